This is an optimization exercise on Yosys and OpenROAD, whose aim is small area, a short achievable clock period and few clock cycles per item, not a production implementation. Only simulation tests tie the RTL to the original design; equivalence was not proved. The runs stand in the order in which they began. Some may have run side by side, so a run need not build on the results above it, and the first need not be the original design. Not every run is shown, and edits may drop behaviour that the tests do not exercise. Power figures rest on the tool's default switching activity, not on a simulated workload.

==> design.v <==
module uint_div #(parameter WIDTH=32)
( 
    input                  clk, resetn,
    input                  start,     
    output                 idle,       
    output reg             dbz,  
    input      [WIDTH-1:0] A,    
    input      [WIDTH-1:0] B,    
    output reg [WIDTH-1:0] RESULT,  
    output reg [WIDTH-1:0] remainder
);
reg fsm_state;
assign idle = (fsm_state == 0 && start == 0);
reg [WIDTH-1:0]         b1;             
reg [WIDTH-1:0]         quo, quo_next;  
reg [WIDTH:0]           acc, acc_next;    
reg [$clog2(WIDTH)-1:0] i;      
always @* begin
    if (acc >= {1'b0, b1}) begin
        acc_next = acc - b1;
        {acc_next, quo_next} = {acc_next[WIDTH-1:0], quo, 1'b1};
    end else begin
        {acc_next, quo_next} = {acc, quo} << 1;
    end
end
always @(posedge clk) begin
    if (resetn == 0) begin
        fsm_state <= 0;
    end else case(fsm_state)
    0:  if (start) begin
            if (B == 0)
                dbz <= 1;
            else begin
                i          <= 0;
                dbz        <= 0;
                b1         <= B;
                {acc, quo} <= {{WIDTH{1'b0}}, A, 1'b0};  
                fsm_state  <= 1;
            end
        end
    1: if (i < WIDTH-1) begin
            i         <= i + 1;
            acc       <= acc_next;
            quo       <= quo_next;
        end else begin
            RESULT    <= quo_next;
            remainder <= acc_next[WIDTH:1];   
            fsm_state <= 0;
        end 
    endcase
end
endmodule
module si570_math
(
    input             clk, resetn,
    input      [47:0] old_si570_regs,
    output     [47:0] new_si570_regs,
    output reg [31:0] fxtal,
    input             start,
    output            idle
);
localparam IB = 40;
localparam FB = 28;
localparam TB = IB + FB;
localparam DB = IB + FB + FB;
localparam[TB-1:0] OLD_FREQ = 156250000;
localparam[TB-1:0] NEW_FREQ = 322265625;
reg          div_start;
reg [DB-1:0] div_A, div_B;
wire         div_idle;
wire[TB-1:0] div_RESULT;
wire[TB-1:0] div_REMAINDER;
wire         div_ROUND = (div_REMAINDER >= (div_B/2));
uint_div #(.WIDTH(DB)) i_uint_div
( 
    .clk        (clk),
    .resetn     (resetn),
    .start      (div_start),
    .idle       (div_idle),
    .A          (div_A),
    .B          (div_B),
    .RESULT     (div_RESULT),
    .remainder  (div_REMAINDER),
    .dbz        () 
);
reg[2:0] fsm_state;
wire[ 2:0] old_HS_DIV_reg;
wire[ 6:0] old_N1_reg;
wire[37:0] old_RFREQ;
assign {old_HS_DIV_reg, old_N1_reg, old_RFREQ} = old_si570_regs;
wire[ 3:0] old_HS_DIV = old_HS_DIV_reg + 4;
wire[ 7:0] old_N1     = old_N1_reg     + 1;
localparam[3:0] new_HS_DIV = 4;
localparam[7:0] new_N1     = 4;
localparam[2:0] new_HS_DIV_reg = new_HS_DIV - 4;
localparam[6:0] new_N1_reg     = new_N1      -1;
localparam[12:0] new_HS_DIVxN1 = new_HS_DIV * new_N1;
localparam[TB-1:0] new_fdco = (NEW_FREQ * new_HS_DIVxN1) << FB;
reg[TB-1:0] old_fdco;
reg[37:0] new_RFREQ;
reg[12:0] old_HS_DIVxN1;
assign new_si570_regs = {new_HS_DIV_reg, new_N1_reg, new_RFREQ};
assign idle = (fsm_state == 0 && start == 0); 
always @(posedge clk) begin
    div_start <= 0;
    if (resetn == 0) begin
        fsm_state <= 0;
        div_start <= 0;
    end else case (fsm_state)
        0:  if (start) begin
                old_HS_DIVxN1 <= old_HS_DIV * old_N1;
                fsm_state     <= fsm_state + 1;
            end
        1:  begin
                old_fdco  <= (OLD_FREQ * old_HS_DIVxN1) << FB;
                fsm_state <= fsm_state + 1;
            end
        2:  begin
                div_A     <= old_fdco << FB;
                div_B     <= old_RFREQ;
                div_start <= 1;
                fsm_state <= fsm_state + 1;
            end
        3:  if (div_idle) begin
                fxtal     <= (div_RESULT >> FB);
                div_A     <= new_fdco << FB;
                div_B     <= div_RESULT;
                div_start <= 1;
                fsm_state <= fsm_state + 1;
            end
        4:  if (div_idle) begin
                new_RFREQ <= div_RESULT + div_ROUND;
                fsm_state <= 0;
            end
    endcase
end
endmodule
==> run.sh <==
#!/bin/bash
# synth_recipe.tcl (not shown) runs the flow's synth.tcl, then flattens the netlist and writes it again
# the make line also repeats each setting of config.mk as NAME=value (left out here)
make -C /OpenROAD-flow-scripts/flow DESIGN_CONFIG=/design/flow/config.mk WORK_HOME=/design/flow/orfs CLKGATE_MAP_FILE= SYNTH_SCRIPT=/design/flow/synth_recipe.tcl finish
==> config.mk <==
export PLATFORM = sky130hd
export DESIGN_NAME = si570_math
export DESIGN_NICKNAME = si570_math
export VERILOG_FILES = /design/flow/design.v
export SDC_FILE = /design/flow/constraint.sdc
export NUM_CORES = 4
export LEC_CHECK = 0
export CAP_MARGIN = 20
export CORE_MARGIN = 2
export CORE_UTILIZATION = 40
export SLEW_MARGIN = 20
==> constraint.sdc <==
create_clock -name core_clock -period 6.5 [get_ports {clk}]
set_input_delay 1.3000 -clock core_clock [delete_from_list [all_inputs] [get_ports {clk}]]
set_output_delay 1.3000 -clock core_clock [all_outputs]
set_load 0.01 [all_outputs]
==> results of run 1 <==
## registers in the layout, indices dropped and copies added, names as in the netlist, 12 cells and up
register	flops
i_uint_div.acc	97
i_uint_div.quo	96
div_A	36
i_uint_div.remainder	68
old_HS_DIVxN1	12
old_fdco	36
i_uint_div.RESULT	68
div_B	68
new_RFREQ	38
i_uint_div.b1	68
fxtal	32
## area by class of cell
type | count | area [um2] | area share
Inverter | 305 | 1150 | 0.0286
Tap cell | 1165 | 1460 | 0.0362
Clock inverter | 53 | 552 | 0.0137
Multi-Input combinational cell | 1946 | 14900 | 0.370
Sequential cell | 631 | 18900 | 0.470
Timing Repair Buffer | 142 | 1450 | 0.0359
Clock buffer | 81 | 1860 | 0.0461
## path summary, 6_finish.rpt
path / from / endpoint / slack [ns] / cells after the start
hold reg to reg: i_uint_div.RESULT[41]$_DFFE_PP_ / fxtal[13]$_DFFE_PP_ / 0.42 / 0
setup / recovery: old_HS_DIVxN1[4]$_DFFE_PP_ / old_fdco[67]$_DFFE_PP_ / 0.51 / 18
setup reg to reg: old_HS_DIVxN1[4]$_DFFE_PP_ / old_fdco[67]$_DFFE_PP_ / 0.51 / 18
hold / removal: i_uint_div.RESULT[41]$_DFFE_PP_ / fxtal[13]$_DFFE_PP_ / 0.42 / 0
## power groups by stage
stage / Sequential, mW / Clock, mW / Combinational [mW]
after floorplan: 5.46 / 0 / 5.27
after global placement: 5.52 / 0 / 6.84
after detailed placement: 5.53 / 0 / 6.82
after CTS: 5.45 / 4.22 / 6.89
after global routing: 5.48 / 4.37 / 7.85
final: 5.44 / 4.13 / 6.82
## kinds of logic after synthesis
group	after synthesis	share of synthesized area
flip-flops	631	0.535
AO/OA/AOI/OAI	513	0.0910
XOR/XNOR	159	0.0394
buffers and inverters	421	0.0469
other	2	0.000212
AND/OR/NAND/NOR	829	0.123
multiplexers	86	0.0271
adder cells (fa/ha/maj)	349	0.138
## layer usage
| metal | wire length (um) | vias up |
|---|---|---|
| met3 | 4160 | 132 |
| met2 | 38100 | 450 |
| met5 | 75 | - |
| met1 | 38100 | 11000 |
| li1 | - | 10900 |
| met4 | 2330 | 6 |
## critical path, stage by stage (launching register included)
cell and delay [ns]:
edfxtp_1 0.54, fa_1 0.52, fa_1 0.52, fa_1 0.44, fa_1 0.55, inv_1 0.06
fa_1 0.52, inv_1 0.04, ha_1 0.37, a21oi_1 0.17, o21ai_0 0.13, nand3_1 0.10
a21bo_2 0.26, o41ai_2 0.41, o21ai_0 0.28, o211ai_1 0.36, o221ai_1 0.18, a21oi_1 0.20
xnor2_1 0.08
## layout by cell type (no fill, tap or decap), drive strengths merged, types with 22 or more instances in the layout
| cell | count |
|---|---|
| edfxtp | 626 |
| inv | 306 |
| ha | 282 |
| a21oi | 193 |
| nor2 | 188 |
| and2 | 166 |
| nand2 | 141 |
| clkdlybuf4s50 | 121 |
| xnor2 | 97 |
| o21ai | 96 |
| clkbuf | 81 |
| mux2 | 79 |
| fa | 67 |
| nand4 | 63 |
| xor2 | 62 |
| a21o | 57 |
| nor2b | 50 |
| nand3 | 39 |
| nor4 | 39 |
| clkinv | 39 |
| nor3 | 30 |
| o21a | 27 |
| nand2b | 27 |
| o21bai | 24 |
| or3 | 23 |
| or2 | 22 |
==> parameters.txt, run 1 <==
Parameter                              Value

Synthesis
  Top post-synthesis cells by count    edfxtp_1, inv_1, ha_1
  EDFF count, synth    626
  Share of synthesized registers carrying an async set or reset    0
  Post-synthesis cell count    2990
  Synthesized area    35400 um2
  Proportion of synthesized chip area in sequential cells    0.535
  Mean instance size in the synthesized netlist    11.8 um2
  Netlist cell types    76
  Dominant cells by area after synthesis    edfxtp_1, ha_1, fa_1
  Synthesized flop and latch total    631
  Ys Warns    4
  Area leader, netlist    edfxtp_1
  Area share of the largest cell type after synthesis    0.532
  Flip-flop cell with the highest count after synthesis    edfxtp_1
  Leading cell type by number of instances after synthesis    edfxtp_1

Floorplanning
  Floorplan row count    109
  Floorplan Core Area    88000 um2
  Die Ht    301 um
  Overall die area    90800 um2
  DIE WIDTH    301 um
  Number of top-level design ports    132
  Effective utilization at floorplan    0.402

Clock tree
  Max clock buf depth    3
  Count of instances resized after the clock tree is built    0
  Hold_buf cts    0
  Insertion delay to the later sink of the worst-skew pair    0.62 ns
  # clock sinks    631
  Post-CTS Repair Setup Buffers    0
  Number of buffers created by CTS    72
  Clock transition time at the flip-flop clock pins of the worst setup and hold paths    0.06 ns
  Buffer type at the clock tree root    clkbuf_16
  CTS tree    yes
  H-tree lvl count    3

Detailed routing
  First-pass DRT Iterations    5
  Routed length per instance    19.1 um
  Iteration-0 DRC Markers    1811
  Number of nets with antenna violations after routing    0
  Ratio of routed vias to standard cells    5.20
  Via Count    22500
  DRC violation count after routing    0
  Final wirelength    82800 um

Global route
  Wire length of the first global-routing pass    130000 um
  Met2 capacity usage during global routing    0.295
  Via count of the first global-routing pass    22800
  Number of antenna violations at the first check in global routing    4
  Global-route met3 utilization    0.0354
  Global-route met1 utilization    0.254
  Total grt overflow    0
  Maximum number of pins on one net before global-route repair    101
  Most crowded layer after global routing    met2
  Total routing resource utilization after global routing    0.185

Timing
  Setup repair after global routing missed its margin    false
  Max_slew headroom    0.279
  Final worst path period share    0.921
  Measured slew at the worst slew-check pin    1.08 ns
  Shortest clock period the worst path allows after layout    5.99 ns
  Count of endpoints failing hold in the final timing report    0
  Max-slew violations    0
  Worst hold slack    0.422 ns
  F_max    0.167 GHz
  Setup-violating endpoint count in the final report    0
  Final worst clock skew    0.0298 ns
  Final setup slack of the worst path    0.510 ns
  Setup_tns    0 ns

Placed design
  Port Buffer Count    121
  Detailed placer's ending HPWL    61100 um
  GP Congestion    0.883
  Number of placed instances with taps included    4187
  Worst slack, placed    0.291 ns
  DP Area    37800 um2

Setup path
  Setup crit start kind    flop
  Worst EP required    6.85 ns
  Data arrival at the endpoint of the critical path    6.34 ns
  Maximum fanout count along the critical path    7
  Critical setup path kind    flop to flop
  Worst Setup End Kind    flop

Power and ir drop
  Share of total power in combinational logic    0.416
  Cell Pwr Density    407 nW/um2
  Sw Ratio    0.347
  Design internal power    10.7 mW
  Switching power summed over all nets    5.69 mW
  Total power    16.4 mW
  Leakage    15.3 nW
  Maximum VDD drop    0.000829 V
  Portion of total power attributed to sequential cells    0.332
  Proportion of power drawn by the clock network    0.252

Final layout
  Fill cell total of the finished layout    7990
  Share of layout cells above drive strength 1    0.0795
  Layout overhead on the synthesized area    13.9%
  Non-filler cells in the finished layout    4323
  Final cell utilization of the core    0.458
  Final standard cell area without fillers    40300 um2
  Antenna cell count    0
  Count of nets after finishing    3498

Hold path
  Tightest Hold Check Type    flop to flop

Run status
  Status  no timing/DRC/antenna violations

Flow run
  Count of max-cap constraint violations    0
Testbench counts, summed over its fixed seeds: cycles 76,416, items 384.
==> run 2, diff against run 1 <==
==> design.v (replaced) <==
module uint_div #(parameter WIDTH=38)
(
    input  [WIDTH-1:0] rem_in,      
    input              bit_in,      
    input  [WIDTH-1:0] div,         
    output [WIDTH-1:0] rem_out,     
    output             q            
);
wire [WIDTH:0]   a = {rem_in, bit_in};
wire [WIDTH+1:0] d = {1'b0, a} - {2'b0, div};
assign q       = ~d[WIDTH+1];
assign rem_out = q ? d[WIDTH-1:0] : a[WIDTH-1:0];
endmodule
module si570_math
(
    input             clk, resetn,
    input      [47:0] old_si570_regs,
    output     [47:0] new_si570_regs,
    output     [31:0] fxtal,
    input             start,
    output            idle
);
localparam S1 = 2;
localparam NI = 6;
localparam NF = 32;
localparam NC1 = (NI + NF) / S1;
localparam S2 = 3;
localparam NS2 = 42;
localparam NC2 = NS2 / S2;
wire[ 2:0] in_hs  = old_si570_regs[47:45];
wire[ 6:0] in_n1  = old_si570_regs[44:38];
wire[37:0] in_rf  = old_si570_regs[37:0];
function [27:0] d5p10(input [3:0] d);
    case (d)
        4'd0:  d5p10 = 28'd0;
        4'd1:  d5p10 = 28'd9765625;
        4'd2:  d5p10 = 28'd19531250;
        4'd3:  d5p10 = 28'd29296875;
        4'd4:  d5p10 = 28'd39062500;
        4'd5:  d5p10 = 28'd48828125;
        4'd6:  d5p10 = 28'd58593750;
        4'd7:  d5p10 = 28'd68359375;
        4'd8:  d5p10 = 28'd78125000;
        4'd9:  d5p10 = 28'd87890625;
        4'd10: d5p10 = 28'd97656250;
        4'd11: d5p10 = 28'd107421875;
        4'd12: d5p10 = 28'd117187500;
        4'd13: d5p10 = 28'd126953125;
        4'd14: d5p10 = 28'd136718750;
        default: d5p10 = 28'd146484375;
    endcase
endfunction
localparam ST_IDLE = 2'd0, ST_PREP = 2'd1, ST_HORN = 2'd2, ST_DIV = 2'd3;
reg [1:0]  state;
reg [4:0]  cnt1;         
reg [3:0]  cnt2;         
reg        hlast;        
reg [37:0] rf;           
reg [10:0] k;            
reg [37:0] p1;           
reg [NI-1:0] qi;         
reg [31:0] fq;           
reg [10:0] p2;           
reg [41:0] qd;           
assign fxtal          = fq;
assign new_si570_regs = {3'd0, 7'd3, qd[37:0]};
assign idle           = (state == ST_IDLE) & ~start;
wire [37:0] r1 [0:S1];
wire [S1-1:0] q1;
wire [NI-1:0] qi_sh = qi << S1;
assign r1[0] = p1;
genvar g;
generate for (g = 0; g < S1; g = g + 1) begin : g_div1
    uint_div #(.WIDTH(38)) u_step (
        .rem_in (r1[g]),
        .bit_in (qi[NI-1-g]),
        .div    (rf),
        .rem_out(r1[g+1]),
        .q      (q1[S1-1-g])
    );
end endgenerate
wire [10:0] r2 [0:S2];
wire [S2-1:0] q2;
assign r2[0] = p2;
generate for (g = 0; g < S2; g = g + 1) begin : g_div2
    uint_div #(.WIDTH(11)) u_step (
        .rem_in (r2[g]),
        .bit_in (qd[41-g]),
        .div    (k),
        .rem_out(r2[g+1]),
        .q      (q2[S2-1-g])
    );
end endgenerate
wire [43:0] e = {rf, 5'd0} + {6'd0, rf} + {34'd0, k[10:1]};
wire [3:0]  hdig  = (state == ST_PREP) ? ((k[10:8] != 0) ? {1'b0, k[10:8]} : k[7:4])
                                       : (hlast ? k[3:0] : k[7:4]);
wire [NI+37:0] acc  = {p1, qi};
wire [NI+37:0] hsum = (state == ST_PREP) ? {{(NI+10){1'b0}}, d5p10(hdig)}
                                         : {acc[NI+33:0], 4'd0} + {{(NI+10){1'b0}}, d5p10(hdig)};
always @(posedge clk) begin
    if (resetn == 0) begin
        state <= ST_IDLE;
    end else case (state)
        ST_IDLE: if (start) begin
            rf    <= in_rf;
            k     <= ({1'b0, in_hs} + 4'd4) * ({1'b0, in_n1} + 8'd1);
            state <= ST_PREP;
        end
        ST_PREP: begin
            {p2, qd}   <= {e[43:42], e[41:0]};
            cnt2       <= NC2 - 1;
            {p1, qi}   <= hsum;
            hlast      <= (k[10:8] == 0);
            state      <= ST_HORN;
        end
        ST_HORN: begin
            {p1, qi} <= hsum;
            hlast    <= 1'b1;
            cnt1     <= NC1 - 1;
            if (hlast) state <= ST_DIV;
        end
        ST_DIV: begin
            p1 <= r1[S1];
            qi <= qi_sh;
            fq <= {fq[31-S1:0], q1};
            cnt1 <= cnt1 - 1;
            if (cnt1 == 0) state <= ST_IDLE;
        end
    endcase
    if (resetn != 0 && (state == ST_HORN || state == ST_DIV) && cnt2 != 4'hF) begin
        p2   <= r2[S2];
        qd   <= {qd[41-S2:0], q2};
        cnt2 <= cnt2 - 1;
    end
end
endmodule
==> parameters.txt, run 2 <==
Parameter                              Value

Floorplanning
  Effective utilization at floorplan    0.406 (was 0.402)
  Overall die area    50200 um2 (was 90800 um2)
  DIE WIDTH    224 um (was 301 um)
  Floorplan Core Area    47700 um2 (was 88000 um2)
  Number of top-level design ports    132 (unchanged)
  Die Ht    224 um (was 301 um)
  Floorplan row count    80 (was 109)

Setup path
  Worst EP required    6.84 ns (was 6.85 ns)
  Worst Setup End Kind    flop (unchanged)
  Critical Path Slowest Stage Cell    o41ai_2 (was fa_1)
  Critical setup path kind    flop to flop (unchanged)
  Setup crit start kind    flop (unchanged)
  Data arrival at the endpoint of the critical path    6.57 ns (was 6.34 ns)
  Delay contributed by the slowest stage of the critical path    0.43 ns (was 0.55 ns)
  Maximum fanout count along the critical path    6 (was 7)

Global route
  Wire length of the first global-routing pass    90800 um (was 130000 um)
  Number of antenna violations at the first check in global routing    0 (was 4)
  Via count of the first global-routing pass    16300 (was 22800)
  Total routing resource utilization after global routing    0.232 (was 0.185)
  Total grt overflow    0 (unchanged)
  Maximum number of pins on one net before global-route repair    58 (was 101)

Detailed routing
  Iteration-0 DRC Markers    1439 (was 1811)
  First-pass DRT Iterations    5 (unchanged)
  Number of nets with antenna violations after routing    0 (unchanged)
  Via Count    17300 (was 22500)
  Ratio of routed vias to standard cells    5.77 (was 5.20)
  Routed length per instance    19.7 um (was 19.1 um)
  Final wirelength    59000 um (was 82800 um)
  DRC violation count after routing    0 (unchanged)

Clock tree
  # clock sinks    190 (was 631)
  Buffer type at the clock tree root    clkbuf_16 (unchanged)
  CTS tree    yes (unchanged)
  Max clock buf depth    2 (was 3)
  Insertion delay to the later sink of the worst-skew pair    0.50 ns (was 0.62 ns)
  H-tree lvl count    4 (was 3)
  Hold_buf cts    0 (unchanged)
  Clock transition time at the flip-flop clock pins of the worst setup and hold paths    0.09 ns (was 0.06 ns)
  Number of buffers created by CTS    17 (was 72)

Final layout
  Antenna cell count    0 (unchanged)
  Most common library cell in the layout ignoring fill and taps    ha_1 (was edfxtp_1)
  Non-filler cells in the finished layout    2996 (was 4323)
  Layout overhead on the synthesized area    16.6% (was 13.9%)
  Fill cell total of the finished layout    4538 (was 7990)
  Max reg flops    42 (was 97)
  Top library cells by usage in the layout, fill and taps aside    ha_1, nand2_1, a21oi_1 (was edfxtp_1, inv_1, ha_1)
  Largest register by flop count    qd (was i_uint_div.acc)
  Count of nets after finishing    2672 (was 3498)
  Final cell utilization of the core    0.474 (was 0.458)
  Regs by FF count    qd (42), p1 (38), rf (38) (was i_uint_div.acc (97), i_uint_div.quo (96))
  Share of layout cells above drive strength 1    0.102 (was 0.0795)

Synthesis
  EDFF count, synth    188 (was 626)
  Top post-synthesis cells by count    ha_1, nand2_1, a21oi_1 (was edfxtp_1, inv_1, ha_1)
  Share of synthesized registers carrying an async set or reset    0 (unchanged)
  Proportion of synthesized chip area in sequential cells    0.293 (was 0.535)
  Dominant cells by area after synthesis    edfxtp_1, ha_1, a21oi_1 (was edfxtp_1, ha_1, fa_1)
  Area share of the largest cell type after synthesis    0.291 (was 0.532)
  Area leader, netlist    edfxtp_1 (unchanged)
  Ys Warns    1 (was 4)
  Synthesized flop and latch total    190 (was 631)
  Leading cell type by number of instances after synthesis    ha_1 (was edfxtp_1)
  Mean instance size in the synthesized netlist    8.75 um2 (was 11.8 um2)
  Synthesized area    19400 um2 (was 35400 um2)
  Flip-flop cell with the highest count after synthesis    edfxtp_1 (unchanged)
  Post-synthesis cell count    2215 (was 2990)
  Netlist cell types    83 (was 76)

Timing
  Count of endpoints failing hold in the final timing report    0 (unchanged)
  Max_slew headroom    0.331 (was 0.279)
  F_max    0.161 GHz (was 0.167 GHz)
  Final worst clock skew    0.0152 ns (was 0.0298 ns)
  Measured slew at the worst slew-check pin    0.978 ns (was 1.08 ns)
  Setup_tns    0 ns (unchanged)
  Shortest clock period the worst path allows after layout    6.23 ns (was 5.99 ns)
  Final worst path period share    0.958 (was 0.921)
  Max-slew violations    0 (unchanged)
  Setup-violating endpoint count in the final report    0 (unchanged)
  Setup repair after global routing missed its margin    true (was false)
  Worst hold slack    0.439 ns (was 0.422 ns)

Flow run
  Count of max-cap constraint violations    0 (unchanged)

Placed design
  Number of placed instances with taps included    2958 (was 4187)
  Detailed placer's ending HPWL    47100 um (was 61100 um)
  GP Congestion    0.956 (was 0.883)
  Port Buffer Count    121 (unchanged)

Hold path
  Tightest Hold Check Type    flop to flop (unchanged)

Run status
  Status  no timing/DRC/antenna violations (unchanged)
run 2: changes by cell type after synthesis, sizes merged, moves of 45 or more:
cell,previous run,this run
mux2,79,18
inv,304,124
fa,67,18
nand4,63,18
edfxtp,626,188
and2,166,24
nand2,141,218
ha,282,235
o21ai,96,173
run 2: routing by layer:
metal  track usage  vias to the layer above  routed length (um)  share of wire
met3        0.0316                       68                3090          0.052
li1              -                     8422                   -              -
met4        0.0630                        0                1200          0.020
met2         0.373                      497               26900           0.46
met5             0                        -                   0              0
met1         0.326                     8293               27800           0.47
run 2: worst max-delay path, delay by kind of cell, from the launching register on:
kind	cells	cell delay, ns
multiplexers	2	0.68
flip-flops	1	0.39
adder cells (fa/ha/maj)	4	1.13
AND/OR/NAND/NOR	5	0.60
buffers and inverters	5	0.69
AO/OA/AOI/OAI	13	2.58
run 2: repair_timing:
action | CTS | global route
resized for setup | 2 | 54
setup endpoints to repair | 11 | 48
pin swaps | 1 | 23
gates cloned | 0 | 0
buffers inserted | 0 | 6
run 2: path summary, 6_finish.rpt:
path         cells past startpoint              from              end  slack (ns)
max                             29  qd[41]$_DFFE_PP_  p2[1]$_DFFE_PP_        0.27
min                              0   fq[7]$_DFFE_PP_  fq[9]$_DFFE_PP_        0.44
max reg2reg                     29  qd[41]$_DFFE_PP_  p2[1]$_DFFE_PP_        0.27
min reg2reg                      0   fq[7]$_DFFE_PP_  fq[9]$_DFFE_PP_        0.44
run 2: kinds of logic after synthesis:
group,Yosys count,share of synthesized area
muxes,62,0.0334
xor gates and xnor gates,158,0.0714
buffers and inverters,247,0.0585
adders and majority gates,253,0.170
DFF,190,0.293
other,2,0.000387
AOI/OAI and AO/OA,685,0.225
and+or+nand+nor,618,0.148
run 2: layout make-up:
cell class,count,area [um2],share of cell area
repair buffers,245,2190,0.0971
inverters,128,480,0.0213
clock buffers,17,425,0.0188
well taps,615,769,0.0340
flip-flops and latches,190,5690,0.251
clock inverters,15,196,0.00869
multi-input cells,1786,12900,0.569
run 2: stage by stage:
| stage | worst slack (ns) | instance area (um2) |
|---|---|---|
| final | 0.274 | 22600 |
| after global routing | -0.0893 | 22600 |
| after CTS | 0.0117 | 22300 |
| after detailed placement | -0.205 | 21700 |
| after global placement | -0.118 | 21700 |
| after floorplan | 0.00669 | 19400 |
Testbench counts for the RTL of run 2, summed over its fixed seeds: cycles 8,599, items 384.
Power of run 2 is not shown: the default activity estimate is doubtful for this run.
==> run 3, diff against run 2 <==
==> design.v (replaced) <==
module add_sk #(parameter W=8)
(
    input  [W-1:0] a, b,
    input          ci,
    output [W-1:0] s,
    output         co
);
localparam L = (W > 1) ? $clog2(W) : 1;
wire [W-1:0] g [0:L];
wire [W-1:0] p [0:L];
wire [W-1:0] p0 = a ^ b;
assign g[0] = (a & b) | {{(W-1){1'b0}}, p0[0] & ci};
assign p[0] = p0;
genvar l, i;
generate for (l = 0; l < L; l = l + 1) begin : g_lvl
    for (i = 0; i < W; i = i + 1) begin : g_bit
        if ((i >> l) & 1) begin : g_op
            localparam integer J = ((i >> l) << l) - 1;
            assign g[l+1][i] = g[l][i] | (p[l][i] & g[l][J]);
            assign p[l+1][i] = p[l][i] & p[l][J];
        end else begin : g_pass
            assign g[l+1][i] = g[l][i];
            assign p[l+1][i] = p[l][i];
        end
    end
end endgenerate
assign s  = p0 ^ {g[L][W-2:0], ci};
assign co = g[L][W-1];
endmodule
module csa #(parameter W=8)
(
    input  [W-1:0] x, y, z,
    output [W-1:0] s, c       
);
assign s = x ^ y ^ z;
wire [W-1:0] m = (x & y) | (x & z) | (y & z);
assign c = {m[W-2:0], 1'b0};
endmodule
module uint_div #(parameter WIDTH=38)
(
    input  [WIDTH-1:0] rem_in,      
    input              bit_in,      
    input  [WIDTH-1:0] div,         
    output [WIDTH-1:0] rem_out,     
    output             q            
);
wire [WIDTH:0] a = {rem_in, bit_in};
wire [WIDTH:0] d;
add_sk #(.W(WIDTH+1)) i_sub (.a(a), .b(~{1'b0, div}), .ci(1'b1), .s(d), .co(q));
assign rem_out = q ? d[WIDTH-1:0] : a[WIDTH-1:0];
endmodule
module add_bk #(parameter W=8)
(
    input  [W-1:0] a, b,
    input          ci,
    output [W-1:0] s,
    output         co
);
localparam L = (W > 1) ? $clog2(W) : 1;
localparam NS = 2 * L;                        
wire [W-1:0] g [0:NS];
wire [W-1:0] p [0:NS];
wire [W-1:0] p0 = a ^ b;
assign g[0] = (a & b) | {{(W-1){1'b0}}, p0[0] & ci};
assign p[0] = p0;
genvar l, i;
generate
    for (l = 0; l < L; l = l + 1) begin : g_up
        for (i = 0; i < W; i = i + 1) begin : g_bit
            if (((i + 1) % (2 << l)) == 0) begin : g_op
                assign g[l+1][i] = g[l][i] | (p[l][i] & g[l][i - (1 << l)]);
                assign p[l+1][i] = p[l][i] & p[l][i - (1 << l)];
            end else begin : g_pass
                assign g[l+1][i] = g[l][i];
                assign p[l+1][i] = p[l][i];
            end
        end
    end
    for (l = 0; l < L; l = l + 1) begin : g_dn
        for (i = 0; i < W; i = i + 1) begin : g_bit
            if ((L - 1 - l) >= 0 && i >= (3 << (L - 1 - l)) - 1 &&
                ((i + 1 - (1 << (L - 1 - l))) % (2 << (L - 1 - l))) == 0) begin : g_op
                assign g[L+l+1][i] = g[L+l][i] | (p[L+l][i] & g[L+l][i - (1 << (L - 1 - l))]);
                assign p[L+l+1][i] = p[L+l][i] & p[L+l][i - (1 << (L - 1 - l))];
            end else begin : g_pass
                assign g[L+l+1][i] = g[L+l][i];
                assign p[L+l+1][i] = p[L+l][i];
            end
        end
    end
endgenerate
assign s  = p0 ^ {g[NS][W-2:0], ci};
assign co = g[NS][W-1];
endmodule
module si570_math
(
    input             clk, resetn,
    input      [47:0] old_si570_regs,
    output     [47:0] new_si570_regs,
    output     [31:0] fxtal,
    input             start,
    output            idle
);
localparam S1  = 2;
localparam NI  = 6;
localparam NC1 = (NI + 32) / S1;           
localparam NCS = 32 / S1;                  
localparam S2  = 3;
localparam NC2 = 42 / S2;                  
wire[ 2:0] in_hs  = old_si570_regs[47:45];
wire[ 6:0] in_n1  = old_si570_regs[44:38];
wire[37:0] in_rf  = old_si570_regs[37:0];
reg        busy;
reg        prep;         
reg [4:0]  cnt;          
reg [37:0] rf;           
reg [10:0] k;            
reg [37:0] p1;           
reg [31:0] fq;           
reg [10:0] p2;           
reg [41:0] qd;           
assign fxtal          = fq;
assign new_si570_regs = {3'd0, 7'd3, qd[37:0]};
assign idle           = ~busy & ~start;
wire [33:0] mt0 = {k, 23'd0};
wire [33:0] mt1 = {3'd0, k, 20'd0};
wire [33:0] mt2 = {5'd0, k, 18'd0};
wire [33:0] mt3 = {7'd0, k, 16'd0};
wire [33:0] mt4 = {14'd0, k, 9'd0};
wire [33:0] mt5 = {15'd0, k, 8'd0};
wire [33:0] mt6 = ~{20'd0, k, 3'd0};      
wire [33:0] mt7 = {23'd0, k};
wire [33:0] ms1, mc1, ms2, mc2, ms3, mc3, ms4, mc4, ms5, mc5, ms6, mc6, m;
csa #(34) i_m1 (mt0, mt1, mt2, ms1, mc1);
csa #(34) i_m2 (mt3, mt4, mt5, ms2, mc2);
csa #(34) i_m3 (ms1, mc1, ms2, ms3, mc3);
csa #(34) i_m4 (mc2, mt6, mt7, ms4, mc4);
csa #(34) i_m5 (ms3, mc3, ms4, ms5, mc5);
csa #(34) i_m6 (ms5, mc5, mc4, ms6, mc6);
add_bk #(34) i_m (.a(ms6), .b(mc6), .ci(1'b1), .s(m), .co());
wire skip = (rf[37:34] != 0)
          | ((rf[37:33] != 0) && (k <= 11'd879))
          | ((rf[37:31] != 0) && (k <= 11'd219))
          | ((rf[37:29] != 0) && (k <= 11'd54));
wire [43:0] es, ec, e;
csa #(44) i_e1 ({1'b0, rf, 5'd0}, {6'd0, rf}, {34'd0, k[10:1]}, es, ec);
add_bk #(44) i_e (.a(es), .b(ec), .ci(1'b0), .s(e), .co());
wire int_phase = (cnt > NC1 - 1 - NI / S1);
wire rf_phase = (cnt <= NCS - 1) && (cnt >= NCS - NC2);
wire [37:0] r1 [0:S1];
wire [S1-1:0] q1;
assign r1[0] = p1;
genvar g;
generate for (g = 0; g < S1; g = g + 1) begin : g_div1
    uint_div #(.WIDTH(38)) u_step (
        .rem_in (r1[g]),
        .bit_in (fq[31-g] & int_phase),
        .div    (rf),
        .rem_out(r1[g+1]),
        .q      (q1[S1-1-g])
    );
end endgenerate
wire [10:0] r2 [0:S2];
wire [S2-1:0] q2;
assign r2[0] = p2;
generate for (g = 0; g < S2; g = g + 1) begin : g_div2
    uint_div #(.WIDTH(11)) u_step (
        .rem_in (r2[g]),
        .bit_in (qd[41-g]),
        .div    (k),
        .rem_out(r2[g+1]),
        .q      (q2[S2-1-g])
    );
end endgenerate
always @(posedge clk) begin
    if (resetn == 0) begin
        busy <= 1'b0;
        prep <= 1'b0;
    end else if (!busy) begin
        if (start) begin
            rf   <= in_rf;
            k    <= ({1'b0, in_hs} + 4'd4) * ({1'b0, in_n1} + 8'd1);
            busy <= 1'b1;
            prep <= 1'b1;
        end
    end else if (prep) begin
        if (skip) begin
            p1        <= {4'd0, m};
            fq[31:26] <= 6'd0;
            cnt       <= NCS - 1;
        end else begin
            p1        <= m[33:NI];
            fq[31:26] <= m[NI-1:0];
            cnt       <= NC1 - 1;
        end
        {p2, qd}  <= {9'd0, e};
        prep      <= 1'b0;
    end else begin
        p1  <= r1[S1];
        fq  <= {fq[31-S1:0], q1};
        if (rf_phase) begin
            p2   <= r2[S2];
            qd   <= {qd[41-S2:0], q2};
        end
        cnt <= cnt - 1;
        if (cnt == 0) busy <= 1'b0;
    end
end
endmodule
--- a/config.mk
+++ b/config.mk
@@ -9,3 +9,4 @@
 export CORE_MARGIN = 2
 export CORE_UTILIZATION = 40
+export SETUP_SLACK_MARGIN = 0.2
 export SLEW_MARGIN = 20
==> parameters.txt, run 3 <==
Parameter                              Value

Global route
  Number of antenna violations at the first check in global routing    2 (was 0)
  Maximum number of pins on one net before global-route repair    70 (was 58)
  Total routing resource utilization after global routing    0.215 (was 0.232)
  Total grt overflow    0 (unchanged)
  Via count of the first global-routing pass    15300 (was 16300)
  Wire length of the first global-routing pass    82500 um (was 90800 um)

Clock tree
  Clock transition time at the flip-flop clock pins of the worst setup and hold paths    0.08 ns (was 0.09 ns)
  Buffer type at the clock tree root    clkbuf_16 (unchanged)
  # clock sinks    179 (was 190)
  Number of buffers created by CTS    17 (unchanged)
  CTS tree    yes (unchanged)
  Insertion delay to the later sink of the worst-skew pair    0.51 ns (was 0.50 ns)
  Hold_buf cts    0 (unchanged)
  Max clock buf depth    2 (unchanged)
  H-tree lvl count    4 (unchanged)

Setup path
  Cell count of the worst reg-to-reg path    28 (was 29)
  RR Endpoint    p1[13]$_DFFE_PP_ (was p2[1]$_DFFE_PP_)
  Worst R2R Start    cnt[0]$_DFFE_PP_ (was qd[41]$_DFFE_PP_)
  Worst EP required    6.73 ns (was 6.84 ns)
  Delay contributed by the slowest stage of the critical path    0.46 ns (was 0.43 ns)
  Setup crit start kind    flop (unchanged)
  Register-to-Register Setup Slack    0.08 ns (was 0.27 ns)
  Critical setup path kind    flop to flop (unchanged)
  Data arrival at the endpoint of the critical path    6.65 ns (was 6.57 ns)
  Maximum fanout count along the critical path    5 (was 6)
  WP buf/inv    5 (unchanged)
  Category of cells accounting for the largest share of critical-path delay    compound AO/OA/AOI/OAI gates (unchanged)
  Critical Path Slowest Stage Cell    or4_4 (was o41ai_2)
  Worst Setup End Kind    flop (unchanged)

Synthesis
  Simple-gate portion of the synthesized area    0.0794 (was 0.148)
  Share of synthesized registers carrying an async set or reset    0 (unchanged)
  Largest family of logic cells by synthesized area    adder cells (was compound AO/OA/AOI/OAI gates)
  Netlist cell types    76 (was 83)
  Synthesized area    19400 um2 (about the same)
  XOR/XNOR share of the synthesized area    0.0565 (was 0.0714)
  Area leader, netlist    edfxtp_1 (unchanged)
  Mean instance size in the synthesized netlist    10.2 um2 (was 8.75 um2)
  Ys Warns    5 (was 1)
  Leading cell type by number of instances after synthesis    ha_1 (unchanged)
  Dominant cells by area after synthesis    edfxtp_1, ha_1, fa_1 (was edfxtp_1, ha_1, a21oi_1)
  Post-synthesis cell count    1894 (was 2215)
  Post-synthesis compound-gate area fraction    0.130 (was 0.225)
  Area share of the largest cell type after synthesis    0.274 (was 0.291)
  Fraction of synthesized area in multiplexers    0.0717 (was 0.0334)
  Synthesized flop and latch total    179 (was 190)
  Flip-flop cell with the highest count after synthesis    edfxtp_1 (unchanged)
  Adder-cell area share of the yosys netlist    0.307 (was 0.170)
  EDFF count, synth    177 (was 188)
  Proportion of synthesized chip area in sequential cells    0.276 (was 0.293)
  Top post-synthesis cells by count    ha_1, inv_1, edfxtp_1 (was ha_1, nand2_1, a21oi_1)

Hold path
  Number of stages on the worst hold path    0 (unchanged)
  Tightest Hold Check Type    flop to flop (unchanged)
  Endpoint of the worst hold-timing path    fq[8]$_DFFE_PP_ (was fq[9]$_DFFE_PP_)
  Hold Startpoint    fq[6]$_DFFE_PP_ (was fq[7]$_DFFE_PP_)

Timing
  Shortest clock period the worst path allows after layout    6.42 ns (was 6.23 ns)
  F_max    0.156 GHz (was 0.161 GHz)
  Count of endpoints failing hold in the final timing report    0 (unchanged)
  Measured slew at the worst slew-check pin    0.890 ns (was 0.978 ns)
  Max_slew headroom    0.407 (was 0.331)
  Final worst path period share    0.987 (was 0.958)
  Setup-violating endpoint count in the final report    0 (unchanged)
  Setup repair after global routing missed its margin    true (unchanged)
  Max-slew violations    0 (unchanged)
  Final worst clock skew    0.0117 ns (was 0.0152 ns)

Placed design
  Number of placed instances with taps included    2656 (was 2958)
  Detailed placer's ending HPWL    41200 um (was 47100 um)
  GP Congestion    0.881 (was 0.956)
  Port Buffer Count    121 (unchanged)

Power and ir drop
  Leakage    10.5 nW
  Cell Pwr Density    476 nW/um2
  Maximum VDD drop    0.000593 V

Floorplanning
  Floorplan Core Area    47700 um2 (unchanged)
  Die Ht    224 um (about the same)
  Effective utilization at floorplan    0.406 (about the same)
  Floorplan row count    80 (unchanged)
  Number of top-level design ports    132 (unchanged)
  Overall die area    50200 um2 (about the same)
  DIE WIDTH    224 um (about the same)

Detailed routing
  Routed length per instance    19.4 um (was 19.7 um)
  DRC violation count after routing    0 (unchanged)
  Via Count    14700 (was 17300)
  Ratio of routed vias to standard cells    5.39 (was 5.77)
  First-pass DRT Iterations    5 (unchanged)
  Number of nets with antenna violations after routing    0 (unchanged)
  Final wirelength    52900 um (was 59000 um)
  Iteration-0 DRC Markers    729 (was 1439)

Flow run
  Count of max-cap constraint violations    0 (unchanged)

Final layout
  Top library cells by usage in the layout, fill and taps aside    ha_1, inv_1, edfxtp_1 (was ha_1, nand2_1, a21oi_1)
  Non-filler cells in the finished layout    2729 (was 2996)
  Largest register by flop count    qd (unchanged)
  Share of layout cells above drive strength 1    0.155 (was 0.102)
  Layout overhead on the synthesized area    19.4% (was 16.6%)
  Final cell utilization of the core    0.485 (was 0.474)
  Max reg flops    42 (unchanged)
  Count of nets after finishing    2566 (was 2672)
  Most common library cell in the layout ignoring fill and taps    ha_1 (unchanged)
  Regs by FF count    qd (42), p1 (38), rf (38) (unchanged)

Run status
  Status  no timing/DRC/antenna violations (unchanged)
==> run 3: cell count changes after synthesis, sizes merged, moves of 80 or more <==
cell and delta:
inv +138, o21ai -105, ha +80, a21oi -110
nand2 -136, fa +82
==> run 3: how the worst max path moves through the flow <==
stage / start / to / slack (ns) / cells after the start
after CTS: cnt[1]$_SDFFCE_PP1P_ / p1[18]$_DFFE_PP_ / 0.18 / 29
after global placement: cnt[1]$_SDFFCE_PP1P_ / p1[29]$_DFFE_PP_ / -0.07 / 25
after detailed placement: cnt[0]$_DFFE_PP_ / p1[29]$_DFFE_PP_ / -0.20 / 26
final: cnt[0]$_DFFE_PP_ / p1[13]$_DFFE_PP_ / 0.08 / 28
after floorplan: k[0]$_DFFE_PP_ / qd[0]$_DFFE_PP_ / -0.06 / 30
after global routing: cnt[0]$_DFFE_PP_ / p1[13]$_DFFE_PP_ / -0.23 / 28
==> run 3: worst register-to-register path, delay by kind of cell (launching register included) <==
| kind | cells | cell delay, ns |
|---|---|---|
| AO/OA/AOI/OAI | 9 | 1.82 |
| XOR/XNOR | 1 | 0.17 |
| adder cells (fa/ha/maj) | 5 | 1.41 |
| buffers and inverters | 5 | 0.60 |
| flip-flops | 1 | 0.42 |
| multiplexers | 3 | 0.58 |
| AND/OR/NAND/NOR | 5 | 1.14 |
==> run 3: metrics by stage <==
stage	setup slack (ns)	hold slack (ns)	area [um2]	TNS [ns]	power, mW
6_report	0.0825	0.454	23100	0	11.0
5_1_grt	-0.225	0.465	23100	-4.89	11.9
4_1_cts	0.176	0.454	22800	0	10.5
3_5_place_dp	-0.199	0.437	21800	-3.66	9.14
3_3_place_gp	-0.0719	0.433	21800	-0.590	8.95
2_1_floorplan	-0.0614	0.471	19600	-0.183	7.07
==> run 3: metal layers <==
metal  GRT usage  vias to the layer above  wire length [um]
met5           0                        -                 0
li1            -                     7050                 -
met3      0.0405                       93              2790
met2       0.359                      388             24900
met4      0.0953                        0              1800
met1       0.270                     7169             23400
==> run 3: logic make-up (layout without fill, tap and decap cells) <==
group | Yosys count | in the layout
AOI/OAI and AO/OA | 371 | 371
xor gates and xnor gates | 125 | 125
adders and majority gates | 415 | 415
buffers and inverters | 351 | 562
DFF | 179 | 179
muxes | 131 | 131
other | 2 | 11
and+or+nand+nor | 320 | 320
==> run 3: power by group <==
| group | internal (mW) | switching [mW] |
|---|---|---|
| Combinational | 3.97 | 4.23 |
| Sequential | 1.62 | 0.103 |
| Clock | 0.544 | 0.548 |
| Total | 6.13 | 4.89 |
==> run 3: layout make-up <==
type	count	area [um2]
multi-input cells	1372	12900
clock buffers	17	425
diodes	1	2.50
repair buffers	268	2490
flip-flops and latches	179	5360
inverters	262	986
well taps	615	769
clock inverters	15	161
fillers	4329	24600
==> run 3: timing repair <==
item / 4_1_cts / 5_1_grt
setup endpoints to repair: 50 / 50
resized for setup: 26 / 52
setup buffers: 27 / 10
pin swaps: 21 / 27
gates cloned: 2 / 1
Testbench counts for the RTL of run 3, summed over its fixed seeds: cycles 7,188, items 384.
==> run 4, diff against run 3 <==
--- a/design.v
+++ b/design.v
@@ -41,11 +41,13 @@
     input  [WIDTH-1:0] rem_in,      
     input              bit_in,      
-    input  [WIDTH-1:0] div,         
+    input  [WIDTH-1:0] divn,        
     output [WIDTH-1:0] rem_out,     
-    output             q            
+    output             q,           
+    output [WIDTH:0]   sum          
 );
 wire [WIDTH:0] a = {rem_in, bit_in};
 wire [WIDTH:0] d;
-add_sk #(.W(WIDTH+1)) i_sub (.a(a), .b(~{1'b0, div}), .ci(1'b1), .s(d), .co(q));
+add_sk #(.W(WIDTH+1)) i_sub (.a(a), .b({1'b1, divn}), .ci(1'b1), .s(d), .co(q));
+assign sum = d;
 assign rem_out = q ? d[WIDTH-1:0] : a[WIDTH-1:0];
 endmodule
@@ -114,6 +116,7 @@
 reg        prep;         
 reg [4:0]  cnt;          
-reg [37:0] rf;           
-reg [10:0] k;            
+reg [37:0] rfn;          
+reg [10:0] kn;           
+wire [10:0] k = ~kn;
 reg [37:0] p1;           
 reg [31:0] fq;           
@@ -123,13 +126,14 @@
 assign new_si570_regs = {3'd0, 7'd3, qd[37:0]};
 assign idle           = ~busy & ~start;
-wire [33:0] mt0 = {k, 23'd0};
-wire [33:0] mt1 = {3'd0, k, 20'd0};
-wire [33:0] mt2 = {5'd0, k, 18'd0};
-wire [33:0] mt3 = {7'd0, k, 16'd0};
-wire [33:0] mt4 = {14'd0, k, 9'd0};
-wire [33:0] mt5 = {15'd0, k, 8'd0};
-wire [33:0] mt6 = ~{20'd0, k, 3'd0};      
-wire [33:0] mt7 = {23'd0, k};
-wire [33:0] ms1, mc1, ms2, mc2, ms3, mc3, ms4, mc4, ms5, mc5, ms6, mc6, m;
+wire [10:0] in_k = ({1'b0, in_hs} + 4'd4) * ({1'b0, in_n1} + 8'd1);
+wire [33:0] mt0 = {in_k, 23'd0};
+wire [33:0] mt1 = {3'd0, in_k, 20'd0};
+wire [33:0] mt2 = {5'd0, in_k, 18'd0};
+wire [33:0] mt3 = {7'd0, in_k, 16'd0};
+wire [33:0] mt4 = {14'd0, in_k, 9'd0};
+wire [33:0] mt5 = {15'd0, in_k, 8'd0};
+wire [33:0] mt6 = ~{20'd0, in_k, 3'd0};      
+wire [33:0] mt7 = {23'd0, in_k};
+wire [33:0] ms1, mc1, ms2, mc2, ms3, mc3, ms4, mc4, ms5, mc5, ms, mc;
 csa #(34) i_m1 (mt0, mt1, mt2, ms1, mc1);
 csa #(34) i_m2 (mt3, mt4, mt5, ms2, mc2);
@@ -137,28 +141,31 @@
 csa #(34) i_m4 (mc2, mt6, mt7, ms4, mc4);
 csa #(34) i_m5 (ms3, mc3, ms4, ms5, mc5);
-csa #(34) i_m6 (ms5, mc5, mc4, ms6, mc6);
-add_bk #(34) i_m (.a(ms6), .b(mc6), .ci(1'b1), .s(m), .co());
-wire skip = (rf[37:34] != 0)
-          | ((rf[37:33] != 0) && (k <= 11'd879))
-          | ((rf[37:31] != 0) && (k <= 11'd219))
-          | ((rf[37:29] != 0) && (k <= 11'd54));
+csa #(34) i_m6 (ms5, mc5, mc4, ms, mc);
 wire [43:0] es, ec, e;
-csa #(44) i_e1 ({1'b0, rf, 5'd0}, {6'd0, rf}, {34'd0, k[10:1]}, es, ec);
+csa #(44) i_e1 ({1'b0, in_rf, 5'd0}, {6'd0, in_rf}, {34'd0, k[10:1]}, es, ec);
 add_bk #(44) i_e (.a(es), .b(ec), .ci(1'b0), .s(e), .co());
 wire int_phase = (cnt > NC1 - 1 - NI / S1);
-wire rf_phase = (cnt <= NCS - 1) && (cnt >= NCS - NC2);
 wire [37:0] r1 [0:S1];
 wire [S1-1:0] q1;
+wire [38:0] sum1;        
 assign r1[0] = p1;
 genvar g;
 generate for (g = 0; g < S1; g = g + 1) begin : g_div1
+    wire [38:0] sum;
     uint_div #(.WIDTH(38)) u_step (
         .rem_in (r1[g]),
         .bit_in (fq[31-g] & int_phase),
-        .div    (rf),
+        .divn   (rfn),
         .rem_out(r1[g+1]),
-        .q      (q1[S1-1-g])
+        .q      (q1[S1-1-g]),
+        .sum    (sum)
     );
 end endgenerate
+assign sum1 = g_div1[0].sum;
+wire [33:0] m = sum1[33:0];
+wire skip = (in_rf[37:34] != 0)
+          | ((in_rf[37:33] != 0) && (k <= 11'd879))
+          | ((in_rf[37:31] != 0) && (k <= 11'd219))
+          | ((in_rf[37:29] != 0) && (k <= 11'd54));
 wire [10:0] r2 [0:S2];
 wire [S2-1:0] q2;
@@ -168,9 +175,11 @@
         .rem_in (r2[g]),
         .bit_in (qd[41-g]),
-        .div    (k),
+        .divn   (kn),
         .rem_out(r2[g+1]),
-        .q      (q2[S2-1-g])
+        .q      (q2[S2-1-g]),
+        .sum    ()
     );
 end endgenerate
+wire rf_phase = (cnt <= NCS - 1) && (cnt >= NCS - NC2);
 always @(posedge clk) begin
     if (resetn == 0) begin
@@ -179,8 +188,11 @@
     end else if (!busy) begin
         if (start) begin
-            rf   <= in_rf;
-            k    <= ({1'b0, in_hs} + 4'd4) * ({1'b0, in_n1} + 8'd1);
-            busy <= 1'b1;
-            prep <= 1'b1;
+            kn       <= ~in_k;
+            p1       <= {5'd0, ms[33:1]};
+            fq[31]   <= ms[0];
+            rfn      <= {4'd0, mc};
+            cnt      <= NC1 - 1;
+            busy     <= 1'b1;
+            prep     <= 1'b1;
         end
     end else if (prep) begin
@@ -194,6 +206,7 @@
             cnt       <= NC1 - 1;
         end
-        {p2, qd}  <= {9'd0, e};
-        prep      <= 1'b0;
+        rfn  <= ~in_rf;
+        {p2, qd} <= {9'd0, e};
+        prep <= 1'b0;
     end else begin
         p1  <= r1[S1];
--- a/config.mk
+++ b/config.mk
@@ -8,5 +8,5 @@
 export CAP_MARGIN = 20
 export CORE_MARGIN = 2
-export CORE_UTILIZATION = 40
-export SETUP_SLACK_MARGIN = 0.2
+export CORE_UTILIZATION = 65
+export SETUP_SLACK_MARGIN = 0.1
 export SLEW_MARGIN = 20
==> parameters.txt, run 4 <==
Parameter                              Value

Synthesis
  Dominant cells by area after synthesis    edfxtp_1, ha_1, fa_1 (unchanged)
  Ys Warns    4 (was 5)
  Leading cell type by number of instances after synthesis    ha_1 (unchanged)
  Synthesized flop and latch total    179 (unchanged)
  Proportion of synthesized chip area in sequential cells    0.290 (was 0.276)
  EDFF count, synth    177 (unchanged)
  Flip-flop cell with the highest count after synthesis    edfxtp_1 (unchanged)
  Netlist cell types    80 (was 76)
  Post-synthesis cell count    1848 (was 1894)
  Synthesized area    18500 um2 (was 19400 um2)
  Share of synthesized registers carrying an async set or reset    0 (unchanged)
  Mean instance size in the synthesized netlist    9.99 um2 (was 10.2 um2)
  Area share of the largest cell type after synthesis    0.288 (was 0.274)
  Area leader, netlist    edfxtp_1 (unchanged)
  Top post-synthesis cells by count    ha_1, inv_1, edfxtp_1 (unchanged)

Timing
  F_max    0.152 GHz (was 0.156 GHz)
  Measured slew at the worst slew-check pin    1.01 ns (was 0.890 ns)
  Max-slew violations    0 (unchanged)
  Final setup slack of the worst path    -0.0870 ns (was 0.0825 ns)
  Shortest clock period the worst path allows after layout    6.59 ns (was 6.42 ns)
  Count of endpoints failing hold in the final timing report    0 (unchanged)
  Final worst clock skew    0.0159 ns (was 0.0117 ns)
  Setup repair after global routing missed its margin    true (unchanged)
  Final worst path period share    1.01 (was 0.987)
  Worst hold slack    0.457 ns (was 0.454 ns)
  Setup-violating endpoint count in the final report    16 (was 0)
  Max_slew headroom    0.328 (was 0.407)

Setup path
  Critical setup path kind    flop to flop (unchanged)
  Delay contributed by the slowest stage of the critical path    0.39 ns (was 0.46 ns)
  Data arrival at the endpoint of the critical path    6.79 ns (was 6.65 ns)
  Worst Setup End Kind    flop (unchanged)
  Critical Path Slowest Stage Cell    edfxtp_1 (was or4_4)
  RR Endpoint    p2[1]$_DFFE_PP_ (was p1[13]$_DFFE_PP_)
  Register-to-Register Setup Slack    -0.09 ns (was 0.08 ns)
  Worst R2R Start    kn[0]$_DFFE_PP_ (was cnt[0]$_DFFE_PP_)
  Worst EP required    6.70 ns (was 6.73 ns)
  Setup crit start kind    flop (unchanged)
  Maximum fanout count along the critical path    6 (was 5)
  Cell count of the worst reg-to-reg path    34 (was 28)

Floorplanning
  Floorplan Core Area    27900 um2 (was 47700 um2)
  Die Ht    173 um (was 224 um)
  Number of top-level design ports    132 (unchanged)
  Floorplan row count    61 (was 80)
  DIE WIDTH    173 um (was 224 um)
  Effective utilization at floorplan    0.663 (was 0.406)
  Overall die area    29800 um2 (was 50200 um2)

Final layout
  Antenna cell count    0 (was 1)
  Multi-input combinational cell area    12500 um2 (was 12900 um2)
  Count of nets after finishing    2553 (was 2566)
  Share of layout cells above drive strength 1    0.219 (was 0.155)
  Max reg flops    42 (unchanged)
  Top library cells by usage in the layout, fill and taps aside    ha_1, inv_1, buf_4 (was ha_1, inv_1, edfxtp_1)
  Most common library cell in the layout ignoring fill and taps    ha_1 (unchanged)
  Regs by FF count    qd (42), p1 (38), rfn (38) (was qd (42), p1 (38), rf (38))
  Layout overhead on the synthesized area    24.9% (was 19.4%)
  Largest register by flop count    qd (unchanged)
  Final standard cell area without fillers    23100 um2 (about the same)
  Sequential standard cell area    5360 um2 (about the same)
  Non-filler cells in the finished layout    2528 (was 2729)
  Fill cell total of the finished layout    1629 (was 4329)

Detailed routing
  Routed length per instance    22.4 um (was 19.4 um)
  DRC violation count after routing    0 (unchanged)
  Ratio of routed vias to standard cells    6.22 (was 5.39)
  Final wirelength    56700 um (was 52900 um)
  First-pass DRT Iterations    9 (was 5)
  Number of nets with antenna violations after routing    0 (unchanged)
  Via Count    15700 (was 14700)
  Iteration-0 DRC Markers    1472 (was 729)

Clock tree
  # clock sinks    179 (unchanged)
  Hold_buf cts    0 (unchanged)
  Buffer type at the clock tree root    clkbuf_16 (unchanged)
  CTS tree    yes (unchanged)
  Clock transition time at the flip-flop clock pins of the worst setup and hold paths    0.09 ns (was 0.08 ns)
  Max clock buf depth    2 (unchanged)
  Number of buffers created by CTS    17 (unchanged)
  Insertion delay to the later sink of the worst-skew pair    0.46 ns (was 0.51 ns)
  H-tree lvl count    4 (unchanged)

Placed design
  Worst slack, placed    -0.480 ns (was -0.199 ns)
  DP Area    21100 um2 (was 21800 um2)
  Number of placed instances with taps included    2430 (was 2656)
  GP Congestion    0.967 (was 0.881)
  Port Buffer Count    121 (unchanged)
  Detailed placer's ending HPWL    41000 um (was 41200 um)

Global route
  Total routing resource utilization after global routing    0.362 (was 0.215)
  Maximum number of pins on one net before global-route repair    68 (was 70)
  Via count of the first global-routing pass    15800 (was 15300)
  Number of antenna violations at the first check in global routing    1 (was 2)
  Total grt overflow    0 (unchanged)
  Wire length of the first global-routing pass    83800 um (was 82500 um)

Hold path
  Tightest Hold Check Type    flop to flop (unchanged)
  Hold Startpoint    fq[5]$_DFFE_PP_ (was fq[6]$_DFFE_PP_)
  Endpoint of the worst hold-timing path    fq[7]$_DFFE_PP_ (was fq[8]$_DFFE_PP_)
  Number of stages on the worst hold path    0 (unchanged)

Flow run
  Count of max-cap constraint violations    0 (unchanged)

Run status
  Layout checks that failed      setup timing
  Status    finished with violations (was no timing/DRC/antenna violations)
-- run 4: changes by cell type after synthesis, sizes merged, moves of 10 or more --
| cell | before | now |
|---|---|---|
| a21o | 54 | 41 |
| a21oi | 97 | 118 |
| clkbuf | 29 | 39 |
| fa | 100 | 85 |
| ha | 315 | 280 |
| inv | 262 | 217 |
| mux2i | 69 | 58 |
| nand2 | 82 | 113 |
| nor2 | 85 | 126 |
| xor2 | 47 | 32 |
-- run 4: cell families after synthesis --
kind of cell    Yosys count  share of synthesized area
other cells               2                   0.000407
buf+inv                 318                     0.0754
compound gates          390                      0.140
xor+xnor                101                     0.0479
fa+ha+maj               365                      0.282
mux                     126                     0.0729
simple gates            367                     0.0914
flops                   179                      0.290
-- run 4: layer usage --
metal,track usage,up-vias,part of all wire
li1,-,7090,-
met1,0.453,7520,0.38
met2,0.609,879,0.48
met3,0.0596,224,0.090
met4,0.178,0,0.053
met5,0,-,0
-- run 4: how the worst max path moves through the flow --
stage                          from                  end  slack, ns  cells past startpoint
3_5_place_dp     old_si570_regs[39]     p1[19]$_DFFE_PP_      -0.48                     26
2_1_floorplan       kn[0]$_DFFE_PP_  p2[5]$_SDFFCE_PP0P_       0.10                     34
6_report            kn[0]$_DFFE_PP_      p2[1]$_DFFE_PP_      -0.09                     34
5_1_grt        cnt[0]$_SDFFCE_PN0P_     p1[10]$_DFFE_PP_      -0.25                     30
4_1_cts             kn[0]$_DFFE_PP_  p2[9]$_SDFFCE_PP0P_        0.1                     33
3_3_place_gp     old_si570_regs[39]     p1[19]$_DFFE_PP_      -0.41                     26
-- run 4: metrics by stage --
step	setup TNS, ns	utilization
floorplan	0	-
global placement	-6.08	0.757
detailed placement	-10.03	0.758
CTS	0	0.798
global route	-6.69	0.828
finish	-0.697	0.828
-- run 4: final cells by class --
| cell class | instances | area share |
|---|---|---|
| Sequential cell | 179 | 0.232 |
| Timing Repair Buffer | 361 | 0.141 |
| Tap cell | 378 | 0.0205 |
| Clock inverter | 14 | 0.00808 |
| Multi-Input combinational cell | 1360 | 0.544 |
| Clock buffer | 18 | 0.0186 |
| Inverter | 218 | 0.0357 |
-- run 4: worst max-delay path: cells and delay by family (launching register included) --
kind	cells	cell delay (ns)
buf+inv	5	0.55
flops	1	0.39
compound gates	19	3.20
simple gates	4	0.56
mux	2	0.63
fa+ha+maj	4	0.98
-- run 4: what timing repair did --
action / CTS / global route
endpoints found under the setup margin: 49 / 50
endpoints found under the hold margin: 0 / 0
pin swaps: 37 / 58
gates resized for setup: 54 / 112
cloned: 2 / 3
buffers inserted: 30 / 31
Testbench counts for the RTL of run 4, summed over its fixed seeds: cycles 7,188, items 384.
Power of run 4 is not shown: the default activity estimate is doubtful for this run.
==> run 5, diff against run 4 <==
--- a/design.v
+++ b/design.v
@@ -95,4 +95,59 @@
 assign co = g[NS][W-1];
 endmodule
+module div4_step #(parameter WIDTH=38)
+(
+    input  [WIDTH-1:0] rem_in,      
+    input  [1:0]       bits_in,     
+    input  [WIDTH-1:0] divn,        
+    input  [WIDTH+1:0] div3n,       
+    output [WIDTH-1:0] rem_out,     
+    output [1:0]       q,           
+    output [WIDTH+1:0] sum1         
+);
+wire [WIDTH+1:0] x = {rem_in, bits_in};
+wire [WIDTH+1:0] s1, s2, s3;
+wire             c1, c2, c3;        
+add_sk #(.W(WIDTH+2)) i_s1 (.a(x), .b({2'b11, divn}),       .ci(1'b1), .s(s1), .co(c1));
+add_sk #(.W(WIDTH+2)) i_s2 (.a(x), .b({1'b1, divn, 1'b1}),  .ci(1'b1), .s(s2), .co(c2));
+add_sk #(.W(WIDTH+2)) i_s3 (.a(x), .b(div3n),               .ci(1'b1), .s(s3), .co(c3));
+assign rem_out = c3 ? s3[WIDTH-1:0] :
+                 c2 ? s2[WIDTH-1:0] :
+                 c1 ? s1[WIDTH-1:0] : x[WIDTH-1:0];
+assign q       = {c2, c3 | (c1 & ~c2)};
+assign sum1    = s1;
+endmodule
+module div8_step #(parameter WIDTH=11)
+(
+    input  [WIDTH-1:0] rem_in,      
+    input  [2:0]       bits_in,     
+    input  [WIDTH+2:0] d1n, d3n, d5n, d7n,
+    output [WIDTH-1:0] rem_out,     
+    output [2:0]       q            
+);
+wire [WIDTH+2:0] x = {rem_in, bits_in};
+wire [WIDTH+2:0] mn [1:7];          
+assign mn[1] = d1n;
+assign mn[2] = {d1n[WIDTH+1:0], 1'b1};
+assign mn[3] = d3n;
+assign mn[4] = {d1n[WIDTH:0], 2'b11};
+assign mn[5] = d5n;
+assign mn[6] = {d3n[WIDTH+1:0], 1'b1};
+assign mn[7] = d7n;
+wire [WIDTH+2:0] s [1:7];
+wire [7:1]       c;                 
+genvar j;
+generate for (j = 1; j <= 7; j = j + 1) begin : g_sub
+    add_sk #(.W(WIDTH+3)) i_s (.a(x), .b(mn[j]), .ci(1'b1), .s(s[j]), .co(c[j]));
+end endgenerate
+assign q = {c[4], c[6] | (c[2] & ~c[4]),
+            c[7] | (c[5] & ~c[6]) | (c[3] & ~c[4]) | (c[1] & ~c[2])};
+assign rem_out = c[7]          ? s[7][WIDTH-1:0] :
+                 c[6]          ? s[6][WIDTH-1:0] :
+                 c[5]          ? s[5][WIDTH-1:0] :
+                 c[4]          ? s[4][WIDTH-1:0] :
+                 c[3]          ? s[3][WIDTH-1:0] :
+                 c[2]          ? s[2][WIDTH-1:0] :
+                 c[1]          ? s[1][WIDTH-1:0] : x[WIDTH-1:0];
+endmodule
 module si570_math
 (
@@ -104,19 +159,21 @@
     output            idle
 );
-localparam S1  = 2;
 localparam NI  = 6;
-localparam NC1 = (NI + 32) / S1;           
-localparam NCS = 32 / S1;                  
-localparam S2  = 3;
-localparam NC2 = 42 / S2;                  
+localparam NC1 = (NI + 32) / 2;            
+localparam NCS = 32 / 2;                   
+localparam NC2 = 42 / 3;                   
 wire[ 2:0] in_hs  = old_si570_regs[47:45];
 wire[ 6:0] in_n1  = old_si570_regs[44:38];
 wire[37:0] in_rf  = old_si570_regs[37:0];
 reg        busy;
-reg        prep;         
+reg        prep1;        
+reg        prep2;        
+reg        sk;           
 reg [4:0]  cnt;          
+reg [3:0]  cnt2;         
 reg [37:0] rfn;          
-reg [10:0] kn;           
-wire [10:0] k = ~kn;
+reg [39:0] r3n;          
+reg [10:0] k;            
+reg [13:0] k3n, k5n, k7n;   
 reg [37:0] p1;           
 reg [31:0] fq;           
@@ -126,13 +183,15 @@
 assign new_si570_regs = {3'd0, 7'd3, qd[37:0]};
 assign idle           = ~busy & ~start;
-wire [10:0] in_k = ({1'b0, in_hs} + 4'd4) * ({1'b0, in_n1} + 8'd1);
-wire [33:0] mt0 = {in_k, 23'd0};
-wire [33:0] mt1 = {3'd0, in_k, 20'd0};
-wire [33:0] mt2 = {5'd0, in_k, 18'd0};
-wire [33:0] mt3 = {7'd0, in_k, 16'd0};
-wire [33:0] mt4 = {14'd0, in_k, 9'd0};
-wire [33:0] mt5 = {15'd0, in_k, 8'd0};
-wire [33:0] mt6 = ~{20'd0, in_k, 3'd0};      
-wire [33:0] mt7 = {23'd0, in_k};
+wire [7:0]  in_n  = {1'b0, in_n1} + 8'd1;
+wire [10:0] in_k  = {1'b0, in_n, 2'b0} + (in_hs[0] ? {3'd0, in_n} : 11'd0)
+                  + (in_hs[1] ? {2'd0, in_n, 1'b0} : 11'd0) + (in_hs[2] ? {1'b0, in_n, 2'b0} : 11'd0);
+wire [33:0] mt0 = {k, 23'd0};
+wire [33:0] mt1 = {3'd0, k, 20'd0};
+wire [33:0] mt2 = {5'd0, k, 18'd0};
+wire [33:0] mt3 = {7'd0, k, 16'd0};
+wire [33:0] mt4 = {14'd0, k, 9'd0};
+wire [33:0] mt5 = {15'd0, k, 8'd0};
+wire [33:0] mt6 = ~{20'd0, k, 3'd0};      
+wire [33:0] mt7 = {23'd0, k};
 wire [33:0] ms1, mc1, ms2, mc2, ms3, mc3, ms4, mc4, ms5, mc5, ms, mc;
 csa #(34) i_m1 (mt0, mt1, mt2, ms1, mc1);
@@ -142,25 +201,25 @@
 csa #(34) i_m5 (ms3, mc3, ms4, ms5, mc5);
 csa #(34) i_m6 (ms5, mc5, mc4, ms, mc);
+wire [39:0] in_r3;
+add_sk #(40) i_r3 (.a({1'b0, in_rf, 1'b0}), .b({2'd0, in_rf}), .ci(1'b0), .s(in_r3), .co());
+wire [13:0] k3 = {2'd0, k, 1'b0} + {3'd0, k};
+wire [13:0] k5 = {1'b0, k, 2'b0} + {3'd0, k};
+wire [13:0] k7 = {k, 3'b0} - {3'd0, k};
 wire [43:0] es, ec, e;
-csa #(44) i_e1 ({1'b0, in_rf, 5'd0}, {6'd0, in_rf}, {34'd0, k[10:1]}, es, ec);
-add_bk #(44) i_e (.a(es), .b(ec), .ci(1'b0), .s(e), .co());
-wire int_phase = (cnt > NC1 - 1 - NI / S1);
-wire [37:0] r1 [0:S1];
-wire [S1-1:0] q1;
-wire [38:0] sum1;        
-assign r1[0] = p1;
-genvar g;
-generate for (g = 0; g < S1; g = g + 1) begin : g_div1
-    wire [38:0] sum;
-    uint_div #(.WIDTH(38)) u_step (
-        .rem_in (r1[g]),
-        .bit_in (fq[31-g] & int_phase),
-        .divn   (rfn),
-        .rem_out(r1[g+1]),
-        .q      (q1[S1-1-g]),
-        .sum    (sum)
-    );
-end endgenerate
-assign sum1 = g_div1[0].sum;
+csa #(44) i_e1 ({1'b0, ~rfn, 5'd0}, {6'd0, ~rfn}, {34'd0, k[10:1]}, es, ec);
+add_sk #(44) i_e (.a(es), .b(ec), .ci(1'b0), .s(e), .co());
+wire int_phase = (cnt > NC1 - 1 - NI / 2);
+wire [37:0] r1;
+wire [1:0]  q1;
+wire [39:0] sum1;        
+div4_step #(.WIDTH(38)) u_div1 (
+    .rem_in (p1),
+    .bits_in(fq[31:30] & {2{int_phase}}),
+    .divn   (rfn),
+    .div3n  (r3n),
+    .rem_out(r1),
+    .q      (q1),
+    .sum1   (sum1)
+);
 wire [33:0] m = sum1[33:0];
 wire skip = (in_rf[37:34] != 0)
@@ -168,55 +227,75 @@
           | ((in_rf[37:31] != 0) && (k <= 11'd219))
           | ((in_rf[37:29] != 0) && (k <= 11'd54));
-wire [10:0] r2 [0:S2];
-wire [S2-1:0] q2;
-assign r2[0] = p2;
-generate for (g = 0; g < S2; g = g + 1) begin : g_div2
-    uint_div #(.WIDTH(11)) u_step (
-        .rem_in (r2[g]),
-        .bit_in (qd[41-g]),
-        .divn   (kn),
-        .rem_out(r2[g+1]),
-        .q      (q2[S2-1-g]),
-        .sum    ()
-    );
-end endgenerate
-wire rf_phase = (cnt <= NCS - 1) && (cnt >= NCS - NC2);
+wire [10:0] r2;
+wire [2:0]  q2;
+div8_step #(.WIDTH(11)) u_div2 (
+    .rem_in (p2),
+    .bits_in(qd[41:39]),
+    .d1n    (~{3'd0, k}),
+    .d3n    (k3n),
+    .d5n    (k5n),
+    .d7n    (k7n),
+    .rem_out(r2),
+    .q      (q2)
+);
+wire rf_phase = (cnt2 != 4'hF);
 always @(posedge clk) begin
     if (resetn == 0) begin
-        busy <= 1'b0;
-        prep <= 1'b0;
+        busy  <= 1'b0;
+        prep1 <= 1'b0;
+        prep2 <= 1'b0;
     end else if (!busy) begin
         if (start) begin
-            kn       <= ~in_k;
-            p1       <= {5'd0, ms[33:1]};
-            fq[31]   <= ms[0];
-            rfn      <= {4'd0, mc};
-            cnt      <= NC1 - 1;
-            busy     <= 1'b1;
-            prep     <= 1'b1;
-        end
-    end else if (prep) begin
-        if (skip) begin
-            p1        <= {4'd0, m};
-            fq[31:26] <= 6'd0;
-            cnt       <= NCS - 1;
+            busy  <= 1'b1;
+            prep1 <= 1'b1;
+        end
+    end else if (prep1) begin
+        prep1 <= 1'b0;
+        prep2 <= 1'b1;
+    end else if (prep2) begin
+        prep2 <= 1'b0;
+    end else if (cnt == 0) begin
+        busy  <= 1'b0;
+    end
+end
+always @(posedge clk) begin
+    r3n <= ~in_r3;
+    k3n <= ~k3;
+    k5n <= ~k5;
+    k7n <= ~k7;
+    if (!busy) k <= in_k;
+    if (prep1) begin
+        p1  <= {6'd0, ms[33:2]};
+        rfn <= {4'd0, mc};
+        cnt <= NC1 - 1;
+    end else begin
+        rfn <= ~in_rf;
+        if (prep2) begin
+            p1  <= skip ? {4'd0, m} : m[33:NI];
+            cnt <= skip ? NCS - 1 : NC1 - 1;
         end else begin
-            p1        <= m[33:NI];
-            fq[31:26] <= m[NI-1:0];
-            cnt       <= NC1 - 1;
-        end
-        rfn  <= ~in_rf;
-        {p2, qd} <= {9'd0, e};
-        prep <= 1'b0;
+            p1  <= r1;
+            cnt <= cnt - 1;
+        end
+    end
+    if (prep1) begin
+        p2   <= {9'd0, e[43:42]};
+        cnt2 <= NC2 - 1;
     end else begin
-        p1  <= r1[S1];
-        fq  <= {fq[31-S1:0], q1};
-        if (rf_phase) begin
-            p2   <= r2[S2];
-            qd   <= {qd[41-S2:0], q2};
-        end
-        cnt <= cnt - 1;
-        if (cnt == 0) busy <= 1'b0;
+        p2   <= r2;
+        if (rf_phase) cnt2 <= cnt2 - 1;
     end
 end
-endmodule
+always @(posedge clk) begin
+    if (prep1) begin
+        fq[31:30] <= ms[1:0];
+        qd        <= e[41:0];
+    end else if (prep2) begin
+        fq[31:26] <= skip ? 6'd0 : m[NI-1:0];
+        if (rf_phase) qd <= {qd[38:0], q2};
+    end else if (busy) begin
+        fq <= {fq[29:0], q1};
+        if (rf_phase) qd <= {qd[38:0], q2};
+    end
+end
+endmodule
--- a/config.mk
+++ b/config.mk
@@ -8,5 +8,4 @@
 export CAP_MARGIN = 20
 export CORE_MARGIN = 2
-export CORE_UTILIZATION = 65
-export SETUP_SLACK_MARGIN = 0.1
+export CORE_UTILIZATION = 60
 export SLEW_MARGIN = 20
==> parameters.txt, run 5 <==
Parameter                              Value

Synthesis
  Area share of the largest cell type after synthesis    0.207 (was 0.288)
  Netlist cell types    80 (unchanged)
  Adder-cell area share of the yosys netlist    0.287 (was 0.282)
  XOR/XNOR share of the synthesized area    0.0683 (was 0.0479)
  Post-synthesis compound-gate area fraction    0.204 (was 0.140)
  Flip-flop cell with the highest count after synthesis    dfxtp_1 (was edfxtp_1)
  Area leader, netlist    ha_1 (was edfxtp_1)
  EDFF count, synth    85 (was 177)
  Dominant cells by area after synthesis    ha_1, dfxtp_1, edfxtp_1 (was edfxtp_1, ha_1, fa_1)
  Synthesized flop and latch total    262 (was 179)
  Largest family of logic cells by synthesized area    adder cells (unchanged)
  Synthesized area    26300 um2 (was 18500 um2)
  Simple-gate portion of the synthesized area    0.116 (was 0.0914)
  Proportion of synthesized chip area in sequential cells    0.232 (was 0.290)
  Fraction of synthesized area in multiplexers    0.0309 (was 0.0729)
  Mean instance size in the synthesized netlist    9.11 um2 (was 9.99 um2)
  Share of synthesized registers carrying an async set or reset    0 (unchanged)
  Post-synthesis cell count    2888 (was 1848)
  Top post-synthesis cells by count    ha_1, inv_1, nand2_1 (was ha_1, inv_1, edfxtp_1)
  Leading cell type by number of instances after synthesis    ha_1 (unchanged)
  Ys Warns    5 (was 4)

Run status
  Status  no timing/DRC/antenna violations (was finished with violations)

Detailed routing
  Number of nets with antenna violations after routing    0 (unchanged)
  Routed length per instance    23.2 um (was 22.4 um)
  First-pass DRT Iterations    7 (was 9)
  Iteration-0 DRC Markers    1995 (was 1472)
  DRC violation count after routing    0 (unchanged)
  Via Count    22600 (was 15700)
  Final wirelength    83300 um (was 56700 um)
  Ratio of routed vias to standard cells    6.30 (was 6.22)

Timing
  Setup repair after global routing missed its margin    false (was true)
  F_max    0.199 GHz (was 0.152 GHz)
  Setup-violating endpoint count in the final report    0 (was 16)
  Measured slew at the worst slew-check pin    1.07 ns (was 1.01 ns)
  Shortest clock period the worst path allows after layout    5.02 ns (was 6.59 ns)
  Max-slew violations    0 (unchanged)
  Count of endpoints failing hold in the final timing report    0 (unchanged)
  Setup_tns    0 ns (was -0.697 ns)
  Final worst clock skew    0.0221 ns (was 0.0159 ns)
  Final worst path period share    0.772 (was 1.01)
  Max_slew headroom    0.287 (was 0.328)

Clock tree
  Insertion delay to the later sink of the worst-skew pair    0.56 ns (was 0.46 ns)
  Max clock buf depth    3 (was 2)
  Count of instances resized after the clock tree is built    0 (was 54)
  Buffer type at the clock tree root    clkbuf_16 (unchanged)
  CTS tree    yes (unchanged)
  Number of buffers created by CTS    34 (was 17)
  Hold_buf cts    0 (unchanged)
  # clock sinks    262 (was 179)
  H-tree lvl count    2 (was 4)
  Clock transition time at the flip-flop clock pins of the worst setup and hold paths    0.07 ns (was 0.09 ns)
  Post-CTS Repair Setup Buffers    0 (was 30)

Final layout
  Share of layout cells above drive strength 1    0.0579 (was 0.219)
  Fill cell total of the finished layout    3576 (was 1629)
  Top library cells by usage in the layout, fill and taps aside    ha_1, inv_1, nand2_1 (was ha_1, inv_1, buf_4)
  Max reg flops    42 (unchanged)
  Count of nets after finishing    3569 (was 2553)
  Layout overhead on the synthesized area    10.8% (was 24.9%)
  Final cell utilization of the core    0.675 (was 0.828)
  Regs by FF count    qd (42), r3n (40) (was qd (42), p1 (38), rfn (38))
  Most common library cell in the layout ignoring fill and taps    ha_1 (unchanged)
  Largest register by flop count    qd (unchanged)
  Antenna cell count    0 (unchanged)

Placed design
  Port Buffer Count    121 (unchanged)
  GP Congestion    1.02 (was 0.967)
  Detailed placer's ending HPWL    65900 um (was 41000 um)

Setup path
  Data arrival at the endpoint of the critical path    5.43 ns (was 6.79 ns)
  Maximum fanout count along the critical path    24 (was 6)
  Worst EP required    6.91 ns (was 6.70 ns)
  Worst Setup End Kind    flop (unchanged)
  Critical setup path kind    flop to flop (unchanged)
  Setup crit start kind    flop (unchanged)

Global route
  Total routing resource utilization after global routing    0.370 (was 0.362)
  Number of antenna violations at the first check in global routing    0 (was 1)
  Total grt overflow    0 (unchanged)
  Wire length of the first global-routing pass    127000 um (was 83800 um)
  Maximum number of pins on one net before global-route repair    68 (unchanged)
  Via count of the first global-routing pass    22600 (was 15800)

Floorplanning
  Overall die area    45500 um2 (was 29800 um2)
  Effective utilization at floorplan    0.609 (was 0.663)
  Floorplan row count    76 (was 61)
  Floorplan Core Area    43200 um2 (was 27900 um2)
  Die Ht    213 um (was 173 um)
  Number of top-level design ports    132 (unchanged)
  DIE WIDTH    213 um (was 173 um)

Hold path
  Tightest Hold Check Type    flop to flop (unchanged)

Flow run
  Count of max-cap constraint violations    0 (unchanged)
run 5: through the flow:
stage / worst slack, ns / instances / area, um2 / hold WS, ns
3_3_place_gp: 1.00 / 3526 / 28000 / 0.428
5_1_grt: 1.23 / 3588 / 29100 / 0.451
2_1_floorplan: 1.88 / 2896 / 26300 / 0.478
3_5_place_dp: 0.935 / 3526 / 28000 / 0.435
6_report: 1.48 / 3588 / 29100 / 0.445
4_1_cts: 1.52 / 3588 / 29100 / 0.448
run 5: metal layers:
metal,vias up,GRT usage,share of wire
li1,10600,-,-
met5,-,0,0
met4,0,0.221,0.064
met2,951,0.588,0.44
met1,10800,0.468,0.42
met3,249,0.0703,0.080
run 5: kinds of logic after synthesis:
group,Yosys count
other,2
AND/OR/NAND/NOR,625
flip-flops,262
AO/OA/AOI/OAI,798
XOR/XNOR,205
buffers and inverters,379
adder cells (fa/ha/maj),541
multiplexers,76
run 5: layout make-up:
cell class	instances	area [um2]	area share
flip-flops and latches	262	6100	0.209
well taps	585	732	0.0251
clock inverters	12	97.6	0.00335
clock buffers	50	1080	0.0370
repair buffers	155	1470	0.0503
multi-input cells	2255	18700	0.640
inverters	269	1010	0.0347
run 5: final timing paths:
check                         start                to  slack (ns)  cells past startpoint
setup / recovery  cnt[0]$_SDFF_PP0_     p1[5]$_DFF_P_        1.48                     14
hold / removal     fq[22]$_DFFE_PP_  fq[24]$_DFFE_PP_        0.45                      0
setup reg to reg  cnt[0]$_SDFF_PP0_     p1[5]$_DFF_P_        1.48                     14
hold reg to reg    fq[22]$_DFFE_PP_  fq[24]$_DFFE_PP_        0.45                      0
run 5: worst max-delay path, cell delays in order (launching register included):
cell      delay (ns)
dfxtp_1         0.34
ha_1            0.20
o21ai_0         0.43
nand2_1         0.17
ha_1            0.23
fa_1            0.41
nand2b_1        0.19
a21o_1          0.23
a211o_1         0.41
a21oi_2         0.35
o21ai_1         0.23
a21oi_4         0.89
mux2_2          0.43
o21ai_0         0.22
o21ai_0         0.14
Testbench counts for the RTL of run 5, summed over its fixed seeds: cycles 7,572, items 384.
Power of run 5 is not shown: the default activity estimate is doubtful for this run.
==> run 6, diff against run 5 <==
--- a/design.v
+++ b/design.v
@@ -103,5 +103,6 @@
     output [WIDTH-1:0] rem_out,     
     output [1:0]       q,           
-    output [WIDTH+1:0] sum1         
+    output [WIDTH+1:0] sum1,        
+    output [WIDTH+1:0] sum2         
 );
 wire [WIDTH+1:0] x = {rem_in, bits_in};
@@ -116,4 +117,5 @@
 assign q       = {c2, c3 | (c1 & ~c2)};
 assign sum1    = s1;
+assign sum2    = s2;
 endmodule
 module div8_step #(parameter WIDTH=11)
@@ -174,4 +176,5 @@
 reg [37:0] rfn;          
 reg [39:0] r3n;          
+reg        int_ph;       
 reg [10:0] k;            
 reg [13:0] k3n, k5n, k7n;   
@@ -201,6 +204,4 @@
 csa #(34) i_m5 (ms3, mc3, ms4, ms5, mc5);
 csa #(34) i_m6 (ms5, mc5, mc4, ms, mc);
-wire [39:0] in_r3;
-add_sk #(40) i_r3 (.a({1'b0, in_rf, 1'b0}), .b({2'd0, in_rf}), .ci(1'b0), .s(in_r3), .co());
 wire [13:0] k3 = {2'd0, k, 1'b0} + {3'd0, k};
 wire [13:0] k5 = {1'b0, k, 2'b0} + {3'd0, k};
@@ -209,16 +210,17 @@
 csa #(44) i_e1 ({1'b0, ~rfn, 5'd0}, {6'd0, ~rfn}, {34'd0, k[10:1]}, es, ec);
 add_sk #(44) i_e (.a(es), .b(ec), .ci(1'b0), .s(e), .co());
-wire int_phase = (cnt > NC1 - 1 - NI / 2);
 wire [37:0] r1;
 wire [1:0]  q1;
 wire [39:0] sum1;        
+wire [39:0] sum2;        
 div4_step #(.WIDTH(38)) u_div1 (
     .rem_in (p1),
-    .bits_in(fq[31:30] & {2{int_phase}}),
+    .bits_in(fq[31:30] & {2{int_ph}}),
     .divn   (rfn),
     .div3n  (r3n),
     .rem_out(r1),
     .q      (q1),
-    .sum1   (sum1)
+    .sum1   (sum1),
+    .sum2   (sum2)
 );
 wire [33:0] m = sum1[33:0];
@@ -260,9 +262,17 @@
 end
 always @(posedge clk) begin
-    r3n <= ~in_r3;
     k3n <= ~k3;
     k5n <= ~k5;
     k7n <= ~k7;
-    if (!busy) k <= in_k;
+    if (!busy) begin
+        k      <= in_k;
+        p1     <= {2'b11, ~in_rf[37:2]};
+        int_ph <= 1'b1;
+    end else if (prep1 | prep2) begin
+        int_ph <= 1'b1;
+    end else begin
+        int_ph <= (cnt > NC1 - NI / 2);
+    end
+    if (prep1) r3n <= sum2;
     if (prep1) begin
         p1  <= {6'd0, ms[33:2]};
@@ -275,5 +285,5 @@
             cnt <= skip ? NCS - 1 : NC1 - 1;
         end else begin
-            p1  <= r1;
+            if (busy) p1 <= r1;
             cnt <= cnt - 1;
         end
@@ -288,5 +298,7 @@
 end
 always @(posedge clk) begin
-    if (prep1) begin
+    if (!busy) begin
+        if (start) fq[31:30] <= ~in_rf[1:0];
+    end else if (prep1) begin
         fq[31:30] <= ms[1:0];
         qd        <= e[41:0];
--- a/config.mk
+++ b/config.mk
@@ -8,4 +8,5 @@
 export CAP_MARGIN = 20
 export CORE_MARGIN = 2
-export CORE_UTILIZATION = 60
+export CORE_UTILIZATION = 55
+export SETUP_SLACK_MARGIN = 2.0
 export SLEW_MARGIN = 20
==> parameters.txt, run 6 <==
Parameter                              Value

Placed design
  Detailed placer's ending HPWL    61700 um (was 65900 um)
  GP Congestion    0.973 (was 1.02)
  Port Buffer Count    121 (unchanged)

Synthesis
  Proportion of synthesized chip area in sequential cells    0.264 (was 0.232)
  Synthesized area    24700 um2 (was 26300 um2)
  Share of synthesized registers carrying an async set or reset    0 (unchanged)
  Area share of the largest cell type after synthesis    0.199 (was 0.207)
  Netlist cell types    84 (was 80)
  Top post-synthesis cells by count    ha_1, inv_1, nand2_1 (unchanged)
  Dominant cells by area after synthesis    ha_1, edfxtp_1, dfxtp_1 (was ha_1, dfxtp_1, edfxtp_1)
  Synthesized flop and latch total    263 (was 262)
  Flip-flop cell with the highest count after synthesis    dfxtp_1 (unchanged)
  Area leader, netlist    ha_1 (unchanged)
  Mean instance size in the synthesized netlist    9.32 um2 (was 9.11 um2)
  EDFF count, synth    125 (was 85)
  Post-synthesis cell count    2644 (was 2888)
  Leading cell type by number of instances after synthesis    ha_1 (unchanged)
  Ys Warns    5 (unchanged)

Final layout
  Fill cell total of the finished layout    3805 (was 3576)
  Max reg flops    42 (unchanged)
  Most common library cell in the layout ignoring fill and taps    ha_1 (unchanged)
  Layout overhead on the synthesized area    12.3% (was 10.8%)
  Largest register by flop count    qd (unchanged)
  Top library cells by usage in the layout, fill and taps aside    ha_1, inv_1, nand2_1 (unchanged)
  Count of nets after finishing    3279 (was 3569)
  Multi-input combinational cell area    16800 um2 (was 18700 um2)
  Sequential standard cell area    6520 um2 (was 6100 um2)
  Share of layout cells above drive strength 1    0.0691 (was 0.0579)
  Regs by FF count    qd (42), r3n (40) (unchanged)

Floorplanning
  DIE WIDTH    216 um (was 213 um)
  Floorplan Core Area    44200 um2 (was 43200 um2)
  Overall die area    46500 um2 (was 45500 um2)
  Effective utilization at floorplan    0.558 (was 0.609)
  Floorplan row count    77 (was 76)
  Die Ht    216 um (was 213 um)
  Number of top-level design ports    132 (unchanged)

Setup path
  Critical Path Slowest Stage Cell    dfxtp_1 (was a21oi_4)
  Worst Setup End Kind    flop (unchanged)
  Setup crit start kind    flop (unchanged)
  Category of cells accounting for the largest share of critical-path delay    compound AO/OA/AOI/OAI gates (unchanged)
  Register-to-Register Setup Slack    1.94 ns (was 1.48 ns)
  Worst R2R Start    rfn[10]$_DFF_P_ (was cnt[0]$_SDFF_PP0_)
  Crit path to    p1[26]$_DFF_P_ (was p1[5]$_DFF_P_)
  Data arrival at the endpoint of the critical path    5.01 ns (was 5.43 ns)
  Critical setup path kind    flop to flop (unchanged)
  Critical path, cell by cell    ha_1 > a21o_1 > o21bai_1 > a221o_1 > o2111ai_1 > a21boi_1 > o31ai_2 > a21o_1 > and2_1 > clkinvlp_4 > buf_4 > a21oi_1 > a21oi_1 > a221o_1 (was ha_1 > o21ai_0 > nand2_1 > ha_1 > fa_1 > nand2b_1 > a21o_1 > a211o_1 > a21oi_2 > o21ai_1 > a21oi_4 > mux2_2 > o21ai_0 > o21ai_0)
  Worst setup path startpoint    rfn[10]$_DFF_P_ (was cnt[0]$_SDFF_PP0_)
  Cell count of the worst reg-to-reg path    14 (unchanged)
  Logic depth of the worst setup path including buffers    14 (unchanged)
  Delay contributed by the slowest stage of the critical path    0.52 ns (was 0.89 ns)
  RR Endpoint    p1[26]$_DFF_P_ (was p1[5]$_DFF_P_)
  WP buf/inv    2 (was 0)
  Maximum fanout count along the critical path    22 (was 24)
  Worst EP required    6.94 ns (was 6.91 ns)

Timing
  Max_slew headroom    0.278 (was 0.287)
  Final worst path period share    0.702 (was 0.772)
  Max-slew violations    0 (unchanged)
  Shortest clock period the worst path allows after layout    4.56 ns (was 5.02 ns)
  Measured slew at the worst slew-check pin    1.08 ns (was 1.07 ns)
  Setup_tns    0 ns (unchanged)
  Setup repair after global routing missed its margin    true (was false)
  F_max    0.219 GHz (was 0.199 GHz)
  Count of endpoints failing hold in the final timing report    0 (unchanged)
  Setup-violating endpoint count in the final report    0 (unchanged)
  Final worst clock skew    0.0203 ns (was 0.0221 ns)

Run status
  Status  no timing/DRC/antenna violations (unchanged)

Clock tree
  Number of buffers created by CTS    35 (was 34)
  Insertion delay to the later sink of the worst-skew pair    0.55 ns (was 0.56 ns)
  Max clock buf depth    3 (unchanged)
  # clock sinks    263 (was 262)
  Buffer type at the clock tree root    clkbuf_16 (unchanged)
  H-tree lvl count    2 (unchanged)
  CTS tree    yes (unchanged)
  Hold_buf cts    0 (unchanged)
  Clock transition time at the flip-flop clock pins of the worst setup and hold paths    0.06 ns (was 0.07 ns)

Global route
  Total routing resource utilization after global routing    0.338 (was 0.370)
  Via count of the first global-routing pass    20400 (was 22600)
  Wire length of the first global-routing pass    120000 um (was 127000 um)
  Number of antenna violations at the first check in global routing    1 (was 0)
  Total grt overflow    0 (unchanged)
  Maximum number of pins on one net before global-route repair    68 (unchanged)

Hold path
  Tightest Hold Check Type    flop to flop (unchanged)

Detailed routing
  Ratio of routed vias to standard cells    6.16 (was 6.30)
  Via Count    20700 (was 22600)
  DRC violation count after routing    0 (unchanged)
  First-pass DRT Iterations    6 (was 7)
  Number of nets with antenna violations after routing    0 (unchanged)
  Final wirelength    79600 um (was 83300 um)
  Routed length per instance    23.7 um (was 23.2 um)
  Iteration-0 DRC Markers    1782 (was 1995)

Flow run
  Count of max-cap constraint violations    0 (unchanged)
[run 6: changes by cell type in the layout (fill, tap and decap cells not counted), moves of 13 or more]
| cell | previous run | this run |
|---|---|---|
| ha_1 | 436 | 391 |
| edfxtp_1 | 85 | 125 |
| dfxtp_1 | 176 | 137 |
| o21ai_0 | 156 | 120 |
| inv_1 | 268 | 237 |
| o211ai_1 | 46 | 19 |
| o221ai_1 | 6 | 22 |
| nand3_1 | 50 | 36 |
| nor3b_1 | 14 | 1 |
| xor2_1 | 82 | 69 |
[run 6: timing repair]
| item | 4_1_cts | 5_1_grt |
|---|---|---|
| resized for setup | 8 | 22 |
| pin swaps | 2 | 9 |
| buffers inserted | 3 | 5 |
| endpoints found under the setup margin | 28 | 30 |
| gates cloned | 0 | 0 |
[run 6: routing by layer]
| layer | vias up | share of wire | track usage |
|---|---|---|---|
| met4 | 0 | 0.043 | 0.141 |
| met3 | 197 | 0.081 | 0.0516 |
| met2 | 854 | 0.44 | 0.526 |
| met5 | - | 0 | 0 |
| li1 | 9588 | - | - |
| met1 | 10000 | 0.43 | 0.470 |
[run 6: logic make-up (layout without fill, tap and decap cells)]
kind of cell,count (synthesis),after routing,share of synthesized area
compound gates,685,685,0.183
xor+xnor,201,201,0.0714
fa+ha+maj,491,491,0.279
buf+inv,358,469,0.0627
flops,263,263,0.264
mux,67,67,0.0291
other cells,2,11,0.000305
simple gates,577,577,0.110
[run 6: worst min path at each step]
stage / depth (start not counted) / start / endpoint
2_1_floorplan: 2 / cnt[4]$_SDFF_PP1_ / int_ph$_SDFF_PN1_
3_3_place_gp: 0 / fq[12]$_DFFE_PP_ / fq[14]$_DFFE_PP_
3_5_place_dp: 0 / fq[14]$_DFFE_PP_ / fq[16]$_DFFE_PP_
4_1_cts: 0 / fq[19]$_DFFE_PP_ / fq[21]$_DFFE_PP_
5_1_grt: 0 / fq[19]$_DFFE_PP_ / fq[21]$_DFFE_PP_
6_report: 0 / fq[9]$_DFFE_PP_ / fq[11]$_DFFE_PP_
[run 6: cell type report]
| class | count | share of cell area |
|---|---|---|
| antenna | 1 | 0.0000904 |
| timing repair buffer | 164 | 0.0566 |
| tap | 592 | 0.0268 |
| clock inverter | 18 | 0.00610 |
| sequential | 263 | 0.236 |
| inverter | 242 | 0.0331 |
| multi-input combinational | 2031 | 0.605 |
| clock buffer | 45 | 0.0364 |
[run 6: metrics by stage]
step	hold WS [ns]	instances	setup WS, ns	util	instance area (um2)
finish	0.442	3356	1.94	0.626	27700
global route	0.456	3355	1.87	0.626	27700
CTS	0.448	3349	2.01	0.622	27500
detailed placement	0.435	3283	1.14	0.595	26300
global placement	0.429	3283	1.19	0.595	26300
floorplan	0.435	2652	2.05	-	24700
Testbench counts for the RTL of run 6, summed over its fixed seeds: cycles 7,572, items 384.
Power of run 6 is not shown: the default activity estimate is doubtful for this run.
==> run 7, diff against run 6 <==
==> design.v (replaced) <==
module add_sk #(parameter W=8)
(
    input  [W-1:0] a, b,
    input          ci,
    output [W-1:0] s,
    output         co
);
localparam L = (W > 1) ? $clog2(W) : 1;
wire [W-1:0] g [0:L];
wire [W-1:0] p [0:L];
wire [W-1:0] p0 = a ^ b;
assign g[0] = (a & b) | {{(W-1){1'b0}}, p0[0] & ci};
assign p[0] = p0;
genvar l, i;
generate for (l = 0; l < L; l = l + 1) begin : g_lvl
    for (i = 0; i < W; i = i + 1) begin : g_bit
        if ((i >> l) & 1) begin : g_op
            localparam integer J = ((i >> l) << l) - 1;
            assign g[l+1][i] = g[l][i] | (p[l][i] & g[l][J]);
            assign p[l+1][i] = p[l][i] & p[l][J];
        end else begin : g_pass
            assign g[l+1][i] = g[l][i];
            assign p[l+1][i] = p[l][i];
        end
    end
end endgenerate
assign s  = p0 ^ {g[L][W-2:0], ci};
assign co = g[L][W-1];
endmodule
module csa #(parameter W=8)
(
    input  [W-1:0] x, y, z,
    output [W-1:0] s, c       
);
assign s = x ^ y ^ z;
wire [W-1:0] m = (x & y) | (x & z) | (y & z);
assign c = {m[W-2:0], 1'b0};
endmodule
module uint_div #(parameter WIDTH=38)
(
    input  [WIDTH-1:0] rem_in,      
    input              bit_in,      
    input  [WIDTH-1:0] divn,        
    output [WIDTH-1:0] rem_out,     
    output             q,           
    output [WIDTH:0]   sum          
);
wire [WIDTH:0] a = {rem_in, bit_in};
wire [WIDTH:0] d;
add_sk #(.W(WIDTH+1)) i_sub (.a(a), .b({1'b1, divn}), .ci(1'b1), .s(d), .co(q));
assign sum = d;
assign rem_out = q ? d[WIDTH-1:0] : a[WIDTH-1:0];
endmodule
module add_bk #(parameter W=8)
(
    input  [W-1:0] a, b,
    input          ci,
    output [W-1:0] s,
    output         co
);
localparam L = (W > 1) ? $clog2(W) : 1;
localparam NS = 2 * L;                        
wire [W-1:0] g [0:NS];
wire [W-1:0] p [0:NS];
wire [W-1:0] p0 = a ^ b;
assign g[0] = (a & b) | {{(W-1){1'b0}}, p0[0] & ci};
assign p[0] = p0;
genvar l, i;
generate
    for (l = 0; l < L; l = l + 1) begin : g_up
        for (i = 0; i < W; i = i + 1) begin : g_bit
            if (((i + 1) % (2 << l)) == 0) begin : g_op
                assign g[l+1][i] = g[l][i] | (p[l][i] & g[l][i - (1 << l)]);
                assign p[l+1][i] = p[l][i] & p[l][i - (1 << l)];
            end else begin : g_pass
                assign g[l+1][i] = g[l][i];
                assign p[l+1][i] = p[l][i];
            end
        end
    end
    for (l = 0; l < L; l = l + 1) begin : g_dn
        for (i = 0; i < W; i = i + 1) begin : g_bit
            if ((L - 1 - l) >= 0 && i >= (3 << (L - 1 - l)) - 1 &&
                ((i + 1 - (1 << (L - 1 - l))) % (2 << (L - 1 - l))) == 0) begin : g_op
                assign g[L+l+1][i] = g[L+l][i] | (p[L+l][i] & g[L+l][i - (1 << (L - 1 - l))]);
                assign p[L+l+1][i] = p[L+l][i] & p[L+l][i - (1 << (L - 1 - l))];
            end else begin : g_pass
                assign g[L+l+1][i] = g[L+l][i];
                assign p[L+l+1][i] = p[L+l][i];
            end
        end
    end
endgenerate
assign s  = p0 ^ {g[NS][W-2:0], ci};
assign co = g[NS][W-1];
endmodule
module si570_math
(
    input             clk, resetn,
    input      [47:0] old_si570_regs,
    output     [47:0] new_si570_regs,
    output     [31:0] fxtal,
    input             start,
    output            idle
);
localparam S1  = 2;
localparam NI  = 6;
localparam NC1 = (NI + 32) / S1;           
localparam NCS = 32 / S1;                  
localparam S2  = 3;
localparam NC2 = 42 / S2;                  
wire[ 2:0] in_hs  = old_si570_regs[47:45];
wire[ 6:0] in_n1  = old_si570_regs[44:38];
wire[37:0] in_rf  = old_si570_regs[37:0];
reg        busy;
reg        prep;         
reg [4:0]  cnt;          
reg [37:0] rfn;          
reg [10:0] kn;           
wire [10:0] k = ~kn;
reg [37:0] p1;           
reg [31:0] fq;           
reg [10:0] p2;           
reg [41:0] qd;           
assign fxtal          = fq;
assign new_si570_regs = {3'd0, 7'd3, qd[37:0]};
assign idle           = ~busy & ~start;
wire [10:0] in_k = ({1'b0, in_hs} + 4'd4) * ({1'b0, in_n1} + 8'd1);
wire [33:0] mt0 = {in_k, 23'd0};
wire [33:0] mt1 = {3'd0, in_k, 20'd0};
wire [33:0] mt2 = {5'd0, in_k, 18'd0};
wire [33:0] mt3 = {7'd0, in_k, 16'd0};
wire [33:0] mt4 = {14'd0, in_k, 9'd0};
wire [33:0] mt5 = {15'd0, in_k, 8'd0};
wire [33:0] mt6 = ~{20'd0, in_k, 3'd0};      
wire [33:0] mt7 = {23'd0, in_k};
wire [33:0] ms1, mc1, ms2, mc2, ms3, mc3, ms4, mc4, ms5, mc5, ms, mc;
csa #(34) i_m1 (mt0, mt1, mt2, ms1, mc1);
csa #(34) i_m2 (mt3, mt4, mt5, ms2, mc2);
csa #(34) i_m3 (ms1, mc1, ms2, ms3, mc3);
csa #(34) i_m4 (mc2, mt6, mt7, ms4, mc4);
csa #(34) i_m5 (ms3, mc3, ms4, ms5, mc5);
csa #(34) i_m6 (ms5, mc5, mc4, ms, mc);
wire [43:0] es, ec, e;
csa #(44) i_e1 ({1'b0, in_rf, 5'd0}, {6'd0, in_rf}, {34'd0, k[10:1]}, es, ec);
add_bk #(44) i_e (.a(es), .b(ec), .ci(1'b0), .s(e), .co());
wire int_phase = (cnt > NC1 - 1 - NI / S1);
wire [37:0] r1 [0:S1];
wire [S1-1:0] q1;
wire [38:0] sum1;        
assign r1[0] = p1;
genvar g;
generate for (g = 0; g < S1; g = g + 1) begin : g_div1
    wire [38:0] sum;
    uint_div #(.WIDTH(38)) u_step (
        .rem_in (r1[g]),
        .bit_in (fq[31-g] & int_phase),
        .divn   (rfn),
        .rem_out(r1[g+1]),
        .q      (q1[S1-1-g]),
        .sum    (sum)
    );
end endgenerate
assign sum1 = g_div1[0].sum;
wire [33:0] m = sum1[33:0];
wire skip = (in_rf[37:34] != 0)
          | ((in_rf[37:33] != 0) && (k <= 11'd879))
          | ((in_rf[37:31] != 0) && (k <= 11'd219))
          | ((in_rf[37:29] != 0) && (k <= 11'd54));
wire [10:0] r2 [0:S2];
wire [S2-1:0] q2;
assign r2[0] = p2;
generate for (g = 0; g < S2; g = g + 1) begin : g_div2
    uint_div #(.WIDTH(11)) u_step (
        .rem_in (r2[g]),
        .bit_in (qd[41-g]),
        .divn   (kn),
        .rem_out(r2[g+1]),
        .q      (q2[S2-1-g]),
        .sum    ()
    );
end endgenerate
reg sk;                  
wire rf_phase = sk ? (cnt >= NCS - NC2) : (cnt >= NC1 - NC2);
always @(posedge clk) begin
    if (resetn == 0) begin
        busy <= 1'b0;
        prep <= 1'b0;
    end else if (!busy) begin
        if (start) begin
            busy <= 1'b1;
            prep <= 1'b1;
        end
    end else if (prep) begin
        prep <= 1'b0;
    end else if (cnt == 0) begin
        busy <= 1'b0;
    end
end
always @(posedge clk) begin
    if (!busy) begin
        p1  <= {5'd0, ms[33:1]};
        cnt <= NC1 - 1;
        kn  <= ~in_k;
        rfn <= {4'd0, mc};
    end else if (prep) begin
        p1  <= skip ? {4'd0, m} : m[33:NI];
        cnt <= skip ? NCS - 1 : NC1 - 1;
        sk  <= skip;
        rfn <= ~in_rf;
    end else begin
        p1  <= r1[S1];
        cnt <= cnt - 1;
    end
    p2 <= prep ? {9'd0, e[43:42]} : r2[S2];
end
always @(posedge clk) begin
    if (!busy) begin
        if (start) fq[31] <= ms[0];
    end else if (prep) begin
        fq[31:26] <= skip ? 6'd0 : m[NI-1:0];
        qd        <= e[41:0];
    end else begin
        fq <= {fq[31-S1:0], q1};
        if (rf_phase) qd <= {qd[41-S2:0], q2};
    end
end
endmodule
--- a/config.mk
+++ b/config.mk
@@ -8,5 +8,5 @@
 export CAP_MARGIN = 20
 export CORE_MARGIN = 2
-export CORE_UTILIZATION = 55
-export SETUP_SLACK_MARGIN = 2.0
+export CORE_UTILIZATION = 50
+export SETUP_SLACK_MARGIN = 0.2
 export SLEW_MARGIN = 20
==> parameters.txt, run 7 <==
Parameter                              Value

Synthesis
  EDFF count, synth    119 (was 125)
  Top post-synthesis cells by count    ha_1, inv_1, nand2_1 (unchanged)
  Proportion of synthesized chip area in sequential cells    0.265 (was 0.264)
  Ys Warns    4 (was 5)
  Netlist cell types    88 (was 84)
  Area leader, netlist    edfxtp_1 (was ha_1)
  Dominant cells by area after synthesis    edfxtp_1, ha_1, fa_1 (was ha_1, edfxtp_1, dfxtp_1)
  Flip-flop cell with the highest count after synthesis    edfxtp_1 (was dfxtp_1)
  Leading cell type by number of instances after synthesis    ha_1 (unchanged)
  Synthesized area    18100 um2 (was 24700 um2)
  Mean instance size in the synthesized netlist    9.66 um2 (was 9.32 um2)
  Area share of the largest cell type after synthesis    0.197 (was 0.199)
  Synthesized flop and latch total    180 (was 263)
  Share of synthesized registers carrying an async set or reset    0 (unchanged)
  Post-synthesis cell count    1875 (was 2644)

Timing
  Max_slew headroom    0.355 (was 0.278)
  Shortest clock period the worst path allows after layout    6.20 ns (was 4.56 ns)
  Max-slew violations    0 (unchanged)
  Measured slew at the worst slew-check pin    0.967 ns (was 1.08 ns)
  Final worst clock skew    0.0228 ns (was 0.0203 ns)
  F_max    0.161 GHz (was 0.219 GHz)
  Count of endpoints failing hold in the final timing report    0 (unchanged)
  Final worst path period share    0.953 (was 0.702)
  Setup-violating endpoint count in the final report    0 (unchanged)
  Setup repair after global routing missed its margin    true (unchanged)

Setup path
  Data arrival at the endpoint of the critical path    6.52 ns (was 5.01 ns)
  Worst EP required    6.83 ns (was 6.94 ns)
  Delay contributed by the slowest stage of the critical path    0.42 ns (was 0.52 ns)
  Critical Path Slowest Stage Cell    or4_4 (was dfxtp_1)
  Worst Setup End Kind    flop (unchanged)
  Setup crit start kind    flop (unchanged)
  Critical setup path kind    flop to flop (unchanged)
  Maximum fanout count along the critical path    7 (was 22)

Floorplanning
  Floorplan Core Area    35700 um2 (was 44200 um2)
  Number of top-level design ports    132 (unchanged)
  Overall die area    37800 um2 (was 46500 um2)
  Die Ht    194 um (was 216 um)
  Effective utilization at floorplan    0.508 (was 0.558)
  DIE WIDTH    194 um (was 216 um)
  Floorplan row count    69 (was 77)

Final layout
  Regs by FF count    qd (42), p1 (38), rfn (38) (was qd (42), r3n (40))
  Count of nets after finishing    2460 (was 3279)
  Layout overhead on the synthesized area    18.2% (was 12.3%)
  Top library cells by usage in the layout, fill and taps aside    ha_1, inv_1, nand2_1 (unchanged)
  Largest register by flop count    qd (unchanged)
  Share of layout cells above drive strength 1    0.147 (was 0.0691)
  Final standard cell area without fillers    21400 um2 (was 27700 um2)
  Fill cell total of the finished layout    3071 (was 3805)
  Most common library cell in the layout ignoring fill and taps    ha_1 (unchanged)
  Max reg flops    42 (unchanged)
  Antenna cell count    0 (was 1)

Detailed routing
  First-pass DRT Iterations    19 (was 6)
  Routed length per instance    21.3 um (was 23.7 um)
  Final wirelength    53600 um (was 79600 um)
  Via Count    14700 (was 20700)
  Number of nets with antenna violations after routing    0 (unchanged)
  DRC violation count after routing    0 (unchanged)
  Iteration-0 DRC Markers    855 (was 1782)
  Ratio of routed vias to standard cells    5.82 (was 6.16)

Run status
  Status  no timing/DRC/antenna violations (unchanged)

Hold path
  Tightest Hold Check Type    flop to flop (unchanged)

Clock tree
  # clock sinks    180 (was 263)
  Number of buffers created by CTS    17 (was 35)
  Clock transition time at the flip-flop clock pins of the worst setup and hold paths    0.08 ns (was 0.06 ns)
  Insertion delay to the later sink of the worst-skew pair    0.47 ns (was 0.55 ns)
  Buffer type at the clock tree root    clkbuf_16 (unchanged)
  Max clock buf depth    2 (was 3)
  CTS tree    yes (unchanged)
  Hold_buf cts    0 (unchanged)
  H-tree lvl count    4 (was 2)

Global route
  Number of antenna violations at the first check in global routing    0 (was 1)
  Wire length of the first global-routing pass    83900 um (was 120000 um)
  Total routing resource utilization after global routing    0.287 (was 0.338)
  Total grt overflow    0 (unchanged)
  Maximum number of pins on one net before global-route repair    61 (was 68)
  Via count of the first global-routing pass    14800 (was 20400)

Placed design
  Detailed placer's ending HPWL    41800 um (was 61700 um)
  GP Congestion    0.906 (was 0.973)
  DP Area    20300 um2 (was 26300 um2)
  Port Buffer Count    121 (unchanged)

Flow run
  Count of max-cap constraint violations    0 (unchanged)
[run 7: cell count changes in the layout (fill, tap and decap cells not counted), sizes merged, moves of 42 or more]
cell / change
nor2: -42
nand2: -63
dfxtp: -77
buf: +82
xor2: -52
ha: -112
a21oi: -75
xnor2: -53
o21ai: -43
[run 7: layout make-up]
type                    instances  area, um2  area share
multi-input cells            1385      12400       0.577
flip-flops and latches        180       4800       0.224
repair buffers                246       2230       0.104
inverters                     213        810      0.0378
well taps                     461        577      0.0269
clock buffers                  18        429      0.0200
clock inverters                14        209     0.00976
[run 7: worst max-delay path: cells and delay by family (launching register included)]
family	cells	cell delay [ns]
flops	1	0.39
fa+ha+maj	4	0.75
compound gates	11	2.37
buf+inv	5	0.51
simple gates	7	1.35
mux	3	0.69
[run 7: worst paths after layout]
path	slack, ns	from	depth (start not counted)	to
min	0.45	fq[5]$_DFFE_PP_	0	fq[7]$_DFFE_PP_
max reg2reg	0.30	qd[41]$_DFFE_PP_	30	p2[7]$_SDFF_PP0_
min reg2reg	0.45	fq[5]$_DFFE_PP_	0	fq[7]$_DFFE_PP_
max	0.30	qd[41]$_DFFE_PP_	30	p2[7]$_SDFF_PP0_
[run 7: routing by layer]
metal	part of all wire	vias to the layer above	global-route usage
met1	0.45	7176	0.387
met3	0.052	83	0.0401
met4	0.023	0	0.0823
met5	0	-	0
li1	-	6967	-
met2	0.48	430	0.483
[run 7: cells by family (layout without fill, tap and decap cells)]
logic type	Yosys count	in the layout	synth area share
AOI/OAI and AO/OA	428	428	0.161
and+or+nand+nor	384	384	0.102
adders and majority gates	366	366	0.288
buffers and inverters	318	491	0.0779
DFF	180	180	0.265
muxes	101	101	0.0592
xor gates and xnor gates	96	96	0.0464
other	2	10	0.000414
[run 7: repair_timing]
action / CTS / global route
setup buffers: 1 / 8
pin swaps: 10 / 31
gates resized for setup: 17 / 82
endpoints found under the setup margin: 27 / 51
[run 7: per-stage QoR]
step	TNS (ns)	std cells	hold WS [ns]	util	setup slack, ns
2_1_floorplan	0	1883	0.478	-	0.203
3_3_place_gp	-1.77	2476	0.429	0.569	-0.267
3_5_place_dp	-4.81	2476	0.436	0.569	-0.363
4_1_cts	0	2509	0.456	0.588	0.203
5_1_grt	0	2517	0.467	0.601	0.0529
6_report	0	2517	0.453	0.601	0.305
Testbench counts for the RTL of run 7, summed over its fixed seeds: cycles 7,188, items 384.
Power of run 7 is not shown: the default activity estimate is doubtful for this run.
==> run 8, diff against run 7 <==
--- a/design.v
+++ b/design.v
@@ -95,4 +95,61 @@
 assign co = g[NS][W-1];
 endmodule
+module div4_step #(parameter WIDTH=38)
+(
+    input  [WIDTH-1:0] rem_in,      
+    input  [1:0]       bits_in,     
+    input  [WIDTH-1:0] divn,        
+    input  [WIDTH+1:0] div3n,       
+    output [WIDTH-1:0] rem_out,     
+    output [1:0]       q,           
+    output [WIDTH+1:0] sum1,        
+    output [WIDTH+1:0] sum2         
+);
+wire [WIDTH+1:0] x = {rem_in, bits_in};
+wire [WIDTH+1:0] s1, s2, s3;
+wire             c1, c2, c3;        
+add_sk #(.W(WIDTH+2)) i_s1 (.a(x), .b({2'b11, divn}),       .ci(1'b1), .s(s1), .co(c1));
+add_sk #(.W(WIDTH+2)) i_s2 (.a(x), .b({1'b1, divn, 1'b1}),  .ci(1'b1), .s(s2), .co(c2));
+add_sk #(.W(WIDTH+2)) i_s3 (.a(x), .b(div3n),               .ci(1'b1), .s(s3), .co(c3));
+assign rem_out = c3 ? s3[WIDTH-1:0] :
+                 c2 ? s2[WIDTH-1:0] :
+                 c1 ? s1[WIDTH-1:0] : x[WIDTH-1:0];
+assign q       = {c2, c3 | (c1 & ~c2)};
+assign sum1    = s1;
+assign sum2    = s2;
+endmodule
+module div8_step #(parameter WIDTH=11)
+(
+    input  [WIDTH-1:0] rem_in,      
+    input  [2:0]       bits_in,     
+    input  [WIDTH+2:0] d1n, d3n, d5n, d7n,
+    output [WIDTH-1:0] rem_out,     
+    output [2:0]       q            
+);
+wire [WIDTH+2:0] x = {rem_in, bits_in};
+wire [WIDTH+2:0] mn [1:7];          
+assign mn[1] = d1n;
+assign mn[2] = {d1n[WIDTH+1:0], 1'b1};
+assign mn[3] = d3n;
+assign mn[4] = {d1n[WIDTH:0], 2'b11};
+assign mn[5] = d5n;
+assign mn[6] = {d3n[WIDTH+1:0], 1'b1};
+assign mn[7] = d7n;
+wire [WIDTH+2:0] s [1:7];
+wire [7:1]       c;                 
+genvar j;
+generate for (j = 1; j <= 7; j = j + 1) begin : g_sub
+    add_sk #(.W(WIDTH+3)) i_s (.a(x), .b(mn[j]), .ci(1'b1), .s(s[j]), .co(c[j]));
+end endgenerate
+assign q = {c[4], c[6] | (c[2] & ~c[4]),
+            c[7] | (c[5] & ~c[6]) | (c[3] & ~c[4]) | (c[1] & ~c[2])};
+assign rem_out = c[7]          ? s[7][WIDTH-1:0] :
+                 c[6]          ? s[6][WIDTH-1:0] :
+                 c[5]          ? s[5][WIDTH-1:0] :
+                 c[4]          ? s[4][WIDTH-1:0] :
+                 c[3]          ? s[3][WIDTH-1:0] :
+                 c[2]          ? s[2][WIDTH-1:0] :
+                 c[1]          ? s[1][WIDTH-1:0] : x[WIDTH-1:0];
+endmodule
 module si570_math
 (
@@ -104,19 +161,22 @@
     output            idle
 );
-localparam S1  = 2;
 localparam NI  = 6;
-localparam NC1 = (NI + 32) / S1;           
-localparam NCS = 32 / S1;                  
-localparam S2  = 3;
-localparam NC2 = 42 / S2;                  
+localparam NC1 = (NI + 32) / 2;            
+localparam NCS = 32 / 2;                   
+localparam NC2 = 42 / 3;                   
 wire[ 2:0] in_hs  = old_si570_regs[47:45];
 wire[ 6:0] in_n1  = old_si570_regs[44:38];
 wire[37:0] in_rf  = old_si570_regs[37:0];
 reg        busy;
-reg        prep;         
+reg        prep1;        
+reg        prep2;        
+reg        sk;           
 reg [4:0]  cnt;          
+reg [3:0]  cnt2;         
 reg [37:0] rfn;          
-reg [10:0] kn;           
-wire [10:0] k = ~kn;
+reg [39:0] r3n;          
+reg        int_ph;       
+reg [10:0] k;            
+wire [13:0] k3n, k5n, k7n;  
 reg [37:0] p1;           
 reg [31:0] fq;           
@@ -126,13 +186,15 @@
 assign new_si570_regs = {3'd0, 7'd3, qd[37:0]};
 assign idle           = ~busy & ~start;
-wire [10:0] in_k = ({1'b0, in_hs} + 4'd4) * ({1'b0, in_n1} + 8'd1);
-wire [33:0] mt0 = {in_k, 23'd0};
-wire [33:0] mt1 = {3'd0, in_k, 20'd0};
-wire [33:0] mt2 = {5'd0, in_k, 18'd0};
-wire [33:0] mt3 = {7'd0, in_k, 16'd0};
-wire [33:0] mt4 = {14'd0, in_k, 9'd0};
-wire [33:0] mt5 = {15'd0, in_k, 8'd0};
-wire [33:0] mt6 = ~{20'd0, in_k, 3'd0};      
-wire [33:0] mt7 = {23'd0, in_k};
+wire [7:0]  in_n  = {1'b0, in_n1} + 8'd1;
+wire [10:0] in_k  = {1'b0, in_n, 2'b0} + (in_hs[0] ? {3'd0, in_n} : 11'd0)
+                  + (in_hs[1] ? {2'd0, in_n, 1'b0} : 11'd0) + (in_hs[2] ? {1'b0, in_n, 2'b0} : 11'd0);
+wire [33:0] mt0 = {k, 23'd0};
+wire [33:0] mt1 = {3'd0, k, 20'd0};
+wire [33:0] mt2 = {5'd0, k, 18'd0};
+wire [33:0] mt3 = {7'd0, k, 16'd0};
+wire [33:0] mt4 = {14'd0, k, 9'd0};
+wire [33:0] mt5 = {15'd0, k, 8'd0};
+wire [33:0] mt6 = ~{20'd0, k, 3'd0};      
+wire [33:0] mt7 = {23'd0, k};
 wire [33:0] ms1, mc1, ms2, mc2, ms3, mc3, ms4, mc4, ms5, mc5, ms, mc;
 csa #(34) i_m1 (mt0, mt1, mt2, ms1, mc1);
@@ -142,25 +204,27 @@
 csa #(34) i_m5 (ms3, mc3, ms4, ms5, mc5);
 csa #(34) i_m6 (ms5, mc5, mc4, ms, mc);
+wire [13:0] k3 = {2'd0, k, 1'b0} + {3'd0, k};
+wire [13:0] k5 = {1'b0, k, 2'b0} + {3'd0, k};
+wire [13:0] k7 = {k, 3'b0} - {3'd0, k};
+assign k3n = ~k3;
+assign k5n = ~k5;
+assign k7n = ~k7;
 wire [43:0] es, ec, e;
-csa #(44) i_e1 ({1'b0, in_rf, 5'd0}, {6'd0, in_rf}, {34'd0, k[10:1]}, es, ec);
-add_bk #(44) i_e (.a(es), .b(ec), .ci(1'b0), .s(e), .co());
-wire int_phase = (cnt > NC1 - 1 - NI / S1);
-wire [37:0] r1 [0:S1];
-wire [S1-1:0] q1;
-wire [38:0] sum1;        
-assign r1[0] = p1;
-genvar g;
-generate for (g = 0; g < S1; g = g + 1) begin : g_div1
-    wire [38:0] sum;
-    uint_div #(.WIDTH(38)) u_step (
-        .rem_in (r1[g]),
-        .bit_in (fq[31-g] & int_phase),
-        .divn   (rfn),
-        .rem_out(r1[g+1]),
-        .q      (q1[S1-1-g]),
-        .sum    (sum)
-    );
-end endgenerate
-assign sum1 = g_div1[0].sum;
+csa #(44) i_e1 ({1'b0, ~rfn, 5'd0}, {6'd0, ~rfn}, {34'd0, k[10:1]}, es, ec);
+add_sk #(44) i_e (.a(es), .b(ec), .ci(1'b0), .s(e), .co());
+wire [37:0] r1;
+wire [1:0]  q1;
+wire [39:0] sum1;        
+wire [39:0] sum2;        
+div4_step #(.WIDTH(38)) u_div1 (
+    .rem_in (p1),
+    .bits_in(fq[31:30] & {2{int_ph}}),
+    .divn   (rfn),
+    .div3n  (r3n),
+    .rem_out(r1),
+    .q      (q1),
+    .sum1   (sum1),
+    .sum2   (sum2)
+);
 wire [33:0] m = sum1[33:0];
 wire skip = (in_rf[37:34] != 0)
@@ -168,60 +232,81 @@
           | ((in_rf[37:31] != 0) && (k <= 11'd219))
           | ((in_rf[37:29] != 0) && (k <= 11'd54));
-wire [10:0] r2 [0:S2];
-wire [S2-1:0] q2;
-assign r2[0] = p2;
-generate for (g = 0; g < S2; g = g + 1) begin : g_div2
-    uint_div #(.WIDTH(11)) u_step (
-        .rem_in (r2[g]),
-        .bit_in (qd[41-g]),
-        .divn   (kn),
-        .rem_out(r2[g+1]),
-        .q      (q2[S2-1-g]),
-        .sum    ()
-    );
-end endgenerate
-reg sk;                  
-wire rf_phase = sk ? (cnt >= NCS - NC2) : (cnt >= NC1 - NC2);
+wire [10:0] r2;
+wire [2:0]  q2;
+div8_step #(.WIDTH(11)) u_div2 (
+    .rem_in (p2),
+    .bits_in(qd[41:39]),
+    .d1n    (~{3'd0, k}),
+    .d3n    (k3n),
+    .d5n    (k5n),
+    .d7n    (k7n),
+    .rem_out(r2),
+    .q      (q2)
+);
+wire rf_phase = (cnt2 != 4'hF);
 always @(posedge clk) begin
     if (resetn == 0) begin
-        busy <= 1'b0;
-        prep <= 1'b0;
+        busy  <= 1'b0;
+        prep1 <= 1'b0;
+        prep2 <= 1'b0;
     end else if (!busy) begin
         if (start) begin
-            busy <= 1'b1;
-            prep <= 1'b1;
-        end
-    end else if (prep) begin
-        prep <= 1'b0;
+            busy  <= 1'b1;
+            prep1 <= 1'b1;
+        end
+    end else if (prep1) begin
+        prep1 <= 1'b0;
+        prep2 <= 1'b1;
+    end else if (prep2) begin
+        prep2 <= 1'b0;
     end else if (cnt == 0) begin
-        busy <= 1'b0;
+        busy  <= 1'b0;
     end
 end
 always @(posedge clk) begin
     if (!busy) begin
-        p1  <= {5'd0, ms[33:1]};
+        k      <= in_k;
+        p1     <= {2'b11, ~in_rf[37:2]};
+        int_ph <= 1'b1;
+    end else if (prep1 | prep2) begin
+        int_ph <= 1'b1;
+    end else begin
+        int_ph <= (cnt > NC1 - NI / 2);
+    end
+    if (prep1) r3n <= sum2;
+    if (prep1) begin
+        p1  <= {6'd0, ms[33:2]};
+        rfn <= {4'd0, mc};
         cnt <= NC1 - 1;
-        kn  <= ~in_k;
-        rfn <= {4'd0, mc};
-    end else if (prep) begin
-        p1  <= skip ? {4'd0, m} : m[33:NI];
-        cnt <= skip ? NCS - 1 : NC1 - 1;
-        sk  <= skip;
+    end else begin
         rfn <= ~in_rf;
+        if (prep2) begin
+            p1  <= skip ? {4'd0, m} : m[33:NI];
+            cnt <= skip ? NCS - 1 : NC1 - 1;
+        end else begin
+            if (busy) p1 <= r1;
+            cnt <= cnt - 1;
+        end
+    end
+    if (prep1) begin
+        p2   <= {9'd0, e[43:42]};
+        cnt2 <= NC2 - 1;
     end else begin
-        p1  <= r1[S1];
-        cnt <= cnt - 1;
-    end
-    p2 <= prep ? {9'd0, e[43:42]} : r2[S2];
+        p2   <= r2;
+        if (rf_phase) cnt2 <= cnt2 - 1;
+    end
 end
 always @(posedge clk) begin
     if (!busy) begin
-        if (start) fq[31] <= ms[0];
-    end else if (prep) begin
+        if (start) fq[31:30] <= ~in_rf[1:0];
+    end else if (prep1) begin
+        fq[31:30] <= ms[1:0];
+        qd        <= e[41:0];
+    end else if (prep2) begin
         fq[31:26] <= skip ? 6'd0 : m[NI-1:0];
-        qd        <= e[41:0];
-    end else begin
-        fq <= {fq[31-S1:0], q1};
-        if (rf_phase) qd <= {qd[41-S2:0], q2};
+        if (rf_phase) qd <= {qd[38:0], q2};
+    end else if (busy) begin
+        fq <= {fq[29:0], q1};
+        if (rf_phase) qd <= {qd[38:0], q2};
     end
 end
--- a/config.mk
+++ b/config.mk
@@ -8,5 +8,5 @@
 export CAP_MARGIN = 20
 export CORE_MARGIN = 2
-export CORE_UTILIZATION = 50
-export SETUP_SLACK_MARGIN = 0.2
+export CORE_UTILIZATION = 55
+export SETUP_SLACK_MARGIN = 2.0
 export SLEW_MARGIN = 20
==> parameters.txt, run 8 <==
Parameter                              Value

Timing
  Final setup slack of the worst path    1.95 ns (was 0.305 ns)
  F_max    0.220 GHz (was 0.161 GHz)
  Max_slew headroom    0.369 (was 0.355)
  Setup_tns    0 ns (unchanged)
  Shortest clock period the worst path allows after layout    4.55 ns (was 6.20 ns)
  Max-slew violations    0 (unchanged)
  Final worst clock skew    0.0250 ns (was 0.0228 ns)
  Final worst path period share    0.700 (was 0.953)
  Setup repair after global routing missed its margin    true (unchanged)
  Setup-violating endpoint count in the final report    0 (unchanged)
  Measured slew at the worst slew-check pin    0.944 ns (was 0.967 ns)
  Count of endpoints failing hold in the final timing report    0 (unchanged)

Detailed routing
  Met2 Wirelength    35500 um (was 25600 um)
  Via Count    20500 (was 14700)
  Iteration-0 DRC Markers    1908 (was 855)
  Routed length per instance    23.7 um (was 21.3 um)
  Detailed route wirelength on metal3    5970 um (was 2810 um)
  Number of nets with antenna violations after routing    0 (unchanged)
  DRT met1 WL    34300 um (was 23900 um)
  DRC violation count after routing    0 (unchanged)
  First-pass DRT Iterations    7 (was 19)
  Ratio of routed vias to standard cells    6.10 (was 5.82)
  Final wirelength    79700 um (was 53600 um)
  Max Used Layer    met5 (was met4)

Global route
  Total grt overflow    0 (unchanged)
  Wire length of the first global-routing pass    120000 um (was 83900 um)
  Maximum number of pins on one net before global-route repair    74 (was 61)
  Total routing resource utilization after global routing    0.349 (was 0.287)
  Via count of the first global-routing pass    20100 (was 14800)
  Number of antenna violations at the first check in global routing    1 (was 0)

Synthesis
  Area share of the largest cell type after synthesis    0.197 (about the same)
  Top post-synthesis cells by count    ha_1, inv_1, a21oi_1 (was ha_1, inv_1, nand2_1)
  Dominant cells by area after synthesis    ha_1, edfxtp_1, dfxtp_1 (was edfxtp_1, ha_1, fa_1)
  Post-synthesis compound-gate area fraction    0.187 (was 0.161)
  Synthesized flop and latch total    225 (was 180)
  Simple-gate portion of the synthesized area    0.109 (was 0.102)
  Post-synthesis cell count    2612 (was 1875)
  Proportion of synthesized chip area in sequential cells    0.238 (was 0.265)
  Adder-cell area share of the yosys netlist    0.279 (was 0.288)
  XOR/XNOR share of the synthesized area    0.0747 (was 0.0464)
  Ys Warns    5 (was 4)
  Leading cell type by number of instances after synthesis    ha_1 (unchanged)
  Area leader, netlist    ha_1 (was edfxtp_1)
  EDFF count, synth    125 (was 119)
  Share of synthesized registers carrying an async set or reset    0 (unchanged)
  Synthesized area    24200 um2 (was 18100 um2)
  Mean instance size in the synthesized netlist    9.25 um2 (was 9.66 um2)
  Fraction of synthesized area in multiplexers    0.0469 (was 0.0592)
  Flip-flop cell with the highest count after synthesis    edfxtp_1 (unchanged)
  Largest family of logic cells by synthesized area    adder cells (unchanged)
  Netlist cell types    99 (was 88)

Clock tree
  Max clock buf depth    3 (was 2)
  Buffer type at the clock tree root    clkbuf_16 (unchanged)
  CTS tree    yes (unchanged)
  Insertion delay to the later sink of the worst-skew pair    0.59 ns (was 0.47 ns)
  H-tree lvl count    1 (was 4)
  Number of buffers created by CTS    30 (was 17)
  # clock sinks    225 (was 180)
  Clock transition time at the flip-flop clock pins of the worst setup and hold paths    0.07 ns (was 0.08 ns)

Floorplanning
  Die Ht    214 um (was 194 um)
  Overall die area    45600 um2 (was 37800 um2)
  Floorplan row count    76 (was 69)
  DIE WIDTH    214 um (was 194 um)
  Floorplan Core Area    43200 um2 (was 35700 um2)
  Number of top-level design ports    132 (unchanged)
  Effective utilization at floorplan    0.560 (was 0.508)

Final layout
  Sequential standard cell area    5760 um2 (was 4800 um2)
  Count of nets after finishing    3283 (was 2460)
  Multi-input combinational cell area    17400 um2 (was 12400 um2)
  Antenna cell count    0 (unchanged)
  Largest register by flop count    qd (unchanged)
  Layout overhead on the synthesized area    16.1% (was 18.2%)
  Non-filler cells in the finished layout    3362 (was 2517)
  Top library cells by usage in the layout, fill and taps aside    ha_1, inv_1, nand2_1 (unchanged)
  Most common library cell in the layout ignoring fill and taps    ha_1 (unchanged)
  Max reg flops    42 (unchanged)
  Share of layout cells above drive strength 1    0.116 (was 0.147)
  Fill cell total of the finished layout    3647 (was 3071)
  Regs by FF count    qd (42), r3n (40) (was qd (42), p1 (38), rfn (38))

Setup path
  Maximum fanout count along the critical path    8 (was 7)
  Setup crit start kind    flop (unchanged)
  Critical path, cell by cell    buf_6 > clkinvlp_4 > fa_2 > nor2_4 > nor2_1 > nor2_1 > nor2_1 > xnor2_2 > ha_2 > or3_4 > o2111ai_4 > o211ai_1 > a221oi_2 > o32ai_1 > or4_4 > buf_12 > a211o_1 > a311oi_2 > o32ai_2
  Delay contributed by the slowest stage of the critical path    0.47 ns (was 0.42 ns)
  Cell occurring most often along the worst timing path    nor2_1
  Worst EP required    6.96 ns (was 6.83 ns)
  Cell count of the worst reg-to-reg path    19 (was 30)
  Worst Setup End Kind    flop (unchanged)
  Register-to-Register Setup Slack    1.95 ns (was 0.30 ns)
  Critical setup path kind    flop to flop (unchanged)
  Critical Path Slowest Stage Cell    or4_4 (unchanged)
  RR Endpoint    p2[6]$_SDFF_PP0_ (was p2[7]$_SDFF_PP0_)
  Data arrival at the endpoint of the critical path    5.01 ns (was 6.52 ns)
  Worst R2R Start    k[1]$_DFFE_PN_ (was qd[41]$_DFFE_PP_)

Hold path
  Number of stages on the worst hold path    0 (unchanged)
  Tightest Hold Check Type    flop to flop (unchanged)
  Endpoint of the worst hold-timing path    fq[24]$_DFFE_PP_ (was fq[7]$_DFFE_PP_)
  Hold Startpoint    fq[22]$_DFFE_PP_ (was fq[5]$_DFFE_PP_)

Placed design
  Port Buffer Count    121 (unchanged)
  Detailed placer's ending HPWL    60100 um (was 41800 um)
  Worst slack, placed    1.09 ns (was -0.363 ns)
  Number of placed instances with taps included    3244 (was 2476)
  GP Congestion    1.01 (was 0.906)

Run status
  Status  no timing/DRC/antenna violations (unchanged)

Flow run
  Count of max-cap constraint violations    0 (unchanged)
## run 8: changes by cell type after synthesis, moves of 24 or more
cell | before | now
a21o_1 | 43 | 83
a21oi_1 | 111 | 171
dfxtp_1 | 61 | 100
ha_1 | 281 | 381
inv_1 | 207 | 239
nand2_1 | 130 | 165
nor2_1 | 96 | 159
nor2b_1 | 15 | 39
o21ai_0 | 75 | 116
o2bb2ai_1 | 26 | 2
xnor2_1 | 76 | 148
xor2_1 | 20 | 58
## run 8: logic make-up after synthesis
kind of cell	after synthesis
adder cells (fa/ha/maj)	479
AO/OA/AOI/OAI	670
buffers and inverters	360
flip-flops	225
AND/OR/NAND/NOR	563
XOR/XNOR	206
other	2
multiplexers	107
## run 8: through the flow
stage                     cell area [um2]   util  hold WS [ns]
after global placement              25800  0.597         0.431
after detailed placement            25800  0.597         0.439
after global routing                28000  0.649         0.461
final                               28000  0.649         0.448
after floorplan                     24200      -         0.448
after CTS                           27500  0.636         0.452
## run 8: area by class of cell
| class | count | share of cell area |
|---|---|---|
| clock buffers | 33 | 0.0279 |
| clock inverters | 23 | 0.0125 |
| inverters | 243 | 0.0335 |
| multi-input cells | 2037 | 0.622 |
| flip-flops and latches | 225 | 0.205 |
| well taps | 585 | 0.0261 |
| repair buffers | 216 | 0.0726 |
## run 8: timing repair
item / CTS / global route
endpoints found under the setup margin: 54 / 48
resized for setup: 53 / 84
pin swaps: 12 / 45
hold buffers: 0 / 0
buffers inserted: 32 / 27
cloned: 3 / 0
## run 8: worst max-delay path, delay by kind of cell, from the launching register on
| kind | cells | cell delay, ns |
|---|---|---|
| AO/OA/AOI/OAI | 7 | 1.55 |
| AND/OR/NAND/NOR | 6 | 1.18 |
| adder cells (fa/ha/maj) | 2 | 0.66 |
| buffers and inverters | 3 | 0.44 |
| flip-flops | 1 | 0.44 |
| XOR/XNOR | 1 | 0.17 |
## run 8: worst max-delay path by stage
stage	to	startpoint	cells after the start
floorplan	qd[0]$_DFFE_PP_	k[0]$_DFFE_PN_	18
global placement	k[10]$_DFFE_PN_	old_si570_regs[38]	16
detailed placement	k[10]$_DFFE_PN_	old_si570_regs[38]	16
CTS	p2[9]$_SDFF_PP0_	k[6]$_DFFE_PN_	18
global route	p2[6]$_SDFF_PP0_	k[0]$_DFFE_PN_	19
finish	p2[6]$_SDFF_PP0_	k[1]$_DFFE_PN_	19
## run 8: metal layers
layer  global-route usage  up-vias
met5                    0        -
met3               0.0599      197
met4                0.149        2
met2                0.555      826
li1                     -     9616
met1                0.470     9866
Testbench counts for the RTL of run 8, summed over its fixed seeds: cycles 7,572, items 384.
Power of run 8 is not shown: default switching activity piles up to over one toggle a cycle in this logic, so the estimate is an artifact.
==> run 9, diff against run 8 <==
--- a/config.mk
+++ b/config.mk
@@ -9,4 +9,7 @@
 export CORE_MARGIN = 2
 export CORE_UTILIZATION = 55
+export CTS_BUF_LIST = sky130_fd_sc_hd__clkbuf_8
+export CTS_CLUSTER_DIAMETER = 60
+export CTS_CLUSTER_SIZE = 24
 export SETUP_SLACK_MARGIN = 2.0
 export SLEW_MARGIN = 20
==> parameters.txt, run 9 <==
Parameter                              Value

Placed design
  Port Buffer Count    121 (unchanged)
  DP Area    25800 um2 (unchanged)
  Detailed placer's ending HPWL    60100 um (unchanged)
  GP Congestion    1.01 (unchanged)

Synthesis
  Post-synthesis compound-gate area fraction    0.187 (unchanged)
  Leading cell type by number of instances after synthesis    ha_1 (unchanged)
  Post-synthesis cell count    2612 (unchanged)
  Synthesized flop and latch total    225 (unchanged)
  EDFF count, synth    125 (unchanged)
  Dominant cells by area after synthesis    ha_1, edfxtp_1, dfxtp_1 (unchanged)
  Proportion of synthesized chip area in sequential cells    0.238 (unchanged)
  Netlist cell types    99 (unchanged)
  Largest family of logic cells by synthesized area    adder cells (unchanged)
  Share of synthesized registers carrying an async set or reset    0 (unchanged)
  Top post-synthesis cells by count    ha_1, inv_1, a21oi_1 (unchanged)
  Synthesized area    24200 um2 (unchanged)
  Area leader, netlist    ha_1 (unchanged)
  Area share of the largest cell type after synthesis    0.197 (unchanged)
  Mean instance size in the synthesized netlist    9.25 um2 (unchanged)
  Ys Warns    5 (unchanged)
  Flip-flop cell with the highest count after synthesis    edfxtp_1 (unchanged)
  XOR/XNOR share of the synthesized area    0.0747 (unchanged)
  Simple-gate portion of the synthesized area    0.109 (unchanged)
  Adder-cell area share of the yosys netlist    0.279 (unchanged)
  Fraction of synthesized area in multiplexers    0.0469 (unchanged)

Flow run
  Count of max-cap constraint violations    0 (unchanged)

Floorplanning
  DIE WIDTH    214 um (unchanged)
  Number of top-level design ports    132 (unchanged)
  Overall die area    45600 um2 (unchanged)
  Floorplan Core Area    43200 um2 (unchanged)
  Effective utilization at floorplan    0.560 (unchanged)
  Floorplan row count    76 (unchanged)
  Die Ht    214 um (unchanged)

Final layout
  Antenna cell count    0 (unchanged)
  Count of nets after finishing    3306 (was 3283)
  Max reg flops    42 (unchanged)
  Regs by FF count    qd (42), r3n (40) (unchanged)
  Final standard cell area without fillers    28000 um2 (about the same)
  Fill cell total of the finished layout    3652 (was 3647)
  Largest register by flop count    qd (unchanged)
  Multi-input combinational cell area    17600 um2 (was 17400 um2)
  Share of layout cells above drive strength 1    0.131 (was 0.116)
  Sequential standard cell area    5760 um2 (unchanged)
  Layout overhead on the synthesized area    15.8% (was 16.1%)
  Top library cells by usage in the layout, fill and taps aside    ha_1, inv_1, nand2_1 (unchanged)
  Most common library cell in the layout ignoring fill and taps    ha_1 (unchanged)

Setup path
  Worst EP required    6.99 ns (was 6.96 ns)
  Maximum fanout count along the critical path    7 (was 8)
  Worst Setup End Kind    flop (unchanged)
  Cell count of the worst reg-to-reg path    21 (was 19)
  Setup crit start kind    flop (unchanged)
  Critical setup path kind    flop to flop (unchanged)
  Data arrival at the endpoint of the critical path    4.98 ns (was 5.01 ns)

Timing
  Max-slew violations    0 (unchanged)
  Count of endpoints failing hold in the final timing report    0 (unchanged)
  Setup_tns    0 ns (unchanged)
  Shortest clock period the worst path allows after layout    4.49 ns (was 4.55 ns)
  Measured slew at the worst slew-check pin    0.965 ns (was 0.944 ns)
  F_max    0.223 GHz (was 0.220 GHz)
  Worst hold slack    0.469 ns (was 0.448 ns)
  Setup repair after global routing missed its margin    true (unchanged)
  Final worst path period share    0.691 (was 0.700)
  Max_slew headroom    0.356 (was 0.369)
  Final worst clock skew    0.0531 ns (was 0.0250 ns)
  Setup-violating endpoint count in the final report    0 (unchanged)

Detailed routing
  Number of nets with antenna violations after routing    0 (unchanged)
  Final wirelength    80500 um (was 79700 um)
  First-pass DRT Iterations    6 (was 7)
  DRC violation count after routing    0 (unchanged)
  Routed length per instance    23.7 um (about the same)
  Ratio of routed vias to standard cells    6.11 (was 6.10)
  Iteration-0 DRC Markers    1923 (was 1908)
  Via Count    20700 (was 20500)

Global route
  Most crowded layer after global routing    met2 (unchanged)
  Maximum number of pins on one net before global-route repair    74 (unchanged)
  Global-route met1 utilization    0.469 (was 0.470)
  Met2 capacity usage during global routing    0.546 (was 0.555)
  Total routing resource utilization after global routing    0.350 (was 0.349)
  Number of antenna violations at the first check in global routing    1 (unchanged)
  Via count of the first global-routing pass    20200 (was 20100)
  Total grt overflow    0 (unchanged)
  Wire length of the first global-routing pass    120000 um (about the same)
  Global-route met3 utilization    0.0681 (was 0.0599)

Hold path
  Tightest Hold Check Type    flop to flop (unchanged)
  Number of stages on the worst hold path    0 (unchanged)

Clock tree
  Clock transition time at the flip-flop clock pins of the worst setup and hold paths    0.12 ns (was 0.07 ns)
  Max clock buf depth    3 (unchanged)
  H-tree lvl count    2 (was 1)
  # clock sinks    225 (unchanged)
  Hold_buf cts    0 (unchanged)
  Buffer type at the clock tree root    clkbuf_8 (was clkbuf_16)
  CTS tree    yes (unchanged)
  Insertion delay to the later sink of the worst-skew pair    0.65 ns (was 0.59 ns)
  Number of buffers created by CTS    35 (was 30)

Run status
  Status  no timing/DRC/antenna violations (unchanged)
==> run 9: cell types whose count changed in the layout (fill, tap and decap cells not counted), moves of 3 or more <==
cell,previous run,this run
ha_1,366,362
buf_4,81,93
clkbuf_16,31,0
nor4_2,1,4
ha_2,9,13
nor4_1,6,3
bufinv_16,8,3
o21ai_1,35,32
buf_6,7,11
inv_12,0,3
clkbuf_8,0,36
==> run 9: area by class of cell <==
cell class	instances	area share
flip-flops and latches	225	0.206
repair buffers	232	0.0774
inverters	243	0.0337
clock buffers	36	0.0177
multi-input cells	2039	0.627
clock inverters	28	0.0118
well taps	585	0.0262
==> run 9: cell families (layout without fill, tap and decap cells) <==
kind of cell,Yosys count,in the layout
AO/OA/AOI/OAI,670,673
AND/OR/NAND/NOR,563,564
adder cells (fa/ha/maj),479,479
buffers and inverters,360,539
flip-flops,225,225
XOR/XNOR,206,206
multiplexers,107,107
other,2,10
==> run 9: per-stage QoR <==
step / cells / util / setup WS, ns
3_3_place_gp: 3243 / 0.597 / 1.12
5_1_grt: 3388 / 0.648 / 1.88
3_5_place_dp: 3244 / 0.597 / 1.09
2_1_floorplan: 2620 / - / 1.92
6_report: 3388 / 0.648 / 2.01
4_1_cts: 3347 / 0.630 / 1.99
==> run 9: repair_timing <==
| action | 4_1_cts | 5_1_grt |
|---|---|---|
| endpoints found under the setup margin | 53 | 48 |
| cloned | 3 | 1 |
| pin swaps | 14 | 47 |
| buffers inserted | 36 | 40 |
| gates resized for setup | 57 | 107 |
==> run 9: critical path, cell delays in order, from the launching register on <==
cell and delay [ns]:
edfxtp_1 0.44, buf_6 0.13, ha_4 0.14, inv_4 0.04, fa_2 0.42, nor2_4 0.14, nor2_1 0.05, nor2_1 0.10
nor2_1 0.08, xnor2_2 0.17, ha_2 0.20, or3_4 0.36, o2111ai_4 0.23, o211ai_1 0.16, a221oi_2 0.36, nor4b_2 0.10
or4_4 0.58, buf_6 0.16, nor2_4 0.20, o21ai_1 0.10, o21ai_1 0.12, nor2_1 0.05
==> run 9: path summary, 6_finish.rpt <==
check,from,slack (ns),endpoint
setup / recovery,k[1]$_DFFE_PN_,2.01,p2[8]$_SDFF_PP0_
hold / removal,fq[7]$_DFFE_PP_,0.47,fq[9]$_DFFE_PP_
setup reg to reg,k[1]$_DFFE_PN_,2.01,p2[8]$_SDFF_PP0_
hold reg to reg,fq[7]$_DFFE_PP_,0.47,fq[9]$_DFFE_PP_
==> run 9: routing by layer <==
metal	part of all wire	routed length (um)	up-vias
li1	-	-	9654
met1	0.43	34400	9937
met2	0.44	35500	889
met3	0.079	6380	209
met4	0.052	4170	2
met5	0.00014	11	-
Power of run 9 is left out for the same reason.
==> run 10, diff against run 9 <==
==> design.v: back to that of run 7 <==
==> config.mk (replaced) <==
export PLATFORM = sky130hd
export DESIGN_NAME = si570_math
export DESIGN_NICKNAME = si570_math
export VERILOG_FILES = /design/flow/design.v
export SDC_FILE = /design/flow/constraint.sdc
export NUM_CORES = 4
export LEC_CHECK = 0
export CAP_MARGIN = 20
export CORE_MARGIN = 2
export CORE_UTILIZATION = 50
export SETUP_SLACK_MARGIN = 1.0
export SLEW_MARGIN = 20
==> parameters.txt, run 10 <==
Parameter                              Value

Run status
  Status  no timing/DRC/antenna violations (unchanged)

Final layout
  Layout overhead on the synthesized area    29.3% (was 15.8%)
  Largest register by flop count    qd (unchanged)
  Share of layout cells above drive strength 1    0.260 (was 0.131)
  Regs by FF count    qd (42), p1 (38), rfn (38) (was qd (42), r3n (40))
  Antenna cell count    0 (unchanged)
  Count of nets after finishing    2547 (was 3306)
  Sequential standard cell area    4810 um2 (was 5760 um2)
  Fill cell total of the finished layout    2868 (was 3652)
  Final cell utilization of the core    0.657 (was 0.648)
  Most common library cell in the layout ignoring fill and taps    ha_1 (unchanged)
  Top library cells by usage in the layout, fill and taps aside    ha_1, inv_1, buf_4 (was ha_1, inv_1, nand2_1)
  Multi-input combinational cell area    13500 um2 (was 17600 um2)
  Max reg flops    42 (unchanged)

Detailed routing
  Via Count    15100 (was 20700)
  Ratio of routed vias to standard cells    5.81 (was 6.11)
  Final wirelength    55800 um (was 80500 um)
  Number of nets with antenna violations after routing    0 (unchanged)
  DRC violation count after routing    0 (unchanged)
  Routed length per instance    21.4 um (was 23.7 um)
  Iteration-0 DRC Markers    784 (was 1923)
  First-pass DRT Iterations    21 (was 6)

Global route
  Via count of the first global-routing pass    15600 (was 20200)
  Total routing resource utilization after global routing    0.295 (was 0.350)
  Number of antenna violations at the first check in global routing    0 (was 1)
  Maximum number of pins on one net before global-route repair    65 (was 74)
  Total grt overflow    0 (unchanged)
  Wire length of the first global-routing pass    86500 um (was 120000 um)

Setup path
  Critical setup path kind    flop to flop (unchanged)
  Worst EP required    6.86 ns (was 6.99 ns)
  Delay contributed by the slowest stage of the critical path    0.42 ns (was 0.58 ns)
  Maximum fanout count along the critical path    5 (was 7)
  Worst Setup End Kind    flop (unchanged)
  Data arrival at the endpoint of the critical path    6.51 ns (was 4.98 ns)
  Critical Path Slowest Stage Cell    or4_4 (unchanged)
  Setup crit start kind    flop (unchanged)

Timing
  Final worst clock skew    0.0102 ns (was 0.0531 ns)
  Setup repair after global routing missed its margin    true (unchanged)
  Setup-violating endpoint count in the final report    0 (unchanged)
  Measured slew at the worst slew-check pin    1.02 ns (was 0.965 ns)
  Max_slew headroom    0.318 (was 0.356)
  Count of endpoints failing hold in the final timing report    0 (unchanged)
  F_max    0.163 GHz (was 0.223 GHz)
  Max-slew violations    0 (unchanged)
  Final worst path period share    0.946 (was 0.691)
  Shortest clock period the worst path allows after layout    6.15 ns (was 4.49 ns)

Synthesis
  Area share of the largest cell type after synthesis    0.197 (about the same)
  Mean instance size in the synthesized netlist    9.66 um2 (was 9.25 um2)
  EDFF count, synth    119 (was 125)
  Post-synthesis cell count    1875 (was 2612)
  Synthesized flop and latch total    180 (was 225)
  Dominant cells by area after synthesis    edfxtp_1, ha_1, fa_1 (was ha_1, edfxtp_1, dfxtp_1)
  Flip-flop cell with the highest count after synthesis    edfxtp_1 (unchanged)
  Netlist cell types    88 (was 99)
  Share of synthesized registers carrying an async set or reset    0 (unchanged)
  Proportion of synthesized chip area in sequential cells    0.265 (was 0.238)
  Ys Warns    4 (was 5)
  Synthesized area    18100 um2 (was 24200 um2)
  Top post-synthesis cells by count    ha_1, inv_1, nand2_1 (was ha_1, inv_1, a21oi_1)
  Leading cell type by number of instances after synthesis    ha_1 (unchanged)
  Area leader, netlist    edfxtp_1 (was ha_1)

Clock tree
  CTS tree    yes (unchanged)
  # clock sinks    180 (was 225)
  Clock transition time at the flip-flop clock pins of the worst setup and hold paths    0.08 ns (was 0.12 ns)
  Max clock buf depth    2 (was 3)
  Number of buffers created by CTS    17 (was 35)
  H-tree lvl count    4 (was 2)
  Hold_buf cts    0 (unchanged)
  Insertion delay to the later sink of the worst-skew pair    0.46 ns (was 0.65 ns)
  Buffer type at the clock tree root    clkbuf_16 (was clkbuf_8)

Placed design
  Port Buffer Count    121 (unchanged)
  GP Congestion    0.931 (was 1.01)
  Detailed placer's ending HPWL    41800 um (was 60100 um)

Floorplanning
  DIE WIDTH    194 um (was 214 um)
  Overall die area    37800 um2 (was 45600 um2)
  Die Ht    194 um (was 214 um)
  Floorplan row count    69 (was 76)
  Effective utilization at floorplan    0.508 (was 0.560)
  Number of top-level design ports    132 (unchanged)
  Floorplan Core Area    35700 um2 (was 43200 um2)

Flow run
  Count of max-cap constraint violations    0 (unchanged)

Hold path
  Tightest Hold Check Type    flop to flop (unchanged)
[run 10: metal layers]
metal | vias up | wire (um) | GRT usage
met3 | 128 | 2840 | 0.0446
li1 | 7151 | - | -
met2 | 420 | 27300 | 0.511
met1 | 7429 | 23700 | 0.377
met5 | - | 0 | 0
met4 | 0 | 1970 | 0.100
[run 10: what timing repair did]
action / in CTS / in global routing
gates cloned: 4 / 0
gates resized for setup: 206 / 143
setup buffers: 72 / 27
setup endpoints to repair: 76 / 74
pin swaps: 86 / 79
[run 10: logic make-up (layout without fill, tap and decap cells)]
group | Yosys count | count (layout) | share of synthesized area
AND/OR/NAND/NOR | 384 | 384 | 0.102
adder cells (fa/ha/maj) | 366 | 366 | 0.288
multiplexers | 101 | 101 | 0.0592
other | 2 | 10 | 0.000414
AO/OA/AOI/OAI | 428 | 428 | 0.161
flip-flops | 180 | 180 | 0.265
buffers and inverters | 318 | 578 | 0.0779
XOR/XNOR | 96 | 96 | 0.0464
[run 10: area by class of cell]
type | instances | area share
clock buffer | 17 | 0.0182
clock inverter | 15 | 0.00678
inverter | 213 | 0.0350
multi-input combinational | 1385 | 0.577
sequential | 180 | 0.205
tap | 461 | 0.0246
timing repair buffer | 333 | 0.133
[run 10: path summary, 6_finish.rpt]
kind / start / to / slack [ns] / cells after the start
max: kn[0]$_DFFE_PN_ / p2[0]$_DFF_P_ / 0.35 / 28
min reg2reg: fq[11]$_DFFE_PP_ / fq[13]$_DFFE_PP_ / 0.45 / 0
max reg2reg: kn[0]$_DFFE_PN_ / p2[0]$_DFF_P_ / 0.35 / 28
min: fq[11]$_DFFE_PP_ / fq[13]$_DFFE_PP_ / 0.45 / 0
[run 10: through the flow]
stage	cells	hold slack, ns	setup WS, ns	TNS, ns	cell area, um2
6_report	2604	0.452	0.353	0	23400
5_1_grt	2604	0.461	0.0939	0	23400
4_1_cts	2577	0.451	0.321	0	22500
3_5_place_dp	2469	0.433	-0.174	-0.461	20400
3_3_place_gp	2469	0.429	-0.0732	-0.118	20400
2_1_floorplan	1883	0.478	0.469	0	18400
[run 10: critical path: cells and delay by family, from the launching register on]
family,cells,cell delay (ns)
compound gates,11,2.12
simple gates,6,1.30
fa+ha+maj,4,0.94
mux,4,0.87
flops,1,0.40
buf+inv,3,0.40
Testbench counts for the RTL of run 10, summed over its fixed seeds: cycles 7,188, items 384.
Power of run 10 is left out for the same reason.
==> run 11, diff against run 10 <==
--- a/design.v
+++ b/design.v
@@ -95,4 +95,61 @@
 assign co = g[NS][W-1];
 endmodule
+module div4_step #(parameter WIDTH=38)
+(
+    input  [WIDTH-1:0] rem_in,      
+    input  [1:0]       bits_in,     
+    input  [WIDTH-1:0] divn,        
+    input  [WIDTH+1:0] div3n,       
+    output [WIDTH-1:0] rem_out,     
+    output [1:0]       q,           
+    output [WIDTH+1:0] sum1,        
+    output [WIDTH+1:0] sum2         
+);
+wire [WIDTH+1:0] x = {rem_in, bits_in};
+wire [WIDTH+1:0] s1, s2, s3;
+wire             c1, c2, c3;        
+add_sk #(.W(WIDTH+2)) i_s1 (.a(x), .b({2'b11, divn}),       .ci(1'b1), .s(s1), .co(c1));
+add_sk #(.W(WIDTH+2)) i_s2 (.a(x), .b({1'b1, divn, 1'b1}),  .ci(1'b1), .s(s2), .co(c2));
+add_sk #(.W(WIDTH+2)) i_s3 (.a(x), .b(div3n),               .ci(1'b1), .s(s3), .co(c3));
+assign rem_out = c3 ? s3[WIDTH-1:0] :
+                 c2 ? s2[WIDTH-1:0] :
+                 c1 ? s1[WIDTH-1:0] : x[WIDTH-1:0];
+assign q       = {c2, c3 | (c1 & ~c2)};
+assign sum1    = s1;
+assign sum2    = s2;
+endmodule
+module div8_step #(parameter WIDTH=11)
+(
+    input  [WIDTH-1:0] rem_in,      
+    input  [2:0]       bits_in,     
+    input  [WIDTH+2:0] d1n, d3n, d5n, d7n,
+    output [WIDTH-1:0] rem_out,     
+    output [2:0]       q            
+);
+wire [WIDTH+2:0] x = {rem_in, bits_in};
+wire [WIDTH+2:0] mn [1:7];          
+assign mn[1] = d1n;
+assign mn[2] = {d1n[WIDTH+1:0], 1'b1};
+assign mn[3] = d3n;
+assign mn[4] = {d1n[WIDTH:0], 2'b11};
+assign mn[5] = d5n;
+assign mn[6] = {d3n[WIDTH+1:0], 1'b1};
+assign mn[7] = d7n;
+wire [WIDTH+2:0] s [1:7];
+wire [7:1]       c;                 
+genvar j;
+generate for (j = 1; j <= 7; j = j + 1) begin : g_sub
+    add_sk #(.W(WIDTH+3)) i_s (.a(x), .b(mn[j]), .ci(1'b1), .s(s[j]), .co(c[j]));
+end endgenerate
+assign q = {c[4], c[6] | (c[2] & ~c[4]),
+            c[7] | (c[5] & ~c[6]) | (c[3] & ~c[4]) | (c[1] & ~c[2])};
+assign rem_out = c[7]          ? s[7][WIDTH-1:0] :
+                 c[6]          ? s[6][WIDTH-1:0] :
+                 c[5]          ? s[5][WIDTH-1:0] :
+                 c[4]          ? s[4][WIDTH-1:0] :
+                 c[3]          ? s[3][WIDTH-1:0] :
+                 c[2]          ? s[2][WIDTH-1:0] :
+                 c[1]          ? s[1][WIDTH-1:0] : x[WIDTH-1:0];
+endmodule
 module si570_math
 (
@@ -104,19 +161,22 @@
     output            idle
 );
-localparam S1  = 2;
 localparam NI  = 6;
-localparam NC1 = (NI + 32) / S1;           
-localparam NCS = 32 / S1;                  
-localparam S2  = 3;
-localparam NC2 = 42 / S2;                  
+localparam NC1 = (NI + 32) / 2;            
+localparam NCS = 32 / 2;                   
+localparam NC2 = 42 / 3;                   
 wire[ 2:0] in_hs  = old_si570_regs[47:45];
 wire[ 6:0] in_n1  = old_si570_regs[44:38];
 wire[37:0] in_rf  = old_si570_regs[37:0];
 reg        busy;
-reg        prep;         
+reg        prep1;        
+reg        prep2;        
+reg        sk;           
 reg [4:0]  cnt;          
+reg [3:0]  cnt2;         
 reg [37:0] rfn;          
-reg [10:0] kn;           
-wire [10:0] k = ~kn;
+reg [39:0] r3n;          
+reg        int_ph;       
+reg [10:0] k;            
+reg [12:0] k3n;          
 reg [37:0] p1;           
 reg [31:0] fq;           
@@ -126,13 +186,15 @@
 assign new_si570_regs = {3'd0, 7'd3, qd[37:0]};
 assign idle           = ~busy & ~start;
-wire [10:0] in_k = ({1'b0, in_hs} + 4'd4) * ({1'b0, in_n1} + 8'd1);
-wire [33:0] mt0 = {in_k, 23'd0};
-wire [33:0] mt1 = {3'd0, in_k, 20'd0};
-wire [33:0] mt2 = {5'd0, in_k, 18'd0};
-wire [33:0] mt3 = {7'd0, in_k, 16'd0};
-wire [33:0] mt4 = {14'd0, in_k, 9'd0};
-wire [33:0] mt5 = {15'd0, in_k, 8'd0};
-wire [33:0] mt6 = ~{20'd0, in_k, 3'd0};      
-wire [33:0] mt7 = {23'd0, in_k};
+wire [7:0]  in_n  = {1'b0, in_n1} + 8'd1;
+wire [10:0] in_k  = {1'b0, in_n, 2'b0} + (in_hs[0] ? {3'd0, in_n} : 11'd0)
+                  + (in_hs[1] ? {2'd0, in_n, 1'b0} : 11'd0) + (in_hs[2] ? {1'b0, in_n, 2'b0} : 11'd0);
+wire [33:0] mt0 = {k, 23'd0};
+wire [33:0] mt1 = {3'd0, k, 20'd0};
+wire [33:0] mt2 = {5'd0, k, 18'd0};
+wire [33:0] mt3 = {7'd0, k, 16'd0};
+wire [33:0] mt4 = {14'd0, k, 9'd0};
+wire [33:0] mt5 = {15'd0, k, 8'd0};
+wire [33:0] mt6 = ~{20'd0, k, 3'd0};      
+wire [33:0] mt7 = {23'd0, k};
 wire [33:0] ms1, mc1, ms2, mc2, ms3, mc3, ms4, mc4, ms5, mc5, ms, mc;
 csa #(34) i_m1 (mt0, mt1, mt2, ms1, mc1);
@@ -142,25 +204,22 @@
 csa #(34) i_m5 (ms3, mc3, ms4, ms5, mc5);
 csa #(34) i_m6 (ms5, mc5, mc4, ms, mc);
+wire [12:0] k3 = {1'b0, k, 1'b0} + {2'd0, k};
 wire [43:0] es, ec, e;
-csa #(44) i_e1 ({1'b0, in_rf, 5'd0}, {6'd0, in_rf}, {34'd0, k[10:1]}, es, ec);
-add_bk #(44) i_e (.a(es), .b(ec), .ci(1'b0), .s(e), .co());
-wire int_phase = (cnt > NC1 - 1 - NI / S1);
-wire [37:0] r1 [0:S1];
-wire [S1-1:0] q1;
-wire [38:0] sum1;        
-assign r1[0] = p1;
-genvar g;
-generate for (g = 0; g < S1; g = g + 1) begin : g_div1
-    wire [38:0] sum;
-    uint_div #(.WIDTH(38)) u_step (
-        .rem_in (r1[g]),
-        .bit_in (fq[31-g] & int_phase),
-        .divn   (rfn),
-        .rem_out(r1[g+1]),
-        .q      (q1[S1-1-g]),
-        .sum    (sum)
-    );
-end endgenerate
-assign sum1 = g_div1[0].sum;
+csa #(44) i_e1 ({1'b0, ~rfn, 5'd0}, {6'd0, ~rfn}, {34'd0, k[10:1]}, es, ec);
+add_sk #(44) i_e (.a(es), .b(ec), .ci(1'b0), .s(e), .co());
+wire [37:0] r1;
+wire [1:0]  q1;
+wire [39:0] sum1;        
+wire [39:0] sum2;        
+div4_step #(.WIDTH(38)) u_div1 (
+    .rem_in (p1),
+    .bits_in(fq[31:30] & {2{int_ph}}),
+    .divn   (rfn),
+    .div3n  (r3n),
+    .rem_out(r1),
+    .q      (q1),
+    .sum1   (sum1),
+    .sum2   (sum2)
+);
 wire [33:0] m = sum1[33:0];
 wire skip = (in_rf[37:34] != 0)
@@ -168,61 +227,93 @@
           | ((in_rf[37:31] != 0) && (k <= 11'd219))
           | ((in_rf[37:29] != 0) && (k <= 11'd54));
-wire [10:0] r2 [0:S2];
-wire [S2-1:0] q2;
-assign r2[0] = p2;
-generate for (g = 0; g < S2; g = g + 1) begin : g_div2
-    uint_div #(.WIDTH(11)) u_step (
-        .rem_in (r2[g]),
-        .bit_in (qd[41-g]),
-        .divn   (kn),
-        .rem_out(r2[g+1]),
-        .q      (q2[S2-1-g]),
-        .sum    ()
-    );
-end endgenerate
-reg sk;                  
-wire rf_phase = sk ? (cnt >= NCS - NC2) : (cnt >= NC1 - NC2);
+wire [10:0] r2a, r2;
+wire [1:0]  q2a;
+wire        q2b;
+wire [2:0]  q2 = {q2a, q2b};
+div4_step #(.WIDTH(11)) u_div2a (
+    .rem_in (p2),
+    .bits_in(qd[41:40]),
+    .divn   (~k),
+    .div3n  (k3n),
+    .rem_out(r2a),
+    .q      (q2a),
+    .sum1   (),
+    .sum2   ()
+);
+uint_div #(.WIDTH(11)) u_div2b (
+    .rem_in (r2a),
+    .bit_in (qd[39]),
+    .divn   (~k),
+    .rem_out(r2),
+    .q      (q2b),
+    .sum    ()
+);
+wire rf_phase = (cnt2 != 4'hF);
 always @(posedge clk) begin
     if (resetn == 0) begin
-        busy <= 1'b0;
-        prep <= 1'b0;
+        busy  <= 1'b0;
+        prep1 <= 1'b0;
+        prep2 <= 1'b0;
     end else if (!busy) begin
         if (start) begin
-            busy <= 1'b1;
-            prep <= 1'b1;
-        end
-    end else if (prep) begin
-        prep <= 1'b0;
+            busy  <= 1'b1;
+            prep1 <= 1'b1;
+        end
+    end else if (prep1) begin
+        prep1 <= 1'b0;
+        prep2 <= 1'b1;
+    end else if (prep2) begin
+        prep2 <= 1'b0;
     end else if (cnt == 0) begin
-        busy <= 1'b0;
+        busy  <= 1'b0;
+    end
+end
+always @(posedge clk) begin
+    k3n <= ~k3;
+    if (!busy) begin
+        k      <= in_k;
+        p1     <= {2'b11, ~in_rf[37:2]};
+        int_ph <= 1'b1;
+    end else if (prep1 | prep2) begin
+        int_ph <= 1'b1;
+    end else begin
+        int_ph <= (cnt > NC1 - NI / 2);
+    end
+    if (prep1) r3n <= sum2;
+    if (prep1) begin
+        p1  <= {6'd0, ms[33:2]};
+        rfn <= {4'd0, mc};
+        cnt <= NC1 - 1;
+    end else begin
+        rfn <= ~in_rf;
+        if (prep2) begin
+            p1  <= skip ? {4'd0, m} : m[33:NI];
+            cnt <= skip ? NCS - 1 : NC1 - 1;
+        end else begin
+            if (busy) p1 <= r1;
+            cnt <= cnt - 1;
+        end
+    end
+    if (prep1) begin
+        p2   <= {9'd0, e[43:42]};
+        cnt2 <= NC2 - 1;
+    end else begin
+        p2   <= r2;
+        if (rf_phase) cnt2 <= cnt2 - 1;
     end
 end
 always @(posedge clk) begin
     if (!busy) begin
-        p1  <= {5'd0, ms[33:1]};
-        cnt <= NC1 - 1;
-        kn  <= ~in_k;
-        rfn <= {4'd0, mc};
-    end else if (prep) begin
-        p1  <= skip ? {4'd0, m} : m[33:NI];
-        cnt <= skip ? NCS - 1 : NC1 - 1;
-        sk  <= skip;
-        rfn <= ~in_rf;
-    end else begin
-        p1  <= r1[S1];
-        cnt <= cnt - 1;
-    end
-    p2 <= prep ? {9'd0, e[43:42]} : r2[S2];
+        if (start) fq[31:30] <= ~in_rf[1:0];
+    end else if (prep1) begin
+        fq[31:30] <= ms[1:0];
+        qd        <= e[41:0];
+    end else if (prep2) begin
+        fq[31:26] <= skip ? 6'd0 : m[NI-1:0];
+        if (rf_phase) qd <= {qd[38:0], q2};
+    end else if (busy) begin
+        fq <= {fq[29:0], q1};
+        if (rf_phase) qd <= {qd[38:0], q2};
+    end
 end
-always @(posedge clk) begin
-    if (!busy) begin
-        if (start) fq[31] <= ms[0];
-    end else if (prep) begin
-        fq[31:26] <= skip ? 6'd0 : m[NI-1:0];
-        qd        <= e[41:0];
-    end else begin
-        fq <= {fq[31-S1:0], q1};
-        if (rf_phase) qd <= {qd[41-S2:0], q2};
-    end
-end
-endmodule
+endmodule
--- a/config.mk
+++ b/config.mk
@@ -8,5 +8,5 @@
 export CAP_MARGIN = 20
 export CORE_MARGIN = 2
-export CORE_UTILIZATION = 50
-export SETUP_SLACK_MARGIN = 1.0
+export CORE_UTILIZATION = 55
+export SETUP_SLACK_MARGIN = 2.0
 export SLEW_MARGIN = 20
==> parameters.txt, run 11 <==
Parameter                              Value

Synthesis
  Post-synthesis cell count    2364 (was 1875)
  EDFF count, synth    125 (was 119)
  Area leader, netlist    ha_1 (was edfxtp_1)
  Area share of the largest cell type after synthesis    0.187 (was 0.197)
  Share of synthesized registers carrying an async set or reset    0 (unchanged)
  Mean instance size in the synthesized netlist    9.52 um2 (was 9.66 um2)
  Ys Warns    5 (was 4)
  Netlist cell types    90 (was 88)
  Top post-synthesis cells by count    ha_1, inv_1, a21oi_1 (was ha_1, inv_1, nand2_1)
  Flip-flop cell with the highest count after synthesis    edfxtp_1 (unchanged)
  Synthesized area    22500 um2 (was 18100 um2)
  Synthesized flop and latch total    238 (was 180)
  Proportion of synthesized chip area in sequential cells    0.267 (was 0.265)
  Leading cell type by number of instances after synthesis    ha_1 (unchanged)
  Dominant cells by area after synthesis    ha_1, edfxtp_1, dfxtp_1 (was edfxtp_1, ha_1, fa_1)

Global route
  Met2 capacity usage during global routing    0.551 (was 0.511)
  Maximum number of pins on one net before global-route repair    52 (was 65)
  Total grt overflow    0 (unchanged)
  Total routing resource utilization after global routing    0.341 (was 0.295)
  Global-route met1 utilization    0.456 (was 0.377)
  Number of antenna violations at the first check in global routing    0 (unchanged)
  Most crowded layer after global routing    met2 (unchanged)
  Global-route met3 utilization    0.0531 (was 0.0446)
  Via count of the first global-routing pass    18400 (was 15600)
  Wire length of the first global-routing pass    109000 um (was 86500 um)

Setup path
  Setup crit start kind    flop (unchanged)
  Critical setup path kind    flop to flop (unchanged)
  Worst Setup End Kind    flop (unchanged)
  Maximum fanout count along the critical path    8 (was 5)
  Critical Path Slowest Stage Cell    edfxtp_1 (was or4_4)
  Critical path, cell by cell    ha_4 > inv_2 > fa_2 > a21o_1 > a21o_1 > a21oi_2 > o31ai_2 > a21boi_2 > buf_6 > mux2_4 > mux2i_2 > mux2i_2 > ha_1 > a21o_1 > a21o_1 > a21oi_2 > o21ai_2 > nand4_1 > nand4b_1 > a221o_2 > mux2_4
  Category of cells accounting for the largest share of critical-path delay    compound AO/OA/AOI/OAI gates (unchanged)
  Cell occurring most often along the worst timing path    a21o_1
  Delay contributed by the slowest stage of the critical path    0.48 ns (was 0.42 ns)
  WP buf/inv    2 (was 3)
  Worst EP required    6.83 ns (was 6.86 ns)
  Data arrival at the endpoint of the critical path    5.00 ns (was 6.51 ns)

Timing
  Measured slew at the worst slew-check pin    1.10 ns (was 1.02 ns)
  Max-slew violations    0 (unchanged)
  Final worst path period share    0.718 (was 0.946)
  F_max    0.214 GHz (was 0.163 GHz)
  Max_slew headroom    0.264 (was 0.318)
  Count of endpoints failing hold in the final timing report    0 (unchanged)
  Final worst clock skew    0.0187 ns (was 0.0102 ns)
  Setup_tns    0 ns (unchanged)
  Setup repair after global routing missed its margin    true (unchanged)
  Shortest clock period the worst path allows after layout    4.67 ns (was 6.15 ns)
  Final setup slack of the worst path    1.83 ns (was 0.353 ns)
  Setup-violating endpoint count in the final report    0 (unchanged)

Clock tree
  Number of buffers created by CTS    31 (was 17)
  # clock sinks    238 (was 180)
  H-tree lvl count    1 (was 4)
  Buffer type at the clock tree root    clkbuf_16 (unchanged)
  Insertion delay to the later sink of the worst-skew pair    0.59 ns (was 0.46 ns)
  Hold_buf cts    0 (unchanged)
  CTS tree    yes (unchanged)
  Max clock buf depth    3 (was 2)
  Clock transition time at the flip-flop clock pins of the worst setup and hold paths    0.06 ns (was 0.08 ns)

Final layout
  Final cell utilization of the core    0.639 (was 0.657)
  Share of layout cells above drive strength 1    0.115 (was 0.260)
  Largest register by flop count    qd (unchanged)
  Top library cells by usage in the layout, fill and taps aside    ha_1, inv_1, nand2_1 (was ha_1, inv_1, buf_4)
  Regs by FF count    qd (42), r3n (40) (was qd (42), p1 (38), rfn (38))
  Antenna cell count    0 (unchanged)
  Count of nets after finishing    2986 (was 2547)
  Layout overhead on the synthesized area    15.4% (was 29.3%)
  Most common library cell in the layout ignoring fill and taps    ha_1 (unchanged)
  Max reg flops    42 (unchanged)

Detailed routing
  Via Count    18800 (was 15100)
  First-pass DRT Iterations    7 (was 21)
  Number of nets with antenna violations after routing    0 (unchanged)
  DRC violation count after routing    0 (unchanged)
  Iteration-0 DRC Markers    1538 (was 784)
  Final wirelength    73000 um (was 55800 um)
  Ratio of routed vias to standard cells    6.13 (was 5.81)
  Routed length per instance    23.8 um (was 21.4 um)

Flow run
  Count of max-cap constraint violations    0 (unchanged)

Run status
  Status  no timing/DRC/antenna violations (unchanged)

Placed design
  Detailed placer's ending HPWL    56000 um (was 41800 um)
  GP Congestion    0.944 (was 0.931)
  Worst slack, placed    0.825 ns (was -0.174 ns)
  Port Buffer Count    121 (unchanged)

Floorplanning
  DIE WIDTH    206 um (was 194 um)
  Number of top-level design ports    132 (unchanged)
  Die Ht    206 um (was 194 um)
  Overall die area    42600 um2 (was 37800 um2)
  Floorplan Core Area    40600 um2 (was 35700 um2)
  Floorplan row count    74 (was 69)
  Effective utilization at floorplan    0.554 (was 0.508)

Hold path
  Tightest Hold Check Type    flop to flop (unchanged)
## run 11: layout make-up
type,count,area [um2]
Clock buffer,42,908
Clock inverter,15,128
Fill cell,3415,14700
Inverter,242,930
Multi-Input combinational cell,1780,15300
Sequential cell,238,6020
Tap cell,532,666
Timing Repair Buffer,216,2030
## run 11: logic make-up after synthesis
kind of cell               after synthesis  share of synthesized area
AOI/OAI and AO/OA                      580                      0.176
xor gates and xnor gates               165                     0.0642
adders and majority gates              426                      0.267
buffers and inverters                  355                     0.0693
DFF                                    238                      0.267
muxes                                  110                     0.0513
other                                    2                   0.000334
and+or+nand+nor                        488                      0.104
## run 11: metrics by stage
step | cells | hold WS [ns] | instance area (um2)
final | 3065 | 0.445 | 26000
after global routing | 3065 | 0.449 | 26000
after CTS | 3047 | 0.444 | 25700
after detailed placement | 2949 | 0.436 | 24100
after global placement | 2949 | 0.434 | 24100
after floorplan | 2372 | 0.448 | 22600
## run 11: worst paths after layout
| check | from | end | slack [ns] | depth (start not counted) |
|---|---|---|---|---|
| max | k[0]$_DFFE_PN_ | qd[0]$_DFFE_PP_ | 1.83 | 21 |
| min reg2reg | fq[22]$_DFFE_PP_ | fq[24]$_DFFE_PP_ | 0.45 | 0 |
| min | fq[22]$_DFFE_PP_ | fq[24]$_DFFE_PP_ | 0.45 | 0 |
| max reg2reg | k[0]$_DFFE_PN_ | qd[0]$_DFFE_PP_ | 1.83 | 21 |
## run 11: timing repair
action                     4_1_cts  5_1_grt
gates resized for setup         49       31
gates cloned                     1        0
setup buffers                   40       17
pin swaps                       26       20
setup endpoints to repair       42       37
## run 11: metal layers
layer  routed length [um]  vias to the layer above
met5                    0                        -
met4                 3300                        0
met3                 5470                      172
met2                33300                      721
met1                31000                     9167
li1                     -                     8714
Testbench counts for the RTL of run 11, summed over its fixed seeds: cycles 7,572, items 384.
Power of run 11 is not shown: the default activity estimate is doubtful for this run.
==> run 12, diff against run 11 <==
--- a/config.mk
+++ b/config.mk
@@ -9,4 +9,4 @@
 export CORE_MARGIN = 2
 export CORE_UTILIZATION = 55
-export SETUP_SLACK_MARGIN = 2.0
+export SETUP_SLACK_MARGIN = 2.5
 export SLEW_MARGIN = 20
==> parameters.txt, run 12 <==
Parameter                              Value

Detailed routing
  First-pass DRT Iterations    5 (was 7)
  Number of nets with antenna violations after routing    0 (unchanged)
  Iteration-0 DRC Markers    1717 (was 1538)
  DRC violation count after routing    0 (unchanged)
  Routed length per instance    23.6 um (was 23.8 um)
  Ratio of routed vias to standard cells    6.14 (was 6.13)
  Final wirelength    73200 um (was 73000 um)
  Via Count    19000 (was 18800)

Setup path
  Critical setup path kind    flop to flop (unchanged)
  Delay contributed by the slowest stage of the critical path    0.48 ns (about the same)
  Setup crit start kind    flop (unchanged)
  Register-to-Register Setup Slack    1.80 ns (was 1.83 ns)
  Worst EP required    6.93 ns (was 6.83 ns)
  Data arrival at the endpoint of the critical path    5.13 ns (was 5.00 ns)
  Critical Path Slowest Stage Cell    edfxtp_1 (unchanged)
  Cell occurring most often along the worst timing path    buf_4 (was a21o_1)
  Maximum fanout count along the critical path    14 (was 8)
  Worst Setup End Kind    flop (unchanged)

Final layout
  Multi-input combinational cell area    15400 um2 (was 15300 um2)
  Top library cells by usage in the layout, fill and taps aside    ha_1, inv_1, nand2_1 (unchanged)
  Max reg flops    42 (unchanged)
  Regs by FF count    qd (42), r3n (40) (unchanged)
  Layout overhead on the synthesized area    17.8% (was 15.4%)
  Fill cell total of the finished layout    3405 (was 3415)
  Largest register by flop count    qd (unchanged)
  Count of nets after finishing    3019 (was 2986)
  Most common library cell in the layout ignoring fill and taps    ha_1 (unchanged)
  Sequential standard cell area    6030 um2 (was 6020 um2)
  Share of layout cells above drive strength 1    0.136 (was 0.115)

Floorplanning
  Floorplan Core Area    40600 um2 (unchanged)
  Die Ht    206 um (unchanged)
  DIE WIDTH    206 um (unchanged)
  Floorplan row count    74 (unchanged)
  Number of top-level design ports    132 (unchanged)
  Effective utilization at floorplan    0.554 (unchanged)
  Overall die area    42600 um2 (unchanged)

Synthesis
  Synthesized area    22500 um2 (unchanged)
  EDFF count, synth    125 (unchanged)
  Flip-flop cell with the highest count after synthesis    edfxtp_1 (unchanged)
  Share of synthesized registers carrying an async set or reset    0 (unchanged)
  Ys Warns    5 (unchanged)
  Netlist cell types    90 (unchanged)
  Mean instance size in the synthesized netlist    9.52 um2 (unchanged)
  Dominant cells by area after synthesis    ha_1, edfxtp_1, dfxtp_1 (unchanged)
  Post-synthesis cell count    2364 (unchanged)
  Area share of the largest cell type after synthesis    0.187 (unchanged)
  Area leader, netlist    ha_1 (unchanged)
  Top post-synthesis cells by count    ha_1, inv_1, a21oi_1 (unchanged)
  Synthesized flop and latch total    238 (unchanged)
  Leading cell type by number of instances after synthesis    ha_1 (unchanged)
  Proportion of synthesized chip area in sequential cells    0.267 (unchanged)

Placed design
  Detailed placer's ending HPWL    55800 um (was 56000 um)
  GP Congestion    0.967 (was 0.944)
  Worst slack, placed    1.12 ns (was 0.825 ns)
  Port Buffer Count    121 (unchanged)

Clock tree
  Clock transition time at the flip-flop clock pins of the worst setup and hold paths    0.06 ns (about the same)
  Insertion delay to the later sink of the worst-skew pair    0.59 ns (about the same)
  Buffer type at the clock tree root    clkbuf_16 (unchanged)
  H-tree lvl count    1 (unchanged)
  # clock sinks    238 (unchanged)
  Hold_buf cts    0 (unchanged)
  Max clock buf depth    3 (unchanged)
  CTS tree    yes (unchanged)
  Number of buffers created by CTS    31 (unchanged)

Timing
  Setup-violating endpoint count in the final report    0 (unchanged)
  Final worst path period share    0.723 (was 0.718)
  Max-slew violations    0 (unchanged)
  Shortest clock period the worst path allows after layout    4.70 ns (was 4.67 ns)
  Measured slew at the worst slew-check pin    0.897 ns (was 1.10 ns)
  Setup_tns    0 ns (unchanged)
  Final setup slack of the worst path    1.80 ns (was 1.83 ns)
  Setup repair after global routing missed its margin    true (unchanged)
  Max_slew headroom    0.402 (was 0.264)
  Final worst clock skew    0.0229 ns (was 0.0187 ns)
  F_max    0.213 GHz (was 0.214 GHz)
  Count of endpoints failing hold in the final timing report    0 (unchanged)
  Worst hold slack    0.452 ns (was 0.445 ns)

Flow run
  Count of max-cap constraint violations    0 (unchanged)

Global route
  Number of antenna violations at the first check in global routing    0 (unchanged)
  Total grt overflow    0 (unchanged)
  Wire length of the first global-routing pass    111000 um (was 109000 um)
  Via count of the first global-routing pass    18800 (was 18400)
  Maximum number of pins on one net before global-route repair    75 (was 52)
  Total routing resource utilization after global routing    0.344 (was 0.341)

Run status
  Status  no timing/DRC/antenna violations (unchanged)

Hold path
  Tightest Hold Check Type    flop to flop (unchanged)
[run 12: path summary, 6_finish.rpt]
check                                       from               end  depth (start not counted)
worst max-delay path              k[0]$_DFFE_PN_  p2[3]$_SDFF_PP0_                         28
worst max register to register    k[0]$_DFFE_PN_  p2[3]$_SDFF_PP0_                         28
worst min register to register  fq[13]$_DFFE_PP_  fq[15]$_DFFE_PP_                          0
worst min-delay path            fq[13]$_DFFE_PP_  fq[15]$_DFFE_PP_                          0
[run 12: cell type report]
type	instances	area share
multi-input combinational	1779	0.582
sequential	238	0.227
timing repair buffer	250	0.0888
inverter	242	0.0355
clock buffer	35	0.0298
tap	532	0.0251
clock inverter	22	0.0110
antenna	1	0.0000944
[run 12: worst max-delay path, delay by kind of cell (launching register included)]
family	cells	cell delay, ns
muxes	3	0.45
AOI/OAI and AO/OA	4	0.76
DFF	1	0.48
and+or+nand+nor	3	0.27
adders and majority gates	1	0.23
buffers and inverters	17	2.32
[run 12: cells by family after synthesis]
kind of cell	after synthesis	share of synthesized area
AO/OA/AOI/OAI	580	0.176
XOR/XNOR	165	0.0642
adder cells (fa/ha/maj)	426	0.267
buffers and inverters	355	0.0693
flip-flops	238	0.267
multiplexers	110	0.0513
other	2	0.000334
AND/OR/NAND/NOR	488	0.104
[run 12: per-stage QoR]
stage	cell area, um2	util	cells
floorplan	22700	-	2372
global placement	24200	0.596	2947
detailed placement	24200	0.596	2947
CTS	26300	0.646	3085
global route	26500	0.652	3098
finish	26500	0.652	3099
[run 12: timing repair]
action	4_1_cts	5_1_grt
pin swaps	31	21
endpoints found under the setup margin	60	44
cloned	1	1
gates resized for setup	88	51
setup buffers	80	12
[run 12: per-layer routing]
| layer | GRT usage | routed length, um | vias to the layer above |
|---|---|---|---|
| li1 | - | - | 8798 |
| met1 | 0.456 | 30600 | 9209 |
| met2 | 0.560 | 33500 | 837 |
| met3 | 0.0470 | 5530 | 185 |
| met4 | 0.151 | 3500 | 2 |
| met5 | 0 | 109 | - |
Power of run 12 is not shown: the default activity estimate is doubtful for this run.
==> run 13, diff against run 12 <==
--- a/config.mk
+++ b/config.mk
@@ -9,4 +9,4 @@
 export CORE_MARGIN = 2
 export CORE_UTILIZATION = 55
-export SETUP_SLACK_MARGIN = 2.5
+export SETUP_SLACK_MARGIN = 1.5
 export SLEW_MARGIN = 20
==> parameters.txt, run 13 <==
Parameter                              Value

Floorplanning
  Number of top-level design ports    132 (unchanged)
  DIE WIDTH    206 um (unchanged)
  Overall die area    42600 um2 (unchanged)
  Die Ht    206 um (unchanged)
  Effective utilization at floorplan    0.554 (unchanged)
  Floorplan Core Area    40600 um2 (unchanged)
  Floorplan row count    74 (unchanged)

Clock tree
  Max clock buf depth    3 (unchanged)
  Clock transition time at the flip-flop clock pins of the worst setup and hold paths    0.06 ns (about the same)
  H-tree lvl count    1 (unchanged)
  Insertion delay to the later sink of the worst-skew pair    0.60 ns (was 0.59 ns)
  Buffer type at the clock tree root    clkbuf_16 (unchanged)
  CTS tree    yes (unchanged)
  # clock sinks    238 (unchanged)
  Number of buffers created by CTS    30 (was 31)

Global route
  Global-route met3 utilization    0.0377 (was 0.0470)
  Maximum number of pins on one net before global-route repair    159 (was 75)
  Wire length of the first global-routing pass    107000 um (was 111000 um)
  Most crowded layer after global routing    met2 (unchanged)
  Total grt overflow    0 (unchanged)
  Met2 capacity usage during global routing    0.559 (was 0.560)
  Global-route met1 utilization    0.443 (was 0.456)
  Total routing resource utilization after global routing    0.332 (was 0.344)
  Via count of the first global-routing pass    18300 (was 18800)
  Number of antenna violations at the first check in global routing    0 (unchanged)

Timing
  Final worst clock skew    0.0239 ns (was 0.0229 ns)
  Final worst path period share    0.751 (was 0.723)
  Max-slew violations    0 (unchanged)
  Max_slew headroom    0.240 (was 0.402)
  Count of endpoints failing hold in the final timing report    0 (unchanged)
  Setup repair after global routing missed its margin    true (unchanged)
  F_max    0.205 GHz (was 0.213 GHz)
  Setup-violating endpoint count in the final report    0 (unchanged)
  Setup_tns    0 ns (unchanged)
  Shortest clock period the worst path allows after layout    4.88 ns (was 4.70 ns)
  Measured slew at the worst slew-check pin    1.13 ns (was 0.897 ns)

Synthesis
  Synthesized area    22500 um2 (unchanged)
  Share of synthesized registers carrying an async set or reset    0 (unchanged)
  Flip-flop cell with the highest count after synthesis    edfxtp_1 (unchanged)
  Dominant cells by area after synthesis    ha_1, edfxtp_1, dfxtp_1 (unchanged)
  EDFF count, synth    125 (unchanged)
  Leading cell type by number of instances after synthesis    ha_1 (unchanged)
  Area leader, netlist    ha_1 (unchanged)
  Synthesized flop and latch total    238 (unchanged)
  Proportion of synthesized chip area in sequential cells    0.267 (unchanged)
  Area share of the largest cell type after synthesis    0.187 (unchanged)
  Post-synthesis cell count    2364 (unchanged)
  Top post-synthesis cells by count    ha_1, inv_1, a21oi_1 (unchanged)
  Mean instance size in the synthesized netlist    9.52 um2 (unchanged)
  Ys Warns    5 (unchanged)
  Netlist cell types    90 (unchanged)

Detailed routing
  First-pass DRT Iterations    6 (was 5)
  Ratio of routed vias to standard cells    6.14 (about the same)
  DRC violation count after routing    0 (unchanged)
  Number of nets with antenna violations after routing    0 (unchanged)
  Final wirelength    71400 um (was 73200 um)
  Iteration-0 DRC Markers    1443 (was 1717)
  Via Count    18700 (was 19000)
  Routed length per instance    23.4 um (was 23.6 um)

Setup path
  Critical Path Slowest Stage Cell    or4_1 (was edfxtp_1)
  Data arrival at the endpoint of the critical path    5.22 ns (was 5.13 ns)
  Worst EP required    6.84 ns (was 6.93 ns)
  Worst Setup End Kind    flop (unchanged)
  Delay contributed by the slowest stage of the critical path    0.57 ns (was 0.48 ns)
  Critical path, cell by cell    buf_12 > clkinvlp_4 > ha_1 > or4_1 > a21oi_4 > o31ai_4 > a21boi_2 > buf_6 > mux2_2 > mux2i_1 > mux2i_1 > ha_1 > a21o_1 > a21o_1 > a21oi_4 > o21ai_2 > nand4_1 > nand4b_1 > a221o_4 > mux2_4
  Maximum fanout count along the critical path    11 (was 14)
  Critical setup path kind    flop to flop (unchanged)
  Setup crit start kind    flop (unchanged)

Final layout
  Regs by FF count    qd (42), r3n (40) (unchanged)
  Largest register by flop count    qd (unchanged)
  Fill cell total of the finished layout    3389 (was 3405)
  Final cell utilization of the core    0.633 (was 0.652)
  Top library cells by usage in the layout, fill and taps aside    ha_1, inv_1, nand2_1 (unchanged)
  Layout overhead on the synthesized area    14.3% (was 17.8%)
  Most common library cell in the layout ignoring fill and taps    ha_1 (unchanged)
  Share of layout cells above drive strength 1    0.101 (was 0.136)
  Max reg flops    42 (unchanged)
  Antenna cell count    0 (was 1)
  Count of nets after finishing    2971 (was 3019)

Placed design
  Detailed placer's ending HPWL    55000 um (was 55800 um)
  GP Congestion    0.972 (was 0.967)
  Port Buffer Count    121 (unchanged)

Hold path
  Tightest Hold Check Type    flop to flop (unchanged)

Run status
  Status  no timing/DRC/antenna violations (unchanged)

Flow run
  Count of max-cap constraint violations    0 (unchanged)
[run 13: changes by cell type in the layout (fill, tap and decap cells not counted), moves of 5 or more]
cell | previous run | this run
buf_6 | 16 | 3
nand2_2 | 7 | 1
clkinvlp_4 | 11 | 6
buf_4 | 105 | 72
clkinv_1 | 10 | 3
nand2_1 | 131 | 137
inv_1 | 224 | 230
clkdlybuf4s50_1 | 112 | 121
[run 13: final timing paths]
kind | startpoint | end | slack (ns) | cells past startpoint
hold reg to reg | fq[23]$_DFFE_PP_ | fq[25]$_DFFE_PP_ | 0.45 | 0
setup reg to reg | k[4]$_DFFE_PN_ | qd[0]$_DFFE_PP_ | 1.62 | 20
hold / removal | fq[23]$_DFFE_PP_ | fq[25]$_DFFE_PP_ | 0.45 | 0
setup / recovery | k[4]$_DFFE_PN_ | qd[0]$_DFFE_PP_ | 1.62 | 20
[run 13: final cells by class]
class	count	area (um2)	area share
Timing Repair Buffer	202	1890	0.0733
Sequential cell	238	6020	0.234
Multi-Input combinational cell	1780	15100	0.589
Tap cell	532	666	0.0259
Inverter	242	927	0.0360
Clock buffer	38	830	0.0323
Clock inverter	18	249	0.00968
[run 13: kinds of logic (layout without fill, tap and decap cells)]
group,count (synthesis),after routing,share of synthesized area
other,2,10,0.000334
multiplexers,110,110,0.0513
XOR/XNOR,165,165,0.0642
buffers and inverters,355,500,0.0693
flip-flops,238,238,0.267
AO/OA/AOI/OAI,580,581,0.176
adder cells (fa/ha/maj),426,426,0.267
AND/OR/NAND/NOR,488,488,0.104
[run 13: timing repair]
item	4_1_cts	5_1_grt
setup endpoints to repair	12	15
gates resized for setup	13	25
pin swaps	1	12
hold buffers	0	0
buffers inserted	13	29
cloned	0	2
[run 13: metrics by stage]
| stage | hold WS, ns | setup WS [ns] | cell area [um2] | cells |
|---|---|---|---|---|
| after floorplan | 0.448 | 1.50 | 22600 | 2372 |
| after global placement | 0.433 | 1.08 | 24100 | 2949 |
| after detailed placement | 0.436 | 1.01 | 24100 | 2950 |
| after CTS | 0.445 | 1.51 | 25400 | 3019 |
| after global routing | 0.457 | 1.44 | 25700 | 3050 |
| final | 0.447 | 1.62 | 25700 | 3050 |
[run 13: critical path, delay by kind of cell, from the launching register on]
| kind | cells | cell delay (ns) |
|---|---|---|
| adder cells (fa/ha/maj) | 2 | 0.53 |
| AO/OA/AOI/OAI | 8 | 1.57 |
| buffers and inverters | 3 | 0.44 |
| multiplexers | 4 | 0.84 |
| AND/OR/NAND/NOR | 3 | 0.83 |
| flip-flops | 1 | 0.38 |
[run 13: layer usage]
| layer | share of wire | wire [um] | up-vias |
|---|---|---|---|
| met5 | 0 | 0 | - |
| met1 | 0.43 | 30300 | 9149 |
| li1 | - | - | 8709 |
| met2 | 0.47 | 33500 | 718 |
| met4 | 0.039 | 2770 | 0 |
| met3 | 0.066 | 4740 | 139 |
Power of run 13 is not shown: the default activity estimate is doubtful for this run.
==> run 14, diff against run 13 <==
--- a/config.mk
+++ b/config.mk
@@ -6,7 +6,9 @@
 export NUM_CORES = 4
 export LEC_CHECK = 0
+export ABC_AREA = 1
+export ABC_CLOCK_PERIOD_IN_PS = 4000
 export CAP_MARGIN = 20
 export CORE_MARGIN = 2
 export CORE_UTILIZATION = 55
-export SETUP_SLACK_MARGIN = 1.5
+export SETUP_SLACK_MARGIN = 2.5
 export SLEW_MARGIN = 20
==> parameters.txt, run 14 <==
Parameter                              Value

Final layout
  Regs by FF count    qd (42), r3n (40) (unchanged)
  Count of nets after finishing    3718 (was 2971)
  Most common library cell in the layout ignoring fill and taps    nand2_1 (was ha_1)
  Non-filler cells in the finished layout    3809 (was 3050)
  Max reg flops    42 (unchanged)
  Antenna cell count    0 (unchanged)
  Largest register by flop count    qd (unchanged)
  Layout overhead on the synthesized area    13.3% (was 14.3%)
  Top library cells by usage in the layout, fill and taps aside    nand2_1, inv_1, ha_1 (was ha_1, inv_1, nand2_1)
  Share of layout cells above drive strength 1    0.0883 (was 0.101)
  Final standard cell area without fillers    26800 um2 (was 25700 um2)

Synthesis
  Top post-synthesis cells by count    nand2_1, inv_1, ha_1 (was ha_1, inv_1, a21oi_1)
  Proportion of synthesized chip area in sequential cells    0.254 (was 0.267)
  Share of synthesized registers carrying an async set or reset    0 (unchanged)
  Synthesized area    23700 um2 (was 22500 um2)
  Dominant cells by area after synthesis    ha_1, edfxtp_1, nand2_1 (was ha_1, edfxtp_1, dfxtp_1)
  EDFF count, synth    125 (unchanged)
  Flip-flop cell with the highest count after synthesis    edfxtp_1 (unchanged)
  Leading cell type by number of instances after synthesis    nand2_1 (was ha_1)
  Mean instance size in the synthesized netlist    7.57 um2 (was 9.52 um2)
  Post-synthesis cell count    3130 (was 2364)
  Area leader, netlist    ha_1 (unchanged)
  Ys Warns    5 (unchanged)
  Area share of the largest cell type after synthesis    0.177 (was 0.187)
  Synthesized flop and latch total    238 (unchanged)
  Netlist cell types    63 (was 90)

Clock tree
  H-tree lvl count    1 (unchanged)
  CTS tree    yes (unchanged)
  Max clock buf depth    3 (unchanged)
  Buffer type at the clock tree root    clkbuf_16 (unchanged)
  # clock sinks    238 (unchanged)
  Insertion delay to the later sink of the worst-skew pair    0.59 ns (was 0.60 ns)
  Number of buffers created by CTS    29 (was 30)
  Clock transition time at the flip-flop clock pins of the worst setup and hold paths    0.06 ns (about the same)
  Hold_buf cts    0 (unchanged)

Timing
  Max-slew violations    0 (unchanged)
  Setup_tns    0 ns (unchanged)
  Max_slew headroom    0.364 (was 0.240)
  F_max    0.255 GHz (was 0.205 GHz)
  Count of endpoints failing hold in the final timing report    0 (unchanged)
  Measured slew at the worst slew-check pin    0.954 ns (was 1.13 ns)
  Setup-violating endpoint count in the final report    0 (unchanged)
  Final worst path period share    0.603 (was 0.751)
  Shortest clock period the worst path allows after layout    3.92 ns (was 4.88 ns)
  Final worst clock skew    0.0295 ns (was 0.0239 ns)
  Setup repair after global routing missed its margin    true (unchanged)

Detailed routing
  Final wirelength    75100 um (was 71400 um)
  First-pass DRT Iterations    6 (unchanged)
  DRC violation count after routing    0 (unchanged)
  Ratio of routed vias to standard cells    5.64 (was 6.14)
  Via Count    21500 (was 18700)
  Routed length per instance    19.7 um (was 23.4 um)
  Iteration-0 DRC Markers    1881 (was 1443)
  Number of nets with antenna violations after routing    0 (unchanged)

Setup path
  Cell occurring most often along the worst timing path    nand2_2
  Cell count of the worst reg-to-reg path    25 (was 20)
  Worst R2R Start    k[9]$_DFFE_PN_ (was k[4]$_DFFE_PN_)
  Delay contributed by the slowest stage of the critical path    0.51 ns (was 0.57 ns)
  RR Endpoint    qd[0]$_DFFE_PP_ (unchanged)
  Register-to-Register Setup Slack    2.58 ns (was 1.62 ns)
  Setup crit start kind    flop (unchanged)
  Critical Path Slowest Stage Cell    edfxtp_1 (was or4_1)
  Data arrival at the endpoint of the critical path    4.25 ns (was 5.22 ns)
  Critical setup path kind    flop to flop (unchanged)
  Worst EP required    6.83 ns (was 6.84 ns)
  Maximum fanout count along the critical path    6 (was 11)
  Worst Setup End Kind    flop (unchanged)

Placed design
  DP Area    25100 um2 (was 24100 um2)
  Port Buffer Count    121 (unchanged)
  Number of placed instances with taps included    3699 (was 2950)
  GP Congestion    0.943 (was 0.972)
  Detailed placer's ending HPWL    58400 um (was 55000 um)

Floorplanning
  DIE WIDTH    212 um (was 206 um)
  Floorplan row count    76 (was 74)
  Floorplan Core Area    42800 um2 (was 40600 um2)
  Effective utilization at floorplan    0.554 (about the same)
  Number of top-level design ports    132 (unchanged)
  Overall die area    44800 um2 (was 42600 um2)
  Die Ht    212 um (was 206 um)

Global route
  Total grt overflow    0 (unchanged)
  Maximum number of pins on one net before global-route repair    81 (was 159)
  Wire length of the first global-routing pass    115000 um (was 107000 um)
  Via count of the first global-routing pass    20100 (was 18300)
  Total routing resource utilization after global routing    0.332 (about the same)
  Number of antenna violations at the first check in global routing    0 (unchanged)

Run status
  Status  no timing/DRC/antenna violations (unchanged)

Flow run
  Count of max-cap constraint violations    0 (unchanged)

Hold path
  Endpoint of the worst hold-timing path    prep1$_SDFFE_PP0P_ (was fq[25]$_DFFE_PP_)
  Hold Startpoint    busy$_SDFF_PN0_ (was fq[23]$_DFFE_PP_)
  Tightest Hold Check Type    flop to flop (unchanged)
  Number of stages on the worst hold path    1 (was 0)
run 14: cell families after synthesis:
family	count (synthesis)	synth area share
simple gates	1335	0.239
buf+inv	571	0.104
compound gates	446	0.108
fa+ha+maj	426	0.253
flops	238	0.254
xor+xnor	102	0.0377
mux	10	0.00422
other cells	2	0.000317
run 14: cell type report:
| cell class | instances | area, um2 |
|---|---|---|
| Fill cell | 3859 | 16000 |
| Timing Repair Buffer | 187 | 1740 |
| Multi-Input combinational cell | 2329 | 15700 |
| Tap cell | 546 | 683 |
| Clock buffer | 40 | 791 |
| Sequential cell | 238 | 6020 |
| Inverter | 456 | 1760 |
| Clock inverter | 13 | 101 |
run 14: repair_timing:
action | in CTS | in global routing
gates cloned | 0 | 1
endpoints found under the setup margin | 19 | 39
gates resized for setup | 22 | 93
buffers inserted | 26 | 30
pin swaps | 17 | 44
run 14: critical path, delay by kind of cell (launching register included):
kind / cells / cell delay [ns]
fa+ha+maj: 2 / 0.57
flops: 1 / 0.51
simple gates: 16 / 1.58
compound gates: 4 / 0.66
buf+inv: 3 / 0.35
run 14: routing by layer:
layer,GRT usage,up-vias,part of all wire
met1,0.482,10100,0.46
met5,0,-,0
li1,-,10400,-
met4,0.0903,0,0.029
met3,0.0384,141,0.074
met2,0.522,821,0.44
run 14: worst max-delay path by stage:
| stage | slack [ns] | startpoint | depth (start not counted) | end |
|---|---|---|---|---|
| after floorplan | 2.43 | old_si570_regs[40] | 17 | k[10]$_DFFE_PN_ |
| after detailed placement | 1.43 | k[6]$_DFFE_PN_ | 25 | qd[0]$_DFFE_PP_ |
| final | 2.58 | k[9]$_DFFE_PN_ | 25 | qd[0]$_DFFE_PP_ |
| after global routing | 2.36 | k[0]$_DFFE_PN_ | 31 | p2[7]$_SDFF_PP0_ |
| after global placement | 1.46 | old_si570_regs[38] | 19 | k[10]$_DFFE_PN_ |
| after CTS | 2.49 | k[0]$_DFFE_PN_ | 29 | qd[0]$_DFFE_PP_ |
run 14: per-stage QoR:
| step | utilization | setup WS (ns) | hold WS, ns |
|---|---|---|---|
| 4_1_cts | 0.614 | 2.49 | 0.432 |
| 2_1_floorplan | - | 2.43 | 0.432 |
| 6_report | 0.627 | 2.58 | 0.428 |
| 5_1_grt | 0.627 | 2.36 | 0.446 |
| 3_3_place_gp | 0.587 | 1.46 | 0.406 |
| 3_5_place_dp | 0.587 | 1.43 | 0.418 |
Power of run 14 is not shown: the default activity estimate is doubtful for this run.
==> run 15, diff against run 14 <==
--- a/design.v
+++ b/design.v
@@ -173,9 +173,9 @@
 reg        sk;           
 reg [4:0]  cnt;          
-reg [3:0]  cnt2;         
 reg [37:0] rfn;          
 reg [39:0] r3n;          
 reg        int_ph;       
-reg [10:0] k;            
+reg [10:0] kn;           
+wire [10:0] k = ~kn;
 reg [12:0] k3n;          
 reg [37:0] p1;           
@@ -234,5 +234,5 @@
     .rem_in (p2),
     .bits_in(qd[41:40]),
-    .divn   (~k),
+    .divn   (kn),
     .div3n  (k3n),
     .rem_out(r2a),
@@ -244,10 +244,10 @@
     .rem_in (r2a),
     .bit_in (qd[39]),
-    .divn   (~k),
+    .divn   (kn),
     .rem_out(r2),
     .q      (q2b),
     .sum    ()
 );
-wire rf_phase = (cnt2 != 4'hF);
+wire rf_phase = prep2 | (sk ? (cnt >= NCS - NC2 + 1) : (cnt >= NC1 - NC2 + 1));
 always @(posedge clk) begin
     if (resetn == 0) begin
@@ -272,5 +272,5 @@
     k3n <= ~k3;
     if (!busy) begin
-        k      <= in_k;
+        kn     <= ~in_k;
         p1     <= {2'b11, ~in_rf[37:2]};
         int_ph <= 1'b1;
@@ -290,4 +290,5 @@
             p1  <= skip ? {4'd0, m} : m[33:NI];
             cnt <= skip ? NCS - 1 : NC1 - 1;
+            sk  <= skip;
         end else begin
             if (busy) p1 <= r1;
@@ -295,11 +296,5 @@
         end
     end
-    if (prep1) begin
-        p2   <= {9'd0, e[43:42]};
-        cnt2 <= NC2 - 1;
-    end else begin
-        p2   <= r2;
-        if (rf_phase) cnt2 <= cnt2 - 1;
-    end
+    p2 <= prep1 ? {9'd0, e[43:42]} : r2;
 end
 always @(posedge clk) begin
--- a/config.mk
+++ b/config.mk
@@ -6,9 +6,7 @@
 export NUM_CORES = 4
 export LEC_CHECK = 0
-export ABC_AREA = 1
-export ABC_CLOCK_PERIOD_IN_PS = 4000
 export CAP_MARGIN = 20
 export CORE_MARGIN = 2
 export CORE_UTILIZATION = 55
-export SETUP_SLACK_MARGIN = 2.5
+export SETUP_SLACK_MARGIN = 2.0
 export SLEW_MARGIN = 20
==> parameters.txt, run 15 <==
Parameter                              Value

Global route
  Total grt overflow    0 (unchanged)
  Number of antenna violations at the first check in global routing    1 (was 0)
  Wire length of the first global-routing pass    119000 um (was 115000 um)
  Via count of the first global-routing pass    20000 (was 20100)
  Total routing resource utilization after global routing    0.358 (was 0.332)
  Maximum number of pins on one net before global-route repair    173 (was 81)

Timing
  Count of endpoints failing hold in the final timing report    0 (unchanged)
  Setup_tns    0 ns (unchanged)
  F_max    0.222 GHz (was 0.255 GHz)
  Shortest clock period the worst path allows after layout    4.50 ns (was 3.92 ns)
  Max_slew headroom    0.277 (was 0.364)
  Setup-violating endpoint count in the final report    0 (unchanged)
  Final worst clock skew    0.0136 ns (was 0.0295 ns)
  Max-slew violations    0 (unchanged)
  Final worst path period share    0.692 (was 0.603)
  Measured slew at the worst slew-check pin    1.07 ns (was 0.954 ns)
  Setup repair after global routing missed its margin    true (unchanged)

Final layout
  Layout overhead on the synthesized area    14.7% (was 13.3%)
  Most common library cell in the layout ignoring fill and taps    ha_1 (was nand2_1)
  Fill cell total of the finished layout    3643 (was 3859)
  Share of layout cells above drive strength 1    0.107 (was 0.0883)
  Largest register by flop count    qd (unchanged)
  Max reg flops    42 (unchanged)
  Final cell utilization of the core    0.636 (was 0.627)
  Regs by FF count    qd (42), r3n (40) (unchanged)
  Top library cells by usage in the layout, fill and taps aside    ha_1, inv_1, nand2_1 (was nand2_1, inv_1, ha_1)
  Count of nets after finishing    3163 (was 3718)

Clock tree
  H-tree lvl count    1 (unchanged)
  Clock transition time at the flip-flop clock pins of the worst setup and hold paths    0.06 ns (about the same)
  Max clock buf depth    3 (unchanged)
  Insertion delay to the later sink of the worst-skew pair    0.59 ns (about the same)
  # clock sinks    235 (was 238)
  Number of buffers created by CTS    31 (was 29)
  CTS tree    yes (unchanged)
  Buffer type at the clock tree root    clkbuf_16 (unchanged)

Setup path
  Data arrival at the endpoint of the critical path    5.02 ns (was 4.25 ns)
  Setup crit start kind    flop (unchanged)
  Critical setup path kind    flop to flop (unchanged)
  Worst EP required    7.02 ns (was 6.83 ns)
  Maximum fanout count along the critical path    7 (was 6)
  Worst Setup End Kind    flop (unchanged)
  Cell count of the worst reg-to-reg path    21 (was 25)

Detailed routing
  Final wirelength    80300 um (was 75100 um)
  Ratio of routed vias to standard cells    6.37 (was 5.64)
  First-pass DRT Iterations    5 (was 6)
  Via Count    20700 (was 21500)
  DRC violation count after routing    0 (unchanged)
  Number of nets with antenna violations after routing    0 (unchanged)
  Iteration-0 DRC Markers    2081 (was 1881)
  Routed length per instance    24.8 um (was 19.7 um)

Synthesis
  Area leader, netlist    ha_1 (unchanged)
  Leading cell type by number of instances after synthesis    ha_1 (was nand2_1)
  Ys Warns    5 (unchanged)
  Mean instance size in the synthesized netlist    9.09 um2 (was 7.57 um2)
  Dominant cells by area after synthesis    ha_1, edfxtp_1, dfxtp_1 (was ha_1, edfxtp_1, nand2_1)
  Flip-flop cell with the highest count after synthesis    edfxtp_1 (unchanged)
  Share of synthesized registers carrying an async set or reset    0 (unchanged)
  Post-synthesis cell count    2556 (was 3130)
  EDFF count, synth    126 (was 125)
  Netlist cell types    86 (was 63)
  Synthesized flop and latch total    235 (was 238)
  Area share of the largest cell type after synthesis    0.184 (was 0.177)
  Proportion of synthesized chip area in sequential cells    0.257 (was 0.254)
  Top post-synthesis cells by count    ha_1, inv_1, a21oi_1 (was nand2_1, inv_1, ha_1)
  Synthesized area    23200 um2 (was 23700 um2)

Hold path
  Tightest Hold Check Type    flop to flop (unchanged)
  Number of stages on the worst hold path    0 (was 1)

Floorplanning
  DIE WIDTH    209 um (was 212 um)
  Floorplan Core Area    41900 um2 (was 42800 um2)
  Floorplan row count    75 (was 76)
  Die Ht    209 um (was 212 um)
  Overall die area    43900 um2 (was 44800 um2)
  Effective utilization at floorplan    0.555 (was 0.554)
  Number of top-level design ports    132 (unchanged)

Flow run
  Count of max-cap constraint violations    0 (unchanged)

Placed design
  Port Buffer Count    121 (unchanged)
  GP Congestion    0.976 (was 0.943)
  Detailed placer's ending HPWL    61900 um (was 58400 um)

Run status
  Status  no timing/DRC/antenna violations (unchanged)
## run 15: cell count changes in the layout (fill, tap and decap cells not counted), moves of 36 or more
cell,change
nand2_1,-628
mux2_2,+41
xnor2_1,+38
nand3_1,-164
a21o_1,+46
inv_1,-153
nor2_1,-42
nand2_2,-36
o21ai_0,+43
## run 15: worst max-delay path, stage by stage, from the launching register on
cell and delay [ns]:
edfxtp_1 0.48, clkinvlp_4 0.17, fa_2 0.38, nand2b_4 0.16
a21oi_4 0.17, o211ai_1 0.12, buf_4 0.17, a31oi_4 0.24
nor2_4 0.08, o21a_1 0.20, o31ai_4 0.32, fa_2 0.27
nor2b_1 0.06, o21a_1 0.19, o21ai_2 0.18, a21oi_2 0.09
o21ai_2 0.14, buf_4 0.14, a21oi_4 0.08, a21o_4 0.28
or4_1 0.40, nand3_1 0.10
## run 15: what timing repair did
item / CTS / global route
setup buffers: 16 / 34
hold endpoints to repair: 0 / 0
setup endpoints to repair: 18 / 33
cloned: 1 / 0
pin swaps: 12 / 25
hold buffers: 0 / 0
resized for setup: 32 / 45
## run 15: cell families after synthesis
logic type                 count (synthesis)  share of synthesized area
adders and majority gates                432                      0.262
buffers and inverters                    398                     0.0742
xor gates and xnor gates                 142                     0.0536
DFF                                      235                      0.257
muxes                                     74                     0.0341
and+or+nand+nor                          590                      0.123
AOI/OAI and AO/OA                        683                      0.196
other                                      2                   0.000323
## run 15: final cells by class
type / count / area (um2) / share of cell area
multi-input combinational: 1932 / 16000 / 0.600
timing repair buffer: 202 / 1840 / 0.0692
sequential: 235 / 5970 / 0.224
clock inverter: 25 / 310 / 0.0116
tap: 539 / 674 / 0.0253
clock buffer: 33 / 783 / 0.0294
inverter: 278 / 1060 / 0.0397
antenna: 1 / 2.50 / 0.0000939
## run 15: layer usage
| layer | GRT usage | wire [um] | vias to the layer above |
|---|---|---|---|
| met5 | 0 | 0 | - |
| met4 | 0.165 | 4220 | 0 |
| met3 | 0.0612 | 7240 | 231 |
| met2 | 0.571 | 35900 | 1066 |
| met1 | 0.478 | 33000 | 9962 |
| li1 | - | - | 9412 |
## run 15: stage by stage
| stage | cell area (um2) | setup slack (ns) | hold WS [ns] | instances |
|---|---|---|---|---|
| floorplan | 23300 | 2.00 | 0.466 | 2564 |
| global placement | 24800 | 1.24 | 0.437 | 3135 |
| detailed placement | 24800 | 1.13 | 0.436 | 3135 |
| CTS | 26100 | 2.00 | 0.452 | 3210 |
| global route | 26600 | 1.81 | 0.470 | 3244 |
| finish | 26600 | 2.00 | 0.454 | 3245 |
## run 15: final timing paths
check                  start         endpoint  slack (ns)
min          fq[7]$_DFFE_PP_  fq[9]$_DFFE_PP_        0.45
max          kn[1]$_DFFE_PN_    p2[1]$_DFF_P_        2.00
max reg2reg  kn[1]$_DFFE_PN_    p2[1]$_DFF_P_        2.00
min reg2reg  fq[7]$_DFFE_PP_  fq[9]$_DFFE_PP_        0.45
Testbench counts for the RTL of run 15, summed over its fixed seeds: cycles 7,572, items 384.
Power of run 15 is left out: the tool's default activity adds up to more than one toggle a clock period on the data nets, which glitch-free logic cannot reach.
==> run 16, diff against run 15 <==
--- a/config.mk
+++ b/config.mk
@@ -6,7 +6,9 @@
 export NUM_CORES = 4
 export LEC_CHECK = 0
+export ABC_AREA = 1
+export ABC_CLOCK_PERIOD_IN_PS = 4000
 export CAP_MARGIN = 20
 export CORE_MARGIN = 2
 export CORE_UTILIZATION = 55
-export SETUP_SLACK_MARGIN = 2.0
+export SETUP_SLACK_MARGIN = 2.5
 export SLEW_MARGIN = 20
==> parameters.txt, run 16 <==
Parameter                              Value

Global route
  Maximum number of pins on one net before global-route repair    71 (was 173)
  Number of antenna violations at the first check in global routing    2 (was 1)
  Wire length of the first global-routing pass    118000 um (was 119000 um)
  Via count of the first global-routing pass    21700 (was 20000)
  Total grt overflow    0 (unchanged)
  Total routing resource utilization after global routing    0.337 (was 0.358)

Setup path
  Data arrival at the endpoint of the critical path    4.43 ns (was 5.02 ns)
  Worst R2R Start    kn[0]$_DFFE_PN_ (was kn[1]$_DFFE_PN_)
  RR Endpoint    qd[0]$_DFFE_PP_ (was p2[1]$_DFF_P_)
  Worst Setup End Kind    flop (unchanged)
  Maximum fanout count along the critical path    7 (unchanged)
  Setup crit start kind    flop (unchanged)
  Worst EP required    6.86 ns (was 7.02 ns)
  Critical setup path kind    flop to flop (unchanged)
  Register-to-Register Setup Slack    2.43 ns (was 2.00 ns)
  Cell count of the worst reg-to-reg path    25 (was 21)

Detailed routing
  Ratio of routed vias to standard cells    5.55 (was 6.37)
  Routed length per instance    19.2 um (was 24.8 um)
  Number of nets with antenna violations after routing    0 (unchanged)
  Detailed route wirelength on metal3    6290 um (was 7240 um)
  First-pass DRT Iterations    6 (was 5)
  Met2 Wirelength    34100 um (was 35900 um)
  DRT met1 WL    33200 um (was 33000 um)
  Max Used Layer    met4 (unchanged)
  DRC violation count after routing    0 (unchanged)
  Final wirelength    76400 um (was 80300 um)
  Via Count    22100 (was 20700)
  Iteration-0 DRC Markers    1882 (was 2081)

Final layout
  Count of nets after finishing    3858 (was 3163)
  Max reg flops    42 (unchanged)
  Most common library cell in the layout ignoring fill and taps    nand2_1 (was ha_1)
  Share of layout cells above drive strength 1    0.0880 (was 0.107)
  Final standard cell area without fillers    27500 um2 (was 26600 um2)
  Largest register by flop count    qd (unchanged)
  Top library cells by usage in the layout, fill and taps aside    nand2_1, inv_1, ha_1 (was ha_1, inv_1, nand2_1)
  Fill cell total of the finished layout    3917 (was 3643)
  Regs by FF count    qd (42), r3n (40) (unchanged)
  Layout overhead on the synthesized area    14.2% (was 14.7%)

Synthesis
  Share of synthesized registers carrying an async set or reset    0 (unchanged)
  Mean instance size in the synthesized netlist    7.40 um2 (was 9.09 um2)
  Dominant cells by area after synthesis    ha_1, edfxtp_1, nand2_1 (was ha_1, edfxtp_1, dfxtp_1)
  EDFF count, synth    126 (unchanged)
  Flip-flop cell with the highest count after synthesis    edfxtp_1 (unchanged)
  Synthesized flop and latch total    235 (unchanged)
  Proportion of synthesized chip area in sequential cells    0.248 (was 0.257)
  Synthesized area    24100 um2 (was 23200 um2)
  Netlist cell types    61 (was 86)
  Area leader, netlist    ha_1 (unchanged)
  Leading cell type by number of instances after synthesis    nand2_1 (was ha_1)
  Post-synthesis cell count    3257 (was 2556)
  Top post-synthesis cells by count    nand2_1, inv_1, ha_1 (was ha_1, inv_1, a21oi_1)
  Area share of the largest cell type after synthesis    0.178 (was 0.184)
  Ys Warns    5 (unchanged)

Floorplanning
  Floorplan row count    76 (was 75)
  Overall die area    45500 um2 (was 43900 um2)
  Effective utilization at floorplan    0.558 (was 0.555)
  DIE WIDTH    213 um (was 209 um)
  Floorplan Core Area    43200 um2 (was 41900 um2)
  Number of top-level design ports    132 (unchanged)
  Die Ht    213 um (was 209 um)

Run status
  Status  no timing/DRC/antenna violations (unchanged)

Clock tree
  Clock transition time at the flip-flop clock pins of the worst setup and hold paths    0.06 ns (about the same)
  Buffer type at the clock tree root    clkbuf_16 (unchanged)
  Max clock buf depth    3 (unchanged)
  H-tree lvl count    1 (unchanged)
  # clock sinks    235 (unchanged)
  Number of buffers created by CTS    30 (was 31)
  CTS tree    yes (unchanged)
  Insertion delay to the later sink of the worst-skew pair    0.60 ns (was 0.59 ns)

Placed design
  Port Buffer Count    121 (unchanged)
  DP Area    25600 um2 (was 24800 um2)
  Detailed placer's ending HPWL    57800 um (was 61900 um)
  GP Congestion    0.980 (was 0.976)

Timing
  Setup_tns    0 ns (unchanged)
  Final worst path period share    0.627 (was 0.692)
  Measured slew at the worst slew-check pin    1.03 ns (was 1.07 ns)
  Final worst clock skew    0.0213 ns (was 0.0136 ns)
  Count of endpoints failing hold in the final timing report    0 (unchanged)
  Max-slew violations    0 (unchanged)
  Setup-violating endpoint count in the final report    0 (unchanged)
  Setup repair after global routing missed its margin    true (unchanged)
  F_max    0.246 GHz (was 0.222 GHz)
  Max_slew headroom    0.313 (was 0.277)
  Shortest clock period the worst path allows after layout    4.07 ns (was 4.50 ns)

Flow run
  Count of max-cap constraint violations    0 (unchanged)

Hold path
  Hold Startpoint    fq[16]$_DFFE_PP_ (was fq[7]$_DFFE_PP_)
  Tightest Hold Check Type    flop to flop (unchanged)
  Endpoint of the worst hold-timing path    fq[18]$_DFFE_PP_ (was fq[9]$_DFFE_PP_)
  Number of stages on the worst hold path    0 (unchanged)
==> run 16: changes by cell type in the layout (fill, tap and decap cells not counted), sizes merged, moves of 29 or more <==
| cell | change |
|---|---|
| a21oi | +38 |
| xnor2 | -29 |
| inv | +193 |
| a21o | -44 |
| a211oi | -34 |
| mux2 | -41 |
| nor2 | +72 |
| nor3 | -35 |
| nand3 | +167 |
| o21ai | -42 |
| nand2 | +787 |
==> run 16: cell families (layout without fill, tap and decap cells) <==
group | Yosys count | in the layout | share of synthesized area
muxes | 12 | 12 | 0.00499
xor gates and xnor gates | 90 | 90 | 0.0327
and+or+nand+nor | 1465 | 1466 | 0.254
buffers and inverters | 601 | 734 | 0.107
AOI/OAI and AO/OA | 420 | 420 | 0.101
DFF | 235 | 235 | 0.248
other | 2 | 12 | 0.000312
adders and majority gates | 432 | 432 | 0.252
==> run 16: how the worst max path moves through the flow <==
stage	cells past startpoint	from	endpoint
3_3_place_gp	19	old_si570_regs[40]	kn[10]$_DFFE_PN_
3_5_place_dp	19	old_si570_regs[40]	kn[10]$_DFFE_PN_
5_1_grt	27	kn[0]$_DFFE_PN_	p2[4]$_SDFF_PP0_
2_1_floorplan	18	old_si570_regs[40]	kn[10]$_DFFE_PN_
4_1_cts	28	kn[0]$_DFFE_PN_	p2[10]$_SDFF_PP0_
6_report	25	kn[0]$_DFFE_PN_	qd[0]$_DFFE_PP_
==> run 16: per-layer routing <==
metal	up-vias	GRT usage
met4	0	0.123
li1	10700	-
met2	848	0.543
met1	10400	0.446
met5	-	0
met3	174	0.0712
==> run 16: stage by stage <==
| stage | setup slack, ns | utilization | instances | hold slack (ns) |
|---|---|---|---|---|
| floorplan | 2.35 | - | 3265 | 0.470 |
| global placement | 1.44 | 0.594 | 3874 | 0.429 |
| detailed placement | 1.40 | 0.594 | 3874 | 0.435 |
| CTS | 2.50 | 0.628 | 3961 | 0.450 |
| global route | 2.30 | 0.637 | 3984 | 0.460 |
| finish | 2.43 | 0.637 | 3986 | 0.449 |
==> run 16: area by class of cell <==
class	count	area, um2	share of cell area
well taps	585	732	0.0266
multi-input cells	2430	16000	0.583
clock buffers	38	822	0.0299
diodes	2	5.00	0.000182
repair buffers	198	1860	0.0675
flip-flops and latches	235	5970	0.217
clock inverters	18	259	0.00941
inverters	480	1830	0.0665
==> run 16: repair_timing <==
| action | in CTS | in global routing |
|---|---|---|
| hold buffers | 0 | 0 |
| buffers inserted | 30 | 23 |
| hold endpoints to repair | 0 | 0 |
| resized for setup | 43 | 77 |
| gates cloned | 1 | 0 |
| endpoints found under the setup margin | 29 | 36 |
| pin swaps | 27 | 38 |
==> run 16: critical path: stages, from the launching register on <==
cell and delay (ns):
edfxtp_1 0.47, inv_4 0.09, ha_4 0.17, fa_2 0.39, inv_2 0.07, nand3_2 0.06, nand2_2 0.10, inv_4 0.06
o21ai_4 0.19, nand3_4 0.15, nand3_4 0.14, buf_6 0.12, nand2_2 0.03, o211ai_1 0.10, a22oi_2 0.09, ha_1 0.34
buf_4 0.15, a31o_4 0.22, nand4_1 0.08, nand2_2 0.08, nand3_2 0.07, nand2_2 0.07, a21oi_4 0.20, nand2_4 0.12
nor2_4 0.17, nor2_1 0.06
Power of run 16 is not shown: the default activity estimate is doubtful for this run.
==> run 17, diff against run 16 <==
--- a/design.v
+++ b/design.v
@@ -178,5 +178,5 @@
 reg [10:0] kn;           
 wire [10:0] k = ~kn;
-reg [12:0] k3n;          
+reg [13:0] k3n, k5n, k7n;   
 reg [37:0] p1;           
 reg [31:0] fq;           
@@ -204,5 +204,7 @@
 csa #(34) i_m5 (ms3, mc3, ms4, ms5, mc5);
 csa #(34) i_m6 (ms5, mc5, mc4, ms, mc);
-wire [12:0] k3 = {1'b0, k, 1'b0} + {2'd0, k};
+wire [13:0] k3 = {2'd0, k, 1'b0} + {3'd0, k};
+wire [13:0] k5 = {1'b0, k, 2'b0} + {3'd0, k};
+wire [13:0] k7 = {k, 3'b0} - {3'd0, k};
 wire [43:0] es, ec, e;
 csa #(44) i_e1 ({1'b0, ~rfn, 5'd0}, {6'd0, ~rfn}, {34'd0, k[10:1]}, es, ec);
@@ -227,25 +229,15 @@
           | ((in_rf[37:31] != 0) && (k <= 11'd219))
           | ((in_rf[37:29] != 0) && (k <= 11'd54));
-wire [10:0] r2a, r2;
-wire [1:0]  q2a;
-wire        q2b;
-wire [2:0]  q2 = {q2a, q2b};
-div4_step #(.WIDTH(11)) u_div2a (
+wire [10:0] r2;
+wire [2:0]  q2;
+div8_step #(.WIDTH(11)) u_div2 (
     .rem_in (p2),
-    .bits_in(qd[41:40]),
-    .divn   (kn),
-    .div3n  (k3n),
-    .rem_out(r2a),
-    .q      (q2a),
-    .sum1   (),
-    .sum2   ()
-);
-uint_div #(.WIDTH(11)) u_div2b (
-    .rem_in (r2a),
-    .bit_in (qd[39]),
-    .divn   (kn),
+    .bits_in(qd[41:39]),
+    .d1n    ({3'b111, kn}),
+    .d3n    (k3n),
+    .d5n    (k5n),
+    .d7n    (k7n),
     .rem_out(r2),
-    .q      (q2b),
-    .sum    ()
+    .q      (q2)
 );
 wire rf_phase = prep2 | (sk ? (cnt >= NCS - NC2 + 1) : (cnt >= NC1 - NC2 + 1));
@@ -271,4 +263,6 @@
 always @(posedge clk) begin
     k3n <= ~k3;
+    k5n <= ~k5;
+    k7n <= ~k7;
     if (!busy) begin
         kn     <= ~in_k;
--- a/config.mk
+++ b/config.mk
@@ -7,8 +7,8 @@
 export LEC_CHECK = 0
 export ABC_AREA = 1
-export ABC_CLOCK_PERIOD_IN_PS = 4000
+export ABC_CLOCK_PERIOD_IN_PS = 3500
 export CAP_MARGIN = 20
 export CORE_MARGIN = 2
 export CORE_UTILIZATION = 55
-export SETUP_SLACK_MARGIN = 2.5
+export SETUP_SLACK_MARGIN = 2.8
 export SLEW_MARGIN = 20
==> parameters.txt, run 17 <==
Parameter                              Value

Synthesis
  Adder-cell area share of the yosys netlist    0.263 (was 0.252)
  Post-synthesis cell count    3489 (was 3257)
  EDFF count, synth    126 (unchanged)
  Fraction of synthesized area in multiplexers    0.00417 (was 0.00499)
  Netlist cell types    63 (was 61)
  Synthesized flop and latch total    260 (was 235)
  Ys Warns    5 (unchanged)
  Dominant cells by area after synthesis    ha_1, edfxtp_1, nand2_1 (unchanged)
  Share of synthesized registers carrying an async set or reset    0 (unchanged)
  Top post-synthesis cells by count    nand2_1, inv_1, ha_1 (unchanged)
  Synthesized area    26400 um2 (was 24100 um2)
  XOR/XNOR share of the synthesized area    0.0464 (was 0.0327)
  Post-synthesis compound-gate area fraction    0.117 (was 0.101)
  Largest family of logic cells by synthesized area    adder cells (was simple AND/OR/NAND/NOR gates)
  Simple-gate portion of the synthesized area    0.228 (was 0.254)
  Area leader, netlist    ha_1 (unchanged)
  Mean instance size in the synthesized netlist    7.57 um2 (was 7.40 um2)
  Proportion of synthesized chip area in sequential cells    0.245 (was 0.248)
  Area share of the largest cell type after synthesis    0.189 (was 0.178)
  Flip-flop cell with the highest count after synthesis    dfxtp_1 (was edfxtp_1)
  Leading cell type by number of instances after synthesis    nand2_1 (unchanged)

Floorplanning
  DIE WIDTH    223 um (was 213 um)
  Die Ht    223 um (was 213 um)
  Number of top-level design ports    132 (unchanged)
  Floorplan Core Area    47500 um2 (was 43200 um2)
  Floorplan row count    80 (was 76)
  Effective utilization at floorplan    0.556 (was 0.558)
  Overall die area    49800 um2 (was 45500 um2)

Final layout
  Count of nets after finishing    4149 (was 3858)
  Layout overhead on the synthesized area    12.4% (was 14.2%)
  Most common library cell in the layout ignoring fill and taps    nand2_1 (unchanged)
  Largest register by flop count    qd (unchanged)
  Max reg flops    42 (unchanged)
  Fill cell total of the finished layout    4340 (was 3917)
  Share of layout cells above drive strength 1    0.0764 (was 0.0880)
  Antenna cell count    0 (was 2)
  Regs by FF count    qd (42), r3n (40) (unchanged)
  Final standard cell area without fillers    29700 um2 (was 27500 um2)
  Top library cells by usage in the layout, fill and taps aside    nand2_1, inv_1, ha_1 (unchanged)

Clock tree
  # clock sinks    260 (was 235)
  Insertion delay to the later sink of the worst-skew pair    0.55 ns (was 0.60 ns)
  Clock transition time at the flip-flop clock pins of the worst setup and hold paths    0.06 ns (about the same)
  Hold_buf cts    0 (unchanged)
  Max clock buf depth    3 (unchanged)
  CTS tree    yes (unchanged)
  Number of buffers created by CTS    34 (was 30)
  H-tree lvl count    2 (was 1)
  Buffer type at the clock tree root    clkbuf_16 (unchanged)

Setup path
  Worst Setup End Kind    flop (unchanged)
  Worst EP required    6.80 ns (was 6.86 ns)
  Worst R2R Start    rfn[9]$_DFF_P_ (was kn[0]$_DFFE_PN_)
  Cell count of the worst reg-to-reg path    17 (was 25)
  Register-to-Register Setup Slack    2.99 ns (was 2.43 ns)
  Maximum fanout count along the critical path    4 (was 7)
  Setup crit start kind    primary input (was flop)
  RR Endpoint    p1[25]$_DFF_P_ (was qd[0]$_DFFE_PP_)
  Data arrival at the endpoint of the critical path    4.17 ns (was 4.43 ns)
  Critical setup path kind    primary input to flop (was flop to flop)

Hold path
  Tightest Hold Check Type    flop to flop (unchanged)
  Endpoint of the worst hold-timing path    fq[24]$_DFFE_PP_ (was fq[18]$_DFFE_PP_)
  Number of stages on the worst hold path    0 (unchanged)
  Hold Startpoint    fq[22]$_DFFE_PP_ (was fq[16]$_DFFE_PP_)

Timing
  Setup repair after global routing missed its margin    true (unchanged)
  Final setup slack of the worst path    2.63 ns (was 2.43 ns)
  Final worst path period share    0.595 (was 0.627)
  Max_slew headroom    0.239 (was 0.313)
  Final worst clock skew    0.0136 ns (was 0.0213 ns)
  Measured slew at the worst slew-check pin    1.14 ns (was 1.03 ns)
  Setup-violating endpoint count in the final report    0 (unchanged)
  Setup_tns    0 ns (unchanged)
  Shortest clock period the worst path allows after layout    3.87 ns (was 4.07 ns)
  F_max    0.259 GHz (was 0.246 GHz)
  Count of endpoints failing hold in the final timing report    0 (unchanged)
  Max-slew violations    0 (unchanged)

Detailed routing
  Via Count    24400 (was 22100)
  Number of nets with antenna violations after routing    0 (unchanged)
  Iteration-0 DRC Markers    2338 (was 1882)
  Routed length per instance    20.3 um (was 19.2 um)
  DRC violation count after routing    0 (unchanged)
  Ratio of routed vias to standard cells    5.76 (was 5.55)
  Final wirelength    86200 um (was 76400 um)
  First-pass DRT Iterations    7 (was 6)

Placed design
  DP Area    28000 um2 (was 25600 um2)
  Worst slack, placed    1.37 ns (was 1.40 ns)
  GP Congestion    1.02 (was 0.980)
  Port Buffer Count    121 (unchanged)
  Detailed placer's ending HPWL    64900 um (was 57800 um)

Run status
  Status  no timing/DRC/antenna violations (unchanged)

Global route
  Wire length of the first global-routing pass    130000 um (was 118000 um)
  Via count of the first global-routing pass    23200 (was 21700)
  Number of antenna violations at the first check in global routing    1 (was 2)
  Total grt overflow    0 (unchanged)
  Maximum number of pins on one net before global-route repair    89 (was 71)
  Total routing resource utilization after global routing    0.337 (about the same)

Flow run
  Count of max-cap constraint violations    0 (unchanged)
-- run 17: worst max-delay path: stages --
cell and delay, ns:
buf_8 0.10, nand2_8 0.05, nor2_4 0.19, nand3_2 0.12
xor2_2 0.17, buf_4 0.13, buf_4 0.13, nor2_2 0.10
fa_1 0.42, inv_1 0.08, fa_1 0.43, inv_2 0.09
ha_4 0.21, a21oi_2 0.16, nand2_1 0.10, nand2_2 0.09
nand2_1 0.07, a21oi_2 0.13, xor2_1 0.08
-- run 17: worst max path at each step --
stage,start,to,slack [ns]
6_report,old_si570_regs[39],kn[9]$_DFFE_PN_,2.63
5_1_grt,old_si570_regs[39],kn[9]$_DFFE_PN_,2.50
4_1_cts,old_si570_regs[38],kn[10]$_DFFE_PN_,2.71
3_5_place_dp,old_si570_regs[38],kn[10]$_DFFE_PN_,1.37
3_3_place_gp,old_si570_regs[38],kn[10]$_DFFE_PN_,1.43
2_1_floorplan,old_si570_regs[39],kn[10]$_DFFE_PN_,2.29
-- run 17: cells by family after synthesis --
logic type / count (synthesis)
AND/OR/NAND/NOR: 1430
buffers and inverters: 601
AO/OA/AOI/OAI: 548
adder cells (fa/ha/maj): 497
flip-flops: 260
XOR/XNOR: 140
multiplexers: 11
other: 2
-- run 17: final cells by class --
type                    instances  area (um2)  area share
inverters                     478        1830      0.0616
multi-input cells            2640       17800       0.600
clock inverters                18         163     0.00548
well taps                     615         769      0.0259
repair buffers                187        1740      0.0587
flip-flops and latches        260        6480       0.218
clock buffers                  43         895      0.0301
-- run 17: layer usage --
layer  routed length, um  GRT usage
met2               37800      0.521
met3                7520     0.0547
met5                   0          0
met1               37800      0.474
met4                3170      0.125
-- run 17: what timing repair did --
| item | in CTS | in global routing |
|---|---|---|
| gates cloned | 0 | 4 |
| endpoints found under the hold margin | 0 | 0 |
| resized for setup | 64 | 28 |
| setup endpoints to repair | 84 | 55 |
| pin swaps | 18 | 17 |
| buffers inserted | 40 | 12 |
-- run 17: through the flow --
step / util / instances / hold WS [ns]
final: 0.625 / 4241 / 0.454
after global routing: 0.625 / 4241 / 0.472
after CTS: 0.619 / 4225 / 0.456
after detailed placement: 0.588 / 4124 / 0.443
after global placement: 0.588 / 4124 / 0.434
after floorplan: - / 3497 / 0.460
Testbench counts for the RTL of run 17, summed over its fixed seeds: cycles 7,572, items 384.
Power of run 17 is not shown: the default activity estimate is doubtful for this run.
==> run 18, diff against run 17 <==
--- a/design.v
+++ b/design.v
@@ -173,10 +173,10 @@
 reg        sk;           
 reg [4:0]  cnt;          
+reg [3:0]  cnt2;         
 reg [37:0] rfn;          
 reg [39:0] r3n;          
 reg        int_ph;       
-reg [10:0] kn;           
-wire [10:0] k = ~kn;
-reg [13:0] k3n, k5n, k7n;   
+reg [10:0] k;            
+reg [12:0] k3n;          
 reg [37:0] p1;           
 reg [31:0] fq;           
@@ -204,7 +204,5 @@
 csa #(34) i_m5 (ms3, mc3, ms4, ms5, mc5);
 csa #(34) i_m6 (ms5, mc5, mc4, ms, mc);
-wire [13:0] k3 = {2'd0, k, 1'b0} + {3'd0, k};
-wire [13:0] k5 = {1'b0, k, 2'b0} + {3'd0, k};
-wire [13:0] k7 = {k, 3'b0} - {3'd0, k};
+wire [12:0] k3 = {1'b0, k, 1'b0} + {2'd0, k};
 wire [43:0] es, ec, e;
 csa #(44) i_e1 ({1'b0, ~rfn, 5'd0}, {6'd0, ~rfn}, {34'd0, k[10:1]}, es, ec);
@@ -229,17 +227,27 @@
           | ((in_rf[37:31] != 0) && (k <= 11'd219))
           | ((in_rf[37:29] != 0) && (k <= 11'd54));
-wire [10:0] r2;
-wire [2:0]  q2;
-div8_step #(.WIDTH(11)) u_div2 (
+wire [10:0] r2a, r2;
+wire [1:0]  q2a;
+wire        q2b;
+wire [2:0]  q2 = {q2a, q2b};
+div4_step #(.WIDTH(11)) u_div2a (
     .rem_in (p2),
-    .bits_in(qd[41:39]),
-    .d1n    ({3'b111, kn}),
-    .d3n    (k3n),
-    .d5n    (k5n),
-    .d7n    (k7n),
+    .bits_in(qd[41:40]),
+    .divn   (~k),
+    .div3n  (k3n),
+    .rem_out(r2a),
+    .q      (q2a),
+    .sum1   (),
+    .sum2   ()
+);
+uint_div #(.WIDTH(11)) u_div2b (
+    .rem_in (r2a),
+    .bit_in (qd[39]),
+    .divn   (~k),
     .rem_out(r2),
-    .q      (q2)
+    .q      (q2b),
+    .sum    ()
 );
-wire rf_phase = prep2 | (sk ? (cnt >= NCS - NC2 + 1) : (cnt >= NC1 - NC2 + 1));
+wire rf_phase = (cnt2 != 4'hF);
 always @(posedge clk) begin
     if (resetn == 0) begin
@@ -263,8 +271,6 @@
 always @(posedge clk) begin
     k3n <= ~k3;
-    k5n <= ~k5;
-    k7n <= ~k7;
     if (!busy) begin
-        kn     <= ~in_k;
+        k      <= in_k;
         p1     <= {2'b11, ~in_rf[37:2]};
         int_ph <= 1'b1;
@@ -284,5 +290,4 @@
             p1  <= skip ? {4'd0, m} : m[33:NI];
             cnt <= skip ? NCS - 1 : NC1 - 1;
-            sk  <= skip;
         end else begin
             if (busy) p1 <= r1;
@@ -290,5 +295,11 @@
         end
     end
-    p2 <= prep1 ? {9'd0, e[43:42]} : r2;
+    if (prep1) begin
+        p2   <= {9'd0, e[43:42]};
+        cnt2 <= NC2 - 1;
+    end else begin
+        p2   <= r2;
+        if (rf_phase) cnt2 <= cnt2 - 1;
+    end
 end
 always @(posedge clk) begin
--- a/config.mk
+++ b/config.mk
@@ -11,4 +11,4 @@
 export CORE_MARGIN = 2
 export CORE_UTILIZATION = 55
-export SETUP_SLACK_MARGIN = 2.8
+export SETUP_SLACK_MARGIN = 3.0
 export SLEW_MARGIN = 20
==> parameters.txt, run 18 <==
Parameter                              Value

Timing
  Shortest clock period the worst path allows after layout    3.94 ns (was 3.87 ns)
  Count of endpoints failing hold in the final timing report    0 (unchanged)
  F_max    0.254 GHz (was 0.259 GHz)
  Setup-violating endpoint count in the final report    0 (unchanged)
  Max-slew violations    0 (unchanged)
  Final worst path period share    0.607 (was 0.595)
  Setup_tns    0 ns (unchanged)
  Final worst clock skew    0.0318 ns (was 0.0136 ns)
  Setup repair after global routing missed its margin    true (unchanged)
  Measured slew at the worst slew-check pin    1.06 ns (was 1.14 ns)
  Max_slew headroom    0.295 (was 0.239)
  Worst hold slack    0.455 ns (was 0.454 ns)

Floorplanning
  Effective utilization at floorplan    0.554 (was 0.556)
  DIE WIDTH    212 um (was 223 um)
  Die Ht    212 um (was 223 um)
  Floorplan row count    76 (was 80)
  Floorplan Core Area    42800 um2 (was 47500 um2)
  Overall die area    44800 um2 (was 49800 um2)
  Number of top-level design ports    132 (unchanged)

Detailed routing
  Routed length per instance    20.1 um (was 20.3 um)
  Ratio of routed vias to standard cells    5.67 (was 5.76)
  DRC violation count after routing    0 (unchanged)
  Iteration-0 DRC Markers    2166 (was 2338)
  Final wirelength    77500 um (was 86200 um)
  First-pass DRT Iterations    6 (was 7)
  Via Count    21900 (was 24400)
  Number of nets with antenna violations after routing    0 (unchanged)

Final layout
  Final standard cell area without fillers    27700 um2 (was 29700 um2)
  Max reg flops    42 (unchanged)
  Count of nets after finishing    3767 (was 4149)
  Most common library cell in the layout ignoring fill and taps    nand2_1 (unchanged)
  Non-filler cells in the finished layout    3859 (was 4241)
  Fill cell total of the finished layout    3727 (was 4340)
  Layout overhead on the synthesized area    17.0% (was 12.4%)
  Top library cells by usage in the layout, fill and taps aside    nand2_1, inv_1, ha_1 (unchanged)
  Share of layout cells above drive strength 1    0.118 (was 0.0764)
  Largest register by flop count    qd (unchanged)
  Antenna cell count    0 (unchanged)
  Regs by FF count    qd (42), r3n (40) (unchanged)

Synthesis
  Leading cell type by number of instances after synthesis    nand2_1 (unchanged)
  Share of synthesized registers carrying an async set or reset    0 (unchanged)
  Post-synthesis cell count    3130 (was 3489)
  Synthesized area    23700 um2 (was 26400 um2)
  Dominant cells by area after synthesis    ha_1, edfxtp_1, nand2_1 (unchanged)
  Flip-flop cell with the highest count after synthesis    edfxtp_1 (was dfxtp_1)
  Simple-gate portion of the synthesized area    0.239 (was 0.228)
  Area leader, netlist    ha_1 (unchanged)
  XOR/XNOR share of the synthesized area    0.0377 (was 0.0464)
  Post-synthesis compound-gate area fraction    0.108 (was 0.117)
  Area share of the largest cell type after synthesis    0.177 (was 0.189)
  Top post-synthesis cells by count    nand2_1, inv_1, ha_1 (unchanged)
  Largest family of logic cells by synthesized area    adder cells (unchanged)
  Proportion of synthesized chip area in sequential cells    0.254 (was 0.245)
  Synthesized flop and latch total    238 (was 260)
  Fraction of synthesized area in multiplexers    0.00422 (was 0.00417)
  Mean instance size in the synthesized netlist    7.57 um2 (about the same)
  Adder-cell area share of the yosys netlist    0.253 (was 0.263)
  Netlist cell types    63 (unchanged)
  Ys Warns    5 (unchanged)
  EDFF count, synth    125 (was 126)

Setup path
  RR Endpoint    p2[5]$_SDFF_PP0_ (was p1[25]$_DFF_P_)
  Setup crit start kind    flop (was primary input)
  Cell count of the worst reg-to-reg path    30 (was 17)
  Cell occurring most often along the worst timing path    nand2_2
  Category of cells accounting for the largest share of critical-path delay    simple AND/OR/NAND/NOR gates (was adder cells)
  WP buf/inv    3 (was 5)
  Worst EP required    6.97 ns (was 6.80 ns)
  Critical Path Slowest Stage Cell    edfxtp_1 (was fa_1)
  Logic depth of the worst setup path including buffers    30 (was 19)
  Register-to-Register Setup Slack    2.56 ns (was 2.99 ns)
  Critical setup path kind    flop to flop (was primary input to flop)
  Data arrival at the endpoint of the critical path    4.41 ns (was 4.17 ns)
  Worst setup path startpoint    k[0]$_DFFE_PN_ (was old_si570_regs[39])
  Worst Setup End Kind    flop (unchanged)
  Worst R2R Start    k[0]$_DFFE_PN_ (was rfn[9]$_DFF_P_)
  Delay contributed by the slowest stage of the critical path    0.49 ns (was 0.43 ns)
  Maximum fanout count along the critical path    7 (was 4)
  Crit path to    p2[5]$_SDFF_PP0_ (was kn[9]$_DFFE_PN_)

Global route
  Total routing resource utilization after global routing    0.338 (was 0.337)
  Wire length of the first global-routing pass    117000 um (was 130000 um)
  Via count of the first global-routing pass    20700 (was 23200)
  Total grt overflow    0 (unchanged)
  Number of antenna violations at the first check in global routing    1 (unchanged)
  Maximum number of pins on one net before global-route repair    73 (was 89)

Hold path
  Tightest Hold Check Type    flop to flop (unchanged)

Placed design
  GP Congestion    0.952 (was 1.02)
  Number of placed instances with taps included    3701 (was 4124)
  DP Area    25200 um2 (was 28000 um2)
  Detailed placer's ending HPWL    58200 um (was 64900 um)
  Port Buffer Count    121 (unchanged)

Clock tree
  Number of buffers created by CTS    30 (was 34)
  Clock transition time at the flip-flop clock pins of the worst setup and hold paths    0.06 ns (about the same)
  Hold_buf cts    0 (unchanged)
  CTS tree    yes (unchanged)
  Buffer type at the clock tree root    clkbuf_16 (unchanged)
  Max clock buf depth    3 (unchanged)
  # clock sinks    238 (was 260)
  Insertion delay to the later sink of the worst-skew pair    0.61 ns (was 0.55 ns)
  H-tree lvl count    1 (was 2)

Run status
  Status  no timing/DRC/antenna violations (unchanged)

Flow run
  Count of max-cap constraint violations    0 (unchanged)
==> run 18: cell count changes after synthesis, moves of 10 or more <==
cell	before	now
nand3_1	246	222
nor2_1	216	174
nand2_1	842	822
inv_1	468	446
or2_2	22	9
o21bai_1	26	12
o21ai_0	126	96
ha_1	399	336
buf_2	21	10
a21oi_1	276	215
xor2_1	79	65
xnor2_1	61	37
dfxtp_1	134	113
o211ai_1	10	20
==> run 18: metal layers <==
metal,global-route usage,vias up,routed length [um]
li1,-,10500,-
met1,0.486,10300,33400
met2,0.529,877,34500
met3,0.0472,166,6840
met4,0.105,2,2790
met5,0,-,11
==> run 18: per-stage QoR <==
step	setup slack [ns]	util
after floorplan	2.43	-
after global placement	1.48	0.589
after detailed placement	1.39	0.589
after CTS	2.72	0.635
after global routing	2.35	0.648
final	2.56	0.648
==> run 18: cells by family after synthesis <==
kind of cell / after synthesis
buffers and inverters: 571
xor gates and xnor gates: 102
muxes: 10
adders and majority gates: 426
and+or+nand+nor: 1335
other: 2
AOI/OAI and AO/OA: 446
DFF: 238
==> run 18: final cells by class <==
| class | instances | area, um2 | area share |
|---|---|---|---|
| multi-input cells | 2334 | 16100 | 0.579 |
| flip-flops and latches | 238 | 6030 | 0.217 |
| clock inverters | 16 | 181 | 0.00654 |
| well taps | 546 | 683 | 0.0246 |
| repair buffers | 228 | 2160 | 0.0777 |
| inverters | 456 | 1800 | 0.0647 |
| clock buffers | 39 | 805 | 0.0290 |
| repair inverters | 2 | 25.0 | 0.000902 |
==> run 18: worst min-delay path by stage <==
stage,from,slack (ns),cells after the start,end
3_3_place_gp,fq[23]$_DFFE_PP_,0.43,0,fq[25]$_DFFE_PP_
3_5_place_dp,fq[15]$_DFFE_PP_,0.43,0,fq[17]$_DFFE_PP_
4_1_cts,fq[12]$_DFFE_PP_,0.45,0,fq[14]$_DFFE_PP_
6_report,fq[18]$_DFFE_PP_,0.46,0,fq[20]$_DFFE_PP_
2_1_floorplan,cnt[0]$_SDFF_PP0_,0.43,1,cnt[0]$_SDFF_PP0_
5_1_grt,fq[18]$_DFFE_PP_,0.47,0,fq[20]$_DFFE_PP_
==> run 18: repair_timing <==
| item | CTS | global route |
|---|---|---|
| pin swaps | 65 | 51 |
| resized for setup | 155 | 63 |
| setup endpoints to repair | 62 | 65 |
| setup buffers | 65 | 30 |
| gates cloned | 4 | 4 |
Testbench counts for the RTL of run 18, summed over its fixed seeds: cycles 7,572, items 384.
Power of run 18 is not shown: the default activity estimate is doubtful for this run.
==> run 19, diff against run 18 <==
--- a/config.mk
+++ b/config.mk
@@ -7,8 +7,9 @@
 export LEC_CHECK = 0
 export ABC_AREA = 1
-export ABC_CLOCK_PERIOD_IN_PS = 3500
+export ABC_CLOCK_PERIOD_IN_PS = 4000
 export CAP_MARGIN = 20
 export CORE_MARGIN = 2
-export CORE_UTILIZATION = 55
-export SETUP_SLACK_MARGIN = 3.0
+export CORE_UTILIZATION = 65
+export PLACE_DENSITY = 0.72
+export SETUP_SLACK_MARGIN = 2.5
 export SLEW_MARGIN = 20
==> parameters.txt, run 19 <==
Parameter                              Value

Setup path
  Critical Path Slowest Stage Cell    edfxtp_1 (unchanged)
  Setup crit start kind    flop (unchanged)
  WP buf/inv    7 (was 3)
  Cell count of the worst reg-to-reg path    32 (was 30)
  Cell occurring most often along the worst timing path    nand2_2 (unchanged)
  Category of cells accounting for the largest share of critical-path delay    simple AND/OR/NAND/NOR gates (unchanged)
  Maximum fanout count along the critical path    7 (unchanged)
  Data arrival at the endpoint of the critical path    4.50 ns (was 4.41 ns)
  Worst Setup End Kind    flop (unchanged)
  Logic depth of the worst setup path including buffers    32 (was 30)
  Critical setup path kind    flop to flop (unchanged)
  Worst EP required    6.99 ns (was 6.97 ns)
  Delay contributed by the slowest stage of the critical path    0.49 ns (about the same)

Timing
  Shortest clock period the worst path allows after layout    4.01 ns (was 3.94 ns)
  Setup repair after global routing missed its margin    true (unchanged)
  Max_slew headroom    0.318 (was 0.295)
  Worst hold slack    0.450 ns (was 0.455 ns)
  Setup-violating endpoint count in the final report    0 (unchanged)
  Final worst path period share    0.617 (was 0.607)
  Measured slew at the worst slew-check pin    1.02 ns (was 1.06 ns)
  Final setup slack of the worst path    2.49 ns (was 2.56 ns)
  Final worst clock skew    0.0364 ns (was 0.0318 ns)
  Count of endpoints failing hold in the final timing report    0 (unchanged)
  Setup_tns    0 ns (unchanged)
  Max-slew violations    0 (unchanged)
  F_max    0.249 GHz (was 0.254 GHz)

Floorplanning
  Die Ht    195 um (was 212 um)
  Floorplan Core Area    35700 um2 (was 42800 um2)
  Overall die area    38000 um2 (was 44800 um2)
  DIE WIDTH    195 um (was 212 um)
  Number of top-level design ports    132 (unchanged)
  Effective utilization at floorplan    0.663 (was 0.554)
  Floorplan row count    69 (was 76)

Final layout
  Share of layout cells above drive strength 1    0.0970 (was 0.118)
  Fill cell total of the finished layout    2706 (was 3727)
  Top library cells by usage in the layout, fill and taps aside    nand2_1, inv_1, ha_1 (unchanged)
  Regs by FF count    qd (42), r3n (40) (unchanged)
  Layout overhead on the synthesized area    13.9% (was 17.0%)
  Most common library cell in the layout ignoring fill and taps    nand2_1 (unchanged)
  Max reg flops    42 (unchanged)
  Count of nets after finishing    3733 (was 3767)
  Largest register by flop count    qd (unchanged)

Synthesis
  Leading cell type by number of instances after synthesis    nand2_1 (unchanged)
  Synthesized flop and latch total    238 (unchanged)
  Post-synthesis cell count    3130 (unchanged)
  Proportion of synthesized chip area in sequential cells    0.254 (unchanged)
  Area share of the largest cell type after synthesis    0.177 (unchanged)
  Area leader, netlist    ha_1 (unchanged)
  Netlist cell types    63 (unchanged)
  Ys Warns    5 (unchanged)
  Top post-synthesis cells by count    nand2_1, inv_1, ha_1 (unchanged)
  EDFF count, synth    125 (unchanged)
  Flip-flop cell with the highest count after synthesis    edfxtp_1 (unchanged)
  Synthesized area    23700 um2 (unchanged)
  Mean instance size in the synthesized netlist    7.57 um2 (unchanged)
  Dominant cells by area after synthesis    ha_1, edfxtp_1, nand2_1 (unchanged)
  Share of synthesized registers carrying an async set or reset    0 (unchanged)

Hold path
  Tightest Hold Check Type    flop to flop (unchanged)
  Number of stages on the worst hold path    0 (unchanged)

Clock tree
  H-tree lvl count    1 (unchanged)
  CTS tree    yes (unchanged)
  Insertion delay to the later sink of the worst-skew pair    0.59 ns (was 0.61 ns)
  Hold_buf cts    0 (unchanged)
  # clock sinks    238 (unchanged)
  Buffer type at the clock tree root    clkbuf_16 (unchanged)
  Max clock buf depth    3 (unchanged)
  Clock transition time at the flip-flop clock pins of the worst setup and hold paths    0.06 ns (about the same)
  Number of buffers created by CTS    27 (was 30)

Detailed routing
  Via Count    22300 (was 21900)
  Number of nets with antenna violations after routing    0 (unchanged)
  Iteration-0 DRC Markers    1994 (was 2166)
  Final wirelength    74400 um (was 77500 um)
  DRC violation count after routing    0 (unchanged)
  Ratio of routed vias to standard cells    5.97 (was 5.67)
  Routed length per instance    19.9 um (was 20.1 um)
  First-pass DRT Iterations    6 (unchanged)

Run status
  Status  no timing/DRC/antenna violations (unchanged)

Global route
  Total grt overflow    0 (unchanged)
  Number of antenna violations at the first check in global routing    0 (was 1)
  Total routing resource utilization after global routing    0.381 (was 0.338)
  Maximum number of pins on one net before global-route repair    81 (was 73)
  Via count of the first global-routing pass    21100 (was 20700)
  Wire length of the first global-routing pass    115000 um (was 117000 um)

Flow run
  Count of max-cap constraint violations    0 (unchanged)

Placed design
  Worst slack, placed    1.37 ns (was 1.39 ns)
  GP Congestion    0.998 (was 0.952)
  Detailed placer's ending HPWL    55900 um (was 58200 um)
  Port Buffer Count    121 (unchanged)
==> run 19: cells by family (layout without fill, tap and decap cells) <==
kind of cell,count (synthesis),count (layout),synth area share
AND/OR/NAND/NOR,1335,1335,0.239
buffers and inverters,571,709,0.104
AO/OA/AOI/OAI,446,447,0.108
adder cells (fa/ha/maj),426,426,0.253
flip-flops,238,238,0.254
XOR/XNOR,102,102,0.0377
multiplexers,10,10,0.00422
other,2,11,0.000317
==> run 19: per-stage QoR <==
stage          instance area (um2)  std cells  utilization
2_1_floorplan                23900       3138            -
3_3_place_gp                 25000       3614        0.700
3_5_place_dp                 25000       3614        0.700
4_1_cts                      26300       3706        0.737
5_1_grt                      27000       3738        0.755
6_report                     27000       3739        0.755
==> run 19: layout make-up <==
class                           count  area, um2  area share
Tap cell                          461        577      0.0214
Antenna cell                        1       2.50   0.0000927
Clock inverter                     20        181     0.00672
Sequential cell                   238       6020       0.223
Timing Repair Buffer              203       1900      0.0705
Multi-Input combinational cell   2330      15800       0.587
Inverter                          456       1770      0.0657
Clock buffer                       30        697      0.0258
==> run 19: worst paths after layout <==
| check | start | endpoint | slack [ns] |
|---|---|---|---|
| hold / removal | fq[18]$_DFFE_PP_ | fq[20]$_DFFE_PP_ | 0.45 |
| setup reg to reg | k[0]$_DFFE_PN_ | p2[4]$_SDFF_PP0_ | 2.49 |
| hold reg to reg | fq[18]$_DFFE_PP_ | fq[20]$_DFFE_PP_ | 0.45 |
| setup / recovery | k[0]$_DFFE_PN_ | p2[4]$_SDFF_PP0_ | 2.49 |
==> run 19: layer usage <==
metal  global-route usage  share of wire
met5                    0              0
met4                0.132          0.042
met3               0.0547           0.10
met2                0.609           0.45
met1                0.530           0.41
==> run 19: what timing repair did <==
item                       in CTS  in global routing
setup endpoints to repair      20                 42
setup buffers                  41                 32
gates resized for setup        33                114
pin swaps                      15                 65
hold endpoints to repair        0                  0
cloned                          1                  0
Power of run 19 is not shown: the default activity estimate is doubtful for this run.
==> run 20, diff against run 19 <==
--- a/design.v
+++ b/design.v
@@ -174,8 +174,10 @@
 reg [4:0]  cnt;          
 reg [3:0]  cnt2;         
+reg        rf_phase;     
 reg [37:0] rfn;          
 reg [39:0] r3n;          
 reg        int_ph;       
-reg [10:0] k;            
+reg [10:0] kn;           
+wire [10:0] k = ~kn;
 reg [12:0] k3n;          
 reg [37:0] p1;           
@@ -234,5 +236,5 @@
     .rem_in (p2),
     .bits_in(qd[41:40]),
-    .divn   (~k),
+    .divn   (kn),
     .div3n  (k3n),
     .rem_out(r2a),
@@ -244,10 +246,9 @@
     .rem_in (r2a),
     .bit_in (qd[39]),
-    .divn   (~k),
+    .divn   (kn),
     .rem_out(r2),
     .q      (q2b),
     .sum    ()
 );
-wire rf_phase = (cnt2 != 4'hF);
 always @(posedge clk) begin
     if (resetn == 0) begin
@@ -272,5 +273,5 @@
     k3n <= ~k3;
     if (!busy) begin
-        k      <= in_k;
+        kn     <= ~in_k;
         p1     <= {2'b11, ~in_rf[37:2]};
         int_ph <= 1'b1;
@@ -296,9 +297,11 @@
     end
     if (prep1) begin
-        p2   <= {9'd0, e[43:42]};
-        cnt2 <= NC2 - 1;
+        p2       <= {9'd0, e[43:42]};
+        cnt2     <= NC2 - 1;
+        rf_phase <= 1'b1;
     end else begin
-        p2   <= r2;
-        if (rf_phase) cnt2 <= cnt2 - 1;
+        p2       <= r2;
+        cnt2     <= cnt2 - 1;
+        if (cnt2 == 0) rf_phase <= 1'b0;
     end
 end
--- a/config.mk
+++ b/config.mk
@@ -10,6 +10,5 @@
 export CAP_MARGIN = 20
 export CORE_MARGIN = 2
-export CORE_UTILIZATION = 65
-export PLACE_DENSITY = 0.72
+export CORE_UTILIZATION = 55
 export SETUP_SLACK_MARGIN = 2.5
 export SLEW_MARGIN = 20
==> parameters.txt, run 20 <==
Parameter                              Value

Final layout
  Largest register by flop count    qd (unchanged)
  Layout overhead on the synthesized area    14.4% (was 13.9%)
  Multi-input combinational cell area    15900 um2 (was 15800 um2)
  Max reg flops    42 (unchanged)
  Antenna cell count    0 (was 1)
  Count of nets after finishing    3776 (was 3733)
  Regs by FF count    qd (42), r3n (40) (unchanged)
  Final standard cell area without fillers    27300 um2 (was 27000 um2)
  Most common library cell in the layout ignoring fill and taps    nand2_1 (unchanged)
  Fill cell total of the finished layout    3838 (was 2706)
  Top library cells by usage in the layout, fill and taps aside    nand2_1, inv_1, ha_1 (unchanged)
  Sequential standard cell area    6040 um2 (was 6020 um2)
  Share of layout cells above drive strength 1    0.0895 (was 0.0970)

Clock tree
  CTS tree    yes (unchanged)
  Max clock buf depth    3 (unchanged)
  Number of buffers created by CTS    30 (was 27)
  # clock sinks    239 (was 238)
  Buffer type at the clock tree root    clkbuf_16 (unchanged)
  Insertion delay to the later sink of the worst-skew pair    0.59 ns (about the same)
  H-tree lvl count    1 (unchanged)
  Clock transition time at the flip-flop clock pins of the worst setup and hold paths    0.07 ns (was 0.06 ns)

Flow run
  Count of max-cap constraint violations    0 (unchanged)

Detailed routing
  Ratio of routed vias to standard cells    5.60 (was 5.97)
  DRC violation count after routing    0 (unchanged)
  Max Used Layer    met5 (was met4)
  First-pass DRT Iterations    6 (unchanged)
  Detailed route wirelength on metal3    5440 um (was 7450 um)
  Via Count    21800 (was 22300)
  Iteration-0 DRC Markers    1742 (was 1994)
  Routed length per instance    19.3 um (was 19.9 um)
  Number of nets with antenna violations after routing    0 (unchanged)
  Final wirelength    75400 um (was 74400 um)
  Met2 Wirelength    34800 um (was 33600 um)
  DRT met1 WL    31700 um (was 30300 um)

Setup path
  Critical setup path kind    flop to flop (unchanged)
  Worst Setup End Kind    flop (unchanged)
  Critical Path Slowest Stage Cell    edfxtp_1 (unchanged)
  RR Endpoint    qd[0]$_DFFE_PP_ (was p2[4]$_SDFF_PP0_)
  Worst R2R Start    qd[40]$_DFFE_PP_ (was k[0]$_DFFE_PN_)
  Setup crit start kind    flop (unchanged)
  Register-to-Register Setup Slack    2.45 ns (was 2.49 ns)
  Category of cells accounting for the largest share of critical-path delay    compound AO/OA/AOI/OAI gates (was simple AND/OR/NAND/NOR gates)
  Data arrival at the endpoint of the critical path    4.38 ns (was 4.50 ns)
  Delay contributed by the slowest stage of the critical path    0.41 ns (was 0.49 ns)
  Worst EP required    6.83 ns (was 6.99 ns)
  Maximum fanout count along the critical path    7 (unchanged)
  Cell count of the worst reg-to-reg path    24 (was 32)
  WP buf/inv    4 (was 7)
  Critical path, cell by cell    inv_2 > ha_4 > fa_2 > inv_1 > nand2_1 > nand2_2 > a21oi_4 > o211ai_1 > buf_4 > nand3_4 > nand2_8 > buf_4 > nor2_1 > a22oi_2 > ha_4 > a21o_1 > a221oi_2 > o31ai_2 > nand2_1 > nand2_2 > a21oi_4 > nand2_4 > nor2_4 > nor2_2

Timing
  Max_slew headroom    0.323 (was 0.318)
  Final worst clock skew    0.0145 ns (was 0.0364 ns)
  Count of endpoints failing hold in the final timing report    0 (unchanged)
  Setup-violating endpoint count in the final report    0 (unchanged)
  Measured slew at the worst slew-check pin    1.01 ns (was 1.02 ns)
  Final setup slack of the worst path    2.45 ns (was 2.49 ns)
  Max-slew violations    0 (unchanged)
  Final worst path period share    0.623 (was 0.617)
  Setup_tns    0 ns (unchanged)
  Setup repair after global routing missed its margin    true (unchanged)
  Shortest clock period the worst path allows after layout    4.05 ns (was 4.01 ns)
  F_max    0.247 GHz (was 0.249 GHz)

Run status
  Status  no timing/DRC/antenna violations (unchanged)

Synthesis
  Netlist cell types    56 (was 63)
  Area share of the largest cell type after synthesis    0.179 (was 0.177)
  Post-synthesis cell count    3183 (was 3130)
  Top post-synthesis cells by count    nand2_1, inv_1, ha_1 (unchanged)
  XOR/XNOR share of the synthesized area    0.0382 (was 0.0377)
  Flip-flop cell with the highest count after synthesis    edfxtp_1 (unchanged)
  EDFF count, synth    125 (unchanged)
  Mean instance size in the synthesized netlist    7.50 um2 (was 7.57 um2)
  Proportion of synthesized chip area in sequential cells    0.253 (was 0.254)
  Simple-gate portion of the synthesized area    0.237 (was 0.239)
  Ys Warns    5 (unchanged)
  Dominant cells by area after synthesis    ha_1, edfxtp_1, nand2_1 (unchanged)
  Post-synthesis compound-gate area fraction    0.108 (about the same)
  Largest family of logic cells by synthesized area    adder cells (unchanged)
  Synthesized area    23900 um2 (was 23700 um2)
  Share of synthesized registers carrying an async set or reset    0 (unchanged)
  Area leader, netlist    ha_1 (unchanged)
  Adder-cell area share of the yosys netlist    0.254 (was 0.253)
  Leading cell type by number of instances after synthesis    nand2_1 (unchanged)
  Synthesized flop and latch total    239 (was 238)
  Fraction of synthesized area in multiplexers    0.00335 (was 0.00422)

Global route
  Total grt overflow    0 (unchanged)
  Via count of the first global-routing pass    21400 (was 21100)
  Number of antenna violations at the first check in global routing    2 (was 0)
  Wire length of the first global-routing pass    116000 um (was 115000 um)
  Maximum number of pins on one net before global-route repair    127 (was 81)
  Total routing resource utilization after global routing    0.333 (was 0.381)

Placed design
  GP Congestion    0.945 (was 0.998)
  Detailed placer's ending HPWL    57800 um (was 55900 um)
  DP Area    25300 um2 (was 25000 um2)
  Port Buffer Count    121 (unchanged)
  Worst slack, placed    1.49 ns (was 1.37 ns)

Floorplanning
  Effective utilization at floorplan    0.555 (was 0.663)
  Floorplan Core Area    43000 um2 (was 35700 um2)
  Number of top-level design ports    132 (unchanged)
  Die Ht    212 um (was 195 um)
  Floorplan row count    76 (was 69)
  DIE WIDTH    212 um (was 195 um)
  Overall die area    45100 um2 (was 38000 um2)

Hold path
  Number of stages on the worst hold path    1 (was 0)
  Tightest Hold Check Type    flop to flop (unchanged)
  Endpoint of the worst hold-timing path    cnt2[0]$_SDFF_PP1_ (was fq[20]$_DFFE_PP_)
  Hold Startpoint    cnt2[0]$_SDFF_PP1_ (was fq[18]$_DFFE_PP_)
run 20: how the worst max path moves through the flow:
stage | startpoint | to | depth (start not counted)
2_1_floorplan | old_si570_regs[38] | kn[10]$_DFFE_PN_ | 16
3_3_place_gp | old_si570_regs[40] | kn[10]$_DFFE_PN_ | 16
3_5_place_dp | old_si570_regs[40] | kn[10]$_DFFE_PN_ | 16
4_1_cts | kn[0]$_DFFE_PN_ | p2[7]$_SDFF_PP0_ | 27
5_1_grt | qd[40]$_DFFE_PP_ | qd[0]$_DFFE_PP_ | 23
6_report | qd[40]$_DFFE_PP_ | qd[0]$_DFFE_PP_ | 24
run 20: through the flow:
step	util	instances	hold WS, ns
final	0.635	3903	0.388
after global routing	0.635	3903	0.446
after CTS	0.624	3882	0.390
after detailed placement	0.589	3789	0.377
after global placement	0.589	3789	0.377
after floorplan	-	3191	0.366
run 20: worst register-to-register path: stages (launching register included):
cell      delay [ns]
edfxtp_1        0.41
inv_2           0.09
ha_4            0.17
fa_2            0.40
inv_1           0.06
nand2_1         0.06
nand2_2         0.08
a21oi_4         0.06
o211ai_1        0.17
buf_4           0.18
nand3_4         0.09
nand2_8         0.11
buf_4           0.12
nor2_1          0.04
a22oi_2         0.21
ha_4            0.25
a21o_1          0.18
a221oi_2        0.29
o31ai_2         0.15
nand2_1         0.10
nand2_2         0.08
a21oi_4         0.19
nand2_4         0.13
nor2_4          0.15
nor2_2          0.05
run 20: cell families (layout without fill, tap and decap cells):
logic type,after synthesis,in the layout
AOI/OAI and AO/OA,458,458
xor gates and xnor gates,104,104
adders and majority gates,431,431
buffers and inverters,596,721
DFF,239,239
muxes,8,8
other,2,10
and+or+nand+nor,1345,1347
run 20: cell type report:
type | instances | area share
clock buffer | 40 | 0.0327
clock inverter | 16 | 0.00619
inverter | 474 | 0.0663
multi-input combinational | 2358 | 0.581
sequential | 239 | 0.221
tap | 585 | 0.0268
timing repair buffer | 191 | 0.0657
run 20: timing repair:
action | in CTS | in global routing
hold buffers | 0 | 0
resized for setup | 36 | 94
pin swaps | 12 | 41
setup endpoints to repair | 50 | 53
setup buffers | 35 | 21
cloned | 2 | 0
run 20: metal layers:
| layer | GRT usage | vias to the layer above |
|---|---|---|
| met5 | 0 | - |
| met1 | 0.437 | 10300 |
| li1 | - | 10500 |
| met3 | 0.0476 | 194 |
| met4 | 0.144 | 2 |
| met2 | 0.550 | 842 |
Testbench counts for the RTL of run 20, summed over its fixed seeds: cycles 7,572, items 384.
Power of run 20 is not shown: the default activity estimate is doubtful for this run.
==> run 21, diff against run 20 <==
--- a/design.v
+++ b/design.v
@@ -174,10 +174,8 @@
 reg [4:0]  cnt;          
 reg [3:0]  cnt2;         
-reg        rf_phase;     
 reg [37:0] rfn;          
 reg [39:0] r3n;          
 reg        int_ph;       
-reg [10:0] kn;           
-wire [10:0] k = ~kn;
+reg [10:0] k;            
 reg [12:0] k3n;          
 reg [37:0] p1;           
@@ -236,5 +234,5 @@
     .rem_in (p2),
     .bits_in(qd[41:40]),
-    .divn   (kn),
+    .divn   (~k),
     .div3n  (k3n),
     .rem_out(r2a),
@@ -246,9 +244,10 @@
     .rem_in (r2a),
     .bit_in (qd[39]),
-    .divn   (kn),
+    .divn   (~k),
     .rem_out(r2),
     .q      (q2b),
     .sum    ()
 );
+wire rf_phase = (cnt2 != 4'hF);
 always @(posedge clk) begin
     if (resetn == 0) begin
@@ -273,5 +272,5 @@
     k3n <= ~k3;
     if (!busy) begin
-        kn     <= ~in_k;
+        k      <= in_k;
         p1     <= {2'b11, ~in_rf[37:2]};
         int_ph <= 1'b1;
@@ -297,11 +296,9 @@
     end
     if (prep1) begin
-        p2       <= {9'd0, e[43:42]};
-        cnt2     <= NC2 - 1;
-        rf_phase <= 1'b1;
+        p2   <= {9'd0, e[43:42]};
+        cnt2 <= NC2 - 1;
     end else begin
-        p2       <= r2;
-        cnt2     <= cnt2 - 1;
-        if (cnt2 == 0) rf_phase <= 1'b0;
+        p2   <= r2;
+        if (rf_phase) cnt2 <= cnt2 - 1;
     end
 end
--- a/config.mk
+++ b/config.mk
@@ -9,4 +9,6 @@
 export ABC_CLOCK_PERIOD_IN_PS = 4000
 export CAP_MARGIN = 20
+export CELL_PAD_IN_SITES_DETAIL_PLACEMENT = 0
+export CELL_PAD_IN_SITES_GLOBAL_PLACEMENT = 0
 export CORE_MARGIN = 2
 export CORE_UTILIZATION = 55
==> parameters.txt, run 21 <==
Parameter                              Value

Clock tree
  Number of buffers created by CTS    29 (was 30)
  H-tree lvl count    1 (unchanged)
  Buffer type at the clock tree root    clkbuf_16 (unchanged)
  CTS tree    yes (unchanged)
  Max clock buf depth    3 (unchanged)
  Hold_buf cts    0 (unchanged)
  Insertion delay to the later sink of the worst-skew pair    0.59 ns (about the same)
  Clock transition time at the flip-flop clock pins of the worst setup and hold paths    0.06 ns (was 0.07 ns)
  # clock sinks    238 (was 239)

Placed design
  Detailed placer's ending HPWL    58400 um (was 57800 um)
  Port Buffer Count    121 (unchanged)
  GP Congestion    0.943 (was 0.945)
  DP Area    25100 um2 (was 25300 um2)

Final layout
  Layout overhead on the synthesized area    13.3% (was 14.4%)
  Max reg flops    42 (unchanged)
  Largest register by flop count    qd (unchanged)
  Share of layout cells above drive strength 1    0.0883 (was 0.0895)
  Top library cells by usage in the layout, fill and taps aside    nand2_1, inv_1, ha_1 (unchanged)
  Final standard cell area without fillers    26800 um2 (was 27300 um2)
  Most common library cell in the layout ignoring fill and taps    nand2_1 (unchanged)
  Regs by FF count    qd (42), r3n (40) (unchanged)
  Antenna cell count    0 (unchanged)
  Count of nets after finishing    3718 (was 3776)

Timing
  Shortest clock period the worst path allows after layout    3.92 ns (was 4.05 ns)
  Setup repair after global routing missed its margin    true (unchanged)
  Setup-violating endpoint count in the final report    0 (unchanged)
  F_max    0.255 GHz (was 0.247 GHz)
  Max-slew violations    0 (unchanged)
  Measured slew at the worst slew-check pin    0.954 ns (was 1.01 ns)
  Setup_tns    0 ns (unchanged)
  Final worst clock skew    0.0295 ns (was 0.0145 ns)
  Final worst path period share    0.603 (was 0.623)
  Worst hold slack    0.428 ns (was 0.388 ns)
  Count of endpoints failing hold in the final timing report    0 (unchanged)
  Max_slew headroom    0.364 (was 0.323)

Setup path
  Critical setup path kind    flop to flop (unchanged)
  Delay contributed by the slowest stage of the critical path    0.51 ns (was 0.41 ns)
  Cell count of the worst reg-to-reg path    25 (was 24)
  Register-to-Register Setup Slack    2.58 ns (was 2.45 ns)
  Data arrival at the endpoint of the critical path    4.25 ns (was 4.38 ns)
  Logic depth of the worst setup path including buffers    25 (was 24)
  Critical Path Slowest Stage Cell    edfxtp_1 (unchanged)
  Worst Setup End Kind    flop (unchanged)
  Cell occurring most often along the worst timing path    nand2_2
  Worst setup path startpoint    k[9]$_DFFE_PN_ (was qd[40]$_DFFE_PP_)
  Worst R2R Start    k[9]$_DFFE_PN_ (was qd[40]$_DFFE_PP_)
  Category of cells accounting for the largest share of critical-path delay    simple AND/OR/NAND/NOR gates (was compound AO/OA/AOI/OAI gates)
  Maximum fanout count along the critical path    6 (was 7)
  WP buf/inv    3 (was 4)
  Setup crit start kind    flop (unchanged)
  Worst EP required    6.83 ns (about the same)

Floorplanning
  Floorplan Core Area    42800 um2 (was 43000 um2)
  DIE WIDTH    212 um (about the same)
  Overall die area    44800 um2 (was 45100 um2)
  Effective utilization at floorplan    0.554 (was 0.555)
  Floorplan row count    76 (unchanged)
  Die Ht    212 um (about the same)
  Number of top-level design ports    132 (unchanged)

Synthesis
  Area share of the largest cell type after synthesis    0.177 (was 0.179)
  Synthesized area    23700 um2 (was 23900 um2)
  EDFF count, synth    125 (unchanged)
  Area leader, netlist    ha_1 (unchanged)
  Proportion of synthesized chip area in sequential cells    0.254 (was 0.253)
  Dominant cells by area after synthesis    ha_1, edfxtp_1, nand2_1 (unchanged)
  Top post-synthesis cells by count    nand2_1, inv_1, ha_1 (unchanged)
  Flip-flop cell with the highest count after synthesis    edfxtp_1 (unchanged)
  Synthesized flop and latch total    238 (was 239)
  Share of synthesized registers carrying an async set or reset    0 (unchanged)
  Netlist cell types    63 (was 56)
  Leading cell type by number of instances after synthesis    nand2_1 (unchanged)
  Mean instance size in the synthesized netlist    7.57 um2 (was 7.50 um2)
  Ys Warns    5 (unchanged)
  Post-synthesis cell count    3130 (was 3183)

Hold path
  Tightest Hold Check Type    flop to flop (unchanged)
  Hold Startpoint    busy$_SDFF_PN0_ (was cnt2[0]$_SDFF_PP1_)
  Number of stages on the worst hold path    1 (unchanged)

Global route
  Total grt overflow    0 (unchanged)
  Total routing resource utilization after global routing    0.332 (was 0.333)
  Maximum number of pins on one net before global-route repair    81 (was 127)
  Number of antenna violations at the first check in global routing    0 (was 2)
  Via count of the first global-routing pass    20100 (was 21400)
  Wire length of the first global-routing pass    115000 um (was 116000 um)

Detailed routing
  Final wirelength    75100 um (was 75400 um)
  Iteration-0 DRC Markers    1881 (was 1742)
  Number of nets with antenna violations after routing    0 (unchanged)
  First-pass DRT Iterations    6 (unchanged)
  Ratio of routed vias to standard cells    5.64 (was 5.60)
  Via Count    21500 (was 21800)
  DRC violation count after routing    0 (unchanged)
  Routed length per instance    19.7 um (was 19.3 um)

Flow run
  Count of max-cap constraint violations    0 (unchanged)

Run status
  Status  no timing/DRC/antenna violations (unchanged)
[run 21: timing repair]
action / CTS / global route
pin swaps: 17 / 44
setup buffers: 26 / 30
gates cloned: 0 / 1
setup endpoints to repair: 19 / 39
resized for setup: 22 / 93
[run 21: kinds of logic (layout without fill, tap and decap cells)]
logic type | Yosys count | in the layout | share of synthesized area
buf+inv | 571 | 696 | 0.104
compound gates | 446 | 446 | 0.108
other cells | 2 | 10 | 0.000317
simple gates | 1335 | 1335 | 0.239
xor+xnor | 102 | 102 | 0.0377
fa+ha+maj | 426 | 426 | 0.253
mux | 10 | 10 | 0.00422
flops | 238 | 238 | 0.254
[run 21: per-layer routing]
metal,wire (um),global-route usage,up-vias,part of all wire
li1,-,-,10400,-
met1,34200,0.482,10100,0.46
met2,33100,0.522,821,0.44
met3,5580,0.0384,141,0.074
met4,2160,0.0903,0,0.029
met5,0,0,-,0
[run 21: metrics by stage]
step                instances  setup WS (ns)   util
floorplan                3138           2.43      -
global placement         3699           1.46  0.587
detailed placement       3699           1.43  0.587
CTS                      3778           2.49  0.614
global route             3809           2.36  0.627
finish                   3809           2.58  0.627
[run 21: worst paths after layout]
path | end
max | qd[0]$_DFFE_PP_
min | prep1$_SDFFE_PP0P_
max reg2reg | qd[0]$_DFFE_PP_
min reg2reg | prep1$_SDFFE_PP0P_
[run 21: layout make-up]
class | instances | area, um2
inverters | 456 | 1760
multi-input cells | 2329 | 15700
clock buffers | 40 | 791
fillers | 3859 | 16000
clock inverters | 13 | 101
flip-flops and latches | 238 | 6020
repair buffers | 187 | 1740
well taps | 546 | 683
[run 21: worst reg2reg max path: stages (launching register included)]
cell	delay, ns
edfxtp_1	0.51
clkinv_4	0.16
ha_4	0.31
buf_4	0.10
nand2_1	0.08
nor4_2	0.29
nand2_4	0.14
nand2_8	0.13
buf_6	0.10
o211ai_1	0.08
a22oi_2	0.24
ha_4	0.26
a21oi_2	0.14
nand2_2	0.08
nand3_2	0.07
nand2_2	0.07
nand2_2	0.07
nand2_2	0.07
nand2_2	0.07
nand2_2	0.06
nand3_2	0.06
nand2_2	0.08
a21oi_4	0.20
nand2_4	0.11
nor2_4	0.15
nor2_1	0.05
Testbench counts for the RTL of run 21, summed over its fixed seeds: cycles 7,572, items 384.
Power of run 21 is not shown: the default activity estimate is doubtful for this run.
==> run 22, diff against run 21 <==
--- a/config.mk
+++ b/config.mk
@@ -9,8 +9,6 @@
 export ABC_CLOCK_PERIOD_IN_PS = 4000
 export CAP_MARGIN = 20
-export CELL_PAD_IN_SITES_DETAIL_PLACEMENT = 0
-export CELL_PAD_IN_SITES_GLOBAL_PLACEMENT = 0
 export CORE_MARGIN = 2
-export CORE_UTILIZATION = 55
-export SETUP_SLACK_MARGIN = 2.5
+export CORE_UTILIZATION = 50
+export SETUP_SLACK_MARGIN = 2.2
 export SLEW_MARGIN = 20
==> parameters.txt, run 22 <==
Parameter                              Value

Synthesis
  Flip-flop cell with the highest count after synthesis    edfxtp_1 (unchanged)
  Synthesized flop and latch total    238 (unchanged)
  Mean instance size in the synthesized netlist    7.57 um2 (unchanged)
  Leading cell type by number of instances after synthesis    nand2_1 (unchanged)
  Share of synthesized registers carrying an async set or reset    0 (unchanged)
  Synthesized area    23700 um2 (unchanged)
  Proportion of synthesized chip area in sequential cells    0.254 (unchanged)
  Netlist cell types    63 (unchanged)
  Area leader, netlist    ha_1 (unchanged)
  Ys Warns    5 (unchanged)
  Dominant cells by area after synthesis    ha_1, edfxtp_1, nand2_1 (unchanged)
  Area share of the largest cell type after synthesis    0.177 (unchanged)
  Post-synthesis cell count    3130 (unchanged)
  EDFF count, synth    125 (unchanged)
  Top post-synthesis cells by count    nand2_1, inv_1, ha_1 (unchanged)

Setup path
  Data arrival at the endpoint of the critical path    4.50 ns (was 4.25 ns)
  Setup crit start kind    primary input (was flop)
  Worst EP required    6.83 ns (about the same)
  Maximum fanout count along the critical path    4 (was 6)
  Worst Setup End Kind    flop (unchanged)
  Critical setup path kind    primary input to flop (was flop to flop)

Clock tree
  Buffer type at the clock tree root    clkbuf_16 (unchanged)
  Number of buffers created by CTS    30 (was 29)
  CTS tree    yes (unchanged)
  Max clock buf depth    3 (unchanged)
  # clock sinks    238 (unchanged)
  Clock transition time at the flip-flop clock pins of the worst setup and hold paths    0.06 ns (about the same)
  Insertion delay to the later sink of the worst-skew pair    0.59 ns (about the same)
  H-tree lvl count    1 (unchanged)

Final layout
  Final standard cell area without fillers    26900 um2 (was 26800 um2)
  Share of layout cells above drive strength 1    0.0763 (was 0.0883)
  Regs by FF count    qd (42), r3n (40) (unchanged)
  Layout overhead on the synthesized area    13.4% (was 13.3%)
  Final cell utilization of the core    0.576 (was 0.627)
  Max reg flops    42 (unchanged)
  Top library cells by usage in the layout, fill and taps aside    nand2_1, inv_1, ha_1 (unchanged)
  Antenna cell count    0 (unchanged)
  Count of nets after finishing    3732 (was 3718)
  Most common library cell in the layout ignoring fill and taps    nand2_1 (unchanged)
  Largest register by flop count    qd (unchanged)

Detailed routing
  Ratio of routed vias to standard cells    5.56 (was 5.64)
  First-pass DRT Iterations    18 (was 6)
  Iteration-0 DRC Markers    1848 (was 1881)
  Final wirelength    77100 um (was 75100 um)
  Via Count    21600 (was 21500)
  Routed length per instance    19.8 um (was 19.7 um)
  Number of nets with antenna violations after routing    0 (unchanged)
  DRC violation count after routing    0 (unchanged)

Timing
  Final worst clock skew    0.0196 ns (was 0.0295 ns)
  Final worst path period share    0.642 (was 0.603)
  Setup_tns    0 ns (unchanged)
  Worst hold slack    0.450 ns (was 0.428 ns)
  Max-slew violations    0 (unchanged)
  Measured slew at the worst slew-check pin    1.03 ns (was 0.954 ns)
  Shortest clock period the worst path allows after layout    4.17 ns (was 3.92 ns)
  Max_slew headroom    0.309 (was 0.364)
  F_max    0.240 GHz (was 0.255 GHz)
  Setup-violating endpoint count in the final report    0 (unchanged)
  Count of endpoints failing hold in the final timing report    0 (unchanged)
  Setup repair after global routing missed its margin    true (unchanged)

Placed design
  GP Congestion    0.937 (was 0.943)
  DP Area    25100 um2 (about the same)
  Detailed placer's ending HPWL    60100 um (was 58400 um)
  Port Buffer Count    121 (unchanged)

Flow run
  Count of max-cap constraint violations    0 (unchanged)

Floorplanning
  Number of top-level design ports    132 (unchanged)
  Die Ht    222 um (was 212 um)
  DIE WIDTH    222 um (was 212 um)
  Floorplan row count    79 (was 76)
  Overall die area    49100 um2 (was 44800 um2)
  Floorplan Core Area    46700 um2 (was 42800 um2)
  Effective utilization at floorplan    0.508 (was 0.554)

Run status
  Status  no timing/DRC/antenna violations (unchanged)

Global route
  Wire length of the first global-routing pass    118000 um (was 115000 um)
  Via count of the first global-routing pass    20500 (was 20100)
  Total routing resource utilization after global routing    0.308 (was 0.332)
  Maximum number of pins on one net before global-route repair    76 (was 81)
  Total grt overflow    0 (unchanged)
  Number of antenna violations at the first check in global routing    0 (unchanged)

Hold path
  Tightest Hold Check Type    flop to flop (unchanged)
[run 22: cell type report]
type                       count  area (um2)
multi-input combinational   2329       15500
inverter                     456        1740
fill                        4372       19800
sequential                   238        6020
timing repair buffer         200        1870
clock inverter                14         148
tap                          607         759
clock buffer                  41         845
[run 22: repair_timing]
action / in CTS / in global routing
buffers inserted: 24 / 36
cloned: 0 / 0
pin swaps: 6 / 17
hold buffers: 0 / 0
resized for setup: 27 / 52
setup endpoints to repair: 16 / 15
[run 22: path summary, 6_finish.rpt]
check        cells past startpoint          startpoint  slack (ns)          endpoint
min reg2reg                      0    fq[21]$_DFFE_PP_        0.45  fq[23]$_DFFE_PP_
min                              0    fq[21]$_DFFE_PP_        0.45  fq[23]$_DFFE_PP_
max                             18  old_si570_regs[42]        2.33   k[10]$_DFFE_PN_
max reg2reg                     21      k[3]$_DFFE_PN_        2.43  p2[6]$_SDFF_PP0_
[run 22: worst max-delay path: stages]
cell	delay (ns)
clkdlybuf4s50_1	0.49
inv_1	0.08
o21ai_2	0.16
nand2_2	0.10
inv_1	0.08
nand2_1	0.07
fa_1	0.54
inv_1	0.06
fa_1	0.58
ha_4	0.23
a21oi_2	0.13
nand2_1	0.11
a21oi_2	0.14
o21bai_1	0.10
nand2_1	0.07
nand2_1	0.05
a21oi_1	0.14
xor2_1	0.08
[run 22: layer usage]
layer / part of all wire / global-route usage
met3: 0.066 / 0.0350
met4: 0.024 / 0.0750
met1: 0.45 / 0.437
met5: 0 / 0
met2: 0.46 / 0.501
[run 22: logic make-up after synthesis]
family | share of synthesized area
AO/OA/AOI/OAI | 0.108
XOR/XNOR | 0.0377
adder cells (fa/ha/maj) | 0.253
buffers and inverters | 0.104
flip-flops | 0.254
multiplexers | 0.00422
other | 0.000317
AND/OR/NAND/NOR | 0.239
[run 22: metrics by stage]
stage,worst slack (ns),instances
after global routing,2.09,3885
after CTS,2.20,3849
after floorplan,2.20,3138
after detailed placement,1.18,3770
final,2.33,3885
after global placement,1.30,3770
Power of run 22 is not shown: the default activity estimate is doubtful for this run.
==> run 23, diff against run 22 <==
--- a/config.mk
+++ b/config.mk
@@ -11,4 +11,4 @@
 export CORE_MARGIN = 2
 export CORE_UTILIZATION = 50
-export SETUP_SLACK_MARGIN = 2.2
+export SETUP_SLACK_MARGIN = 2.5
 export SLEW_MARGIN = 20
==> parameters.txt, run 23 <==
Parameter                              Value

Setup path
  Cell occurring most often along the worst timing path    nand2_2 (was nand2_1)
  Worst R2R Start    k[0]$_DFFE_PN_ (was k[3]$_DFFE_PN_)
  Data arrival at the endpoint of the critical path    4.29 ns (was 4.50 ns)
  Setup crit start kind    flop (was primary input)
  RR Endpoint    qd[0]$_DFFE_PP_ (was p2[6]$_SDFF_PP0_)
  Cell count of the worst reg-to-reg path    27 (was 21)
  Register-to-Register Setup Slack    2.54 ns (was 2.43 ns)
  Maximum fanout count along the critical path    7 (was 4)
  Worst EP required    6.83 ns (about the same)
  Critical Path Slowest Stage Cell    edfxtp_1 (was fa_1)
  WP buf/inv    2 (was 4)
  Delay contributed by the slowest stage of the critical path    0.49 ns (was 0.58 ns)
  Worst Setup End Kind    flop (unchanged)
  Critical setup path kind    flop to flop (was primary input to flop)
  Category of cells accounting for the largest share of critical-path delay    simple AND/OR/NAND/NOR gates (was adder cells)

Floorplanning
  DIE WIDTH    222 um (unchanged)
  Floorplan row count    79 (unchanged)
  Floorplan Core Area    46700 um2 (unchanged)
  Number of top-level design ports    132 (unchanged)
  Die Ht    222 um (unchanged)
  Effective utilization at floorplan    0.508 (unchanged)
  Overall die area    49100 um2 (unchanged)

Synthesis
  Ys Warns    5 (unchanged)
  Flip-flop cell with the highest count after synthesis    edfxtp_1 (unchanged)
  Area leader, netlist    ha_1 (unchanged)
  Mean instance size in the synthesized netlist    7.57 um2 (unchanged)
  Area share of the largest cell type after synthesis    0.177 (unchanged)
  Post-synthesis cell count    3130 (unchanged)
  Dominant cells by area after synthesis    ha_1, edfxtp_1, nand2_1 (unchanged)
  Share of synthesized registers carrying an async set or reset    0 (unchanged)
  Proportion of synthesized chip area in sequential cells    0.254 (unchanged)
  Synthesized area    23700 um2 (unchanged)
  Top post-synthesis cells by count    nand2_1, inv_1, ha_1 (unchanged)
  Netlist cell types    63 (unchanged)
  EDFF count, synth    125 (unchanged)
  Synthesized flop and latch total    238 (unchanged)
  Leading cell type by number of instances after synthesis    nand2_1 (unchanged)

Hold path
  Tightest Hold Check Type    flop to flop (unchanged)
  Hold Startpoint    fq[22]$_DFFE_PP_ (was fq[21]$_DFFE_PP_)
  Number of stages on the worst hold path    0 (unchanged)
  Endpoint of the worst hold-timing path    fq[24]$_DFFE_PP_ (was fq[23]$_DFFE_PP_)

Timing
  Count of endpoints failing hold in the final timing report    0 (unchanged)
  F_max    0.252 GHz (was 0.240 GHz)
  Final worst clock skew    0.0173 ns (was 0.0196 ns)
  Setup repair after global routing missed its margin    true (unchanged)
  Setup-violating endpoint count in the final report    0 (unchanged)
  Final worst path period share    0.609 (was 0.642)
  Shortest clock period the worst path allows after layout    3.96 ns (was 4.17 ns)
  Max-slew violations    0 (unchanged)
  Measured slew at the worst slew-check pin    1.02 ns (was 1.03 ns)
  Setup_tns    0 ns (unchanged)
  Max_slew headroom    0.322 (was 0.309)

Clock tree
  # clock sinks    238 (unchanged)
  Insertion delay to the later sink of the worst-skew pair    0.60 ns (was 0.59 ns)
  Max clock buf depth    3 (unchanged)
  Hold_buf cts    0 (unchanged)
  Number of buffers created by CTS    31 (was 30)
  H-tree lvl count    1 (unchanged)
  Clock transition time at the flip-flop clock pins of the worst setup and hold paths    0.06 ns (about the same)
  CTS tree    yes (unchanged)
  Buffer type at the clock tree root    clkbuf_16 (unchanged)

Placed design
  GP Congestion    0.949 (was 0.937)
  Port Buffer Count    121 (unchanged)
  Detailed placer's ending HPWL    58500 um (was 60100 um)

Final layout
  Top library cells by usage in the layout, fill and taps aside    nand2_1, inv_1, ha_1 (unchanged)
  Max reg flops    42 (unchanged)
  Share of layout cells above drive strength 1    0.101 (was 0.0763)
  Largest register by flop count    qd (unchanged)
  Regs by FF count    qd (42), r3n (40) (unchanged)
  Most common library cell in the layout ignoring fill and taps    nand2_1 (unchanged)
  Antenna cell count    0 (unchanged)
  Count of nets after finishing    3733 (was 3732)
  Layout overhead on the synthesized area    15.2% (was 13.4%)

Global route
  Total grt overflow    0 (unchanged)
  Number of antenna violations at the first check in global routing    0 (unchanged)
  Maximum number of pins on one net before global-route repair    74 (was 76)
  Wire length of the first global-routing pass    118000 um (about the same)
  Total routing resource utilization after global routing    0.306 (was 0.308)
  Via count of the first global-routing pass    20900 (was 20500)

Detailed routing
  Via Count    21500 (was 21600)
  Iteration-0 DRC Markers    1902 (was 1848)
  First-pass DRT Iterations    17 (was 18)
  Final wirelength    76800 um (was 77100 um)
  Number of nets with antenna violations after routing    0 (unchanged)
  DRC violation count after routing    0 (unchanged)
  Ratio of routed vias to standard cells    5.53 (was 5.56)
  Routed length per instance    19.8 um (about the same)

Run status
  Status  no timing/DRC/antenna violations (unchanged)

Flow run
  Count of max-cap constraint violations    0 (unchanged)
## run 23: changes by cell type in the layout (fill, tap and decap cells not counted), sizes merged, moves of 3 or more
| cell | previous run | this run |
|---|---|---|
| inv | 447 | 452 |
| clkinv | 13 | 18 |
| dlymetal6s2s | 0 | 3 |
| clkbuf | 42 | 36 |
| clkdlybuf4s50 | 117 | 113 |
## run 23: repair_timing
item / CTS / global route
cloned: 1 / 0
endpoints found under the setup margin: 19 / 31
setup buffers: 41 / 21
pin swaps: 24 / 59
gates resized for setup: 63 / 100
hold endpoints to repair: 0 / 0
## run 23: worst register-to-register path, cell delays in order (launching register included)
cell and delay [ns]:
edfxtp_1 0.49, ha_2 0.24, inv_2 0.05, fa_2 0.20, nand3_2 0.10, nand2_4 0.11, nand3_4 0.08, o21ai_4 0.20
nand2_4 0.10, nand2_8 0.12, buf_6 0.10, o211ai_1 0.11, a22oi_2 0.21, ha_4 0.25, a21oi_2 0.16, nand2_2 0.08
nand3_2 0.06, nand2_2 0.06, nand2_2 0.06, nand2_2 0.06, nand2_2 0.07, nand2_2 0.08, nand3_2 0.07, nand2_2 0.08
a21oi_4 0.23, nand2_4 0.13, nor2_4 0.15, nor2_1 0.06
## run 23: worst max-delay path by stage
stage	slack, ns	cells after the start	from	end
6_report	2.54	27	k[0]$_DFFE_PN_	qd[0]$_DFFE_PP_
5_1_grt	2.36	27	k[0]$_DFFE_PN_	qd[0]$_DFFE_PP_
4_1_cts	2.48	27	k[2]$_DFFE_PN_	qd[0]$_DFFE_PP_
3_5_place_dp	1.31	26	k[4]$_DFFE_PN_	qd[0]$_DFFE_PP_
3_3_place_gp	1.46	25	k[6]$_DFFE_PN_	qd[0]$_DFFE_PP_
2_1_floorplan	2.43	17	old_si570_regs[40]	k[10]$_DFFE_PN_
## run 23: cell type report
class,count,area [um2]
Clock buffer,33,783
Clock inverter,25,228
Fill cell,4395,19400
Inverter,456,1780
Multi-Input combinational cell,2330,15800
Sequential cell,238,6030
Tap cell,607,759
Timing Repair Buffer,199,1890
## run 23: kinds of logic after synthesis
family / synth area share
AND/OR/NAND/NOR: 0.239
buffers and inverters: 0.104
AO/OA/AOI/OAI: 0.108
adder cells (fa/ha/maj): 0.253
flip-flops: 0.254
XOR/XNOR: 0.0377
multiplexers: 0.00422
other: 0.000317
## run 23: metrics by stage
stage / area (um2) / util / instances / worst slack (ns) / hold slack (ns)
final: 27300 / 0.585 / 3888 / 2.54 / 0.449
after global routing: 27300 / 0.585 / 3888 / 2.36 / 0.461
after CTS: 26800 / 0.575 / 3867 / 2.48 / 0.452
after detailed placement: 25300 / 0.542 / 3767 / 1.31 / 0.436
after global placement: 25300 / 0.542 / 3767 / 1.46 / 0.433
after floorplan: 23900 / - / 3138 / 2.43 / 0.432
## run 23: routing by layer
layer | wire (um) | up-vias | track usage
met2 | 35400 | 734 | 0.507
met5 | 0 | - | 0
met1 | 34200 | 10200 | 0.423
met4 | 1880 | 0 | 0.0793
met3 | 5300 | 112 | 0.0396
li1 | - | 10400 | -
Power of run 23 is not shown: the default activity estimate is doubtful for this run.
==> run 24, diff against run 23 <==
--- a/config.mk
+++ b/config.mk
@@ -10,5 +10,5 @@
 export CAP_MARGIN = 20
 export CORE_MARGIN = 2
-export CORE_UTILIZATION = 50
-export SETUP_SLACK_MARGIN = 2.5
+export CORE_UTILIZATION = 55
+export SETUP_SLACK_MARGIN = 2.7
 export SLEW_MARGIN = 20
==> parameters.txt, run 24 <==
Parameter                              Value

Synthesis
  Area leader, netlist    ha_1 (unchanged)
  Flip-flop cell with the highest count after synthesis    edfxtp_1 (unchanged)
  Dominant cells by area after synthesis    ha_1, edfxtp_1, nand2_1 (unchanged)
  Ys Warns    5 (unchanged)
  Area share of the largest cell type after synthesis    0.177 (unchanged)
  Netlist cell types    63 (unchanged)
  Synthesized flop and latch total    238 (unchanged)
  EDFF count, synth    125 (unchanged)
  Post-synthesis cell count    3130 (unchanged)
  Share of synthesized registers carrying an async set or reset    0 (unchanged)
  Synthesized area    23700 um2 (unchanged)
  Leading cell type by number of instances after synthesis    nand2_1 (unchanged)
  Mean instance size in the synthesized netlist    7.57 um2 (unchanged)
  Top post-synthesis cells by count    nand2_1, inv_1, ha_1 (unchanged)
  Proportion of synthesized chip area in sequential cells    0.254 (unchanged)

Global route
  Wire length of the first global-routing pass    115000 um (was 118000 um)
  Maximum number of pins on one net before global-route repair    129 (was 74)
  Number of antenna violations at the first check in global routing    0 (unchanged)
  Total routing resource utilization after global routing    0.333 (was 0.306)
  Total grt overflow    0 (unchanged)
  Via count of the first global-routing pass    20100 (was 20900)

Timing
  Measured slew at the worst slew-check pin    1.01 ns (was 1.02 ns)
  Final worst path period share    0.612 (was 0.609)
  Shortest clock period the worst path allows after layout    3.98 ns (was 3.96 ns)
  Count of endpoints failing hold in the final timing report    0 (unchanged)
  Final setup slack of the worst path    2.52 ns (was 2.54 ns)
  Setup-violating endpoint count in the final report    0 (unchanged)
  Setup_tns    0 ns (unchanged)
  Max_slew headroom    0.325 (was 0.322)
  Final worst clock skew    0.0255 ns (was 0.0173 ns)
  Setup repair after global routing missed its margin    true (unchanged)
  F_max    0.251 GHz (was 0.252 GHz)
  Max-slew violations    0 (unchanged)

Setup path
  Register-to-Register Setup Slack    2.52 ns (was 2.54 ns)
  Data arrival at the endpoint of the critical path    4.44 ns (was 4.29 ns)
  Setup crit start kind    flop (unchanged)
  Worst Setup End Kind    flop (unchanged)
  Worst EP required    6.97 ns (was 6.83 ns)
  Maximum fanout count along the critical path    5 (was 7)
  Critical setup path kind    flop to flop (unchanged)

Final layout
  Sequential standard cell area    6020 um2 (was 6030 um2)
  Most common library cell in the layout ignoring fill and taps    nand2_1 (unchanged)
  Largest register by flop count    qd (unchanged)
  Final standard cell area without fillers    27300 um2 (about the same)
  Max reg flops    42 (unchanged)
  Top library cells by usage in the layout, fill and taps aside    nand2_1, inv_1, ha_1 (unchanged)
  Layout overhead on the synthesized area    15.2% (about the same)
  Multi-input combinational cell area    15900 um2 (was 15800 um2)
  Final cell utilization of the core    0.638 (was 0.585)
  Fill cell total of the finished layout    3765 (was 4395)
  Count of nets after finishing    3748 (was 3733)
  Share of layout cells above drive strength 1    0.105 (was 0.101)
  Antenna cell count    0 (unchanged)
  Regs by FF count    qd (42), r3n (40) (unchanged)

Placed design
  Port Buffer Count    121 (unchanged)
  GP Congestion    0.942 (was 0.949)
  Worst slack, placed    1.43 ns (was 1.31 ns)
  DP Area    25200 um2 (was 25300 um2)
  Detailed placer's ending HPWL    57500 um (was 58500 um)

Detailed routing
  DRC violation count after routing    0 (unchanged)
  Number of nets with antenna violations after routing    0 (unchanged)
  First-pass DRT Iterations    7 (was 17)
  Via Count    21800 (was 21500)
  Final wirelength    75900 um (was 76800 um)
  Ratio of routed vias to standard cells    5.67 (was 5.53)
  Routed length per instance    19.8 um (about the same)
  Iteration-0 DRC Markers    1798 (was 1902)

Clock tree
  # clock sinks    238 (unchanged)
  Hold_buf cts    0 (unchanged)
  Clock transition time at the flip-flop clock pins of the worst setup and hold paths    0.06 ns (about the same)
  Buffer type at the clock tree root    clkbuf_16 (unchanged)
  Max clock buf depth    3 (unchanged)
  H-tree lvl count    1 (unchanged)
  Insertion delay to the later sink of the worst-skew pair    0.60 ns (about the same)
  CTS tree    yes (unchanged)
  Number of buffers created by CTS    29 (was 31)

Flow run
  Count of max-cap constraint violations    0 (unchanged)

Floorplanning
  Die Ht    212 um (was 222 um)
  DIE WIDTH    212 um (was 222 um)
  Floorplan row count    76 (was 79)
  Number of top-level design ports    132 (unchanged)
  Floorplan Core Area    42800 um2 (was 46700 um2)
  Effective utilization at floorplan    0.554 (was 0.508)
  Overall die area    44800 um2 (was 49100 um2)

Run status
  Status  no timing/DRC/antenna violations (unchanged)

Hold path
  Tightest Hold Check Type    flop to flop (unchanged)
run 24: cell types whose count changed in the layout (fill, tap and decap cells not counted), sizes merged, moves of 2 or more:
cell / before / now
dlymetal6s2s: 3 / 0
clkinvlp: 8 / 5
clkbuf: 36 / 40
buf: 79 / 97
inv: 452 / 448
clkinv: 18 / 16
bufinv: 3 / 1
dlygate4sd2: 1 / 3
run 24: cells by family after synthesis:
logic type | synth area share
AO/OA/AOI/OAI | 0.108
XOR/XNOR | 0.0377
adder cells (fa/ha/maj) | 0.253
buffers and inverters | 0.104
flip-flops | 0.254
multiplexers | 0.00422
other | 0.000317
AND/OR/NAND/NOR | 0.239
run 24: through the flow:
step	instances	hold slack, ns
global placement	3700	0.432
global route	3839	0.456
CTS	3815	0.455
detailed placement	3700	0.435
floorplan	3138	0.432
finish	3839	0.458
run 24: worst paths after layout:
kind,start,end,cells after the start
hold / removal,fq[12]$_DFFE_PP_,fq[14]$_DFFE_PP_,0
setup reg to reg,qd[40]$_DFFE_PP_,p2[4]$_SDFF_PP0_,23
hold reg to reg,fq[12]$_DFFE_PP_,fq[14]$_DFFE_PP_,0
setup / recovery,qd[40]$_DFFE_PP_,p2[4]$_SDFF_PP0_,23
run 24: layout make-up:
cell class	instances	area share
multi-input cells	2332	0.583
flip-flops and latches	238	0.221
repair buffers	214	0.0720
inverters	456	0.0663
clock buffers	39	0.0288
well taps	546	0.0250
clock inverters	14	0.00440
run 24: worst max-delay path: stages, from the launching register on:
cell      delay (ns)
edfxtp_1        0.46
inv_2           0.13
ha_4            0.13
inv_2           0.03
fa_2            0.41
fa_1            0.43
xnor2_1         0.16
nand2_1         0.09
o211ai_1        0.10
a22oi_1         0.39
ha_1            0.32
nand3_2         0.09
nand2_2         0.08
nand2_2         0.07
nand2_2         0.06
nand2_2         0.06
nand2_2         0.06
nand3_2         0.06
nand2_2         0.08
a21oi_4         0.20
nand2_4         0.09
buf_4           0.17
nor2_1          0.14
nor2_1          0.05
run 24: repair_timing:
action / CTS / global route
endpoints found under the setup margin: 24 / 55
pin swaps: 42 / 63
cloned: 1 / 2
gates resized for setup: 86 / 88
setup buffers: 61 / 22
run 24: routing by layer:
metal | wire length, um | vias to the layer above | share of wire | track usage
met1 | 33900 | 10300 | 0.45 | 0.478
li1 | - | 10500 | - | -
met5 | 0 | - | 0 | 0
met2 | 33400 | 884 | 0.44 | 0.516
met4 | 2610 | 0 | 0.034 | 0.102
met3 | 6060 | 167 | 0.080 | 0.0510
Power of run 24 is not shown: the default activity estimate is doubtful for this run.
==> run 25, diff against run 24 <==
--- a/config.mk
+++ b/config.mk
@@ -11,4 +11,6 @@
 export CORE_MARGIN = 2
 export CORE_UTILIZATION = 55
-export SETUP_SLACK_MARGIN = 2.7
+export CTS_CLUSTER_DIAMETER = 80
+export CTS_CLUSTER_SIZE = 30
+export SETUP_SLACK_MARGIN = 2.5
 export SLEW_MARGIN = 20
==> parameters.txt, run 25 <==
Parameter                              Value

Setup path
  WP buf/inv    3 (unchanged)
  Worst R2R Start    qd[40]$_DFFE_PP_ (unchanged)
  Register-to-Register Setup Slack    2.58 ns (was 2.52 ns)
  Cell count of the worst reg-to-reg path    29 (was 23)
  Worst Setup End Kind    flop (unchanged)
  Maximum fanout count along the critical path    6 (was 5)
  Delay contributed by the slowest stage of the critical path    0.42 ns (was 0.46 ns)
  Critical setup path kind    flop to flop (unchanged)
  Cell occurring most often along the worst timing path    nand2_2 (unchanged)
  Critical Path Slowest Stage Cell    edfxtp_1 (unchanged)
  RR Endpoint    qd[0]$_DFFE_PP_ (was p2[4]$_SDFF_PP0_)
  Category of cells accounting for the largest share of critical-path delay    simple AND/OR/NAND/NOR gates (was adder cells)
  Setup crit start kind    flop (unchanged)
  Data arrival at the endpoint of the critical path    4.23 ns (was 4.44 ns)
  Worst EP required    6.81 ns (was 6.97 ns)

Global route
  Total grt overflow    0 (unchanged)
  Total routing resource utilization after global routing    0.329 (was 0.333)
  Wire length of the first global-routing pass    114000 um (was 115000 um)
  Via count of the first global-routing pass    20100 (about the same)
  Maximum number of pins on one net before global-route repair    81 (was 129)
  Number of antenna violations at the first check in global routing    0 (unchanged)

Clock tree
  Buffer type at the clock tree root    clkbuf_16 (unchanged)
  CTS tree    yes (unchanged)
  Number of buffers created by CTS    22 (was 29)
  H-tree lvl count    1 (unchanged)
  Insertion delay to the later sink of the worst-skew pair    0.57 ns (was 0.60 ns)
  # clock sinks    238 (unchanged)
  Clock transition time at the flip-flop clock pins of the worst setup and hold paths    0.08 ns (was 0.06 ns)
  Max clock buf depth    3 (unchanged)

Run status
  Status  no timing/DRC/antenna violations (unchanged)

Synthesis
  Area leader, netlist    ha_1 (unchanged)
  EDFF count, synth    125 (unchanged)
  Share of synthesized registers carrying an async set or reset    0 (unchanged)
  Post-synthesis cell count    3130 (unchanged)
  Ys Warns    5 (unchanged)
  Proportion of synthesized chip area in sequential cells    0.254 (unchanged)
  Leading cell type by number of instances after synthesis    nand2_1 (unchanged)
  Synthesized area    23700 um2 (unchanged)
  Mean instance size in the synthesized netlist    7.57 um2 (unchanged)
  Dominant cells by area after synthesis    ha_1, edfxtp_1, nand2_1 (unchanged)
  Area share of the largest cell type after synthesis    0.177 (unchanged)
  Flip-flop cell with the highest count after synthesis    edfxtp_1 (unchanged)
  Synthesized flop and latch total    238 (unchanged)
  Netlist cell types    63 (unchanged)
  Top post-synthesis cells by count    nand2_1, inv_1, ha_1 (unchanged)

Detailed routing
  DRT met1 WL    34100 um (was 33900 um)
  Number of nets with antenna violations after routing    0 (unchanged)
  Max Used Layer    met4 (unchanged)
  First-pass DRT Iterations    6 (was 7)
  Detailed route wirelength on metal3    5490 um (was 6060 um)
  Via Count    21400 (was 21800)
  Met2 Wirelength    32900 um (was 33400 um)
  Iteration-0 DRC Markers    1728 (was 1798)
  DRC violation count after routing    0 (unchanged)
  Ratio of routed vias to standard cells    5.64 (was 5.67)
  Final wirelength    74600 um (was 75900 um)
  Routed length per instance    19.6 um (was 19.8 um)

Floorplanning
  Die Ht    212 um (unchanged)
  Floorplan row count    76 (unchanged)
  Effective utilization at floorplan    0.554 (unchanged)
  Number of top-level design ports    132 (unchanged)
  Floorplan Core Area    42800 um2 (unchanged)
  Overall die area    44800 um2 (unchanged)
  DIE WIDTH    212 um (unchanged)

Final layout
  Count of nets after finishing    3713 (was 3748)
  Multi-input combinational cell area    15800 um2 (was 15900 um2)
  Top library cells by usage in the layout, fill and taps aside    nand2_1, inv_1, ha_1 (unchanged)
  Sequential standard cell area    6020 um2 (about the same)
  Antenna cell count    0 (unchanged)
  Regs by FF count    qd (42), r3n (40) (unchanged)
  Share of layout cells above drive strength 1    0.0886 (was 0.105)
  Fill cell total of the finished layout    3863 (was 3765)
  Layout overhead on the synthesized area    13.1% (was 15.2%)
  Most common library cell in the layout ignoring fill and taps    nand2_1 (unchanged)
  Largest register by flop count    qd (unchanged)
  Max reg flops    42 (unchanged)

Timing
  Max_slew headroom    0.357 (was 0.325)
  Measured slew at the worst slew-check pin    0.964 ns (was 1.01 ns)
  Count of endpoints failing hold in the final timing report    0 (unchanged)
  F_max    0.255 GHz (was 0.251 GHz)
  Shortest clock period the worst path allows after layout    3.92 ns (was 3.98 ns)
  Worst hold slack    0.435 ns (was 0.458 ns)
  Final worst path period share    0.603 (was 0.612)
  Setup-violating endpoint count in the final report    0 (unchanged)
  Setup_tns    0 ns (unchanged)
  Setup repair after global routing missed its margin    true (unchanged)
  Max-slew violations    0 (unchanged)
  Final setup slack of the worst path    2.58 ns (was 2.52 ns)
  Final worst clock skew    0.0220 ns (was 0.0255 ns)

Hold path
  Tightest Hold Check Type    flop to flop (unchanged)
  Endpoint of the worst hold-timing path    prep1$_SDFFE_PP0P_ (was fq[14]$_DFFE_PP_)
  Number of stages on the worst hold path    1 (was 0)
  Hold Startpoint    busy$_SDFF_PN0_ (was fq[12]$_DFFE_PP_)

Placed design
  Detailed placer's ending HPWL    58400 um (was 57500 um)
  GP Congestion    0.943 (was 0.942)
  Worst slack, placed    1.43 ns (about the same)
  Port Buffer Count    121 (unchanged)

Flow run
  Count of max-cap constraint violations    0 (unchanged)
run 25: layout make-up:
class                           instances  area share
Multi-Input combinational cell       2329       0.588
Sequential cell                       238       0.225
Tap cell                              546      0.0255
Inverter                              456      0.0660
Timing Repair Buffer                  189      0.0649
Clock inverter                         17     0.00962
Clock buffer                           23      0.0215
run 25: how the worst max path moves through the flow:
stage | startpoint | endpoint | slack [ns] | cells after the start
2_1_floorplan | old_si570_regs[40] | k[10]$_DFFE_PN_ | 2.43 | 17
3_3_place_gp | old_si570_regs[38] | k[10]$_DFFE_PN_ | 1.46 | 19
3_5_place_dp | k[6]$_DFFE_PN_ | qd[0]$_DFFE_PP_ | 1.43 | 25
4_1_cts | old_si570_regs[42] | k[9]$_DFFE_PN_ | 2.50 | 13
5_1_grt | k[0]$_DFFE_PN_ | p2[7]$_SDFF_PP0_ | 2.37 | 31
6_report | qd[40]$_DFFE_PP_ | qd[0]$_DFFE_PP_ | 2.58 | 29
run 25: kinds of logic (layout without fill, tap and decap cells):
family,Yosys count,after routing,synth area share
AO/OA/AOI/OAI,446,446,0.108
XOR/XNOR,102,102,0.0377
adder cells (fa/ha/maj),426,426,0.253
buffers and inverters,571,685,0.104
flip-flops,238,238,0.254
multiplexers,10,10,0.00422
other,2,10,0.000317
AND/OR/NAND/NOR,1335,1335,0.239
run 25: what timing repair did:
action,4_1_cts,5_1_grt
hold buffers,0,0
gates resized for setup,22,101
pin swaps,18,46
buffers inserted,32,27
endpoints found under the setup margin,19,38
run 25: layer usage:
metal / GRT usage / up-vias
li1: - / 10400
met1: 0.481 / 10100
met2: 0.518 / 795
met3: 0.0365 / 128
met4: 0.0872 / 0
met5: 0 / -
run 25: per-stage QoR:
stage,utilization,std cells,cell area [um2]
global route,0.626,3798,26800
CTS,0.614,3771,26300
global placement,0.587,3699,25100
detailed placement,0.587,3699,25100
finish,0.626,3798,26800
floorplan,-,3138,23900
Power of run 25 is not shown: the default activity estimate is doubtful for this run.
==> run 26, diff against run 25 <==
--- a/design.v
+++ b/design.v
@@ -176,5 +176,5 @@
 reg [37:0] rfn;          
 reg [39:0] r3n;          
-reg        int_ph;       
+reg [NI-1:0] qi;         
 reg [10:0] k;            
 reg [12:0] k3n;          
@@ -214,5 +214,5 @@
 div4_step #(.WIDTH(38)) u_div1 (
     .rem_in (p1),
-    .bits_in(fq[31:30] & {2{int_ph}}),
+    .bits_in(qi[NI-1:NI-2]),
     .divn   (rfn),
     .div3n  (r3n),
@@ -274,9 +274,11 @@
         k      <= in_k;
         p1     <= {2'b11, ~in_rf[37:2]};
-        int_ph <= 1'b1;
-    end else if (prep1 | prep2) begin
-        int_ph <= 1'b1;
+        qi     <= {~in_rf[1:0], 4'd0};
+    end else if (prep1) begin
+        qi     <= {ms[1:0], 4'd0};
+    end else if (prep2) begin
+        qi     <= skip ? 6'd0 : m[NI-1:0];
     end else begin
-        int_ph <= (cnt > NC1 - NI / 2);
+        qi     <= {qi[NI-3:0], 2'b00};
     end
     if (prep1) r3n <= sum2;
@@ -304,14 +306,8 @@
 end
 always @(posedge clk) begin
-    if (!busy) begin
-        if (start) fq[31:30] <= ~in_rf[1:0];
-    end else if (prep1) begin
-        fq[31:30] <= ms[1:0];
+    if (prep1) begin
         qd        <= e[41:0];
-    end else if (prep2) begin
-        fq[31:26] <= skip ? 6'd0 : m[NI-1:0];
-        if (rf_phase) qd <= {qd[38:0], q2};
     end else if (busy) begin
-        fq <= {fq[29:0], q1};
+        if (!prep2) fq <= {fq[29:0], q1};
         if (rf_phase) qd <= {qd[38:0], q2};
     end
--- a/config.mk
+++ b/config.mk
@@ -11,6 +11,4 @@
 export CORE_MARGIN = 2
 export CORE_UTILIZATION = 55
-export CTS_CLUSTER_DIAMETER = 80
-export CTS_CLUSTER_SIZE = 30
 export SETUP_SLACK_MARGIN = 2.5
 export SLEW_MARGIN = 20
==> parameters.txt, run 26 <==
Parameter                              Value

Run status
  Status  no timing/DRC/antenna violations (unchanged)

Global route
  Total routing resource utilization after global routing    0.331 (was 0.329)
  Wire length of the first global-routing pass    115000 um (was 114000 um)
  Total grt overflow    0 (unchanged)
  Number of antenna violations at the first check in global routing    2 (was 0)
  Via count of the first global-routing pass    20800 (was 20100)
  Maximum number of pins on one net before global-route repair    79 (was 81)

Timing
  Final setup slack of the worst path    2.40 ns (was 2.58 ns)
  Count of endpoints failing hold in the final timing report    0 (unchanged)
  Max_slew headroom    0.341 (was 0.357)
  Max-slew violations    0 (unchanged)
  Shortest clock period the worst path allows after layout    4.10 ns (was 3.92 ns)
  Final worst path period share    0.631 (was 0.603)
  Final worst clock skew    0.0201 ns (was 0.0220 ns)
  Setup repair after global routing missed its margin    true (unchanged)
  Setup-violating endpoint count in the final report    0 (unchanged)
  Worst hold slack    0.443 ns (was 0.435 ns)
  F_max    0.244 GHz (was 0.255 GHz)
  Measured slew at the worst slew-check pin    0.988 ns (was 0.964 ns)
  Setup_tns    0 ns (unchanged)

Setup path
  Delay contributed by the slowest stage of the critical path    0.45 ns (was 0.42 ns)
  WP buf/inv    3 (unchanged)
  Worst EP required    6.83 ns (was 6.81 ns)
  Worst Setup End Kind    flop (unchanged)
  Category of cells accounting for the largest share of critical-path delay    compound AO/OA/AOI/OAI gates (was simple AND/OR/NAND/NOR gates)
  Setup crit start kind    flop (unchanged)
  Critical path, cell by cell    inv_1 > buf_4 > ha_1 > a21oi_1 > nand3_4 > a21oi_4 > buf_6 > o211ai_1 > a22oi_2 > ha_4 > a21oi_2 > nand2_2 > a21boi_2 > o21bai_1 > nand2_1 > nand2_2 > nand3_2 > nand2_2 > a21oi_4 > nand2_4 > nor2_4 > nor2_1
  Critical Path Slowest Stage Cell    edfxtp_1 (unchanged)
  Data arrival at the endpoint of the critical path    4.44 ns (was 4.23 ns)
  Cell occurring most often along the worst timing path    nand2_2 (unchanged)
  Register-to-Register Setup Slack    2.40 ns (was 2.58 ns)
  Critical setup path kind    flop to flop (unchanged)
  Maximum fanout count along the critical path    8 (was 6)

Synthesis
  Netlist cell types    60 (was 63)
  Ys Warns    5 (unchanged)
  Area share of the largest cell type after synthesis    0.176 (was 0.177)
  Adder-cell area share of the yosys netlist    0.252 (was 0.253)
  XOR/XNOR share of the synthesized area    0.0384 (was 0.0377)
  Largest family of logic cells by synthesized area    adder cells (unchanged)
  Top post-synthesis cells by count    nand2_1, inv_1, ha_1 (unchanged)
  Leading cell type by number of instances after synthesis    nand2_1 (unchanged)
  Synthesized flop and latch total    243 (was 238)
  Proportion of synthesized chip area in sequential cells    0.256 (was 0.254)
  Dominant cells by area after synthesis    ha_1, edfxtp_1, nand2_1 (unchanged)
  Area leader, netlist    ha_1 (unchanged)
  EDFF count, synth    125 (unchanged)
  Synthesized area    23900 um2 (was 23700 um2)
  Flip-flop cell with the highest count after synthesis    edfxtp_1 (unchanged)
  Post-synthesis compound-gate area fraction    0.110 (was 0.108)
  Share of synthesized registers carrying an async set or reset    0 (unchanged)
  Simple-gate portion of the synthesized area    0.238 (was 0.239)
  Fraction of synthesized area in multiplexers    0.00335 (was 0.00422)
  Post-synthesis cell count    3122 (was 3130)
  Mean instance size in the synthesized netlist    7.66 um2 (was 7.57 um2)

Detailed routing
  Number of nets with antenna violations after routing    0 (unchanged)
  DRC violation count after routing    0 (unchanged)
  Ratio of routed vias to standard cells    5.60 (was 5.64)
  Routed length per instance    19.5 um (was 19.6 um)
  Final wirelength    75600 um (was 74600 um)
  First-pass DRT Iterations    5 (was 6)
  Iteration-0 DRC Markers    1714 (was 1728)
  Via Count    21700 (was 21400)

Final layout
  Top library cells by usage in the layout, fill and taps aside    nand2_1, inv_1, ha_1 (unchanged)
  Final cell utilization of the core    0.644 (was 0.626)
  Regs by FF count    qd (42), r3n (40) (unchanged)
  Largest register by flop count    qd (unchanged)
  Count of nets after finishing    3754 (was 3713)
  Most common library cell in the layout ignoring fill and taps    nand2_1 (unchanged)
  Max reg flops    42 (unchanged)
  Layout overhead on the synthesized area    15.6% (was 13.1%)
  Share of layout cells above drive strength 1    0.109 (was 0.0886)

Floorplanning
  Number of top-level design ports    132 (unchanged)
  DIE WIDTH    213 um (was 212 um)
  Die Ht    213 um (was 212 um)
  Effective utilization at floorplan    0.557 (was 0.554)
  Overall die area    45200 um2 (was 44800 um2)
  Floorplan Core Area    43000 um2 (was 42800 um2)
  Floorplan row count    76 (unchanged)

Hold path
  Tightest Hold Check Type    flop to flop (unchanged)

Clock tree
  Buffer type at the clock tree root    clkbuf_16 (unchanged)
  CTS tree    yes (unchanged)
  H-tree lvl count    1 (unchanged)
  Clock transition time at the flip-flop clock pins of the worst setup and hold paths    0.06 ns (was 0.08 ns)
  Hold_buf cts    0 (unchanged)
  Number of buffers created by CTS    29 (was 22)
  Max clock buf depth    3 (unchanged)
  # clock sinks    243 (was 238)
  Insertion delay to the later sink of the worst-skew pair    0.59 ns (was 0.57 ns)

Placed design
  Detailed placer's ending HPWL    56800 um (was 58400 um)
  Worst slack, placed    1.39 ns (was 1.43 ns)
  GP Congestion    0.954 (was 0.943)
  Port Buffer Count    121 (unchanged)

Flow run
  Count of max-cap constraint violations    0 (unchanged)
[run 26: worst reg2reg max path, delay by kind of cell, from the launching register on]
family	cells	cell delay, ns
compound gates	8	1.54
buf+inv	3	0.44
simple gates	9	0.87
flops	1	0.45
fa+ha+maj	2	0.56
[run 26: kinds of logic after synthesis]
| logic type | after synthesis |
|---|---|
| and+or+nand+nor | 1314 |
| buffers and inverters | 566 |
| AOI/OAI and AO/OA | 457 |
| adders and majority gates | 427 |
| DFF | 243 |
| xor gates and xnor gates | 105 |
| muxes | 8 |
| other | 2 |
[run 26: layout make-up]
cell class	instances	area, um2
multi-input cells	2323	15900
fillers	3788	15300
flip-flops and latches	243	6120
repair buffers	227	2130
inverters	452	1750
clock buffers	35	790
well taps	585	732
clock inverters	19	264
diodes	1	2.50
[run 26: final timing paths]
path | endpoint | from | cells past startpoint
setup / recovery | qd[0]$_DFFE_PP_ | k[6]$_DFFE_PN_ | 22
hold / removal | fq[24]$_DFFE_PP_ | fq[22]$_DFFE_PP_ | 0
setup reg to reg | qd[0]$_DFFE_PP_ | k[6]$_DFFE_PN_ | 22
hold reg to reg | fq[24]$_DFFE_PP_ | fq[22]$_DFFE_PP_ | 0
[run 26: metrics by stage]
stage | std cells | area (um2)
4_1_cts | 3854 | 27200
3_3_place_gp | 3741 | 25400
5_1_grt | 3884 | 27700
2_1_floorplan | 3130 | 24100
3_5_place_dp | 3741 | 25400
6_report | 3885 | 27700
[run 26: layer usage]
layer / share of wire / up-vias / GRT usage / wire (um)
met5: 0.00013 / - / 0 / 10
met4: 0.038 / 2 / 0.129 / 2900
met3: 0.080 / 183 / 0.0468 / 6050
met2: 0.45 / 779 / 0.534 / 33900
met1: 0.43 / 10300 / 0.448 / 32700
li1: - / 10500 / - / -
[run 26: repair_timing]
| action | in CTS | in global routing |
|---|---|---|
| endpoints found under the setup margin | 19 | 37 |
| pin swaps | 29 | 50 |
| gates cloned | 2 | 0 |
| gates resized for setup | 58 | 77 |
| endpoints found under the hold margin | 0 | 0 |
| setup buffers | 57 | 29 |
Testbench counts for the RTL of run 26, summed over its fixed seeds: cycles 7,572, items 384.
Power of run 26 is not shown: the default activity estimate is doubtful for this run.
==> run 27, diff against run 26 <==
--- a/design.v
+++ b/design.v
@@ -176,5 +176,5 @@
 reg [37:0] rfn;          
 reg [39:0] r3n;          
-reg [NI-1:0] qi;         
+reg        int_ph;       
 reg [10:0] k;            
 reg [12:0] k3n;          
@@ -214,5 +214,5 @@
 div4_step #(.WIDTH(38)) u_div1 (
     .rem_in (p1),
-    .bits_in(qi[NI-1:NI-2]),
+    .bits_in(fq[31:30] & {2{int_ph}}),
     .divn   (rfn),
     .div3n  (r3n),
@@ -274,11 +274,9 @@
         k      <= in_k;
         p1     <= {2'b11, ~in_rf[37:2]};
-        qi     <= {~in_rf[1:0], 4'd0};
-    end else if (prep1) begin
-        qi     <= {ms[1:0], 4'd0};
-    end else if (prep2) begin
-        qi     <= skip ? 6'd0 : m[NI-1:0];
+        int_ph <= 1'b1;
+    end else if (prep1 | prep2) begin
+        int_ph <= 1'b1;
     end else begin
-        qi     <= {qi[NI-3:0], 2'b00};
+        int_ph <= (cnt > NC1 - NI / 2);
     end
     if (prep1) r3n <= sum2;
@@ -306,8 +304,14 @@
 end
 always @(posedge clk) begin
-    if (prep1) begin
+    if (!busy) begin
+        if (start) fq[31:30] <= ~in_rf[1:0];
+    end else if (prep1) begin
+        fq[31:30] <= ms[1:0];
         qd        <= e[41:0];
+    end else if (prep2) begin
+        fq[31:26] <= skip ? 6'd0 : m[NI-1:0];
+        if (rf_phase) qd <= {qd[38:0], q2};
     end else if (busy) begin
-        if (!prep2) fq <= {fq[29:0], q1};
+        fq <= {fq[29:0], q1};
         if (rf_phase) qd <= {qd[38:0], q2};
     end
--- a/config.mk
+++ b/config.mk
@@ -11,4 +11,6 @@
 export CORE_MARGIN = 2
 export CORE_UTILIZATION = 55
+export CTS_CLUSTER_DIAMETER = 100
+export CTS_CLUSTER_SIZE = 40
 export SETUP_SLACK_MARGIN = 2.5
 export SLEW_MARGIN = 20
==> parameters.txt, run 27 <==
Parameter                              Value

Synthesis
  XOR/XNOR share of the synthesized area    0.0377 (was 0.0384)
  Share of synthesized registers carrying an async set or reset    0 (unchanged)
  Proportion of synthesized chip area in sequential cells    0.254 (was 0.256)
  Adder-cell area share of the yosys netlist    0.253 (was 0.252)
  Mean instance size in the synthesized netlist    7.57 um2 (was 7.66 um2)
  Largest family of logic cells by synthesized area    adder cells (unchanged)
  Area share of the largest cell type after synthesis    0.177 (was 0.176)
  Synthesized area    23700 um2 (was 23900 um2)
  Post-synthesis compound-gate area fraction    0.108 (was 0.110)
  Netlist cell types    63 (was 60)
  Dominant cells by area after synthesis    ha_1, edfxtp_1, nand2_1 (unchanged)
  Fraction of synthesized area in multiplexers    0.00422 (was 0.00335)
  Post-synthesis cell count    3130 (was 3122)
  Leading cell type by number of instances after synthesis    nand2_1 (unchanged)
  EDFF count, synth    125 (unchanged)
  Ys Warns    5 (unchanged)
  Synthesized flop and latch total    238 (was 243)
  Top post-synthesis cells by count    nand2_1, inv_1, ha_1 (unchanged)
  Flip-flop cell with the highest count after synthesis    edfxtp_1 (unchanged)
  Simple-gate portion of the synthesized area    0.239 (was 0.238)
  Area leader, netlist    ha_1 (unchanged)

Placed design
  GP Congestion    0.943 (was 0.954)
  Port Buffer Count    121 (unchanged)
  Detailed placer's ending HPWL    58400 um (was 56800 um)

Clock tree
  H-tree lvl count    1 (unchanged)
  Number of buffers created by CTS    15 (was 29)
  Hold_buf cts    0 (unchanged)
  Max clock buf depth    3 (unchanged)
  CTS tree    yes (unchanged)
  Clock transition time at the flip-flop clock pins of the worst setup and hold paths    0.12 ns (was 0.06 ns)
  Buffer type at the clock tree root    clkbuf_16 (unchanged)
  Insertion delay to the later sink of the worst-skew pair    0.56 ns (was 0.59 ns)
  # clock sinks    238 (was 243)

Timing
  Final worst path period share    0.613 (was 0.631)
  Setup repair after global routing missed its margin    true (unchanged)
  Measured slew at the worst slew-check pin    0.960 ns (was 0.988 ns)
  F_max    0.251 GHz (was 0.244 GHz)
  Setup-violating endpoint count in the final report    0 (unchanged)
  Max_slew headroom    0.360 (was 0.341)
  Max-slew violations    0 (unchanged)
  Final worst clock skew    0.0349 ns (was 0.0201 ns)
  Shortest clock period the worst path allows after layout    3.99 ns (was 4.10 ns)
  Count of endpoints failing hold in the final timing report    0 (unchanged)
  Setup_tns    0 ns (unchanged)

Detailed routing
  DRC violation count after routing    0 (unchanged)
  Routed length per instance    19.6 um (was 19.5 um)
  Iteration-0 DRC Markers    1685 (was 1714)
  Via Count    21200 (was 21700)
  Final wirelength    74300 um (was 75600 um)
  Ratio of routed vias to standard cells    5.60 (about the same)
  Number of nets with antenna violations after routing    0 (unchanged)
  First-pass DRT Iterations    6 (was 5)

Final layout
  Count of nets after finishing    3702 (was 3754)
  Regs by FF count    qd (42), r3n (40) (unchanged)
  Layout overhead on the synthesized area    11.5% (was 15.6%)
  Share of layout cells above drive strength 1    0.0801 (was 0.109)
  Most common library cell in the layout ignoring fill and taps    nand2_1 (unchanged)
  Antenna cell count    0 (was 1)
  Top library cells by usage in the layout, fill and taps aside    nand2_1, inv_1, ha_1 (unchanged)
  Max reg flops    42 (unchanged)
  Largest register by flop count    qd (unchanged)

Global route
  Total routing resource utilization after global routing    0.328 (was 0.331)
  Global-route met1 utilization    0.478 (was 0.448)
  Global-route met3 utilization    0.0409 (was 0.0468)
  Wire length of the first global-routing pass    113000 um (was 115000 um)
  Total grt overflow    0 (unchanged)
  Most crowded layer after global routing    met2 (unchanged)
  Met2 capacity usage during global routing    0.521 (was 0.534)
  Number of antenna violations at the first check in global routing    0 (was 2)
  Maximum number of pins on one net before global-route repair    81 (was 79)
  Via count of the first global-routing pass    19900 (was 20800)

Setup path
  Worst Setup End Kind    flop (unchanged)
  Delay contributed by the slowest stage of the critical path    0.49 ns (was 0.45 ns)
  Worst EP required    6.99 ns (was 6.83 ns)
  Maximum fanout count along the critical path    6 (was 8)
  Data arrival at the endpoint of the critical path    4.48 ns (was 4.44 ns)
  Setup crit start kind    flop (unchanged)
  Critical setup path kind    flop to flop (unchanged)
  Cell occurring most often along the worst timing path    nand2_2 (unchanged)
  Critical Path Slowest Stage Cell    edfxtp_1 (unchanged)

Floorplanning
  Floorplan Core Area    42800 um2 (was 43000 um2)
  Overall die area    44800 um2 (was 45200 um2)
  Effective utilization at floorplan    0.554 (was 0.557)
  Die Ht    212 um (was 213 um)
  Floorplan row count    76 (unchanged)
  Number of top-level design ports    132 (unchanged)
  DIE WIDTH    212 um (was 213 um)

Flow run
  Count of max-cap constraint violations    0 (unchanged)

Run status
  Status  no timing/DRC/antenna violations (unchanged)

Hold path
  Tightest Hold Check Type    flop to flop (unchanged)
run 27: changes by cell type after synthesis, sizes merged, moves of 4 or more:
cell / previous run / this run
nand2: 827 / 850
a21oi: 237 / 226
o21ai: 126 / 116
dfxtp: 118 / 113
a21o: 21 / 17
and2: 4 / 8
nand3: 230 / 226
nor3: 34 / 30
o21a: 0 / 4
run 27: final timing paths:
| path | end | from | slack [ns] | depth (start not counted) |
|---|---|---|---|---|
| max | p2[4]$_SDFF_PP0_ | k[0]$_DFFE_PN_ | 2.51 | 29 |
| max reg2reg | p2[4]$_SDFF_PP0_ | k[0]$_DFFE_PN_ | 2.51 | 29 |
| min | prep1$_SDFFE_PP0P_ | busy$_SDFF_PN0_ | 0.43 | 1 |
| min reg2reg | prep1$_SDFFE_PP0P_ | busy$_SDFF_PN0_ | 0.43 | 1 |
run 27: cell type report:
class,instances,area (um2)
Tap cell,546,683
Clock buffer,17,404
Inverter,456,1770
Timing Repair Buffer,185,1730
Multi-Input combinational cell,2329,15700
Fill cell,3911,16400
Sequential cell,238,6020
Clock inverter,9,141
run 27: cells by family after synthesis:
family                   count (synthesis)
AND/OR/NAND/NOR                       1335
buffers and inverters                  571
AO/OA/AOI/OAI                          446
adder cells (fa/ha/maj)                426
flip-flops                             238
XOR/XNOR                               102
multiplexers                            10
other                                    2
run 27: through the flow:
step                instance area (um2)  worst slack [ns]  hold WS, ns  utilization  cells
floorplan                         23900              2.43        0.432            -   3138
global placement                  25100              1.46        0.406        0.587   3699
detailed placement                25100              1.43        0.418        0.587   3699
CTS                               26000              2.51        0.435        0.608   3756
global route                      26400              2.31        0.448        0.617   3780
finish                            26400              2.51        0.431        0.617   3780
run 27: metal layers:
layer,vias to the layer above,share of wire
met5,-,0
met4,0,0.023
met3,110,0.076
met2,746,0.44
met1,9960,0.46
li1,10400,-
run 27: timing repair:
action,in CTS,in global routing
pin swaps,19,34
resized for setup,27,76
hold endpoints to repair,0,0
cloned,0,1
setup endpoints to repair,19,40
buffers inserted,31,23
run 27: worst max-delay path, delay by kind of cell, from the launching register on:
kind                       cells  cell delay (ns)
buffers and inverters          3             0.33
AOI/OAI and AO/OA              5             0.90
adders and majority gates      3             0.69
DFF                            1             0.49
and+or+nand+nor               18             1.49
Testbench counts for the RTL of run 27, summed over its fixed seeds: cycles 7,572, items 384.
Power of run 27 is not shown: the default activity estimate is doubtful for this run.

re-timing with driven ports:
How much do the figures lean on ideal ports? The routed layouts below were timed once more, with nothing changed but the port constraints.
Step 1 (the two cells are an assumption about what drives the block):
set clk [get_ports {clk}]
set_driving_cell -lib_cell sky130_fd_sc_hd__clkbuf_16 $clk
set_driving_cell -lib_cell sky130_fd_sc_hd__buf_2 [delete_from_list [all_inputs] $clk]
Step 2, shift: input delay + t, output delay - t, t = (earliest + latest rising clock arrival at the registers) / 2. This alone moves slack from input paths to output paths.
a / b / c = ideal / step 1 / step 2; a / b = the first two.
run | shift t [ns] | setup slack, ns | worst setup path after step 2 | clock arrival spread, ns
run 1 | 0.669 | 0.510 / 0.510 / 0.510 | register to register | 0.033 / 0.032
run 2 | 0.554 | 0.274 / 0.274 / 0.274 | register to register | 0.016 / 0.016
run 3 | 0.557 | 0.083 / 0.083 / 0.083 | register to register | 0.011 / 0.012
run 4 | 0.507 | -0.087 / -0.087 / -0.122 | input to register | 0.016 / 0.016
run 5 | 0.611 | 1.482 / 1.482 / 0.964 | input to register | 0.023 / 0.023
run 6 | 0.602 | 1.936 / 1.936 / 1.703 | input to register | 0.022 / 0.022
run 7 | 0.520 | 0.305 / 0.305 / 0.002 | input to register | 0.023 / 0.023
run 8 | 0.641 | 1.948 / 1.948 / 1.495 | input to register | 0.025 / 0.025
run 9 | 0.682 | 2.007 / 2.007 / 1.521 | input to register | 0.058 / 0.058
run 10 | 0.512 | 0.353 / 0.353 / 0.204 | input to register | 0.010 / 0.011
run 11 | 0.639 | 1.831 / 1.831 / 1.529 | input to register | 0.020 / 0.019
run 12 | 0.634 | 1.802 / 1.802 / 1.802 | register to register | 0.028 / 0.028
run 13 | 0.645 | 1.617 / 1.617 / 1.162 | input to register | 0.024 / 0.025
run 14 | 0.630 | 2.582 / 2.582 / 2.039 | input to register | 0.030 / 0.030
run 15 | 0.644 | 2.004 / 2.004 / 1.558 | input to register | 0.016 / 0.016
run 16 | 0.647 | 2.427 / 2.427 / 2.020 | input to register | 0.023 / 0.023
run 17 | 0.610 | 2.633 / 2.622 / 2.012 | input to register | 0.016 / 0.016
run 18 | 0.653 | 2.557 / 2.557 / 2.088 | input to register | 0.033 / 0.033
run 19 | 0.623 | 2.487 / 2.487 / 2.014 | input to register | 0.037 / 0.037
run 20 | 0.645 | 2.449 / 2.449 / 2.065 | input to register | 0.014 / 0.015
run 21 | 0.630 | 2.582 / 2.582 / 2.039 | input to register | 0.030 / 0.030
run 22 | 0.647 | 2.327 / 2.363 / 1.716 | input to register | 0.020 / 0.019
run 23 | 0.647 | 2.539 / 2.539 / 2.033 | input to register | 0.017 / 0.018
run 24 | 0.641 | 2.523 / 2.523 / 2.089 | input to register | 0.027 / 0.027
run 25 | 0.621 | 2.580 / 2.580 / 2.050 | input to register | 0.024 / 0.023
run 26 | 0.641 | 2.398 / 2.398 / 1.959 | input to register | 0.020 / 0.020
run 27 | 0.603 | 2.513 / 2.513 / 2.064 | input to register | 0.035 / 0.036
The setup slack of run 17, which loses most, moves by -0.011 ns with the drivers and by -0.621 ns with both steps.
